From an optimization exercise on the open Yosys and OpenROAD flow, aimed at small area; shortcuts taken in it are not production practice.
At most, simulation tests tie the RTL to the original design; equivalence was not proved.
Runs are listed by start time; runs that overlapped did not see each other's results, and the first one shown may already differ from the original design.
The series may have gaps, and a smaller design here may also do less where the tests do not look.
Function not checked in runs 1, 3 to 5, 8, 12 and 18: the RTL went through the layout flow alone.
No driver is modelled on the clock port, so clocking that relies on it looks cheaper here than on a real chip.

**design.v**
```verilog
module Controller (Vppg, Find_Setting, clk, rst_n, DC_Comp, PGA_Gain, LED_IR, LED_RED,
IR_ADC_Value, RED_ADC_Value, clk_filter);
input [7:0] Vppg;
input Find_Setting;
input clk;
output reg clk_filter;
input rst_n;
output reg [6:0] DC_Comp;
output reg [3:0] PGA_Gain;
output reg LED_RED, LED_IR;
output reg [7:0] IR_ADC_Value, RED_ADC_Value;
integer o;
reg [3:0] Red_Gain, IR_Gain;
reg [6:0] Red_DC, IR_DC;
always @(posedge clk) begin
if(!rst_n) begin
clk_filter <= 0;
end
else
begin
clk_filter <= !clk_filter;
end
end
reg [3:0] State;
localparam S1 = 4'b0000;
localparam S2 = 4'b0100;
localparam S3 = 4'b1100;
localparam S4 = 4'b1000;
localparam S5 = 4'b1010;
localparam S6 = 4'b1110;
localparam S7 = 4'b0110;
localparam S8 = 4'b0010;
localparam S9 = 4'b0001;
localparam S10 = 4'b0101;
localparam S11 = 4'b1011;
integer i, j, k, l, m, n, z;
always @(posedge clk) begin
if(!rst_n) begin
State <= S1;
LED_RED <= 0;
LED_IR <= 0;
l <= 0;
m <= 0;
n <= 0;
DC_Comp <= 7'b0000000;
PGA_Gain <= 4'b0000;
IR_ADC_Value <= 0;
RED_ADC_Value <= 0;
end
else if(rst_n) begin
if (Find_Setting) begin
l <= 1;
end
if (l == 1) begin
case(State)
S1: begin  
PGA_Gain <= 4'b0000;
LED_RED <= 1;
LED_IR <= 0;
if (m == 2)begin
State <= S9;
end
else begin
m <= m + 1;
end
end
S9: begin  
DC_Comp <= DC_Comp + 1;
if (Vppg < 150) begin
State <= S2;
end
end
S2: begin  
PGA_Gain <= PGA_Gain + 1;
i <= 0;
State <= S3;
end
S3: begin  
if (Vppg < 4 | Vppg > 250) begin
State <= S4;
Red_DC <= DC_Comp;
Red_Gain <= PGA_Gain;
end
else
begin
if (i == 475) State <= S2;
else begin
i <= i + 1;
end
end
end
S4: begin  
LED_RED <= 0;
LED_IR <= 1;
DC_Comp <= 7'b0000000;
State <= S5;
end
S5: begin  
PGA_Gain <= 4'b0000;
if (n == 2) begin
State <= S11;
end
else begin
n <= n + 1;
end
end
S11:begin
DC_Comp <= DC_Comp + 1;
if (Vppg < 150) begin
State <= S6;
end
end
S6: begin
PGA_Gain <= PGA_Gain + 1;
j <= 0;
k <= 0;
State <= S7;
end
S7: begin
if (Vppg < 21 | Vppg > 250) begin
LED_IR <= 0;
LED_RED <= 1;
IR_DC <= DC_Comp;
IR_Gain <= PGA_Gain;
PGA_Gain <= Red_Gain;
DC_Comp <= Red_DC;
RED_ADC_Value <= Vppg;
State <= S8;
end
else
begin
if (j == 475) State <= S6;
else begin
j <= j + 1;
end
end
end
S8: begin  
if (k == 4) begin
LED_RED <= !LED_RED;
LED_IR <= !LED_IR;
PGA_Gain <= IR_Gain;
DC_Comp <= IR_DC;
z <= 0;
IR_ADC_Value <= Vppg;
State <= S10;
end
else k <= k + 1;
end
S10:begin
k <= 0;
if (z == 4) begin
LED_RED <= !LED_RED;
LED_IR <= !LED_IR;
PGA_Gain <= Red_Gain;
DC_Comp <= Red_DC;
RED_ADC_Value <= Vppg;
State <= S8;
end
else z <= z + 1;
end
endcase
end
end
end
endmodule
module FIR_FILTER2 (clk, rst_n, en, IR_ADC_Value, Out_IR_Filtered);
input clk, rst_n, en;
input [7:0] IR_ADC_Value;
output reg [19:0] Out_IR_Filtered;
wire [7:0] b0 = 8'b00000010;
wire [7:0] b1 = 8'b00001010;
wire [7:0] b2 = 8'b00010000;
wire [7:0] b3 = 8'b00011100;
wire [7:0] b4 = 8'b00101011;
wire [7:0] b5 = 8'b00111100;
wire [7:0] b6 = 8'b01001110;
wire [7:0] b7 = 8'b01011111;
wire [7:0] b8 = 8'b01101111;
wire [7:0] b9 = 8'b01110111;
wire [7:0] b10 = 8'b10000000;
wire [7:0] b11 = 8'b10000000;
wire [7:0] b12 = 8'b01110111;
wire [7:0] b13 = 8'b01101111;
wire [7:0] b14 = 8'b01011111;
wire [7:0] b15 = 8'b01001110;
wire [7:0] b16 = 8'b00111100;
wire [7:0] b17 = 8'b00101011;
wire [7:0] b18 = 8'b00011100;
wire [7:0] b19 = 8'b00010000;
wire [7:0] b20 = 8'b00001010;
wire [7:0] b21 = 8'b00000010;
reg [7:0] x1,x2,x3,x4,x5,x6,x7,x8,x9,x10,x11,x12,x13,x14,x15,x16,x17,x18,x19,x20,x21;
always@(posedge clk)
begin
if (!rst_n) begin
x1 <= 0;
x2 <= 0;
x3 <= 0;
x4 <= 0;
x5 <= 0;
x6 <= 0;
x7 <= 0;
x8 <= 0;
x9 <= 0;
x10 <= 0;
x11 <= 0;
x12 <= 0;
x13 <= 0;
x14 <= 0;
x15 <= 0;
x16 <= 0;
x17 <= 0;
x18 <= 0;
x19 <= 0;
x20 <= 0;
x21 <= 0;
end
else if (en) begin
x1 <= IR_ADC_Value;
x2 <= x1;
x3 <= x2;
x4 <= x3;
x5 <= x4;
x6 <= x5;
x7 <= x6;
x8 <= x7;
x9 <= x8;
x10 <= x9;
x11 <= x10;
x12 <= x11;
x13 <= x12;
x14 <= x13;
x15 <= x14;
x16 <= x15;
x17 <= x16;
x18 <= x17;
x19 <= x18;
x20 <= x19;
x21 <= x20;
end
end
wire [19:0] Mul0, Mul1, Mul2, Mul3,Mul4, Mul5, Mul6, Mul7,Mul8, Mul9, Mul10, Mul11,Mul12,
Mul13, Mul14, Mul15,Mul16, Mul17, Mul18, Mul19,Mul20, Mul21;
assign Mul0 = IR_ADC_Value * b0;
assign Mul1 = x1 * b1;
assign Mul2 = x2 * b2;
assign Mul3 = x3 * b3;
assign Mul4 = x4 * b4;
assign Mul5 = x5 * b5;
assign Mul6 = x6 * b6;
assign Mul7 = x7 * b7;
assign Mul8 = x8 * b8;
assign Mul9 = x9 * b9;
assign Mul10 = x10 * b10;
assign Mul11 = x11 * b11;
assign Mul12 = x12 * b12;
assign Mul13 = x13 * b13;
assign Mul14 = x14 * b14;
assign Mul15 = x15 * b15;
assign Mul16 = x16 * b16;
assign Mul17 = x17 * b17;
assign Mul18 = x18 * b18;
assign Mul19 = x19 * b19;
assign Mul20 = x20 * b20;
assign Mul21 = x21 * b21;
wire [19:0] Add_final;
assign Add_final = Mul0 + Mul1 + Mul2 + Mul3 + Mul4 + Mul5 + Mul6 + Mul7 + Mul8 + Mul9 +
Mul10 + Mul11 + Mul12 + Mul13 + Mul14 + Mul15+ Mul16 + Mul17 + Mul18 + Mul19 + Mul20
+ Mul21;
always@(posedge clk)
if (!rst_n) Out_IR_Filtered <= 0;
else if (en) Out_IR_Filtered <= Add_final;
endmodule
module pulse_oximeter (
    input         CLK,
    input         rst_n,
    input         Find_Setting,
    input  [7:0]  V_ADC,
    output [6:0]  DC_Comp,
    output [3:0]  PGA_Gain,
    output        LED_IR,
    output        LED_RED,
    output [19:0] Out_IR,
    output [19:0] Out_RED
);
    wire       clk_filter;
    wire [7:0] ir_adc, red_adc;
    Controller u_ctrl (
        .Vppg(V_ADC), .Find_Setting(Find_Setting), .clk(CLK), .rst_n(rst_n),
        .DC_Comp(DC_Comp), .PGA_Gain(PGA_Gain), .LED_IR(LED_IR), .LED_RED(LED_RED),
        .IR_ADC_Value(ir_adc), .RED_ADC_Value(red_adc), .clk_filter(clk_filter)
    );
    FIR_FILTER2 u_fir_ir (
        .clk(CLK), .rst_n(rst_n), .en(!clk_filter),
        .IR_ADC_Value(ir_adc), .Out_IR_Filtered(Out_IR)
    );
    FIR_FILTER2 u_fir_red (
        .clk(CLK), .rst_n(rst_n), .en(!clk_filter),
        .IR_ADC_Value(red_adc), .Out_IR_Filtered(Out_RED)
    );
endmodule
```
**config.mk**
```make
export PLATFORM = sky130hd
export DESIGN_NAME = pulse_oximeter
export DESIGN_NICKNAME = pulse_oximeter
export VERILOG_FILES = /design/flow/design.v
export SDC_FILE = /design/flow/constraint.sdc
export NUM_CORES = 4
export LEC_CHECK = 0
export CAP_MARGIN = 20
export CORE_MARGIN = 2
export CORE_UTILIZATION = 40
export SLEW_MARGIN = 20
```
**run.sh**
```bash
#!/bin/bash
# synth_recipe.tcl (not shown) runs the flow's synth.tcl, then flattens the netlist and writes it again
# the make line also repeats each setting of config.mk as NAME=value (left out here)
make -C /OpenROAD-flow-scripts/flow DESIGN_CONFIG=/design/flow/config.mk WORK_HOME=/design/flow/orfs CLKGATE_MAP_FILE= SYNTH_SCRIPT=/design/flow/synth_recipe.tcl finish
```
**constraint.sdc**
```tcl
create_clock -name core_clock -period 15.0 [get_ports {CLK}]
set_input_delay 3.0000 -clock core_clock [delete_from_list [all_inputs] [get_ports {CLK}]]
set_output_delay 3.0000 -clock core_clock [all_outputs]
set_load 0.01 [all_outputs]
```
==> results_dict.tcl, run 1 <==
set metrics [dict create \
    status "no timing/DRC/antenna violations" \
    start_util_pct 40.3 \
    final-setup-viol-count 0 \
    yosysSeqAreaShare_pct 20.8 \
    ys.flop_type "dfxtp_1" \
    synthMuxAreaShare_pct 5.58 \
    grt_start_max_net_pins 166 \
    core_um2 167000 \
    drc 0 \
    synthAdderAreaFrac_pct 43.3 \
    cts_htree_levels 3 \
    hold_class "reg -> reg" \
    rsz0062_at_grt "no" \
    dr_wl_met3_mm 5.20 \
    ios 64 \
    routed-wl-met2_mm 78.3 \
    cts_buffers 83 \
    die_x_um 415 \
    cts.clk_slew.worst_paths_ns 0.06 \
    cts_setup_buffers 0 \
    synth-xor-area-share_pct 5.86 \
    synth_cell_type_count 82 \
    synth_top_area_cell "fa_1" \
    gr-total-overflow 0 \
    crit_path_start_kind "flop" \
    synth-warning-count 2 \
    yosys-top-cells-count "inv_1, ha_1, fa_1, nor2_1, dfxtp_1" \
    drtPass1Iterations 7 \
    fmax_mhz 99.3 \
    rows 150 \
    crit_top_cell "fa_1" \
    fin_crit_ns 10.07 \
    slew-limit-headroom_pct 30.8 \
    highest_layer "met4" \
    cp_slowest_cell "a2111oi_0" \
    clock_sinks 625 \
    finish.utilization_pct 43.9 \
    antenna_found_initial 0 \
    yosys-top-cells-area "fa_1, ha_1, dfxtp_1, inv_1, edfxtp_1" \
    endpoint_kind "flop" \
    cp_max_fo 6 \
    layout.nets 8689 \
    yosys.area.top_type_share_pct 26.2 \
    fin_tns_setup_ns 0 \
    synth_top_family_by_area "adder cells" \
    antenna_left 0 \
    cp_slowest_stage_delay_ns 0.89 \
    ys_seq_elements 625 \
    synth_cells 6826 \
    totalWireLength_mm 163 \
    drt-initial-drc-count 2431 \
    port_buffers 63 \
    hold_buffers 0 \
    wl_met1_mm 74.9 \
    cts_tree "done" \
    cts_resized 0 \
    postSynthAreaPerCell_um2 9.88 \
    clk_latency_ns 0.72 \
    syn-cell-area_um2 67500 \
    dp_hpwl_mm 133 \
    post-route-period-util_pct 67.1 \
    synth_compound_area_share_pct 6.16 \
    grt_first_pass_wirelength_mm 265 \
    grt_usage_pct 19.3 \
    clk_path_buf_depth 3 \
    maxSlewViolCount 0 \
    worst_pin_slew_ns 1.04 \
    maxCapViolCount 0 \
    post-synth-top-count-cell "inv_1" \
    finClkSkew_ns 0.0652 \
    fillers 16100 \
    hold_viol 0 \
    async_flop_share_pct 0 \
    vias 45800 \
    die_h_um 415 \
    path_class "reg -> reg" \
    area_growth_pct 8.97 \
    yosys.area_share.simple_pct 10.4 \
    routedWlPerCell_um 17.8 \
    die_area_um2 172000 \
    whs_ns 0.464 \
    avgViaCountPerCell 5.00 \
    synth_edf_count 150 \
    gp_congestion 0.891 \
    grt_pass1_vias 47600 \
    critPathArrivalTime_ns 10.73 \
    required_ns 15.66 \
    drive_gt1_share_pct 2.85 \
    cts_root_buf "clkbuf_16" \
]
-- registers in the layout, indices dropped and copies added (netlist names), 20 cells and up --
register and count:
u_fir_red.Out_IR_Filtered 20, u_ctrl.m 32, u_ctrl.z 32, u_ctrl.j 32, u_fir_ir.Out_IR_Filtered 20, u_ctrl.i 32, u_ctrl.k 32, u_ctrl.n 32
-- metrics by stage --
stage,setup slack (ns),std cells,cell area (µm²)
floorplan,5.97,6826,67500
global placement,5.16,8989,70600
detailed placement,5.14,8989,70600
CTS,5.10,9144,73500
global route,4.44,9144,73500
finish,4.93,9145,73500
-- worst paths after layout --
kind	start	endpoint	slack, ns	depth (start not counted)
hold / removal	u_fir_red.Out_IR_Filtered[13]	u_fir_red.Out_IR_Filtered[13]	0.46	2
setup reg to reg	u_fir_ir.x14[4]	u_fir_ir.Out_IR_Filtered[17]	4.93	31
hold reg to reg	u_fir_red.Out_IR_Filtered[13]	u_fir_red.Out_IR_Filtered[13]	0.46	2
setup / recovery	u_fir_ir.x14[4]	u_fir_ir.Out_IR_Filtered[17]	4.93	31
-- per-layer routing --
| layer | global-route usage, % | up-vias |
|---|---|---|
| met2 | 32.9 | 601 |
| li1 | - | 22300 |
| met3 | 2.00 | 166 |
| met4 | 5.38 | 0 |
| met5 | 0 | - |
| met1 | 26.0 | 22700 |
-- worst max-delay path: cells and delay by family, from the launching register on --
kind	cells	cell delay, ns
compound gates	7	2.62
xor+xnor	2	0.26
buf+inv	7	0.48
simple gates	2	0.29
flops	1	0.51
fa+ha+maj	13	5.84
-- final cells by class --
type | count | area, µm² | share of cell area [%]
Clock buffer | 116 | 2360 | 3.21
Sequential cell | 625 | 14000 | 19.1
Multi-Input combinational cell | 4780 | 48100 | 65.5
Antenna cell | 1 | 2.50 | 0.00340
Tap cell | 2204 | 2760 | 3.75
Inverter | 1292 | 4860 | 6.61
Clock inverter | 39 | 556 | 0.756
Timing Repair Buffer | 88 | 826 | 1.12
-- placed cells by master (no fill, tap or decap), types with 12 or more instances in the layout --
master and instances:
fa_1 882, a211oi_1 17, nand4_1 38, nor4b_1 12, a21o_1 56, xnor2_1 226
dfxtp_1 474, mux2i_1 375, xor2_1 225, o21a_1 24, nand3_1 118, nand2_1 204
nor2b_1 57, nor3_1 96, ha_1 926, a21boi_0 12, clkdlybuf4s50_1 62, clkinv_2 12
nand2b_1 42, and3_1 50, or3_1 39, clkbuf_1 17, edfxtp_1 150, o21bai_1 30
o211ai_1 33, o41ai_1 24, a31oi_1 31, buf_4 24, inv_1 1289, nor2_1 722
clkbuf_8 16, o21ai_0 114, and4_1 17, nor4_1 47, a21oi_1 197, clkbuf_16 83
a2111oi_0 13
-- cell families after synthesis --
family | count (synthesis)
AOI/OAI and AO/OA | 639
DFF | 625
muxes | 376
buffers and inverters | 1421
and+or+nand+nor | 1506
xor gates and xnor gates | 451
adders and majority gates | 1808
Power of run 1 is not shown: the default activity estimate is doubtful for this run.
==> run 2, diff against run 1 <==
==> design.v (replaced) <==
module Controller (
    input            clk,
    input            rst_n,
    input            Find_Setting,
    input      [7:0] Vppg,
    output reg [6:0] DC_Comp,
    output reg [3:0] PGA_Gain,
    output reg       LED_RED,
    output reg       LED_IR,
    output reg       clk_filter,
    output           cap_red,      
    output           cap_ir,       
    output           run,          
    output           half,         
    output     [2:0] q             
);
    localparam S1 = 4'd0, S9 = 4'd1, S2 = 4'd2, S3 = 4'd3, S4 = 4'd4, S5 = 4'd5,
               S11 = 4'd6, S6 = 4'd7, S7 = 4'd8, S8 = 4'd9, S10 = 4'd10;
    reg [3:0] State;
    reg [8:0] cnt;
    reg       l;
    reg [6:0] Oth_DC;
    reg [3:0] Oth_Gain;
    wire clip_red = (Vppg < 8'd4)  | (Vppg > 8'd250);
    wire clip_ir  = (Vppg < 8'd21) | (Vppg > 8'd250);
    wire low      = Vppg < 8'd150;
    assign run  = (State == S8) | (State == S10);
    assign half = (State == S10);
    assign q    = cnt[2:0];
    wire   c4   = (cnt[2:0] == 3'd4);
    assign cap_red = rst_n & l & (((State == S7) & clip_ir) | ((State == S10) & c4));
    assign cap_ir  = rst_n & l & (State == S8) & c4;
    always @(posedge clk) begin
        if (!rst_n) clk_filter <= 1'b0;
        else        clk_filter <= !clk_filter;
    end
    always @(posedge clk) begin
        if (!rst_n) begin
            State    <= S1;
            LED_RED  <= 1'b0;
            LED_IR   <= 1'b0;
            l        <= 1'b0;
            cnt      <= 9'd0;
            DC_Comp  <= 7'd0;
            PGA_Gain <= 4'd0;
        end else begin
            if (Find_Setting) l <= 1'b1;
            if (l) begin
                case (State)
                S1: begin
                    PGA_Gain <= 4'd0;
                    LED_RED  <= 1'b1;
                    LED_IR   <= 1'b0;
                    if (cnt[1:0] == 2'd2) State <= S9;
                    else cnt <= cnt + 9'd1;
                end
                S9: begin
                    DC_Comp <= DC_Comp + 7'd1;
                    if (low) State <= S2;
                end
                S2: begin
                    PGA_Gain <= PGA_Gain + 4'd1;
                    cnt      <= 9'd0;
                    State    <= S3;
                end
                S3: begin
                    if (clip_red) begin
                        State    <= S4;
                        Oth_DC   <= DC_Comp;
                        Oth_Gain <= PGA_Gain;
                    end else if (cnt == 9'd475) State <= S2;
                    else cnt <= cnt + 9'd1;
                end
                S4: begin
                    LED_RED <= 1'b0;
                    LED_IR  <= 1'b1;
                    DC_Comp <= 7'd0;
                    cnt     <= 9'd0;
                    State   <= S5;
                end
                S5: begin
                    PGA_Gain <= 4'd0;
                    if (cnt[1:0] == 2'd2) State <= S11;
                    else cnt <= cnt + 9'd1;
                end
                S11: begin
                    DC_Comp <= DC_Comp + 7'd1;
                    if (low) State <= S6;
                end
                S6: begin
                    PGA_Gain <= PGA_Gain + 4'd1;
                    cnt      <= 9'd0;
                    State    <= S7;
                end
                S7: begin
                    if (clip_ir) begin
                        LED_IR   <= 1'b0;
                        LED_RED  <= 1'b1;
                        DC_Comp  <= Oth_DC;
                        PGA_Gain <= Oth_Gain;
                        Oth_DC   <= DC_Comp;
                        Oth_Gain <= PGA_Gain;
                        cnt      <= 9'd0;
                        State    <= S8;
                    end else if (cnt == 9'd475) State <= S6;
                    else cnt <= cnt + 9'd1;
                end
                default: begin  
                    if (c4) begin
                        LED_RED  <= !LED_RED;
                        LED_IR   <= !LED_IR;
                        DC_Comp  <= Oth_DC;
                        PGA_Gain <= Oth_Gain;
                        Oth_DC   <= DC_Comp;
                        Oth_Gain <= PGA_Gain;
                        cnt      <= 9'd0;
                        State    <= (State == S8) ? S10 : S8;
                    end else cnt <= cnt + 9'd1;
                end
                endcase
            end
        end
    end
endmodule
module FIR_FILTER2 (
    input             clk,
    input             rst_n,
    input             en,
    input       [7:0] Vppg,
    input             cap_red,
    input             cap_ir,
    input             run,
    input             half,
    input       [2:0] q,
    output reg [19:0] Out_IR,
    output reg [19:0] Out_RED
);
    reg [7:0] R0, R1, R2, R3, R4, R5;
    reg [7:0] I0, I1, I2, I3, I4, I5;
    always @(posedge clk) begin
        if (!rst_n) begin
            R0 <= 0; R1 <= 0; R2 <= 0; R3 <= 0; R4 <= 0; R5 <= 0;
        end else if (cap_red) begin
            R0 <= Vppg; R1 <= R0; R2 <= R1; R3 <= R2; R4 <= R3; R5 <= R4;
        end
    end
    always @(posedge clk) begin
        if (!rst_n) begin
            I0 <= 0; I1 <= 0; I2 <= 0; I3 <= 0; I4 <= 0; I5 <= 0;
        end else if (cap_ir) begin
            I0 <= Vppg; I1 <= I0; I2 <= I1; I3 <= I2; I4 <= I3; I5 <= I4;
        end
    end
    wire ch_red = run & ~(q[0] ^ half);
    wire [7:0] v0 = ch_red ? R0 : I0;
    wire [7:0] v1 = ch_red ? R1 : I1;
    wire [7:0] v2 = ch_red ? R2 : I2;
    wire [7:0] v3 = ch_red ? R3 : I3;
    wire [7:0] v4 = ch_red ? R4 : I4;
    wire [7:0] v5 = ch_red ? R5 : I5;
    wire sel1 = (q == 3'd0);
    wire sel2 = ~q[0] & ~q[2];
    wire sel3 = ~q[0];
    wire sel4 = ~(q[0] & q[1]);
    wire [7:0] x0  = v0;
    wire [7:0] x1  = sel1 ? v1 : v0;
    wire [7:0] x2  = sel2 ? v1 : v0;
    wire [7:0] x3  = sel3 ? v1 : v0;
    wire [7:0] x4  = sel4 ? v1 : v0;
    wire [7:0] x5  = v1;
    wire [7:0] x6  = sel1 ? v2 : v1;
    wire [7:0] x7  = sel2 ? v2 : v1;
    wire [7:0] x8  = sel3 ? v2 : v1;
    wire [7:0] x9  = sel4 ? v2 : v1;
    wire [7:0] x10 = v2;
    wire [7:0] x11 = sel1 ? v3 : v2;
    wire [7:0] x12 = sel2 ? v3 : v2;
    wire [7:0] x13 = sel3 ? v3 : v2;
    wire [7:0] x14 = sel4 ? v3 : v2;
    wire [7:0] x15 = v3;
    wire [7:0] x16 = sel1 ? v4 : v3;
    wire [7:0] x17 = sel2 ? v4 : v3;
    wire [7:0] x18 = sel3 ? v4 : v3;
    wire [7:0] x19 = sel4 ? v4 : v3;
    wire [7:0] x20 = v4;
    wire [7:0] x21 = sel1 ? v5 : v4;
    wire [18:0] mac;
    FIR_MAC u_mac (
        .x0(x0), .x1(x1), .x2(x2), .x3(x3), .x4(x4), .x5(x5), .x6(x6), .x7(x7),
        .x8(x8), .x9(x9), .x10(x10), .x11(x11), .x12(x12), .x13(x13), .x14(x14),
        .x15(x15), .x16(x16), .x17(x17), .x18(x18), .x19(x19), .x20(x20), .x21(x21),
        .sum(mac)
    );
    reg [18:0] A;
    always @(posedge clk) begin
        if (!rst_n) A <= 0;
        else        A <= mac;
    end
    always @(posedge clk) begin
        if (!rst_n) begin
            Out_IR  <= 0;
            Out_RED <= 0;
        end else if (en) begin
            Out_RED <= ch_red ? mac : A;
            Out_IR  <= ch_red ? A : mac;
        end
    end
endmodule
module FIR_MAC (
    input  [7:0] x0, x1, x2, x3, x4, x5, x6, x7, x8, x9, x10, x11, x12, x13, x14, x15, x16, x17, x18, x19, x20, x21,
    output [18:0] sum
);
    wire s1 = x1[0] ^ x20[0];
    wire c2 = x1[0] & x20[0];
    wire s3 = x1[1] ^ x20[1] ^ c2;
    wire c4 = (x1[1] & x20[1]) | (c2 & (x1[1] ^ x20[1]));
    wire s5 = x1[2] ^ x20[2] ^ c4;
    wire c6 = (x1[2] & x20[2]) | (c4 & (x1[2] ^ x20[2]));
    wire s7 = x1[3] ^ x20[3] ^ c6;
    wire c8 = (x1[3] & x20[3]) | (c6 & (x1[3] ^ x20[3]));
    wire s9 = x1[4] ^ x20[4] ^ c8;
    wire c10 = (x1[4] & x20[4]) | (c8 & (x1[4] ^ x20[4]));
    wire s11 = x1[5] ^ x20[5] ^ c10;
    wire c12 = (x1[5] & x20[5]) | (c10 & (x1[5] ^ x20[5]));
    wire s13 = x1[6] ^ x20[6] ^ c12;
    wire c14 = (x1[6] & x20[6]) | (c12 & (x1[6] ^ x20[6]));
    wire s15 = x1[7] ^ x20[7] ^ c14;
    wire c16 = (x1[7] & x20[7]) | (c14 & (x1[7] ^ x20[7]));
    wire [8:0] p1 = {c16, s15, s13, s11, s9, s7, s5, s3, s1};
    wire s17 = x3[0] ^ x18[0];
    wire c18 = x3[0] & x18[0];
    wire s19 = x3[1] ^ x18[1] ^ c18;
    wire c20 = (x3[1] & x18[1]) | (c18 & (x3[1] ^ x18[1]));
    wire s21 = x3[2] ^ x18[2] ^ c20;
    wire c22 = (x3[2] & x18[2]) | (c20 & (x3[2] ^ x18[2]));
    wire s23 = x3[3] ^ x18[3] ^ c22;
    wire c24 = (x3[3] & x18[3]) | (c22 & (x3[3] ^ x18[3]));
    wire s25 = x3[4] ^ x18[4] ^ c24;
    wire c26 = (x3[4] & x18[4]) | (c24 & (x3[4] ^ x18[4]));
    wire s27 = x3[5] ^ x18[5] ^ c26;
    wire c28 = (x3[5] & x18[5]) | (c26 & (x3[5] ^ x18[5]));
    wire s29 = x3[6] ^ x18[6] ^ c28;
    wire c30 = (x3[6] & x18[6]) | (c28 & (x3[6] ^ x18[6]));
    wire s31 = x3[7] ^ x18[7] ^ c30;
    wire c32 = (x3[7] & x18[7]) | (c30 & (x3[7] ^ x18[7]));
    wire [8:0] p3 = {c32, s31, s29, s27, s25, s23, s21, s19, s17};
    wire s33 = x4[0] ^ x17[0];
    wire c34 = x4[0] & x17[0];
    wire s35 = x4[1] ^ x17[1] ^ c34;
    wire c36 = (x4[1] & x17[1]) | (c34 & (x4[1] ^ x17[1]));
    wire s37 = x4[2] ^ x17[2] ^ c36;
    wire c38 = (x4[2] & x17[2]) | (c36 & (x4[2] ^ x17[2]));
    wire s39 = x4[3] ^ x17[3] ^ c38;
    wire c40 = (x4[3] & x17[3]) | (c38 & (x4[3] ^ x17[3]));
    wire s41 = x4[4] ^ x17[4] ^ c40;
    wire c42 = (x4[4] & x17[4]) | (c40 & (x4[4] ^ x17[4]));
    wire s43 = x4[5] ^ x17[5] ^ c42;
    wire c44 = (x4[5] & x17[5]) | (c42 & (x4[5] ^ x17[5]));
    wire s45 = x4[6] ^ x17[6] ^ c44;
    wire c46 = (x4[6] & x17[6]) | (c44 & (x4[6] ^ x17[6]));
    wire s47 = x4[7] ^ x17[7] ^ c46;
    wire c48 = (x4[7] & x17[7]) | (c46 & (x4[7] ^ x17[7]));
    wire [8:0] p4 = {c48, s47, s45, s43, s41, s39, s37, s35, s33};
    wire s49 = x5[0] ^ x16[0];
    wire c50 = x5[0] & x16[0];
    wire s51 = x5[1] ^ x16[1] ^ c50;
    wire c52 = (x5[1] & x16[1]) | (c50 & (x5[1] ^ x16[1]));
    wire s53 = x5[2] ^ x16[2] ^ c52;
    wire c54 = (x5[2] & x16[2]) | (c52 & (x5[2] ^ x16[2]));
    wire s55 = x5[3] ^ x16[3] ^ c54;
    wire c56 = (x5[3] & x16[3]) | (c54 & (x5[3] ^ x16[3]));
    wire s57 = x5[4] ^ x16[4] ^ c56;
    wire c58 = (x5[4] & x16[4]) | (c56 & (x5[4] ^ x16[4]));
    wire s59 = x5[5] ^ x16[5] ^ c58;
    wire c60 = (x5[5] & x16[5]) | (c58 & (x5[5] ^ x16[5]));
    wire s61 = x5[6] ^ x16[6] ^ c60;
    wire c62 = (x5[6] & x16[6]) | (c60 & (x5[6] ^ x16[6]));
    wire s63 = x5[7] ^ x16[7] ^ c62;
    wire c64 = (x5[7] & x16[7]) | (c62 & (x5[7] ^ x16[7]));
    wire [8:0] p5 = {c64, s63, s61, s59, s57, s55, s53, s51, s49};
    wire s65 = x6[0] ^ x15[0];
    wire c66 = x6[0] & x15[0];
    wire s67 = x6[1] ^ x15[1] ^ c66;
    wire c68 = (x6[1] & x15[1]) | (c66 & (x6[1] ^ x15[1]));
    wire s69 = x6[2] ^ x15[2] ^ c68;
    wire c70 = (x6[2] & x15[2]) | (c68 & (x6[2] ^ x15[2]));
    wire s71 = x6[3] ^ x15[3] ^ c70;
    wire c72 = (x6[3] & x15[3]) | (c70 & (x6[3] ^ x15[3]));
    wire s73 = x6[4] ^ x15[4] ^ c72;
    wire c74 = (x6[4] & x15[4]) | (c72 & (x6[4] ^ x15[4]));
    wire s75 = x6[5] ^ x15[5] ^ c74;
    wire c76 = (x6[5] & x15[5]) | (c74 & (x6[5] ^ x15[5]));
    wire s77 = x6[6] ^ x15[6] ^ c76;
    wire c78 = (x6[6] & x15[6]) | (c76 & (x6[6] ^ x15[6]));
    wire s79 = x6[7] ^ x15[7] ^ c78;
    wire c80 = (x6[7] & x15[7]) | (c78 & (x6[7] ^ x15[7]));
    wire [8:0] p6 = {c80, s79, s77, s75, s73, s71, s69, s67, s65};
    wire s81 = x7[0] ^ x14[0];
    wire c82 = x7[0] & x14[0];
    wire s83 = x7[1] ^ x14[1] ^ c82;
    wire c84 = (x7[1] & x14[1]) | (c82 & (x7[1] ^ x14[1]));
    wire s85 = x7[2] ^ x14[2] ^ c84;
    wire c86 = (x7[2] & x14[2]) | (c84 & (x7[2] ^ x14[2]));
    wire s87 = x7[3] ^ x14[3] ^ c86;
    wire c88 = (x7[3] & x14[3]) | (c86 & (x7[3] ^ x14[3]));
    wire s89 = x7[4] ^ x14[4] ^ c88;
    wire c90 = (x7[4] & x14[4]) | (c88 & (x7[4] ^ x14[4]));
    wire s91 = x7[5] ^ x14[5] ^ c90;
    wire c92 = (x7[5] & x14[5]) | (c90 & (x7[5] ^ x14[5]));
    wire s93 = x7[6] ^ x14[6] ^ c92;
    wire c94 = (x7[6] & x14[6]) | (c92 & (x7[6] ^ x14[6]));
    wire s95 = x7[7] ^ x14[7] ^ c94;
    wire c96 = (x7[7] & x14[7]) | (c94 & (x7[7] ^ x14[7]));
    wire [8:0] p7 = {c96, s95, s93, s91, s89, s87, s85, s83, s81};
    wire s97 = x8[0] ^ x13[0];
    wire c98 = x8[0] & x13[0];
    wire s99 = x8[1] ^ x13[1] ^ c98;
    wire c100 = (x8[1] & x13[1]) | (c98 & (x8[1] ^ x13[1]));
    wire s101 = x8[2] ^ x13[2] ^ c100;
    wire c102 = (x8[2] & x13[2]) | (c100 & (x8[2] ^ x13[2]));
    wire s103 = x8[3] ^ x13[3] ^ c102;
    wire c104 = (x8[3] & x13[3]) | (c102 & (x8[3] ^ x13[3]));
    wire s105 = x8[4] ^ x13[4] ^ c104;
    wire c106 = (x8[4] & x13[4]) | (c104 & (x8[4] ^ x13[4]));
    wire s107 = x8[5] ^ x13[5] ^ c106;
    wire c108 = (x8[5] & x13[5]) | (c106 & (x8[5] ^ x13[5]));
    wire s109 = x8[6] ^ x13[6] ^ c108;
    wire c110 = (x8[6] & x13[6]) | (c108 & (x8[6] ^ x13[6]));
    wire s111 = x8[7] ^ x13[7] ^ c110;
    wire c112 = (x8[7] & x13[7]) | (c110 & (x8[7] ^ x13[7]));
    wire [8:0] p8 = {c112, s111, s109, s107, s105, s103, s101, s99, s97};
    wire s113 = x9[0] ^ x12[0];
    wire c114 = x9[0] & x12[0];
    wire s115 = x9[1] ^ x12[1] ^ c114;
    wire c116 = (x9[1] & x12[1]) | (c114 & (x9[1] ^ x12[1]));
    wire s117 = x9[2] ^ x12[2] ^ c116;
    wire c118 = (x9[2] & x12[2]) | (c116 & (x9[2] ^ x12[2]));
    wire s119 = x9[3] ^ x12[3] ^ c118;
    wire c120 = (x9[3] & x12[3]) | (c118 & (x9[3] ^ x12[3]));
    wire s121 = x9[4] ^ x12[4] ^ c120;
    wire c122 = (x9[4] & x12[4]) | (c120 & (x9[4] ^ x12[4]));
    wire s123 = x9[5] ^ x12[5] ^ c122;
    wire c124 = (x9[5] & x12[5]) | (c122 & (x9[5] ^ x12[5]));
    wire s125 = x9[6] ^ x12[6] ^ c124;
    wire c126 = (x9[6] & x12[6]) | (c124 & (x9[6] ^ x12[6]));
    wire s127 = x9[7] ^ x12[7] ^ c126;
    wire c128 = (x9[7] & x12[7]) | (c126 & (x9[7] ^ x12[7]));
    wire [8:0] p9 = {c128, s127, s125, s123, s121, s119, s117, s115, s113};
    wire s129 = 1'b1 ^ p4[0] ^ ~p7[0];
    wire c130 = (1'b1 & p4[0]) | (~p7[0] & (1'b1 ^ p4[0]));
    wire s131 = ~p8[0] ^ ~p9[0] ^ s129;
    wire c132 = (~p8[0] & ~p9[0]) | (s129 & (~p8[0] ^ ~p9[0]));
    wire s133 = x0[0] ^ x21[0] ^ p1[0];
    wire c134 = (x0[0] & x21[0]) | (p1[0] & (x0[0] ^ x21[0]));
    wire s135 = p4[0] ^ ~p6[0] ^ p4[1];
    wire c136 = (p4[0] & ~p6[0]) | (p4[1] & (p4[0] ^ ~p6[0]));
    wire s137 = s133 ^ ~p7[1] ^ ~p8[1];
    wire c138 = (s133 & ~p7[1]) | (~p8[1] & (s133 ^ ~p7[1]));
    wire s139 = ~p9[1] ^ c130 ^ s135;
    wire c140 = (~p9[1] & c130) | (s135 & (~p9[1] ^ c130));
    wire s141 = c132 ^ s137 ^ s139;
    wire c142 = (c132 & s137) | (s139 & (c132 ^ s137));
    wire s143 = 1'b1 ^ x0[1] ^ x21[1];
    wire c144 = (1'b1 & x0[1]) | (x21[1] & (1'b1 ^ x0[1]));
    wire s145 = ~p3[0] ^ ~p5[0] ^ s143;
    wire c146 = (~p3[0] & ~p5[0]) | (s143 & (~p3[0] ^ ~p5[0]));
    wire s147 = p1[1] ^ p4[1] ^ c134;
    wire c148 = (p1[1] & p4[1]) | (c134 & (p1[1] ^ p4[1]));
    wire s149 = ~p6[1] ^ s145 ^ c136;
    wire c150 = (~p6[1] & s145) | (c136 & (~p6[1] ^ s145));
    wire s151 = p4[2] ^ s147 ^ c138;
    wire c152 = (p4[2] & s147) | (c138 & (p4[2] ^ s147));
    wire s153 = ~p7[2] ^ ~p8[2] ^ ~p9[2];
    wire c154 = (~p7[2] & ~p8[2]) | (~p9[2] & (~p7[2] ^ ~p8[2]));
    wire s155 = c140 ^ s149 ^ s151;
    wire c156 = (c140 & s149) | (s151 & (c140 ^ s149));
    wire s157 = s153 ^ c142 ^ s155;
    wire c158 = (s153 & c142) | (s155 & (s153 ^ c142));
    wire s159 = x0[2] ^ x21[2] ^ p1[0];
    wire c160 = (x0[2] & x21[2]) | (p1[0] & (x0[2] ^ x21[2]));
    wire s161 = p4[0] ^ ~p9[0] ^ c144;
    wire c162 = (p4[0] & ~p9[0]) | (c144 & (p4[0] ^ ~p9[0]));
    wire s163 = s159 ^ ~p3[1] ^ ~p5[1];
    wire c164 = (s159 & ~p3[1]) | (~p5[1] & (s159 ^ ~p3[1]));
    wire s165 = s161 ^ c146 ^ c148;
    wire c166 = (s161 & c146) | (c148 & (s161 ^ c146));
    wire s167 = p1[2] ^ p4[2] ^ ~p6[2];
    wire c168 = (p1[2] & p4[2]) | (~p6[2] & (p1[2] ^ p4[2]));
    wire s169 = s163 ^ c150 ^ p4[3];
    wire c170 = (s163 & c150) | (p4[3] & (s163 ^ c150));
    wire s171 = s165 ^ c152 ^ ~p7[3];
    wire c172 = (s165 & c152) | (~p7[3] & (s165 ^ c152));
    wire s173 = ~p8[3] ^ ~p9[3] ^ c154;
    wire c174 = (~p8[3] & ~p9[3]) | (c154 & (~p8[3] ^ ~p9[3]));
    wire s175 = s167 ^ s169 ^ c156;
    wire c176 = (s167 & s169) | (c156 & (s167 ^ s169));
    wire s177 = s171 ^ s173 ^ c158;
    wire c178 = (s171 & s173) | (c158 & (s171 ^ s173));
    wire s179 = s175 ^ s177;
    wire c180 = s175 & s177;
    wire s181 = x0[3] ^ x21[3] ^ x2[0];
    wire c182 = (x0[3] & x21[3]) | (x2[0] & (x0[3] ^ x21[3]));
    wire s183 = x19[0] ^ p6[0] ^ ~p8[0];
    wire c184 = (x19[0] & p6[0]) | (~p8[0] & (x19[0] ^ p6[0]));
    wire s185 = s181 ^ p1[1] ^ p4[1];
    wire c186 = (s181 & p1[1]) | (p4[1] & (s181 ^ p1[1]));
    wire s187 = c160 ^ ~p9[1] ^ c162;
    wire c188 = (c160 & ~p9[1]) | (c162 & (c160 ^ ~p9[1]));
    wire s189 = s183 ^ s185 ^ c164;
    wire c190 = (s183 & s185) | (c164 & (s183 ^ s185));
    wire s191 = ~p3[2] ^ ~p5[2] ^ s187;
    wire c192 = (~p3[2] & ~p5[2]) | (s187 & (~p3[2] ^ ~p5[2]));
    wire s193 = c166 ^ p1[3] ^ p4[3];
    wire c194 = (c166 & p1[3]) | (p4[3] & (c166 ^ p1[3]));
    wire s195 = ~p6[3] ^ c168 ^ s189;
    wire c196 = (~p6[3] & c168) | (s189 & (~p6[3] ^ c168));
    wire s197 = s191 ^ p4[4] ^ c170;
    wire c198 = (s191 & p4[4]) | (c170 & (s191 ^ p4[4]));
    wire s199 = s193 ^ ~p7[4] ^ ~p8[4];
    wire c200 = (s193 & ~p7[4]) | (~p8[4] & (s193 ^ ~p7[4]));
    wire s201 = ~p9[4] ^ c172 ^ c174;
    wire c202 = (~p9[4] & c172) | (c174 & (~p9[4] ^ c172));
    wire s203 = s195 ^ s197 ^ c176;
    wire c204 = (s195 & s197) | (c176 & (s195 ^ s197));
    wire s205 = s199 ^ s201 ^ c178;
    wire c206 = (s199 & s201) | (c178 & (s199 ^ s201));
    wire s207 = s203 ^ c180 ^ s205;
    wire c208 = (s203 & c180) | (s205 & (s203 ^ c180));
    wire s209 = 1'b1 ^ x0[4] ^ x21[4];
    wire c210 = (1'b1 & x0[4]) | (x21[4] & (1'b1 ^ x0[4]));
    wire s211 = x2[1] ^ x19[1] ^ p3[0];
    wire c212 = (x2[1] & x19[1]) | (p3[0] & (x2[1] ^ x19[1]));
    wire s213 = p4[0] ^ p7[0] ^ c182;
    wire c214 = (p4[0] & p7[0]) | (c182 & (p4[0] ^ p7[0]));
    wire s215 = s209 ^ p6[1] ^ s211;
    wire c216 = (s209 & p6[1]) | (s211 & (s209 ^ p6[1]));
    wire s217 = ~p8[1] ^ c184 ^ s213;
    wire c218 = (~p8[1] & c184) | (s213 & (~p8[1] ^ c184));
    wire s219 = c186 ^ p1[2] ^ p4[2];
    wire c220 = (c186 & p1[2]) | (p4[2] & (c186 ^ p1[2]));
    wire s221 = s215 ^ ~p9[2] ^ c188;
    wire c222 = (s215 & ~p9[2]) | (c188 & (s215 ^ ~p9[2]));
    wire s223 = s217 ^ s219 ^ c190;
    wire c224 = (s217 & s219) | (c190 & (s217 ^ s219));
    wire s225 = ~p3[3] ^ ~p5[3] ^ c192;
    wire c226 = (~p3[3] & ~p5[3]) | (c192 & (~p3[3] ^ ~p5[3]));
    wire s227 = s221 ^ p1[4] ^ p4[4];
    wire c228 = (s221 & p1[4]) | (p4[4] & (s221 ^ p1[4]));
    wire s229 = c194 ^ ~p6[4] ^ c196;
    wire c230 = (c194 & ~p6[4]) | (c196 & (c194 ^ ~p6[4]));
    wire s231 = s223 ^ s225 ^ p4[5];
    wire c232 = (s223 & s225) | (p4[5] & (s223 ^ s225));
    wire s233 = c198 ^ s227 ^ ~p7[5];
    wire c234 = (c198 & s227) | (~p7[5] & (c198 ^ s227));
    wire s235 = ~p8[5] ^ ~p9[5] ^ c200;
    wire c236 = (~p8[5] & ~p9[5]) | (c200 & (~p8[5] ^ ~p9[5]));
    wire s237 = c202 ^ s229 ^ s231;
    wire c238 = (c202 & s229) | (s231 & (c202 ^ s229));
    wire s239 = c204 ^ s233 ^ s235;
    wire c240 = (c204 & s233) | (s235 & (c204 ^ s233));
    wire s241 = s237 ^ c206 ^ s239;
    wire c242 = (s237 & c206) | (s239 & (s237 ^ c206));
    wire s243 = c208 ^ s241;
    wire c244 = c208 & s241;
    wire s245 = x0[5] ^ x21[5] ^ x2[2];
    wire c246 = (x0[5] & x21[5]) | (x2[2] & (x0[5] ^ x21[5]));
    wire s247 = x19[2] ^ p5[0] ^ p6[0];
    wire c248 = (x19[2] & p5[0]) | (p6[0] & (x19[2] ^ p5[0]));
    wire s249 = p7[0] ^ c210 ^ s245;
    wire c250 = (p7[0] & c210) | (s245 & (p7[0] ^ c210));
    wire s251 = p3[1] ^ p4[1] ^ p7[1];
    wire c252 = (p3[1] & p4[1]) | (p7[1] & (p3[1] ^ p4[1]));
    wire s253 = c212 ^ s247 ^ c214;
    wire c254 = (c212 & s247) | (c214 & (c212 ^ s247));
    wire s255 = s249 ^ p6[2] ^ c216;
    wire c256 = (s249 & p6[2]) | (c216 & (s249 ^ p6[2]));
    wire s257 = s251 ^ ~p8[2] ^ c218;
    wire c258 = (s251 & ~p8[2]) | (c218 & (s251 ^ ~p8[2]));
    wire s259 = s253 ^ p1[3] ^ p4[3];
    wire c260 = (s253 & p1[3]) | (p4[3] & (s253 ^ p1[3]));
    wire s261 = c220 ^ ~p9[3] ^ s255;
    wire c262 = (c220 & ~p9[3]) | (s255 & (c220 ^ ~p9[3]));
    wire s263 = c222 ^ s257 ^ s259;
    wire c264 = (c222 & s257) | (s259 & (c222 ^ s257));
    wire s265 = c224 ^ ~p3[4] ^ ~p5[4];
    wire c266 = (c224 & ~p3[4]) | (~p5[4] & (c224 ^ ~p3[4]));
    wire s267 = s261 ^ c226 ^ p1[5];
    wire c268 = (s261 & c226) | (p1[5] & (s261 ^ c226));
    wire s269 = p4[5] ^ c228 ^ ~p6[5];
    wire c270 = (p4[5] & c228) | (~p6[5] & (p4[5] ^ c228));
    wire s271 = s263 ^ c230 ^ s265;
    wire c272 = (s263 & c230) | (s265 & (s263 ^ c230));
    wire s273 = p4[6] ^ c232 ^ s267;
    wire c274 = (p4[6] & c232) | (s267 & (p4[6] ^ c232));
    wire s275 = ~p7[6] ^ ~p8[6] ^ ~p9[6];
    wire c276 = (~p7[6] & ~p8[6]) | (~p9[6] & (~p7[6] ^ ~p8[6]));
    wire s277 = c234 ^ c236 ^ s269;
    wire c278 = (c234 & c236) | (s269 & (c234 ^ c236));
    wire s279 = s271 ^ c238 ^ s273;
    wire c280 = (s271 & c238) | (s273 & (s271 ^ c238));
    wire s281 = c240 ^ s275 ^ s277;
    wire c282 = (c240 & s275) | (s277 & (c240 ^ s275));
    wire s283 = s279 ^ c242 ^ s281;
    wire c284 = (s279 & c242) | (s281 & (s279 ^ c242));
    wire s285 = c244 ^ s283;
    wire c286 = c244 & s283;
    wire s287 = x0[6] ^ x21[6] ^ x2[3];
    wire c288 = (x0[6] & x21[6]) | (x2[3] & (x0[6] ^ x21[6]));
    wire s289 = x19[3] ^ x10[0] ^ x11[0];
    wire c290 = (x19[3] & x10[0]) | (x11[0] & (x19[3] ^ x10[0]));
    wire s291 = p8[0] ^ p9[0] ^ c246;
    wire c292 = (p8[0] & p9[0]) | (c246 & (p8[0] ^ p9[0]));
    wire s293 = s287 ^ s289 ^ p5[1];
    wire c294 = (s287 & s289) | (p5[1] & (s287 ^ s289));
    wire s295 = p6[1] ^ p7[1] ^ c248;
    wire c296 = (p6[1] & p7[1]) | (c248 & (p6[1] ^ p7[1]));
    wire s297 = s291 ^ c250 ^ c252;
    wire c298 = (s291 & c250) | (c252 & (s291 ^ c250));
    wire s299 = p3[2] ^ p4[2] ^ p7[2];
    wire c300 = (p3[2] & p4[2]) | (p7[2] & (p3[2] ^ p4[2]));
    wire s301 = s293 ^ s295 ^ c254;
    wire c302 = (s293 & s295) | (c254 & (s293 ^ s295));
    wire s303 = p6[3] ^ c256 ^ s297;
    wire c304 = (p6[3] & c256) | (s297 & (p6[3] ^ c256));
    wire s305 = s299 ^ ~p8[3] ^ c258;
    wire c306 = (s299 & ~p8[3]) | (c258 & (s299 ^ ~p8[3]));
    wire s307 = s301 ^ p1[4] ^ p4[4];
    wire c308 = (s301 & p1[4]) | (p4[4] & (s301 ^ p1[4]));
    wire s309 = c260 ^ ~p9[4] ^ c262;
    wire c310 = (c260 & ~p9[4]) | (c262 & (c260 ^ ~p9[4]));
    wire s311 = s303 ^ s305 ^ c264;
    wire c312 = (s303 & s305) | (c264 & (s303 ^ s305));
    wire s313 = s307 ^ ~p3[5] ^ ~p5[5];
    wire c314 = (s307 & ~p3[5]) | (~p5[5] & (s307 ^ ~p3[5]));
    wire s315 = c266 ^ s309 ^ p1[6];
    wire c316 = (c266 & s309) | (p1[6] & (c266 ^ s309));
    wire s317 = p4[6] ^ c268 ^ ~p6[6];
    wire c318 = (p4[6] & c268) | (~p6[6] & (p4[6] ^ c268));
    wire s319 = c270 ^ s311 ^ c272;
    wire c320 = (c270 & s311) | (c272 & (c270 ^ s311));
    wire s321 = s313 ^ p4[7] ^ s315;
    wire c322 = (s313 & p4[7]) | (s315 & (s313 ^ p4[7]));
    wire s323 = c274 ^ ~p7[7] ^ ~p8[7];
    wire c324 = (c274 & ~p7[7]) | (~p8[7] & (c274 ^ ~p7[7]));
    wire s325 = ~p9[7] ^ c276 ^ c278;
    wire c326 = (~p9[7] & c276) | (c278 & (~p9[7] ^ c276));
    wire s327 = s317 ^ s319 ^ s321;
    wire c328 = (s317 & s319) | (s321 & (s317 ^ s319));
    wire s329 = c280 ^ s323 ^ c282;
    wire c330 = (c280 & s323) | (c282 & (c280 ^ s323));
    wire s331 = s325 ^ s327 ^ c284;
    wire c332 = (s325 & s327) | (c284 & (s325 ^ s327));
    wire s333 = s329 ^ c286 ^ s331;
    wire c334 = (s329 & c286) | (s331 & (s329 ^ c286));
    wire s335 = x0[7] ^ x21[7] ^ x2[4];
    wire c336 = (x0[7] & x21[7]) | (x2[4] & (x0[7] ^ x21[7]));
    wire s337 = x19[4] ^ x10[1] ^ x11[1];
    wire c338 = (x19[4] & x10[1]) | (x11[1] & (x19[4] ^ x10[1]));
    wire s339 = c288 ^ c290 ^ s335;
    wire c340 = (c288 & c290) | (s335 & (c288 ^ c290));
    wire s341 = s337 ^ p8[1] ^ p9[1];
    wire c342 = (s337 & p8[1]) | (p9[1] & (s337 ^ p8[1]));
    wire s343 = c292 ^ s339 ^ c294;
    wire c344 = (c292 & s339) | (c294 & (c292 ^ s339));
    wire s345 = c296 ^ p5[2] ^ p6[2];
    wire c346 = (c296 & p5[2]) | (p6[2] & (c296 ^ p5[2]));
    wire s347 = p7[2] ^ s341 ^ c298;
    wire c348 = (p7[2] & s341) | (c298 & (p7[2] ^ s341));
    wire s349 = p3[3] ^ p4[3] ^ p7[3];
    wire c350 = (p3[3] & p4[3]) | (p7[3] & (p3[3] ^ p4[3]));
    wire s351 = c300 ^ s343 ^ s345;
    wire c352 = (c300 & s343) | (s345 & (c300 ^ s343));
    wire s353 = c302 ^ p6[4] ^ c304;
    wire c354 = (c302 & p6[4]) | (c304 & (c302 ^ p6[4]));
    wire s355 = s347 ^ s349 ^ ~p8[4];
    wire c356 = (s347 & s349) | (~p8[4] & (s347 ^ s349));
    wire s357 = s351 ^ c306 ^ p1[5];
    wire c358 = (s351 & c306) | (p1[5] & (s351 ^ c306));
    wire s359 = p4[5] ^ c308 ^ ~p9[5];
    wire c360 = (p4[5] & c308) | (~p9[5] & (p4[5] ^ c308));
    wire s361 = c310 ^ s353 ^ s355;
    wire c362 = (c310 & s353) | (s355 & (c310 ^ s353));
    wire s363 = c312 ^ s357 ^ ~p3[6];
    wire c364 = (c312 & s357) | (~p3[6] & (c312 ^ s357));
    wire s365 = ~p5[6] ^ c314 ^ s359;
    wire c366 = (~p5[6] & c314) | (s359 & (~p5[6] ^ c314));
    wire s367 = s361 ^ p4[8] ^ p1[7];
    wire c368 = (s361 & p4[8]) | (p1[7] & (s361 ^ p4[8]));
    wire s369 = p4[7] ^ c316 ^ ~p7[8];
    wire c370 = (p4[7] & c316) | (~p7[8] & (p4[7] ^ c316));
    wire s371 = ~p8[8] ^ ~p9[8] ^ ~p6[7];
    wire c372 = (~p8[8] & ~p9[8]) | (~p6[7] & (~p8[8] ^ ~p9[8]));
    wire s373 = c318 ^ c320 ^ s363;
    wire c374 = (c318 & c320) | (s363 & (c318 ^ c320));
    wire s375 = s365 ^ c322 ^ s367;
    wire c376 = (s365 & c322) | (s367 & (s365 ^ c322));
    wire s377 = c324 ^ s369 ^ s371;
    wire c378 = (c324 & s369) | (s371 & (c324 ^ s369));
    wire s379 = c326 ^ s373 ^ c328;
    wire c380 = (c326 & s373) | (c328 & (c326 ^ s373));
    wire s381 = s375 ^ s377 ^ c330;
    wire c382 = (s375 & s377) | (c330 & (s375 ^ s377));
    wire s383 = s379 ^ c332 ^ s381;
    wire c384 = (s379 & c332) | (s381 & (s379 ^ c332));
    wire s385 = c334 ^ s383;
    wire c386 = c334 & s383;
    wire s387 = 1'b1 ^ x2[5] ^ x19[5];
    wire c388 = (1'b1 & x2[5]) | (x19[5] & (1'b1 ^ x2[5]));
    wire s389 = x10[2] ^ x11[2] ^ c336;
    wire c390 = (x10[2] & x11[2]) | (c336 & (x10[2] ^ x11[2]));
    wire s391 = c338 ^ s387 ^ s389;
    wire c392 = (c338 & s387) | (s389 & (c338 ^ s387));
    wire s393 = c340 ^ c342 ^ p8[2];
    wire c394 = (c340 & c342) | (p8[2] & (c340 ^ c342));
    wire s395 = p9[2] ^ s391 ^ c344;
    wire c396 = (p9[2] & s391) | (c344 & (p9[2] ^ s391));
    wire s397 = p5[3] ^ p6[3] ^ p7[3];
    wire c398 = (p5[3] & p6[3]) | (p7[3] & (p5[3] ^ p6[3]));
    wire s399 = c346 ^ s393 ^ c348;
    wire c400 = (c346 & s393) | (c348 & (c346 ^ s393));
    wire s401 = p3[4] ^ p4[4] ^ p7[4];
    wire c402 = (p3[4] & p4[4]) | (p7[4] & (p3[4] ^ p4[4]));
    wire s403 = c350 ^ s395 ^ c352;
    wire c404 = (c350 & s395) | (c352 & (c350 ^ s395));
    wire s405 = s397 ^ p6[5] ^ c354;
    wire c406 = (s397 & p6[5]) | (c354 & (s397 ^ p6[5]));
    wire s407 = s399 ^ s401 ^ ~p8[5];
    wire c408 = (s399 & s401) | (~p8[5] & (s399 ^ s401));
    wire s409 = c356 ^ s403 ^ p1[6];
    wire c410 = (c356 & s403) | (p1[6] & (c356 ^ s403));
    wire s411 = p4[6] ^ c358 ^ ~p9[6];
    wire c412 = (p4[6] & c358) | (~p9[6] & (p4[6] ^ c358));
    wire s413 = c360 ^ s405 ^ c362;
    wire c414 = (c360 & s405) | (c362 & (c360 ^ s405));
    wire s415 = s407 ^ p1[8] ^ p4[8];
    wire c416 = (s407 & p1[8]) | (p4[8] & (s407 ^ p1[8]));
    wire s417 = ~p6[8] ^ s409 ^ ~p3[7];
    wire c418 = (~p6[8] & s409) | (~p3[7] & (~p6[8] ^ s409));
    wire s419 = ~p5[7] ^ c364 ^ c366;
    wire c420 = (~p5[7] & c364) | (c366 & (~p5[7] ^ c364));
    wire s421 = s411 ^ s413 ^ s415;
    wire c422 = (s411 & s413) | (s415 & (s411 ^ s413));
    wire s423 = c368 ^ c370 ^ c372;
    wire c424 = (c368 & c370) | (c372 & (c368 ^ c370));
    wire s425 = s417 ^ c374 ^ s419;
    wire c426 = (s417 & c374) | (s419 & (s417 ^ c374));
    wire s427 = s421 ^ c376 ^ c378;
    wire c428 = (s421 & c376) | (c378 & (s421 ^ c376));
    wire s429 = s423 ^ s425 ^ c380;
    wire c430 = (s423 & s425) | (c380 & (s423 ^ s425));
    wire s431 = s427 ^ c382 ^ s429;
    wire c432 = (s427 & c382) | (s429 & (s427 ^ c382));
    wire s433 = c384 ^ c386 ^ s431;
    wire c434 = (c384 & c386) | (s431 & (c384 ^ c386));
    wire s435 = 1'b1 ^ x2[6] ^ x19[6];
    wire c436 = (1'b1 & x2[6]) | (x19[6] & (1'b1 ^ x2[6]));
    wire s437 = x10[3] ^ x11[3] ^ c388;
    wire c438 = (x10[3] & x11[3]) | (c388 & (x10[3] ^ x11[3]));
    wire s439 = s435 ^ c390 ^ s437;
    wire c440 = (s435 & c390) | (s437 & (s435 ^ c390));
    wire s441 = c392 ^ s439 ^ p8[3];
    wire c442 = (c392 & s439) | (p8[3] & (c392 ^ s439));
    wire s443 = p9[3] ^ c394 ^ c396;
    wire c444 = (p9[3] & c394) | (c396 & (p9[3] ^ c394));
    wire s445 = p5[4] ^ p6[4] ^ p7[4];
    wire c446 = (p5[4] & p6[4]) | (p7[4] & (p5[4] ^ p6[4]));
    wire s447 = c398 ^ s441 ^ c400;
    wire c448 = (c398 & s441) | (c400 & (c398 ^ s441));
    wire s449 = p3[5] ^ p4[5] ^ p7[5];
    wire c450 = (p3[5] & p4[5]) | (p7[5] & (p3[5] ^ p4[5]));
    wire s451 = c402 ^ s443 ^ c404;
    wire c452 = (c402 & s443) | (c404 & (c402 ^ s443));
    wire s453 = s445 ^ p6[6] ^ c406;
    wire c454 = (s445 & p6[6]) | (c406 & (s445 ^ p6[6]));
    wire s455 = s447 ^ s449 ^ ~p8[6];
    wire c456 = (s447 & s449) | (~p8[6] & (s447 ^ s449));
    wire s457 = c408 ^ s451 ^ p1[7];
    wire c458 = (c408 & s451) | (p1[7] & (c408 ^ s451));
    wire s459 = p4[7] ^ c410 ^ ~p3[8];
    wire c460 = (p4[7] & c410) | (~p3[8] & (p4[7] ^ c410));
    wire s461 = ~p5[8] ^ ~p9[7] ^ s453;
    wire c462 = (~p5[8] & ~p9[7]) | (s453 & (~p5[8] ^ ~p9[7]));
    wire s463 = c412 ^ c414 ^ s455;
    wire c464 = (c412 & c414) | (s455 & (c412 ^ c414));
    wire s465 = c416 ^ s457 ^ c418;
    wire c466 = (c416 & s457) | (c418 & (c416 ^ s457));
    wire s467 = s459 ^ s461 ^ c420;
    wire c468 = (s459 & s461) | (c420 & (s459 ^ s461));
    wire s469 = s463 ^ c422 ^ c424;
    wire c470 = (s463 & c422) | (c424 & (s463 ^ c422));
    wire s471 = s465 ^ c426 ^ s467;
    wire c472 = (s465 & c426) | (s467 & (s465 ^ c426));
    wire s473 = c428 ^ s469 ^ s471;
    wire c474 = (c428 & s469) | (s471 & (c428 ^ s469));
    wire s475 = c430 ^ s473 ^ c432;
    wire c476 = (c430 & s473) | (c432 & (c430 ^ s473));
    wire s477 = c434 ^ s475;
    wire c478 = c434 & s475;
    wire s479 = x2[7] ^ x19[7] ^ x10[4];
    wire c480 = (x2[7] & x19[7]) | (x10[4] & (x2[7] ^ x19[7]));
    wire s481 = x11[4] ^ c436 ^ s479;
    wire c482 = (x11[4] & c436) | (s479 & (x11[4] ^ c436));
    wire s483 = c438 ^ s481 ^ c440;
    wire c484 = (c438 & s481) | (c440 & (c438 ^ s481));
    wire s485 = s483 ^ p8[4] ^ p9[4];
    wire c486 = (s483 & p8[4]) | (p9[4] & (s483 ^ p8[4]));
    wire s487 = c442 ^ c444 ^ p5[5];
    wire c488 = (c442 & c444) | (p5[5] & (c442 ^ c444));
    wire s489 = p6[5] ^ p7[5] ^ c446;
    wire c490 = (p6[5] & p7[5]) | (c446 & (p6[5] ^ p7[5]));
    wire s491 = s485 ^ c448 ^ p3[6];
    wire c492 = (s485 & c448) | (p3[6] & (s485 ^ c448));
    wire s493 = p4[6] ^ p7[6] ^ c450;
    wire c494 = (p4[6] & p7[6]) | (c450 & (p4[6] ^ p7[6]));
    wire s495 = c452 ^ s487 ^ s489;
    wire c496 = (c452 & s487) | (s489 & (c452 ^ s487));
    wire s497 = p1[8] ^ p4[8] ^ p6[7];
    wire c498 = (p1[8] & p4[8]) | (p6[7] & (p1[8] ^ p4[8]));
    wire s499 = ~p9[8] ^ c454 ^ s491;
    wire c500 = (~p9[8] & c454) | (s491 & (~p9[8] ^ c454));
    wire s501 = s493 ^ ~p8[7] ^ c456;
    wire c502 = (s493 & ~p8[7]) | (c456 & (s493 ^ ~p8[7]));
    wire s503 = s495 ^ c458 ^ c460;
    wire c504 = (s495 & c458) | (c460 & (s495 ^ c458));
    wire s505 = s497 ^ c462 ^ s499;
    wire c506 = (s497 & c462) | (s499 & (s497 ^ c462));
    wire s507 = c464 ^ s501 ^ c466;
    wire c508 = (c464 & s501) | (c466 & (c464 ^ s501));
    wire s509 = s503 ^ s505 ^ c468;
    wire c510 = (s503 & s505) | (c468 & (s503 ^ s505));
    wire s511 = c470 ^ s507 ^ c472;
    wire c512 = (c470 & s507) | (c472 & (c470 ^ s507));
    wire s513 = s509 ^ c474 ^ s511;
    wire c514 = (s509 & c474) | (s511 & (s509 ^ c474));
    wire s515 = s513 ^ c476 ^ c478;
    wire c516 = (s513 & c476) | (c478 & (s513 ^ c476));
    wire s517 = 1'b1 ^ x10[5] ^ x11[5];
    wire c518 = (1'b1 & x10[5]) | (x11[5] & (1'b1 ^ x10[5]));
    wire s519 = c480 ^ s517 ^ c482;
    wire c520 = (c480 & s517) | (c482 & (c480 ^ s517));
    wire s521 = s519 ^ c484 ^ p8[5];
    wire c522 = (s519 & c484) | (p8[5] & (s519 ^ c484));
    wire s523 = p9[5] ^ c486 ^ p5[6];
    wire c524 = (p9[5] & c486) | (p5[6] & (p9[5] ^ c486));
    wire s525 = p6[6] ^ p7[6] ^ c488;
    wire c526 = (p6[6] & p7[6]) | (c488 & (p6[6] ^ p7[6]));
    wire s527 = c490 ^ s521 ^ p6[8];
    wire c528 = (c490 & s521) | (p6[8] & (c490 ^ s521));
    wire s529 = p3[7] ^ p4[7] ^ p7[7];
    wire c530 = (p3[7] & p4[7]) | (p7[7] & (p3[7] ^ p4[7]));
    wire s531 = c492 ^ c494 ^ ~p8[8];
    wire c532 = (c492 & c494) | (~p8[8] & (c492 ^ c494));
    wire s533 = s523 ^ s525 ^ c496;
    wire c534 = (s523 & s525) | (c496 & (s523 ^ s525));
    wire s535 = s527 ^ c498 ^ c500;
    wire c536 = (s527 & c498) | (c500 & (s527 ^ c498));
    wire s537 = s529 ^ s531 ^ c502;
    wire c538 = (s529 & s531) | (c502 & (s529 ^ s531));
    wire s539 = s533 ^ c504 ^ c506;
    wire c540 = (s533 & c504) | (c506 & (s533 ^ c504));
    wire s541 = s535 ^ s537 ^ c508;
    wire c542 = (s535 & s537) | (c508 & (s535 ^ s537));
    wire s543 = s539 ^ c510 ^ s541;
    wire c544 = (s539 & c510) | (s541 & (s539 ^ c510));
    wire s545 = c512 ^ s543 ^ c514;
    wire c546 = (c512 & s543) | (c514 & (c512 ^ s543));
    wire s547 = c516 ^ s545;
    wire c548 = c516 & s545;
    wire s549 = 1'b1 ^ x10[6] ^ x11[6];
    wire c550 = (1'b1 & x10[6]) | (x11[6] & (1'b1 ^ x10[6]));
    wire s551 = c518 ^ s549 ^ c520;
    wire c552 = (c518 & s549) | (c520 & (c518 ^ s549));
    wire s553 = s551 ^ p8[6] ^ p9[6];
    wire c554 = (s551 & p8[6]) | (p9[6] & (s551 ^ p8[6]));
    wire s555 = c522 ^ p3[8] ^ p4[8];
    wire c556 = (c522 & p3[8]) | (p4[8] & (c522 ^ p3[8]));
    wire s557 = p7[8] ^ p5[7] ^ p6[7];
    wire c558 = (p7[8] & p5[7]) | (p6[7] & (p7[8] ^ p5[7]));
    wire s559 = p7[7] ^ c524 ^ c526;
    wire c560 = (p7[7] & c524) | (c526 & (p7[7] ^ c524));
    wire s561 = s553 ^ c528 ^ s555;
    wire c562 = (s553 & c528) | (s555 & (s553 ^ c528));
    wire s563 = c530 ^ c532 ^ s557;
    wire c564 = (c530 & c532) | (s557 & (c530 ^ c532));
    wire s565 = s559 ^ c534 ^ s561;
    wire c566 = (s559 & c534) | (s561 & (s559 ^ c534));
    wire s567 = c536 ^ s563 ^ c538;
    wire c568 = (c536 & s563) | (c538 & (c536 ^ s563));
    wire s569 = s565 ^ c540 ^ s567;
    wire c570 = (s565 & c540) | (s567 & (s565 ^ c540));
    wire s571 = c542 ^ s569 ^ c544;
    wire c572 = (c542 & s569) | (c544 & (c542 ^ s569));
    wire s573 = s571 ^ c546 ^ c548;
    wire c574 = (s571 & c546) | (c548 & (s571 ^ c546));
    wire s575 = x10[7] ^ x11[7] ^ c550;
    wire c576 = (x10[7] & x11[7]) | (c550 & (x10[7] ^ x11[7]));
    wire s577 = s575 ^ c552 ^ p5[8];
    wire c578 = (s575 & c552) | (p5[8] & (s575 ^ c552));
    wire s579 = p6[8] ^ p7[8] ^ p8[7];
    wire c580 = (p6[8] & p7[8]) | (p8[7] & (p6[8] ^ p7[8]));
    wire s581 = p9[7] ^ c554 ^ c556;
    wire c582 = (p9[7] & c554) | (c556 & (p9[7] ^ c554));
    wire s583 = s577 ^ c558 ^ c560;
    wire c584 = (s577 & c558) | (c560 & (s577 ^ c558));
    wire s585 = s579 ^ c562 ^ s581;
    wire c586 = (s579 & c562) | (s581 & (s579 ^ c562));
    wire s587 = c564 ^ s583 ^ c566;
    wire c588 = (c564 & s583) | (c566 & (c564 ^ s583));
    wire s589 = s585 ^ c568 ^ s587;
    wire c590 = (s585 & c568) | (s587 & (s585 ^ c568));
    wire s591 = c570 ^ s589 ^ c572;
    wire c592 = (c570 & s589) | (c572 & (c570 ^ s589));
    wire s593 = c574 ^ s591;
    wire c594 = c574 & s591;
    wire s595 = 1'b1 ^ c576 ^ p8[8];
    wire c596 = (1'b1 & c576) | (p8[8] & (1'b1 ^ c576));
    wire s597 = p9[8] ^ c578 ^ s595;
    wire c598 = (p9[8] & c578) | (s595 & (p9[8] ^ c578));
    wire s599 = c580 ^ c582 ^ c584;
    wire c600 = (c580 & c582) | (c584 & (c580 ^ c582));
    wire s601 = s597 ^ c586 ^ s599;
    wire c602 = (s597 & c586) | (s599 & (s597 ^ c586));
    wire s603 = c588 ^ s601 ^ c590;
    wire c604 = (c588 & s601) | (c590 & (c588 ^ s601));
    wire s605 = s603 ^ c592 ^ c594;
    wire c606 = (s603 & c592) | (c594 & (s603 ^ c592));
    wire s607 = 1'b1 ^ c596 ^ c598;
    wire c608 = (1'b1 & c596) | (c598 & (1'b1 ^ c596));
    wire s609 = c600 ^ s607 ^ c602;
    wire c610 = (c600 & s607) | (c602 & (c600 ^ s607));
    wire s611 = s609 ^ c604 ^ c606;
    wire c612 = (s609 & c604) | (c606 & (s609 ^ c604));
    wire s613 = 1'b1 ^ c608 ^ c610;
    wire c614 = (1'b1 & c608) | (c610 & (1'b1 ^ c608));
    wire s615 = c612 ^ s613;
    wire c616 = c612 & s613;
    wire s617 = 1'b1 ^ c614 ^ c616;
    wire c618 = (1'b1 & c614) | (c616 & (1'b1 ^ c614));
    assign sum = {s617, s615, s611, s605, s593, s573, s547, s515, s477, s433, s385, s333, s285, s243, s207, s179, s157, s141, s131};
endmodule
module pulse_oximeter (
    input         CLK,
    input         rst_n,
    input         Find_Setting,
    input  [7:0]  V_ADC,
    output [6:0]  DC_Comp,
    output [3:0]  PGA_Gain,
    output        LED_IR,
    output        LED_RED,
    output [19:0] Out_IR,
    output [19:0] Out_RED
);
    wire       clk_filter, cap_red, cap_ir, run, half;
    wire [2:0] q;
    Controller u_ctrl (
        .clk(CLK), .rst_n(rst_n), .Find_Setting(Find_Setting), .Vppg(V_ADC),
        .DC_Comp(DC_Comp), .PGA_Gain(PGA_Gain), .LED_RED(LED_RED), .LED_IR(LED_IR),
        .clk_filter(clk_filter), .cap_red(cap_red), .cap_ir(cap_ir),
        .run(run), .half(half), .q(q)
    );
    FIR_FILTER2 u_fir (
        .clk(CLK), .rst_n(rst_n), .en(!clk_filter), .Vppg(V_ADC),
        .cap_red(cap_red), .cap_ir(cap_ir), .run(run), .half(half), .q(q),
        .Out_IR(Out_IR), .Out_RED(Out_RED)
    );
endmodule
==> run 2 against run 1 <==
Effect of this change: still clean on timing, DRC and antenna; count of clock-buffer cells in the layout down 97; die area down 74%; final area down 75%; synthesized cell count down 72%; area after synthesis down 75%; clock skew down 0.044 ns; critical path depth up 12; critical path type unchanged.
==> results_dict.tcl, run 2 <==
set metrics [dict create \
    avgViaCountPerCell 5.10 \
    hold_class "reg -> reg" \
    cts_tree "done" \
    synth-warning-count 2 \
    hold_viol 0 \
    fmax_mhz 86.8 \
    ios 64 \
    critPathArrivalTime_ns 11.89 \
    antenna_found_initial 0 \
    clk_path_buf_depth 2 \
    crit_family "adder cells" \
    layout.nets 2217 \
    hold_depth 2 \
    reg2reg_slack_ns 3.48 \
    gr-total-overflow 0 \
    grt_pass1_vias 12500 \
    final_common_cell "inv_1" \
    cp_max_fo 44 \
    postSynthAreaPerCell_um2 8.90 \
    finClkSkew_ns 0.0213 \
    post-route-period-util_pct 76.8 \
    routedWlPerCell_um 17.5 \
    cts_resized 0 \
    grt_usage_pct 20.3 \
    worst_r2r_endpoint "u_fir.Out_RED[18]" \
    die_area_um2 43900 \
    slew-limit-headroom_pct 30.3 \
    reg2reg_from "u_ctrl.State[1]" \
    crit_buf_inv 11 \
    yosys-top-cells-count "inv_1, nand2_1, fa_1, dfxtp_1, a21oi_1" \
    dp_hpwl_mm 34.0 \
    ys_seq_elements 192 \
    async_flop_share_pct 0 \
    post-synth-top-count-cell "inv_1" \
    yosys.area.top_type_share_pct 33.1 \
    rsz0062_at_grt "no" \
    ys.flop_type "dfxtp_1" \
    hold_buffers 0 \
    yosysSeqAreaShare_pct 23.4 \
    cts_root_buf "clkbuf_16" \
    rows 75 \
    maxSlewViolCount 0 \
    drive_gt1_share_pct 5.09 \
    synth_cell_type_count 75 \
    most-common-layout-cells "inv_1, nand2_1, fa_1" \
    status "no timing/DRC/antenna violations" \
    drc 0 \
    die_x_um 210 \
    area_growth_pct 9.04 \
    totalWireLength_mm 42.9 \
    gp_congestion 0.892 \
    fin_crit_ns 11.52 \
    port_buffers 61 \
    path_class "reg -> reg" \
    cp_slowest_stage_delay_ns 0.82 \
    hold_path_end "u_fir.I5[5]" \
    cts_buffers 17 \
    biggestRegsByFlops "u_fir.A x19, u_fir.Out_IR x19, u_fir.Out_RED x19" \
    cts_setup_buffers 0 \
    diodes 0 \
    worst_pin_slew_ns 1.03 \
    start_util_pct 40.4 \
    synth_edf_count 11 \
    cp_slowest_cell "dfxtp_1" \
    fin_cells 2445 \
    fin_tns_setup_ns 0 \
    dp_cells 2413 \
    clock_sinks 192 \
    core_um2 41900 \
    endpoint_kind "flop" \
    r2r_cells 43 \
    cts.clk_slew.worst_paths_ns 0.08 \
    grt_first_pass_wirelength_mm 69.1 \
    synth_top_area_cell "fa_1" \
    vias 12500 \
    drtPass1Iterations 6 \
    synth_cells 1899 \
    clk_latency_ns 0.46 \
    syn-cell-area_um2 16900 \
    die_h_um 210 \
    yosys-top-cells-area "fa_1, dfxtp_1, inv_1, nand2_1, a21oi_1" \
    required_ns 15.36 \
    cts_htree_levels 4 \
    worstHoldStart "u_fir.I5[5]" \
    crit_path_start_kind "flop" \
    grt_start_max_net_pins 97 \
    final-setup-viol-count 0 \
    crit_top_cell "fa_1" \
    maxCapViolCount 0 \
    antenna_left 0 \
    drt-initial-drc-count 960 \
]
## run 2: cell types whose count changed after synthesis, moves of 55 or more
cell and delta:
a21o_1 -55, dfxtp_1 -294, edfxtp_1 -139, fa_1 -603
ha_1 -892, inv_1 -988, mux2i_1 -300, nand2_1 +76
nand3_1 -103, nor2_1 -560, nor3_1 -87, xnor2_1 -222
xor2_1 -221
## run 2: routing by layer
| metal | vias up | share of wire (%) | GRT usage, % |
|---|---|---|---|
| li1 | 5955 | - | - |
| met2 | 292 | 48 | 33.4 |
| met4 | 0 | 0.81 | 3.82 |
| met3 | 25 | 4.4 | 2.89 |
| met1 | 6204 | 47 | 28.8 |
| met5 | - | 0 | 0 |
## run 2: cell families (layout without fill, tap and decap cells)
kind of cell               after synthesis  after routing  share of synthesized area (%)
and+or+nand+nor                        540            540                           13.7
buffers and inverters                  405            411                           9.58
AOI/OAI and AO/OA                      346            346                           11.5
adders and majority gates              313            313                           35.6
DFF                                    192            192                           23.4
muxes                                   94             94                           5.78
xor gates and xnor gates                 8              8                          0.415
other                                    1              2                         0.0222
## run 2: metrics by stage
step	area [µm²]	hold WS (ns)	setup WS [ns]	utilization [%]
3_5_place_dp	17800	0.439	3.42	42.6
4_1_cts	18400	0.449	3.45	44.0
2_1_floorplan	16900	0.428	4.82	-
6_report	18400	0.449	3.48	44.0
5_1_grt	18400	0.473	2.77	44.0
3_3_place_gp	17800	0.435	3.53	42.6
## run 2: worst max-delay path by stage
stage / startpoint / endpoint / depth (start not counted)
after floorplan: u_ctrl.cnt[0] / u_fir.Out_RED[18] / 47
after global placement: u_ctrl.State[1] / u_fir.Out_RED[18] / 43
after detailed placement: u_ctrl.State[1] / u_fir.Out_RED[18] / 43
after CTS: u_ctrl.State[1] / u_fir.Out_RED[18] / 43
after global routing: u_ctrl.State[1] / u_fir.Out_RED[18] / 41
final: u_ctrl.State[1] / u_fir.Out_RED[18] / 43
## run 2: worst min-delay path, delay by kind of cell, from the launching register on
kind	cells	cell delay (ns)
flip-flops	1	0.31
AND/OR/NAND/NOR	1	0.05
AO/OA/AOI/OAI	1	0.05
## run 2: layout make-up
type / count / area (µm²)
timing repair buffer: 75 / 711
inverter: 304 / 1140
tap: 539 / 674
clock inverter: 13 / 133
sequential: 192 / 3960
fill: 4104 / 23400
multi-input combinational: 1303 / 11400
clock buffer: 19 / 454
Power of run 2 is not shown: default switching activity piles up to over one toggle a cycle in this logic, so the estimate is an artifact.
## Run 3: large edit since run 2, in outline
design.v: 866 -> 820 lines; modules unchanged: 0
  FIR_MAC: edited, 632 -> 624 lines, shown in part
  FIR_FA: new, 4 lines
  pulse_oximeter: edited, 26 -> 192 lines
  removed: Controller, FIR_FILTER2
==> module FIR_MAC as of run 3, first 43 of 624 lines <==
module FIR_MAC (
    input  [7:0] x0, x1, x2, x3, x4, x5, x6, x7, x8, x9, x10, x11, x12, x13, x14, x15, x16, x17, x18, x19, x20, x21,
    output [18:0] sum
);
    wire s1 = x1[0] ^ x20[0];
    wire c2 = x1[0] & x20[0];
    wire s3, c4;
    FIR_FA u5 (.a(x1[1]), .b(x20[1]), .c(c2), .s(s3), .co(c4));
    wire s6, c7;
    FIR_FA u8 (.a(x1[2]), .b(x20[2]), .c(c4), .s(s6), .co(c7));
    wire s9, c10;
    FIR_FA u11 (.a(x1[3]), .b(x20[3]), .c(c7), .s(s9), .co(c10));
    wire s12, c13;
    FIR_FA u14 (.a(x1[4]), .b(x20[4]), .c(c10), .s(s12), .co(c13));
    wire s15, c16;
    FIR_FA u17 (.a(x1[5]), .b(x20[5]), .c(c13), .s(s15), .co(c16));
    wire s18, c19;
    FIR_FA u20 (.a(x1[6]), .b(x20[6]), .c(c16), .s(s18), .co(c19));
    wire s21, c22;
    FIR_FA u23 (.a(x1[7]), .b(x20[7]), .c(c19), .s(s21), .co(c22));
    wire s24 = x3[0] ^ x18[0];
    wire c25 = x3[0] & x18[0];
    wire s26, c27;
    FIR_FA u28 (.a(x3[1]), .b(x18[1]), .c(c25), .s(s26), .co(c27));
    wire s29, c30;
    FIR_FA u31 (.a(x3[2]), .b(x18[2]), .c(c27), .s(s29), .co(c30));
    wire s32, c33;
    FIR_FA u34 (.a(x3[3]), .b(x18[3]), .c(c30), .s(s32), .co(c33));
    wire s35, c36;
    FIR_FA u37 (.a(x3[4]), .b(x18[4]), .c(c33), .s(s35), .co(c36));
    wire s38, c39;
    FIR_FA u40 (.a(x3[5]), .b(x18[5]), .c(c36), .s(s38), .co(c39));
    wire s41, c42;
    FIR_FA u43 (.a(x3[6]), .b(x18[6]), .c(c39), .s(s41), .co(c42));
    wire s44, c45;
    FIR_FA u46 (.a(x3[7]), .b(x18[7]), .c(c42), .s(s44), .co(c45));
    wire s47 = x4[0] ^ x17[0];
    wire c48 = x4[0] & x17[0];
    wire s49, c50;
    FIR_FA u51 (.a(x4[1]), .b(x17[1]), .c(c48), .s(s49), .co(c50));
    wire s52, c53;
    FIR_FA u54 (.a(x4[2]), .b(x17[2]), .c(c50), .s(s52), .co(c53));
    wire s55, c56;
==> module FIR_FA as of run 3 <==
module FIR_FA (input a, input b, input c, output s, output co);
    assign s  = a ^ b ^ c;
    assign co = (a & b) | (c & (a ^ b));
endmodule
==> module pulse_oximeter as of run 3 <==
module pulse_oximeter (
    input             CLK,
    input             rst_n,
    input             Find_Setting,
    input      [7:0]  V_ADC,
    output reg [6:0]  DC_Comp,
    output reg [3:0]  PGA_Gain,
    output reg        LED_IR,
    output reg        LED_RED,
    output reg [19:0] Out_IR,
    output reg [19:0] Out_RED
);
    wire       clk = CLK;
    wire [7:0] Vppg = V_ADC;
    reg        clk_filter;
    wire       en = !clk_filter;
    localparam S1 = 4'd0, S9 = 4'd1, S2 = 4'd2, S3 = 4'd3, S4 = 4'd4, S5 = 4'd5,
               S11 = 4'd6, S6 = 4'd7, S7 = 4'd8, S8 = 4'd9, S10 = 4'd10;
    reg [3:0] State;
    reg [8:0] cnt;
    reg       l;
    reg [6:0] Oth_DC;
    reg [3:0] Oth_Gain;
    wire clip_red = (Vppg < 8'd4)  | (Vppg > 8'd250);
    wire clip_ir  = (Vppg < 8'd21) | (Vppg > 8'd250);
    wire low      = Vppg < 8'd150;
    wire       run  = (State == S8) | (State == S10);
    wire       half = (State == S10);
    wire [2:0] q    = cnt[2:0];
    wire       c4   = (cnt[2:0] == 3'd4);
    wire cap_red = rst_n & l & (((State == S7) & clip_ir) | ((State == S10) & c4));
    wire cap_ir  = rst_n & l & (State == S8) & c4;
    always @(posedge clk) begin
        if (!rst_n) clk_filter <= 1'b0;
        else        clk_filter <= !clk_filter;
    end
    always @(posedge clk) begin
        if (!rst_n) begin
            State    <= S1;
            LED_RED  <= 1'b0;
            LED_IR   <= 1'b0;
            l        <= 1'b0;
            cnt      <= 9'd0;
            DC_Comp  <= 7'd0;
            PGA_Gain <= 4'd0;
        end else begin
            if (Find_Setting) l <= 1'b1;
            if (l) begin
                case (State)
                S1: begin
                    PGA_Gain <= 4'd0;
                    LED_RED  <= 1'b1;
                    LED_IR   <= 1'b0;
                    if (cnt[1:0] == 2'd2) State <= S9;
                    else cnt <= cnt + 9'd1;
                end
                S9: begin
                    DC_Comp <= DC_Comp + 7'd1;
                    if (low) State <= S2;
                end
                S2: begin
                    PGA_Gain <= PGA_Gain + 4'd1;
                    cnt      <= 9'd0;
                    State    <= S3;
                end
                S3: begin
                    if (clip_red) begin
                        State    <= S4;
                        Oth_DC   <= DC_Comp;
                        Oth_Gain <= PGA_Gain;
                    end else if (cnt == 9'd475) State <= S2;
                    else cnt <= cnt + 9'd1;
                end
                S4: begin
                    LED_RED <= 1'b0;
                    LED_IR  <= 1'b1;
                    DC_Comp <= 7'd0;
                    cnt     <= 9'd0;
                    State   <= S5;
                end
                S5: begin
                    PGA_Gain <= 4'd0;
                    if (cnt[1:0] == 2'd2) State <= S11;
                    else cnt <= cnt + 9'd1;
                end
                S11: begin
                    DC_Comp <= DC_Comp + 7'd1;
                    if (low) State <= S6;
                end
                S6: begin
                    PGA_Gain <= PGA_Gain + 4'd1;
                    cnt      <= 9'd0;
                    State    <= S7;
                end
                S7: begin
                    if (clip_ir) begin
                        LED_IR   <= 1'b0;
                        LED_RED  <= 1'b1;
                        DC_Comp  <= Oth_DC;
                        PGA_Gain <= Oth_Gain;
                        Oth_DC   <= DC_Comp;
                        Oth_Gain <= PGA_Gain;
                        cnt      <= 9'd0;
                        State    <= S8;
                    end else if (cnt == 9'd475) State <= S6;
                    else cnt <= cnt + 9'd1;
                end
                default: begin  
                    if (c4) begin
                        LED_RED  <= !LED_RED;
                        LED_IR   <= !LED_IR;
                        DC_Comp  <= Oth_DC;
                        PGA_Gain <= Oth_Gain;
                        Oth_DC   <= DC_Comp;
                        Oth_Gain <= PGA_Gain;
                        cnt      <= 9'd0;
                        State    <= (State == S8) ? S10 : S8;
                    end else cnt <= cnt + 9'd1;
                end
                endcase
            end
        end
    end
    reg [7:0] R0, R1, R2, R3, R4, R5;
    reg [7:0] I0, I1, I2, I3, I4, I5;
    wire shift_red = cap_red | !run;
    wire shift_ir  = cap_ir  | !run;
    always @(posedge clk) begin
        if (shift_red) begin
            R0 <= cap_red ? Vppg : 8'd0;
            R1 <= R0; R2 <= R1; R3 <= R2; R4 <= R3; R5 <= R4;
        end
    end
    always @(posedge clk) begin
        if (shift_ir) begin
            I0 <= cap_ir ? Vppg : 8'd0;
            I1 <= I0; I2 <= I1; I3 <= I2; I4 <= I3; I5 <= I4;
        end
    end
    wire ch_red = run & ~(q[0] ^ half);
    wire ch_ir  = run &  (q[0] ^ half);
    wire [7:0] v0 = ({8{ch_red}} & R0) | ({8{ch_ir}} & I0);
    wire [7:0] v1 = ({8{ch_red}} & R1) | ({8{ch_ir}} & I1);
    wire [7:0] v2 = ({8{ch_red}} & R2) | ({8{ch_ir}} & I2);
    wire [7:0] v3 = ({8{ch_red}} & R3) | ({8{ch_ir}} & I3);
    wire [7:0] v4 = ({8{ch_red}} & R4) | ({8{ch_ir}} & I4);
    wire [7:0] v5 = ({8{ch_red}} & R5) | ({8{ch_ir}} & I5);
    wire sel1 = (q == 3'd0);
    wire sel2 = ~q[0] & ~q[2];
    wire sel3 = ~q[0];
    wire sel4 = ~(q[0] & q[1]);
    wire [7:0] x0  = v0;
    wire [7:0] x1  = sel1 ? v1 : v0;
    wire [7:0] x2  = sel2 ? v1 : v0;
    wire [7:0] x3  = sel3 ? v1 : v0;
    wire [7:0] x4  = sel4 ? v1 : v0;
    wire [7:0] x5  = v1;
    wire [7:0] x6  = sel1 ? v2 : v1;
    wire [7:0] x7  = sel2 ? v2 : v1;
    wire [7:0] x8  = sel3 ? v2 : v1;
    wire [7:0] x9  = sel4 ? v2 : v1;
    wire [7:0] x10 = v2;
    wire [7:0] x11 = sel1 ? v3 : v2;
    wire [7:0] x12 = sel2 ? v3 : v2;
    wire [7:0] x13 = sel3 ? v3 : v2;
    wire [7:0] x14 = sel4 ? v3 : v2;
    wire [7:0] x15 = v3;
    wire [7:0] x16 = sel1 ? v4 : v3;
    wire [7:0] x17 = sel2 ? v4 : v3;
    wire [7:0] x18 = sel3 ? v4 : v3;
    wire [7:0] x19 = sel4 ? v4 : v3;
    wire [7:0] x20 = v4;
    wire [7:0] x21 = sel1 ? v5 : v4;
    wire [18:0] mac;
    FIR_MAC u_mac (
        .x0(x0), .x1(x1), .x2(x2), .x3(x3), .x4(x4), .x5(x5), .x6(x6), .x7(x7),
        .x8(x8), .x9(x9), .x10(x10), .x11(x11), .x12(x12), .x13(x13), .x14(x14),
        .x15(x15), .x16(x16), .x17(x17), .x18(x18), .x19(x19), .x20(x20), .x21(x21),
        .sum(mac)
    );
    reg [18:0] A;
    always @(posedge clk) A <= mac;
    always @(posedge clk) begin
        if (!rst_n) begin
            Out_IR  <= 0;
            Out_RED <= 0;
        end else if (en) begin
            Out_RED <= (ch_red | !run) ? mac : A;
            Out_IR  <= ch_red ? A : mac;
        end
    end
endmodule
--- a/config.mk
+++ b/config.mk
@@ -10,2 +10,3 @@
 export CORE_UTILIZATION = 40
 export SLEW_MARGIN = 20
+export SYNTH_HIERARCHICAL = 1
==> run 3 against run 2 <==
Effect of this change: still clean; non-clock buffer count is the same; hold slack lost 0.050 ns; setup slack lost 0.42 ns; critical path depth shrank 9; first-iteration DRC count shrank 15%; clock skew grew 0.0035 ns; sequential share of layout area grew 6.1 points; die area shrank 2.9%; count of clock-buffer cells in the layout is the same; final area shrank 3.2%; area after synthesis shrank 2.9%; largest cell class unchanged.
==> results_dict.tcl, run 3 <==
set metrics [dict create \
    status "no timing/DRC/antenna violations" \
    routedWlPerCell_um 19.5 \
    rsz0062_at_grt "no" \
    start_util_pct 40.4 \
    crit_path_start_kind "flop" \
    async_flop_share_pct 0 \
    vias 10100 \
    cts_setup_buffers 0 \
    hold_buffers 0 \
    grt_start_max_net_pins 77 \
    ys_seq_elements 192 \
    cp_max_fo 67 \
    clock_sinks 192 \
    clk_latency_ns 0.48 \
    path_class "reg -> reg" \
    postSynthAreaPerCell_um2 11.6 \
    gp_congestion 0.865 \
    biggestRegsByFlops "A x19, Out_IR x19, Out_RED x19" \
    die_x_um 207 \
    clk_path_buf_depth 2 \
    drtPass1Iterations 5 \
    required_ns 15.36 \
    layout.nets 1727 \
    endpoint_kind "flop" \
    post-synth-top-count-cell "fa_1" \
    diodes 0 \
    dp_hpwl_mm 29.0 \
    totalWireLength_mm 38.0 \
    ios 64 \
    cts_resized 0 \
    rows 74 \
    cts_buffers 17 \
    cts_tree "done" \
    drc 0 \
    drive_gt1_share_pct 10.7 \
    most-common-layout-cells "fa_1, nor2_1, edfxtp_1" \
    cp_slowest_cell "dfxtp_1" \
    maxCapViolCount 0 \
    grt_pass1_vias 10700 \
    synth_cell_type_count 71 \
    syn-cell-area_um2 16400 \
    die_h_um 207 \
    fin_tns_setup_ns 0 \
    post-route-period-util_pct 79.6 \
    finish.utilization_pct 43.9 \
    final_common_cell "fa_1" \
    cts_htree_levels 4 \
    whs_ns 0.399 \
    crit_buf_inv 3 \
    hold_class "reg -> reg" \
    yosys-top-cells-count "fa_1, nor2_1, edfxtp_1, inv_1, dfxtp_1" \
    yosys-top-cells-area "fa_1, edfxtp_1, dfxtp_1, mux2_2, nor2_1" \
    drt-initial-drc-count 814 \
    ys.flop_type "edfxtp_1" \
    core_um2 40600 \
    cts_root_buf "clkbuf_16" \
    worst_pin_slew_ns 0.912 \
    final-setup-viol-count 0 \
    die_area_um2 42700 \
    hold_viol 0 \
    antenna_found_initial 0 \
    antenna_left 0 \
    maxSlewViolCount 0 \
    crit_top_cell "fa_1" \
    yosysSeqAreaShare_pct 30.0 \
    synth_top_area_cell "fa_1" \
    yosys.area.top_type_share_pct 34.4 \
    area_growth_pct 8.69 \
    grt_first_pass_wirelength_mm 61.0 \
    gr-total-overflow 0 \
    grt_usage_pct 19.1 \
    synth_edf_count 107 \
    slew-limit-headroom_pct 39.2 \
    fmax_mhz 83.7 \
    port_buffers 61 \
    fin_crit_ns 11.94 \
    synth_cells 1415 \
    avgViaCountPerCell 5.20 \
    critPathArrivalTime_ns 12.30 \
    crit_family "adder cells" \
    cts.clk_slew.worst_paths_ns 0.08 \
    finClkSkew_ns 0.0248 \
    cp_slowest_stage_delay_ns 0.91 \
    synth-warning-count 7 \
]
[run 3: cell types whose count changed after synthesis, moves of 35 or more]
cell,delta
and2_1,+44
inv_1,-211
o21ai_0,-101
mux2_2,+59
nor2_1,+47
o21ai_1,+49
edfxtp_1,+96
mux2i_1,-35
dfxtp_1,-96
a21oi_1,-153
a22o_1,+43
nand2_1,-220
[run 3: metrics by stage]
| step | cells | cell area [µm²] | setup WS (ns) |
|---|---|---|---|
| after global routing | 1948 | 17800 | 2.31 |
| after global placement | 1916 | 17200 | 3.20 |
| final | 1948 | 17800 | 3.06 |
| after floorplan | 1416 | 16400 | 4.50 |
| after detailed placement | 1916 | 17200 | 3.05 |
| after CTS | 1948 | 17800 | 3.02 |
[run 3: logic make-up after synthesis]
kind of cell,share of synthesized area [%]
AND/OR/NAND/NOR,11.7
adder cells (fa/ha/maj),36.8
buffers and inverters,5.68
flip-flops,30.0
AO/OA/AOI/OAI,7.87
multiplexers,7.52
XOR/XNOR,0.480
other,0.0229
[run 3: path summary, 6_finish.rpt]
kind         slack (ns)          end  cells past startpoint       start
max                3.06  Out_RED[18]                     34    State[1]
min                0.40   clk_filter                      1  clk_filter
max reg2reg        3.06  Out_RED[18]                     34    State[1]
min reg2reg        0.40   clk_filter                      1  clk_filter
[run 3: layout make-up]
class                   instances  area, µm²
flip-flops and latches        192       4920
repair buffers                 75        711
clock buffers                  19        475
fillers                      3769      22800
well taps                     532        666
multi-input cells            1025      10600
inverters                      92        345
clock inverters                13        135
[run 3: routing by layer]
| metal | track usage (%) | part of all wire, % |
|---|---|---|
| met1 | 27.3 | 48 |
| met4 | 5.97 | 1.9 |
| met2 | 28.7 | 45 |
| met3 | 4.43 | 5.4 |
| met5 | 0 | 0 |
[run 3: Yosys stat by module, one instance, submodules excluded]
module / flip-flops and latches / area [µm²]
pulse_oximeter: 192 / 10000
FIR_MAC: 0 / 766
FIR_FA: 0 / 20.0
Power of run 3 is left out for the same reason.
==> run 4, diff against run 3 <==
--- a/design.v
+++ b/design.v
@@ -768,34 +768,35 @@
     wire ch_red = run & ~(q[0] ^ half);
     wire ch_ir  = run &  (q[0] ^ half);
-    wire [7:0] v0 = ({8{ch_red}} & R0) | ({8{ch_ir}} & I0);
-    wire [7:0] v1 = ({8{ch_red}} & R1) | ({8{ch_ir}} & I1);
+    wire rev    = q[0];
+    wire red_rev = ch_red & rev, red_fwd = ch_red & ~rev;
+    wire ir_rev = ch_ir & rev,  ir_fwd = ch_ir & ~rev;
+    wire [7:0] v0 = ({8{red_fwd}} & R0) | ({8{red_rev}} & R4) | ({8{ir_fwd}} & I0) | ({8{ir_rev}} & I4);
+    wire [7:0] v1 = ({8{red_fwd}} & R1) | ({8{red_rev}} & R3) | ({8{ir_fwd}} & I1) | ({8{ir_rev}} & I3);
     wire [7:0] v2 = ({8{ch_red}} & R2) | ({8{ch_ir}} & I2);
-    wire [7:0] v3 = ({8{ch_red}} & R3) | ({8{ch_ir}} & I3);
-    wire [7:0] v4 = ({8{ch_red}} & R4) | ({8{ch_ir}} & I4);
+    wire [7:0] v3 = ({8{red_fwd}} & R3) | ({8{red_rev}} & R1) | ({8{ir_fwd}} & I3) | ({8{ir_rev}} & I1);
+    wire [7:0] v4 = ({8{red_fwd}} & R4) | ({8{red_rev}} & R0) | ({8{ir_fwd}} & I4) | ({8{ir_rev}} & I0);
     wire [7:0] v5 = ({8{ch_red}} & R5) | ({8{ch_ir}} & I5);
-    wire sel1 = (q == 3'd0);
-    wire sel2 = ~q[0] & ~q[2];
-    wire sel3 = ~q[0];
-    wire sel4 = ~(q[0] & q[1]);
+    wire sel1 = (q == 3'd0);           
+    wire sel2 = (q == 3'd0) | (q == 3'd2) | (q == 3'd3);    
     wire [7:0] x0  = v0;
     wire [7:0] x1  = sel1 ? v1 : v0;
     wire [7:0] x2  = sel2 ? v1 : v0;
-    wire [7:0] x3  = sel3 ? v1 : v0;
-    wire [7:0] x4  = sel4 ? v1 : v0;
+    wire [7:0] x3  = v1;
+    wire [7:0] x4  = v1;
     wire [7:0] x5  = v1;
     wire [7:0] x6  = sel1 ? v2 : v1;
     wire [7:0] x7  = sel2 ? v2 : v1;
-    wire [7:0] x8  = sel3 ? v2 : v1;
-    wire [7:0] x9  = sel4 ? v2 : v1;
+    wire [7:0] x8  = v2;
+    wire [7:0] x9  = v2;
     wire [7:0] x10 = v2;
     wire [7:0] x11 = sel1 ? v3 : v2;
     wire [7:0] x12 = sel2 ? v3 : v2;
-    wire [7:0] x13 = sel3 ? v3 : v2;
-    wire [7:0] x14 = sel4 ? v3 : v2;
+    wire [7:0] x13 = v3;
+    wire [7:0] x14 = v3;
     wire [7:0] x15 = v3;
     wire [7:0] x16 = sel1 ? v4 : v3;
     wire [7:0] x17 = sel2 ? v4 : v3;
-    wire [7:0] x18 = sel3 ? v4 : v3;
-    wire [7:0] x19 = sel4 ? v4 : v3;
+    wire [7:0] x18 = v4;
+    wire [7:0] x19 = v4;
     wire [7:0] x20 = v4;
     wire [7:0] x21 = sel1 ? v5 : v4;
--- a/config.mk
+++ b/config.mk
@@ -8,5 +8,7 @@
 export CAP_MARGIN = 20
 export CORE_MARGIN = 2
-export CORE_UTILIZATION = 40
+export CORE_UTILIZATION = 65
+export CTS_BUF_LIST = sky130_fd_sc_hd__clkbuf_8
+export CTS_CLUSTER_SIZE = 12
 export SLEW_MARGIN = 20
 export SYNTH_HIERARCHICAL = 1
==> run 4 against run 3 <==
Effect of this change: area after synthesis is 4.1% lower; still clean on timing, DRC and antenna; count of clock-buffer cells in the layout is 2 lower; hold slack better by 0.065 ns; final area is 5.0% lower; critical path type unchanged.
==> results_dict.tcl, run 4 <==
set metrics [dict create \
    layout_setup_ws_ns 3.23 \
    rsz0062_at_grt "no" \
    cts_htree_levels 4 \
    biggestRegsByFlops "A x19, Out_IR x19, Out_RED x19" \
    slew-limit-headroom_pct 31.1 \
    crit_top_cell "fa_1" \
    final_common_cell "fa_1" \
    yosys-top-cells-count "fa_1, edfxtp_1, mux2_2, inv_1, nor2_1" \
    layout.nets 1569 \
    drive_gt1_share_pct 13.3 \
    maxCapViolCount 0 \
    gp_congestion 0.907 \
    hold_buffers 0 \
    fin_crit_ns 11.77 \
    synth_top_area_cell "fa_1" \
    status "no timing/DRC/antenna violations" \
    cts.clk_slew.worst_paths_ns 0.11 \
    cts_resized 0 \
    postSynthAreaPerCell_um2 13.0 \
    postPlaceCellArea_um2 16600 \
    routedWlPerCell_um 22.0 \
    required_ns 15.33 \
    synth_cells 1215 \
    yosysSeqAreaShare_pct 31.2 \
    crit_path_start_kind "flop" \
    cp_max_fo 32 \
    hold_viol 0 \
    fmax_mhz 85.0 \
    cts_setup_buffers 0 \
    worst_pin_slew_ns 1.03 \
    path_class "reg -> reg" \
    post-synth-top-count-cell "fa_1" \
    critPathArrivalTime_ns 12.10 \
    area_growth_pct 7.68 \
    maxSlewViolCount 0 \
    cp_slowest_stage_delay_ns 0.76 \
    grt_start_max_net_pins 62 \
    cts_buffers 17 \
    vias 9599 \
    grt_first_pass_wirelength_mm 57.2 \
    crit_buf_inv 4 \
    ios 64 \
    ys_seq_elements 192 \
    synth-warning-count 7 \
    drtPass1Iterations 5 \
    core_um2 23600 \
    antenna_left 0 \
    synth_cell_type_count 65 \
    whs_ns 0.464 \
    grt_pass1_vias 10500 \
    grt_usage_pct 29.4 \
    post-route-period-util_pct 78.4 \
    hold_class "reg -> reg" \
    cp_slowest_cell "dfxtp_1" \
    finClkSkew_ns 0.0188 \
    yosys-top-cells-area "fa_1, edfxtp_1, dfxtp_1, mux2_2, mux2i_1" \
    yosys.area.top_type_share_pct 35.9 \
    dp_hpwl_mm 27.0 \
    place_ws_ns 3.22 \
    async_flop_share_pct 0 \
    totalWireLength_mm 34.7 \
    ys.flop_type "edfxtp_1" \
    avgViaCountPerCell 6.09 \
    endpoint_kind "flop" \
    die_h_um 160 \
    drc 0 \
    clock_sinks 192 \
    die_x_um 160 \
    gr-total-overflow 0 \
    antenna_found_initial 0 \
    final-setup-viol-count 0 \
    cts_tree "done" \
    clk_path_buf_depth 2 \
    start_util_pct 66.7 \
    clk_latency_ns 0.47 \
    cts_root_buf "clkbuf_8" \
    fin_area_um2 16900 \
    fin_tns_setup_ns 0 \
    die_area_um2 25500 \
    drt-initial-drc-count 870 \
    syn-cell-area_um2 15700 \
    crit_family "adder cells" \
    synth_edf_count 107 \
    port_buffers 61 \
    most-common-layout-cells "fa_1, edfxtp_1, mux2_2" \
    rows 56 \
    diodes 0 \
]
## run 4: cell count changes in the layout (fill, tap and decap cells not counted), sizes merged, moves of 6 or more
cell,before,now
o21ai,60,38
mux2,74,102
and2,57,21
a22oi,2,29
nand4,4,10
a221o,0,8
a22o,45,8
nand2,61,31
o31ai,8,2
mux2i,40,75
nor2,213,88
## run 4: kinds of logic after synthesis
group           count (synthesis)  share of synthesized area (%)
other cells                     1                         0.0238
mux                           177                           12.1
compound gates                155                           7.06
xor+xnor                        3                          0.167
buf+inv                       162                           4.52
flops                         192                           31.2
simple gates                  211                           6.53
fa+ha+maj                     314                           38.4
## run 4: metrics by stage
stage / utilization [%] / cells
finish: 71.8 / 1576
global route: 71.8 / 1576
CTS: 71.8 / 1576
detailed placement: 70.1 / 1544
global placement: 70.1 / 1544
floorplan: - / 1216
## run 4: path summary, 6_finish.rpt
check                               from          end  slack (ns)  cells past startpoint
worst max-delay path            State[1]  Out_RED[18]        3.23                     36
worst min-delay path               I2[4]        I3[4]        0.46                      0
worst max register to register  State[1]  Out_RED[18]        3.23                     36
worst min register to register     I2[4]        I3[4]        0.46                      0
## run 4: cell type report
| class | instances | area [µm²] |
|---|---|---|
| repair buffers | 79 | 746 |
| flip-flops and latches | 192 | 4920 |
| fillers | 1662 | 6660 |
| clock buffers | 17 | 234 |
| multi-input cells | 862 | 10100 |
| clock inverters | 15 | 156 |
| inverters | 92 | 345 |
| well taps | 319 | 399 |
## run 4: Yosys stat by module (local to each module, per instance)
module,cells inside,area (µm²),flip-flops and latches
FIR_MAC,126,766,0
FIR_FA,1,20.0,0
pulse_oximeter,807,9330,192
## run 4: routing by layer
| metal | vias up | part of all wire (%) | GRT usage, % |
|---|---|---|---|
| met4 | 0 | 1.4 | 6.32 |
| met1 | 5020 | 43 | 41.5 |
| li1 | 4267 | - | - |
| met2 | 286 | 50 | 48.4 |
| met5 | - | 0 | 0 |
| met3 | 26 | 6.1 | 5.71 |
## run 4: worst reg2reg max path, delay by kind of cell (launching register included)
| kind | cells | cell delay, ns |
|---|---|---|
| multiplexers | 3 | 0.84 |
| AO/OA/AOI/OAI | 2 | 0.56 |
| AND/OR/NAND/NOR | 4 | 0.65 |
| XOR/XNOR | 1 | 0.18 |
| buffers and inverters | 4 | 0.42 |
| flip-flops | 1 | 0.76 |
| adder cells (fa/ha/maj) | 22 | 8.22 |
Power of run 4 is not shown: the default activity estimate is doubtful for this run.
==> run 5, diff against run 4 <==
--- a/config.mk
+++ b/config.mk
@@ -9,6 +9,5 @@
 export CORE_MARGIN = 2
 export CORE_UTILIZATION = 65
-export CTS_BUF_LIST = sky130_fd_sc_hd__clkbuf_8
-export CTS_CLUSTER_SIZE = 12
+export CTS_BUF_LIST = sky130_fd_sc_hd__clkbuf_4 sky130_fd_sc_hd__clkbuf_8 sky130_fd_sc_hd__clkbuf_16
 export SLEW_MARGIN = 20
 export SYNTH_HIERARCHICAL = 1
==> run 5 against run 4 <==
Effect of this change: final area is 1.1% higher; sequential cell count stayed put; utilization is 0.81 points higher; area after synthesis stayed put; via count is 1.1% higher; critical path type unchanged; critical endpoint unchanged; clock skew is 0.0030 ns higher; still clean on timing, DRC and antenna; first-iteration DRC count is 10% lower.
==> results_dict.tcl, run 5 <==
set metrics [dict create \
    vias 9705 \
    crit_buf_inv 1 \
    gr-total-overflow 0 \
    synth-warning-count 7 \
    cts_buffers 17 \
    maxCapViolCount 0 \
    postSynthAreaPerCell_um2 13.0 \
    clk_path_buf_depth 2 \
    yosysSeqAreaShare_pct 31.2 \
    fin_crit_ns 11.78 \
    grt_first_pass_wirelength_mm 57.4 \
    cts_tree "done" \
    grt_pass1_vias 10500 \
    dp_hpwl_mm 27.0 \
    clock_sinks 192 \
    hold_path_end "R3[6]" \
    yosys-top-cells-count "fa_1, edfxtp_1, mux2_2, inv_1, nor2_1" \
    fmax_mhz 84.9 \
    maxSlewViolCount 0 \
    routedWlPerCell_um 22.3 \
    synth_cell_type_count 65 \
    die_x_um 160 \
    cts.clk_slew.worst_paths_ns 0.08 \
    die_area_um2 25500 \
    yosys-top-cells-area "fa_1, edfxtp_1, dfxtp_1, mux2_2, mux2i_1" \
    final-setup-viol-count 0 \
    cts_setup_buffers 0 \
    grt_start_max_net_pins 62 \
    cts_resized 0 \
    rsz0062_at_grt "no" \
    required_ns 15.31 \
    hold_depth 0 \
    crit_path_start_kind "flop" \
    post-synth-top-count-cell "fa_1" \
    port_buffers 61 \
    endpoint_kind "flop" \
    drtPass1Iterations 5 \
    biggestRegsByFlops "A x19, Out_IR x19, Out_RED x19" \
    die_h_um 160 \
    final_common_cell "fa_1" \
    diodes 0 \
    yosys.area.top_type_share_pct 35.9 \
    hold_viol 0 \
    cp_slowest_stage_delay_ns 0.59 \
    gp_congestion 0.907 \
    drt-initial-drc-count 781 \
    drc 0 \
    cts_root_buf "clkbuf_16" \
    core_um2 23600 \
    syn-cell-area_um2 15700 \
    synth_cells 1215 \
    reg2reg_from "State[1]" \
    fin_tns_setup_ns 0 \
    layout.nets 1569 \
    drive_gt1_share_pct 13.3 \
    slew-limit-headroom_pct 30.1 \
    grt_usage_pct 29.6 \
    reg2reg_slack_ns 3.22 \
    worst_r2r_endpoint "Out_RED[18]" \
    hold_class "reg -> reg" \
    r2r_cells 31 \
    clk_latency_ns 0.45 \
    critPathArrivalTime_ns 12.09 \
    cts_htree_levels 4 \
    antenna_found_initial 0 \
    path_class "reg -> reg" \
    post-route-period-util_pct 78.5 \
    start_util_pct 66.7 \
    totalWireLength_mm 35.1 \
    crit_top_cell "fa_1" \
    hold_buffers 0 \
    synth_top_area_cell "fa_1" \
    cp_max_fo 22 \
    most-common-layout-cells "fa_1, edfxtp_1, mux2_2" \
    fillers 1640 \
    ys.flop_type "edfxtp_1" \
    async_flop_share_pct 0 \
    worstHoldStart "R2[6]" \
    crit_family "adder cells" \
    cp_slowest_cell "fa_1" \
    avgViaCountPerCell 6.16 \
    finClkSkew_ns 0.0217 \
    worst_pin_slew_ns 1.05 \
    area_growth_pct 8.90 \
    synth_edf_count 107 \
    rows 56 \
    ios 64 \
    antenna_left 0 \
    ys_seq_elements 192 \
    status "no timing/DRC/antenna violations" \
]
## run 5: worst max path at each step
stage                   from          end  slack, ns  cells after the start
floorplan             cnt[0]   Out_IR[18]       4.30                     36
global placement    State[1]   Out_IR[18]       3.42                     33
detailed placement  State[1]  Out_RED[18]       3.22                     31
CTS                 State[1]  Out_RED[18]       3.22                     31
global route        State[1]  Out_RED[18]       2.59                     36
finish              State[1]  Out_RED[18]       3.22                     31
## run 5: cell families (layout without fill, tap and decap cells)
kind of cell	after synthesis	after routing	share of synthesized area (%)
xor gates and xnor gates	3	3	0.167
muxes	177	177	12.1
other	1	2	0.0238
AOI/OAI and AO/OA	155	155	7.06
DFF	192	192	31.2
adders and majority gates	314	314	38.4
buffers and inverters	162	203	4.52
and+or+nand+nor	211	211	6.53
## run 5: routing by layer
metal / part of all wire, % / track usage (%) / up-vias
li1: - / - / 4271
met1: 42 / 41.7 / 5060
met2: 49 / 48.6 / 333
met3: 6.5 / 5.71 / 41
met4: 1.8 / 6.82 / 0
met5: 0 / 0 / -
## run 5: per-stage QoR
step	instances	utilization, %	area (µm²)	worst slack (ns)	hold WS [ns]
floorplan	1216	-	15700	4.30	0.427
global placement	1544	70.1	16600	3.42	0.429
detailed placement	1544	70.1	16600	3.22	0.437
CTS	1576	72.6	17100	3.22	0.456
global route	1576	72.6	17100	2.59	0.468
finish	1576	72.6	17100	3.22	0.455
## run 5: layout make-up
class | count | area, µm² | area share, %
clock inverters | 15 | 156 | 0.912
well taps | 319 | 399 | 2.33
repair buffers | 79 | 746 | 4.35
clock buffers | 17 | 425 | 2.48
inverters | 92 | 345 | 2.01
flip-flops and latches | 192 | 4920 | 28.7
multi-input cells | 862 | 10100 | 59.2
## run 5: Yosys stat by module (local to each module, per instance)
module          flops+latches  cells
FIR_FA                      0      1
pulse_oximeter            192    807
FIR_MAC                     0    126
Power of run 5 is not shown: the default activity estimate is doubtful for this run.
==> run 6, diff against run 5 <==
==> design.v (replaced) <==
module FIR_MAC (
    input  [7:0] v0, v1, v2, v3, v4, y0, y1, y2, y3, y4, z0, z1, z2, z3,
    output [18:0] sum
);
    wire s1, c2;
    FIR_FA u3 (.a(~v1[0]), .b(z1[0]), .c(z2[0]), .s(s1), .co(c2));
    wire s4 = z3[0] ^ ~s1;
    wire c5 = z3[0] & ~s1;
    wire s6, c7;
    FIR_FA u8 (.a(v0[0]), .b(v1[1]), .c(v1[0]), .s(s6), .co(c7));
    wire s9, c10;
    FIR_FA u11 (.a(v2[0]), .b(v4[0]), .c(y1[0]), .s(s9), .co(c10));
    wire s12, c13;
    FIR_FA u14 (.a(y0[0]), .b(y4[0]), .c(z3[1]), .s(s12), .co(c13));
    wire s15, c16;
    FIR_FA u17 (.a(z1[1]), .b(z2[1]), .c(c2), .s(s15), .co(c16));
    wire s18, c19;
    FIR_FA u20 (.a(z3[0]), .b(s6), .c(s12), .s(s18), .co(c19));
    wire s21, c22;
    FIR_FA u23 (.a(s9), .b(~c5), .c(s15), .s(s21), .co(c22));
    wire s24 = s18 ^ ~s21;
    wire c25 = s18 & ~s21;
    wire s26, c27;
    FIR_FA u28 (.a(v0[1]), .b(v1[2]), .c(v1[1]), .s(s26), .co(c27));
    wire s29, c30;
    FIR_FA u31 (.a(v2[1]), .b(v3[0]), .c(v4[1]), .s(s29), .co(c30));
    wire s32, c33;
    FIR_FA u34 (.a(y1[1]), .b(y3[0]), .c(z1[2]), .s(s32), .co(c33));
    wire s35, c36;
    FIR_FA u37 (.a(y0[1]), .b(y4[1]), .c(z3[2]), .s(s35), .co(c36));
    wire s38, c39;
    FIR_FA u40 (.a(z3[1]), .b(c7), .c(c13), .s(s38), .co(c39));
    wire s41, c42;
    FIR_FA u43 (.a(z2[2]), .b(c10), .c(s29), .s(s41), .co(c42));
    wire s44, c45;
    FIR_FA u46 (.a(s26), .b(s35), .c(c19), .s(s44), .co(c45));
    wire s47, c48;
    FIR_FA u49 (.a(s32), .b(c16), .c(s41), .s(s47), .co(c48));
    wire s50, c51;
    FIR_FA u52 (.a(s38), .b(s44), .c(c25), .s(s50), .co(c51));
    wire s53, c54;
    FIR_FA u55 (.a(c22), .b(s47), .c(~s50), .s(s53), .co(c54));
    wire s56, c57;
    FIR_FA u58 (.a(v0[2]), .b(v1[3]), .c(v1[2]), .s(s56), .co(c57));
    wire s59, c60;
    FIR_FA u61 (.a(v2[2]), .b(v3[1]), .c(v4[2]), .s(s59), .co(c60));
    wire s62, c63;
    FIR_FA u64 (.a(v2[0]), .b(y0[2]), .c(y0[0]), .s(s62), .co(c63));
    wire s65, c66;
    FIR_FA u67 (.a(v4[0]), .b(y1[2]), .c(y3[1]), .s(s65), .co(c66));
    wire s68, c69;
    FIR_FA u70 (.a(y4[2]), .b(z3[3]), .c(z3[2]), .s(s68), .co(c69));
    wire s71, c72;
    FIR_FA u73 (.a(z1[3]), .b(z2[3]), .c(z2[0]), .s(s71), .co(c72));
    wire s74, c75;
    FIR_FA u76 (.a(z3[0]), .b(c27), .c(c36), .s(s74), .co(c75));
    wire s77, c78;
    FIR_FA u79 (.a(c30), .b(c33), .c(s59), .s(s77), .co(c78));
    wire s80, c81;
    FIR_FA u82 (.a(s56), .b(s62), .c(s68), .s(s80), .co(c81));
    wire s83, c84;
    FIR_FA u85 (.a(s65), .b(s71), .c(c42), .s(s83), .co(c84));
    wire s86, c87;
    FIR_FA u88 (.a(c39), .b(s74), .c(s80), .s(s86), .co(c87));
    wire s89, c90;
    FIR_FA u91 (.a(s77), .b(c48), .c(s83), .s(s89), .co(c90));
    wire s92, c93;
    FIR_FA u94 (.a(c45), .b(s86), .c(c51), .s(s92), .co(c93));
    wire s95, c96;
    FIR_FA u97 (.a(s89), .b(~s92), .c(c54), .s(s95), .co(c96));
    wire s98, c99;
    FIR_FA u100 (.a(v0[3]), .b(v1[4]), .c(v1[3]), .s(s98), .co(c99));
    wire s101, c102;
    FIR_FA u103 (.a(v2[3]), .b(v3[2]), .c(v4[3]), .s(s101), .co(c102));
    wire s104, c105;
    FIR_FA u106 (.a(v2[1]), .b(y0[3]), .c(y0[1]), .s(s104), .co(c105));
    wire s107, c108;
    FIR_FA u109 (.a(v4[1]), .b(y1[3]), .c(y3[2]), .s(s107), .co(c108));
    wire s110, c111;
    FIR_FA u112 (.a(y1[0]), .b(y4[3]), .c(z0[0]), .s(s110), .co(c111));
    wire s113, c114;
    FIR_FA u115 (.a(z1[4]), .b(z2[4]), .c(z2[1]), .s(s113), .co(c114));
    wire s116, c117;
    FIR_FA u118 (.a(z3[4]), .b(z3[3]), .c(z3[1]), .s(s116), .co(c117));
    wire s119, c120;
    FIR_FA u121 (.a(c57), .b(c63), .c(c69), .s(s119), .co(c120));
    wire s122, c123;
    FIR_FA u124 (.a(c60), .b(c66), .c(c72), .s(s122), .co(c123));
    wire s125, c126;
    FIR_FA u127 (.a(s98), .b(s104), .c(s110), .s(s125), .co(c126));
    wire s128, c129;
    FIR_FA u130 (.a(s101), .b(s107), .c(s113), .s(s128), .co(c129));
    wire s131, c132;
    FIR_FA u133 (.a(s116), .b(c75), .c(c81), .s(s131), .co(c132));
    wire s134, c135;
    FIR_FA u136 (.a(c78), .b(s122), .c(s128), .s(s134), .co(c135));
    wire s137, c138;
    FIR_FA u139 (.a(s119), .b(s125), .c(c87), .s(s137), .co(c138));
    wire s140, c141;
    FIR_FA u142 (.a(c84), .b(s134), .c(c90), .s(s140), .co(c141));
    wire s143, c144;
    FIR_FA u145 (.a(s131), .b(s137), .c(c93), .s(s143), .co(c144));
    wire s146, c147;
    FIR_FA u148 (.a(s140), .b(~s143), .c(c96), .s(s146), .co(c147));
    wire s149, c150;
    FIR_FA u151 (.a(v0[4]), .b(v1[5]), .c(v1[4]), .s(s149), .co(c150));
    wire s152, c153;
    FIR_FA u154 (.a(v2[4]), .b(v2[0]), .c(v3[3]), .s(s152), .co(c153));
    wire s155, c156;
    FIR_FA u157 (.a(v2[2]), .b(v3[0]), .c(y0[4]), .s(s155), .co(c156));
    wire s158, c159;
    FIR_FA u160 (.a(v4[4]), .b(v4[2]), .c(y1[4]), .s(s158), .co(c159));
    wire s161, c162;
    FIR_FA u163 (.a(y0[2]), .b(y1[1]), .c(y4[4]), .s(s161), .co(c162));
    wire s164, c165;
    FIR_FA u166 (.a(y3[3]), .b(z1[5]), .c(z2[5]), .s(s164), .co(c165));
    wire s167, c168;
    FIR_FA u169 (.a(z0[1]), .b(z1[0]), .c(z3[5]), .s(s167), .co(c168));
    wire s170, c171;
    FIR_FA u172 (.a(z3[4]), .b(z3[2]), .c(z3[0]), .s(s170), .co(c171));
    wire s173, c174;
    FIR_FA u175 (.a(z2[2]), .b(c102), .c(c108), .s(s173), .co(c174));
    wire s176, c177;
    FIR_FA u178 (.a(c99), .b(c105), .c(c111), .s(s176), .co(c177));
    wire s179, c180;
    FIR_FA u181 (.a(c114), .b(s152), .c(s158), .s(s179), .co(c180));
    wire s182, c183;
    FIR_FA u184 (.a(c117), .b(s149), .c(s155), .s(s182), .co(c183));
    wire s185, c186;
    FIR_FA u187 (.a(s161), .b(s167), .c(s170), .s(s185), .co(c186));
    wire s188, c189;
    FIR_FA u190 (.a(s164), .b(c123), .c(c129), .s(s188), .co(c189));
    wire s191, c192;
    FIR_FA u193 (.a(c120), .b(c126), .c(s176), .s(s191), .co(c192));
    wire s194, c195;
    FIR_FA u196 (.a(s182), .b(s185), .c(c132), .s(s194), .co(c195));
    wire s197, c198;
    FIR_FA u199 (.a(s173), .b(s179), .c(c135), .s(s197), .co(c198));
    wire s200, c201;
    FIR_FA u202 (.a(s191), .b(c138), .c(s194), .s(s200), .co(c201));
    wire s203, c204;
    FIR_FA u205 (.a(s188), .b(s197), .c(c141), .s(s203), .co(c204));
    wire s206, c207;
    FIR_FA u208 (.a(s200), .b(~s203), .c(c144), .s(s206), .co(c207));
    wire s209 = ~c147 ^ s206;
    wire c210 = ~c147 & s206;
    wire s211 = ~(v0[5] ^ v1[6]);
    wire c212 = v0[5] | v1[6];
    wire s213, c214;
    FIR_FA u215 (.a(v1[5]), .b(v2[3]), .c(v3[1]), .s(s213), .co(c214));
    wire s216, c217;
    FIR_FA u218 (.a(v2[5]), .b(v2[1]), .c(v3[4]), .s(s216), .co(c217));
    wire s219, c220;
    FIR_FA u221 (.a(v4[5]), .b(v4[3]), .c(y1[5]), .s(s219), .co(c220));
    wire s222, c223;
    FIR_FA u224 (.a(v4[0]), .b(y0[5]), .c(y0[3]), .s(s222), .co(c223));
    wire s225, c226;
    FIR_FA u227 (.a(y1[2]), .b(y1[0]), .c(y3[0]), .s(s225), .co(c226));
    wire s228, c229;
    FIR_FA u230 (.a(y4[5]), .b(z0[2]), .c(z1[1]), .s(s228), .co(c229));
    wire s231, c232;
    FIR_FA u233 (.a(y3[4]), .b(z1[6]), .c(z2[6]), .s(s231), .co(c232));
    wire s234, c235;
    FIR_FA u236 (.a(z1[0]), .b(z3[6]), .c(z3[5]), .s(s234), .co(c235));
    wire s237, c238;
    FIR_FA u239 (.a(z3[3]), .b(z3[1]), .c(s211), .s(s237), .co(c238));
    wire s240, c241;
    FIR_FA u242 (.a(z2[3]), .b(c153), .c(c159), .s(s240), .co(c241));
    wire s243, c244;
    FIR_FA u245 (.a(c150), .b(c156), .c(c162), .s(s243), .co(c244));
    wire s246, c247;
    FIR_FA u248 (.a(c165), .b(s216), .c(s219), .s(s246), .co(c247));
    wire s249, c250;
    FIR_FA u251 (.a(c168), .b(c171), .c(s213), .s(s249), .co(c250));
    wire s252, c253;
    FIR_FA u254 (.a(s222), .b(s225), .c(s228), .s(s252), .co(c253));
    wire s255, c256;
    FIR_FA u257 (.a(s234), .b(s237), .c(c177), .s(s255), .co(c256));
    wire s258, c259;
    FIR_FA u260 (.a(s231), .b(c174), .c(c180), .s(s258), .co(c259));
    wire s261, c262;
    FIR_FA u263 (.a(c183), .b(c186), .c(s243), .s(s261), .co(c262));
    wire s264, c265;
    FIR_FA u266 (.a(s240), .b(s246), .c(c189), .s(s264), .co(c265));
    wire s267, c268;
    FIR_FA u269 (.a(s249), .b(s252), .c(c192), .s(s267), .co(c268));
    wire s270, c271;
    FIR_FA u272 (.a(s255), .b(s261), .c(c195), .s(s270), .co(c271));
    wire s273, c274;
    FIR_FA u275 (.a(s258), .b(c198), .c(s264), .s(s273), .co(c274));
    wire s276, c277;
    FIR_FA u278 (.a(s267), .b(c201), .c(s270), .s(s276), .co(c277));
    wire s279, c280;
    FIR_FA u281 (.a(s273), .b(c204), .c(~s276), .s(s279), .co(c280));
    wire s282, c283;
    FIR_FA u284 (.a(~s279), .b(c207), .c(c210), .s(s282), .co(c283));
    wire s285, c286;
    FIR_FA u287 (.a(v0[6]), .b(v1[7]), .c(v1[6]), .s(s285), .co(c286));
    wire s288, c289;
    FIR_FA u290 (.a(v1[0]), .b(v2[4]), .c(v2[0]), .s(s288), .co(c289));
    wire s291, c292;
    FIR_FA u293 (.a(v2[6]), .b(v2[2]), .c(v3[5]), .s(s291), .co(c292));
    wire s294, c295;
    FIR_FA u296 (.a(v3[2]), .b(v4[1]), .c(y0[6]), .s(s294), .co(c295));
    wire s297, c298;
    FIR_FA u299 (.a(v4[6]), .b(v4[4]), .c(y1[6]), .s(s297), .co(c298));
    wire s300, c301;
    FIR_FA u302 (.a(y0[4]), .b(y1[3]), .c(y1[1]), .s(s300), .co(c301));
    wire s303, c304;
    FIR_FA u305 (.a(y2[0]), .b(y3[1]), .c(y4[6]), .s(s303), .co(c304));
    wire s306, c307;
    FIR_FA u308 (.a(y3[5]), .b(z1[7]), .c(z2[7]), .s(s306), .co(c307));
    wire s309, c310;
    FIR_FA u311 (.a(z0[3]), .b(z1[2]), .c(z1[1]), .s(s309), .co(c310));
    wire s312, c313;
    FIR_FA u314 (.a(z2[0]), .b(z3[7]), .c(z3[6]), .s(s312), .co(c313));
    wire s315, c316;
    FIR_FA u317 (.a(z3[4]), .b(z3[2]), .c(c212), .s(s315), .co(c316));
    wire s318, c319;
    FIR_FA u320 (.a(z2[4]), .b(c217), .c(c220), .s(s318), .co(c319));
    wire s321, c322;
    FIR_FA u323 (.a(c214), .b(c223), .c(c226), .s(s321), .co(c322));
    wire s324, c325;
    FIR_FA u326 (.a(c229), .b(c235), .c(s285), .s(s324), .co(c325));
    wire s327, c328;
    FIR_FA u329 (.a(c232), .b(s291), .c(s297), .s(s327), .co(c328));
    wire s330, c331;
    FIR_FA u332 (.a(s288), .b(s294), .c(s300), .s(s330), .co(c331));
    wire s333, c334;
    FIR_FA u335 (.a(s303), .b(s309), .c(s312), .s(s333), .co(c334));
    wire s336, c337;
    FIR_FA u338 (.a(s315), .b(c238), .c(c244), .s(s336), .co(c337));
    wire s339, c340;
    FIR_FA u341 (.a(s306), .b(c241), .c(c247), .s(s339), .co(c340));
    wire s342, c343;
    FIR_FA u344 (.a(c250), .b(c253), .c(s321), .s(s342), .co(c343));
    wire s345, c346;
    FIR_FA u347 (.a(s324), .b(s330), .c(s333), .s(s345), .co(c346));
    wire s348, c349;
    FIR_FA u350 (.a(s318), .b(s327), .c(c259), .s(s348), .co(c349));
    wire s351, c352;
    FIR_FA u353 (.a(c256), .b(c262), .c(s336), .s(s351), .co(c352));
    wire s354, c355;
    FIR_FA u356 (.a(s342), .b(s345), .c(c268), .s(s354), .co(c355));
    wire s357, c358;
    FIR_FA u359 (.a(s339), .b(c265), .c(s348), .s(s357), .co(c358));
    wire s360, c361;
    FIR_FA u362 (.a(s351), .b(c271), .c(s354), .s(s360), .co(c361));
    wire s363, c364;
    FIR_FA u365 (.a(c274), .b(s357), .c(~c277), .s(s363), .co(c364));
    wire s366, c367;
    FIR_FA u368 (.a(~s360), .b(s363), .c(c280), .s(s366), .co(c367));
    wire s369 = c283 ^ ~s366;
    wire c370 = c283 & ~s366;
    wire s371, c372;
    FIR_FA u373 (.a(v0[7]), .b(v1[7]), .c(v1[1]), .s(s371), .co(c372));
    wire s374, c375;
    FIR_FA u376 (.a(v2[7]), .b(v2[3]), .c(v3[6]), .s(s374), .co(c375));
    wire s377, c378;
    FIR_FA u379 (.a(v2[5]), .b(v2[1]), .c(v2[0]), .s(s377), .co(c378));
    wire s380, c381;
    FIR_FA u382 (.a(v3[3]), .b(v3[0]), .c(v4[2]), .s(s380), .co(c381));
    wire s383, c384;
    FIR_FA u385 (.a(v4[7]), .b(v4[5]), .c(y1[7]), .s(s383), .co(c384));
    wire s386, c387;
    FIR_FA u388 (.a(y0[7]), .b(y0[5]), .c(y1[4]), .s(s386), .co(c387));
    wire s389, c390;
    FIR_FA u391 (.a(y1[2]), .b(y2[1]), .c(y3[2]), .s(s389), .co(c390));
    wire s392, c393;
    FIR_FA u394 (.a(y4[7]), .b(z0[4]), .c(z1[3]), .s(s392), .co(c393));
    wire s395, c396;
    FIR_FA u397 (.a(z1[2]), .b(z2[1]), .c(z3[7]), .s(s395), .co(c396));
    wire s398, c399;
    FIR_FA u400 (.a(z3[5]), .b(z3[3]), .c(c286), .s(s398), .co(c399));
    wire s401, c402;
    FIR_FA u403 (.a(y3[6]), .b(z2[5]), .c(c292), .s(s401), .co(c402));
    wire s404, c405;
    FIR_FA u406 (.a(c289), .b(c295), .c(c301), .s(s404), .co(c405));
    wire s407, c408;
    FIR_FA u409 (.a(c304), .b(c310), .c(c313), .s(s407), .co(c408));
    wire s410, c411;
    FIR_FA u412 (.a(c298), .b(c307), .c(s374), .s(s410), .co(c411));
    wire s413, c414;
    FIR_FA u415 (.a(s371), .b(s377), .c(s380), .s(s413), .co(c414));
    wire s416, c417;
    FIR_FA u418 (.a(s386), .b(s389), .c(s392), .s(s416), .co(c417));
    wire s419, c420;
    FIR_FA u421 (.a(s395), .b(c316), .c(c322), .s(s419), .co(c420));
    wire s422, c423;
    FIR_FA u424 (.a(s383), .b(c319), .c(c328), .s(s422), .co(c423));
    wire s425, c426;
    FIR_FA u427 (.a(c325), .b(c331), .c(c334), .s(s425), .co(c426));
    wire s428, c429;
    FIR_FA u430 (.a(s398), .b(s404), .c(s407), .s(s428), .co(c429));
    wire s431, c432;
    FIR_FA u433 (.a(s413), .b(s416), .c(c337), .s(s431), .co(c432));
    wire s434, c435;
    FIR_FA u436 (.a(s401), .b(s410), .c(c340), .s(s434), .co(c435));
    wire s437, c438;
    FIR_FA u439 (.a(c343), .b(s419), .c(c346), .s(s437), .co(c438));
    wire s440, c441;
    FIR_FA u442 (.a(s425), .b(s428), .c(c352), .s(s440), .co(c441));
    wire s443, c444;
    FIR_FA u445 (.a(s422), .b(c349), .c(s434), .s(s443), .co(c444));
    wire s446, c447;
    FIR_FA u448 (.a(s431), .b(s437), .c(c355), .s(s446), .co(c447));
    wire s449, c450;
    FIR_FA u451 (.a(s440), .b(c361), .c(s446), .s(s449), .co(c450));
    wire s452, c453;
    FIR_FA u454 (.a(c358), .b(s443), .c(c364), .s(s452), .co(c453));
    wire s455, c456;
    FIR_FA u457 (.a(~s449), .b(s452), .c(c367), .s(s455), .co(c456));
    wire s458 = c370 ^ ~s455;
    wire c459 = c370 & ~s455;
    wire s460, c461;
    FIR_FA u462 (.a(v1[2]), .b(v2[6]), .c(v2[2]), .s(s460), .co(c461));
    wire s463, c464;
    FIR_FA u465 (.a(v2[4]), .b(v3[7]), .c(v4[6]), .s(s463), .co(c464));
    wire s466, c467;
    FIR_FA u468 (.a(v2[1]), .b(v3[4]), .c(v3[1]), .s(s466), .co(c467));
    wire s469, c470;
    FIR_FA u471 (.a(v4[3]), .b(y0[6]), .c(y1[5]), .s(s469), .co(c470));
    wire s472, c473;
    FIR_FA u474 (.a(y1[3]), .b(y2[2]), .c(y3[3]), .s(s472), .co(c473));
    wire s475, c476;
    FIR_FA u477 (.a(z0[5]), .b(z1[4]), .c(z1[3]), .s(s475), .co(c476));
    wire s478, c479;
    FIR_FA u480 (.a(z2[2]), .b(z3[6]), .c(z3[4]), .s(s478), .co(c479));
    wire s481, c482;
    FIR_FA u483 (.a(y3[7]), .b(z2[6]), .c(c375), .s(s481), .co(c482));
    wire s484, c485;
    FIR_FA u486 (.a(c372), .b(c378), .c(c381), .s(s484), .co(c485));
    wire s487, c488;
    FIR_FA u489 (.a(c387), .b(c390), .c(c393), .s(s487), .co(c488));
    wire s490, c491;
    FIR_FA u492 (.a(c396), .b(s460), .c(s466), .s(s490), .co(c491));
    wire s493, c494;
    FIR_FA u495 (.a(s469), .b(s472), .c(s475), .s(s493), .co(c494));
    wire s496, c497;
    FIR_FA u498 (.a(c384), .b(s463), .c(c402), .s(s496), .co(c497));
    wire s499, c500;
    FIR_FA u501 (.a(s478), .b(c399), .c(c405), .s(s499), .co(c500));
    wire s502, c503;
    FIR_FA u504 (.a(c408), .b(c414), .c(c417), .s(s502), .co(c503));
    wire s505, c506;
    FIR_FA u507 (.a(s484), .b(s487), .c(s490), .s(s505), .co(c506));
    wire s508, c509;
    FIR_FA u510 (.a(c411), .b(s481), .c(c423), .s(s508), .co(c509));
    wire s511, c512;
    FIR_FA u513 (.a(s493), .b(c420), .c(c426), .s(s511), .co(c512));
    wire s514, c515;
    FIR_FA u516 (.a(c429), .b(s499), .c(s502), .s(s514), .co(c515));
    wire s517, c518;
    FIR_FA u519 (.a(s496), .b(c435), .c(s508), .s(s517), .co(c518));
    wire s520, c521;
    FIR_FA u522 (.a(s505), .b(c432), .c(c438), .s(s520), .co(c521));
    wire s523, c524;
    FIR_FA u525 (.a(s511), .b(s514), .c(c441), .s(s523), .co(c524));
    wire s526, c527;
    FIR_FA u528 (.a(s520), .b(c447), .c(s523), .s(s526), .co(c527));
    wire s529, c530;
    FIR_FA u531 (.a(c444), .b(s517), .c(c453), .s(s529), .co(c530));
    wire s532, c533;
    FIR_FA u534 (.a(c450), .b(s526), .c(~s529), .s(s532), .co(c533));
    wire s535, c536;
    FIR_FA u537 (.a(~c456), .b(s532), .c(c459), .s(s535), .co(c536));
    wire s538, c539;
    FIR_FA u540 (.a(v1[3]), .b(v2[7]), .c(v2[3]), .s(s538), .co(c539));
    wire s541, c542;
    FIR_FA u543 (.a(v2[2]), .b(v3[5]), .c(v3[2]), .s(s541), .co(c542));
    wire s544, c545;
    FIR_FA u546 (.a(v4[4]), .b(y0[7]), .c(y1[6]), .s(s544), .co(c545));
    wire s547, c548;
    FIR_FA u549 (.a(y1[4]), .b(y2[3]), .c(y3[4]), .s(s547), .co(c548));
    wire s550, c551;
    FIR_FA u552 (.a(v2[5]), .b(v4[7]), .c(z2[7]), .s(s550), .co(c551));
    wire s553, c554;
    FIR_FA u555 (.a(z0[6]), .b(z1[5]), .c(z1[4]), .s(s553), .co(c554));
    wire s556, c557;
    FIR_FA u558 (.a(z2[3]), .b(z3[7]), .c(z3[5]), .s(s556), .co(c557));
    wire s559, c560;
    FIR_FA u561 (.a(c461), .b(c467), .c(c470), .s(s559), .co(c560));
    wire s562, c563;
    FIR_FA u564 (.a(c473), .b(c476), .c(c479), .s(s562), .co(c563));
    wire s565, c566;
    FIR_FA u567 (.a(s538), .b(s541), .c(s544), .s(s565), .co(c566));
    wire s568, c569;
    FIR_FA u570 (.a(s547), .b(s553), .c(s556), .s(s568), .co(c569));
    wire s571, c572;
    FIR_FA u573 (.a(c464), .b(s550), .c(c482), .s(s571), .co(c572));
    wire s574, c575;
    FIR_FA u576 (.a(c485), .b(c488), .c(c491), .s(s574), .co(c575));
    wire s577, c578;
    FIR_FA u579 (.a(c494), .b(s559), .c(s562), .s(s577), .co(c578));
    wire s580, c581;
    FIR_FA u582 (.a(s565), .b(s568), .c(c500), .s(s580), .co(c581));
    wire s583, c584;
    FIR_FA u585 (.a(c503), .b(c506), .c(s574), .s(s583), .co(c584));
    wire s586, c587;
    FIR_FA u588 (.a(c497), .b(s571), .c(c509), .s(s586), .co(c587));
    wire s589, c590;
    FIR_FA u591 (.a(s577), .b(c512), .c(s580), .s(s589), .co(c590));
    wire s592, c593;
    FIR_FA u594 (.a(c515), .b(s583), .c(c521), .s(s592), .co(c593));
    wire s595, c596;
    FIR_FA u597 (.a(s589), .b(c524), .c(s592), .s(s595), .co(c596));
    wire s598, c599;
    FIR_FA u600 (.a(c518), .b(s586), .c(~c527), .s(s598), .co(c599));
    wire s601, c602;
    FIR_FA u603 (.a(~s595), .b(s598), .c(c530), .s(s601), .co(c602));
    wire s604, c605;
    FIR_FA u606 (.a(c533), .b(~s601), .c(c536), .s(s604), .co(c605));
    wire s607, c608;
    FIR_FA u609 (.a(v1[4]), .b(v2[4]), .c(v2[3]), .s(s607), .co(c608));
    wire s610, c611;
    FIR_FA u612 (.a(v3[6]), .b(v3[3]), .c(v4[5]), .s(s610), .co(c611));
    wire s613, c614;
    FIR_FA u615 (.a(y1[7]), .b(y1[5]), .c(y2[4]), .s(s613), .co(c614));
    wire s616, c617;
    FIR_FA u618 (.a(y3[5]), .b(z0[7]), .c(z1[6]), .s(s616), .co(c617));
    wire s619, c620;
    FIR_FA u621 (.a(z1[5]), .b(z2[4]), .c(z3[6]), .s(s619), .co(c620));
    wire s622, c623;
    FIR_FA u624 (.a(c539), .b(c542), .c(c545), .s(s622), .co(c623));
    wire s625, c626;
    FIR_FA u627 (.a(c548), .b(c554), .c(c557), .s(s625), .co(c626));
    wire s628, c629;
    FIR_FA u630 (.a(s607), .b(s610), .c(s613), .s(s628), .co(c629));
    wire s631, c632;
    FIR_FA u633 (.a(s616), .b(s619), .c(c560), .s(s631), .co(c632));
    wire s634, c635;
    FIR_FA u636 (.a(c563), .b(c566), .c(c569), .s(s634), .co(c635));
    wire s637, c638;
    FIR_FA u639 (.a(s622), .b(s625), .c(s628), .s(s637), .co(c638));
    wire s640, c641;
    FIR_FA u642 (.a(v2[6]), .b(c551), .c(c572), .s(s640), .co(c641));
    wire s643, c644;
    FIR_FA u645 (.a(c575), .b(c578), .c(s631), .s(s643), .co(c644));
    wire s646, c647;
    FIR_FA u648 (.a(s634), .b(s637), .c(c581), .s(s646), .co(c647));
    wire s649, c650;
    FIR_FA u651 (.a(c584), .b(s643), .c(c590), .s(s649), .co(c650));
    wire s652, c653;
    FIR_FA u654 (.a(s646), .b(c593), .c(s649), .s(s652), .co(c653));
    wire s655, c656;
    FIR_FA u657 (.a(s640), .b(c587), .c(c599), .s(s655), .co(c656));
    wire s658, c659;
    FIR_FA u660 (.a(c596), .b(s652), .c(~s655), .s(s658), .co(c659));
    wire s661, c662;
    FIR_FA u663 (.a(~c602), .b(s658), .c(c605), .s(s661), .co(c662));
    wire s664, c665;
    FIR_FA u666 (.a(v1[5]), .b(v2[5]), .c(v2[4]), .s(s664), .co(c665));
    wire s667, c668;
    FIR_FA u669 (.a(v3[7]), .b(v3[4]), .c(v4[6]), .s(s667), .co(c668));
    wire s670, c671;
    FIR_FA u672 (.a(y1[6]), .b(y2[5]), .c(y3[6]), .s(s670), .co(c671));
    wire s673, c674;
    FIR_FA u675 (.a(z1[7]), .b(z1[6]), .c(z2[5]), .s(s673), .co(c674));
    wire s676, c677;
    FIR_FA u678 (.a(z3[7]), .b(c608), .c(c611), .s(s676), .co(c677));
    wire s679, c680;
    FIR_FA u681 (.a(c614), .b(c617), .c(c620), .s(s679), .co(c680));
    wire s682, c683;
    FIR_FA u684 (.a(s664), .b(s667), .c(s670), .s(s682), .co(c683));
    wire s685, c686;
    FIR_FA u687 (.a(s673), .b(c623), .c(c626), .s(s685), .co(c686));
    wire s688, c689;
    FIR_FA u690 (.a(c629), .b(s676), .c(s679), .s(s688), .co(c689));
    wire s691, c692;
    FIR_FA u693 (.a(s682), .b(c632), .c(c635), .s(s691), .co(c692));
    wire s694, c695;
    FIR_FA u696 (.a(s685), .b(c638), .c(s688), .s(s694), .co(c695));
    wire s697, c698;
    FIR_FA u699 (.a(c644), .b(s691), .c(s694), .s(s697), .co(c698));
    wire s700, c701;
    FIR_FA u702 (.a(c647), .b(s697), .c(c650), .s(s700), .co(c701));
    wire s703, c704;
    FIR_FA u705 (.a(v2[7]), .b(c641), .c(~s700), .s(s703), .co(c704));
    wire s706, c707;
    FIR_FA u708 (.a(~c653), .b(s703), .c(c656), .s(s706), .co(c707));
    wire s709, c710;
    FIR_FA u711 (.a(c659), .b(~s706), .c(c662), .s(s709), .co(c710));
    wire s712, c713;
    FIR_FA u714 (.a(v1[6]), .b(v2[6]), .c(v2[5]), .s(s712), .co(c713));
    wire s715, c716;
    FIR_FA u717 (.a(v3[5]), .b(v4[7]), .c(y1[7]), .s(s715), .co(c716));
    wire s718, c719;
    FIR_FA u720 (.a(y2[6]), .b(y3[7]), .c(z1[7]), .s(s718), .co(c719));
    wire s721, c722;
    FIR_FA u723 (.a(z2[6]), .b(c665), .c(c668), .s(s721), .co(c722));
    wire s724, c725;
    FIR_FA u726 (.a(c671), .b(c674), .c(s712), .s(s724), .co(c725));
    wire s727, c728;
    FIR_FA u729 (.a(s715), .b(s718), .c(c677), .s(s727), .co(c728));
    wire s730, c731;
    FIR_FA u732 (.a(c680), .b(c683), .c(s721), .s(s730), .co(c731));
    wire s733, c734;
    FIR_FA u735 (.a(s724), .b(c686), .c(c689), .s(s733), .co(c734));
    wire s736, c737;
    FIR_FA u738 (.a(s727), .b(s730), .c(c692), .s(s736), .co(c737));
    wire s739, c740;
    FIR_FA u741 (.a(c695), .b(s733), .c(s736), .s(s739), .co(c740));
    wire s742, c743;
    FIR_FA u744 (.a(c698), .b(s739), .c(c701), .s(s742), .co(c743));
    wire s745, c746;
    FIR_FA u747 (.a(~s742), .b(c704), .c(c707), .s(s745), .co(c746));
    wire s748 = c710 ^ ~s745;
    wire c749 = c710 & ~s745;
    wire s750 = ~(v1[7] ^ v2[7]);
    wire c751 = v1[7] | v2[7];
    wire s752, c753;
    FIR_FA u754 (.a(v2[6]), .b(v3[6]), .c(y2[7]), .s(s752), .co(c753));
    wire s755, c756;
    FIR_FA u757 (.a(z2[7]), .b(s750), .c(c713), .s(s755), .co(c756));
    wire s758, c759;
    FIR_FA u760 (.a(c716), .b(c719), .c(s752), .s(s758), .co(c759));
    wire s761, c762;
    FIR_FA u763 (.a(c722), .b(c725), .c(s755), .s(s761), .co(c762));
    wire s764, c765;
    FIR_FA u766 (.a(s758), .b(c728), .c(c731), .s(s764), .co(c765));
    wire s767, c768;
    FIR_FA u769 (.a(s761), .b(c734), .c(s764), .s(s767), .co(c768));
    wire s770, c771;
    FIR_FA u772 (.a(c737), .b(s767), .c(c740), .s(s770), .co(c771));
    wire s773, c774;
    FIR_FA u775 (.a(s770), .b(c743), .c(~c746), .s(s773), .co(c774));
    wire s776 = c749 ^ s773;
    wire c777 = c749 & s773;
    wire s778 = ~(v2[7] ^ v3[7]);
    wire c779 = v2[7] | v3[7];
    wire s780, c781;
    FIR_FA u782 (.a(c751), .b(s778), .c(c753), .s(s780), .co(c781));
    wire s783, c784;
    FIR_FA u785 (.a(c756), .b(c759), .c(s780), .s(s783), .co(c784));
    wire s786, c787;
    FIR_FA u788 (.a(c762), .b(s783), .c(c765), .s(s786), .co(c787));
    wire s789, c790;
    FIR_FA u791 (.a(c768), .b(s786), .c(c771), .s(s789), .co(c790));
    wire s792, c793;
    FIR_FA u794 (.a(s789), .b(c774), .c(c777), .s(s792), .co(c793));
    wire s795 = ~(c779 ^ c781);
    wire c796 = c779 | c781;
    wire s797, c798;
    FIR_FA u799 (.a(s795), .b(c784), .c(c787), .s(s797), .co(c798));
    wire s800, c801;
    FIR_FA u802 (.a(s797), .b(c790), .c(c793), .s(s800), .co(c801));
    wire s803 = ~(c796 ^ c798);
    wire c804 = c796 | c798;
    wire s805 = c801 ^ s803;
    wire c806 = c801 & s803;
    wire s807 = ~(c804 ^ c806);
    wire c808 = c804 | c806;
    assign sum = {s807, s805, s800, s792, s776, s748, s709, s661, s604, s535, s458, s369, s282, s209, ~s146, ~s95, ~s53, s24, s4};
endmodule
module FIR_FA (input a, input b, input c, output s, output co);
    assign s  = a ^ b ^ c;
    assign co = (a & b) | (c & (a ^ b));
endmodule
module pulse_oximeter (
    input             CLK,
    input             rst_n,
    input             Find_Setting,
    input      [7:0]  V_ADC,
    output reg [6:0]  DC_Comp,
    output reg [3:0]  PGA_Gain,
    output reg        LED_IR,
    output reg        LED_RED,
    output reg [19:0] Out_IR,
    output reg [19:0] Out_RED
);
    wire       clk = CLK;
    wire [7:0] Vppg = V_ADC;
    reg        clk_filter;
    wire       en = !clk_filter;
    localparam S1 = 4'b0000, S9 = 4'b0001, S2 = 4'b0010, S3 = 4'b0011,
               S4 = 4'b0100, S8 = 4'b0101,
               S5 = 4'b1000, S11 = 4'b1001, S6 = 4'b1010, S7 = 4'b1011,
               S10 = 4'b1101;
    reg [3:0] State;
    reg [8:0] cnt;
    reg       l;
    reg [6:0] Oth_DC;
    reg [3:0] Oth_Gain;
    wire ir_on = State[3];
    wire [2:0] step = State[2:0];
    wire st_delay = (step == 3'b000);
    wire st_dc    = (step == 3'b001);
    wire st_gain  = (step == 3'b010);
    wire st_clip  = (step == 3'b011);
    wire st_sw    = (step == 3'b100);
    wire run      = (step == 3'b101);
    wire half     = ir_on;
    wire clip = ir_on ? ((Vppg < 8'd21) | (Vppg > 8'd250))
                      : ((Vppg < 8'd4)  | (Vppg > 8'd250));
    wire low  = Vppg < 8'd150;
    wire [2:0] q  = cnt[2:0];
    wire       c4 = (cnt[2:0] == 3'd4);
    wire active   = l | ir_on | (step != 3'b000);
    wire clip_end = st_clip & clip;             
    wire toggle   = run & c4;                   
    wire swap     = (clip_end & ir_on) | toggle;
    wire cap_red  = (clip_end & ir_on) | (toggle & ir_on);
    wire cap_ir   = toggle & ~ir_on;
    always @(*) begin
        LED_IR  = ir_on;
        LED_RED = ~ir_on & ((step != 3'b000) | (cnt[1:0] != 2'd0));
    end
    always @(posedge clk) begin
        if (!rst_n) clk_filter <= 1'b0;
        else        clk_filter <= !clk_filter;
    end
    always @(posedge clk) begin
        if (clip_end | toggle) begin
            Oth_DC   <= DC_Comp;
            Oth_Gain <= PGA_Gain;
        end
    end
    always @(posedge clk) begin
        if (!rst_n) begin
            State    <= S1;
            l        <= 1'b0;
            cnt      <= 9'd0;
            DC_Comp  <= 7'd0;
            PGA_Gain <= 4'd0;
        end else begin
            if (Find_Setting) l <= 1'b1;
            if (active) begin
                if (swap) begin
                    DC_Comp  <= Oth_DC;
                    PGA_Gain <= Oth_Gain;
                end
                case (step)
                3'b000: begin
                    PGA_Gain <= 4'd0;
                    if (cnt[1:0] == 2'd2) State <= {ir_on, 3'b001};
                    else cnt <= cnt + 9'd1;
                end
                3'b001: begin
                    DC_Comp <= DC_Comp + 7'd1;
                    if (low) State <= {ir_on, 3'b010};
                end
                3'b010: begin
                    PGA_Gain <= PGA_Gain + 4'd1;
                    cnt      <= 9'd0;
                    State    <= {ir_on, 3'b011};
                end
                3'b011: begin
                    if (clip) begin
                        cnt   <= 9'd0;
                        State <= ir_on ? S8 : S4;
                    end else if (cnt == 9'd475) State <= {ir_on, 3'b010};
                    else cnt <= cnt + 9'd1;
                end
                3'b100: begin
                    DC_Comp <= 7'd0;
                    State   <= S5;
                end
                default: begin  
                    if (c4) begin
                        cnt   <= 9'd0;
                        State <= {~ir_on, 3'b101};
                    end else cnt <= cnt + 9'd1;
                end
                endcase
            end
        end
    end
    reg [7:0] R0, R1, R2, R3, R4, R5;
    reg [7:0] I0, I1, I2, I3, I4, I5;
    wire shift_red = cap_red | !run;
    wire shift_ir  = cap_ir  | !run;
    always @(posedge clk) begin
        if (shift_red) begin
            R0 <= cap_red ? Vppg : 8'd0;
            R1 <= R0; R2 <= R1; R3 <= R2; R4 <= R3; R5 <= R4;
        end
    end
    always @(posedge clk) begin
        if (shift_ir) begin
            I0 <= cap_ir ? Vppg : 8'd0;
            I1 <= I0; I2 <= I1; I3 <= I2; I4 <= I3; I5 <= I4;
        end
    end
    wire ch_red = run & ~(q[0] ^ half);
    wire ch_ir  = run &  (q[0] ^ half);
    wire rev    = q[0];
    wire red_rev = ch_red & rev, red_fwd = ch_red & ~rev;
    wire ir_rev = ch_ir & rev,  ir_fwd = ch_ir & ~rev;
    wire [7:0] v0 = ({8{red_fwd}} & R0) | ({8{red_rev}} & R4) | ({8{ir_fwd}} & I0) | ({8{ir_rev}} & I4);
    wire [7:0] v1 = ({8{red_fwd}} & R1) | ({8{red_rev}} & R3) | ({8{ir_fwd}} & I1) | ({8{ir_rev}} & I3);
    wire [7:0] v2 = ({8{ch_red}} & R2) | ({8{ch_ir}} & I2);
    wire [7:0] v3 = ({8{red_fwd}} & R3) | ({8{red_rev}} & R1) | ({8{ir_fwd}} & I3) | ({8{ir_rev}} & I1);
    wire [7:0] v4 = ({8{red_fwd}} & R4) | ({8{red_rev}} & R0) | ({8{ir_fwd}} & I4) | ({8{ir_rev}} & I0);
    wire [7:0] v5 = ({8{ch_red}} & R5) | ({8{ch_ir}} & I5);
    wire sel1 = (q == 3'd0);                               
    wire sel2 = (q == 3'd0) | (q == 3'd2) | (q == 3'd3);   
    wire [7:0] y0 = sel1 ? v1 : v0;
    wire [7:0] y1 = sel1 ? v2 : v1;
    wire [7:0] y2 = sel1 ? v3 : v2;
    wire [7:0] y3 = sel1 ? v4 : v3;
    wire [7:0] y4 = sel1 ? v5 : v4;
    wire [7:0] z0 = sel2 ? v1 : v0;
    wire [7:0] z1 = sel2 ? v2 : v1;
    wire [7:0] z2 = sel2 ? v3 : v2;
    wire [7:0] z3 = sel2 ? v4 : v3;
    wire [18:0] mac;
    FIR_MAC u_mac (
        .v0(v0), .v1(v1), .v2(v2), .v3(v3), .v4(v4),
        .y0(y0), .y1(y1), .y2(y2), .y3(y3), .y4(y4),
        .z0(z0), .z1(z1), .z2(z2), .z3(z3),
        .sum(mac)
    );
    reg [18:0] A;
    always @(posedge clk) A <= mac;
    always @(posedge clk) begin
        if (!rst_n) begin
            Out_IR  <= 0;
            Out_RED <= 0;
        end else if (en) begin
            Out_RED <= (ch_red | !run) ? mac : A;
            Out_IR  <= ch_red ? A : mac;
        end
    end
endmodule
==> flow/run.sh (new file) <==
#!/bin/bash
# The standard layout (standard.sh), with the port buffers made from the
# smallest buffer cell.
set -e
export BUFFER_PORTS_ARGS="-buffer_cell sky130_fd_sc_hd__buf_1"
bash standard.sh > standard.log 2>&1
==> standard.sh (new file) <==
#!/bin/bash
# synth_recipe.tcl (not shown) runs the flow's synth.tcl, then flattens the netlist and writes it again
# the make line also repeats each setting of config.mk as NAME=value (left out here)
make -C /OpenROAD-flow-scripts/flow DESIGN_CONFIG=/design/flow/config.mk WORK_HOME=/design/flow/orfs CLKGATE_MAP_FILE= SYNTH_SCRIPT=/design/flow/synth_recipe.tcl "${@:-finish}"
--- a/config.mk
+++ b/config.mk
@@ -9,5 +9,4 @@
 export CORE_MARGIN = 2
 export CORE_UTILIZATION = 65
-export CTS_BUF_LIST = sky130_fd_sc_hd__clkbuf_4 sky130_fd_sc_hd__clkbuf_8 sky130_fd_sc_hd__clkbuf_16
 export SLEW_MARGIN = 20
 export SYNTH_HIERARCHICAL = 1
removed: run.sh
==> run 6 against run 5 <==
Effect of this change: still clean; non-clock buffer count fell by 2; cell count fell by 6.7%; die area fell by 6.0%; sequential share of layout area rose by 2.3 points; critical path depth fell by 2; global-route usage rose by 0.65 points; sequential cell count fell by 2; clock skew barely moved; synthesized cell count fell by 5.5%; register-to-register slack improved by 0.98 ns; setup slack improved by 0.98 ns; critical path type unchanged.
==> results_dict.tcl, run 6 <==
set metrics [dict create \
    status "no timing/DRC/antenna violations" \
    ys.flop_type "edfxtp_1" \
    cts_buffers 17 \
    synth_edf_count 107 \
    yosys-top-cells-count "fa_1, edfxtp_1, nand2_1, nor2_1, dfxtp_1" \
    wl_met1_mm 13.7 \
    clock_sinks 190 \
    drtPass1Iterations 5 \
    rsz0062_at_grt "no" \
    grt_first_pass_wirelength_mm 53.6 \
    totalWireLength_mm 33.7 \
    cts_htree_levels 4 \
    fin_tns_setup_ns 0 \
    synthMuxAreaShare_pct 11.2 \
    hold_buffers 0 \
    highest_layer "met4" \
    dr_wl_met3_mm 2.37 \
    async_flop_share_pct 0 \
    required_ns 15.30 \
    finClkSkew_ns 0.0214 \
    synth-warning-count 7 \
    final_common_cell "fa_1" \
    crit_path_start_kind "flop" \
    synth_compound_area_share_pct 5.84 \
    antenna_found_initial 0 \
    postSynthAreaPerCell_um2 12.9 \
    ios 64 \
    synth_cells 1148 \
    gp_congestion 0.997 \
    dp_hpwl_mm 26.3 \
    port_buffers 61 \
    clk_latency_ns 0.44 \
    cp_slowest_cell "and2_1" \
    biggestRegsByFlops "A x19, Out_IR x19, Out_RED x19" \
    path_class "reg -> reg" \
    synth-xor-area-share_pct 0.712 \
    post-synth-top-count-cell "fa_1" \
    drc 0 \
    cts_setup_buffers 0 \
    ys_seq_elements 190 \
    antenna_left 0 \
    area_growth_pct 6.71 \
    syn-cell-area_um2 14800 \
    crit_top_cell "fa_1" \
    yosys-top-cells-area "fa_1, edfxtp_1, dfxtp_1, mux4_2, mux2i_1" \
    drt-initial-drc-count 730 \
    synth_cell_type_count 60 \
    yosys.area_share.simple_pct 7.87 \
    fmax_mhz 92.6 \
    grt_pass1_vias 9321 \
    worst_pin_slew_ns 1.04 \
    maxSlewViolCount 0 \
    grt_start_max_net_pins 81 \
    slew-limit-headroom_pct 29.9 \
    core_um2 22500 \
    cts_root_buf "clkbuf_16" \
    start_util_pct 65.6 \
    avgViaCountPerCell 6.05 \
    die_area_um2 23900 \
    die_h_um 155 \
    yosys.area.top_type_share_pct 35.2 \
    synth_top_family_by_area "adder cells" \
    vias 8897 \
    cp_slowest_stage_delay_ns 0.68 \
    routedWlPerCell_um 22.9 \
    maxCapViolCount 0 \
    gr-total-overflow 0 \
    grt_usage_pct 30.3 \
    cts_tree "done" \
    yosysSeqAreaShare_pct 33.0 \
    rows 55 \
    diodes 0 \
    cp_max_fo 36 \
    synth_top_area_cell "fa_1" \
    cts.clk_slew.worst_paths_ns 0.08 \
    final-setup-viol-count 0 \
    fin_crit_ns 10.80 \
    most-common-layout-cells "fa_1, edfxtp_1, nand2_1" \
    layout.nets 1462 \
    cts_resized 0 \
    synthAdderAreaFrac_pct 36.9 \
    routed-wl-met2_mm 16.7 \
    critPathArrivalTime_ns 11.10 \
    post-route-period-util_pct 72.0 \
    hold_class "reg -> reg" \
    die_x_um 155 \
    endpoint_kind "flop" \
    clk_path_buf_depth 2 \
    hold_viol 0 \
    drive_gt1_share_pct 11.1 \
]
[run 6: per-stage QoR]
step	worst slack, ns	cell area (µm²)	hold WS [ns]	util, %	std cells
final	4.20	15800	0.453	70.0	1470
after floorplan	4.91	14800	0.427	-	1149
after global routing	3.58	15800	0.472	70.0	1470
after global placement	4.37	15100	0.431	67.2	1438
after CTS	4.11	15800	0.453	70.0	1470
after detailed placement	4.18	15100	0.445	67.2	1438
[run 6: final timing paths]
| kind | from | to | slack [ns] | cells after the start |
|---|---|---|---|---|
| worst max-delay path | State[0] | Out_RED[18] | 4.20 | 29 |
| worst min-delay path | R2[4] | R3[4] | 0.45 | 0 |
| worst max register to register | State[0] | Out_RED[18] | 4.20 | 29 |
| worst min register to register | R2[4] | R3[4] | 0.45 | 0 |
[run 6: area by class of cell]
type                       count  area (µm²)
tap                          285         357
multi-input combinational    809        9260
sequential                   190        4880
fill                        1620        6740
clock inverter                14         175
timing repair buffer          77         349
clock buffer                  18         450
inverter                      77         289
[run 6: logic make-up (layout without fill, tap and decap cells)]
kind of cell	Yosys count	count (layout)
fa+ha+maj	279	279
simple gates	258	258
flops	190	190
buf+inv	150	186
compound gates	138	138
mux	120	120
xor+xnor	12	12
other cells	1	2
[run 6: worst max-delay path: cells and delay by family, from the launching register on]
family          cells  cell delay [ns]
flops               1             0.60
buf+inv             2             0.40
fa+ha+maj          18             7.04
simple gates        4             1.05
compound gates      2             0.98
mux                 2             0.40
xor+xnor            1             0.18
[run 6: routing by layer]
metal  vias up  GRT usage [%]
met1      4564           41.5
li1       3928              -
met3        50           6.22
met4         0           9.44
met2       355           49.6
met5         -              0
[run 6: per-module statistics from Yosys (local to each module, per instance)]
module          flip-flops and latches  cells inside  area, µm²
pulse_oximeter                     190           812       9100
FIR_FA                               0             1       20.0
FIR_MAC                              0            76        464
Power of run 6 is not shown: the default activity estimate is doubtful for this run.
==> run 7, diff against run 6 <==
==> flow/run.sh (replaced) <==
#!/bin/bash
# The standard layout (standard.sh), with two changes: the port buffers are
# made from the smallest buffer cell, and the clock tree may use clkbuf_8 as
# well as clkbuf_16, in smaller sink clusters, without dummy loads.
set -e
export BUFFER_PORTS_ARGS="-buffer_cell sky130_fd_sc_hd__buf_1"
export CTS_ARGS='-sink_clustering_enable -repair_clock_nets -root_buf sky130_fd_sc_hd__clkbuf_16 -buf_list {sky130_fd_sc_hd__clkbuf_8 sky130_fd_sc_hd__clkbuf_16} -sink_clustering_size 10 -sink_clustering_max_diameter 40 -dont_use_dummy_load'
bash standard.sh > standard.log 2>&1
==> run 7 against run 6 <==
Effect of this change: still clean; utilization shrank 0.89 points; hold slack lost 0.014 ns; clock skew grew 0.013 ns; critical path depth grew 5; non-clock buffer count is the same; cell count shrank 1.0%; final area shrank 1.3%; die area is the same; fmax grew 0.16%; area after synthesis is the same; sequential share of layout area grew 0.40 points; critical path type unchanged; largest cell class unchanged; highest routed layer unchanged.
==> results_dict.tcl, run 7 <==
set metrics [dict create \
    status "no timing/DRC/antenna violations" \
    drive_gt1_share_pct 9.91 \
    gr-total-overflow 0 \
    yosys-top-cells-area "fa_1, edfxtp_1, dfxtp_1, mux4_2, mux2i_1" \
    antenna_left 0 \
    post-synth-top-count-cell "fa_1" \
    synth_edf_count 107 \
    async_flop_share_pct 0 \
    whs_ns 0.439 \
    cp_max_fo 36 \
    drc 0 \
    routedWlPerCell_um 23.2 \
    yosys.area.top_type_share_pct 35.2 \
    hold_buffers 0 \
    cp_slowest_stage_delay_ns 0.68 \
    cts_buffers 17 \
    critPathArrivalTime_ns 11.07 \
    ios 64 \
    multi_input_area_um2 9260 \
    dp_cells 1438 \
    cts_root_buf "clkbuf_16" \
    cts_tree "done" \
    area_growth_pct 5.35 \
    cts_htree_levels 4 \
    diodes 0 \
    avgViaCountPerCell 6.08 \
    clk_latency_ns 0.44 \
    drtPass1Iterations 5 \
    maxSlewViolCount 0 \
    clock_sinks 190 \
    layout.nets 1462 \
    postSynthAreaPerCell_um2 12.9 \
    ys.flop_type "edfxtp_1" \
    fin_tns_setup_ns 0 \
    grt_start_max_net_pins 81 \
    cp_slowest_cell "and2_1" \
    slew-limit-headroom_pct 29.1 \
    port_buffers 61 \
    maxCapViolCount 0 \
    yosysSeqAreaShare_pct 33.0 \
    synth_top_area_cell "fa_1" \
    final_common_cell "fa_1" \
    hold_viol 0 \
    cts_setup_buffers 0 \
    grt_pass1_vias 9331 \
    endpoint_kind "flop" \
    grt_first_pass_wirelength_mm 53.3 \
    clk_path_buf_depth 2 \
    yosys-top-cells-count "fa_1, edfxtp_1, nand2_1, nor2_1, dfxtp_1" \
    cts_resized 0 \
    path_class "reg -> reg" \
    start_util_pct 65.6 \
    rows 55 \
    final-setup-viol-count 0 \
    required_ns 15.29 \
    fillers 1643 \
    biggestRegsByFlops "A x19, Out_IR x19, Out_RED x19" \
    totalWireLength_mm 33.7 \
    gp_congestion 0.997 \
    syn-cell-area_um2 14800 \
    fin_cells 1455 \
    synth_cell_type_count 60 \
    fin_crit_ns 10.78 \
    die_x_um 155 \
    synth-warning-count 7 \
    crit_top_cell "fa_1" \
    die_h_um 155 \
    finish.utilization_pct 69.1 \
    fmax_mhz 92.8 \
    hold_class "reg -> reg" \
    drt-initial-drc-count 665 \
    core_um2 22500 \
    worst_pin_slew_ns 1.05 \
    antenna_found_initial 0 \
    cts.clk_slew.worst_paths_ns 0.07 \
    synth_cells 1148 \
    ys_seq_elements 190 \
    crit_path_start_kind "flop" \
    rsz0062_at_grt "no" \
    grt_usage_pct 30.1 \
    vias 8853 \
    dp_hpwl_mm 26.3 \
    finClkSkew_ns 0.0342 \
    layout.area.seq_um2 4880 \
    die_area_um2 23900 \
    post-route-period-util_pct 71.9 \
    most-common-layout-cells "fa_1, edfxtp_1, nand2_1" \
]
==> run 7: worst max-delay path: cells and delay by family (launching register included) <==
family / cells / cell delay [ns]
AO/OA/AOI/OAI: 2 / 1.04
XOR/XNOR: 1 / 0.19
adder cells (fa/ha/maj): 21 / 6.84
buffers and inverters: 4 / 0.52
flip-flops: 1 / 0.59
multiplexers: 2 / 0.40
AND/OR/NAND/NOR: 4 / 1.04
==> run 7: routing by layer <==
layer | global-route usage [%] | wire, µm | vias up
met5 | 0 | 0 | -
met4 | 9.39 | 952 | 0
met3 | 5.94 | 2240 | 49
met2 | 49.6 | 16700 | 343
met1 | 41.2 | 13800 | 4553
li1 | - | - | 3908
==> run 7: cell families after synthesis <==
family                     count (synthesis)  synth area share, %
AOI/OAI and AO/OA                        138                 5.84
xor gates and xnor gates                  12                0.712
adders and majority gates                279                 36.9
buffers and inverters                    150                 4.52
DFF                                      190                 33.0
muxes                                    120                 11.2
other                                      1               0.0254
and+or+nand+nor                          258                 7.87
==> run 7: per-stage QoR <==
step,area [µm²],worst slack [ns]
6_report,15600,4.22
5_1_grt,15600,3.56
4_1_cts,15600,4.14
3_5_place_dp,15100,4.18
3_3_place_gp,15100,4.37
2_1_floorplan,14800,4.91
==> run 7: final timing paths <==
path | startpoint | endpoint | slack (ns) | cells after the start
min reg2reg | R2[4] | R3[4] | 0.44 | 0
min | R2[4] | R3[4] | 0.44 | 0
max reg2reg | State[0] | Out_RED[18] | 4.22 | 34
max | State[0] | Out_RED[18] | 4.22 | 34
==> run 7: modules after synthesis (local to each module, per instance) <==
module	copies in the design	cells inside	cell area (µm²)	flops+latches
FIR_FA	260	1	20.0	0
FIR_MAC	1	76	464	0
pulse_oximeter	1	812	9100	190
==> run 7: layout make-up <==
type | count | area share (%)
multi-input cells | 809 | 59.5
flip-flops and latches | 190 | 31.4
clock buffers | 17 | 2.73
well taps | 285 | 2.29
repair buffers | 77 | 2.24
inverters | 77 | 1.86
Power of run 7 is not shown: the default activity estimate is doubtful for this run.
==> run 8, diff against run 7 <==
--- a/design.v
+++ b/design.v
@@ -573,5 +573,6 @@
     reg        clk_filter;
     wire       en = !clk_filter;
-    localparam S1 = 4'b0000, S9 = 4'b0001, S2 = 4'b0010, S3 = 4'b0011,
+    localparam S0 = 4'b0110,
+               S1 = 4'b0000, S9 = 4'b0001, S2 = 4'b0010, S3 = 4'b0011,
                S4 = 4'b0100, S8 = 4'b0101,
                S5 = 4'b1000, S11 = 4'b1001, S6 = 4'b1010, S7 = 4'b1011,
@@ -579,23 +580,21 @@
     reg [3:0] State;
     reg [8:0] cnt;
-    reg       l;
     reg [6:0] Oth_DC;
     reg [3:0] Oth_Gain;
     wire ir_on = State[3];
     wire [2:0] step = State[2:0];
-    wire st_delay = (step == 3'b000);
-    wire st_dc    = (step == 3'b001);
-    wire st_gain  = (step == 3'b010);
-    wire st_clip  = (step == 3'b011);
-    wire st_sw    = (step == 3'b100);
-    wire run      = (step == 3'b101);
-    wire half     = ir_on;
+    wire run  = (step == 3'b101);
+    wire half = ir_on;
     wire clip = ir_on ? ((Vppg < 8'd21) | (Vppg > 8'd250))
                       : ((Vppg < 8'd4)  | (Vppg > 8'd250));
     wire low  = Vppg < 8'd150;
-    wire [2:0] q  = cnt[2:0];
-    wire       c4 = (cnt[2:0] == 3'd4);
-    wire active   = l | ir_on | (step != 3'b000);
-    wire clip_end = st_clip & clip;             
+    wire [8:0] cnt_next = {cnt[7:0], ~(cnt[8] ^ cnt[4])};
+    wire c2   = cnt[1];                      
+    wire c4   = cnt[3];                      
+    wire c475 = (cnt == 9'b110100001);
+    wire q0   = ~cnt[0];                     
+    wire qodd = (cnt[0] & ~cnt[1]) | (cnt[2] & ~cnt[3]);    
+    wire q023 = ~cnt[0] | (cnt[1] & ~cnt[3]);               
+    wire clip_end = (step == 3'b011) & clip;    
     wire toggle   = run & c4;                   
     wire swap     = (clip_end & ir_on) | toggle;
@@ -604,5 +603,5 @@
     always @(*) begin
         LED_IR  = ir_on;
-        LED_RED = ~ir_on & ((step != 3'b000) | (cnt[1:0] != 2'd0));
+        LED_RED = ~ir_on & (step != 3'b110) & ((step != 3'b000) | cnt[0]);
     end
     always @(posedge clk) begin
@@ -618,50 +617,49 @@
     always @(posedge clk) begin
         if (!rst_n) begin
-            State    <= S1;
-            l        <= 1'b0;
+            State    <= S0;
             cnt      <= 9'd0;
             DC_Comp  <= 7'd0;
             PGA_Gain <= 4'd0;
         end else begin
-            if (Find_Setting) l <= 1'b1;
-            if (active) begin
-                if (swap) begin
-                    DC_Comp  <= Oth_DC;
-                    PGA_Gain <= Oth_Gain;
-                end
-                case (step)
-                3'b000: begin
-                    PGA_Gain <= 4'd0;
-                    if (cnt[1:0] == 2'd2) State <= {ir_on, 3'b001};
-                    else cnt <= cnt + 9'd1;
-                end
-                3'b001: begin
-                    DC_Comp <= DC_Comp + 7'd1;
-                    if (low) State <= {ir_on, 3'b010};
-                end
-                3'b010: begin
-                    PGA_Gain <= PGA_Gain + 4'd1;
-                    cnt      <= 9'd0;
-                    State    <= {ir_on, 3'b011};
-                end
-                3'b011: begin
-                    if (clip) begin
-                        cnt   <= 9'd0;
-                        State <= ir_on ? S8 : S4;
-                    end else if (cnt == 9'd475) State <= {ir_on, 3'b010};
-                    else cnt <= cnt + 9'd1;
-                end
-                3'b100: begin
-                    DC_Comp <= 7'd0;
-                    State   <= S5;
-                end
-                default: begin  
-                    if (c4) begin
-                        cnt   <= 9'd0;
-                        State <= {~ir_on, 3'b101};
-                    end else cnt <= cnt + 9'd1;
-                end
-                endcase
+            if (swap) begin
+                DC_Comp  <= Oth_DC;
+                PGA_Gain <= Oth_Gain;
             end
+            case (step)
+            3'b110: begin
+                if (Find_Setting) State <= S1;
+            end
+            3'b000: begin
+                PGA_Gain <= 4'd0;
+                if (c2) State <= {ir_on, 3'b001};
+                else cnt <= cnt_next;
+            end
+            3'b001: begin
+                DC_Comp <= DC_Comp + 7'd1;
+                if (low) State <= {ir_on, 3'b010};
+            end
+            3'b010: begin
+                PGA_Gain <= PGA_Gain + 4'd1;
+                cnt      <= 9'd0;
+                State    <= {ir_on, 3'b011};
+            end
+            3'b011: begin
+                if (clip) begin
+                    cnt   <= 9'd0;
+                    State <= ir_on ? S8 : S4;
+                end else if (c475) State <= {ir_on, 3'b010};
+                else cnt <= cnt_next;
+            end
+            3'b100: begin
+                DC_Comp <= 7'd0;
+                State   <= S5;
+            end
+            default: begin  
+                if (c4) begin
+                    cnt   <= 9'd0;
+                    State <= {~ir_on, 3'b101};
+                end else cnt <= cnt_next;
+            end
+            endcase
         end
     end
@@ -682,7 +680,7 @@
         end
     end
-    wire ch_red = run & ~(q[0] ^ half);
-    wire ch_ir  = run &  (q[0] ^ half);
-    wire rev    = q[0];
+    wire ch_red = run & ~(qodd ^ half);
+    wire ch_ir  = run &  (qodd ^ half);
+    wire rev    = qodd;
     wire red_rev = ch_red & rev, red_fwd = ch_red & ~rev;
     wire ir_rev = ch_ir & rev,  ir_fwd = ch_ir & ~rev;
@@ -693,6 +691,6 @@
     wire [7:0] v4 = ({8{red_fwd}} & R4) | ({8{red_rev}} & R0) | ({8{ir_fwd}} & I4) | ({8{ir_rev}} & I0);
     wire [7:0] v5 = ({8{ch_red}} & R5) | ({8{ch_ir}} & I5);
-    wire sel1 = (q == 3'd0);                               
-    wire sel2 = (q == 3'd0) | (q == 3'd2) | (q == 3'd3);   
+    wire sel1 = q0;      
+    wire sel2 = q023;    
     wire [7:0] y0 = sel1 ? v1 : v0;
     wire [7:0] y1 = sel1 ? v2 : v1;
==> run 8 against run 7 <==
Effect of this change: clock skew is essentially flat; sequential cell count shrank 1; via count grew 2.1%; count of clock-buffer cells in the layout is the same; final area shrank 1.6%; non-clock buffer count grew 2; critical path depth shrank 5; global-route usage shrank 0.063 points; area after synthesis shrank 1.3%; critical path type unchanged; register-to-register slack lost 0.69 ns; wire length shrank 1.6%; still clean on timing, DRC and antenna.
==> results_dict.tcl, run 8 <==
set metrics [dict create \
    vias 9038 \
    grt_first_pass_wirelength_mm 53.3 \
    path_class "reg -> reg" \
    cts_root_buf "clkbuf_16" \
    synth_cell_type_count 54 \
    grt_usage_pct 30.0 \
    status "no timing/DRC/antenna violations" \
    gr-total-overflow 0 \
    postSynthAreaPerCell_um2 12.6 \
    start_util_pct 66.6 \
    antenna_left 0 \
    required_ns 15.35 \
    reg2reg_from "State[2]" \
    worstHoldStart "clk_filter" \
    r2r_cells 29 \
    ios 64 \
    area_growth_pct 5.04 \
    ys.flop_type "edfxtp_1" \
    cp_slowest_stage_delay_ns 0.85 \
    avgViaCountPerCell 6.23 \
    routedWlPerCell_um 22.9 \
    post-route-period-util_pct 76.5 \
    core_um2 21900 \
    synth-warning-count 7 \
    cp_max_fo 100 \
    cts_resized 0 \
    grt_start_max_net_pins 101 \
    maxSlewViolCount 0 \
    final-setup-viol-count 0 \
    final_common_cell "fa_1" \
    clk_latency_ns 0.45 \
    cp_slowest_cell "o21ai_0" \
    die_h_um 154 \
    clock_sinks 189 \
    fin_crit_ns 11.47 \
    reg2reg_slack_ns 3.53 \
    synth_cells 1160 \
    clk_path_buf_depth 2 \
    gp_congestion 0.994 \
    drt-initial-drc-count 877 \
    die_area_um2 23600 \
    ys_seq_elements 189 \
    hold_viol 0 \
    hold_class "reg -> reg" \
    yosysSeqAreaShare_pct 33.3 \
    yosys.area.top_type_share_pct 35.7 \
    async_flop_share_pct 0 \
    syn-cell-area_um2 14600 \
    grt_pass1_vias 9568 \
    totalWireLength_mm 33.2 \
    endpoint_kind "flop" \
    cts_tree "done" \
    worst_pin_slew_ns 1.13 \
    fillers 1629 \
    post-synth-top-count-cell "fa_1" \
    hold_path_end "clk_filter" \
    cts.clk_slew.worst_paths_ns 0.07 \
    dp_hpwl_mm 25.7 \
    diodes 0 \
    yosys-top-cells-area "fa_1, edfxtp_1, dfxtp_1, mux4_2, o21ai_0" \
    yosys-top-cells-count "fa_1, edfxtp_1, o21ai_0, inv_1, a21oi_1" \
    synth_top_area_cell "fa_1" \
    rows 54 \
    fin_tns_setup_ns 0 \
    die_x_um 154 \
    crit_path_start_kind "flop" \
    biggestRegsByFlops "A x19, Out_IR x19, Out_RED x19" \
    most-common-layout-cells "fa_1, edfxtp_1, o21ai_0" \
    cts_buffers 17 \
    crit_top_cell "fa_1" \
    antenna_found_initial 0 \
    worst_r2r_endpoint "Out_RED[18]" \
    finClkSkew_ns 0.0338 \
    port_buffers 61 \
    slew-limit-headroom_pct 23.7 \
    rsz0062_at_grt "no" \
    layout.nets 1459 \
    drtPass1Iterations 6 \
    maxCapViolCount 0 \
    drive_gt1_share_pct 7.26 \
    cts_setup_buffers 0 \
    fmax_mhz 87.2 \
    critPathArrivalTime_ns 11.82 \
    hold_depth 1 \
    drc 0 \
    cts_htree_levels 4 \
    synth_edf_count 107 \
    hold_buffers 0 \
]
-- run 8: changes by cell type in the layout (fill, tap and decap cells not counted), moves of 28 or more --
cell,previous run,this run
a21oi_1,35,91
mux2_2,38,0
nand2_1,91,63
nand3_1,8,60
nor2_1,88,18
o21ai_0,51,94
-- run 8: Yosys stat by module (local to each module, per instance) --
module	copies in the design	cells inside	area [µm²]	flip-flops and latches
FIR_FA	260	1	20.0	0
pulse_oximeter	1	824	8910	189
FIR_MAC	1	76	464	0
-- run 8: worst max-delay path, delay by kind of cell, from the launching register on --
family	cells	cell delay [ns]
fa+ha+maj	18	7.11
flops	1	0.72
compound gates	3	1.26
buf+inv	4	1.47
simple gates	2	0.51
mux	1	0.10
xor+xnor	1	0.22
-- run 8: worst max-delay path by stage --
stage               startpoint  cells past startpoint           to
detailed placement    State[2]                     29  Out_RED[18]
global placement        cnt[0]                     29  Out_RED[18]
CTS                   State[2]                     29  Out_RED[18]
floorplan             State[3]                     31   Out_IR[18]
finish                State[2]                     29  Out_RED[18]
global route          State[2]                     29  Out_RED[18]
-- run 8: per-layer routing --
metal / GRT usage [%] / routed length, µm
met3: 6.45 / 2450
met4: 7.47 / 740
met2: 50.2 / 16500
met5: 0 / 0
met1: 41.0 / 13500
-- run 8: kinds of logic after synthesis --
logic type	Yosys count	synth area share, %
AO/OA/AOI/OAI	258	10.5
XOR/XNOR	5	0.300
adder cells (fa/ha/maj)	275	37.0
buffers and inverters	182	5.55
flip-flops	189	33.3
multiplexers	71	7.62
other	1	0.0257
AND/OR/NAND/NOR	179	5.70
-- run 8: area by class of cell --
| type | instances | area (µm²) | area share, % |
|---|---|---|---|
| Inverter | 96 | 360 | 2.35 |
| Tap cell | 280 | 350 | 2.29 |
| Multi-Input combinational cell | 790 | 8960 | 58.5 |
| Clock buffer | 17 | 425 | 2.78 |
| Sequential cell | 189 | 4860 | 31.7 |
| Timing Repair Buffer | 79 | 363 | 2.37 |
-- run 8: per-stage QoR --
step	cell area [µm²]	setup WS [ns]	hold slack [ns]	cells	utilization [%]
6_report	15300	3.53	0.430	1451	69.9
5_1_grt	15300	2.89	0.460	1451	69.9
4_1_cts	15300	3.55	0.434	1450	69.9
3_5_place_dp	14900	3.59	0.416	1433	68.0
3_3_place_gp	14900	3.74	0.409	1433	68.0
2_1_floorplan	14600	5.43	0.392	1161	-
Power of run 8 is not shown: the default activity estimate is doubtful for this run.
==> run 9, diff against run 8 <==
==> design.v (replaced) <==
module FIR_MAC (
    input  [7:0] v0, v1, v2, v3, v4, y0, y1, y2, y3, y4, z0, z1, z2, z3,
    output [18:0] sum
);
    wire s1 = ~(v1[0] ^ v2[0]);
    wire c2 = v1[0] | v2[0];
    wire s3, c4;
    FIR_FA u5 (.a(v1[1]), .b(v2[1]), .c(c2), .s(s3), .co(c4));
    wire s6, c7;
    FIR_FA u8 (.a(v1[2]), .b(v2[2]), .c(c4), .s(s6), .co(c7));
    wire s9, c10;
    FIR_FA u11 (.a(v1[3]), .b(v2[3]), .c(c7), .s(s9), .co(c10));
    wire s12, c13;
    FIR_FA u14 (.a(v1[4]), .b(v2[4]), .c(c10), .s(s12), .co(c13));
    wire s15, c16;
    FIR_FA u17 (.a(v1[5]), .b(v2[5]), .c(c13), .s(s15), .co(c16));
    wire s18, c19;
    FIR_FA u20 (.a(v1[6]), .b(v2[6]), .c(c16), .s(s18), .co(c19));
    wire s21, c22;
    FIR_FA u23 (.a(v1[7]), .b(v2[7]), .c(c19), .s(s21), .co(c22));
    wire s24 = ~(v3[0] ^ z3[0]);
    wire c25 = v3[0] | z3[0];
    wire s26, c27;
    FIR_FA u28 (.a(v3[1]), .b(z3[1]), .c(c25), .s(s26), .co(c27));
    wire s29, c30;
    FIR_FA u31 (.a(v3[2]), .b(z3[2]), .c(c27), .s(s29), .co(c30));
    wire s32, c33;
    FIR_FA u34 (.a(v3[3]), .b(z3[3]), .c(c30), .s(s32), .co(c33));
    wire s35, c36;
    FIR_FA u37 (.a(v3[4]), .b(z3[4]), .c(c33), .s(s35), .co(c36));
    wire s38, c39;
    FIR_FA u40 (.a(v3[5]), .b(z3[5]), .c(c36), .s(s38), .co(c39));
    wire s41, c42;
    FIR_FA u43 (.a(v3[6]), .b(z3[6]), .c(c39), .s(s41), .co(c42));
    wire s44, c45;
    FIR_FA u46 (.a(v3[7]), .b(z3[7]), .c(c42), .s(s44), .co(c45));
    wire s47 = ~(v4[0] ^ y1[0]);
    wire c48 = v4[0] | y1[0];
    wire s49, c50;
    FIR_FA u51 (.a(v4[1]), .b(y1[1]), .c(c48), .s(s49), .co(c50));
    wire s52, c53;
    FIR_FA u54 (.a(v4[2]), .b(y1[2]), .c(c50), .s(s52), .co(c53));
    wire s55, c56;
    FIR_FA u57 (.a(v4[3]), .b(y1[3]), .c(c53), .s(s55), .co(c56));
    wire s58, c59;
    FIR_FA u60 (.a(v4[4]), .b(y1[4]), .c(c56), .s(s58), .co(c59));
    wire s61, c62;
    FIR_FA u63 (.a(v4[5]), .b(y1[5]), .c(c59), .s(s61), .co(c62));
    wire s64, c65;
    FIR_FA u66 (.a(v4[6]), .b(y1[6]), .c(c62), .s(s64), .co(c65));
    wire s67, c68;
    FIR_FA u69 (.a(v4[7]), .b(y1[7]), .c(c65), .s(s67), .co(c68));
    wire s70 = z1[0] ^ z2[0];
    wire c71 = z1[0] & z2[0];
    wire s72, c73;
    FIR_FA u74 (.a(z1[1]), .b(z2[1]), .c(c71), .s(s72), .co(c73));
    wire s75, c76;
    FIR_FA u77 (.a(z1[2]), .b(z2[2]), .c(c73), .s(s75), .co(c76));
    wire s78, c79;
    FIR_FA u80 (.a(z1[3]), .b(z2[3]), .c(c76), .s(s78), .co(c79));
    wire s81, c82;
    FIR_FA u83 (.a(z1[4]), .b(z2[4]), .c(c79), .s(s81), .co(c82));
    wire s84, c85;
    FIR_FA u86 (.a(z1[5]), .b(z2[5]), .c(c82), .s(s84), .co(c85));
    wire s87, c88;
    FIR_FA u89 (.a(z1[6]), .b(z2[6]), .c(c85), .s(s87), .co(c88));
    wire s90, c91;
    FIR_FA u92 (.a(z1[7]), .b(z2[7]), .c(c88), .s(s90), .co(c91));
    wire s93, c94;
    FIR_FA u95 (.a(~v1[0]), .b(z3[0]), .c(s70), .s(s93), .co(c94));
    wire s96, c97;
    FIR_FA u98 (.a(v0[0]), .b(v1[1]), .c(y0[0]), .s(s96), .co(c97));
    wire s99, c100;
    FIR_FA u101 (.a(y4[0]), .b(s1), .c(s96), .s(s99), .co(c100));
    wire s102, c103;
    FIR_FA u104 (.a(z3[1]), .b(s47), .c(s72), .s(s102), .co(c103));
    wire s105, c106;
    FIR_FA u107 (.a(c94), .b(~s99), .c(s102), .s(s105), .co(c106));
    wire s108, c109;
    FIR_FA u110 (.a(v0[1]), .b(v1[2]), .c(v2[0]), .s(s108), .co(c109));
    wire s111, c112;
    FIR_FA u113 (.a(y3[0]), .b(z3[2]), .c(s24), .s(s111), .co(c112));
    wire s114, c115;
    FIR_FA u116 (.a(y0[1]), .b(y4[1]), .c(c97), .s(s114), .co(c115));
    wire s117, c118;
    FIR_FA u119 (.a(s108), .b(s3), .c(c100), .s(s117), .co(c118));
    wire s120, c121;
    FIR_FA u122 (.a(s49), .b(s111), .c(s75), .s(s120), .co(c121));
    wire s123, c124;
    FIR_FA u125 (.a(c103), .b(s120), .c(c106), .s(s123), .co(c124));
    wire s126, c127;
    FIR_FA u128 (.a(s114), .b(s117), .c(~s123), .s(s126), .co(c127));
    wire s129, c130;
    FIR_FA u131 (.a(v0[2]), .b(v1[3]), .c(v2[1]), .s(s129), .co(c130));
    wire s132, c133;
    FIR_FA u134 (.a(v4[0]), .b(y3[1]), .c(z2[0]), .s(s132), .co(c133));
    wire s135, c136;
    FIR_FA u137 (.a(y0[2]), .b(y0[0]), .c(y4[2]), .s(s135), .co(c136));
    wire s138, c139;
    FIR_FA u140 (.a(c109), .b(s129), .c(s135), .s(s138), .co(c139));
    wire s141, c142;
    FIR_FA u143 (.a(z3[3]), .b(s132), .c(s26), .s(s141), .co(c142));
    wire s144, c145;
    FIR_FA u146 (.a(c115), .b(s138), .c(s6), .s(s144), .co(c145));
    wire s147, c148;
    FIR_FA u149 (.a(c112), .b(s52), .c(s141), .s(s147), .co(c148));
    wire s150, c151;
    FIR_FA u152 (.a(s78), .b(c121), .c(s147), .s(s150), .co(c151));
    wire s153, c154;
    FIR_FA u155 (.a(c118), .b(s144), .c(c127), .s(s153), .co(c154));
    wire s156, c157;
    FIR_FA u158 (.a(c124), .b(s150), .c(~s153), .s(s156), .co(c157));
    wire s159, c160;
    FIR_FA u161 (.a(v0[3]), .b(v1[4]), .c(v2[2]), .s(s159), .co(c160));
    wire s162, c163;
    FIR_FA u164 (.a(y0[3]), .b(y0[1]), .c(y1[0]), .s(s162), .co(c163));
    wire s165, c166;
    FIR_FA u167 (.a(v4[1]), .b(y3[2]), .c(z2[1]), .s(s165), .co(c166));
    wire s168, c169;
    FIR_FA u170 (.a(y4[3]), .b(z0[0]), .c(z3[0]), .s(s168), .co(c169));
    wire s171, c172;
    FIR_FA u173 (.a(c130), .b(c136), .c(s159), .s(s171), .co(c172));
    wire s174, c175;
    FIR_FA u176 (.a(z3[4]), .b(c133), .c(s165), .s(s174), .co(c175));
    wire s177, c178;
    FIR_FA u179 (.a(s162), .b(s168), .c(c139), .s(s177), .co(c178));
    wire s180, c181;
    FIR_FA u182 (.a(s174), .b(s29), .c(c142), .s(s180), .co(c181));
    wire s183, c184;
    FIR_FA u185 (.a(s171), .b(s177), .c(s9), .s(s183), .co(c184));
    wire s186, c187;
    FIR_FA u188 (.a(s55), .b(c148), .c(s180), .s(s186), .co(c187));
    wire s189, c190;
    FIR_FA u191 (.a(s81), .b(c151), .c(s186), .s(s189), .co(c190));
    wire s192, c193;
    FIR_FA u194 (.a(c145), .b(s183), .c(c154), .s(s192), .co(c193));
    wire s195, c196;
    FIR_FA u197 (.a(s189), .b(~s192), .c(c157), .s(s195), .co(c196));
    wire s198, c199;
    FIR_FA u200 (.a(v0[4]), .b(v1[5]), .c(v2[3]), .s(s198), .co(c199));
    wire s201, c202;
    FIR_FA u203 (.a(v2[0]), .b(v4[2]), .c(y3[3]), .s(s201), .co(c202));
    wire s204, c205;
    FIR_FA u206 (.a(y0[4]), .b(y0[2]), .c(y1[1]), .s(s204), .co(c205));
    wire s207, c208;
    FIR_FA u209 (.a(y4[4]), .b(z0[1]), .c(z3[1]), .s(s207), .co(c208));
    wire s210, c211;
    FIR_FA u212 (.a(z1[0]), .b(z2[2]), .c(z3[5]), .s(s210), .co(c211));
    wire s213, c214;
    FIR_FA u215 (.a(s24), .b(c160), .c(c163), .s(s213), .co(c214));
    wire s216, c217;
    FIR_FA u218 (.a(c169), .b(s198), .c(s204), .s(s216), .co(c217));
    wire s219, c220;
    FIR_FA u221 (.a(c166), .b(s201), .c(s210), .s(s219), .co(c220));
    wire s222, c223;
    FIR_FA u224 (.a(s207), .b(c172), .c(s213), .s(s222), .co(c223));
    wire s225, c226;
    FIR_FA u227 (.a(s216), .b(c178), .c(s222), .s(s225), .co(c226));
    wire s228, c229;
    FIR_FA u230 (.a(c175), .b(s219), .c(s32), .s(s228), .co(c229));
    wire s231, c232;
    FIR_FA u233 (.a(s225), .b(s12), .c(c184), .s(s231), .co(c232));
    wire s234, c235;
    FIR_FA u236 (.a(c181), .b(s58), .c(c187), .s(s234), .co(c235));
    wire s237, c238;
    FIR_FA u239 (.a(s228), .b(s84), .c(c190), .s(s237), .co(c238));
    wire s240, c241;
    FIR_FA u242 (.a(~s231), .b(s234), .c(s237), .s(s240), .co(c241));
    wire s243, c244;
    FIR_FA u245 (.a(~c193), .b(s240), .c(c196), .s(s243), .co(c244));
    wire s246, c247;
    FIR_FA u248 (.a(v0[5]), .b(v1[6]), .c(v2[4]), .s(s246), .co(c247));
    wire s249, c250;
    FIR_FA u251 (.a(v2[1]), .b(v4[3]), .c(y3[4]), .s(s249), .co(c250));
    wire s252, c253;
    FIR_FA u254 (.a(y0[5]), .b(y0[3]), .c(y1[2]), .s(s252), .co(c253));
    wire s255, c256;
    FIR_FA u257 (.a(y3[0]), .b(y4[5]), .c(z0[2]), .s(s255), .co(c256));
    wire s258, c259;
    FIR_FA u260 (.a(z1[1]), .b(z2[3]), .c(z3[6]), .s(s258), .co(c259));
    wire s261, c262;
    FIR_FA u263 (.a(z3[2]), .b(s47), .c(c199), .s(s261), .co(c262));
    wire s264, c265;
    FIR_FA u266 (.a(c202), .b(c211), .c(s249), .s(s264), .co(c265));
    wire s267, c268;
    FIR_FA u269 (.a(c205), .b(c208), .c(s246), .s(s267), .co(c268));
    wire s270, c271;
    FIR_FA u272 (.a(s252), .b(s255), .c(s26), .s(s270), .co(c271));
    wire s273, c274;
    FIR_FA u275 (.a(c214), .b(c217), .c(s261), .s(s273), .co(c274));
    wire s276, c277;
    FIR_FA u278 (.a(s258), .b(c220), .c(s264), .s(s276), .co(c277));
    wire s279, c280;
    FIR_FA u281 (.a(s267), .b(s270), .c(c223), .s(s279), .co(c280));
    wire s282, c283;
    FIR_FA u284 (.a(s273), .b(c226), .c(s279), .s(s282), .co(c283));
    wire s285, c286;
    FIR_FA u287 (.a(s276), .b(s35), .c(c229), .s(s285), .co(c286));
    wire s288, c289;
    FIR_FA u290 (.a(s282), .b(s15), .c(c232), .s(s288), .co(c289));
    wire s291, c292;
    FIR_FA u293 (.a(s61), .b(c235), .c(s285), .s(s291), .co(c292));
    wire s294, c295;
    FIR_FA u296 (.a(s87), .b(c238), .c(s291), .s(s294), .co(c295));
    wire s297, c298;
    FIR_FA u299 (.a(~s288), .b(s294), .c(c241), .s(s297), .co(c298));
    wire s300 = ~c244 ^ ~s297;
    wire c301 = ~c244 & ~s297;
    wire s302 = ~(v0[6] ^ v1[7]);
    wire c303 = v0[6] | v1[7];
    wire s304, c305;
    FIR_FA u306 (.a(v2[5]), .b(y0[6]), .c(y0[4]), .s(s304), .co(c305));
    wire s307, c308;
    FIR_FA u309 (.a(v2[2]), .b(v4[4]), .c(y3[5]), .s(s307), .co(c308));
    wire s310, c311;
    FIR_FA u312 (.a(y1[3]), .b(y2[0]), .c(y3[1]), .s(s310), .co(c311));
    wire s313, c314;
    FIR_FA u315 (.a(y4[6]), .b(z0[3]), .c(z3[3]), .s(s313), .co(c314));
    wire s316, c317;
    FIR_FA u318 (.a(z1[2]), .b(z2[4]), .c(z3[7]), .s(s316), .co(c317));
    wire s319, c320;
    FIR_FA u321 (.a(s1), .b(s70), .c(s302), .s(s319), .co(c320));
    wire s322, c323;
    FIR_FA u324 (.a(c247), .b(c253), .c(c256), .s(s322), .co(c323));
    wire s325, c326;
    FIR_FA u327 (.a(c250), .b(c259), .c(s307), .s(s325), .co(c326));
    wire s328, c329;
    FIR_FA u330 (.a(s304), .b(s310), .c(s313), .s(s328), .co(c329));
    wire s331, c332;
    FIR_FA u333 (.a(s49), .b(s319), .c(c262), .s(s331), .co(c332));
    wire s334, c335;
    FIR_FA u336 (.a(s316), .b(c265), .c(s325), .s(s334), .co(c335));
    wire s337, c338;
    FIR_FA u339 (.a(c268), .b(s322), .c(s328), .s(s337), .co(c338));
    wire s340, c341;
    FIR_FA u342 (.a(s29), .b(c271), .c(c274), .s(s340), .co(c341));
    wire s343, c344;
    FIR_FA u345 (.a(s331), .b(s337), .c(c280), .s(s343), .co(c344));
    wire s346, c347;
    FIR_FA u348 (.a(s340), .b(c283), .c(s343), .s(s346), .co(c347));
    wire s349, c350;
    FIR_FA u351 (.a(c277), .b(s334), .c(s38), .s(s349), .co(c350));
    wire s352, c353;
    FIR_FA u354 (.a(s346), .b(s18), .c(c289), .s(s352), .co(c353));
    wire s355, c356;
    FIR_FA u357 (.a(c286), .b(s64), .c(c292), .s(s355), .co(c356));
    wire s358, c359;
    FIR_FA u360 (.a(s349), .b(s90), .c(s355), .s(s358), .co(c359));
    wire s361, c362;
    FIR_FA u363 (.a(c295), .b(s358), .c(c298), .s(s361), .co(c362));
    wire s364, c365;
    FIR_FA u366 (.a(s352), .b(~s361), .c(c301), .s(s364), .co(c365));
    wire s367, c368;
    FIR_FA u369 (.a(v0[7]), .b(v2[6]), .c(v2[0]), .s(s367), .co(c368));
    wire s370, c371;
    FIR_FA u372 (.a(v3[0]), .b(y0[7]), .c(y0[5]), .s(s370), .co(c371));
    wire s373, c374;
    FIR_FA u375 (.a(v2[3]), .b(v4[5]), .c(y3[6]), .s(s373), .co(c374));
    wire s376, c377;
    FIR_FA u378 (.a(y1[4]), .b(y2[1]), .c(y3[2]), .s(s376), .co(c377));
    wire s379, c380;
    FIR_FA u381 (.a(y4[7]), .b(z0[4]), .c(z3[4]), .s(s379), .co(c380));
    wire s382, c383;
    FIR_FA u384 (.a(z1[3]), .b(z2[5]), .c(c308), .s(s382), .co(c383));
    wire s385, c386;
    FIR_FA u387 (.a(c303), .b(c305), .c(c311), .s(s385), .co(c386));
    wire s388, c389;
    FIR_FA u390 (.a(c314), .b(s367), .c(s370), .s(s388), .co(c389));
    wire s391, c392;
    FIR_FA u393 (.a(s376), .b(s379), .c(s3), .s(s391), .co(c392));
    wire s394, c395;
    FIR_FA u396 (.a(s72), .b(c320), .c(c323), .s(s394), .co(c395));
    wire s397, c398;
    FIR_FA u399 (.a(c317), .b(s373), .c(c326), .s(s397), .co(c398));
    wire s400, c401;
    FIR_FA u402 (.a(c329), .b(s385), .c(s388), .s(s400), .co(c401));
    wire s403, c404;
    FIR_FA u405 (.a(s52), .b(s391), .c(c332), .s(s403), .co(c404));
    wire s406, c407;
    FIR_FA u408 (.a(s382), .b(c335), .c(s397), .s(s406), .co(c407));
    wire s409, c410;
    FIR_FA u411 (.a(s394), .b(c338), .c(s400), .s(s409), .co(c410));
    wire s412, c413;
    FIR_FA u414 (.a(s32), .b(c341), .c(s403), .s(s412), .co(c413));
    wire s415, c416;
    FIR_FA u417 (.a(s409), .b(c344), .c(s412), .s(s415), .co(c416));
    wire s418, c419;
    FIR_FA u420 (.a(s406), .b(s41), .c(c350), .s(s418), .co(c419));
    wire s421, c422;
    FIR_FA u423 (.a(c347), .b(s415), .c(s21), .s(s421), .co(c422));
    wire s424, c425;
    FIR_FA u426 (.a(c91), .b(s67), .c(c356), .s(s424), .co(c425));
    wire s427, c428;
    FIR_FA u429 (.a(s418), .b(c359), .c(s424), .s(s427), .co(c428));
    wire s430, c431;
    FIR_FA u432 (.a(c353), .b(s421), .c(~s427), .s(s430), .co(c431));
    wire s433, c434;
    FIR_FA u435 (.a(~c362), .b(s430), .c(c365), .s(s433), .co(c434));
    wire s436, c437;
    FIR_FA u438 (.a(v2[7]), .b(v2[1]), .c(v3[1]), .s(s436), .co(c437));
    wire s439, c440;
    FIR_FA u441 (.a(v2[4]), .b(v4[6]), .c(y3[7]), .s(s439), .co(c440));
    wire s442, c443;
    FIR_FA u444 (.a(y0[6]), .b(y1[5]), .c(y2[2]), .s(s442), .co(c443));
    wire s445, c446;
    FIR_FA u447 (.a(y3[3]), .b(z0[5]), .c(z3[5]), .s(s445), .co(c446));
    wire s448, c449;
    FIR_FA u450 (.a(z1[4]), .b(z2[6]), .c(c374), .s(s448), .co(c449));
    wire s451, c452;
    FIR_FA u453 (.a(c368), .b(c371), .c(c377), .s(s451), .co(c452));
    wire s454, c455;
    FIR_FA u456 (.a(c380), .b(s436), .c(s442), .s(s454), .co(c455));
    wire s457, c458;
    FIR_FA u459 (.a(s445), .b(c386), .c(c389), .s(s457), .co(c458));
    wire s460, c461;
    FIR_FA u462 (.a(s439), .b(c383), .c(s448), .s(s460), .co(c461));
    wire s463, c464;
    FIR_FA u465 (.a(s451), .b(s454), .c(s6), .s(s463), .co(c464));
    wire s466, c467;
    FIR_FA u468 (.a(s75), .b(c392), .c(c395), .s(s466), .co(c467));
    wire s469, c470;
    FIR_FA u471 (.a(c401), .b(s457), .c(s55), .s(s469), .co(c470));
    wire s472, c473;
    FIR_FA u474 (.a(s463), .b(c404), .c(s466), .s(s472), .co(c473));
    wire s475, c476;
    FIR_FA u477 (.a(c398), .b(s460), .c(c407), .s(s475), .co(c476));
    wire s478, c479;
    FIR_FA u480 (.a(c410), .b(s35), .c(s469), .s(s478), .co(c479));
    wire s481, c482;
    FIR_FA u483 (.a(c413), .b(s472), .c(s478), .s(s481), .co(c482));
    wire s484, c485;
    FIR_FA u486 (.a(c416), .b(s481), .c(c22), .s(s484), .co(c485));
    wire s487, c488;
    FIR_FA u489 (.a(s475), .b(c68), .c(s44), .s(s487), .co(c488));
    wire s490, c491;
    FIR_FA u492 (.a(c419), .b(s487), .c(c425), .s(s490), .co(c491));
    wire s493, c494;
    FIR_FA u495 (.a(c422), .b(s484), .c(c431), .s(s493), .co(c494));
    wire s496, c497;
    FIR_FA u498 (.a(c428), .b(s490), .c(~s493), .s(s496), .co(c497));
    wire s499 = c434 ^ ~s496;
    wire c500 = c434 & ~s496;
    wire s501 = ~(~v2[5] ^ v2[2]);
    wire c502 = ~v2[5] | v2[2];
    wire s503, c504;
    FIR_FA u505 (.a(v3[2]), .b(y0[7]), .c(y1[6]), .s(s503), .co(c504));
    wire s506, c507;
    FIR_FA u508 (.a(v4[7]), .b(z1[5]), .c(z2[7]), .s(s506), .co(c507));
    wire s509, c510;
    FIR_FA u511 (.a(y2[3]), .b(y3[4]), .c(z0[6]), .s(s509), .co(c510));
    wire s512, c513;
    FIR_FA u514 (.a(z3[6]), .b(s501), .c(c437), .s(s512), .co(c513));
    wire s515, c516;
    FIR_FA u517 (.a(c443), .b(c446), .c(s503), .s(s515), .co(c516));
    wire s518, c519;
    FIR_FA u520 (.a(c440), .b(s506), .c(c449), .s(s518), .co(c519));
    wire s521, c522;
    FIR_FA u523 (.a(s509), .b(c452), .c(c455), .s(s521), .co(c522));
    wire s524, c525;
    FIR_FA u526 (.a(s512), .b(s515), .c(c458), .s(s524), .co(c525));
    wire s527, c528;
    FIR_FA u529 (.a(s521), .b(s9), .c(s78), .s(s527), .co(c528));
    wire s530, c531;
    FIR_FA u532 (.a(c464), .b(c467), .c(s524), .s(s530), .co(c531));
    wire s533, c534;
    FIR_FA u535 (.a(s58), .b(c470), .c(s527), .s(s533), .co(c534));
    wire s536, c537;
    FIR_FA u538 (.a(c461), .b(s518), .c(c476), .s(s536), .co(c537));
    wire s539, c540;
    FIR_FA u541 (.a(c473), .b(s530), .c(s38), .s(s539), .co(c540));
    wire s542, c543;
    FIR_FA u544 (.a(c479), .b(s533), .c(s539), .s(s542), .co(c543));
    wire s545, c546;
    FIR_FA u547 (.a(c482), .b(s542), .c(c485), .s(s545), .co(c546));
    wire s548, c549;
    FIR_FA u550 (.a(s536), .b(c45), .c(c488), .s(s548), .co(c549));
    wire s551, c552;
    FIR_FA u553 (.a(~s545), .b(s548), .c(c491), .s(s551), .co(c552));
    wire s554, c555;
    FIR_FA u556 (.a(s551), .b(~c494), .c(c497), .s(s554), .co(c555));
    wire s557 = c500 ^ ~s554;
    wire c558 = c500 & ~s554;
    wire s559 = ~(~v2[6] ^ v2[3]);
    wire c560 = ~v2[6] | v2[3];
    wire s561, c562;
    FIR_FA u563 (.a(v3[3]), .b(y1[7]), .c(y2[4]), .s(s561), .co(c562));
    wire s564, c565;
    FIR_FA u566 (.a(y3[5]), .b(z0[7]), .c(z3[7]), .s(s564), .co(c565));
    wire s567, c568;
    FIR_FA u569 (.a(c502), .b(s559), .c(c504), .s(s567), .co(c568));
    wire s570, c571;
    FIR_FA u572 (.a(c510), .b(s561), .c(s564), .s(s570), .co(c571));
    wire s573, c574;
    FIR_FA u575 (.a(c513), .b(c516), .c(s567), .s(s573), .co(c574));
    wire s576, c577;
    FIR_FA u578 (.a(z1[6]), .b(c507), .c(c519), .s(s576), .co(c577));
    wire s579, c580;
    FIR_FA u581 (.a(s570), .b(c522), .c(s573), .s(s579), .co(c580));
    wire s582, c583;
    FIR_FA u584 (.a(c525), .b(s579), .c(s12), .s(s582), .co(c583));
    wire s585, c586;
    FIR_FA u587 (.a(s81), .b(c528), .c(c531), .s(s585), .co(c586));
    wire s588, c589;
    FIR_FA u590 (.a(s61), .b(c534), .c(s582), .s(s588), .co(c589));
    wire s591, c592;
    FIR_FA u593 (.a(s585), .b(s41), .c(c540), .s(s591), .co(c592));
    wire s594, c595;
    FIR_FA u596 (.a(s588), .b(c543), .c(s591), .s(s594), .co(c595));
    wire s597, c598;
    FIR_FA u599 (.a(s576), .b(c537), .c(c549), .s(s597), .co(c598));
    wire s600, c601;
    FIR_FA u602 (.a(s594), .b(c546), .c(~s597), .s(s600), .co(c601));
    wire s603, c604;
    FIR_FA u605 (.a(c552), .b(~s600), .c(c555), .s(s603), .co(c604));
    wire s606 = c558 ^ ~s603;
    wire c607 = c558 & ~s603;
    wire s608 = ~(~v2[7] ^ v2[4]);
    wire c609 = ~v2[7] | v2[4];
    wire s610, c611;
    FIR_FA u612 (.a(v3[4]), .b(y2[5]), .c(y3[6]), .s(s610), .co(c611));
    wire s613, c614;
    FIR_FA u615 (.a(c560), .b(s608), .c(c562), .s(s613), .co(c614));
    wire s616, c617;
    FIR_FA u618 (.a(c565), .b(s610), .c(c568), .s(s616), .co(c617));
    wire s619, c620;
    FIR_FA u621 (.a(c571), .b(s613), .c(c574), .s(s619), .co(c620));
    wire s622, c623;
    FIR_FA u624 (.a(s616), .b(c580), .c(s619), .s(s622), .co(c623));
    wire s625, c626;
    FIR_FA u627 (.a(s622), .b(s15), .c(s84), .s(s625), .co(c626));
    wire s628, c629;
    FIR_FA u630 (.a(c583), .b(c586), .c(s64), .s(s628), .co(c629));
    wire s631, c632;
    FIR_FA u633 (.a(c589), .b(s625), .c(s44), .s(s631), .co(c632));
    wire s634, c635;
    FIR_FA u636 (.a(c592), .b(s628), .c(s631), .s(s634), .co(c635));
    wire s637, c638;
    FIR_FA u639 (.a(z1[7]), .b(c577), .c(~c595), .s(s637), .co(c638));
    wire s640, c641;
    FIR_FA u642 (.a(~s634), .b(s637), .c(c598), .s(s640), .co(c641));
    wire s643, c644;
    FIR_FA u645 (.a(~c601), .b(s640), .c(c604), .s(s643), .co(c644));
    wire s646 = c607 ^ ~s643;
    wire c647 = c607 & ~s643;
    wire s648, c649;
    FIR_FA u650 (.a(v2[5]), .b(v3[5]), .c(y2[6]), .s(s648), .co(c649));
    wire s651, c652;
    FIR_FA u653 (.a(y3[7]), .b(c609), .c(c611), .s(s651), .co(c652));
    wire s654, c655;
    FIR_FA u656 (.a(s648), .b(c614), .c(s651), .s(s654), .co(c655));
    wire s657, c658;
    FIR_FA u659 (.a(c617), .b(s654), .c(c620), .s(s657), .co(c658));
    wire s660, c661;
    FIR_FA u662 (.a(c623), .b(s657), .c(s18), .s(s660), .co(c661));
    wire s663, c664;
    FIR_FA u665 (.a(s87), .b(c626), .c(c45), .s(s663), .co(c664));
    wire s666, c667;
    FIR_FA u668 (.a(s67), .b(c629), .c(s660), .s(s666), .co(c667));
    wire s669, c670;
    FIR_FA u671 (.a(c632), .b(s663), .c(s666), .s(s669), .co(c670));
    wire s672, c673;
    FIR_FA u674 (.a(c635), .b(~c638), .c(s669), .s(s672), .co(c673));
    wire s675, c676;
    FIR_FA u677 (.a(~s672), .b(c641), .c(c644), .s(s675), .co(c676));
    wire s678 = c647 ^ ~s675;
    wire c679 = c647 & ~s675;
    wire s680, c681;
    FIR_FA u682 (.a(v2[6]), .b(v3[6]), .c(y2[7]), .s(s680), .co(c681));
    wire s683, c684;
    FIR_FA u685 (.a(c649), .b(s680), .c(c652), .s(s683), .co(c684));
    wire s686, c687;
    FIR_FA u688 (.a(c655), .b(s683), .c(c658), .s(s686), .co(c687));
    wire s689, c690;
    FIR_FA u691 (.a(s686), .b(c68), .c(s21), .s(s689), .co(c690));
    wire s692, c693;
    FIR_FA u694 (.a(s90), .b(c661), .c(c664), .s(s692), .co(c693));
    wire s695, c696;
    FIR_FA u697 (.a(s689), .b(c667), .c(s692), .s(s695), .co(c696));
    wire s698, c699;
    FIR_FA u700 (.a(c670), .b(s695), .c(c673), .s(s698), .co(c699));
    wire s701, c702;
    FIR_FA u703 (.a(s698), .b(~c676), .c(c679), .s(s701), .co(c702));
    wire s704 = ~(v2[7] ^ v3[7]);
    wire c705 = v2[7] | v3[7];
    wire s706, c707;
    FIR_FA u708 (.a(s704), .b(c681), .c(c684), .s(s706), .co(c707));
    wire s709, c710;
    FIR_FA u711 (.a(s706), .b(c687), .c(c22), .s(s709), .co(c710));
    wire s712, c713;
    FIR_FA u714 (.a(c91), .b(c690), .c(s709), .s(s712), .co(c713));
    wire s715, c716;
    FIR_FA u717 (.a(c693), .b(s712), .c(c696), .s(s715), .co(c716));
    wire s718, c719;
    FIR_FA u720 (.a(s715), .b(c699), .c(c702), .s(s718), .co(c719));
    wire s721 = ~(c705 ^ c707);
    wire c722 = c705 | c707;
    wire s723, c724;
    FIR_FA u725 (.a(s721), .b(c710), .c(c713), .s(s723), .co(c724));
    wire s726, c727;
    FIR_FA u728 (.a(s723), .b(c716), .c(c719), .s(s726), .co(c727));
    wire s729 = ~(c722 ^ c724);
    wire c730 = c722 | c724;
    wire s731 = c727 ^ s729;
    wire c732 = c727 & s729;
    wire s733 = ~(c730 ^ c732);
    wire c734 = c730 | c732;
    assign sum = {s733, s731, s726, s718, s701, s678, s646, s606, s557, s499, s433, s364, s300, ~s243, ~s195, ~s156, s126, ~s105, ~s93};
endmodule
module FIR_FA (input a, input b, input c, output s, output co);
    assign s  = a ^ b ^ c;
    assign co = (a & b) | (c & (a ^ b));
endmodule
module pulse_oximeter (
    input             CLK,
    input             rst_n,
    input             Find_Setting,
    input      [7:0]  V_ADC,
    output reg [6:0]  DC_Comp,
    output reg [3:0]  PGA_Gain,
    output reg        LED_IR,
    output reg        LED_RED,
    output reg [19:0] Out_IR,
    output reg [19:0] Out_RED
);
    wire       clk = CLK;
    wire [7:0] Vppg = V_ADC;
    reg        clk_filter;
    wire       en = !clk_filter;
    localparam S0 = 4'b0110,
               S1 = 4'b0000, S9 = 4'b0001, S2 = 4'b0010, S3 = 4'b0011,
               S4 = 4'b0100, S8 = 4'b0101,
               S5 = 4'b1000, S11 = 4'b1001, S6 = 4'b1010, S7 = 4'b1011,
               S10 = 4'b1101;
    reg [3:0] State;
    reg [8:0] cnt;
    reg [6:0] Oth_DC;
    reg [3:0] Oth_Gain;
    wire ir_on = State[3];
    wire [2:0] step = State[2:0];
    wire run  = (step == 3'b101);
    wire half = ir_on;
    wire clip = ir_on ? ((Vppg < 8'd21) | (Vppg > 8'd250))
                      : ((Vppg < 8'd4)  | (Vppg > 8'd250));
    wire low  = Vppg < 8'd150;
    wire [8:0] cnt_next = {cnt[7:0], ~(cnt[8] ^ cnt[4])};
    wire c2   = cnt[1];                      
    wire c4   = cnt[3];                      
    wire c475 = (cnt == 9'b110100001);
    wire q0   = ~cnt[0];                     
    wire qodd = (cnt[0] & ~cnt[1]) | (cnt[2] & ~cnt[3]);    
    wire q023 = ~cnt[0] | (cnt[1] & ~cnt[3]);               
    wire clip_end = (step == 3'b011) & clip;    
    wire toggle   = run & c4;                   
    wire swap     = (clip_end & ir_on) | toggle;
    wire cap_red  = (clip_end & ir_on) | (toggle & ir_on);
    wire cap_ir   = toggle & ~ir_on;
    always @(*) begin
        LED_IR  = ir_on;
        LED_RED = ~ir_on & (step != 3'b110) & ((step != 3'b000) | cnt[0]);
    end
    always @(posedge clk) begin
        if (!rst_n) clk_filter <= 1'b0;
        else        clk_filter <= !clk_filter;
    end
    always @(posedge clk) begin
        if (clip_end | toggle) begin
            Oth_DC   <= DC_Comp;
            Oth_Gain <= PGA_Gain;
        end
    end
    always @(posedge clk) begin
        if (!rst_n) begin
            State    <= S0;
            cnt      <= 9'd0;
            DC_Comp  <= 7'd0;
            PGA_Gain <= 4'd0;
        end else begin
            if (swap) begin
                DC_Comp  <= Oth_DC;
                PGA_Gain <= Oth_Gain;
            end
            case (step)
            3'b110: begin
                if (Find_Setting) State <= S1;
            end
            3'b000: begin
                PGA_Gain <= 4'd0;
                if (c2) State <= {ir_on, 3'b001};
                else cnt <= cnt_next;
            end
            3'b001: begin
                DC_Comp <= DC_Comp + 7'd1;
                if (low) State <= {ir_on, 3'b010};
            end
            3'b010: begin
                PGA_Gain <= PGA_Gain + 4'd1;
                cnt      <= 9'd0;
                State    <= {ir_on, 3'b011};
            end
            3'b011: begin
                if (clip) begin
                    cnt   <= 9'd0;
                    State <= ir_on ? S8 : S4;
                end else if (c475) State <= {ir_on, 3'b010};
                else cnt <= cnt_next;
            end
            3'b100: begin
                DC_Comp <= 7'd0;
                State   <= S5;
            end
            default: begin  
                if (c4) begin
                    cnt   <= 9'd0;
                    State <= {~ir_on, 3'b101};
                end else cnt <= cnt_next;
            end
            endcase
        end
    end
    reg [7:0] R0, R1, R2, R3, R4, R5;
    reg [7:0] I0, I1, I2, I3, I4, I5;
    wire shift_red = cap_red | !run;
    wire shift_ir  = cap_ir  | !run;
    always @(posedge clk) begin
        if (shift_red) begin
            R0 <= cap_red ? Vppg : 8'd0;
            R1 <= R0; R2 <= R1; R3 <= R2; R4 <= R3; R5 <= R4;
        end
    end
    always @(posedge clk) begin
        if (shift_ir) begin
            I0 <= cap_ir ? Vppg : 8'd0;
            I1 <= I0; I2 <= I1; I3 <= I2; I4 <= I3; I5 <= I4;
        end
    end
    wire ch_red = run & ~(qodd ^ half);
    wire ch_ir  = run &  (qodd ^ half);
    wire rev    = qodd;
    wire red_rev = ch_red & rev, red_fwd = ch_red & ~rev;
    wire ir_rev = ch_ir & rev,  ir_fwd = ch_ir & ~rev;
    wire [7:0] v0 = ({8{red_fwd}} & R0) | ({8{red_rev}} & R4) | ({8{ir_fwd}} & I0) | ({8{ir_rev}} & I4);
    wire [7:0] v1 = ({8{red_fwd}} & R1) | ({8{red_rev}} & R3) | ({8{ir_fwd}} & I1) | ({8{ir_rev}} & I3);
    wire [7:0] v2 = ({8{ch_red}} & R2) | ({8{ch_ir}} & I2);
    wire [7:0] v3 = ({8{red_fwd}} & R3) | ({8{red_rev}} & R1) | ({8{ir_fwd}} & I3) | ({8{ir_rev}} & I1);
    wire [7:0] v4 = ({8{red_fwd}} & R4) | ({8{red_rev}} & R0) | ({8{ir_fwd}} & I4) | ({8{ir_rev}} & I0);
    wire [7:0] v5 = ({8{ch_red}} & R5) | ({8{ch_ir}} & I5);
    wire sel1 = q0;      
    wire sel2 = q023;    
    wire [7:0] y0 = sel1 ? v1 : v0;
    wire [7:0] y1 = sel1 ? v2 : v1;
    wire [7:0] y2 = sel1 ? v3 : v2;
    wire [7:0] y3 = sel1 ? v4 : v3;
    wire [7:0] y4 = sel1 ? v5 : v4;
    wire [7:0] z0 = sel2 ? v1 : v0;
    wire [7:0] z1 = sel2 ? v2 : v1;
    wire [7:0] z2 = sel2 ? v3 : v2;
    wire [7:0] z3 = sel2 ? v4 : v3;
    wire [18:0] mac;
    FIR_MAC u_mac (
        .v0(v0), .v1(v1), .v2(v2), .v3(v3), .v4(v4),
        .y0(y0), .y1(y1), .y2(y2), .y3(y3), .y4(y4),
        .z0(z0), .z1(z1), .z2(z2), .z3(z3),
        .sum(mac)
    );
    reg [18:0] A;
    always @(posedge clk) A <= mac;
    always @(posedge clk) begin
        if (!rst_n) begin
            Out_IR  <= 0;
            Out_RED <= 0;
        end else if (en) begin
            Out_RED <= (ch_red | !run) ? mac : A;
            Out_IR  <= ch_red ? A : mac;
        end
    end
endmodule
==> run 9 against run 8 <==
Effect of this change: cell count decreased by 1.0%; wire length decreased by 4.2%; utilization rose by 0.19 points; synthesized cell count fell by 0.52%; sequential share of layout area increased by 1.0 points; fmax fell by 6.4%; setup slack worse by 0.78 ns; hold slack gained 0.0027 ns; critical path type unchanged; largest cell class unchanged; highest routed layer unchanged.
==> results_dict.tcl, run 9 <==
set metrics [dict create \
    yosys.area.top_type_share_pct 32.9 \
    crit_top_cell "fa_1" \
    diodes 0 \
    synth_cell_type_count 54 \
    critPathArrivalTime_ns 12.52 \
    cp_slowest_stage_delay_ns 0.76 \
    cts.clk_slew.worst_paths_ns 0.07 \
    syn-cell-area_um2 14100 \
    post-synth-top-count-cell "fa_1" \
    area_growth_pct 4.96 \
    cts_setup_buffers 0 \
    cp_max_fo 22 \
    grt_start_max_net_pins 77 \
    drtPass1Iterations 6 \
    maxSlewViolCount 0 \
    slew-limit-headroom_pct 33.4 \
    cts_root_buf "clkbuf_16" \
    antenna_left 0 \
    post-route-period-util_pct 81.7 \
    cts_tree "done" \
    core_um2 21200 \
    dp_hpwl_mm 25.3 \
    biggestRegsByFlops "A x19, Out_IR x19, Out_RED x19" \
    ys_seq_elements 189 \
    cts_resized 0 \
    die_h_um 151 \
    hold_viol 0 \
    synth_edf_count 107 \
    required_ns 15.27 \
    fin_crit_ns 12.25 \
    yosys-top-cells-count "fa_1, inv_1, edfxtp_1, o21ai_0, a21oi_1" \
    port_buffers 61 \
    die_area_um2 22900 \
    startpoint "State[2]" \
    hold_buffers 0 \
    finClkSkew_ns 0.0261 \
    gr-total-overflow 0 \
    fillers 1551 \
    antenna_found_initial 0 \
    totalWireLength_mm 31.8 \
    clock_sinks 189 \
    synth-warning-count 7 \
    hold_class "reg -> reg" \
    synth_top_area_cell "fa_1" \
    path_class "reg -> reg" \
    worst_pin_slew_ns 0.997 \
    fin_tns_setup_ns 0 \
    rsz0062_at_grt "no" \
    fmax_mhz 81.6 \
    cp_slowest_cell "dfxtp_1" \
    die_x_um 151 \
    synth_cells 1154 \
    worstHoldStart "clk_filter" \
    yosysSeqAreaShare_pct 34.3 \
    postSynthAreaPerCell_um2 12.2 \
    drive_gt1_share_pct 6.89 \
    grt_first_pass_wirelength_mm 50.0 \
    layout.nets 1426 \
    status "no timing/DRC/antenna violations" \
    ios 64 \
    routedWlPerCell_um 22.1 \
    cts_buffers 17 \
    cts_htree_levels 4 \
    crit_path_start_kind "flop" \
    avgViaCountPerCell 6.17 \
    ys.flop_type "edfxtp_1" \
    gp_congestion 0.957 \
    yosys-top-cells-area "fa_1, edfxtp_1, dfxtp_1, mux4_2, o21ai_0" \
    grt_usage_pct 30.3 \
    maxCapViolCount 0 \
    reg2reg_from "State[2]" \
    endpoint_kind "flop" \
    final_common_cell "fa_1" \
    async_flop_share_pct 0 \
    grt_pass1_vias 9134 \
    drc 0 \
    vias 8861 \
    clk_path_buf_depth 2 \
    drt-initial-drc-count 577 \
    clk_latency_ns 0.44 \
    most-common-layout-cells "fa_1, inv_1, edfxtp_1" \
    rows 53 \
    start_util_pct 66.8 \
    final-setup-viol-count 0 \
]
run 9: through the flow:
| stage | hold WS (ns) | utilization (%) | cells | worst slack, ns | instance area (µm²) |
|---|---|---|---|---|---|
| global placement | 0.422 | 68.1 | 1419 | 2.99 | 14400 |
| detailed placement | 0.427 | 68.1 | 1419 | 2.83 | 14400 |
| floorplan | 0.392 | - | 1155 | 4.09 | 14100 |
| CTS | 0.438 | 70.1 | 1436 | 2.76 | 14800 |
| global route | 0.464 | 70.1 | 1436 | 2.18 | 14800 |
| finish | 0.432 | 70.1 | 1436 | 2.75 | 14800 |
run 9: worst paths after layout:
path | to | slack [ns] | cells after the start
worst min register to register | clk_filter | 0.43 | 1
worst max-delay path | Out_RED[18] | 2.75 | 32
worst min-delay path | clk_filter | 0.43 | 1
worst max register to register | Out_RED[18] | 2.75 | 32
run 9: metal layers:
layer	global-route usage, %	vias to the layer above	wire [µm]
met3	6.71	63	2550
li1	-	3984	-
met5	0	-	0
met4	11.4	0	1060
met2	47.9	365	15100
met1	41.8	4449	13100
run 9: logic make-up after synthesis:
kind of cell | count (synthesis) | synth area share [%]
AO/OA/AOI/OAI | 258 | 10.8
XOR/XNOR | 5 | 0.310
other | 1 | 0.0265
AND/OR/NAND/NOR | 179 | 5.88
adder cells (fa/ha/maj) | 252 | 34.6
flip-flops | 189 | 34.3
multiplexers | 71 | 7.86
buffers and inverters | 199 | 6.12
run 9: cell type report:
type | instances | area (µm²) | share of cell area, %
repair buffers | 73 | 320 | 2.16
flip-flops and latches | 189 | 4860 | 32.7
inverters | 115 | 432 | 2.91
multi-input cells | 767 | 8460 | 57.0
clock buffers | 17 | 425 | 2.87
well taps | 275 | 344 | 2.32
run 9: modules after synthesis, one instance, submodules excluded:
module          cells  area [µm²]  copies in the design  flops+latches
FIR_MAC            98         583                     1              0
pulse_oximeter    824        8910                     1            189
FIR_FA              1        20.0                   232              0
run 9: worst max-delay path: cells and delay by family (launching register included):
kind / cells / cell delay, ns
simple gates: 2 / 1.27
xor+xnor: 1 / 0.18
fa+ha+maj: 21 / 8.60
flops: 1 / 0.76
compound gates: 3 / 0.79
mux: 1 / 0.14
buf+inv: 4 / 0.33
Power of run 9 is not shown: the default activity estimate is doubtful for this run.
==> run 10, diff against run 9 <==
==> flow/run.sh (replaced) <==
#!/bin/bash
# The standard layout (standard.sh), with two changes: the port buffers are
# made from the smallest buffer cell, and the clock tree may use clkbuf_8 as
# well as clkbuf_16, in smaller sink clusters, without dummy loads.
set -e
export BUFFER_PORTS_ARGS="-buffer_cell sky130_fd_sc_hd__buf_1"
export CTS_ARGS='-sink_clustering_enable -repair_clock_nets -root_buf sky130_fd_sc_hd__clkbuf_16 -buf_list {sky130_fd_sc_hd__clkbuf_8} -sink_buffer_max_cap_derate 0.3 -dont_use_dummy_load'
bash standard.sh > standard.log 2>&1
--- a/config.mk
+++ b/config.mk
@@ -8,5 +8,6 @@
 export CAP_MARGIN = 20
 export CORE_MARGIN = 2
-export CORE_UTILIZATION = 65
+export CORE_UTILIZATION = 75
+export PLACE_DENSITY = 0.8
 export SLEW_MARGIN = 20
 export SYNTH_HIERARCHICAL = 1
==> run 10 against run 9 <==
Effect of this change: register-to-register slack worse by 0.19 ns; hold slack worse by 0.0088 ns; critical path depth is 3 higher; synthesized cell count stayed put; sequential share of layout area is 0.46 points higher; first-iteration DRC count is 41% higher; sequential cell count stayed put; fmax is 1.5% lower; count of clock-buffer cells in the layout stayed put; setup slack worse by 0.19 ns; largest cell class unchanged.
==> results_dict.tcl, run 10 <==
set metrics [dict create \
    status "no timing/DRC/antenna violations" \
    die_area_um2 20000 \
    cts_root_buf "clkbuf_16" \
    rsz0062_at_grt "no" \
    finClkSkew_ns 0.0387 \
    final-setup-viol-count 0 \
    drt-initial-drc-count 813 \
    reg2reg_slack_ns 2.56 \
    fin_crit_ns 12.44 \
    synth_cell_type_count 54 \
    synth-warning-count 7 \
    clk_latency_ns 0.40 \
    r2r_cells 35 \
    drc 0 \
    clk_path_buf_depth 2 \
    area_growth_pct 3.51 \
    slew-limit-headroom_pct 31.1 \
    grt_pass1_vias 9213 \
    routedWlPerCell_um 22.9 \
    grt_usage_pct 34.1 \
    crit_top_cell "fa_1" \
    cts_htree_levels 4 \
    maxCapViolCount 0 \
    drtPass1Iterations 6 \
    cp_slowest_cell "fa_1" \
    cts_setup_buffers 0 \
    reg2reg_from "cnt[0]" \
    fin_tns_setup_ns 0 \
    fillers 1146 \
    path_class "reg -> reg" \
    ios 64 \
    critPathArrivalTime_ns 12.76 \
    worst_pin_slew_ns 1.02 \
    antenna_left 0 \
    grt_start_max_net_pins 77 \
    crit_path_start_kind "flop" \
    yosys-top-cells-count "fa_1, inv_1, edfxtp_1, o21ai_0, a21oi_1" \
    totalWireLength_mm 32.0 \
    gp_congestion 0.985 \
    rows 50 \
    async_flop_share_pct 0 \
    cts_resized 0 \
    core_um2 18600 \
    endpoint_kind "flop" \
    yosysSeqAreaShare_pct 34.3 \
    yosys.area.top_type_share_pct 32.9 \
    crit_end "Out_IR[18]" \
    cts_tree "done" \
    biggestRegsByFlops "A x19, Out_IR x19, Out_RED x19" \
    final_common_cell "fa_1" \
    diodes 0 \
    cts.clk_slew.worst_paths_ns 0.09 \
    synth_top_area_cell "fa_1" \
    maxSlewViolCount 0 \
    synth_cells 1154 \
    syn-cell-area_um2 14100 \
    hold_class "reg -> reg" \
    worst_r2r_endpoint "Out_IR[18]" \
    die_x_um 141 \
    hold_viol 0 \
    drive_gt1_share_pct 6.88 \
    synth_edf_count 107 \
    required_ns 15.32 \
    post-route-period-util_pct 82.9 \
    post-synth-top-count-cell "fa_1" \
    clock_sinks 189 \
    layout.area.seq_um2 4860 \
    gr-total-overflow 0 \
    hold_buffers 0 \
    port_buffers 61 \
    startpoint "cnt[0]" \
    layout.nets 1427 \
    start_util_pct 76.1 \
    most-common-layout-cells "fa_1, inv_1, edfxtp_1" \
    cp_slowest_stage_delay_ns 0.52 \
    dp_hpwl_mm 25.6 \
    whs_ns 0.424 \
    grt_first_pass_wirelength_mm 50.3 \
    ys_seq_elements 189 \
    cts_buffers 17 \
    cp_max_fo 48 \
    fmax_mhz 80.4 \
    vias 9184 \
    postSynthAreaPerCell_um2 12.2 \
    avgViaCountPerCell 6.58 \
    antenna_found_initial 0 \
    die_h_um 141 \
    yosys-top-cells-area "fa_1, edfxtp_1, dfxtp_1, mux4_2, o21ai_0" \
    ys.flop_type "edfxtp_1" \
    multi_input_area_um2 8460 \
]
## run 10: worst min-delay path by stage
stage | start | to | slack [ns] | depth (start not counted)
after global routing | clk_filter | clk_filter | 0.44 | 1
final | clk_filter | clk_filter | 0.42 | 1
after CTS | clk_filter | clk_filter | 0.43 | 1
after detailed placement | clk_filter | clk_filter | 0.41 | 1
after floorplan | clk_filter | clk_filter | 0.39 | 1
after global placement | clk_filter | clk_filter | 0.41 | 1
## run 10: final cells by class
cell class | instances | area share (%)
multi-input cells | 767 | 57.8
well taps | 234 | 2.00
clock buffers | 17 | 1.68
inverters | 115 | 2.95
flip-flops and latches | 189 | 33.2
repair buffers | 74 | 2.38
## run 10: metrics by stage
step | util, % | cell area [µm²] | setup slack [ns] | cells
after floorplan | - | 14100 | 4.09 | 1155
after global placement | 77.3 | 14400 | 2.87 | 1378
after detailed placement | 77.4 | 14400 | 2.55 | 1379
after CTS | 78.7 | 14600 | 2.54 | 1396
after global routing | 78.7 | 14600 | 2.01 | 1396
final | 78.7 | 14600 | 2.56 | 1396
## run 10: cell families (layout without fill, tap and decap cells)
| group | Yosys count | in the layout | synth area share, % |
|---|---|---|---|
| buf+inv | 199 | 206 | 6.12 |
| simple gates | 179 | 179 | 5.88 |
| xor+xnor | 5 | 5 | 0.310 |
| mux | 71 | 71 | 7.86 |
| compound gates | 258 | 258 | 10.8 |
| fa+ha+maj | 252 | 252 | 34.6 |
| flops | 189 | 189 | 34.3 |
| other cells | 1 | 2 | 0.0265 |
## run 10: Yosys stat by module, one instance, submodules excluded
module,cells inside,cell area [µm²],flops+latches,times used
pulse_oximeter,824,8910,189,1
FIR_MAC,98,583,0,1
FIR_FA,1,20.0,0,232
## run 10: per-layer routing
| layer | global-route usage [%] | part of all wire, % | vias to the layer above |
|---|---|---|---|
| met2 | 54.2 | 49 | 497 |
| met3 | 8.91 | 9.0 | 80 |
| li1 | - | - | 4001 |
| met5 | 0 | 0 | - |
| met1 | 47.0 | 39 | 4606 |
| met4 | 11.8 | 3.3 | 0 |
## run 10: worst max-delay path, delay by kind of cell, from the launching register on
family	cells	cell delay, ns
fa+ha+maj	20	8.22
buf+inv	7	1.77
compound gates	4	1.14
xor+xnor	2	0.55
flops	1	0.31
simple gates	1	0.25
mux	1	0.11
Power of run 10 is not shown: the default activity estimate is doubtful for this run.
==> run 11, diff against run 10 <==
--- a/flow/run.sh
+++ b/flow/run.sh
@@ -1,6 +1,6 @@
 #!/bin/bash
 # The standard layout (standard.sh), with two changes: the port buffers are
-# made from the smallest buffer cell, and the clock tree may use clkbuf_8 as
-# well as clkbuf_16, in smaller sink clusters, without dummy loads.
+# made from the smallest buffer cell, and the clock tree's sink buffers are
+# clkbuf_8 (below a clkbuf_16 root), without dummy loads.
 set -e
 export BUFFER_PORTS_ARGS="-buffer_cell sky130_fd_sc_hd__buf_1"
--- a/config.mk
+++ b/config.mk
@@ -8,6 +8,6 @@
 export CAP_MARGIN = 20
 export CORE_MARGIN = 2
-export CORE_UTILIZATION = 75
-export PLACE_DENSITY = 0.8
+export CORE_UTILIZATION = 85
+export PLACE_DENSITY = 0.9
 export SLEW_MARGIN = 20
 export SYNTH_HIERARCHICAL = 1
==> run 11 against run 10 <==
Effect of this change: register-to-register slack worse by 0.28 ns; highest routed layer unchanged; final area is 0.27% lower; non-clock buffer count is 1 lower; setup slack worse by 0.28 ns; still clean; area after synthesis stayed put; wire length is 22% higher; clock skew is 0.0024 ns lower; critical path depth is 3 higher; global-route usage is 14 points higher; sequential cell count stayed put; via count is 9.9% higher.
==> results_dict.tcl, run 11 <==
set metrics [dict create \
    grt_usage_pct 47.8 \
    cts_buffers 17 \
    ys_seq_elements 189 \
    routedWlPerCell_um 28.2 \
    synthAdderAreaFrac_pct 34.6 \
    hold_class "reg -> reg" \
    yosys-top-cells-area "fa_1, edfxtp_1, dfxtp_1, mux4_2, o21ai_0" \
    synthMuxAreaShare_pct 7.86 \
    synth_compound_area_share_pct 10.8 \
    critPathArrivalTime_ns 13.04 \
    dp_hpwl_mm 28.2 \
    die_x_um 133 \
    worst_pin_slew_ns 0.974 \
    port_buffers 61 \
    status "no timing/DRC/antenna violations" \
    rows 47 \
    fin_tns_setup_ns 0 \
    most-common-layout-cells "fa_1, inv_1, edfxtp_1" \
    final-setup-viol-count 0 \
    fmax_mhz 78.6 \
    grt_first_pass_wirelength_mm 61.2 \
    syn-cell-area_um2 14100 \
    ios 64 \
    yosys.area_share.simple_pct 5.88 \
    die_area_um2 17700 \
    endpoint_kind "flop" \
    worstHoldStart "clk_filter" \
    area_growth_pct 3.23 \
    async_flop_share_pct 0 \
    synth_top_area_cell "fa_1" \
    grt_start_max_net_pins 97 \
    finClkSkew_ns 0.0363 \
    clk_latency_ns 0.41 \
    crit_top_cell "fa_1" \
    cp_max_fo 48 \
    worst_r2r_endpoint "Out_RED[18]" \
    required_ns 15.32 \
    fillers 681 \
    hold_depth 1 \
    grt.busiest_layer "met2" \
    drtPass1Iterations 5 \
    reg2reg_slack_ns 2.28 \
    biggestRegsByFlops "A x19, Out_IR x19, Out_RED x19" \
    startpoint "cnt[0]" \
    antenna_found_initial 1 \
    maxSlewViolCount 0 \
    hold_viol 0 \
    post-synth-top-count-cell "fa_1" \
    core_um2 16400 \
    ys.flop_type "edfxtp_1" \
    synth-xor-area-share_pct 0.310 \
    yosysSeqAreaShare_pct 34.3 \
    layout.nets 1426 \
    die_h_um 133 \
    cts_htree_levels 4 \
    post-route-period-util_pct 84.8 \
    drt-initial-drc-count 1718 \
    whs_ns 0.424 \
    diodes 0 \
    path_class "reg -> reg" \
    gr-usage-met1_pct 57.0 \
    met3_usage_pct 15.5 \
    synth_cell_type_count 54 \
    cp_slowest_stage_delay_ns 0.52 \
    cts_setup_buffers 0 \
    crit_path_start_kind "flop" \
    fin_crit_ns 12.72 \
    clk_path_buf_depth 2 \
    maxCapViolCount 0 \
    final_common_cell "fa_1" \
    yosys-top-cells-count "fa_1, inv_1, edfxtp_1, o21ai_0, a21oi_1" \
    postSynthAreaPerCell_um2 12.2 \
    gr-total-overflow 0 \
    r2r_cells 38 \
    start_util_pct 86.2 \
    synth_cells 1154 \
    antenna_left 0 \
    synth_top_family_by_area "adder cells" \
    cts.clk_slew.worst_paths_ns 0.08 \
    totalWireLength_mm 39.0 \
    rsz0062_at_grt "no" \
    yosys.area.top_type_share_pct 32.9 \
    cp_slowest_cell "fa_1" \
    synth_edf_count 107 \
    drive_gt1_share_pct 6.80 \
    met2_usage_pct 75.8 \
    slew-limit-headroom_pct 34.4 \
    hold_path_end "clk_filter" \
    drc 0 \
    synth-warning-count 7 \
    avgViaCountPerCell 7.31 \
    cts_tree "done" \
    grt_pass1_vias 10800 \
    vias 10100 \
    reg2reg_from "cnt[0]" \
    cts_resized 0 \
    cts_root_buf "clkbuf_16" \
    gp_congestion 1.04 \
    hold_buffers 0 \
    clock_sinks 189 \
]
-- run 11: cell counts after synthesis --
Identical to the previous run, type by type.
-- run 11: cells by family (layout without fill, tap and decap cells) --
family	Yosys count	in the layout
simple gates	179	179
mux	71	71
compound gates	258	258
fa+ha+maj	252	252
xor+xnor	5	5
flops	189	189
buf+inv	199	205
other cells	1	2
-- run 11: how the worst max path moves through the flow --
stage	depth (start not counted)	endpoint	slack (ns)
5_1_grt	36	Out_RED[18]	1.85
4_1_cts	38	Out_RED[18]	2.51
6_report	38	Out_RED[18]	2.28
3_3_place_gp	35	Out_IR[18]	3.05
3_5_place_dp	35	Out_RED[18]	2.70
2_1_floorplan	34	Out_IR[18]	4.09
-- run 11: per-stage QoR --
step | cells | util (%) | setup WS (ns) | cell area [µm²]
global placement | 1364 | 87.4 | 3.05 | 14300
finish | 1381 | 88.9 | 2.28 | 14600
global route | 1381 | 88.9 | 1.85 | 14600
detailed placement | 1364 | 87.4 | 2.70 | 14300
floorplan | 1155 | - | 4.09 | 14100
CTS | 1381 | 88.9 | 2.51 | 14600
-- run 11: per-layer routing --
layer / share of wire, % / vias to the layer above
met5: 0 / -
met4: 7.5 / 0
met1: 32 / 4914
met3: 13 / 250
li1: - / 3996
met2: 48 / 937
-- run 11: layout make-up --
type                            count  area (µm²)  share of cell area [%]
Multi-Input combinational cell    767        8460                    58.0
Sequential cell                   189        4860                    33.3
Inverter                          115         432                    2.96
Timing Repair Buffer               73         320                    2.20
Tap cell                          220         275                    1.89
Clock buffer                       17         245                    1.68
-- run 11: Yosys stat by module (local to each module, per instance) --
module | flip-flops and latches | times used | cells inside
pulse_oximeter | 189 | 1 | 824
FIR_MAC | 0 | 1 | 98
FIR_FA | 0 | 232 | 1
-- run 11: worst max-delay path, delay by kind of cell (launching register included) --
kind            cells  cell delay, ns
compound gates      4            1.06
mux                 1            0.14
simple gates        1            0.19
fa+ha+maj          22            8.67
xor+xnor            2            0.59
flops               1            0.39
buf+inv             8            1.61
Power of run 11 is left out: the tool's default activity adds up to more than one toggle a clock period on the data nets, which glitch-free logic cannot reach.
==> run 12, diff against run 11 <==
==> design.v (replaced) <==
module FIR_FA (input a, input b, input c, output s, output co);
    assign s  = a ^ b ^ c;
    assign co = (a & b) | (c & (a ^ b));
endmodule
module pulse_oximeter (
    input             CLK,
    input             rst_n,
    input             Find_Setting,
    input      [7:0]  V_ADC,
    output reg [6:0]  DC_Comp,
    output reg [3:0]  PGA_Gain,
    output reg        LED_IR,
    output reg        LED_RED,
    output reg [19:0] Out_IR,
    output reg [19:0] Out_RED
);
    wire       clk = CLK;
    wire [7:0] Vppg = V_ADC;
    reg        clk_filter;
    wire       en = !clk_filter;
    localparam S0 = 4'b0110,
               S1 = 4'b0000, S9 = 4'b0001, S2 = 4'b0010, S3 = 4'b0011,
               S4 = 4'b0100, S8 = 4'b0101,
               S5 = 4'b1000, S11 = 4'b1001, S6 = 4'b1010, S7 = 4'b1011,
               S10 = 4'b1101;
    reg [3:0] State;
    reg [8:0] cnt;
    reg [6:0] Oth_DC;
    reg [3:0] Oth_Gain;
    wire ir_on = State[3];
    wire [2:0] step = State[2:0];
    wire run  = (step == 3'b101);
    wire half = ir_on;
    wire clip = ir_on ? ((Vppg < 8'd21) | (Vppg > 8'd250))
                      : ((Vppg < 8'd4)  | (Vppg > 8'd250));
    wire low  = Vppg < 8'd150;
    wire [8:0] cnt_next = {cnt[7:0], ~(cnt[8] ^ cnt[4])};
    wire c2   = cnt[1];                      
    wire c4   = cnt[3];                      
    wire c475 = (cnt == 9'b110100001);
    wire q0   = ~cnt[0];                     
    wire qodd = (cnt[0] & ~cnt[1]) | (cnt[2] & ~cnt[3]);    
    wire q023 = ~cnt[0] | (cnt[1] & ~cnt[3]);               
    wire clip_end = (step == 3'b011) & clip;    
    wire toggle   = run & c4;                   
    wire swap     = (clip_end & ir_on) | toggle;
    wire cap_red  = (clip_end & ir_on) | (toggle & ir_on);
    wire cap_ir   = toggle & ~ir_on;
    always @(*) begin
        LED_IR  = ir_on;
        LED_RED = ~ir_on & (step != 3'b110) & ((step != 3'b000) | cnt[0]);
    end
    always @(posedge clk) begin
        if (!rst_n) clk_filter <= 1'b0;
        else        clk_filter <= !clk_filter;
    end
    always @(posedge clk) begin
        if (clip_end | toggle) begin
            Oth_DC   <= DC_Comp;
            Oth_Gain <= PGA_Gain;
        end
    end
    always @(posedge clk) begin
        if (!rst_n) begin
            State    <= S0;
            cnt      <= 9'd0;
            DC_Comp  <= 7'd0;
            PGA_Gain <= 4'd0;
        end else begin
            if (swap) begin
                DC_Comp  <= Oth_DC;
                PGA_Gain <= Oth_Gain;
            end
            case (step)
            3'b110: begin
                if (Find_Setting) State <= S1;
            end
            3'b000: begin
                PGA_Gain <= 4'd0;
                if (c2) State <= {ir_on, 3'b001};
                else cnt <= cnt_next;
            end
            3'b001: begin
                DC_Comp <= DC_Comp + 7'd1;
                if (low) State <= {ir_on, 3'b010};
            end
            3'b010: begin
                PGA_Gain <= PGA_Gain + 4'd1;
                cnt      <= 9'd0;
                State    <= {ir_on, 3'b011};
            end
            3'b011: begin
                if (clip) begin
                    cnt   <= 9'd0;
                    State <= ir_on ? S8 : S4;
                end else if (c475) State <= {ir_on, 3'b010};
                else cnt <= cnt_next;
            end
            3'b100: begin
                DC_Comp <= 7'd0;
                State   <= S5;
            end
            default: begin  
                if (c4) begin
                    cnt   <= 9'd0;
                    State <= {~ir_on, 3'b101};
                end else cnt <= cnt_next;
            end
            endcase
        end
    end
    reg [7:0] R0, R1, R2, R3, R4, R5;
    reg [7:0] I0, I1, I2, I3, I4, I5;
    wire shift_red = cap_red | !run;
    wire shift_ir  = cap_ir  | !run;
    always @(posedge clk) begin
        if (shift_red) begin
            R0 <= cap_red ? Vppg : 8'd0;
            R1 <= R0; R2 <= R1; R3 <= R2; R4 <= R3; R5 <= R4;
        end
    end
    always @(posedge clk) begin
        if (shift_ir) begin
            I0 <= cap_ir ? Vppg : 8'd0;
            I1 <= I0; I2 <= I1; I3 <= I2; I4 <= I3; I5 <= I4;
        end
    end
    wire ch_red = run & ~(qodd ^ half);
    wire ch_ir  = run &  (qodd ^ half);
    wire rev    = qodd;
    wire red_rev = ch_red & rev, red_fwd = ch_red & ~rev;
    wire ir_rev = ch_ir & rev,  ir_fwd = ch_ir & ~rev;
    wire [7:0] v0 = ({8{red_fwd}} & R0) | ({8{red_rev}} & R4) | ({8{ir_fwd}} & I0) | ({8{ir_rev}} & I4);
    wire [7:0] v1 = ({8{red_fwd}} & R1) | ({8{red_rev}} & R3) | ({8{ir_fwd}} & I1) | ({8{ir_rev}} & I3);
    wire [7:0] v2 = ({8{ch_red}} & R2) | ({8{ch_ir}} & I2);
    wire [7:0] v3 = ({8{red_fwd}} & R3) | ({8{red_rev}} & R1) | ({8{ir_fwd}} & I3) | ({8{ir_rev}} & I1);
    wire [7:0] v4 = ({8{red_fwd}} & R4) | ({8{red_rev}} & R0) | ({8{ir_fwd}} & I4) | ({8{ir_rev}} & I0);
    wire [7:0] v5 = ({8{ch_red}} & R5) | ({8{ch_ir}} & I5);
    wire sel1 = q0;      
    wire sel2 = q023;    
    wire [7:0] y0 = sel1 ? v1 : v0;
    wire [7:0] y1 = sel1 ? v2 : v1;
    wire [7:0] y2 = sel1 ? v3 : v2;
    wire [7:0] y3 = sel1 ? v4 : v3;
    wire [7:0] y4 = sel1 ? v5 : v4;
    wire [7:0] z0 = sel2 ? v1 : v0;
    wire [7:0] z1 = sel2 ? v2 : v1;
    wire [7:0] z2 = sel2 ? v3 : v2;
    wire [7:0] z3 = sel2 ? v4 : v3;
    wire [18:0] mac;
    wire ms1 = ~(v1[0] ^ v2[0]);
    wire mc2 = v1[0] | v2[0];
    wire ms3, mc4;
    FIR_FA mu5 (.a(v1[1]), .b(v2[1]), .c(mc2), .s(ms3), .co(mc4));
    wire ms6, mc7;
    FIR_FA mu8 (.a(v1[2]), .b(v2[2]), .c(mc4), .s(ms6), .co(mc7));
    wire ms9, mc10;
    FIR_FA mu11 (.a(v1[3]), .b(v2[3]), .c(mc7), .s(ms9), .co(mc10));
    wire ms12, mc13;
    FIR_FA mu14 (.a(v1[4]), .b(v2[4]), .c(mc10), .s(ms12), .co(mc13));
    wire ms15, mc16;
    FIR_FA mu17 (.a(v1[5]), .b(v2[5]), .c(mc13), .s(ms15), .co(mc16));
    wire ms18, mc19;
    FIR_FA mu20 (.a(v1[6]), .b(v2[6]), .c(mc16), .s(ms18), .co(mc19));
    wire ms21, mc22;
    FIR_FA mu23 (.a(v1[7]), .b(v2[7]), .c(mc19), .s(ms21), .co(mc22));
    wire ms24 = ~(v3[0] ^ z3[0]);
    wire mc25 = v3[0] | z3[0];
    wire ms26, mc27;
    FIR_FA mu28 (.a(v3[1]), .b(z3[1]), .c(mc25), .s(ms26), .co(mc27));
    wire ms29, mc30;
    FIR_FA mu31 (.a(v3[2]), .b(z3[2]), .c(mc27), .s(ms29), .co(mc30));
    wire ms32, mc33;
    FIR_FA mu34 (.a(v3[3]), .b(z3[3]), .c(mc30), .s(ms32), .co(mc33));
    wire ms35, mc36;
    FIR_FA mu37 (.a(v3[4]), .b(z3[4]), .c(mc33), .s(ms35), .co(mc36));
    wire ms38, mc39;
    FIR_FA mu40 (.a(v3[5]), .b(z3[5]), .c(mc36), .s(ms38), .co(mc39));
    wire ms41, mc42;
    FIR_FA mu43 (.a(v3[6]), .b(z3[6]), .c(mc39), .s(ms41), .co(mc42));
    wire ms44, mc45;
    FIR_FA mu46 (.a(v3[7]), .b(z3[7]), .c(mc42), .s(ms44), .co(mc45));
    wire ms47 = ~(v4[0] ^ y1[0]);
    wire mc48 = v4[0] | y1[0];
    wire ms49, mc50;
    FIR_FA mu51 (.a(v4[1]), .b(y1[1]), .c(mc48), .s(ms49), .co(mc50));
    wire ms52, mc53;
    FIR_FA mu54 (.a(v4[2]), .b(y1[2]), .c(mc50), .s(ms52), .co(mc53));
    wire ms55, mc56;
    FIR_FA mu57 (.a(v4[3]), .b(y1[3]), .c(mc53), .s(ms55), .co(mc56));
    wire ms58, mc59;
    FIR_FA mu60 (.a(v4[4]), .b(y1[4]), .c(mc56), .s(ms58), .co(mc59));
    wire ms61, mc62;
    FIR_FA mu63 (.a(v4[5]), .b(y1[5]), .c(mc59), .s(ms61), .co(mc62));
    wire ms64, mc65;
    FIR_FA mu66 (.a(v4[6]), .b(y1[6]), .c(mc62), .s(ms64), .co(mc65));
    wire ms67, mc68;
    FIR_FA mu69 (.a(v4[7]), .b(y1[7]), .c(mc65), .s(ms67), .co(mc68));
    wire ms70 = z1[0] ^ z2[0];
    wire mc71 = z1[0] & z2[0];
    wire ms72, mc73;
    FIR_FA mu74 (.a(z1[1]), .b(z2[1]), .c(mc71), .s(ms72), .co(mc73));
    wire ms75, mc76;
    FIR_FA mu77 (.a(z1[2]), .b(z2[2]), .c(mc73), .s(ms75), .co(mc76));
    wire ms78, mc79;
    FIR_FA mu80 (.a(z1[3]), .b(z2[3]), .c(mc76), .s(ms78), .co(mc79));
    wire ms81, mc82;
    FIR_FA mu83 (.a(z1[4]), .b(z2[4]), .c(mc79), .s(ms81), .co(mc82));
    wire ms84, mc85;
    FIR_FA mu86 (.a(z1[5]), .b(z2[5]), .c(mc82), .s(ms84), .co(mc85));
    wire ms87, mc88;
    FIR_FA mu89 (.a(z1[6]), .b(z2[6]), .c(mc85), .s(ms87), .co(mc88));
    wire ms90, mc91;
    FIR_FA mu92 (.a(z1[7]), .b(z2[7]), .c(mc88), .s(ms90), .co(mc91));
    wire ms93, mc94;
    FIR_FA mu95 (.a(~v1[0]), .b(z3[0]), .c(ms70), .s(ms93), .co(mc94));
    wire ms96, mc97;
    FIR_FA mu98 (.a(v0[0]), .b(v1[1]), .c(y0[0]), .s(ms96), .co(mc97));
    wire ms99, mc100;
    FIR_FA mu101 (.a(y4[0]), .b(ms1), .c(ms96), .s(ms99), .co(mc100));
    wire ms102, mc103;
    FIR_FA mu104 (.a(z3[1]), .b(ms47), .c(ms72), .s(ms102), .co(mc103));
    wire ms105, mc106;
    FIR_FA mu107 (.a(mc94), .b(~ms99), .c(ms102), .s(ms105), .co(mc106));
    wire ms108, mc109;
    FIR_FA mu110 (.a(v0[1]), .b(v1[2]), .c(v2[0]), .s(ms108), .co(mc109));
    wire ms111, mc112;
    FIR_FA mu113 (.a(y3[0]), .b(z3[2]), .c(ms24), .s(ms111), .co(mc112));
    wire ms114, mc115;
    FIR_FA mu116 (.a(y0[1]), .b(y4[1]), .c(mc97), .s(ms114), .co(mc115));
    wire ms117, mc118;
    FIR_FA mu119 (.a(ms108), .b(ms3), .c(mc100), .s(ms117), .co(mc118));
    wire ms120, mc121;
    FIR_FA mu122 (.a(ms49), .b(ms111), .c(ms75), .s(ms120), .co(mc121));
    wire ms123, mc124;
    FIR_FA mu125 (.a(mc103), .b(ms120), .c(mc106), .s(ms123), .co(mc124));
    wire ms126, mc127;
    FIR_FA mu128 (.a(ms114), .b(ms117), .c(~ms123), .s(ms126), .co(mc127));
    wire ms129, mc130;
    FIR_FA mu131 (.a(v0[2]), .b(v1[3]), .c(v2[1]), .s(ms129), .co(mc130));
    wire ms132, mc133;
    FIR_FA mu134 (.a(v4[0]), .b(y3[1]), .c(z2[0]), .s(ms132), .co(mc133));
    wire ms135, mc136;
    FIR_FA mu137 (.a(y0[2]), .b(y0[0]), .c(y4[2]), .s(ms135), .co(mc136));
    wire ms138, mc139;
    FIR_FA mu140 (.a(mc109), .b(ms129), .c(ms135), .s(ms138), .co(mc139));
    wire ms141, mc142;
    FIR_FA mu143 (.a(z3[3]), .b(ms132), .c(ms26), .s(ms141), .co(mc142));
    wire ms144, mc145;
    FIR_FA mu146 (.a(mc115), .b(ms138), .c(ms6), .s(ms144), .co(mc145));
    wire ms147, mc148;
    FIR_FA mu149 (.a(mc112), .b(ms52), .c(ms141), .s(ms147), .co(mc148));
    wire ms150, mc151;
    FIR_FA mu152 (.a(ms78), .b(mc121), .c(ms147), .s(ms150), .co(mc151));
    wire ms153, mc154;
    FIR_FA mu155 (.a(mc118), .b(ms144), .c(mc127), .s(ms153), .co(mc154));
    wire ms156, mc157;
    FIR_FA mu158 (.a(mc124), .b(ms150), .c(~ms153), .s(ms156), .co(mc157));
    wire ms159, mc160;
    FIR_FA mu161 (.a(v0[3]), .b(v1[4]), .c(v2[2]), .s(ms159), .co(mc160));
    wire ms162, mc163;
    FIR_FA mu164 (.a(y0[3]), .b(y0[1]), .c(y1[0]), .s(ms162), .co(mc163));
    wire ms165, mc166;
    FIR_FA mu167 (.a(v4[1]), .b(y3[2]), .c(z2[1]), .s(ms165), .co(mc166));
    wire ms168, mc169;
    FIR_FA mu170 (.a(y4[3]), .b(z0[0]), .c(z3[0]), .s(ms168), .co(mc169));
    wire ms171, mc172;
    FIR_FA mu173 (.a(mc130), .b(mc136), .c(ms159), .s(ms171), .co(mc172));
    wire ms174, mc175;
    FIR_FA mu176 (.a(z3[4]), .b(mc133), .c(ms165), .s(ms174), .co(mc175));
    wire ms177, mc178;
    FIR_FA mu179 (.a(ms162), .b(ms168), .c(mc139), .s(ms177), .co(mc178));
    wire ms180, mc181;
    FIR_FA mu182 (.a(ms174), .b(ms29), .c(mc142), .s(ms180), .co(mc181));
    wire ms183, mc184;
    FIR_FA mu185 (.a(ms171), .b(ms177), .c(ms9), .s(ms183), .co(mc184));
    wire ms186, mc187;
    FIR_FA mu188 (.a(ms55), .b(mc148), .c(ms180), .s(ms186), .co(mc187));
    wire ms189, mc190;
    FIR_FA mu191 (.a(ms81), .b(mc151), .c(ms186), .s(ms189), .co(mc190));
    wire ms192, mc193;
    FIR_FA mu194 (.a(mc145), .b(ms183), .c(mc154), .s(ms192), .co(mc193));
    wire ms195, mc196;
    FIR_FA mu197 (.a(ms189), .b(~ms192), .c(mc157), .s(ms195), .co(mc196));
    wire ms198, mc199;
    FIR_FA mu200 (.a(v0[4]), .b(v1[5]), .c(v2[3]), .s(ms198), .co(mc199));
    wire ms201, mc202;
    FIR_FA mu203 (.a(v2[0]), .b(v4[2]), .c(y3[3]), .s(ms201), .co(mc202));
    wire ms204, mc205;
    FIR_FA mu206 (.a(y0[4]), .b(y0[2]), .c(y1[1]), .s(ms204), .co(mc205));
    wire ms207, mc208;
    FIR_FA mu209 (.a(y4[4]), .b(z0[1]), .c(z3[1]), .s(ms207), .co(mc208));
    wire ms210, mc211;
    FIR_FA mu212 (.a(z1[0]), .b(z2[2]), .c(z3[5]), .s(ms210), .co(mc211));
    wire ms213, mc214;
    FIR_FA mu215 (.a(ms24), .b(mc160), .c(mc163), .s(ms213), .co(mc214));
    wire ms216, mc217;
    FIR_FA mu218 (.a(mc169), .b(ms198), .c(ms204), .s(ms216), .co(mc217));
    wire ms219, mc220;
    FIR_FA mu221 (.a(mc166), .b(ms201), .c(ms210), .s(ms219), .co(mc220));
    wire ms222, mc223;
    FIR_FA mu224 (.a(ms207), .b(mc172), .c(ms213), .s(ms222), .co(mc223));
    wire ms225, mc226;
    FIR_FA mu227 (.a(ms216), .b(mc178), .c(ms222), .s(ms225), .co(mc226));
    wire ms228, mc229;
    FIR_FA mu230 (.a(mc175), .b(ms219), .c(ms32), .s(ms228), .co(mc229));
    wire ms231, mc232;
    FIR_FA mu233 (.a(ms225), .b(ms12), .c(mc184), .s(ms231), .co(mc232));
    wire ms234, mc235;
    FIR_FA mu236 (.a(mc181), .b(ms58), .c(mc187), .s(ms234), .co(mc235));
    wire ms237, mc238;
    FIR_FA mu239 (.a(ms228), .b(ms84), .c(mc190), .s(ms237), .co(mc238));
    wire ms240, mc241;
    FIR_FA mu242 (.a(~ms231), .b(ms234), .c(ms237), .s(ms240), .co(mc241));
    wire ms243, mc244;
    FIR_FA mu245 (.a(~mc193), .b(ms240), .c(mc196), .s(ms243), .co(mc244));
    wire ms246, mc247;
    FIR_FA mu248 (.a(v0[5]), .b(v1[6]), .c(v2[4]), .s(ms246), .co(mc247));
    wire ms249, mc250;
    FIR_FA mu251 (.a(v2[1]), .b(v4[3]), .c(y3[4]), .s(ms249), .co(mc250));
    wire ms252, mc253;
    FIR_FA mu254 (.a(y0[5]), .b(y0[3]), .c(y1[2]), .s(ms252), .co(mc253));
    wire ms255, mc256;
    FIR_FA mu257 (.a(y3[0]), .b(y4[5]), .c(z0[2]), .s(ms255), .co(mc256));
    wire ms258, mc259;
    FIR_FA mu260 (.a(z1[1]), .b(z2[3]), .c(z3[6]), .s(ms258), .co(mc259));
    wire ms261, mc262;
    FIR_FA mu263 (.a(z3[2]), .b(ms47), .c(mc199), .s(ms261), .co(mc262));
    wire ms264, mc265;
    FIR_FA mu266 (.a(mc202), .b(mc211), .c(ms249), .s(ms264), .co(mc265));
    wire ms267, mc268;
    FIR_FA mu269 (.a(mc205), .b(mc208), .c(ms246), .s(ms267), .co(mc268));
    wire ms270, mc271;
    FIR_FA mu272 (.a(ms252), .b(ms255), .c(ms26), .s(ms270), .co(mc271));
    wire ms273, mc274;
    FIR_FA mu275 (.a(mc214), .b(mc217), .c(ms261), .s(ms273), .co(mc274));
    wire ms276, mc277;
    FIR_FA mu278 (.a(ms258), .b(mc220), .c(ms264), .s(ms276), .co(mc277));
    wire ms279, mc280;
    FIR_FA mu281 (.a(ms267), .b(ms270), .c(mc223), .s(ms279), .co(mc280));
    wire ms282, mc283;
    FIR_FA mu284 (.a(ms273), .b(mc226), .c(ms279), .s(ms282), .co(mc283));
    wire ms285, mc286;
    FIR_FA mu287 (.a(ms276), .b(ms35), .c(mc229), .s(ms285), .co(mc286));
    wire ms288, mc289;
    FIR_FA mu290 (.a(ms282), .b(ms15), .c(mc232), .s(ms288), .co(mc289));
    wire ms291, mc292;
    FIR_FA mu293 (.a(ms61), .b(mc235), .c(ms285), .s(ms291), .co(mc292));
    wire ms294, mc295;
    FIR_FA mu296 (.a(ms87), .b(mc238), .c(ms291), .s(ms294), .co(mc295));
    wire ms297, mc298;
    FIR_FA mu299 (.a(~ms288), .b(ms294), .c(mc241), .s(ms297), .co(mc298));
    wire ms300 = ~mc244 ^ ~ms297;
    wire mc301 = ~mc244 & ~ms297;
    wire ms302 = ~(v0[6] ^ v1[7]);
    wire mc303 = v0[6] | v1[7];
    wire ms304, mc305;
    FIR_FA mu306 (.a(v2[5]), .b(y0[6]), .c(y0[4]), .s(ms304), .co(mc305));
    wire ms307, mc308;
    FIR_FA mu309 (.a(v2[2]), .b(v4[4]), .c(y3[5]), .s(ms307), .co(mc308));
    wire ms310, mc311;
    FIR_FA mu312 (.a(y1[3]), .b(y2[0]), .c(y3[1]), .s(ms310), .co(mc311));
    wire ms313, mc314;
    FIR_FA mu315 (.a(y4[6]), .b(z0[3]), .c(z3[3]), .s(ms313), .co(mc314));
    wire ms316, mc317;
    FIR_FA mu318 (.a(z1[2]), .b(z2[4]), .c(z3[7]), .s(ms316), .co(mc317));
    wire ms319, mc320;
    FIR_FA mu321 (.a(ms1), .b(ms70), .c(ms302), .s(ms319), .co(mc320));
    wire ms322, mc323;
    FIR_FA mu324 (.a(mc247), .b(mc253), .c(mc256), .s(ms322), .co(mc323));
    wire ms325, mc326;
    FIR_FA mu327 (.a(mc250), .b(mc259), .c(ms307), .s(ms325), .co(mc326));
    wire ms328, mc329;
    FIR_FA mu330 (.a(ms304), .b(ms310), .c(ms313), .s(ms328), .co(mc329));
    wire ms331, mc332;
    FIR_FA mu333 (.a(ms49), .b(ms319), .c(mc262), .s(ms331), .co(mc332));
    wire ms334, mc335;
    FIR_FA mu336 (.a(ms316), .b(mc265), .c(ms325), .s(ms334), .co(mc335));
    wire ms337, mc338;
    FIR_FA mu339 (.a(mc268), .b(ms322), .c(ms328), .s(ms337), .co(mc338));
    wire ms340, mc341;
    FIR_FA mu342 (.a(ms29), .b(mc271), .c(mc274), .s(ms340), .co(mc341));
    wire ms343, mc344;
    FIR_FA mu345 (.a(ms331), .b(ms337), .c(mc280), .s(ms343), .co(mc344));
    wire ms346, mc347;
    FIR_FA mu348 (.a(ms340), .b(mc283), .c(ms343), .s(ms346), .co(mc347));
    wire ms349, mc350;
    FIR_FA mu351 (.a(mc277), .b(ms334), .c(ms38), .s(ms349), .co(mc350));
    wire ms352, mc353;
    FIR_FA mu354 (.a(ms346), .b(ms18), .c(mc289), .s(ms352), .co(mc353));
    wire ms355, mc356;
    FIR_FA mu357 (.a(mc286), .b(ms64), .c(mc292), .s(ms355), .co(mc356));
    wire ms358, mc359;
    FIR_FA mu360 (.a(ms349), .b(ms90), .c(ms355), .s(ms358), .co(mc359));
    wire ms361, mc362;
    FIR_FA mu363 (.a(mc295), .b(ms358), .c(mc298), .s(ms361), .co(mc362));
    wire ms364, mc365;
    FIR_FA mu366 (.a(ms352), .b(~ms361), .c(mc301), .s(ms364), .co(mc365));
    wire ms367, mc368;
    FIR_FA mu369 (.a(v0[7]), .b(v2[6]), .c(v2[0]), .s(ms367), .co(mc368));
    wire ms370, mc371;
    FIR_FA mu372 (.a(v3[0]), .b(y0[7]), .c(y0[5]), .s(ms370), .co(mc371));
    wire ms373, mc374;
    FIR_FA mu375 (.a(v2[3]), .b(v4[5]), .c(y3[6]), .s(ms373), .co(mc374));
    wire ms376, mc377;
    FIR_FA mu378 (.a(y1[4]), .b(y2[1]), .c(y3[2]), .s(ms376), .co(mc377));
    wire ms379, mc380;
    FIR_FA mu381 (.a(y4[7]), .b(z0[4]), .c(z3[4]), .s(ms379), .co(mc380));
    wire ms382, mc383;
    FIR_FA mu384 (.a(z1[3]), .b(z2[5]), .c(mc308), .s(ms382), .co(mc383));
    wire ms385, mc386;
    FIR_FA mu387 (.a(mc303), .b(mc305), .c(mc311), .s(ms385), .co(mc386));
    wire ms388, mc389;
    FIR_FA mu390 (.a(mc314), .b(ms367), .c(ms370), .s(ms388), .co(mc389));
    wire ms391, mc392;
    FIR_FA mu393 (.a(ms376), .b(ms379), .c(ms3), .s(ms391), .co(mc392));
    wire ms394, mc395;
    FIR_FA mu396 (.a(ms72), .b(mc320), .c(mc323), .s(ms394), .co(mc395));
    wire ms397, mc398;
    FIR_FA mu399 (.a(mc317), .b(ms373), .c(mc326), .s(ms397), .co(mc398));
    wire ms400, mc401;
    FIR_FA mu402 (.a(mc329), .b(ms385), .c(ms388), .s(ms400), .co(mc401));
    wire ms403, mc404;
    FIR_FA mu405 (.a(ms52), .b(ms391), .c(mc332), .s(ms403), .co(mc404));
    wire ms406, mc407;
    FIR_FA mu408 (.a(ms382), .b(mc335), .c(ms397), .s(ms406), .co(mc407));
    wire ms409, mc410;
    FIR_FA mu411 (.a(ms394), .b(mc338), .c(ms400), .s(ms409), .co(mc410));
    wire ms412, mc413;
    FIR_FA mu414 (.a(ms32), .b(mc341), .c(ms403), .s(ms412), .co(mc413));
    wire ms415, mc416;
    FIR_FA mu417 (.a(ms409), .b(mc344), .c(ms412), .s(ms415), .co(mc416));
    wire ms418, mc419;
    FIR_FA mu420 (.a(ms406), .b(ms41), .c(mc350), .s(ms418), .co(mc419));
    wire ms421, mc422;
    FIR_FA mu423 (.a(mc347), .b(ms415), .c(ms21), .s(ms421), .co(mc422));
    wire ms424, mc425;
    FIR_FA mu426 (.a(mc91), .b(ms67), .c(mc356), .s(ms424), .co(mc425));
    wire ms427, mc428;
    FIR_FA mu429 (.a(ms418), .b(mc359), .c(ms424), .s(ms427), .co(mc428));
    wire ms430, mc431;
    FIR_FA mu432 (.a(mc353), .b(ms421), .c(~ms427), .s(ms430), .co(mc431));
    wire ms433, mc434;
    FIR_FA mu435 (.a(~mc362), .b(ms430), .c(mc365), .s(ms433), .co(mc434));
    wire ms436, mc437;
    FIR_FA mu438 (.a(v2[7]), .b(v2[1]), .c(v3[1]), .s(ms436), .co(mc437));
    wire ms439, mc440;
    FIR_FA mu441 (.a(v2[4]), .b(v4[6]), .c(y3[7]), .s(ms439), .co(mc440));
    wire ms442, mc443;
    FIR_FA mu444 (.a(y0[6]), .b(y1[5]), .c(y2[2]), .s(ms442), .co(mc443));
    wire ms445, mc446;
    FIR_FA mu447 (.a(y3[3]), .b(z0[5]), .c(z3[5]), .s(ms445), .co(mc446));
    wire ms448, mc449;
    FIR_FA mu450 (.a(z1[4]), .b(z2[6]), .c(mc374), .s(ms448), .co(mc449));
    wire ms451, mc452;
    FIR_FA mu453 (.a(mc368), .b(mc371), .c(mc377), .s(ms451), .co(mc452));
    wire ms454, mc455;
    FIR_FA mu456 (.a(mc380), .b(ms436), .c(ms442), .s(ms454), .co(mc455));
    wire ms457, mc458;
    FIR_FA mu459 (.a(ms445), .b(mc386), .c(mc389), .s(ms457), .co(mc458));
    wire ms460, mc461;
    FIR_FA mu462 (.a(ms439), .b(mc383), .c(ms448), .s(ms460), .co(mc461));
    wire ms463, mc464;
    FIR_FA mu465 (.a(ms451), .b(ms454), .c(ms6), .s(ms463), .co(mc464));
    wire ms466, mc467;
    FIR_FA mu468 (.a(ms75), .b(mc392), .c(mc395), .s(ms466), .co(mc467));
    wire ms469, mc470;
    FIR_FA mu471 (.a(mc401), .b(ms457), .c(ms55), .s(ms469), .co(mc470));
    wire ms472, mc473;
    FIR_FA mu474 (.a(ms463), .b(mc404), .c(ms466), .s(ms472), .co(mc473));
    wire ms475, mc476;
    FIR_FA mu477 (.a(mc398), .b(ms460), .c(mc407), .s(ms475), .co(mc476));
    wire ms478, mc479;
    FIR_FA mu480 (.a(mc410), .b(ms35), .c(ms469), .s(ms478), .co(mc479));
    wire ms481, mc482;
    FIR_FA mu483 (.a(mc413), .b(ms472), .c(ms478), .s(ms481), .co(mc482));
    wire ms484, mc485;
    FIR_FA mu486 (.a(mc416), .b(ms481), .c(mc22), .s(ms484), .co(mc485));
    wire ms487, mc488;
    FIR_FA mu489 (.a(ms475), .b(mc68), .c(ms44), .s(ms487), .co(mc488));
    wire ms490, mc491;
    FIR_FA mu492 (.a(mc419), .b(ms487), .c(mc425), .s(ms490), .co(mc491));
    wire ms493, mc494;
    FIR_FA mu495 (.a(mc422), .b(ms484), .c(mc431), .s(ms493), .co(mc494));
    wire ms496, mc497;
    FIR_FA mu498 (.a(mc428), .b(ms490), .c(~ms493), .s(ms496), .co(mc497));
    wire ms499 = mc434 ^ ~ms496;
    wire mc500 = mc434 & ~ms496;
    wire ms501 = ~(~v2[5] ^ v2[2]);
    wire mc502 = ~v2[5] | v2[2];
    wire ms503, mc504;
    FIR_FA mu505 (.a(v3[2]), .b(y0[7]), .c(y1[6]), .s(ms503), .co(mc504));
    wire ms506, mc507;
    FIR_FA mu508 (.a(v4[7]), .b(z1[5]), .c(z2[7]), .s(ms506), .co(mc507));
    wire ms509, mc510;
    FIR_FA mu511 (.a(y2[3]), .b(y3[4]), .c(z0[6]), .s(ms509), .co(mc510));
    wire ms512, mc513;
    FIR_FA mu514 (.a(z3[6]), .b(ms501), .c(mc437), .s(ms512), .co(mc513));
    wire ms515, mc516;
    FIR_FA mu517 (.a(mc443), .b(mc446), .c(ms503), .s(ms515), .co(mc516));
    wire ms518, mc519;
    FIR_FA mu520 (.a(mc440), .b(ms506), .c(mc449), .s(ms518), .co(mc519));
    wire ms521, mc522;
    FIR_FA mu523 (.a(ms509), .b(mc452), .c(mc455), .s(ms521), .co(mc522));
    wire ms524, mc525;
    FIR_FA mu526 (.a(ms512), .b(ms515), .c(mc458), .s(ms524), .co(mc525));
    wire ms527, mc528;
    FIR_FA mu529 (.a(ms521), .b(ms9), .c(ms78), .s(ms527), .co(mc528));
    wire ms530, mc531;
    FIR_FA mu532 (.a(mc464), .b(mc467), .c(ms524), .s(ms530), .co(mc531));
    wire ms533, mc534;
    FIR_FA mu535 (.a(ms58), .b(mc470), .c(ms527), .s(ms533), .co(mc534));
    wire ms536, mc537;
    FIR_FA mu538 (.a(mc461), .b(ms518), .c(mc476), .s(ms536), .co(mc537));
    wire ms539, mc540;
    FIR_FA mu541 (.a(mc473), .b(ms530), .c(ms38), .s(ms539), .co(mc540));
    wire ms542, mc543;
    FIR_FA mu544 (.a(mc479), .b(ms533), .c(ms539), .s(ms542), .co(mc543));
    wire ms545, mc546;
    FIR_FA mu547 (.a(mc482), .b(ms542), .c(mc485), .s(ms545), .co(mc546));
    wire ms548, mc549;
    FIR_FA mu550 (.a(ms536), .b(mc45), .c(mc488), .s(ms548), .co(mc549));
    wire ms551, mc552;
    FIR_FA mu553 (.a(~ms545), .b(ms548), .c(mc491), .s(ms551), .co(mc552));
    wire ms554, mc555;
    FIR_FA mu556 (.a(ms551), .b(~mc494), .c(mc497), .s(ms554), .co(mc555));
    wire ms557 = mc500 ^ ~ms554;
    wire mc558 = mc500 & ~ms554;
    wire ms559 = ~(~v2[6] ^ v2[3]);
    wire mc560 = ~v2[6] | v2[3];
    wire ms561, mc562;
    FIR_FA mu563 (.a(v3[3]), .b(y1[7]), .c(y2[4]), .s(ms561), .co(mc562));
    wire ms564, mc565;
    FIR_FA mu566 (.a(y3[5]), .b(z0[7]), .c(z3[7]), .s(ms564), .co(mc565));
    wire ms567, mc568;
    FIR_FA mu569 (.a(mc502), .b(ms559), .c(mc504), .s(ms567), .co(mc568));
    wire ms570, mc571;
    FIR_FA mu572 (.a(mc510), .b(ms561), .c(ms564), .s(ms570), .co(mc571));
    wire ms573, mc574;
    FIR_FA mu575 (.a(mc513), .b(mc516), .c(ms567), .s(ms573), .co(mc574));
    wire ms576, mc577;
    FIR_FA mu578 (.a(z1[6]), .b(mc507), .c(mc519), .s(ms576), .co(mc577));
    wire ms579, mc580;
    FIR_FA mu581 (.a(ms570), .b(mc522), .c(ms573), .s(ms579), .co(mc580));
    wire ms582, mc583;
    FIR_FA mu584 (.a(mc525), .b(ms579), .c(ms12), .s(ms582), .co(mc583));
    wire ms585, mc586;
    FIR_FA mu587 (.a(ms81), .b(mc528), .c(mc531), .s(ms585), .co(mc586));
    wire ms588, mc589;
    FIR_FA mu590 (.a(ms61), .b(mc534), .c(ms582), .s(ms588), .co(mc589));
    wire ms591, mc592;
    FIR_FA mu593 (.a(ms585), .b(ms41), .c(mc540), .s(ms591), .co(mc592));
    wire ms594, mc595;
    FIR_FA mu596 (.a(ms588), .b(mc543), .c(ms591), .s(ms594), .co(mc595));
    wire ms597, mc598;
    FIR_FA mu599 (.a(ms576), .b(mc537), .c(mc549), .s(ms597), .co(mc598));
    wire ms600, mc601;
    FIR_FA mu602 (.a(ms594), .b(mc546), .c(~ms597), .s(ms600), .co(mc601));
    wire ms603, mc604;
    FIR_FA mu605 (.a(mc552), .b(~ms600), .c(mc555), .s(ms603), .co(mc604));
    wire ms606 = mc558 ^ ~ms603;
    wire mc607 = mc558 & ~ms603;
    wire ms608 = ~(~v2[7] ^ v2[4]);
    wire mc609 = ~v2[7] | v2[4];
    wire ms610, mc611;
    FIR_FA mu612 (.a(v3[4]), .b(y2[5]), .c(y3[6]), .s(ms610), .co(mc611));
    wire ms613, mc614;
    FIR_FA mu615 (.a(mc560), .b(ms608), .c(mc562), .s(ms613), .co(mc614));
    wire ms616, mc617;
    FIR_FA mu618 (.a(mc565), .b(ms610), .c(mc568), .s(ms616), .co(mc617));
    wire ms619, mc620;
    FIR_FA mu621 (.a(mc571), .b(ms613), .c(mc574), .s(ms619), .co(mc620));
    wire ms622, mc623;
    FIR_FA mu624 (.a(ms616), .b(mc580), .c(ms619), .s(ms622), .co(mc623));
    wire ms625, mc626;
    FIR_FA mu627 (.a(ms622), .b(ms15), .c(ms84), .s(ms625), .co(mc626));
    wire ms628, mc629;
    FIR_FA mu630 (.a(mc583), .b(mc586), .c(ms64), .s(ms628), .co(mc629));
    wire ms631, mc632;
    FIR_FA mu633 (.a(mc589), .b(ms625), .c(ms44), .s(ms631), .co(mc632));
    wire ms634, mc635;
    FIR_FA mu636 (.a(mc592), .b(ms628), .c(ms631), .s(ms634), .co(mc635));
    wire ms637, mc638;
    FIR_FA mu639 (.a(z1[7]), .b(mc577), .c(~mc595), .s(ms637), .co(mc638));
    wire ms640, mc641;
    FIR_FA mu642 (.a(~ms634), .b(ms637), .c(mc598), .s(ms640), .co(mc641));
    wire ms643, mc644;
    FIR_FA mu645 (.a(~mc601), .b(ms640), .c(mc604), .s(ms643), .co(mc644));
    wire ms646 = mc607 ^ ~ms643;
    wire mc647 = mc607 & ~ms643;
    wire ms648, mc649;
    FIR_FA mu650 (.a(v2[5]), .b(v3[5]), .c(y2[6]), .s(ms648), .co(mc649));
    wire ms651, mc652;
    FIR_FA mu653 (.a(y3[7]), .b(mc609), .c(mc611), .s(ms651), .co(mc652));
    wire ms654, mc655;
    FIR_FA mu656 (.a(ms648), .b(mc614), .c(ms651), .s(ms654), .co(mc655));
    wire ms657, mc658;
    FIR_FA mu659 (.a(mc617), .b(ms654), .c(mc620), .s(ms657), .co(mc658));
    wire ms660, mc661;
    FIR_FA mu662 (.a(mc623), .b(ms657), .c(ms18), .s(ms660), .co(mc661));
    wire ms663, mc664;
    FIR_FA mu665 (.a(ms87), .b(mc626), .c(mc45), .s(ms663), .co(mc664));
    wire ms666, mc667;
    FIR_FA mu668 (.a(ms67), .b(mc629), .c(ms660), .s(ms666), .co(mc667));
    wire ms669, mc670;
    FIR_FA mu671 (.a(mc632), .b(ms663), .c(ms666), .s(ms669), .co(mc670));
    wire ms672, mc673;
    FIR_FA mu674 (.a(mc635), .b(~mc638), .c(ms669), .s(ms672), .co(mc673));
    wire ms675, mc676;
    FIR_FA mu677 (.a(~ms672), .b(mc641), .c(mc644), .s(ms675), .co(mc676));
    wire ms678 = mc647 ^ ~ms675;
    wire mc679 = mc647 & ~ms675;
    wire ms680, mc681;
    FIR_FA mu682 (.a(v2[6]), .b(v3[6]), .c(y2[7]), .s(ms680), .co(mc681));
    wire ms683, mc684;
    FIR_FA mu685 (.a(mc649), .b(ms680), .c(mc652), .s(ms683), .co(mc684));
    wire ms686, mc687;
    FIR_FA mu688 (.a(mc655), .b(ms683), .c(mc658), .s(ms686), .co(mc687));
    wire ms689, mc690;
    FIR_FA mu691 (.a(ms686), .b(mc68), .c(ms21), .s(ms689), .co(mc690));
    wire ms692, mc693;
    FIR_FA mu694 (.a(ms90), .b(mc661), .c(mc664), .s(ms692), .co(mc693));
    wire ms695, mc696;
    FIR_FA mu697 (.a(ms689), .b(mc667), .c(ms692), .s(ms695), .co(mc696));
    wire ms698, mc699;
    FIR_FA mu700 (.a(mc670), .b(ms695), .c(mc673), .s(ms698), .co(mc699));
    wire ms701, mc702;
    FIR_FA mu703 (.a(ms698), .b(~mc676), .c(mc679), .s(ms701), .co(mc702));
    wire ms704 = ~(v2[7] ^ v3[7]);
    wire mc705 = v2[7] | v3[7];
    wire ms706, mc707;
    FIR_FA mu708 (.a(ms704), .b(mc681), .c(mc684), .s(ms706), .co(mc707));
    wire ms709, mc710;
    FIR_FA mu711 (.a(ms706), .b(mc687), .c(mc22), .s(ms709), .co(mc710));
    wire ms712, mc713;
    FIR_FA mu714 (.a(mc91), .b(mc690), .c(ms709), .s(ms712), .co(mc713));
    wire ms715, mc716;
    FIR_FA mu717 (.a(mc693), .b(ms712), .c(mc696), .s(ms715), .co(mc716));
    wire ms718, mc719;
    FIR_FA mu720 (.a(ms715), .b(mc699), .c(mc702), .s(ms718), .co(mc719));
    wire ms721 = ~(mc705 ^ mc707);
    wire mc722 = mc705 | mc707;
    wire ms723, mc724;
    FIR_FA mu725 (.a(ms721), .b(mc710), .c(mc713), .s(ms723), .co(mc724));
    wire ms726, mc727;
    FIR_FA mu728 (.a(ms723), .b(mc716), .c(mc719), .s(ms726), .co(mc727));
    wire ms729 = ~(mc722 ^ mc724);
    wire mc730 = mc722 | mc724;
    wire ms731 = mc727 ^ ms729;
    wire mc732 = mc727 & ms729;
    wire ms733 = ~(mc730 ^ mc732);
    wire mc734 = mc730 | mc732;
    assign mac = {ms733, ms731, ms726, ms718, ms701, ms678, ms646, ms606, ms557, ms499, ms433, ms364, ms300, ~ms243, ~ms195, ~ms156, ms126, ~ms105, ~ms93};
    reg [18:0] A;
    always @(posedge clk) A <= mac;
    always @(posedge clk) begin
        if (!rst_n) begin
            Out_IR  <= 0;
            Out_RED <= 0;
        end else if (en) begin
            Out_RED <= (ch_red | !run) ? mac : A;
            Out_IR  <= ch_red ? A : mac;
        end
    end
endmodule
--- a/flow/run.sh
+++ b/flow/run.sh
@@ -1,6 +1,6 @@
 #!/bin/bash
 # The standard layout (standard.sh), with two changes: the port buffers are
-# made from the smallest buffer cell, and the clock tree's sink buffers are
-# clkbuf_8 (below a clkbuf_16 root), without dummy loads.
+# made from the smallest buffer cell, and the clock tree may use clkbuf_8 as
+# well as clkbuf_16, in smaller sink clusters, without dummy loads.
 set -e
 export BUFFER_PORTS_ARGS="-buffer_cell sky130_fd_sc_hd__buf_1"
--- a/config.mk
+++ b/config.mk
@@ -8,6 +8,6 @@
 export CAP_MARGIN = 20
 export CORE_MARGIN = 2
-export CORE_UTILIZATION = 85
-export PLACE_DENSITY = 0.9
+export CORE_UTILIZATION = 75
+export PLACE_DENSITY = 0.8
 export SLEW_MARGIN = 20
 export SYNTH_HIERARCHICAL = 1
==> run 12 against run 11 <==
Effect of this change: clock skew up 0.0072 ns; area after synthesis down 0.49%; cell count up 0.43%; wire length down 14%; setup slack better by 0.35 ns; final area up 0.33%; fmax up 2.8%; die area up 12%; hold slack better by 0.024 ns; sequential share of layout area down 0.11 points; synthesized cell count down 2.1%; critical path type unchanged; largest cell class unchanged; highest routed layer unchanged.
==> results_dict.tcl, run 12 <==
set metrics [dict create \
    slew-limit-headroom_pct 33.6 \
    cts_htree_levels 4 \
    startpoint "State[2]" \
    drt-initial-drc-count 1069 \
    final_common_cell "fa_1" \
    routedWlPerCell_um 24.1 \
    worstHoldStart "I3[2]" \
    hold_viol 0 \
    fin_tns_setup_ns 0 \
    dp_hpwl_mm 26.8 \
    rows 50 \
    reg2reg_from "State[2]" \
    required_ns 15.30 \
    die_x_um 141 \
    maxSlewViolCount 0 \
    crit_buf_inv 6 \
    ys_seq_elements 189 \
    drc 0 \
    clk_latency_ns 0.40 \
    diodes 0 \
    grt_pass1_vias 9450 \
    fmax_mhz 80.8 \
    crit_family "adder cells" \
    critPathArrivalTime_ns 12.67 \
    grt_usage_pct 36.2 \
    cts_root_buf "clkbuf_16" \
    crit_path_start_kind "flop" \
    core_um2 18600 \
    antenna_found_initial 0 \
    cp_slowest_cell "dfxtp_1" \
    cts_buffers 17 \
    hold_class "reg -> reg" \
    fin_crit_ns 12.37 \
    final-setup-viol-count 0 \
    synth_cell_type_count 66 \
    finClkSkew_ns 0.0435 \
    yosys-top-cells-area "fa_1, edfxtp_1, dfxtp_1, mux4_2, o21ai_0" \
    crit_top_cell "fa_1" \
    drive_gt1_share_pct 7.81 \
    synth_cells 1130 \
    endpoint_kind "flop" \
    grt_start_max_net_pins 74 \
    postSynthAreaPerCell_um2 12.4 \
    maxCapViolCount 0 \
    vias 9252 \
    syn-cell-area_um2 14100 \
    synth-warning-count 7 \
    rsz0062_at_grt "no" \
    yosys-top-cells-count "fa_1, edfxtp_1, inv_1, o21ai_0, dfxtp_1" \
    gr-total-overflow 0 \
    ios 64 \
    cts_resized 0 \
    synth_top_area_cell "fa_1" \
    worst_pin_slew_ns 0.985 \
    cp_slowest_stage_delay_ns 0.73 \
    status "no timing/DRC/antenna violations" \
    most-common-layout-cells "fa_1, edfxtp_1, inv_1" \
    post-synth-top-count-cell "fa_1" \
    drtPass1Iterations 5 \
    fillers 1143 \
    ys.flop_type "edfxtp_1" \
    cp_max_fo 47 \
    gp_congestion 1.01 \
    die_area_um2 19900 \
    port_buffers 61 \
    path_class "reg -> reg" \
    hold_buffers 0 \
    die_h_um 141 \
    yosysSeqAreaShare_pct 34.5 \
    post-route-period-util_pct 82.5 \
    biggestRegsByFlops "A x19, Out_IR x19, Out_RED x19" \
    layout.nets 1418 \
    cts.clk_slew.worst_paths_ns 0.12 \
    synth_edf_count 107 \
    yosys.area.top_type_share_pct 33.0 \
    area_growth_pct 4.08 \
    clk_path_buf_depth 2 \
    totalWireLength_mm 33.4 \
    cts_tree "done" \
    antenna_left 0 \
    avgViaCountPerCell 6.67 \
    start_util_pct 75.7 \
    grt_first_pass_wirelength_mm 52.9 \
    clock_sinks 189 \
    async_flop_share_pct 0 \
    cts_setup_buffers 0 \
]
## run 12: cell count changes in the layout (fill, tap and decap cells not counted), moves of 9 or more
| cell | previous run | this run |
|---|---|---|
| a31oi_1 | 2 | 11 |
| and2_1 | 7 | 17 |
| inv_1 | 111 | 98 |
| a21oi_1 | 91 | 77 |
| or2_2 | 0 | 12 |
| mux2i_1 | 39 | 30 |
## run 12: logic make-up (layout without fill, tap and decap cells)
group	count (synthesis)	after routing	synth area share, %
simple gates	202	202	7.56
fa+ha+maj	252	252	34.8
flops	189	189	34.5
buf+inv	168	190	4.95
mux	62	62	7.26
other cells	1	2	0.0267
xor+xnor	9	9	0.560
compound gates	247	247	10.3
## run 12: stage by stage
step	area, µm²	setup slack [ns]	utilization [%]	cells	hold WS [ns]
5_1_grt	14600	2.02	78.8	1387	0.455
2_1_floorplan	14100	4.25	-	1131	0.427
4_1_cts	14600	2.68	78.8	1387	0.442
3_3_place_gp	14400	3.07	77.5	1370	0.436
3_5_place_dp	14400	2.76	77.5	1370	0.441
6_report	14600	2.63	78.8	1387	0.448
## run 12: layout make-up
| class | instances | area (µm²) | area share, % |
|---|---|---|---|
| multi-input cells | 774 | 8550 | 58.4 |
| flip-flops and latches | 189 | 4860 | 33.2 |
| inverters | 100 | 375 | 2.56 |
| repair buffers | 73 | 320 | 2.19 |
| well taps | 234 | 293 | 2.00 |
| clock buffers | 17 | 245 | 1.68 |
## run 12: worst paths after layout
kind	endpoint	depth (start not counted)	slack, ns
setup / recovery	Out_IR[18]	34	2.63
hold / removal	I4[2]	0	0.45
setup reg to reg	Out_IR[18]	34	2.63
hold reg to reg	I4[2]	0	0.45
## run 12: per-module statistics from Yosys, one instance, submodules excluded
| module | cell area, µm² | copies in the design | flops+latches |
|---|---|---|---|
| FIR_FA | 20.0 | 232 | 0 |
| pulse_oximeter | 9420 | 1 | 189 |
## run 12: layer usage
| metal | global-route usage [%] | routed length (µm) | share of wire (%) |
|---|---|---|---|
| met2 | 57.0 | 16300 | 49 |
| met3 | 8.87 | 3180 | 9.5 |
| met1 | 50.6 | 12800 | 38 |
| met4 | 12.9 | 1160 | 3.5 |
| met5 | 0 | 0 | 0 |
Power of run 12 is not shown: the default activity estimate is doubtful for this run.
==> run 13, diff against run 12 <==
==> design.v (replaced) <==
module FIR_MAC (
    input  [7:0] v0, v1, v2, v3, v4, y0, y1, y2, y3, y4, z0, z1, z2, z3,
    output [18:0] sum
);
    wire s1 = ~(v1[0] ^ v2[0]);
    wire c2 = v1[0] | v2[0];
    wire s3, c4;
    FIR_FA u5 (.a(v1[1]), .b(v2[1]), .c(c2), .s(s3), .co(c4));
    wire s6, c7;
    FIR_FA u8 (.a(v1[2]), .b(v2[2]), .c(c4), .s(s6), .co(c7));
    wire s9, c10;
    FIR_FA u11 (.a(v1[3]), .b(v2[3]), .c(c7), .s(s9), .co(c10));
    wire s12, c13;
    FIR_FA u14 (.a(v1[4]), .b(v2[4]), .c(c10), .s(s12), .co(c13));
    wire s15, c16;
    FIR_FA u17 (.a(v1[5]), .b(v2[5]), .c(c13), .s(s15), .co(c16));
    wire s18, c19;
    FIR_FA u20 (.a(v1[6]), .b(v2[6]), .c(c16), .s(s18), .co(c19));
    wire s21, c22;
    FIR_FA u23 (.a(v1[7]), .b(v2[7]), .c(c19), .s(s21), .co(c22));
    wire s24 = ~(v3[0] ^ z3[0]);
    wire c25 = v3[0] | z3[0];
    wire s26, c27;
    FIR_FA u28 (.a(v3[1]), .b(z3[1]), .c(c25), .s(s26), .co(c27));
    wire s29, c30;
    FIR_FA u31 (.a(v3[2]), .b(z3[2]), .c(c27), .s(s29), .co(c30));
    wire s32, c33;
    FIR_FA u34 (.a(v3[3]), .b(z3[3]), .c(c30), .s(s32), .co(c33));
    wire s35, c36;
    FIR_FA u37 (.a(v3[4]), .b(z3[4]), .c(c33), .s(s35), .co(c36));
    wire s38, c39;
    FIR_FA u40 (.a(v3[5]), .b(z3[5]), .c(c36), .s(s38), .co(c39));
    wire s41, c42;
    FIR_FA u43 (.a(v3[6]), .b(z3[6]), .c(c39), .s(s41), .co(c42));
    wire s44, c45;
    FIR_FA u46 (.a(v3[7]), .b(z3[7]), .c(c42), .s(s44), .co(c45));
    wire s47 = ~(v4[0] ^ y1[0]);
    wire c48 = v4[0] | y1[0];
    wire s49, c50;
    FIR_FA u51 (.a(v4[1]), .b(y1[1]), .c(c48), .s(s49), .co(c50));
    wire s52, c53;
    FIR_FA u54 (.a(v4[2]), .b(y1[2]), .c(c50), .s(s52), .co(c53));
    wire s55, c56;
    FIR_FA u57 (.a(v4[3]), .b(y1[3]), .c(c53), .s(s55), .co(c56));
    wire s58, c59;
    FIR_FA u60 (.a(v4[4]), .b(y1[4]), .c(c56), .s(s58), .co(c59));
    wire s61, c62;
    FIR_FA u63 (.a(v4[5]), .b(y1[5]), .c(c59), .s(s61), .co(c62));
    wire s64, c65;
    FIR_FA u66 (.a(v4[6]), .b(y1[6]), .c(c62), .s(s64), .co(c65));
    wire s67, c68;
    FIR_FA u69 (.a(v4[7]), .b(y1[7]), .c(c65), .s(s67), .co(c68));
    wire s70 = z1[0] ^ z2[0];
    wire c71 = z1[0] & z2[0];
    wire s72, c73;
    FIR_FA u74 (.a(z1[1]), .b(z2[1]), .c(c71), .s(s72), .co(c73));
    wire s75, c76;
    FIR_FA u77 (.a(z1[2]), .b(z2[2]), .c(c73), .s(s75), .co(c76));
    wire s78, c79;
    FIR_FA u80 (.a(z1[3]), .b(z2[3]), .c(c76), .s(s78), .co(c79));
    wire s81, c82;
    FIR_FA u83 (.a(z1[4]), .b(z2[4]), .c(c79), .s(s81), .co(c82));
    wire s84, c85;
    FIR_FA u86 (.a(z1[5]), .b(z2[5]), .c(c82), .s(s84), .co(c85));
    wire s87, c88;
    FIR_FA u89 (.a(z1[6]), .b(z2[6]), .c(c85), .s(s87), .co(c88));
    wire s90, c91;
    FIR_FA u92 (.a(z1[7]), .b(z2[7]), .c(c88), .s(s90), .co(c91));
    wire s93, c94;
    FIR_FA u95 (.a(~v1[0]), .b(z3[0]), .c(s70), .s(s93), .co(c94));
    wire s96, c97;
    FIR_FA u98 (.a(v0[0]), .b(v1[1]), .c(y0[0]), .s(s96), .co(c97));
    wire s99, c100;
    FIR_FA u101 (.a(y4[0]), .b(s1), .c(s96), .s(s99), .co(c100));
    wire s102, c103;
    FIR_FA u104 (.a(z3[1]), .b(s47), .c(s72), .s(s102), .co(c103));
    wire s105, c106;
    FIR_FA u107 (.a(c94), .b(~s99), .c(s102), .s(s105), .co(c106));
    wire s108, c109;
    FIR_FA u110 (.a(v0[1]), .b(v1[2]), .c(v2[0]), .s(s108), .co(c109));
    wire s111, c112;
    FIR_FA u113 (.a(y3[0]), .b(z3[2]), .c(s24), .s(s111), .co(c112));
    wire s114, c115;
    FIR_FA u116 (.a(y0[1]), .b(y4[1]), .c(c97), .s(s114), .co(c115));
    wire s117, c118;
    FIR_FA u119 (.a(s108), .b(s3), .c(c100), .s(s117), .co(c118));
    wire s120, c121;
    FIR_FA u122 (.a(s49), .b(s111), .c(s75), .s(s120), .co(c121));
    wire s123, c124;
    FIR_FA u125 (.a(c103), .b(s120), .c(c106), .s(s123), .co(c124));
    wire s126, c127;
    FIR_FA u128 (.a(s114), .b(s117), .c(~s123), .s(s126), .co(c127));
    wire s129, c130;
    FIR_FA u131 (.a(v0[2]), .b(v1[3]), .c(v2[1]), .s(s129), .co(c130));
    wire s132, c133;
    FIR_FA u134 (.a(v4[0]), .b(y3[1]), .c(z2[0]), .s(s132), .co(c133));
    wire s135, c136;
    FIR_FA u137 (.a(y0[2]), .b(y0[0]), .c(y4[2]), .s(s135), .co(c136));
    wire s138, c139;
    FIR_FA u140 (.a(c109), .b(s129), .c(s135), .s(s138), .co(c139));
    wire s141, c142;
    FIR_FA u143 (.a(z3[3]), .b(s132), .c(s26), .s(s141), .co(c142));
    wire s144, c145;
    FIR_FA u146 (.a(c115), .b(s138), .c(s6), .s(s144), .co(c145));
    wire s147, c148;
    FIR_FA u149 (.a(c112), .b(s52), .c(s141), .s(s147), .co(c148));
    wire s150, c151;
    FIR_FA u152 (.a(s78), .b(c121), .c(s147), .s(s150), .co(c151));
    wire s153, c154;
    FIR_FA u155 (.a(c118), .b(s144), .c(c127), .s(s153), .co(c154));
    wire s156, c157;
    FIR_FA u158 (.a(c124), .b(s150), .c(~s153), .s(s156), .co(c157));
    wire s159, c160;
    FIR_FA u161 (.a(v0[3]), .b(v1[4]), .c(v2[2]), .s(s159), .co(c160));
    wire s162, c163;
    FIR_FA u164 (.a(y0[3]), .b(y0[1]), .c(y1[0]), .s(s162), .co(c163));
    wire s165, c166;
    FIR_FA u167 (.a(v4[1]), .b(y3[2]), .c(z2[1]), .s(s165), .co(c166));
    wire s168, c169;
    FIR_FA u170 (.a(y4[3]), .b(z0[0]), .c(z3[0]), .s(s168), .co(c169));
    wire s171, c172;
    FIR_FA u173 (.a(c130), .b(c136), .c(s159), .s(s171), .co(c172));
    wire s174, c175;
    FIR_FA u176 (.a(z3[4]), .b(c133), .c(s165), .s(s174), .co(c175));
    wire s177, c178;
    FIR_FA u179 (.a(s162), .b(s168), .c(c139), .s(s177), .co(c178));
    wire s180, c181;
    FIR_FA u182 (.a(s174), .b(s29), .c(c142), .s(s180), .co(c181));
    wire s183, c184;
    FIR_FA u185 (.a(s171), .b(s177), .c(s9), .s(s183), .co(c184));
    wire s186, c187;
    FIR_FA u188 (.a(s55), .b(c148), .c(s180), .s(s186), .co(c187));
    wire s189, c190;
    FIR_FA u191 (.a(s81), .b(c151), .c(s186), .s(s189), .co(c190));
    wire s192, c193;
    FIR_FA u194 (.a(c145), .b(s183), .c(c154), .s(s192), .co(c193));
    wire s195, c196;
    FIR_FA u197 (.a(s189), .b(~s192), .c(c157), .s(s195), .co(c196));
    wire s198, c199;
    FIR_FA u200 (.a(v0[4]), .b(v1[5]), .c(v2[3]), .s(s198), .co(c199));
    wire s201, c202;
    FIR_FA u203 (.a(v2[0]), .b(v4[2]), .c(y3[3]), .s(s201), .co(c202));
    wire s204, c205;
    FIR_FA u206 (.a(y0[4]), .b(y0[2]), .c(y1[1]), .s(s204), .co(c205));
    wire s207, c208;
    FIR_FA u209 (.a(y4[4]), .b(z0[1]), .c(z3[1]), .s(s207), .co(c208));
    wire s210, c211;
    FIR_FA u212 (.a(z1[0]), .b(z2[2]), .c(z3[5]), .s(s210), .co(c211));
    wire s213, c214;
    FIR_FA u215 (.a(s24), .b(c160), .c(c163), .s(s213), .co(c214));
    wire s216, c217;
    FIR_FA u218 (.a(c169), .b(s198), .c(s204), .s(s216), .co(c217));
    wire s219, c220;
    FIR_FA u221 (.a(c166), .b(s201), .c(s210), .s(s219), .co(c220));
    wire s222, c223;
    FIR_FA u224 (.a(s207), .b(c172), .c(s213), .s(s222), .co(c223));
    wire s225, c226;
    FIR_FA u227 (.a(s216), .b(c178), .c(s222), .s(s225), .co(c226));
    wire s228, c229;
    FIR_FA u230 (.a(c175), .b(s219), .c(s32), .s(s228), .co(c229));
    wire s231, c232;
    FIR_FA u233 (.a(s225), .b(s12), .c(c184), .s(s231), .co(c232));
    wire s234, c235;
    FIR_FA u236 (.a(c181), .b(s58), .c(c187), .s(s234), .co(c235));
    wire s237, c238;
    FIR_FA u239 (.a(s228), .b(s84), .c(c190), .s(s237), .co(c238));
    wire s240, c241;
    FIR_FA u242 (.a(~s231), .b(s234), .c(s237), .s(s240), .co(c241));
    wire s243, c244;
    FIR_FA u245 (.a(~c193), .b(s240), .c(c196), .s(s243), .co(c244));
    wire s246, c247;
    FIR_FA u248 (.a(v0[5]), .b(v1[6]), .c(v2[4]), .s(s246), .co(c247));
    wire s249, c250;
    FIR_FA u251 (.a(v2[1]), .b(v4[3]), .c(y3[4]), .s(s249), .co(c250));
    wire s252, c253;
    FIR_FA u254 (.a(y0[5]), .b(y0[3]), .c(y1[2]), .s(s252), .co(c253));
    wire s255, c256;
    FIR_FA u257 (.a(y3[0]), .b(y4[5]), .c(z0[2]), .s(s255), .co(c256));
    wire s258, c259;
    FIR_FA u260 (.a(z1[1]), .b(z2[3]), .c(z3[6]), .s(s258), .co(c259));
    wire s261, c262;
    FIR_FA u263 (.a(z3[2]), .b(s47), .c(c199), .s(s261), .co(c262));
    wire s264, c265;
    FIR_FA u266 (.a(c202), .b(c211), .c(s249), .s(s264), .co(c265));
    wire s267, c268;
    FIR_FA u269 (.a(c205), .b(c208), .c(s246), .s(s267), .co(c268));
    wire s270, c271;
    FIR_FA u272 (.a(s252), .b(s255), .c(s26), .s(s270), .co(c271));
    wire s273, c274;
    FIR_FA u275 (.a(c214), .b(c217), .c(s261), .s(s273), .co(c274));
    wire s276, c277;
    FIR_FA u278 (.a(s258), .b(c220), .c(s264), .s(s276), .co(c277));
    wire s279, c280;
    FIR_FA u281 (.a(s267), .b(s270), .c(c223), .s(s279), .co(c280));
    wire s282, c283;
    FIR_FA u284 (.a(s273), .b(c226), .c(s279), .s(s282), .co(c283));
    wire s285, c286;
    FIR_FA u287 (.a(s276), .b(s35), .c(c229), .s(s285), .co(c286));
    wire s288, c289;
    FIR_FA u290 (.a(s282), .b(s15), .c(c232), .s(s288), .co(c289));
    wire s291, c292;
    FIR_FA u293 (.a(s61), .b(c235), .c(s285), .s(s291), .co(c292));
    wire s294, c295;
    FIR_FA u296 (.a(s87), .b(c238), .c(s291), .s(s294), .co(c295));
    wire s297, c298;
    FIR_FA u299 (.a(~s288), .b(s294), .c(c241), .s(s297), .co(c298));
    wire s300 = ~c244 ^ ~s297;
    wire c301 = ~c244 & ~s297;
    wire s302 = ~(v0[6] ^ v1[7]);
    wire c303 = v0[6] | v1[7];
    wire s304, c305;
    FIR_FA u306 (.a(v2[5]), .b(y0[6]), .c(y0[4]), .s(s304), .co(c305));
    wire s307, c308;
    FIR_FA u309 (.a(v2[2]), .b(v4[4]), .c(y3[5]), .s(s307), .co(c308));
    wire s310, c311;
    FIR_FA u312 (.a(y1[3]), .b(y2[0]), .c(y3[1]), .s(s310), .co(c311));
    wire s313, c314;
    FIR_FA u315 (.a(y4[6]), .b(z0[3]), .c(z3[3]), .s(s313), .co(c314));
    wire s316, c317;
    FIR_FA u318 (.a(z1[2]), .b(z2[4]), .c(z3[7]), .s(s316), .co(c317));
    wire s319, c320;
    FIR_FA u321 (.a(s1), .b(s70), .c(s302), .s(s319), .co(c320));
    wire s322, c323;
    FIR_FA u324 (.a(c247), .b(c253), .c(c256), .s(s322), .co(c323));
    wire s325, c326;
    FIR_FA u327 (.a(c250), .b(c259), .c(s307), .s(s325), .co(c326));
    wire s328, c329;
    FIR_FA u330 (.a(s304), .b(s310), .c(s313), .s(s328), .co(c329));
    wire s331, c332;
    FIR_FA u333 (.a(s49), .b(s319), .c(c262), .s(s331), .co(c332));
    wire s334, c335;
    FIR_FA u336 (.a(s316), .b(c265), .c(s325), .s(s334), .co(c335));
    wire s337, c338;
    FIR_FA u339 (.a(c268), .b(s322), .c(s328), .s(s337), .co(c338));
    wire s340, c341;
    FIR_FA u342 (.a(s29), .b(c271), .c(c274), .s(s340), .co(c341));
    wire s343, c344;
    FIR_FA u345 (.a(s331), .b(s337), .c(c280), .s(s343), .co(c344));
    wire s346, c347;
    FIR_FA u348 (.a(s340), .b(c283), .c(s343), .s(s346), .co(c347));
    wire s349, c350;
    FIR_FA u351 (.a(c277), .b(s334), .c(s38), .s(s349), .co(c350));
    wire s352, c353;
    FIR_FA u354 (.a(s346), .b(s18), .c(c289), .s(s352), .co(c353));
    wire s355, c356;
    FIR_FA u357 (.a(c286), .b(s64), .c(c292), .s(s355), .co(c356));
    wire s358, c359;
    FIR_FA u360 (.a(s349), .b(s90), .c(s355), .s(s358), .co(c359));
    wire s361, c362;
    FIR_FA u363 (.a(c295), .b(s358), .c(c298), .s(s361), .co(c362));
    wire s364, c365;
    FIR_FA u366 (.a(s352), .b(~s361), .c(c301), .s(s364), .co(c365));
    wire s367, c368;
    FIR_FA u369 (.a(v0[7]), .b(v2[6]), .c(v2[0]), .s(s367), .co(c368));
    wire s370, c371;
    FIR_FA u372 (.a(v3[0]), .b(y0[7]), .c(y0[5]), .s(s370), .co(c371));
    wire s373, c374;
    FIR_FA u375 (.a(v2[3]), .b(v4[5]), .c(y3[6]), .s(s373), .co(c374));
    wire s376, c377;
    FIR_FA u378 (.a(y1[4]), .b(y2[1]), .c(y3[2]), .s(s376), .co(c377));
    wire s379, c380;
    FIR_FA u381 (.a(y4[7]), .b(z0[4]), .c(z3[4]), .s(s379), .co(c380));
    wire s382, c383;
    FIR_FA u384 (.a(z1[3]), .b(z2[5]), .c(c308), .s(s382), .co(c383));
    wire s385, c386;
    FIR_FA u387 (.a(c303), .b(c305), .c(c311), .s(s385), .co(c386));
    wire s388, c389;
    FIR_FA u390 (.a(c314), .b(s367), .c(s370), .s(s388), .co(c389));
    wire s391, c392;
    FIR_FA u393 (.a(s376), .b(s379), .c(s3), .s(s391), .co(c392));
    wire s394, c395;
    FIR_FA u396 (.a(s72), .b(c320), .c(c323), .s(s394), .co(c395));
    wire s397, c398;
    FIR_FA u399 (.a(c317), .b(s373), .c(c326), .s(s397), .co(c398));
    wire s400, c401;
    FIR_FA u402 (.a(c329), .b(s385), .c(s388), .s(s400), .co(c401));
    wire s403, c404;
    FIR_FA u405 (.a(s52), .b(s391), .c(c332), .s(s403), .co(c404));
    wire s406, c407;
    FIR_FA u408 (.a(s382), .b(c335), .c(s397), .s(s406), .co(c407));
    wire s409, c410;
    FIR_FA u411 (.a(s394), .b(c338), .c(s400), .s(s409), .co(c410));
    wire s412, c413;
    FIR_FA u414 (.a(s32), .b(c341), .c(s403), .s(s412), .co(c413));
    wire s415, c416;
    FIR_FA u417 (.a(s409), .b(c344), .c(s412), .s(s415), .co(c416));
    wire s418, c419;
    FIR_FA u420 (.a(s406), .b(s41), .c(c350), .s(s418), .co(c419));
    wire s421, c422;
    FIR_FA u423 (.a(c347), .b(s415), .c(s21), .s(s421), .co(c422));
    wire s424, c425;
    FIR_FA u426 (.a(c91), .b(s67), .c(c356), .s(s424), .co(c425));
    wire s427, c428;
    FIR_FA u429 (.a(s418), .b(c359), .c(s424), .s(s427), .co(c428));
    wire s430, c431;
    FIR_FA u432 (.a(c353), .b(s421), .c(~s427), .s(s430), .co(c431));
    wire s433, c434;
    FIR_FA u435 (.a(~c362), .b(s430), .c(c365), .s(s433), .co(c434));
    wire s436, c437;
    FIR_FA u438 (.a(v2[7]), .b(v2[1]), .c(v3[1]), .s(s436), .co(c437));
    wire s439, c440;
    FIR_FA u441 (.a(v2[4]), .b(v4[6]), .c(y3[7]), .s(s439), .co(c440));
    wire s442, c443;
    FIR_FA u444 (.a(y0[6]), .b(y1[5]), .c(y2[2]), .s(s442), .co(c443));
    wire s445, c446;
    FIR_FA u447 (.a(y3[3]), .b(z0[5]), .c(z3[5]), .s(s445), .co(c446));
    wire s448, c449;
    FIR_FA u450 (.a(z1[4]), .b(z2[6]), .c(c374), .s(s448), .co(c449));
    wire s451, c452;
    FIR_FA u453 (.a(c368), .b(c371), .c(c377), .s(s451), .co(c452));
    wire s454, c455;
    FIR_FA u456 (.a(c380), .b(s436), .c(s442), .s(s454), .co(c455));
    wire s457, c458;
    FIR_FA u459 (.a(s445), .b(c386), .c(c389), .s(s457), .co(c458));
    wire s460, c461;
    FIR_FA u462 (.a(s439), .b(c383), .c(s448), .s(s460), .co(c461));
    wire s463, c464;
    FIR_FA u465 (.a(s451), .b(s454), .c(s6), .s(s463), .co(c464));
    wire s466, c467;
    FIR_FA u468 (.a(s75), .b(c392), .c(c395), .s(s466), .co(c467));
    wire s469, c470;
    FIR_FA u471 (.a(c401), .b(s457), .c(s55), .s(s469), .co(c470));
    wire s472, c473;
    FIR_FA u474 (.a(s463), .b(c404), .c(s466), .s(s472), .co(c473));
    wire s475, c476;
    FIR_FA u477 (.a(c398), .b(s460), .c(c407), .s(s475), .co(c476));
    wire s478, c479;
    FIR_FA u480 (.a(c410), .b(s35), .c(s469), .s(s478), .co(c479));
    wire s481, c482;
    FIR_FA u483 (.a(c413), .b(s472), .c(s478), .s(s481), .co(c482));
    wire s484, c485;
    FIR_FA u486 (.a(c416), .b(s481), .c(c22), .s(s484), .co(c485));
    wire s487, c488;
    FIR_FA u489 (.a(s475), .b(c68), .c(s44), .s(s487), .co(c488));
    wire s490, c491;
    FIR_FA u492 (.a(c419), .b(s487), .c(c425), .s(s490), .co(c491));
    wire s493, c494;
    FIR_FA u495 (.a(c422), .b(s484), .c(c431), .s(s493), .co(c494));
    wire s496, c497;
    FIR_FA u498 (.a(c428), .b(s490), .c(~s493), .s(s496), .co(c497));
    wire s499 = c434 ^ ~s496;
    wire c500 = c434 & ~s496;
    wire s501 = ~(~v2[5] ^ v2[2]);
    wire c502 = ~v2[5] | v2[2];
    wire s503, c504;
    FIR_FA u505 (.a(v3[2]), .b(y0[7]), .c(y1[6]), .s(s503), .co(c504));
    wire s506, c507;
    FIR_FA u508 (.a(v4[7]), .b(z1[5]), .c(z2[7]), .s(s506), .co(c507));
    wire s509, c510;
    FIR_FA u511 (.a(y2[3]), .b(y3[4]), .c(z0[6]), .s(s509), .co(c510));
    wire s512, c513;
    FIR_FA u514 (.a(z3[6]), .b(s501), .c(c437), .s(s512), .co(c513));
    wire s515, c516;
    FIR_FA u517 (.a(c443), .b(c446), .c(s503), .s(s515), .co(c516));
    wire s518, c519;
    FIR_FA u520 (.a(c440), .b(s506), .c(c449), .s(s518), .co(c519));
    wire s521, c522;
    FIR_FA u523 (.a(s509), .b(c452), .c(c455), .s(s521), .co(c522));
    wire s524, c525;
    FIR_FA u526 (.a(s512), .b(s515), .c(c458), .s(s524), .co(c525));
    wire s527, c528;
    FIR_FA u529 (.a(s521), .b(s9), .c(s78), .s(s527), .co(c528));
    wire s530, c531;
    FIR_FA u532 (.a(c464), .b(c467), .c(s524), .s(s530), .co(c531));
    wire s533, c534;
    FIR_FA u535 (.a(s58), .b(c470), .c(s527), .s(s533), .co(c534));
    wire s536, c537;
    FIR_FA u538 (.a(c461), .b(s518), .c(c476), .s(s536), .co(c537));
    wire s539, c540;
    FIR_FA u541 (.a(c473), .b(s530), .c(s38), .s(s539), .co(c540));
    wire s542, c543;
    FIR_FA u544 (.a(c479), .b(s533), .c(s539), .s(s542), .co(c543));
    wire s545, c546;
    FIR_FA u547 (.a(c482), .b(s542), .c(c485), .s(s545), .co(c546));
    wire s548, c549;
    FIR_FA u550 (.a(s536), .b(c45), .c(c488), .s(s548), .co(c549));
    wire s551, c552;
    FIR_FA u553 (.a(~s545), .b(s548), .c(c491), .s(s551), .co(c552));
    wire s554, c555;
    FIR_FA u556 (.a(s551), .b(~c494), .c(c497), .s(s554), .co(c555));
    wire s557 = c500 ^ ~s554;
    wire c558 = c500 & ~s554;
    wire s559 = ~(~v2[6] ^ v2[3]);
    wire c560 = ~v2[6] | v2[3];
    wire s561, c562;
    FIR_FA u563 (.a(v3[3]), .b(y1[7]), .c(y2[4]), .s(s561), .co(c562));
    wire s564, c565;
    FIR_FA u566 (.a(y3[5]), .b(z0[7]), .c(z3[7]), .s(s564), .co(c565));
    wire s567, c568;
    FIR_FA u569 (.a(c502), .b(s559), .c(c504), .s(s567), .co(c568));
    wire s570, c571;
    FIR_FA u572 (.a(c510), .b(s561), .c(s564), .s(s570), .co(c571));
    wire s573, c574;
    FIR_FA u575 (.a(c513), .b(c516), .c(s567), .s(s573), .co(c574));
    wire s576, c577;
    FIR_FA u578 (.a(z1[6]), .b(c507), .c(c519), .s(s576), .co(c577));
    wire s579, c580;
    FIR_FA u581 (.a(s570), .b(c522), .c(s573), .s(s579), .co(c580));
    wire s582, c583;
    FIR_FA u584 (.a(c525), .b(s579), .c(s12), .s(s582), .co(c583));
    wire s585, c586;
    FIR_FA u587 (.a(s81), .b(c528), .c(c531), .s(s585), .co(c586));
    wire s588, c589;
    FIR_FA u590 (.a(s61), .b(c534), .c(s582), .s(s588), .co(c589));
    wire s591, c592;
    FIR_FA u593 (.a(s585), .b(s41), .c(c540), .s(s591), .co(c592));
    wire s594, c595;
    FIR_FA u596 (.a(s588), .b(c543), .c(s591), .s(s594), .co(c595));
    wire s597, c598;
    FIR_FA u599 (.a(s576), .b(c537), .c(c549), .s(s597), .co(c598));
    wire s600, c601;
    FIR_FA u602 (.a(s594), .b(c546), .c(~s597), .s(s600), .co(c601));
    wire s603, c604;
    FIR_FA u605 (.a(c552), .b(~s600), .c(c555), .s(s603), .co(c604));
    wire s606 = c558 ^ ~s603;
    wire c607 = c558 & ~s603;
    wire s608 = ~(~v2[7] ^ v2[4]);
    wire c609 = ~v2[7] | v2[4];
    wire s610, c611;
    FIR_FA u612 (.a(v3[4]), .b(y2[5]), .c(y3[6]), .s(s610), .co(c611));
    wire s613, c614;
    FIR_FA u615 (.a(c560), .b(s608), .c(c562), .s(s613), .co(c614));
    wire s616, c617;
    FIR_FA u618 (.a(c565), .b(s610), .c(c568), .s(s616), .co(c617));
    wire s619, c620;
    FIR_FA u621 (.a(c571), .b(s613), .c(c574), .s(s619), .co(c620));
    wire s622, c623;
    FIR_FA u624 (.a(s616), .b(c580), .c(s619), .s(s622), .co(c623));
    wire s625, c626;
    FIR_FA u627 (.a(s622), .b(s15), .c(s84), .s(s625), .co(c626));
    wire s628, c629;
    FIR_FA u630 (.a(c583), .b(c586), .c(s64), .s(s628), .co(c629));
    wire s631, c632;
    FIR_FA u633 (.a(c589), .b(s625), .c(s44), .s(s631), .co(c632));
    wire s634, c635;
    FIR_FA u636 (.a(c592), .b(s628), .c(s631), .s(s634), .co(c635));
    wire s637, c638;
    FIR_FA u639 (.a(z1[7]), .b(c577), .c(~c595), .s(s637), .co(c638));
    wire s640, c641;
    FIR_FA u642 (.a(~s634), .b(s637), .c(c598), .s(s640), .co(c641));
    wire s643, c644;
    FIR_FA u645 (.a(~c601), .b(s640), .c(c604), .s(s643), .co(c644));
    wire s646 = c607 ^ ~s643;
    wire c647 = c607 & ~s643;
    wire s648, c649;
    FIR_FA u650 (.a(v2[5]), .b(v3[5]), .c(y2[6]), .s(s648), .co(c649));
    wire s651, c652;
    FIR_FA u653 (.a(y3[7]), .b(c609), .c(c611), .s(s651), .co(c652));
    wire s654, c655;
    FIR_FA u656 (.a(s648), .b(c614), .c(s651), .s(s654), .co(c655));
    wire s657, c658;
    FIR_FA u659 (.a(c617), .b(s654), .c(c620), .s(s657), .co(c658));
    wire s660, c661;
    FIR_FA u662 (.a(c623), .b(s657), .c(s18), .s(s660), .co(c661));
    wire s663, c664;
    FIR_FA u665 (.a(s87), .b(c626), .c(c45), .s(s663), .co(c664));
    wire s666, c667;
    FIR_FA u668 (.a(s67), .b(c629), .c(s660), .s(s666), .co(c667));
    wire s669, c670;
    FIR_FA u671 (.a(c632), .b(s663), .c(s666), .s(s669), .co(c670));
    wire s672, c673;
    FIR_FA u674 (.a(c635), .b(~c638), .c(s669), .s(s672), .co(c673));
    wire s675, c676;
    FIR_FA u677 (.a(~s672), .b(c641), .c(c644), .s(s675), .co(c676));
    wire s678 = c647 ^ ~s675;
    wire c679 = c647 & ~s675;
    wire s680, c681;
    FIR_FA u682 (.a(v2[6]), .b(v3[6]), .c(y2[7]), .s(s680), .co(c681));
    wire s683, c684;
    FIR_FA u685 (.a(c649), .b(s680), .c(c652), .s(s683), .co(c684));
    wire s686, c687;
    FIR_FA u688 (.a(c655), .b(s683), .c(c658), .s(s686), .co(c687));
    wire s689, c690;
    FIR_FA u691 (.a(s686), .b(c68), .c(s21), .s(s689), .co(c690));
    wire s692, c693;
    FIR_FA u694 (.a(s90), .b(c661), .c(c664), .s(s692), .co(c693));
    wire s695, c696;
    FIR_FA u697 (.a(s689), .b(c667), .c(s692), .s(s695), .co(c696));
    wire s698, c699;
    FIR_FA u700 (.a(c670), .b(s695), .c(c673), .s(s698), .co(c699));
    wire s701, c702;
    FIR_FA u703 (.a(s698), .b(~c676), .c(c679), .s(s701), .co(c702));
    wire s704 = ~(v2[7] ^ v3[7]);
    wire c705 = v2[7] | v3[7];
    wire s706, c707;
    FIR_FA u708 (.a(s704), .b(c681), .c(c684), .s(s706), .co(c707));
    wire s709, c710;
    FIR_FA u711 (.a(s706), .b(c687), .c(c22), .s(s709), .co(c710));
    wire s712, c713;
    FIR_FA u714 (.a(c91), .b(c690), .c(s709), .s(s712), .co(c713));
    wire s715, c716;
    FIR_FA u717 (.a(c693), .b(s712), .c(c696), .s(s715), .co(c716));
    wire s718, c719;
    FIR_FA u720 (.a(s715), .b(c699), .c(c702), .s(s718), .co(c719));
    wire s721 = ~(c705 ^ c707);
    wire c722 = c705 | c707;
    wire s723, c724;
    FIR_FA u725 (.a(s721), .b(c710), .c(c713), .s(s723), .co(c724));
    wire s726, c727;
    FIR_FA u728 (.a(s723), .b(c716), .c(c719), .s(s726), .co(c727));
    wire s729 = ~(c722 ^ c724);
    wire c730 = c722 | c724;
    wire s731 = c727 ^ s729;
    wire c732 = c727 & s729;
    wire s733 = ~(c730 ^ c732);
    wire c734 = c730 | c732;
    assign sum = {s733, s731, s726, s718, s701, s678, s646, s606, s557, s499, s433, s364, s300, ~s243, ~s195, ~s156, s126, ~s105, ~s93};
endmodule
module FIR_FA (input a, input b, input c, output s, output co);
    assign s  = a ^ b ^ c;
    assign co = (a & b) | (c & (a ^ b));
endmodule
module pulse_oximeter (
    input             CLK,
    input             rst_n,
    input             Find_Setting,
    input      [7:0]  V_ADC,
    output reg [6:0]  DC_Comp,
    output reg [3:0]  PGA_Gain,
    output reg        LED_IR,
    output reg        LED_RED,
    output reg [19:0] Out_IR,
    output reg [19:0] Out_RED
);
    wire       clk = CLK;
    wire [7:0] Vppg = V_ADC;
    reg        clk_filter;
    wire       en = !clk_filter;
    localparam S0 = 4'b0110,
               S1 = 4'b0000, S9 = 4'b0001, S2 = 4'b0010, S3 = 4'b0011,
               S4 = 4'b0100, S8 = 4'b0101,
               S5 = 4'b1000, S11 = 4'b1001, S6 = 4'b1010, S7 = 4'b1011,
               S10 = 4'b1101;
    reg [3:0] State;
    reg [8:0] cnt;
    reg [6:0] Oth_DC;
    reg [3:0] Oth_Gain;
    wire ir_on = State[3];
    wire [2:0] step = State[2:0];
    wire run  = (step == 3'b101);
    wire half = ir_on;
    wire clip = ir_on ? ((Vppg < 8'd21) | (Vppg > 8'd250))
                      : ((Vppg < 8'd4)  | (Vppg > 8'd250));
    wire low  = Vppg < 8'd150;
    wire [8:0] cnt_next = {cnt[7:0], ~(cnt[8] ^ cnt[4])};
    wire c2   = cnt[1];                      
    wire c4   = cnt[3];                      
    wire c475 = (cnt == 9'b110100001);
    wire q0   = ~cnt[0];                     
    wire qodd = (cnt[0] & ~cnt[1]) | (cnt[2] & ~cnt[3]);    
    wire q023 = ~cnt[0] | (cnt[1] & ~cnt[3]);               
    wire clip_end = (step == 3'b011) & clip;    
    wire toggle   = run & c4;                   
    wire swap     = (clip_end & ir_on) | toggle;
    wire cap_red  = (clip_end & ir_on) | (toggle & ir_on);
    wire cap_ir   = toggle & ~ir_on;
    always @(*) begin
        LED_IR  = ir_on;
        LED_RED = ~ir_on & (step != 3'b110) & ((step != 3'b000) | cnt[0]);
    end
    always @(posedge clk) begin
        if (!rst_n) clk_filter <= 1'b0;
        else        clk_filter <= !clk_filter;
    end
    always @(posedge clk) begin
        if (clip_end | toggle) begin
            Oth_DC   <= DC_Comp;
            Oth_Gain <= PGA_Gain;
        end
    end
    always @(posedge clk) begin
        if (!rst_n) begin
            State    <= S0;
            cnt      <= 9'd0;
            DC_Comp  <= 7'd0;
            PGA_Gain <= 4'd0;
        end else begin
            if (swap) begin
                DC_Comp  <= Oth_DC;
                PGA_Gain <= Oth_Gain;
            end
            case (step)
            3'b110: begin
                if (Find_Setting) State <= S1;
            end
            3'b000: begin
                PGA_Gain <= 4'd0;
                if (c2) State <= {ir_on, 3'b001};
                else cnt <= cnt_next;
            end
            3'b001: begin
                DC_Comp <= DC_Comp + 7'd1;
                if (low) State <= {ir_on, 3'b010};
            end
            3'b010: begin
                PGA_Gain <= PGA_Gain + 4'd1;
                cnt      <= 9'd0;
                State    <= {ir_on, 3'b011};
            end
            3'b011: begin
                if (clip) begin
                    cnt   <= 9'd0;
                    State <= ir_on ? S8 : S4;
                end else if (c475) State <= {ir_on, 3'b010};
                else cnt <= cnt_next;
            end
            3'b100: begin
                DC_Comp <= 7'd0;
                State   <= S5;
            end
            default: begin  
                if (c4) begin
                    cnt   <= 9'd0;
                    State <= {~ir_on, 3'b101};
                end else cnt <= cnt_next;
            end
            endcase
        end
    end
    reg [7:0] R0, R1, R2, R3, R4;
    reg [7:0] I0, I1, I2, I3, I4;
    reg [7:0] V5;
    wire shift_red = cap_red | !run;
    wire shift_ir  = cap_ir  | !run;
    always @(posedge clk) begin
        if (shift_red) begin
            R0 <= cap_red ? Vppg : 8'd0;
            R1 <= R0; R2 <= R1; R3 <= R2; R4 <= R3;
        end
    end
    always @(posedge clk) begin
        if (cap_ir)         V5 <= I4;
        else if (shift_red) V5 <= R4;
    end
    always @(posedge clk) begin
        if (shift_ir) begin
            I0 <= cap_ir ? Vppg : 8'd0;
            I1 <= I0; I2 <= I1; I3 <= I2; I4 <= I3;
        end
    end
    wire ch_red = run & ~(qodd ^ half);
    wire ch_ir  = run &  (qodd ^ half);
    wire rev    = qodd;
    wire red_rev = ch_red & rev, red_fwd = ch_red & ~rev;
    wire ir_rev = ch_ir & rev,  ir_fwd = ch_ir & ~rev;
    wire [7:0] v0 = ({8{red_fwd}} & R0) | ({8{red_rev}} & R4) | ({8{ir_fwd}} & I0) | ({8{ir_rev}} & I4);
    wire [7:0] v1 = ({8{red_fwd}} & R1) | ({8{red_rev}} & R3) | ({8{ir_fwd}} & I1) | ({8{ir_rev}} & I3);
    wire [7:0] v2 = ({8{ch_red}} & R2) | ({8{ch_ir}} & I2);
    wire [7:0] v3 = ({8{red_fwd}} & R3) | ({8{red_rev}} & R1) | ({8{ir_fwd}} & I3) | ({8{ir_rev}} & I1);
    wire [7:0] v4 = ({8{red_fwd}} & R4) | ({8{red_rev}} & R0) | ({8{ir_fwd}} & I4) | ({8{ir_rev}} & I0);
    wire [7:0] v5 = {8{run}} & V5;
    wire sel1 = q0;      
    wire sel2 = q023;    
    wire [7:0] y0 = sel1 ? v1 : v0;
    wire [7:0] y1 = sel1 ? v2 : v1;
    wire [7:0] y2 = sel1 ? v3 : v2;
    wire [7:0] y3 = sel1 ? v4 : v3;
    wire [7:0] y4 = sel1 ? v5 : v4;
    wire [7:0] z0 = sel2 ? v1 : v0;
    wire [7:0] z1 = sel2 ? v2 : v1;
    wire [7:0] z2 = sel2 ? v3 : v2;
    wire [7:0] z3 = sel2 ? v4 : v3;
    wire [18:0] mac;
    FIR_MAC u_mac (
        .v0(v0), .v1(v1), .v2(v2), .v3(v3), .v4(v4),
        .y0(y0), .y1(y1), .y2(y2), .y3(y3), .y4(y4),
        .z0(z0), .z1(z1), .z2(z2), .z3(z3),
        .sum(mac)
    );
    reg [18:0] A;
    always @(posedge clk) A <= mac;
    always @(posedge clk) begin
        if (!rst_n) begin
            Out_IR  <= 0;
            Out_RED <= 0;
        end else if (en) begin
            Out_RED <= (ch_red | !run) ? mac : A;
            Out_IR  <= ch_red ? A : mac;
        end
    end
endmodule
==> flow/run.sh (replaced) <==
#!/bin/bash
# The standard layout (standard.sh), with two changes: the port buffers are
# made from the smallest buffer cell, and the clock tree is built without
# dummy loads.
set -e
export BUFFER_PORTS_ARGS="-buffer_cell sky130_fd_sc_hd__buf_1"
export CTS_ARGS='-sink_clustering_enable -repair_clock_nets -dont_use_dummy_load'
bash standard.sh > standard.log 2>&1
==> run 13 against run 12 <==
Effect of this change: first-iteration DRC count is 5.5% lower; fmax rose by 1.8%; final area hardly changed; register-to-register slack gained 0.22 ns; die area shrank 0.47%; via count increased by 1.8%; count of clock-buffer cells in the layout is the same; synthesized cell count increased by 5.8%; global-route usage grew 0.42 points; hold slack got worse by 0.0083 ns.
==> results_dict.tcl, run 13 <==
set metrics [dict create \
    routedWlPerCell_um 23.4 \
    rsz0062_at_grt "no" \
    clock_sinks 181 \
    reg2reg_from "State[2]" \
    die_x_um 141 \
    cts_buffers 17 \
    antenna_left 0 \
    crit_buf_inv 4 \
    maxSlewViolCount 0 \
    grt_first_pass_wirelength_mm 53.8 \
    fin_tns_setup_ns 0 \
    synth_cells 1195 \
    vias 9423 \
    crit_path_start_kind "flop" \
    drc 0 \
    hold_buffers 0 \
    grt_usage_pct 36.6 \
    cts_htree_levels 4 \
    fillers 1082 \
    crit_top_cell "fa_1" \
    port_buffers 61 \
    post-route-period-util_pct 81.0 \
    synth_edf_count 99 \
    core_um2 18100 \
    fin_crit_ns 12.15 \
    yosys-top-cells-count "fa_1, nand2_1, inv_1, o21ai_0, edfxtp_1" \
    layout.area.seq_um2 4620 \
    avgViaCountPerCell 6.57 \
    ys_seq_elements 181 \
    slew-limit-headroom_pct 34.2 \
    maxCapViolCount 0 \
    yosys.area.top_type_share_pct 33.2 \
    multi_input_area_um2 8570 \
    gp_congestion 0.977 \
    path_class "reg -> reg" \
    cp_slowest_stage_delay_ns 0.91 \
    finClkSkew_ns 0.0420 \
    cts_tree "done" \
    final-setup-viol-count 0 \
    rows 49 \
    die_h_um 141 \
    cts_resized 0 \
    required_ns 15.34 \
    synth-warning-count 7 \
    cts_root_buf "clkbuf_16" \
    post-synth-top-count-cell "fa_1" \
    crit_end "Out_IR[18]" \
    synth_top_area_cell "fa_1" \
    synth_cell_type_count 63 \
    drive_gt1_share_pct 7.38 \
    startpoint "State[2]" \
    gr-total-overflow 0 \
    yosys-top-cells-area "fa_1, edfxtp_1, dfxtp_1, mux4_2, nand2_1" \
    most-common-layout-cells "fa_1, nand2_1, inv_1" \
    postPlaceCellArea_um2 14200 \
    antenna_found_initial 0 \
    biggestRegsByFlops "A x19, Out_IR x19, Out_RED x19" \
    path_depth 32 \
    cp_max_fo 85 \
    critPathArrivalTime_ns 12.49 \
    hold_viol 0 \
    cts.clk_slew.worst_paths_ns 0.06 \
    grt_pass1_vias 9708 \
    start_util_pct 77.1 \
    drt-initial-drc-count 1010 \
    totalWireLength_mm 33.6 \
    yosysSeqAreaShare_pct 33.0 \
    fmax_mhz 82.3 \
    async_flop_share_pct 0 \
    cts_setup_buffers 0 \
    area_growth_pct 4.59 \
    worst_pin_slew_ns 0.986 \
    clk_latency_ns 0.45 \
    syn-cell-area_um2 14000 \
    die_area_um2 19800 \
    final_common_cell "fa_1" \
    clk_path_buf_depth 2 \
    cp_slowest_cell "dfxtp_1" \
    postSynthAreaPerCell_um2 11.7 \
    ios 64 \
    layout.nets 1471 \
    ys.flop_type "edfxtp_1" \
    worst_r2r_endpoint "Out_IR[18]" \
    crit_family "adder cells" \
    r2r_cells 32 \
    dp_hpwl_mm 26.0 \
    fin_area_um2 14600 \
    reg2reg_slack_ns 2.85 \
    drtPass1Iterations 6 \
    status "no timing/DRC/antenna violations" \
    grt_start_max_net_pins 86 \
    endpoint_kind "flop" \
    hold_class "reg -> reg" \
    diodes 0 \
]
-- run 13: cell count changes after synthesis, sizes merged, moves of 8 or more --
| cell | before | now |
|---|---|---|
| a21oi | 78 | 41 |
| a31oi | 11 | 42 |
| buf | 27 | 40 |
| edfxtp | 107 | 99 |
| inv | 99 | 114 |
| mux2 | 0 | 9 |
| mux2i | 30 | 14 |
| nand2 | 57 | 143 |
| nand3 | 64 | 54 |
| nor2 | 16 | 38 |
| or2 | 12 | 2 |
-- run 13: area by class of cell --
type	instances	share of cell area, %
clock buffers	17	2.91
inverters	114	2.94
multi-input cells	823	58.6
flip-flops and latches	181	31.5
well taps	229	1.96
repair buffers	71	2.09
-- run 13: per-stage QoR --
step / utilization, % / setup WS [ns] / std cells / hold WS (ns)
3_3_place_gp: 78.3 / 3.24 / 1418 / 0.419
5_1_grt: 80.7 / 2.29 / 1435 / 0.477
6_report: 80.7 / 2.85 / 1435 / 0.440
4_1_cts: 80.7 / 2.89 / 1435 / 0.442
3_5_place_dp: 78.3 / 2.90 / 1418 / 0.430
2_1_floorplan: - / 4.04 / 1196 / 0.393
-- run 13: modules after synthesis, one instance, submodules excluded --
| module | cells | times used |
|---|---|---|
| pulse_oximeter | 865 | 1 |
| FIR_MAC | 98 | 1 |
| FIR_FA | 1 | 232 |
-- run 13: worst register-to-register path: cells and delay by family, from the launching register on --
family / cells / cell delay, ns
simple gates: 4 / 0.94
xor+xnor: 1 / 0.24
compound gates: 2 / 0.61
buf+inv: 4 / 0.84
flops: 1 / 0.91
fa+ha+maj: 21 / 8.49
-- run 13: cells by family (layout without fill, tap and decap cells) --
family	Yosys count	count (layout)	share of synthesized area, %
buffers and inverters	192	202	6.00
flip-flops	181	181	33.0
other	1	2	0.0268
adder cells (fa/ha/maj)	252	252	35.0
AND/OR/NAND/NOR	279	279	8.96
XOR/XNOR	8	8	0.554
AO/OA/AOI/OAI	227	227	9.63
multiplexers	55	55	6.90
-- run 13: worst min path at each step --
stage / from / endpoint / slack [ns] / depth (start not counted)
after floorplan: clk_filter / clk_filter / 0.39 / 1
after global placement: clk_filter / clk_filter / 0.42 / 1
after detailed placement: clk_filter / clk_filter / 0.43 / 1
after CTS: clk_filter / clk_filter / 0.44 / 1
after global routing: clk_filter / clk_filter / 0.48 / 1
final: clk_filter / clk_filter / 0.44 / 1
-- run 13: per-layer routing --
metal	up-vias	GRT usage [%]	wire, µm
met4	0	13.6	1330
met5	-	0	0
met2	554	59.0	16200
met1	4686	50.9	12800
met3	100	7.24	3310
li1	4083	-	-
Power of run 13 is not shown: the default activity estimate is doubtful for this run.
==> run 14, diff against run 13 <==
--- a/design.v
+++ b/design.v
@@ -618,35 +618,27 @@
         end
     end
-    reg [7:0] R0, R1, R2, R3, R4;
-    reg [7:0] I0, I1, I2, I3, I4;
+    reg [7:0] P0, P1, P2, P3, P4;
+    reg [7:0] Q0, Q1, Q2, Q3, Q4;
     reg [7:0] V5;
-    wire shift_red = cap_red | !run;
-    wire shift_ir  = cap_ir  | !run;
+    wire cap   = cap_red | cap_ir;
+    wire shift = cap | !run;
     always @(posedge clk) begin
-        if (shift_red) begin
-            R0 <= cap_red ? Vppg : 8'd0;
-            R1 <= R0; R2 <= R1; R3 <= R2; R4 <= R3;
-        end
-    end
-    always @(posedge clk) begin
-        if (cap_ir)         V5 <= I4;
-        else if (shift_red) V5 <= R4;
-    end
-    always @(posedge clk) begin
-        if (shift_ir) begin
-            I0 <= cap_ir ? Vppg : 8'd0;
-            I1 <= I0; I2 <= I1; I3 <= I2; I4 <= I3;
+        Q0 <= P0; Q1 <= P1; Q2 <= P2; Q3 <= P3; Q4 <= P4;
+        if (shift) begin
+            P0 <= cap ? Vppg : 8'd0;
+            P1 <= Q0; P2 <= Q1; P3 <= Q2; P4 <= Q3;
+            V5 <= Q4;
+        end else begin
+            P0 <= Q0; P1 <= Q1; P2 <= Q2; P3 <= Q3; P4 <= Q4;
         end
     end
     wire ch_red = run & ~(qodd ^ half);
-    wire ch_ir  = run &  (qodd ^ half);
     wire rev    = qodd;
-    wire red_rev = ch_red & rev, red_fwd = ch_red & ~rev;
-    wire ir_rev = ch_ir & rev,  ir_fwd = ch_ir & ~rev;
-    wire [7:0] v0 = ({8{red_fwd}} & R0) | ({8{red_rev}} & R4) | ({8{ir_fwd}} & I0) | ({8{ir_rev}} & I4);
-    wire [7:0] v1 = ({8{red_fwd}} & R1) | ({8{red_rev}} & R3) | ({8{ir_fwd}} & I1) | ({8{ir_rev}} & I3);
-    wire [7:0] v2 = ({8{ch_red}} & R2) | ({8{ch_ir}} & I2);
-    wire [7:0] v3 = ({8{red_fwd}} & R3) | ({8{red_rev}} & R1) | ({8{ir_fwd}} & I3) | ({8{ir_rev}} & I1);
-    wire [7:0] v4 = ({8{red_fwd}} & R4) | ({8{red_rev}} & R0) | ({8{ir_fwd}} & I4) | ({8{ir_rev}} & I0);
+    wire fwd_on = run & ~rev, rev_on = run & rev;
+    wire [7:0] v0 = ({8{fwd_on}} & P0) | ({8{rev_on}} & P4);
+    wire [7:0] v1 = ({8{fwd_on}} & P1) | ({8{rev_on}} & P3);
+    wire [7:0] v2 = {8{run}} & P2;
+    wire [7:0] v3 = ({8{fwd_on}} & P3) | ({8{rev_on}} & P1);
+    wire [7:0] v4 = ({8{fwd_on}} & P4) | ({8{rev_on}} & P0);
     wire [7:0] v5 = {8{run}} & V5;
     wire sel1 = q0;      
==> run 14 against run 13 <==
Effect of this change: register-to-register slack worse by 0.12 ns; cell count is 2.4% higher; largest cell class unchanged; still clean; via count is 6.0% lower; count of clock-buffer cells in the layout stayed put.
==> results_dict.tcl, run 14 <==
set metrics [dict create \
    synth_top_area_cell "fa_1" \
    whs_ns 0.350 \
    path_depth 37 \
    crit_family "adder cells" \
    cts_root_buf "clkbuf_16" \
    dp_hpwl_mm 24.3 \
    grt_first_pass_wirelength_mm 49.4 \
    slew-limit-headroom_pct 30.8 \
    required_ns 15.31 \
    maxSlewViolCount 0 \
    critPathArrivalTime_ns 12.58 \
    ys.flop_type "dfxtp_1" \
    rows 48 \
    antenna_left 0 \
    crit_path_start_kind "flop" \
    hold_viol 0 \
    yosys.area.top_type_share_pct 35.8 \
    cp_slowest_stage_delay_ns 0.59 \
    drc 0 \
    clock_sinks 181 \
    port_buffers 61 \
    ios 64 \
    synth_cells 1229 \
    cp_slowest_cell "a21oi_1" \
    cts_setup_buffers 0 \
    post-synth-top-count-cell "nand2_1" \
    yosysSeqAreaShare_pct 29.4 \
    cp_max_fo 55 \
    rsz0062_at_grt "no" \
    clk_path_buf_depth 2 \
    hold_class "reg -> reg" \
    synth-warning-count 7 \
    hold_buffers 0 \
    gr-total-overflow 0 \
    yosys-top-cells-area "fa_1, dfxtp_1, nand2_1, edfxtp_1, mux2_2" \
    die_x_um 135 \
    cts.clk_slew.worst_paths_ns 0.07 \
    fmax_mhz 81.5 \
    fin_tns_setup_ns 0 \
    final-setup-viol-count 0 \
    synth_cell_type_count 57 \
    drtPass1Iterations 8 \
    path_class "reg -> reg" \
    maxCapViolCount 0 \
    status "no timing/DRC/antenna violations" \
    biggestRegsByFlops "A x19, Out_IR x19, Out_RED x19" \
    final_common_cell "nand2_1" \
    vias 8855 \
    yosys-top-cells-count "nand2_1, fa_1, dfxtp_1, inv_1, o21ai_0" \
    finClkSkew_ns 0.0321 \
    endpoint_kind "flop" \
    postSynthAreaPerCell_um2 10.5 \
    place_ws_ns 2.93 \
    fin_crit_ns 12.27 \
    grt_pass1_vias 9205 \
    die_area_um2 18300 \
    grt_usage_pct 36.5 \
    crit_buf_inv 6 \
    drt-initial-drc-count 811 \
    grt_start_max_net_pins 78 \
    clk_latency_ns 0.44 \
    post-route-period-util_pct 81.8 \
    layout_setup_ws_ns 2.73 \
    diodes 0 \
    cts_resized 0 \
    cts_tree "done" \
    antenna_found_initial 0 \
    async_flop_share_pct 0 \
    area_growth_pct 4.90 \
    start_util_pct 75.7 \
    cts_htree_levels 4 \
    worst_pin_slew_ns 1.04 \
    avgViaCountPerCell 6.02 \
    totalWireLength_mm 31.0 \
    r2r_cells 37 \
    core_um2 17100 \
    die_h_um 135 \
    routedWlPerCell_um 21.1 \
    ys_seq_elements 181 \
    synth_edf_count 19 \
    layout.nets 1510 \
    most-common-layout-cells "nand2_1, fa_1, dfxtp_1" \
    syn-cell-area_um2 13000 \
    cts_buffers 17 \
    gp_congestion 0.976 \
    crit_top_cell "fa_1" \
    hold_depth 0 \
    fillers 1105 \
    drive_gt1_share_pct 5.94 \
]
[run 14: cell count changes after synthesis, sizes merged, moves of 10 or more]
| cell | change |
|---|---|
| nor2 | -21 |
| a22o | +12 |
| mux2 | +25 |
| a31oi | -39 |
| mux4 | -32 |
| nand3 | -43 |
| and2 | +24 |
| dfxtp | +80 |
| a21oi | +10 |
| nand2 | +124 |
| edfxtp | -80 |
| inv | -36 |
| mux2i | +23 |
[run 14: final timing paths]
| kind | startpoint | endpoint | slack [ns] |
|---|---|---|---|
| worst max-delay path | cnt[0] | Out_RED[18] | 2.73 |
| worst max register to register | cnt[0] | Out_RED[18] | 2.73 |
| worst min register to register | P2[1] | Q2[1] | 0.35 |
| worst min-delay path | P2[1] | Q2[1] | 0.35 |
[run 14: worst register-to-register path: cells and delay by family, from the launching register on]
kind	cells	cell delay, ns
adders and majority gates	22	8.62
and+or+nand+nor	5	1.26
AOI/OAI and AO/OA	2	0.79
buffers and inverters	6	0.71
DFF	1	0.32
muxes	1	0.28
xor gates and xnor gates	1	0.19
[run 14: per-stage QoR]
step	cell area [µm²]	utilization, %	cells
global placement	13200	77.0	1453
CTS	13600	79.4	1470
global route	13600	79.4	1470
finish	13600	79.4	1470
floorplan	13000	-	1230
detailed placement	13200	77.0	1453
[run 14: cells by family after synthesis]
kind of cell	after synthesis	synth area share, %
DFF	181	29.4
and+or+nand+nor	378	12.8
xor gates and xnor gates	7	0.473
adders and majority gates	252	37.8
other	1	0.0289
muxes	71	5.84
buffers and inverters	153	5.45
AOI/OAI and AO/OA	186	8.19
[run 14: area by class of cell]
class | count | area (µm²) | share of cell area (%)
Multi-Input combinational cell | 896 | 8460 | 62.2
Sequential cell | 181 | 3810 | 28.1
Inverter | 78 | 293 | 2.15
Timing Repair Buffer | 73 | 320 | 2.36
Clock buffer | 17 | 425 | 3.13
Tap cell | 225 | 282 | 2.07
[run 14: metal layers]
metal / GRT usage, % / up-vias / routed length, µm
li1: - / 3966 / -
met1: 45.6 / 4428 / 11700
met2: 60.8 / 377 / 15500
met3: 10.2 / 84 / 2630
met4: 14.7 / 0 / 1210
met5: 0 / - / 0
[run 14: modules after synthesis (local to each module, per instance)]
| module | times used | cells | flops+latches | cell area (µm²) |
|---|---|---|---|---|
| FIR_FA | 232 | 1 | 0 | 20.0 |
| FIR_MAC | 1 | 98 | 0 | 583 |
| pulse_oximeter | 1 | 899 | 181 | 7730 |
Power of run 14 is not shown: the default activity estimate is doubtful for this run.
==> run 15, diff against run 14 <==
--- a/design.v
+++ b/design.v
@@ -635,11 +635,10 @@
     wire ch_red = run & ~(qodd ^ half);
     wire rev    = qodd;
-    wire fwd_on = run & ~rev, rev_on = run & rev;
-    wire [7:0] v0 = ({8{fwd_on}} & P0) | ({8{rev_on}} & P4);
-    wire [7:0] v1 = ({8{fwd_on}} & P1) | ({8{rev_on}} & P3);
-    wire [7:0] v2 = {8{run}} & P2;
-    wire [7:0] v3 = ({8{fwd_on}} & P3) | ({8{rev_on}} & P1);
-    wire [7:0] v4 = ({8{fwd_on}} & P4) | ({8{rev_on}} & P0);
-    wire [7:0] v5 = {8{run}} & V5;
+    wire [7:0] v0 = rev ? P4 : P0;
+    wire [7:0] v1 = rev ? P3 : P1;
+    wire [7:0] v2 = P2;
+    wire [7:0] v3 = rev ? P1 : P3;
+    wire [7:0] v4 = rev ? P0 : P4;
+    wire [7:0] v5 = V5;
     wire sel1 = q0;      
     wire sel2 = q023;    
@@ -666,6 +665,6 @@
             Out_IR  <= 0;
             Out_RED <= 0;
-        end else if (en) begin
-            Out_RED <= (ch_red | !run) ? mac : A;
+        end else if (en & run) begin
+            Out_RED <= ch_red ? mac : A;
             Out_IR  <= ch_red ? A : mac;
         end
==> run 15 against run 14 <==
Effect of this change: cell count decreased by 11%; first-iteration DRC count is 36% lower; register-to-register slack improved by 0.44 ns; global-route usage decreased by 2.8 points; critical path depth unchanged; clock skew decreased by 0.011 ns; wire length down 7.6%; critical path type unchanged; critical endpoint is now Out_IR[18].
==> results_dict.tcl, run 15 <==
set metrics [dict create \
    synth_cell_type_count 69 \
    cts_buffers 17 \
    totalWireLength_mm 28.7 \
    antenna_found_initial 0 \
    fin_crit_ns 11.83 \
    drive_gt1_share_pct 7.81 \
    clk_path_buf_depth 2 \
    gr-total-overflow 0 \
    slew-limit-headroom_pct 29.5 \
    maxCapViolCount 0 \
    cts_htree_levels 4 \
    final-setup-viol-count 0 \
    drtPass1Iterations 7 \
    crit_path_start_kind "flop" \
    vias 8076 \
    grt_pass1_vias 8520 \
    postPlaceCellArea_um2 13000 \
    drc 0 \
    required_ns 15.32 \
    post-route-period-util_pct 78.9 \
    whs_ns 0.360 \
    ios 64 \
    ys.flop_type "dfxtp_1" \
    postSynthAreaPerCell_um2 12.0 \
    fin_tns_setup_ns 0 \
    fmax_mhz 84.5 \
    maxSlewViolCount 0 \
    diodes 0 \
    avgViaCountPerCell 6.17 \
    start_util_pct 77.1 \
    synth_cells 1069 \
    hold_viol 0 \
    cts_resized 0 \
    final_common_cell "fa_1" \
    critPathArrivalTime_ns 12.15 \
    hold_buffers 0 \
    post-synth-top-count-cell "fa_1" \
    multi_input_area_um2 8280 \
    syn-cell-area_um2 12800 \
    cp_slowest_stage_delay_ns 0.54 \
    async_flop_share_pct 0 \
    biggestRegsByFlops "A x19, Out_IR x19, Out_RED x19" \
    crit_top_cell "fa_1" \
    cts_tree "done" \
    yosys-top-cells-count "fa_1, dfxtp_1, inv_1, mux2i_1, nor2_1" \
    die_x_um 135 \
    hold_class "reg -> reg" \
    endpoint_kind "flop" \
    finClkSkew_ns 0.0213 \
    yosysSeqAreaShare_pct 29.7 \
    ys_seq_elements 181 \
    most-common-layout-cells "fa_1, dfxtp_1, inv_1" \
    synth_top_area_cell "fa_1" \
    area_growth_pct 4.97 \
    path_class "reg -> reg" \
    clk_latency_ns 0.43 \
    gp_congestion 0.995 \
    grt_usage_pct 33.7 \
    cts_root_buf "clkbuf_16" \
    worst_pin_slew_ns 1.05 \
    cp_max_fo 33 \
    cp_slowest_cell "fa_1" \
    cts_setup_buffers 0 \
    routedWlPerCell_um 21.9 \
    rsz0062_at_grt "no" \
    clock_sinks 181 \
    die_area_um2 18200 \
    layout.area.seq_um2 3810 \
    core_um2 16600 \
    yosys.area.top_type_share_pct 36.2 \
    drt-initial-drc-count 518 \
    layout.nets 1353 \
    yosys-top-cells-area "fa_1, dfxtp_1, mux2i_1, edfxtp_1, mux2_2" \
    dp_hpwl_mm 22.6 \
    synth_edf_count 19 \
    synth-warning-count 7 \
    grt_first_pass_wirelength_mm 45.5 \
    status "no timing/DRC/antenna violations" \
    rows 47 \
    fillers 1029 \
    cts.clk_slew.worst_paths_ns 0.08 \
    fin_area_um2 13500 \
    antenna_left 0 \
    die_h_um 135 \
    grt_start_max_net_pins 77 \
    port_buffers 61 \
]
-- run 15: per-stage QoR --
step	setup slack, ns	utilization [%]	cells
after floorplan	4.03	-	1070
after global placement	3.60	78.4	1291
after detailed placement	3.19	78.4	1291
after CTS	3.15	80.9	1308
after global routing	2.61	80.9	1308
final	3.17	80.9	1308
-- run 15: kinds of logic (layout without fill, tap and decap cells) --
| family | Yosys count | after routing | share of synthesized area, % |
|---|---|---|---|
| and+or+nand+nor | 152 | 152 | 5.24 |
| muxes | 141 | 141 | 11.6 |
| adders and majority gates | 252 | 252 | 38.1 |
| buffers and inverters | 173 | 191 | 6.07 |
| AOI/OAI and AO/OA | 160 | 160 | 8.60 |
| DFF | 181 | 181 | 29.7 |
| xor gates and xnor gates | 9 | 9 | 0.614 |
| other | 1 | 2 | 0.0292 |
-- run 15: worst max-delay path: cells and delay by family, from the launching register on --
| family | cells | cell delay (ns) |
|---|---|---|
| buffers and inverters | 8 | 1.12 |
| adders and majority gates | 22 | 8.71 |
| DFF | 1 | 0.52 |
| and+or+nand+nor | 1 | 0.05 |
| muxes | 2 | 0.35 |
| AOI/OAI and AO/OA | 3 | 0.74 |
| xor gates and xnor gates | 1 | 0.23 |
-- run 15: per-layer routing --
metal | global-route usage [%] | wire length [µm]
met5 | 0 | 0
met4 | 13.7 | 1220
met3 | 7.09 | 1930
met2 | 54.1 | 13800
met1 | 45.6 | 11700
-- run 15: path summary, 6_finish.rpt --
| path | end | from | slack [ns] | depth (start not counted) |
|---|---|---|---|---|
| setup / recovery | Out_IR[18] | cnt[3] | 3.17 | 37 |
| hold / removal | Q3[6] | P3[6] | 0.36 | 0 |
| setup reg to reg | Out_IR[18] | cnt[3] | 3.17 | 37 |
| hold reg to reg | Q3[6] | P3[6] | 0.36 | 0 |
-- run 15: layout make-up --
cell class | count | share of cell area (%)
Clock buffer | 17 | 3.16
Multi-Input combinational cell | 716 | 61.5
Inverter | 107 | 2.98
Tap cell | 220 | 2.04
Sequential cell | 181 | 28.3
Timing Repair Buffer | 67 | 2.03
-- run 15: Yosys stat by module, one instance, submodules excluded --
module	area, µm²	flops+latches	copies in the design
FIR_MAC	583	0	1
FIR_FA	20.0	0	232
pulse_oximeter	7600	181	1
Power of run 15 is not shown: the default activity estimate is doubtful for this run.
==> run 16, diff against run 15 <==
==> flow/run.sh (replaced) <==
#!/bin/bash
# The standard layout (standard.sh), with these changes: the port buffers are
# made from the smallest buffer cell; the clock tree's sink buffers are
# clkbuf_8 (below a clkbuf_16 root), without dummy loads; and after clock
# tree synthesis, fix_clk.tcl replaces the clkbuf_8 that drive flip-flops
# with too high a clock slew by clkbuf_16.
set -e
export BUFFER_PORTS_ARGS="-buffer_cell sky130_fd_sc_hd__buf_1"
export CTS_ARGS='-sink_clustering_enable -repair_clock_nets -root_buf sky130_fd_sc_hd__clkbuf_16 -buf_list {sky130_fd_sc_hd__clkbuf_8} -sink_buffer_max_cap_derate 0.3 -dont_use_dummy_load'
bash standard.sh cts > standard_cts.log 2>&1
RES=$PWD/orfs/results/sky130hd/pulse_oximeter/base CLK_SLEW_PS=90 \
  openroad -no_init -exit flow/fix_clk.tcl > fix_clk.log 2>&1
bash standard.sh > standard.log 2>&1
==> flow/fix_clk.tcl (new file) <==
# After clock tree synthesis: every clkbuf_8 of the clock tree that drives a
# flip-flop clock pin whose slew (with placement-estimated parasitics) is
# over the threshold is replaced by a clkbuf_16, and placement is legalised.
set res $::env(RES)
read_liberty $::env(FLOW_HOME)/platforms/sky130hd/lib/sky130_fd_sc_hd__tt_025C_1v80.lib
read_db $res/4_cts.odb
read_sdc $res/4_cts.sdc
source $::env(FLOW_HOME)/platforms/sky130hd/setRC.tcl
estimate_parasitics -placement
set th_ps $::env(CLK_SLEW_PS)
set fix {}
foreach pin [all_registers -clock_pins -edge_triggered] {
  set worst 0
  foreach edge {rise fall} {
    foreach analysis {min max} {
      set s [sta::time_ui_sta [get_property $pin slew_${analysis}_$edge]]
      set worst [expr {max($worst, $s * 1e12)}]
    }
  }
  if {$worst > $th_ps} {
    set net [get_nets -of_objects $pin]
    foreach d [get_pins -of_objects $net -filter "direction==output"] {
      set inst [get_cells -of_objects $d]
      if {[get_property $inst ref_name] eq "sky130_fd_sc_hd__clkbuf_8"} {
        dict set fix [get_full_name $inst] 1
      }
    }
  }
}
foreach name [dict keys $fix] {
  puts "upsize $name"
  replace_cell [get_cells $name] sky130_fd_sc_hd__clkbuf_16
}
puts "upsized [dict size $fix] clock buffers"
detailed_placement
check_placement -verbose
write_db $res/4_cts.odb
==> run 16 against run 15 <==
Effect of this change: setup slack gained 0.023 ns; wire length down 0.75%; final area shrank 1.2%; via count shrank 0.97%; cell count stayed put; critical endpoint unchanged.
==> results_dict.tcl, run 16 <==
set metrics [dict create \
    ys_seq_elements 181 \
    status "no timing/DRC/antenna violations" \
    post-route-period-util_pct 78.7 \
    yosys-top-cells-area "fa_1, dfxtp_1, mux2i_1, edfxtp_1, mux2_2" \
    synth_cell_type_count 69 \
    finClkSkew_ns 0.0219 \
    r2r_cells 37 \
    fin_cells 1308 \
    grt_first_pass_wirelength_mm 45.5 \
    synthMuxAreaShare_pct 11.6 \
    cts_resized 0 \
    routedWlPerCell_um 21.8 \
    yosysSeqAreaShare_pct 29.7 \
    postSynthAreaPerCell_um2 12.0 \
    hold_class "reg -> reg" \
    drt-initial-drc-count 545 \
    drive_gt1_share_pct 7.81 \
    reg2reg_slack_ns 3.19 \
    rows 47 \
    start_util_pct 77.1 \
    diodes 0 \
    grt_start_max_net_pins 77 \
    rsz0062_at_grt "no" \
    clock_sinks 181 \
    synth_edf_count 19 \
    syn-cell-area_um2 12800 \
    path_class "reg -> reg" \
    core_um2 16600 \
    ys.flop_type "dfxtp_1" \
    hold_viol 0 \
    cts_root_buf "clkbuf_16" \
    fin_tns_setup_ns 0 \
    die_area_um2 18200 \
    hold_path_end "Q4[7]" \
    async_flop_share_pct 0 \
    most-common-layout-cells "fa_1, dfxtp_1, inv_1" \
    cts_setup_buffers 0 \
    cp_max_fo 33 \
    drtPass1Iterations 6 \
    dp_hpwl_mm 22.6 \
    worst_r2r_endpoint "Out_IR[18]" \
    area_growth_pct 3.74 \
    maxSlewViolCount 0 \
    hold_depth 0 \
    place_ws_ns 3.19 \
    biggestRegsByFlops "A x19, Out_IR x19, Out_RED x19" \
    post-synth-top-count-cell "fa_1" \
    final_common_cell "fa_1" \
    gp_congestion 0.995 \
    totalWireLength_mm 28.5 \
    critPathArrivalTime_ns 12.09 \
    required_ns 15.28 \
    cp_slowest_stage_delay_ns 0.54 \
    avgViaCountPerCell 6.11 \
    worstHoldStart "P4[7]" \
    endpoint_kind "flop" \
    fin_crit_ns 11.81 \
    vias 7998 \
    yosys.area_share.simple_pct 5.24 \
    drc 0 \
    antenna_found_initial 0 \
    ios 64 \
    grt_pass1_vias 8536 \
    clk_latency_ns 0.39 \
    synthAdderAreaFrac_pct 38.1 \
    antenna_left 0 \
    slew-limit-headroom_pct 27.7 \
    hold_buffers 0 \
    maxCapViolCount 0 \
    worst_pin_slew_ns 1.08 \
    dp_cells 1291 \
    cts_htree_levels 4 \
    synth_top_area_cell "fa_1" \
    cts.clk_slew.worst_paths_ns 0.07 \
    fmax_mhz 84.7 \
    crit_top_cell "fa_1" \
    synth_compound_area_share_pct 8.60 \
    die_h_um 135 \
    whs_ns 0.364 \
    layout_setup_ws_ns 3.19 \
    gr-total-overflow 0 \
    yosys.area.top_type_share_pct 36.2 \
    grt_usage_pct 33.7 \
    cts_buffers 17 \
    crit_path_start_kind "flop" \
    yosys-top-cells-count "fa_1, dfxtp_1, inv_1, mux2i_1, nor2_1" \
    die_x_um 135 \
    synth_top_family_by_area "adder cells" \
    synth-xor-area-share_pct 0.614 \
    reg2reg_from "cnt[3]" \
    cp_slowest_cell "fa_1" \
    synth_cells 1069 \
    layout.nets 1353 \
    clk_path_buf_depth 2 \
    synth-warning-count 7 \
    port_buffers 61 \
    final-setup-viol-count 0 \
    cts_tree "done" \
]
==> run 16: cell counts after synthesis <==
No cell type changed its count.
==> run 16: worst max-delay path by stage <==
stage / startpoint / end / slack, ns / cells past startpoint
finish: cnt[3] / Out_IR[18] / 3.19 / 37
global route: cnt[3] / Out_IR[18] / 2.61 / 37
CTS: cnt[3] / Out_IR[18] / 3.15 / 37
detailed placement: cnt[3] / Out_IR[18] / 3.19 / 37
global placement: cnt[3] / Out_IR[18] / 3.60 / 37
floorplan: cnt[3] / Out_IR[18] / 4.03 / 39
==> run 16: metrics by stage <==
stage                     instance area [µm²]  utilization (%)
after CTS                               13300             79.9
final                                   13300             80.0
after global routing                    13300             80.0
after floorplan                         12800                -
after global placement                  13000             78.4
after detailed placement                13000             78.4
==> run 16: cell type report <==
| type | count | area (µm²) |
|---|---|---|
| multi-input combinational | 716 | 8280 |
| sequential | 181 | 3810 |
| fill | 1060 | 3330 |
| inverter | 107 | 402 |
| tap | 220 | 275 |
| timing repair buffer | 67 | 274 |
| clock buffer | 17 | 268 |
==> run 16: per-module statistics from Yosys (local to each module, per instance) <==
module          times used  cell area (µm²)
FIR_MAC                  1              583
pulse_oximeter           1             7600
FIR_FA                 232             20.0
==> run 16: logic make-up (layout without fill, tap and decap cells) <==
logic type               after synthesis  after routing
AO/OA/AOI/OAI                        160            160
XOR/XNOR                               9              9
adder cells (fa/ha/maj)              252            252
buffers and inverters                173            191
flip-flops                           181            181
multiplexers                         141            141
other                                  1              2
AND/OR/NAND/NOR                      152            152
==> run 16: routing by layer <==
metal / vias up / global-route usage [%] / share of wire, %
met5: - / 0 / 0
met4: 0 / 13.5 / 3.8
met3: 76 / 7.47 / 6.8
met2: 333 / 54.4 / 49
met1: 4003 / 45.1 / 41
li1: 3586 / - / -
==> run 16: critical path: cells and delay by family (launching register included) <==
family	cells	cell delay (ns)
DFF	1	0.52
xor gates and xnor gates	1	0.23
and+or+nand+nor	1	0.05
buffers and inverters	8	1.12
adders and majority gates	22	8.69
muxes	2	0.35
AOI/OAI and AO/OA	3	0.73
Power of run 16 is not shown: the default activity estimate is doubtful for this run.
==> run 17, diff against run 16 <==
--- a/config.mk
+++ b/config.mk
@@ -8,6 +8,6 @@
 export CAP_MARGIN = 20
 export CORE_MARGIN = 2
-export CORE_UTILIZATION = 75
-export PLACE_DENSITY = 0.8
+export CORE_UTILIZATION = 85
+export PLACE_DENSITY = 0.9
 export SLEW_MARGIN = 20
 export SYNTH_HIERARCHICAL = 1
==> run 17 against run 16 <==
Effect of this change: utilization up 11 points; highest routed layer unchanged; still clean on timing, DRC and antenna; final area down 0.20%; cell count down 2.7%; die area down 11%; count of clock-buffer cells in the layout unchanged; via count up 15%.
==> results_dict.tcl, run 17 <==
set metrics [dict create \
    status "no timing/DRC/antenna violations" \
    gp_congestion 1.03 \
    avgViaCountPerCell 7.20 \
    worst_r2r_endpoint "Out_RED[18]" \
    vias 9168 \
    required_ns 15.29 \
    fin_crit_ns 12.41 \
    post-route-period-util_pct 82.7 \
    crit_path_start_kind "flop" \
    die_h_um 127 \
    cts_tree "done" \
    r2r_cells 37 \
    layout.nets 1354 \
    biggestRegsByFlops "A x19, Out_IR x19, Out_RED x19" \
    slew-limit-headroom_pct 33.4 \
    drc 0 \
    grt_usage_pct 48.5 \
    finClkSkew_ns 0.0269 \
    cts_htree_levels 4 \
    hold_buffers 0 \
    drtPass1Iterations 8 \
    synth_cells 1069 \
    cts.clk_slew.worst_paths_ns 0.07 \
    die_area_um2 16100 \
    crit_family "adder cells" \
    endpoint_kind "flop" \
    grt_start_max_net_pins 77 \
    hold_depth 0 \
    yosys-top-cells-area "fa_1, dfxtp_1, mux2i_1, edfxtp_1, mux2_2" \
    worstHoldStart "P4[7]" \
    antenna_found_initial 1 \
    drive_gt1_share_pct 7.90 \
    grt_pass1_vias 9646 \
    grt_first_pass_wirelength_mm 56.4 \
    final_common_cell "fa_1" \
    rows 44 \
    cp_max_fo 33 \
    maxSlewViolCount 0 \
    synth-warning-count 7 \
    fmax_mhz 80.6 \
    reg2reg_slack_ns 2.59 \
    yosysSeqAreaShare_pct 29.7 \
    start_util_pct 87.6 \
    worst_pin_slew_ns 0.971 \
    gr-total-overflow 0 \
    ios 64 \
    totalWireLength_mm 36.7 \
    final-setup-viol-count 0 \
    area_growth_pct 3.54 \
    cts_setup_buffers 0 \
    synth_top_area_cell "fa_1" \
    hold_class "reg -> reg" \
    clk_path_buf_depth 2 \
    hold_viol 0 \
    cp_slowest_stage_delay_ns 0.53 \
    cts_root_buf "clkbuf_16" \
    cp_slowest_cell "dfxtp_1" \
    synth_edf_count 19 \
    ys.flop_type "dfxtp_1" \
    clk_latency_ns 0.41 \
    yosys-top-cells-count "fa_1, dfxtp_1, inv_1, mux2i_1, nor2_1" \
    yosys.area.top_type_share_pct 36.2 \
    hold_path_end "Q4[7]" \
    drt-initial-drc-count 1065 \
    routedWlPerCell_um 28.8 \
    core_um2 14600 \
    rsz0062_at_grt "no" \
    reg2reg_from "cnt[3]" \
    clock_sinks 181 \
    async_flop_share_pct 0 \
    path_class "reg -> reg" \
    fin_tns_setup_ns 0 \
    syn-cell-area_um2 12800 \
    crit_buf_inv 8 \
    antenna_left 0 \
    crit_top_cell "fa_1" \
    dp_hpwl_mm 24.7 \
    ys_seq_elements 181 \
    fin_cells 1273 \
    maxCapViolCount 0 \
    die_x_um 127 \
    critPathArrivalTime_ns 12.70 \
    diodes 0 \
    most-common-layout-cells "fa_1, dfxtp_1, inv_1" \
    post-synth-top-count-cell "fa_1" \
    synth_cell_type_count 69 \
    cts_resized 0 \
    cts_buffers 17 \
    port_buffers 61 \
    dp_cells 1255 \
    postSynthAreaPerCell_um2 12.0 \
]
==> run 17: cell types whose count changed in the layout (fill, tap and decap cells not counted) <==
| cell | change |
|---|---|
| clkbuf_16 | +1 |
| clkbuf_4 | +1 |
| clkbuf_8 | -1 |
==> run 17: metal layers <==
metal,track usage [%],vias to the layer above,wire length [µm]
li1,-,3606,-
met5,0,-,0
met1,57.7,4443,12000
met4,34.8,0,3460
met3,17.1,292,4350
met2,74.0,827,16900
==> run 17: final cells by class <==
| type | count | area, µm² |
|---|---|---|
| Inverter | 107 | 402 |
| Sequential cell | 181 | 3810 |
| Fill cell | 549 | 1360 |
| Tap cell | 184 | 230 |
| Clock buffer | 17 | 279 |
| Timing Repair Buffer | 68 | 282 |
| Multi-Input combinational cell | 716 | 8280 |
==> run 17: how the worst max path moves through the flow <==
stage	startpoint	depth (start not counted)	endpoint
2_1_floorplan	cnt[3]	39	Out_IR[18]
5_1_grt	cnt[3]	37	Out_RED[18]
3_5_place_dp	cnt[3]	37	Out_RED[18]
6_report	cnt[3]	37	Out_RED[18]
3_3_place_gp	cnt[3]	37	Out_IR[18]
4_1_cts	cnt[3]	37	Out_RED[18]
==> run 17: cells by family after synthesis <==
kind of cell	after synthesis	share of synthesized area, %
adders and majority gates	252	38.1
DFF	181	29.7
buffers and inverters	173	6.07
AOI/OAI and AO/OA	160	8.60
and+or+nand+nor	152	5.24
muxes	141	11.6
xor gates and xnor gates	9	0.614
other	1	0.0292
==> run 17: metrics by stage <==
stage / util, % / cell area [µm²] / worst slack (ns) / hold slack, ns
detailed placement: 88.8 / 13000 / 3.04 / 0.361
finish: 90.7 / 13300 / 2.59 / 0.371
floorplan: - / 12800 / 4.03 / 0.350
global placement: 88.8 / 13000 / 3.64 / 0.357
CTS: 90.4 / 13200 / 2.84 / 0.353
global route: 90.7 / 13300 / 2.37 / 0.378
==> run 17: worst register-to-register path: cells and delay by family, from the launching register on <==
family	cells	cell delay (ns)
simple gates	1	0.12
fa+ha+maj	22	8.80
buf+inv	8	1.28
compound gates	3	0.88
mux	2	0.42
flops	1	0.53
xor+xnor	1	0.28
==> run 17: per-module statistics from Yosys, one instance, submodules excluded <==
module	times used	cells	flops+latches	cell area (µm²)
pulse_oximeter	1	739	181	7600
FIR_FA	232	1	0	20.0
FIR_MAC	1	98	0	583
Power of run 17 is not shown: the default activity estimate is doubtful for this run.
==> run 18, diff against run 17 <==
==> design.v (replaced) <==
module FIR_MAC (
    input  [7:0] v0, v1, v2, v3, v4, y0, y1, y2, y3, y4, z0, z1, z2, z3,
    output [18:0] sum
);
    wire s1, c2;
    FIR_FA u3 (.a(v1[0]), .b(v2[0]), .c(1'b1), .s(s1), .co(c2));
    wire s4, c5;
    FIR_FA u6 (.a(v1[1]), .b(v2[1]), .c(c2), .s(s4), .co(c5));
    wire s7, c8;
    FIR_FA u9 (.a(v1[2]), .b(v2[2]), .c(c5), .s(s7), .co(c8));
    wire s10, c11;
    FIR_FA u12 (.a(v1[3]), .b(v2[3]), .c(c8), .s(s10), .co(c11));
    wire s13, c14;
    FIR_FA u15 (.a(v1[4]), .b(v2[4]), .c(c11), .s(s13), .co(c14));
    wire s16, c17;
    FIR_FA u18 (.a(v1[5]), .b(v2[5]), .c(c14), .s(s16), .co(c17));
    wire s19, c20;
    FIR_FA u21 (.a(v1[6]), .b(v2[6]), .c(c17), .s(s19), .co(c20));
    wire s22, c23;
    FIR_FA u24 (.a(v1[7]), .b(v2[7]), .c(c20), .s(s22), .co(c23));
    wire s25, c26;
    FIR_FA u27 (.a(v3[0]), .b(z3[0]), .c(1'b1), .s(s25), .co(c26));
    wire s28, c29;
    FIR_FA u30 (.a(v3[1]), .b(z3[1]), .c(c26), .s(s28), .co(c29));
    wire s31, c32;
    FIR_FA u33 (.a(v3[2]), .b(z3[2]), .c(c29), .s(s31), .co(c32));
    wire s34, c35;
    FIR_FA u36 (.a(v3[3]), .b(z3[3]), .c(c32), .s(s34), .co(c35));
    wire s37, c38;
    FIR_FA u39 (.a(v3[4]), .b(z3[4]), .c(c35), .s(s37), .co(c38));
    wire s40, c41;
    FIR_FA u42 (.a(v3[5]), .b(z3[5]), .c(c38), .s(s40), .co(c41));
    wire s43, c44;
    FIR_FA u45 (.a(v3[6]), .b(z3[6]), .c(c41), .s(s43), .co(c44));
    wire s46, c47;
    FIR_FA u48 (.a(v3[7]), .b(z3[7]), .c(c44), .s(s46), .co(c47));
    wire s49, c50;
    FIR_FA u51 (.a(v4[0]), .b(y1[0]), .c(1'b1), .s(s49), .co(c50));
    wire s52, c53;
    FIR_FA u54 (.a(v4[1]), .b(y1[1]), .c(c50), .s(s52), .co(c53));
    wire s55, c56;
    FIR_FA u57 (.a(v4[2]), .b(y1[2]), .c(c53), .s(s55), .co(c56));
    wire s58, c59;
    FIR_FA u60 (.a(v4[3]), .b(y1[3]), .c(c56), .s(s58), .co(c59));
    wire s61, c62;
    FIR_FA u63 (.a(v4[4]), .b(y1[4]), .c(c59), .s(s61), .co(c62));
    wire s64, c65;
    FIR_FA u66 (.a(v4[5]), .b(y1[5]), .c(c62), .s(s64), .co(c65));
    wire s67, c68;
    FIR_FA u69 (.a(v4[6]), .b(y1[6]), .c(c65), .s(s67), .co(c68));
    wire s70, c71;
    FIR_FA u72 (.a(v4[7]), .b(y1[7]), .c(c68), .s(s70), .co(c71));
    wire s73 = z1[0] ^ z2[0];
    wire c74 = z1[0] & z2[0];
    wire s75, c76;
    FIR_FA u77 (.a(z1[1]), .b(z2[1]), .c(c74), .s(s75), .co(c76));
    wire s78, c79;
    FIR_FA u80 (.a(z1[2]), .b(z2[2]), .c(c76), .s(s78), .co(c79));
    wire s81, c82;
    FIR_FA u83 (.a(z1[3]), .b(z2[3]), .c(c79), .s(s81), .co(c82));
    wire s84, c85;
    FIR_FA u86 (.a(z1[4]), .b(z2[4]), .c(c82), .s(s84), .co(c85));
    wire s87, c88;
    FIR_FA u89 (.a(z1[5]), .b(z2[5]), .c(c85), .s(s87), .co(c88));
    wire s90, c91;
    FIR_FA u92 (.a(z1[6]), .b(z2[6]), .c(c88), .s(s90), .co(c91));
    wire s93, c94;
    FIR_FA u95 (.a(z1[7]), .b(z2[7]), .c(c91), .s(s93), .co(c94));
    wire s96, c97;
    FIR_FA u98 (.a(~v1[0]), .b(z3[0]), .c(s73), .s(s96), .co(c97));
    wire s99, c100;
    FIR_FA u101 (.a(v0[0]), .b(v1[1]), .c(y0[0]), .s(s99), .co(c100));
    wire s102, c103;
    FIR_FA u104 (.a(y4[0]), .b(s1), .c(s99), .s(s102), .co(c103));
    wire s105, c106;
    FIR_FA u107 (.a(z3[1]), .b(s49), .c(s75), .s(s105), .co(c106));
    wire s108, c109;
    FIR_FA u110 (.a(c97), .b(~s102), .c(s105), .s(s108), .co(c109));
    wire s111, c112;
    FIR_FA u113 (.a(v0[1]), .b(v1[2]), .c(v2[0]), .s(s111), .co(c112));
    wire s114, c115;
    FIR_FA u116 (.a(y0[1]), .b(y4[1]), .c(c100), .s(s114), .co(c115));
    wire s117, c118;
    FIR_FA u119 (.a(y3[0]), .b(z3[2]), .c(s25), .s(s117), .co(c118));
    wire s120, c121;
    FIR_FA u122 (.a(s111), .b(c103), .c(s4), .s(s120), .co(c121));
    wire s123, c124;
    FIR_FA u125 (.a(s52), .b(s117), .c(s78), .s(s123), .co(c124));
    wire s126, c127;
    FIR_FA u128 (.a(c106), .b(s123), .c(c109), .s(s126), .co(c127));
    wire s129, c130;
    FIR_FA u131 (.a(s114), .b(s120), .c(~s126), .s(s129), .co(c130));
    wire s132, c133;
    FIR_FA u134 (.a(v0[2]), .b(v1[3]), .c(v2[1]), .s(s132), .co(c133));
    wire s135, c136;
    FIR_FA u137 (.a(v4[0]), .b(y3[1]), .c(z2[0]), .s(s135), .co(c136));
    wire s138, c139;
    FIR_FA u140 (.a(y0[2]), .b(y0[0]), .c(y4[2]), .s(s138), .co(c139));
    wire s141, c142;
    FIR_FA u143 (.a(c112), .b(s132), .c(s138), .s(s141), .co(c142));
    wire s144, c145;
    FIR_FA u146 (.a(z3[3]), .b(s135), .c(c118), .s(s144), .co(c145));
    wire s147, c148;
    FIR_FA u149 (.a(c115), .b(s141), .c(s7), .s(s147), .co(c148));
    wire s150, c151;
    FIR_FA u152 (.a(s28), .b(s55), .c(s144), .s(s150), .co(c151));
    wire s153, c154;
    FIR_FA u155 (.a(s81), .b(c124), .c(s150), .s(s153), .co(c154));
    wire s156, c157;
    FIR_FA u158 (.a(c121), .b(s147), .c(c130), .s(s156), .co(c157));
    wire s159, c160;
    FIR_FA u161 (.a(c127), .b(s153), .c(~s156), .s(s159), .co(c160));
    wire s162, c163;
    FIR_FA u164 (.a(v0[3]), .b(v1[4]), .c(v2[2]), .s(s162), .co(c163));
    wire s165, c166;
    FIR_FA u167 (.a(y0[3]), .b(y0[1]), .c(y1[0]), .s(s165), .co(c166));
    wire s168, c169;
    FIR_FA u170 (.a(v4[1]), .b(y3[2]), .c(z2[1]), .s(s168), .co(c169));
    wire s171, c172;
    FIR_FA u173 (.a(y4[3]), .b(z0[0]), .c(z3[0]), .s(s171), .co(c172));
    wire s174, c175;
    FIR_FA u176 (.a(c133), .b(c139), .c(s162), .s(s174), .co(c175));
    wire s177, c178;
    FIR_FA u179 (.a(z3[4]), .b(c136), .c(s168), .s(s177), .co(c178));
    wire s180, c181;
    FIR_FA u182 (.a(s165), .b(s171), .c(c142), .s(s180), .co(c181));
    wire s183, c184;
    FIR_FA u185 (.a(s177), .b(c145), .c(s31), .s(s183), .co(c184));
    wire s186, c187;
    FIR_FA u188 (.a(s174), .b(s180), .c(s10), .s(s186), .co(c187));
    wire s189, c190;
    FIR_FA u191 (.a(s58), .b(c151), .c(s183), .s(s189), .co(c190));
    wire s192, c193;
    FIR_FA u194 (.a(s84), .b(c154), .c(s189), .s(s192), .co(c193));
    wire s195, c196;
    FIR_FA u197 (.a(c148), .b(s186), .c(c157), .s(s195), .co(c196));
    wire s198, c199;
    FIR_FA u200 (.a(s192), .b(~s195), .c(c160), .s(s198), .co(c199));
    wire s201, c202;
    FIR_FA u203 (.a(v0[4]), .b(v1[5]), .c(v2[3]), .s(s201), .co(c202));
    wire s204, c205;
    FIR_FA u206 (.a(v2[0]), .b(v4[2]), .c(y3[3]), .s(s204), .co(c205));
    wire s207, c208;
    FIR_FA u209 (.a(y0[4]), .b(y0[2]), .c(y1[1]), .s(s207), .co(c208));
    wire s210, c211;
    FIR_FA u212 (.a(y4[4]), .b(z0[1]), .c(z3[1]), .s(s210), .co(c211));
    wire s213, c214;
    FIR_FA u215 (.a(z1[0]), .b(z2[2]), .c(z3[5]), .s(s213), .co(c214));
    wire s216, c217;
    FIR_FA u218 (.a(c163), .b(c166), .c(c172), .s(s216), .co(c217));
    wire s219, c220;
    FIR_FA u221 (.a(s25), .b(s201), .c(s207), .s(s219), .co(c220));
    wire s222, c223;
    FIR_FA u224 (.a(c169), .b(s204), .c(s213), .s(s222), .co(c223));
    wire s225, c226;
    FIR_FA u227 (.a(s210), .b(c175), .c(s216), .s(s225), .co(c226));
    wire s228, c229;
    FIR_FA u230 (.a(s219), .b(c181), .c(s225), .s(s228), .co(c229));
    wire s231, c232;
    FIR_FA u233 (.a(c178), .b(s222), .c(s34), .s(s231), .co(c232));
    wire s234, c235;
    FIR_FA u236 (.a(s228), .b(s13), .c(c187), .s(s234), .co(c235));
    wire s237, c238;
    FIR_FA u239 (.a(c184), .b(s61), .c(c190), .s(s237), .co(c238));
    wire s240, c241;
    FIR_FA u242 (.a(s231), .b(s87), .c(c193), .s(s240), .co(c241));
    wire s243, c244;
    FIR_FA u245 (.a(~s234), .b(s237), .c(s240), .s(s243), .co(c244));
    wire s246, c247;
    FIR_FA u248 (.a(~c196), .b(s243), .c(c199), .s(s246), .co(c247));
    wire s249, c250;
    FIR_FA u251 (.a(v0[5]), .b(v1[6]), .c(v2[4]), .s(s249), .co(c250));
    wire s252, c253;
    FIR_FA u254 (.a(v2[1]), .b(v4[3]), .c(y3[4]), .s(s252), .co(c253));
    wire s255, c256;
    FIR_FA u257 (.a(y0[5]), .b(y0[3]), .c(y1[2]), .s(s255), .co(c256));
    wire s258, c259;
    FIR_FA u260 (.a(y3[0]), .b(y4[5]), .c(z0[2]), .s(s258), .co(c259));
    wire s261, c262;
    FIR_FA u263 (.a(z1[1]), .b(z2[3]), .c(z3[6]), .s(s261), .co(c262));
    wire s264, c265;
    FIR_FA u266 (.a(z3[2]), .b(c202), .c(c208), .s(s264), .co(c265));
    wire s267, c268;
    FIR_FA u269 (.a(c205), .b(c214), .c(s252), .s(s267), .co(c268));
    wire s270, c271;
    FIR_FA u272 (.a(c211), .b(s49), .c(s249), .s(s270), .co(c271));
    wire s273, c274;
    FIR_FA u275 (.a(s255), .b(s258), .c(c217), .s(s273), .co(c274));
    wire s276, c277;
    FIR_FA u278 (.a(c220), .b(s28), .c(s264), .s(s276), .co(c277));
    wire s279, c280;
    FIR_FA u281 (.a(s261), .b(c223), .c(s267), .s(s279), .co(c280));
    wire s282, c283;
    FIR_FA u284 (.a(s270), .b(c226), .c(s273), .s(s282), .co(c283));
    wire s285, c286;
    FIR_FA u287 (.a(s276), .b(c229), .c(s282), .s(s285), .co(c286));
    wire s288, c289;
    FIR_FA u290 (.a(s279), .b(s37), .c(c232), .s(s288), .co(c289));
    wire s291, c292;
    FIR_FA u293 (.a(s285), .b(s16), .c(c235), .s(s291), .co(c292));
    wire s294, c295;
    FIR_FA u296 (.a(s64), .b(c238), .c(s288), .s(s294), .co(c295));
    wire s297, c298;
    FIR_FA u299 (.a(s90), .b(c241), .c(s294), .s(s297), .co(c298));
    wire s300, c301;
    FIR_FA u302 (.a(~s291), .b(s297), .c(c244), .s(s300), .co(c301));
    wire s303, c304;
    FIR_FA u305 (.a(c247), .b(s300), .c(1'b1), .s(s303), .co(c304));
    wire s306 = v2[2] ^ v4[4];
    wire c307 = v2[2] & v4[4];
    wire s308, c309;
    FIR_FA u310 (.a(y3[5]), .b(z1[2]), .c(z2[4]), .s(s308), .co(c309));
    wire s311, c312;
    FIR_FA u313 (.a(v0[6]), .b(v1[7]), .c(v2[5]), .s(s311), .co(c312));
    wire s314, c315;
    FIR_FA u316 (.a(y0[6]), .b(y0[4]), .c(y1[3]), .s(s314), .co(c315));
    wire s317, c318;
    FIR_FA u319 (.a(y2[0]), .b(y3[1]), .c(y4[6]), .s(s317), .co(c318));
    wire s320, c321;
    FIR_FA u322 (.a(z0[3]), .b(z3[3]), .c(s73), .s(s320), .co(c321));
    wire s323, c324;
    FIR_FA u325 (.a(z3[7]), .b(s306), .c(c253), .s(s323), .co(c324));
    wire s326, c327;
    FIR_FA u328 (.a(c250), .b(c256), .c(c259), .s(s326), .co(c327));
    wire s329, c330;
    FIR_FA u331 (.a(s1), .b(s311), .c(s314), .s(s329), .co(c330));
    wire s332, c333;
    FIR_FA u334 (.a(s317), .b(s320), .c(c265), .s(s332), .co(c333));
    wire s335, c336;
    FIR_FA u337 (.a(c262), .b(s308), .c(c268), .s(s335), .co(c336));
    wire s338, c339;
    FIR_FA u340 (.a(c271), .b(s52), .c(s326), .s(s338), .co(c339));
    wire s341, c342;
    FIR_FA u343 (.a(s329), .b(c274), .c(s31), .s(s341), .co(c342));
    wire s344, c345;
    FIR_FA u346 (.a(s323), .b(c280), .c(s335), .s(s344), .co(c345));
    wire s347, c348;
    FIR_FA u349 (.a(c277), .b(s332), .c(s338), .s(s347), .co(c348));
    wire s350, c351;
    FIR_FA u352 (.a(c283), .b(s341), .c(s347), .s(s350), .co(c351));
    wire s353, c354;
    FIR_FA u355 (.a(s344), .b(s40), .c(c289), .s(s353), .co(c354));
    wire s356, c357;
    FIR_FA u358 (.a(c286), .b(s350), .c(s19), .s(s356), .co(c357));
    wire s359, c360;
    FIR_FA u361 (.a(s67), .b(s353), .c(c295), .s(s359), .co(c360));
    wire s362, c363;
    FIR_FA u364 (.a(s93), .b(c298), .c(s359), .s(s362), .co(c363));
    wire s365, c366;
    FIR_FA u367 (.a(c292), .b(s356), .c(~s362), .s(s365), .co(c366));
    wire s368, c369;
    FIR_FA u370 (.a(c301), .b(~s365), .c(c304), .s(s368), .co(c369));
    wire s371, c372;
    FIR_FA u373 (.a(v0[7]), .b(v2[6]), .c(v2[0]), .s(s371), .co(c372));
    wire s374, c375;
    FIR_FA u376 (.a(v3[0]), .b(y0[7]), .c(y0[5]), .s(s374), .co(c375));
    wire s377, c378;
    FIR_FA u379 (.a(v2[3]), .b(v4[5]), .c(y3[6]), .s(s377), .co(c378));
    wire s380, c381;
    FIR_FA u382 (.a(y1[4]), .b(y2[1]), .c(y3[2]), .s(s380), .co(c381));
    wire s383, c384;
    FIR_FA u385 (.a(y4[7]), .b(z0[4]), .c(z3[4]), .s(s383), .co(c384));
    wire s386, c387;
    FIR_FA u388 (.a(z1[3]), .b(z2[5]), .c(c307), .s(s386), .co(c387));
    wire s389, c390;
    FIR_FA u391 (.a(c312), .b(c315), .c(c318), .s(s389), .co(c390));
    wire s392, c393;
    FIR_FA u394 (.a(s371), .b(s374), .c(s380), .s(s392), .co(c393));
    wire s395, c396;
    FIR_FA u397 (.a(c309), .b(s377), .c(s386), .s(s395), .co(c396));
    wire s398, c399;
    FIR_FA u400 (.a(s383), .b(s75), .c(c321), .s(s398), .co(c399));
    wire s401, c402;
    FIR_FA u403 (.a(c327), .b(c330), .c(s4), .s(s401), .co(c402));
    wire s404, c405;
    FIR_FA u406 (.a(s389), .b(s392), .c(s398), .s(s404), .co(c405));
    wire s407, c408;
    FIR_FA u409 (.a(c324), .b(s395), .c(c336), .s(s407), .co(c408));
    wire s410, c411;
    FIR_FA u412 (.a(c333), .b(s55), .c(c339), .s(s410), .co(c411));
    wire s413, c414;
    FIR_FA u415 (.a(s401), .b(s404), .c(s34), .s(s413), .co(c414));
    wire s416, c417;
    FIR_FA u418 (.a(c342), .b(c348), .c(s410), .s(s416), .co(c417));
    wire s419, c420;
    FIR_FA u421 (.a(s413), .b(c351), .c(s416), .s(s419), .co(c420));
    wire s422, c423;
    FIR_FA u424 (.a(c345), .b(s407), .c(s43), .s(s422), .co(c423));
    wire s425, c426;
    FIR_FA u427 (.a(c354), .b(c94), .c(s70), .s(s425), .co(c426));
    wire s428, c429;
    FIR_FA u430 (.a(s419), .b(s22), .c(c357), .s(s428), .co(c429));
    wire s431, c432;
    FIR_FA u433 (.a(s422), .b(c360), .c(s425), .s(s431), .co(c432));
    wire s434, c435;
    FIR_FA u436 (.a(~s428), .b(c363), .c(s431), .s(s434), .co(c435));
    wire s437, c438;
    FIR_FA u439 (.a(~c366), .b(s434), .c(c369), .s(s437), .co(c438));
    wire s440, c441;
    FIR_FA u442 (.a(v2[7]), .b(v2[1]), .c(v3[1]), .s(s440), .co(c441));
    wire s443, c444;
    FIR_FA u445 (.a(v2[4]), .b(v4[6]), .c(y3[7]), .s(s443), .co(c444));
    wire s446, c447;
    FIR_FA u448 (.a(y0[6]), .b(y1[5]), .c(y2[2]), .s(s446), .co(c447));
    wire s449, c450;
    FIR_FA u451 (.a(y3[3]), .b(z0[5]), .c(z3[5]), .s(s449), .co(c450));
    wire s452, c453;
    FIR_FA u454 (.a(z1[4]), .b(z2[6]), .c(c378), .s(s452), .co(c453));
    wire s455, c456;
    FIR_FA u457 (.a(c372), .b(c375), .c(c381), .s(s455), .co(c456));
    wire s458, c459;
    FIR_FA u460 (.a(c384), .b(s440), .c(s446), .s(s458), .co(c459));
    wire s461, c462;
    FIR_FA u463 (.a(s449), .b(c390), .c(c393), .s(s461), .co(c462));
    wire s464, c465;
    FIR_FA u466 (.a(s443), .b(c387), .c(s452), .s(s464), .co(c465));
    wire s467, c468;
    FIR_FA u469 (.a(s455), .b(s458), .c(s78), .s(s467), .co(c468));
    wire s470, c471;
    FIR_FA u472 (.a(c399), .b(s7), .c(c402), .s(s470), .co(c471));
    wire s473, c474;
    FIR_FA u475 (.a(s461), .b(c405), .c(s467), .s(s473), .co(c474));
    wire s476, c477;
    FIR_FA u478 (.a(c396), .b(s464), .c(c408), .s(s476), .co(c477));
    wire s479, c480;
    FIR_FA u481 (.a(s58), .b(c411), .c(s470), .s(s479), .co(c480));
    wire s482, c483;
    FIR_FA u484 (.a(s473), .b(s37), .c(c414), .s(s482), .co(c483));
    wire s485, c486;
    FIR_FA u487 (.a(c417), .b(s479), .c(s482), .s(s485), .co(c486));
    wire s488, c489;
    FIR_FA u490 (.a(c420), .b(s485), .c(c23), .s(s488), .co(c489));
    wire s491, c492;
    FIR_FA u493 (.a(s476), .b(c71), .c(s46), .s(s491), .co(c492));
    wire s494, c495;
    FIR_FA u496 (.a(c423), .b(c426), .c(s491), .s(s494), .co(c495));
    wire s497, c498;
    FIR_FA u499 (.a(c432), .b(s494), .c(c435), .s(s497), .co(c498));
    wire s500, c501;
    FIR_FA u502 (.a(s488), .b(c429), .c(~s497), .s(s500), .co(c501));
    wire s503, c504;
    FIR_FA u505 (.a(c438), .b((~s500)), .c(1'b1), .s(s503), .co(c504));
    wire s506 = v2[5] ^ v4[7];
    wire c507 = v2[5] & v4[7];
    wire s508, c509;
    FIR_FA u510 (.a(v2[2]), .b(v3[2]), .c(y0[7]), .s(s508), .co(c509));
    wire s511, c512;
    FIR_FA u513 (.a(y1[6]), .b(y2[3]), .c(y3[4]), .s(s511), .co(c512));
    wire s514, c515;
    FIR_FA u516 (.a(z1[5]), .b(z2[7]), .c(s506), .s(s514), .co(c515));
    wire s517, c518;
    FIR_FA u519 (.a(z0[6]), .b(z3[6]), .c(c441), .s(s517), .co(c518));
    wire s520, c521;
    FIR_FA u522 (.a(c447), .b(c450), .c(s508), .s(s520), .co(c521));
    wire s523, c524;
    FIR_FA u525 (.a(c444), .b(s514), .c(c453), .s(s523), .co(c524));
    wire s526, c527;
    FIR_FA u528 (.a(s511), .b(c456), .c(c459), .s(s526), .co(c527));
    wire s529, c530;
    FIR_FA u531 (.a(s517), .b(s520), .c(c462), .s(s529), .co(c530));
    wire s532, c533;
    FIR_FA u534 (.a(s526), .b(s81), .c(c468), .s(s532), .co(c533));
    wire s535, c536;
    FIR_FA u537 (.a(s10), .b(c471), .c(s529), .s(s535), .co(c536));
    wire s538, c539;
    FIR_FA u540 (.a(c465), .b(s523), .c(c477), .s(s538), .co(c539));
    wire s541, c542;
    FIR_FA u543 (.a(c474), .b(s532), .c(s61), .s(s541), .co(c542));
    wire s544, c545;
    FIR_FA u546 (.a(c480), .b(s535), .c(s40), .s(s544), .co(c545));
    wire s547, c548;
    FIR_FA u549 (.a(c483), .b(s541), .c(s544), .s(s547), .co(c548));
    wire s550, c551;
    FIR_FA u552 (.a(c486), .b(s547), .c(c489), .s(s550), .co(c551));
    wire s553, c554;
    FIR_FA u555 (.a(s538), .b(c47), .c(c492), .s(s553), .co(c554));
    wire s556, c557;
    FIR_FA u558 (.a(~s550), .b(c495), .c(s553), .s(s556), .co(c557));
    wire s559, c560;
    FIR_FA u561 (.a(s556), .b(c498), .c(c504), .s(s559), .co(c560));
    wire s562 = c501 ^ (~s559);
    wire c563 = c501 & (~s559);
    wire s564 = v2[6] ^ z1[6];
    wire c565 = v2[6] & z1[6];
    wire s566, c567;
    FIR_FA u568 (.a(v2[3]), .b(v3[3]), .c(y1[7]), .s(s566), .co(c567));
    wire s569, c570;
    FIR_FA u571 (.a(y2[4]), .b(y3[5]), .c(z0[7]), .s(s569), .co(c570));
    wire s572, c573;
    FIR_FA u574 (.a(z3[7]), .b(c509), .c(c512), .s(s572), .co(c573));
    wire s575, c576;
    FIR_FA u577 (.a(c507), .b(s564), .c(c515), .s(s575), .co(c576));
    wire s578, c579;
    FIR_FA u580 (.a(s566), .b(s569), .c(c518), .s(s578), .co(c579));
    wire s581, c582;
    FIR_FA u583 (.a(c521), .b(s572), .c(c527), .s(s581), .co(c582));
    wire s584, c585;
    FIR_FA u586 (.a(s578), .b(c530), .c(s581), .s(s584), .co(c585));
    wire s587, c588;
    FIR_FA u589 (.a(s84), .b(c533), .c(s13), .s(s587), .co(c588));
    wire s590, c591;
    FIR_FA u592 (.a(s575), .b(c524), .c(c539), .s(s590), .co(c591));
    wire s593, c594;
    FIR_FA u595 (.a(c536), .b(s584), .c(s64), .s(s593), .co(c594));
    wire s596, c597;
    FIR_FA u598 (.a(c542), .b(s587), .c(s43), .s(s596), .co(c597));
    wire s599, c600;
    FIR_FA u601 (.a(c545), .b(s593), .c(c548), .s(s599), .co(c600));
    wire s602, c603;
    FIR_FA u604 (.a(s596), .b(s599), .c(c551), .s(s602), .co(c603));
    wire s605, c606;
    FIR_FA u607 (.a(s590), .b(c554), .c(c557), .s(s605), .co(c606));
    wire s608, c609;
    FIR_FA u610 (.a(~s602), .b(s605), .c(c560), .s(s608), .co(c609));
    wire s611 = c563 ^ (~s608);
    wire c612 = c563 & (~s608);
    wire s613 = v2[7] ^ z1[7];
    wire c614 = v2[7] & z1[7];
    wire s615, c616;
    FIR_FA u617 (.a(v2[4]), .b(v3[4]), .c(y2[5]), .s(s615), .co(c616));
    wire s618, c619;
    FIR_FA u620 (.a(y3[6]), .b(c567), .c(c570), .s(s618), .co(c619));
    wire s621, c622;
    FIR_FA u623 (.a(s615), .b(c573), .c(s618), .s(s621), .co(c622));
    wire s624, c625;
    FIR_FA u626 (.a(c565), .b(s613), .c(c576), .s(s624), .co(c625));
    wire s627, c628;
    FIR_FA u629 (.a(c579), .b(s621), .c(c582), .s(s627), .co(c628));
    wire s630, c631;
    FIR_FA u632 (.a(c585), .b(s627), .c(s87), .s(s630), .co(c631));
    wire s633, c634;
    FIR_FA u635 (.a(s16), .b(c588), .c(s630), .s(s633), .co(c634));
    wire s636, c637;
    FIR_FA u638 (.a(s67), .b(c594), .c(s633), .s(s636), .co(c637));
    wire s639, c640;
    FIR_FA u641 (.a(s46), .b(c597), .c(s636), .s(s639), .co(c640));
    wire s642, c643;
    FIR_FA u644 (.a(s624), .b(c591), .c(~c600), .s(s642), .co(c643));
    wire s645, c646;
    FIR_FA u647 (.a(s639), .b(~s642), .c(c603), .s(s645), .co(c646));
    wire s648, c649;
    FIR_FA u650 (.a(~s645), .b(c606), .c(c609), .s(s648), .co(c649));
    wire s651 = c612 ^ (~s648);
    wire c652 = c612 & (~s648);
    wire s653, c654;
    FIR_FA u655 (.a(v2[5]), .b(v3[5]), .c(y2[6]), .s(s653), .co(c654));
    wire s656, c657;
    FIR_FA u658 (.a(y3[7]), .b(c616), .c(s653), .s(s656), .co(c657));
    wire s659, c660;
    FIR_FA u661 (.a(c619), .b(s656), .c(c622), .s(s659), .co(c660));
    wire s662, c663;
    FIR_FA u664 (.a(c614), .b(c625), .c(~s659), .s(s662), .co(c663));
    wire s665, c666;
    FIR_FA u667 (.a(c628), .b(s90), .c(c631), .s(s665), .co(c666));
    wire s668, c669;
    FIR_FA u670 (.a(s19), .b(c634), .c(s665), .s(s668), .co(c669));
    wire s671, c672;
    FIR_FA u673 (.a(c47), .b(s70), .c(c637), .s(s671), .co(c672));
    wire s674, c675;
    FIR_FA u676 (.a(s668), .b(c640), .c(s671), .s(s674), .co(c675));
    wire s677, c678;
    FIR_FA u679 (.a(s662), .b(c643), .c(~s674), .s(s677), .co(c678));
    wire s680, c681;
    FIR_FA u682 (.a(~c646), .b(s677), .c(c649), .s(s680), .co(c681));
    wire s683 = c652 ^ (~s680);
    wire c684 = c652 & (~s680);
    wire s685, c686;
    FIR_FA u687 (.a(v2[6]), .b(v3[6]), .c(y2[7]), .s(s685), .co(c686));
    wire s688, c689;
    FIR_FA u690 (.a(c654), .b(s685), .c(c657), .s(s688), .co(c689));
    wire s691, c692;
    FIR_FA u693 (.a(s688), .b(c660), .c(~c663), .s(s691), .co(c692));
    wire s694, c695;
    FIR_FA u696 (.a(s691), .b(s93), .c(c666), .s(s694), .co(c695));
    wire s697, c698;
    FIR_FA u699 (.a(c71), .b(s22), .c(c669), .s(s697), .co(c698));
    wire s700, c701;
    FIR_FA u702 (.a(s694), .b(c672), .c(s697), .s(s700), .co(c701));
    wire s703, c704;
    FIR_FA u705 (.a(c675), .b(s700), .c(~c678), .s(s703), .co(c704));
    wire s706, c707;
    FIR_FA u708 (.a(s703), .b(~c681), .c(c684), .s(s706), .co(c707));
    wire s709, c710;
    FIR_FA u711 (.a(v2[7]), .b(v3[7]), .c(1'b1), .s(s709), .co(c710));
    wire s712, c713;
    FIR_FA u714 (.a(c686), .b(s709), .c(c689), .s(s712), .co(c713));
    wire s715, c716;
    FIR_FA u717 (.a(s712), .b(c692), .c(c94), .s(s715), .co(c716));
    wire s718, c719;
    FIR_FA u720 (.a(c23), .b(s715), .c(c695), .s(s718), .co(c719));
    wire s721, c722;
    FIR_FA u723 (.a(c698), .b(s718), .c(c701), .s(s721), .co(c722));
    wire s724, c725;
    FIR_FA u726 (.a(s721), .b(c704), .c(c707), .s(s724), .co(c725));
    wire s727, c728;
    FIR_FA u729 (.a(c710), .b(c713), .c(1'b1), .s(s727), .co(c728));
    wire s730, c731;
    FIR_FA u732 (.a(s727), .b(c716), .c(c719), .s(s730), .co(c731));
    wire s733, c734;
    FIR_FA u735 (.a(s730), .b(c722), .c(c725), .s(s733), .co(c734));
    wire s736, c737;
    FIR_FA u738 (.a(c728), .b(c731), .c(1'b1), .s(s736), .co(c737));
    wire s739 = c734 ^ s736;
    wire c740 = c734 & s736;
    wire s741, c742;
    FIR_FA u743 (.a(c737), .b(c740), .c(1'b1), .s(s741), .co(c742));
    assign sum = {s741, s739, s733, s724, s706, s683, s651, s611, s562, ~s503, ~s437, ~s368, ~s303, ~s246, ~s198, ~s159, s129, ~s108, ~s96};
endmodule
module FIR_FA (input a, input b, input c, output s, output co);
    assign s  = a ^ b ^ c;
    assign co = (a & b) | (c & (a ^ b));
endmodule
module pulse_oximeter (
    input             CLK,
    input             rst_n,
    input             Find_Setting,
    input      [7:0]  V_ADC,
    output reg [6:0]  DC_Comp,
    output reg [3:0]  PGA_Gain,
    output reg        LED_IR,
    output reg        LED_RED,
    output reg [19:0] Out_IR,
    output reg [19:0] Out_RED
);
    wire       clk = CLK;
    wire [7:0] Vppg = V_ADC;
    reg        clk_filter;
    wire       en = !clk_filter;
    localparam S0 = 4'b0110,
               S1 = 4'b0000, S9 = 4'b0001, S2 = 4'b0010, S3 = 4'b0011,
               S4 = 4'b0100, S8 = 4'b0101,
               S5 = 4'b1000, S11 = 4'b1001, S6 = 4'b1010, S7 = 4'b1011,
               S10 = 4'b1101;
    reg [3:0] State;
    reg [8:0] cnt;
    reg [6:0] Oth_DC;
    reg [3:0] Oth_Gain;
    wire ir_on = State[3];
    wire [2:0] step = State[2:0];
    wire run  = (step == 3'b101);
    wire half = ir_on;
    wire clip = ir_on ? ((Vppg < 8'd21) | (Vppg > 8'd250))
                      : ((Vppg < 8'd4)  | (Vppg > 8'd250));
    wire low  = Vppg < 8'd150;
    wire [8:0] cnt_next = {cnt[7:0], ~(cnt[8] ^ cnt[4])};
    wire c2   = cnt[1];                      
    wire c4   = cnt[3];                      
    wire c475 = (cnt == 9'b110100001);
    wire q0   = ~cnt[0];                     
    wire qodd = (cnt[0] & ~cnt[1]) | (cnt[2] & ~cnt[3]);    
    wire q023 = ~cnt[0] | (cnt[1] & ~cnt[3]);               
    wire clip_end = (step == 3'b011) & clip;    
    wire toggle   = run & c4;                   
    wire swap     = (clip_end & ir_on) | toggle;
    wire cap_red  = (clip_end & ir_on) | (toggle & ir_on);
    wire cap_ir   = toggle & ~ir_on;
    always @(*) begin
        LED_IR  = ir_on;
        LED_RED = ~ir_on & (step != 3'b110) & ((step != 3'b000) | cnt[0]);
    end
    always @(posedge clk) begin
        if (!rst_n) clk_filter <= 1'b0;
        else        clk_filter <= !clk_filter;
    end
    always @(posedge clk) begin
        if (clip_end | toggle) begin
            Oth_DC   <= DC_Comp;
            Oth_Gain <= PGA_Gain;
        end
    end
    always @(posedge clk) begin
        if (!rst_n) begin
            State    <= S0;
            cnt      <= 9'd0;
            DC_Comp  <= 7'd0;
            PGA_Gain <= 4'd0;
        end else begin
            if (swap) begin
                DC_Comp  <= Oth_DC;
                PGA_Gain <= Oth_Gain;
            end
            case (step)
            3'b110: begin
                if (Find_Setting) State <= S1;
            end
            3'b000: begin
                PGA_Gain <= 4'd0;
                if (c2) State <= {ir_on, 3'b001};
                else cnt <= cnt_next;
            end
            3'b001: begin
                DC_Comp <= DC_Comp + 7'd1;
                if (low) State <= {ir_on, 3'b010};
            end
            3'b010: begin
                PGA_Gain <= PGA_Gain + 4'd1;
                cnt      <= 9'd0;
                State    <= {ir_on, 3'b011};
            end
            3'b011: begin
                if (clip) begin
                    cnt   <= 9'd0;
                    State <= ir_on ? S8 : S4;
                end else if (c475) State <= {ir_on, 3'b010};
                else cnt <= cnt_next;
            end
            3'b100: begin
                DC_Comp <= 7'd0;
                State   <= S5;
            end
            default: begin  
                if (c4) begin
                    cnt   <= 9'd0;
                    State <= {~ir_on, 3'b101};
                end else cnt <= cnt_next;
            end
            endcase
        end
    end
    reg [7:0] P0, P1, P2, P3, P4;
    reg [7:0] Q0, Q1, Q2, Q3, Q4;
    reg [7:0] V5;
    wire cap   = cap_red | cap_ir;
    wire shift = cap | !run;
    always @(posedge clk) begin
        Q0 <= P0; Q1 <= P1; Q2 <= P2; Q3 <= P3; Q4 <= P4;
        if (shift) begin
            P0 <= cap ? Vppg : 8'd0;
            P1 <= Q0; P2 <= Q1; P3 <= Q2; P4 <= Q3;
            V5 <= Q4;
        end else begin
            P0 <= Q0; P1 <= Q1; P2 <= Q2; P3 <= Q3; P4 <= Q4;
        end
    end
    wire ch_red = run & ~(qodd ^ half);
    wire rev    = qodd;
    wire [7:0] v0 = rev ? P4 : P0;
    wire [7:0] v1 = rev ? P3 : P1;
    wire [7:0] v2 = P2;
    wire [7:0] v3 = rev ? P1 : P3;
    wire [7:0] v4 = rev ? P0 : P4;
    wire [7:0] v5 = V5;
    wire sel1 = q0;      
    wire sel2 = q023;    
    wire [7:0] y0 = sel1 ? v1 : v0;
    wire [7:0] y1 = sel1 ? v2 : v1;
    wire [7:0] y2 = sel1 ? v3 : v2;
    wire [7:0] y3 = sel1 ? v4 : v3;
    wire [7:0] y4 = sel1 ? v5 : v4;
    wire [7:0] z0 = sel2 ? v1 : v0;
    wire [7:0] z1 = sel2 ? v2 : v1;
    wire [7:0] z2 = sel2 ? v3 : v2;
    wire [7:0] z3 = sel2 ? v4 : v3;
    wire [18:0] mac;
    FIR_MAC u_mac (
        .v0(v0), .v1(v1), .v2(v2), .v3(v3), .v4(v4),
        .y0(y0), .y1(y1), .y2(y2), .y3(y3), .y4(y4),
        .z0(z0), .z1(z1), .z2(z2), .z3(z3),
        .sum(mac)
    );
    reg [18:0] A;
    always @(posedge clk) A <= mac;
    always @(posedge clk) begin
        if (!rst_n) begin
            Out_IR  <= 0;
            Out_RED <= 0;
        end else if (en & run) begin
            Out_RED <= ch_red ? mac : A;
            Out_IR  <= ch_red ? A : mac;
        end
    end
endmodule
--- a/config.mk
+++ b/config.mk
@@ -8,6 +8,6 @@
 export CAP_MARGIN = 20
 export CORE_MARGIN = 2
-export CORE_UTILIZATION = 85
-export PLACE_DENSITY = 0.9
+export CORE_UTILIZATION = 75
+export PLACE_DENSITY = 0.8
 export SLEW_MARGIN = 20
 export SYNTH_HIERARCHICAL = 1
==> run 18 against run 17 <==
Effect of this change: critical path depth down 3; die area is 12% higher; utilization fell by 11 points; via count is 13% lower; cell count is 1.3% higher; count of clock-buffer cells in the layout unchanged; setup slack got worse by 0.13 ns; fmax down 1.1%; sequential share of layout area decreased by 0.11 points; largest cell class unchanged; highest routed layer unchanged.
==> results_dict.tcl, run 18 <==
set metrics [dict create \
    status "no timing/DRC/antenna violations" \
    fmax_mhz 79.7 \
    grt_start_max_net_pins 77 \
    synth_cells 1039 \
    clk_path_buf_depth 2 \
    yosys-top-cells-area "fa_1, dfxtp_1, mux2i_1, edfxtp_1, mux2_2" \
    cts_setup_buffers 0 \
    crit_top_cell "fa_1" \
    grt_first_pass_wirelength_mm 44.8 \
    grt_usage_pct 33.6 \
    maxCapViolCount 0 \
    drc 0 \
    yosys-top-cells-count "fa_1, dfxtp_1, mux2i_1, nor2_1, inv_1" \
    yosys.area.top_type_share_pct 37.8 \
    grt_pass1_vias 8351 \
    die_h_um 135 \
    maxSlewViolCount 0 \
    yosysSeqAreaShare_pct 29.9 \
    ys_seq_elements 181 \
    diodes 0 \
    async_flop_share_pct 0 \
    totalWireLength_mm 28.6 \
    fin_crit_ns 12.54 \
    drtPass1Iterations 5 \
    port_buffers 61 \
    rows 47 \
    path_class "reg -> reg" \
    rsz0062_at_grt "no" \
    fillers 997 \
    post-synth-top-count-cell "fa_1" \
    synth_top_area_cell "fa_1" \
    cp_slowest_cell "fa_1" \
    gp_congestion 0.946 \
    final_common_cell "fa_1" \
    final-setup-viol-count 0 \
    ios 64 \
    cts_htree_levels 4 \
    required_ns 15.27 \
    crit_path_start_kind "flop" \
    hold_class "reg -> reg" \
    post-route-period-util_pct 83.6 \
    layout_setup_ws_ns 2.46 \
    core_um2 16600 \
    worst_pin_slew_ns 1.06 \
    synth-warning-count 7 \
    antenna_found_initial 0 \
    gr-total-overflow 0 \
    cp_slowest_stage_delay_ns 0.57 \
    synth_edf_count 19 \
    start_util_pct 76.8 \
    slew-limit-headroom_pct 29.1 \
    drive_gt1_share_pct 7.94 \
    cts.clk_slew.worst_paths_ns 0.08 \
    finClkSkew_ns 0.0183 \
    postSynthAreaPerCell_um2 12.3 \
    layout.nets 1336 \
    hold_viol 0 \
    routedWlPerCell_um 22.1 \
    cts_resized 0 \
    ys.flop_type "dfxtp_1" \
    most-common-layout-cells "fa_1, dfxtp_1, mux2i_1" \
    drt-initial-drc-count 665 \
    hold_buffers 0 \
    area_growth_pct 4.41 \
    die_area_um2 18100 \
    cts_buffers 17 \
    clock_sinks 181 \
    dp_hpwl_mm 22.7 \
    die_x_um 135 \
    vias 7965 \
    clk_latency_ns 0.39 \
    endpoint_kind "flop" \
    critPathArrivalTime_ns 12.81 \
    cts_tree "done" \
    cts_root_buf "clkbuf_16" \
    fin_tns_setup_ns 0 \
    cp_max_fo 33 \
    place_ws_ns 2.48 \
    synth_cell_type_count 69 \
    antenna_left 0 \
    avgViaCountPerCell 6.17 \
    biggestRegsByFlops "A x19, Out_IR x19, Out_RED x19" \
    syn-cell-area_um2 12800 \
]
-- run 18: area by class of cell --
cell class	instances	area [µm²]	area share (%)
tap	220	275	2.06
timing repair buffer	67	274	2.05
multi-input combinational	725	8380	62.9
clock buffer	17	290	2.18
inverter	80	300	2.25
sequential	181	3810	28.6
-- run 18: logic make-up (layout without fill, tap and decap cells) --
group / count (synthesis) / in the layout / synth area share, %
and+or+nand+nor: 152 / 152 / 5.26
adders and majority gates: 253 / 253 / 38.9
AOI/OAI and AO/OA: 160 / 160 / 8.64
DFF: 181 / 181 / 29.9
muxes: 141 / 141 / 11.6
other: 2 / 11 / 0.0588
buffers and inverters: 142 / 164 / 5.07
xor gates and xnor gates: 8 / 8 / 0.548
-- run 18: metrics by stage --
step	cells	cell area [µm²]	util, %	hold WS (ns)
CTS	1290	13300	79.9	0.335
finish	1290	13300	80.2	0.353
global route	1290	13300	80.2	0.359
floorplan	1048	12800	-	0.350
detailed placement	1273	13000	78.4	0.357
global placement	1273	13000	78.4	0.357
-- run 18: worst max-delay path, delay by kind of cell, from the launching register on --
family / cells / cell delay (ns)
AO/OA/AOI/OAI: 3 / 0.68
buffers and inverters: 5 / 0.76
adder cells (fa/ha/maj): 24 / 9.88
flip-flops: 1 / 0.50
multiplexers: 2 / 0.60
-- run 18: worst paths after layout --
| path | cells past startpoint | startpoint | to | slack [ns] |
|---|---|---|---|---|
| hold reg to reg | 0 | P1[6] | Q1[6] | 0.35 |
| setup reg to reg | 34 | cnt[3] | Out_RED[18] | 2.46 |
| hold / removal | 0 | P1[6] | Q1[6] | 0.35 |
| setup / recovery | 34 | cnt[3] | Out_RED[18] | 2.46 |
-- run 18: layer usage --
layer | track usage [%] | vias up | routed length, µm
li1 | - | 3542 | -
met1 | 46.5 | 4030 | 11900
met2 | 53.7 | 320 | 13900
met3 | 6.68 | 73 | 1860
met4 | 13.0 | 0 | 932
met5 | 0 | - | 0
-- run 18: Yosys stat by module, one instance, submodules excluded --
module / times used / cells inside / area (µm²) / flops+latches
pulse_oximeter: 1 / 739 / 7600 / 181
FIR_MAC: 1 / 59 / 347 / 0
FIR_FA: 241 / 1 / 20.0 / 0
Power of run 18 is not shown: the default activity estimate is doubtful for this run.

-- static timing again, ports no longer ideal --
In the flow no input, the clock included, has a driving cell. The finished layouts below were timed again as built, in two steps. Step 1 (the two cells are an assumption about what drives the block):
set clk [get_ports {CLK}]
set_driving_cell -lib_cell sky130_fd_sc_hd__clkbuf_16 $clk
set_driving_cell -lib_cell sky130_fd_sc_hd__buf_2 [delete_from_list [all_inputs] $clk]
Step 2 also shifts input and output timing later by t, the mid clock arrival at the registers, as if the neighbouring blocks saw the same clock. Three values: ideal ports, drivers, drivers and shift; two values: the first two.
run	t (ns)	setup WS [ns]	worst setup path after step 2	clock arrival spread, ns	pins driven straight from the clock port
run 1	0.777	4.930 / 4.930 / 4.930	register to register	0.091 / 0.091	1
run 2	0.504	3.477 / 3.477 / 3.477	register to register	0.021 / 0.021	1
run 3	0.527	3.057 / 3.057 / 3.057	register to register	0.025 / 0.026	1
run 4	0.514	3.233 / 3.233 / 3.233	register to register	0.019 / 0.019	1
run 5	0.494	3.221 / 3.221 / 3.221	register to register	0.021 / 0.021	1
run 6	0.481	4.204 / 4.204 / 4.204	register to register	0.022 / 0.023	1
run 7	0.469	4.221 / 4.221 / 4.221	register to register	0.044 / 0.043	1
run 8	0.483	3.532 / 3.532 / 3.532	register to register	0.035 / 0.035	1
run 9	0.477	2.749 / 2.749 / 2.749	register to register	0.029 / 0.030	1
run 10	0.422	2.559 / 2.559 / 2.559	register to register	0.039 / 0.039	1
run 11	0.441	2.279 / 2.279 / 2.279	register to register	0.036 / 0.036	1
run 12	0.426	2.628 / 2.628 / 2.628	register to register	0.052 / 0.052	1
run 13	0.477	2.846 / 2.846 / 2.846	register to register	0.042 / 0.042	1
run 14	0.467	2.726 / 2.726 / 2.726	register to register	0.032 / 0.032	1
run 15	0.470	3.167 / 3.167 / 3.167	register to register	0.027 / 0.027	1
run 16	0.426	3.190 / 3.190 / 3.190	register to register	0.023 / 0.024	1
run 17	0.442	2.592 / 2.592 / 2.592	register to register	0.027 / 0.027	1
run 18	0.430	2.459 / 2.459 / 2.459	register to register	0.019 / 0.019	1
After both steps setup and hold are still met in every run listed.
